Source: an optimization exercise on an open RTL-to-GDS flow (aim: small area and a short achievable clock period). Production flows keep margins and buffers that such runs may drop. At most, simulation tests tie the RTL to the original design; equivalence was not proved. Order is by start time. A run may have started before the one above it ended, and the first run may already hold edits. Not every run is shown, and edits may drop behaviour that the tests do not exercise. No functional check of the RTL was part of runs 2, 3, 5, 7, 8, 17, 20, 21, 23, 30 and 31. Power figures rest on the tool's default switching activity, not on a simulated workload.

$ cat design/flow/run.sh
#!/bin/bash
# synth_recipe.tcl (not shown) runs the flow's synth.tcl, then flattens the netlist and writes it again
# the make line also repeats each setting of config.mk as NAME=value (left out here)
make -C /OpenROAD-flow-scripts/flow DESIGN_CONFIG=/design/flow/config.mk WORK_HOME=/design/flow/orfs CLKGATE_MAP_FILE= SYNTH_SCRIPT=/design/flow/synth_recipe.tcl finish
$ cat design/flow/design.v
module apb_slave(
  input wire sys_clk,
  input wire sys_rst_n,
  input wire tim_pwrite,
  input wire tim_psel,
  input wire tim_penable,
  output wire tim_pready,
  output wire wr_en,
  output wire rd_en
);
reg wait_state;
assign wr_en = tim_psel & tim_penable & tim_pwrite;
assign rd_en = tim_psel & tim_penable & ~tim_pwrite;
always @(posedge sys_clk or negedge sys_rst_n) begin
  if (!sys_rst_n) begin
    wait_state <= 0;
  end
  else begin
    if (tim_psel & tim_penable) begin
      wait_state <= 1;
    end
    else begin
      wait_state <= 0;
    end
  end
end
assign tim_pready = (tim_psel & tim_penable) ? (wait_state ? 1'b1 : 1'b0) : 1'b0;
endmodule
module register
(
  input wire sys_clk,
  input wire sys_rst_n,
  input wire [63:0] cnt,
  input wire wr_en,
  input wire rd_en,
  input wire [11:0] addr,
  input wire [31:0] wdata,
  input wire [3:0] pstrb,
  input wire tim_pready,
  input wire halt_ack,
  input wire int_st,
  output reg int_en,
  output wire tisr_wr_sel,
  output wire cnt_clr,
  output reg [31:0] rdata,
  output reg timer_en,
  output reg [3:0] div_val,
  output reg div_en,
  output reg halt_req,
  output reg [63:0] tcmp,
  output wire tdr_0_wr_sel,
  output wire tdr_1_wr_sel,
  output wire error
);
parameter ADDR_TCR    = 12'h00;
parameter ADDR_TDR0   = 12'h04;
parameter ADDR_TDR1   = 12'h08;
parameter ADDR_TCMP0  = 12'h0C;
parameter ADDR_TCMP1  = 12'h10;
parameter ADDR_TIER   = 12'h14;
parameter ADDR_TISR   = 12'h18;
parameter ADDR_THCSR  = 12'h1C;
wire tcr_wr_sel;
wire tier_wr_sel;
reg timer_en_pre;
wire err_div_en_change;
wire err_div_val_change;
assign tcr_wr_sel    = wr_en & (addr == ADDR_TCR);  
assign tdr_0_wr_sel  = wr_en & (addr == ADDR_TDR0); 
assign tdr_1_wr_sel  = wr_en & (addr == ADDR_TDR1); 
assign tier_wr_sel   = wr_en & (addr == ADDR_TIER); 
assign tisr_wr_sel   = wr_en & (addr == ADDR_TISR); 
assign err_div_en_change    = timer_en & tcr_wr_sel & pstrb[0] & (wdata[1] != div_en);
assign err_div_val_change   = (timer_en & tcr_wr_sel & pstrb[1] & (wdata[11:8] != div_val)) | (tcr_wr_sel && pstrb[1] && (wdata[11:8] > 4'b1000));
assign error = err_div_en_change || err_div_val_change ;
always @(posedge sys_clk or negedge sys_rst_n) begin
  if (!sys_rst_n) begin
    div_en   <= 1'b0;
    timer_en <= 1'b0;
    div_val  <= 4'b0001;
    tcmp     <= 64'hFFFF_FFFF_FFFF_FFFF;
    halt_req <= 1'b0;
    int_en   <= 1'b0;
  end
  else if (wr_en) begin
    case (addr)
      ADDR_TCR: begin
	timer_en <= (~error && pstrb[0]) ? wdata[0] : timer_en; 	
	div_en   <= (~error && pstrb[0]) ? wdata[1] : div_en; 	
	div_val  <= (~error && pstrb[1]) ? wdata[11:8] : div_val; 	
      end
      ADDR_TCMP0: begin
        tcmp[31:24] <= (pstrb[3]) ? wdata[31:24]  : tcmp[31:24];
        tcmp[23:16] <= (pstrb[2]) ? wdata[23:16]  : tcmp[23:16];
        tcmp[15:8]  <= (pstrb[1]) ? wdata[15:8]   : tcmp[15:8];
        tcmp[7:0]   <= (pstrb[0]) ? wdata[7:0]    : tcmp[7:0];
      end     
      ADDR_TCMP1: begin
        tcmp[63:56] <= (pstrb[3]) ? wdata[31:24]  : tcmp[63:56];
        tcmp[55:48] <= (pstrb[2]) ? wdata[23:16]  : tcmp[55:48];
        tcmp[47:40] <= (pstrb[1]) ? wdata[15:8]   : tcmp[47:40];
        tcmp[39:32] <= (pstrb[0]) ? wdata[7:0]    : tcmp[39:32];
      end     
      ADDR_TIER: begin
        int_en <= (pstrb[0]) ? wdata[0] : int_en;
      end
      ADDR_THCSR: begin
        halt_req <= (pstrb[0]) ? wdata[0] : halt_req;
      end
      default: begin
        div_val  <= div_val;
	div_en   <= div_en;
	timer_en <= timer_en;
	tcmp     <= tcmp;
	int_en   <= int_en;
	halt_req <= halt_req;
      end
    endcase
  end
  else begin
    div_val  <= div_val;
    div_en   <= div_en;
    timer_en <= timer_en;
    tcmp     <= tcmp;
    int_en   <= int_en;
    halt_req <= halt_req;
  end
end
always @(*) begin
  if (rd_en && tim_pready) begin
    case (addr)
      ADDR_TCR    : rdata = {20'b0, div_val, 6'b0, div_en, timer_en};
      ADDR_TDR0   : rdata = cnt[31:0];
      ADDR_TDR1   : rdata = cnt[63:32];
      ADDR_TCMP0  : rdata = tcmp[31:0];
      ADDR_TCMP1  : rdata = tcmp[63:32];
      ADDR_TIER   : rdata = {31'b0, int_en};
      ADDR_TISR   : rdata = {31'b0, int_st};
      ADDR_THCSR  : rdata = {30'b0, halt_ack, halt_req};
      default     : rdata = 32'h0000_0000;  
    endcase
  end
  else begin
    rdata = 32'h0000_0000;
  end
end
always @(posedge sys_clk or negedge sys_rst_n) begin
  if(!sys_rst_n)
    timer_en_pre <= 1'b0;
  else
    timer_en_pre <= timer_en;
end
assign cnt_clr = timer_en_pre & ~timer_en;
endmodule
module counter_control
(
  input wire sys_clk,
  input wire sys_rst_n,
  input wire dbg_mode,
  input wire timer_en,
  input wire div_en,
  input wire halt_req,
  input wire [3:0] div_val,
  output wire cnt_en,
  output wire halt_ack
);
reg [7:0] int_cnt;
reg [7:0] limit;
wire normal_mode;
wire control_mode;
wire mode0;
wire cnt_rst;
wire [7:0] int_cnt_nxt;
always @* begin
  case (div_val)
    4'b0001: limit = 8'd1;
    4'b0010: limit = 8'd3;
    4'b0011: limit = 8'd7;
    4'b0100: limit = 8'd15;
    4'b0101: limit = 8'd31;
    4'b0110: limit = 8'd63;
    4'b0111: limit = 8'd127;
    4'b1000: limit = 8'd255;
    default: limit = 8'd0;
  endcase
end
assign cnt_rst = ~timer_en | ~div_en | (int_cnt == limit);
assign halt_ack = halt_req & dbg_mode;
assign normal_mode = timer_en & ~div_en;
assign mode0 = timer_en & div_en & (div_val == 4'b0000);
assign control_mode = timer_en & div_en & (div_val != 4'b0000);
assign int_cnt_nxt = halt_ack ? int_cnt : (cnt_rst ? 8'h0 : (timer_en ? int_cnt + 1 : int_cnt));
always @(posedge sys_clk or negedge sys_rst_n)
  if (!sys_rst_n)
    int_cnt  <= 1'b0;
  else
    int_cnt <= int_cnt_nxt;
assign cnt_en = (normal_mode || mode0 || (control_mode && (int_cnt == limit))) & ~halt_ack;
endmodule
module counter_block
(
  input wire sys_clk,
  input wire sys_rst_n,
  input wire cnt_en,
  input wire [3:0] pstrb,
  input wire [31:0] wdata,
  input wire tdr_0_wr_sel,
  input wire tdr_1_wr_sel,
  input wire cnt_clr,
  output reg [63:0] cnt
);
always @(posedge sys_clk or negedge sys_rst_n) begin
  if (!sys_rst_n) begin
    cnt[63:0] <= 64'b0;
  end
  else if (cnt_clr) begin
    cnt[63:0] <= 64'b0;
  end
  else if (tdr_0_wr_sel) begin
    cnt[31:24] <= (pstrb[3]) ? wdata[31:24]  : cnt[31:24];
    cnt[23:16] <= (pstrb[2]) ? wdata[23:16]  : cnt[23:16];
    cnt[15:8]  <= (pstrb[1]) ? wdata[15:8]   : cnt[15:8];
    cnt[7:0]   <= (pstrb[0]) ? wdata[7:0]    : cnt[7:0];
  end
  else if (tdr_1_wr_sel) begin
    cnt[63:56] <= (pstrb[3]) ? wdata[31:24]  : cnt[63:56];
    cnt[55:48] <= (pstrb[2]) ? wdata[23:16]  : cnt[55:48];
    cnt[47:40] <= (pstrb[1]) ? wdata[15:8]   : cnt[47:40];
    cnt[39:32] <= (pstrb[0]) ? wdata[7:0]    : cnt[39:32];
  end
  else if (cnt_en)
    cnt <= cnt + 1;
  else 
    cnt <= cnt;
end
endmodule
module interrupt
(
  input wire sys_clk,
  input wire sys_rst_n,
  input wire tisr_wr_sel,
  input wire [31:0] wdata,
  input wire [3:0] pstrb,
  input wire [63:0] cnt,
  input wire [63:0] tcmp,
  input wire int_en,
  output reg int_st,
  output wire tim_int
);
wire int_set;
wire int_clr;
assign int_set = (cnt == tcmp);
assign int_clr = (int_st == 1) && tisr_wr_sel && (wdata[0] == 1'b1) && pstrb[0]; 
always @(posedge sys_clk or negedge sys_rst_n) begin
  if (!sys_rst_n) begin
    int_st <= 0;
  end
  else begin
    if (int_clr)
      int_st <= 1'b0;
    else begin
      if (int_set)
        int_st <= 1'b1;
      else
        int_st <= int_st;
    end
  end
end
assign tim_int = int_en && int_st;
endmodule
module timer_top
( input wire sys_clk,
  input wire sys_rst_n,
  input wire tim_pwrite,
  input wire tim_psel,
  input wire tim_penable,
  input wire [11:0] tim_paddr,
  input wire [31:0] tim_pwdata,
  input wire [3:0] tim_pstrb,
  input wire dbg_mode,
  output wire [31:0] tim_prdata,
  output wire tim_int,
  output wire tim_pready,
  output wire tim_pslverr
);
wire wr_en;
wire rd_en;
wire timer_en;
wire [3:0] div_val;
wire div_en;
wire halt_req;
wire halt_ack;
wire [63:0] cnt;
wire cnt_clr;
wire cnt_en;
wire tdr_0_wr_sel;
wire tdr_1_wr_sel;
wire int_st;
wire int_en;
wire tisr_wr_sel;
wire [63:0] tcmp;
apb_slave u_apb_slave
(
  .sys_clk                  (sys_clk),
  .sys_rst_n                (sys_rst_n),
  .tim_pwrite               (tim_pwrite),
  .tim_psel                 (tim_psel),
  .tim_penable              (tim_penable),
  .tim_pready               (tim_pready),
  .wr_en                    (wr_en),
  .rd_en                    (rd_en)
);
register u_register
(
  .sys_clk                  (sys_clk),
  .sys_rst_n                (sys_rst_n),
  .cnt                      (cnt),
  .wr_en                    (wr_en),
  .rd_en                    (rd_en),
  .addr                     (tim_paddr),
  .wdata                    (tim_pwdata),
  .pstrb                    (tim_pstrb),
  .tim_pready               (tim_pready),
  .halt_ack                 (halt_ack),
  .int_st                   (int_st),    
  .int_en                   (int_en),
  .tisr_wr_sel              (tisr_wr_sel),
  .cnt_clr                  (cnt_clr),
  .rdata                    (tim_prdata),
  .timer_en                 (timer_en),
  .div_val                  (div_val),
  .div_en                   (div_en),
  .halt_req                 (halt_req),
  .tcmp                     (tcmp), 
  .tdr_0_wr_sel             (tdr_0_wr_sel),
  .tdr_1_wr_sel             (tdr_1_wr_sel),
  .error                    (tim_pslverr)
);
counter_control u_counter_control
(
  .sys_clk                  (sys_clk),
  .sys_rst_n                (sys_rst_n),
  .dbg_mode                 (dbg_mode),
  .timer_en                 (timer_en),
  .div_en                   (div_en),
  .halt_req                 (halt_req),
  .div_val                  (div_val),
  .cnt_en                   (cnt_en),
  .halt_ack                 (halt_ack)
);
counter_block u_counter_block
(
  .sys_clk		    (sys_clk),	      
  .sys_rst_n                (sys_rst_n),
  .cnt_en                   (cnt_en),
  .pstrb                    (tim_pstrb),
  .wdata                    (tim_pwdata),
  .tdr_0_wr_sel             (tdr_0_wr_sel),
  .tdr_1_wr_sel             (tdr_1_wr_sel),
  .cnt_clr                  (cnt_clr),                            
  .cnt                      (cnt)
);
interrupt u_interrupt
(
  .sys_clk		    (sys_clk),	      
  .sys_rst_n                (sys_rst_n),
  .tisr_wr_sel              (tisr_wr_sel),
  .wdata                    (tim_pwdata),
  .pstrb                    (tim_pstrb),
  .cnt                      (cnt),
  .tcmp                     (tcmp), 
  .int_en                   (int_en),
  .int_st                   (int_st),    
  .tim_int                  (tim_int)
);
endmodule
$ cat design/flow/constraint.sdc
create_clock -name core_clock -period 5.0 [get_ports {sys_clk}]
set_input_delay 1.0000 -clock core_clock [delete_from_list [all_inputs] [get_ports {sys_clk}]]
set_output_delay 1.0000 -clock core_clock [all_outputs]
set_load 0.01 [all_outputs]
$ cat design/flow/config.mk
export PLATFORM = sky130hd
export DESIGN_NAME = timer_top
export DESIGN_NICKNAME = timer_top
export VERILOG_FILES = /design/flow/design.v
export SDC_FILE = /design/flow/constraint.sdc
export NUM_CORES = 4
export LEC_CHECK = 0
export CAP_MARGIN = 20
export CORE_MARGIN = 2
export CORE_UTILIZATION = 40
export SLEW_MARGIN = 20
==> results of run 1 <==
placed cells by master, fill, tap and decap left out, types with 29 or more instances in the layout:
| cell | instances |
|---|---|
| nor2_1 | 46 |
| mux2_2 | 74 |
| dfstp_2 | 65 |
| dfrtp_1 | 82 |
| clkdlybuf4s50_1 | 87 |
| o21ai_0 | 37 |
| xnor2_1 | 67 |
| nand4_1 | 29 |
| nor4_1 | 44 |
| nand2_1 | 118 |
| a222oi_1 | 30 |
| a21oi_1 | 83 |
| nand3_1 | 39 |
cells in the mapped netlist (4+ instances only):
master       n  area [um^2]
a21o_1       6         45.0
xnor2_1     67          587
dfrtp_1     82         2050
nand3_1     39          195
nor4_1      44          275
nand2b_1     6         37.5
a2bb2oi_1   17          149
a31oi_1     12         75.1
o31a_1       5         43.8
clkbuf_1    56          210
inv_1       14         52.6
or2_2        4         25.0
o311ai_0     5         43.8
mux2_2      74          833
nor2_2       4         25.0
o41a_1       5         56.3
o22ai_1     11         68.8
xor2_1       8         70.1
buf_2       11         55.1
a21oi_1     83          415
o31ai_1     10         75.1
nand2_1    118          443
or4_1        6         45.0
dfstp_2     65         1710
o211ai_1    19          143
nor2b_1      8         50.1
nor2_1      46          173
and3_1      12         75.1
nor3_1      20          100
o311ai_1     8         70.1
o21ai_1     23          115
o21ai_0     37          185
and4_1       5         43.8
nand4_1     29          181
a222oi_1    30          300
a22oi_1      6         45.0
nor3b_1      5         37.5
and2_1      16          100
per-stage QoR:
stage	cell area, um^2	total power, W	util [%]	hold slack, ps
after floorplan	9880	0.00124	-	465
after global placement	11200	0.00134	45.9	511
after detailed placement	11200	0.00134	45.9	504
after CTS	11800	0.00264	48.3	515
after global routing	11800	0.00271	48.3	574
final	11800	0.00263	48.3	508
worst max-delay path, stage by stage:
cell and delay (ps):
clkdlybuf4s50_1 400, nor4_1 350, nand3_1 380, or3b_2 560, buf_4 270, a21oi_1 180
clkdlybuf4s50_1 550
logic make-up after synthesis:
logic type | Yosys count
AO/OA/AOI/OAI | 313
XOR/XNOR | 75
adder cells (fa/ha/maj) | 2
buffers and inverters | 87
flip-flops | 147
multiplexers | 75
AND/OR/NAND/NOR | 383
report_power, final:
part	internal, W	switching [W]
clock network	0.000779	0.000534
logic	0.0000487	0.0000695
registers	0.00119	0.00000212
layout make-up:
cell class,count,area (um^2),share of cell area (%)
Multi-Input combinational cell,848,5800,49.3
Sequential cell,147,3760,32.0
Timing Repair Buffer,117,1150,9.78
Clock buffer,17,425,3.62
Tap cell,324,405,3.45
Clock inverter,14,165,1.41
Inverter,14,52.6,0.447
per-layer routing:
layer | part of all wire [%] | global-route usage (%) | routed length, um
met2 | 46 | 44.0 | 16600
met1 | 44 | 39.7 | 15900
met4 | 2.7 | 8.32 | 952
met5 | 0 | 0 | 0
met3 | 6.7 | 4.65 | 2390
flip-flops by register name, summed over array words and instances (netlist names):
name / cells
u_register.tcmp: 64
u_register.int_en: 1
u_register.timer_en: 1
u_register.timer_en_pre: 1
u_register.halt_req: 1
u_register.div_en: 1
u_interrupt.int_st: 1
u_counter_control.int_cnt: 8
u_apb_slave.wait_state: 1
u_counter_block.cnt: 64
u_register.div_val: 4
worst paths after layout:
check,start,endpoint,slack (ps),depth (start not counted)
worst max-delay path,tim_paddr[9],tim_prdata[22],270,7
worst min-delay path,u_interrupt.int_st$_DFFE_PN0P_,u_interrupt.int_st$_DFFE_PN0P_,510,1
worst max register to register,u_register.div_val[3]$_DFFE_PN0P_,u_counter_block.cnt[50]$_DFFE_PN0P_,1350,9
worst min register to register,u_interrupt.int_st$_DFFE_PN0P_,u_interrupt.int_st$_DFFE_PN0P_,510,1
max in group asynchronous,sys_rst_n,u_register.tcmp[26]$_DFFE_PN1P_,3300,2
min in group asynchronous,sys_rst_n,u_counter_control.int_cnt[6]$_DFFE_PN0P_,590,1
==> notes.md, run 1 <==
* Synth warn at 5
* DRC at 0
* Fillers at 2,310
* Setup TNS at 0 ps
* Grt ovf at 0
* Core outline area at 24,300 um^2
* H-tree levels at 4
* IO Count at 89
* Hold Crit Class: flip-flop to flip-flop
* Count of buffers from port buffering at 88
* Worst vdd ir at 0.172 mV
* Clock Skew at 8.88 ps
* Antenna diodes at 0
* Initial antenna violation count at 0
* Final Hold Fails at 0
* Vias/cell at 6.43
* Setup ws final at 274 ps
* Worst-margin pin slew at 1060 ps
* Commonest register cell after synthesis: dfrtp_1
* CTS buffer count at 17
* Row count at 57
* Cells after DPL at 1,450
* Post-CTS sizing at 0
* Post-Syn Nets at 1,138
* Fin crit share at 94.5%
* CTS hold repair buffers at 0
* GRT Util Overall at 28.0%
* Die area at 26,000 um^2
* CTS tree: built
* Netlist cell types at 83
* Final HPWL DP at 25,800 um
* Setup CP Type: input pin to output port
* Post-synthesis compound-gate area fraction at 22.2%
* CP Capture Type: output port
* Register area share after synthesis at 38.0%
* CTS sink cnt at 147
* Clock latency (worst-skew pair) at 430 ps
* Die H at 161 um
* Max FO, Critical Path at 32
* XOR/XNOR share of the synthesized area at 6.65%
* Crit start category: input pin
* Largest net degree at the start of global routing at 83
* Synth async-reset ratio at 100%
* Post-route ant nets at 0
* Synth Area in Simple Gates at 20.6%
* # setup viols final at 0
* Max Root-Sink Buffers at 2
* Mean post-synth cell area at 9.13 um^2
* Drt pass-1 iters at 6
* Nets at 1,201
* Post-Place Worst Slack at 251 ps
* Starting Density at 40.6%
* Vias in the first global route at 9,013
* Fmax at 0.212 GHz
* WL final at 35,900 um
* Adder-cell share of the synthesized area at 0.253%
* Largest family of logic cells by synthesized area: compound AO/OA/AOI/OAI gates
* # Max-Cap Violations at 0
* Post-Syn Instances at 1,082
* Finished Layout Cells at 1,481
* Routed length per placed instance at 24.2 um
* Unrepaired setup endpoints after global routing: false
* Post-CTS setup buffers at 0
* Area Growth Syn to Fin at 19.0%
* Initial DRC Count at 1,085
* Final min period at 4730 ps
* Final Slew Violations at 0
* RePlAce Congestion at 0.972
* Vias at 9,516
* Post-synthesis mux area share at 8.66%
* Die W at 161 um
* CP required at 4000 ps
* Clk slew on worst S/H paths at 60 ps
* Fraction of layout cells with a size suffix above 1 at 20.0%
* Root buffer cell: clkbuf_16
* EDFF count, synth at 0
* Register bit count reported by yosys at 147
* Post-synthesis cell area at 9880 um^2
* Pwr/cell area at 223 nW/um^2
* Leak at 4.00 nW
* First-pass GRT wire length at 55,900 um
* Relative slew slack at 29.1%
* Run status: no timing/DRC/antenna violations
* WP data arrival at 3730 ps
==> inputs of run 2 (changes only) <==
==> design/flow/design.v (replaced) <==
module timer_top
( input wire sys_clk,
  input wire sys_rst_n,
  input wire tim_pwrite,
  input wire tim_psel,
  input wire tim_penable,
  input wire [11:0] tim_paddr,
  input wire [31:0] tim_pwdata,
  input wire [3:0] tim_pstrb,
  input wire dbg_mode,
  output wire [31:0] tim_prdata,
  output wire tim_int,
  output wire tim_pready,
  output wire tim_pslverr
);
reg wait_state;
wire acc = tim_psel & tim_penable;
always @(posedge sys_clk or negedge sys_rst_n)
  if (!sys_rst_n) wait_state <= 1'b0;
  else            wait_state <= acc;
assign tim_pready = acc & wait_state;
reg [2:0] a_idx;
reg       a_ok;
always @(posedge sys_clk) begin
  a_idx <= tim_paddr[4:2];
  a_ok  <= (tim_paddr[11:5] == 7'd0) & (tim_paddr[1:0] == 2'd0);
end
wire s_tcr   = a_ok & (a_idx == 3'd0);
wire s_tdr0  = a_ok & (a_idx == 3'd1);
wire s_tdr1  = a_ok & (a_idx == 3'd2);
wire s_tcmp0 = a_ok & (a_idx == 3'd3);
wire s_tcmp1 = a_ok & (a_idx == 3'd4);
wire s_tier  = a_ok & (a_idx == 3'd5);
wire s_tisr  = a_ok & (a_idx == 3'd6);
wire s_thcsr = a_ok & (a_idx == 3'd7);
wire wr = acc & tim_pwrite;
wire [3:0] st = tim_pstrb;
wire [31:0] wd = tim_pwdata;
reg        timer_en, div_en, halt_req, int_en, int_st, timer_en_pre;
reg  [3:0] div_val;
reg [63:0] tcmp;
reg [63:0] cnt;
reg  [7:0] p;
wire halt_ack = halt_req & dbg_mode;
wire err_cond = (timer_en & st[0] & (wd[1] != div_en)) |
                (timer_en & st[1] & (wd[11:8] != div_val)) |
                (st[1] & (wd[11:8] > 4'd8));
wire wr_tcr = wr & s_tcr;
always @(posedge sys_clk or negedge sys_rst_n) begin
  if (!sys_rst_n) begin
    timer_en <= 1'b0;
    div_en   <= 1'b0;
    div_val  <= 4'd1;
    halt_req <= 1'b0;
    int_en   <= 1'b0;
  end else begin
    if (wr_tcr & ~err_cond & st[0]) begin
      timer_en <= wd[0];
      div_en   <= wd[1];
    end
    if (wr_tcr & ~err_cond & st[1]) div_val <= wd[11:8];
    if (wr & s_tier & st[0])  int_en   <= wd[0];
    if (wr & s_thcsr & st[0]) halt_req <= wd[0];
  end
end
reg err_q;
always @(posedge sys_clk or negedge sys_rst_n)
  if (!sys_rst_n) err_q <= 1'b0;
  else            err_q <= wr_tcr & err_cond;
assign tim_pslverr = err_q;
genvar b;
generate for (b = 0; b < 4; b = b + 1) begin : g_tcmp
  always @(posedge sys_clk or negedge sys_rst_n)
    if (!sys_rst_n) begin
      tcmp[8*b+7:8*b]    <= 8'hFF;
      tcmp[8*b+39:8*b+32] <= 8'hFF;
    end else begin
      if (wr & s_tcmp0 & st[b]) tcmp[8*b+7:8*b]     <= wd[8*b+7:8*b];
      if (wr & s_tcmp1 & st[b]) tcmp[8*b+39:8*b+32] <= wd[8*b+7:8*b];
    end
end endgenerate
reg [7:0] limit;
always @* begin
  case (div_val)
    4'd1: limit = 8'd1;
    4'd2: limit = 8'd3;
    4'd3: limit = 8'd7;
    4'd4: limit = 8'd15;
    4'd5: limit = 8'd31;
    4'd6: limit = 8'd63;
    4'd7: limit = 8'd127;
    4'd8: limit = 8'd255;
    default: limit = 8'd0;
  endcase
end
wire p_hit = (p == limit);
always @(posedge sys_clk or negedge sys_rst_n)
  if (!sys_rst_n) p <= 8'd0;
  else if (!halt_ack) p <= (~timer_en | ~div_en | p_hit) ? 8'd0 : p + 8'd1;
wire cnt_en = timer_en & ~halt_ack & (~div_en | (div_val == 4'd0) | p_hit);
always @(posedge sys_clk or negedge sys_rst_n)
  if (!sys_rst_n) timer_en_pre <= 1'b0;
  else            timer_en_pre <= timer_en;
wire cnt_clr = timer_en_pre & ~timer_en;
wire wr_tdr0 = wr & s_tdr0;
wire wr_tdr1 = wr & s_tdr1;
wire [63:0] cnt_inc = cnt + 64'd1;
generate for (b = 0; b < 4; b = b + 1) begin : g_cnt
  always @(posedge sys_clk or negedge sys_rst_n)
    if (!sys_rst_n) begin
      cnt[8*b+7:8*b]     <= 8'd0;
      cnt[8*b+39:8*b+32] <= 8'd0;
    end else if (cnt_clr) begin
      cnt[8*b+7:8*b]     <= 8'd0;
      cnt[8*b+39:8*b+32] <= 8'd0;
    end else if (wr_tdr0 | wr_tdr1) begin
      if (wr_tdr0 & st[b]) cnt[8*b+7:8*b]     <= wd[8*b+7:8*b];
      if (wr_tdr1 & st[b]) cnt[8*b+39:8*b+32] <= wd[8*b+7:8*b];
    end else if (cnt_en) begin
      cnt[8*b+7:8*b]     <= cnt_inc[8*b+7:8*b];
      cnt[8*b+39:8*b+32] <= cnt_inc[8*b+39:8*b+32];
    end
end endgenerate
wire int_set = (cnt == tcmp);
wire int_clr_req = wr & s_tisr & st[0] & wd[0];
always @(posedge sys_clk or negedge sys_rst_n)
  if (!sys_rst_n) int_st <= 1'b0;
  else            int_st <= int_st ? ~int_clr_req : int_set;
assign tim_int = int_en & int_st;
assign tim_prdata =
    ({32{s_tcr}}   & {20'b0, div_val, 6'b0, div_en, timer_en}) |
    ({32{s_tdr0}}  & cnt[31:0]) |
    ({32{s_tdr1}}  & cnt[63:32]) |
    ({32{s_tcmp0}} & tcmp[31:0]) |
    ({32{s_tcmp1}} & tcmp[63:32]) |
    ({32{s_tier}}  & {31'b0, int_en}) |
    ({32{s_tisr}}  & {31'b0, int_st}) |
    ({32{s_thcsr}} & {30'b0, halt_ack, halt_req});
endmodule
==> notes.md, run 2 <==
* Post-Place Worst Slack at 1090 ps (+839 ps)
* CP required at 4000 ps (about the same)
* Area contributors post-synth: dfrtp_1, dfstp_2, mux2_2
* Routed length per placed instance at 26.2 um (+8.3%)
* Core outline area at 25,000 um^2 (+2.6%)
* Setup CP Type: flip-flop to output port
* CP Cell Sequence: nand3_1, o21ai_0, a221o_1, clkdlybuf4s50_1
* Setup ws final at 922 ps (+648 ps)
* Final HPWL DP at 28,800 um (+11%)
* Grt ovf at 0 (unchanged)
* Clock latency (worst-skew pair) at 440 ps (about the same)
* First-pass GRT wire length at 61,100 um (+9.3%)
* # setup viols final at 0 (unchanged)
* Worst-margin pin slew at 1080 ps (+20.6 ps)
* Area Growth Syn to Fin at 16.9%
* Worst vdd ir at 0.170 mV (-1.6%)
* Drt pass-1 iters at 6 (unchanged)
* Worst r2r src: cnt[0]$_DFFE_PN0P_
* Worst R2R Path Depth at 9 (unchanged)
* CP startpoint: a_idx[1]$_DFF_P_
* CTS hold repair buffers at 0 (unchanged)
* Fin crit share at 81.6% (-13 points)
* Most frequent cells in the layout: nand2_1, clkdlybuf4s50_1, dfrtp_1, mux2_2
* CTS sink cnt at 152 (+3.4%)
* Post-synth top cells: nand2_1, dfrtp_1, mux2_2, dfstp_2, o21ai_0
* Antenna diodes at 0 (unchanged)
* Final Slew Violations at 0 (unchanged)
* Worst Hold Launch: int_en$_DFFE_PN0P_
* WL final at 40,000 um (+11%)
* Row count at 58 (+1.8%)
* CTS buffer count at 17 (unchanged)
* EDFF count, synth at 0 (unchanged)
* Register bit count reported by yosys at 152 (+3.4%)
* # Max-Cap Violations at 0 (unchanged)
* Post-Syn Instances at 1,132 (+4.6%)
* Fillers at 2,444 (+5.8%)
* CP Capture Type: output port
* Initial antenna violation count at 2 (+2)
* H-tree levels at 4 (unchanged)
* Area after DPL at 11,200 um^2 (+0.38%)
* Leak at 4.35 nW (+8.6%)
* Max FO, Critical Path at 15 (-53%)
* Largest net degree at the start of global routing at 74 (-11%)
* GRT Util Overall at 30.7% (+2.7 points)
* Final Cell Area at 11,800 um^2 (+0.55%)
* Die H at 163 um (+1.1%)
* Hold WS at 524 ps (+16.1 ps)
* Clock Skew at 10.4 ps (+1.57 ps)
* Worst reg2reg endpoint: cnt[52]$_DFFE_PN0P_
* Synth async-reset ratio at 97.4% (-2.6 points)
* Critical Path Slowest Stage Cell: nand3_1
* Clk slew on worst S/H paths at 60 ps (about the same)
* Vias/cell at 6.66 (+3.7%)
* Count of buffers from port buffering at 88 (unchanged)
* Initial DRC Count at 1,380 (+27%)
* Post-synthesis cell area at 10,100 um^2 (+2.3%)
* Pwr/cell area at 233 nW/um^2 (+4.4%)
* Unrepaired setup endpoints after global routing: false
* Commonest register cell after synthesis: dfrtp_1
* Hold Crit Class: flip-flop to flip-flop
* Post-synth top area cell: dfrtp_1
* Fmax at 0.245 GHz (+16%)
* Top cell type's share of synthesized area at 20.5% (-0.22 points)
* Most common cell after layout, fill and taps aside: nand2_1
* WP data arrival at 3080 ps (-650 ps)
* Biggest regs: cnt (64), tcmp (64), p (8)
* DRC at 0 (unchanged)
* Root buffer cell: clkbuf_16
* Run status: no timing/DRC/antenna violations
* IO Count at 89 (unchanged)
* Post-Syn Nets at 1,188 (+4.4%)
* Register area share after synthesis at 38.2% (+0.19 points)
* Setup TNS at 0 ps (unchanged)
* Nets at 1,235 (+2.8%)
* Netlist cell types at 77 (-7.2%)
* Hold EP: int_en$_DFFE_PN0P_
* Die W at 163 um (+1.1%)
* Max Root-Sink Buffers at 2 (unchanged)
* Crit start category: flip-flop
* Final min period at 4080 ps (-648 ps)
* RePlAce Congestion at 0.992 (+2.1%)
* Post-CTS sizing at 0 (unchanged)
* Hold path depth at 1 (unchanged)
* Synth warn at 1 (-4)
* Fraction of layout cells with a size suffix above 1 at 17.6% (-2.3 points)
* Vias in the first global route at 9,634 (+6.9%)
* Relative slew slack at 28.1% (-0.93 points)
* Vias at 10,100 (+6.6%)
* CP peak stage delay at 840 ps (+280 ps)
* Final Hold Fails at 0 (unchanged)
* Mean post-synth cell area at 8.93 um^2 (-2.2%)
* Post-route ant nets at 0 (unchanged)
* Post-layout util at 47.3% (-0.99 points)
* Die area at 26,600 um^2 (+2.2%)
* Starting Density at 40.5% (-0.15 points)
* Post-CTS setup buffers at 0 (unchanged)
* Count leader, synth: nand2_1
* Worst R2R Setup Slack at 1350 ps (about the same)
* CTS tree: built
==> run 2: changes by cell type after synthesis, moves of 20 or more <==
cell | before | now
o31ai_1 | 10 | 31
nor3_1 | 20 | 52
nor4_1 | 44 | 13
o21ai_1 | 23 | 3
inv_1 | 14 | 42
a21oi_1 | 83 | 46
a222oi_1 | 30 | 1
o21ai_0 | 37 | 65
xnor2_1 | 67 | 38
a22oi_1 | 6 | 52
nand2_1 | 118 | 95
==> run 2: final cells by class <==
type / count / area (um^2) / area share (%)
well taps: 330 / 413 / 3.49
multi-input cells: 861 / 5760 / 48.7
flip-flops and latches: 152 / 3860 / 32.7
inverters: 42 / 158 / 1.33
clock buffers: 20 / 437 / 3.69
repair buffers: 105 / 1010 / 8.54
clock inverters: 12 / 176 / 1.49
==> run 2: how the worst max path moves through the flow <==
| stage | endpoint |
|---|---|
| 2_1_floorplan | tim_prdata[12] |
| 3_3_place_gp | tim_prdata[1] |
| 3_5_place_dp | tim_prdata[1] |
| 4_1_cts | tim_prdata[6] |
| 5_1_grt | tim_prdata[16] |
| 6_report | tim_prdata[6] |
==> run 2: cells by family after synthesis <==
group,after synthesis,share of synthesized area [%]
buf+inv,119,4.88
xor+xnor,49,4.25
simple gates,388,20.2
compound gates,346,23.7
flops,152,38.2
fa+ha+maj,2,0.248
mux,76,8.55
==> run 2: per-layer routing <==
metal | up-vias | GRT usage [%] | share of wire, %
li1 | 4420 | - | -
met1 | 5019 | 43.6 | 43
met2 | 608 | 46.3 | 44
met3 | 93 | 6.57 | 10
met4 | 0 | 10.6 | 3.1
met5 | - | 0 | 0
==> run 2: where the power goes <==
part	switching, W	internal [W]
logic	0.0000683	0.0000497
clock network	0.000552	0.000836
registers	0.0000119	0.00124
total	0.000633	0.00212
==> run 2: per-stage QoR <==
step / power (W) / std cells
global placement: 0.00139 / 1490
CTS: 0.00277 / 1522
detailed placement: 0.00139 / 1490
global route: 0.00283 / 1522
finish: 0.00276 / 1522
floorplan: 0.00129 / 1132
==> run 2: critical path, delay by kind of cell (launching register included) <==
family                 cells  cell delay (ps)
AND/OR/NAND/NOR            1              840
flip-flops                 1              600
AO/OA/AOI/OAI              2              650
buffers and inverters      1              550
==> inputs of run 3 (changes only) <==
--- a/design/flow/design.v
+++ b/design/flow/design.v
@@ -38,8 +38,6 @@
 wire [31:0] wd = tim_pwdata;
 reg        timer_en, div_en, halt_req, int_en, int_st, timer_en_pre;
 reg  [3:0] div_val;
-reg [63:0] tcmp;
-reg [63:0] cnt;
 reg  [7:0] p;
 wire halt_ack = halt_req & dbg_mode;
 wire err_cond = (timer_en & st[0] & (wd[1] != div_en)) |
@@ -68,16 +66,26 @@
   if (!sys_rst_n) err_q <= 1'b0;
   else            err_q <= wr_tcr & err_cond;
 assign tim_pslverr = err_q;
+reg [63:0] tcmp_q;
+reg  [7:0] tcmp_v;
 genvar b;
 generate for (b = 0; b < 4; b = b + 1) begin : g_tcmp
+  always @(posedge sys_clk) begin
+    if (wr & s_tcmp0 & st[b]) tcmp_q[8*b+7:8*b]     <= wd[8*b+7:8*b];
+    if (wr & s_tcmp1 & st[b]) tcmp_q[8*b+39:8*b+32] <= wd[8*b+7:8*b];
+  end
   always @(posedge sys_clk or negedge sys_rst_n)
     if (!sys_rst_n) begin
-      tcmp[8*b+7:8*b]    <= 8'hFF;
-      tcmp[8*b+39:8*b+32] <= 8'hFF;
+      tcmp_v[b]   <= 1'b0;
+      tcmp_v[b+4] <= 1'b0;
     end else begin
-      if (wr & s_tcmp0 & st[b]) tcmp[8*b+7:8*b]     <= wd[8*b+7:8*b];
-      if (wr & s_tcmp1 & st[b]) tcmp[8*b+39:8*b+32] <= wd[8*b+7:8*b];
+      if (wr & s_tcmp0 & st[b]) tcmp_v[b]   <= 1'b1;
+      if (wr & s_tcmp1 & st[b]) tcmp_v[b+4] <= 1'b1;
     end
+end endgenerate
+wire [63:0] tcmp;
+generate for (b = 0; b < 8; b = b + 1) begin : g_tcmp_eff
+  assign tcmp[8*b+7:8*b] = tcmp_q[8*b+7:8*b] | {8{~tcmp_v[b]}};
 end endgenerate
 reg [7:0] limit;
 always @* begin
@@ -102,24 +110,21 @@
   if (!sys_rst_n) timer_en_pre <= 1'b0;
   else            timer_en_pre <= timer_en;
 wire cnt_clr = timer_en_pre & ~timer_en;
+reg cnt_v;
+always @(posedge sys_clk or negedge sys_rst_n)
+  if (!sys_rst_n) cnt_v <= 1'b0;
+  else            cnt_v <= ~cnt_clr;
+reg [63:0] cnt_q;
+wire [63:0] cnt = cnt_q & {64{cnt_v}};
 wire wr_tdr0 = wr & s_tdr0;
 wire wr_tdr1 = wr & s_tdr1;
-wire [63:0] cnt_inc = cnt + 64'd1;
+wire inc = cnt_en & ~wr_tdr0 & ~wr_tdr1;
+wire [63:0] cnt_inc = cnt + {63'd0, inc};
 generate for (b = 0; b < 4; b = b + 1) begin : g_cnt
-  always @(posedge sys_clk or negedge sys_rst_n)
-    if (!sys_rst_n) begin
-      cnt[8*b+7:8*b]     <= 8'd0;
-      cnt[8*b+39:8*b+32] <= 8'd0;
-    end else if (cnt_clr) begin
-      cnt[8*b+7:8*b]     <= 8'd0;
-      cnt[8*b+39:8*b+32] <= 8'd0;
-    end else if (wr_tdr0 | wr_tdr1) begin
-      if (wr_tdr0 & st[b]) cnt[8*b+7:8*b]     <= wd[8*b+7:8*b];
-      if (wr_tdr1 & st[b]) cnt[8*b+39:8*b+32] <= wd[8*b+7:8*b];
-    end else if (cnt_en) begin
-      cnt[8*b+7:8*b]     <= cnt_inc[8*b+7:8*b];
-      cnt[8*b+39:8*b+32] <= cnt_inc[8*b+39:8*b+32];
-    end
+  always @(posedge sys_clk) begin
+    cnt_q[8*b+7:8*b]     <= (wr_tdr0 & st[b]) ? wd[8*b+7:8*b] : cnt_inc[8*b+7:8*b];
+    cnt_q[8*b+39:8*b+32] <= (wr_tdr1 & st[b]) ? wd[8*b+7:8*b] : cnt_inc[8*b+39:8*b+32];
+  end
 end endgenerate
 wire int_set = (cnt == tcmp);
 wire int_clr_req = wr & s_tisr & st[0] & wd[0];
--- a/design/flow/config.mk
+++ b/design/flow/config.mk
@@ -8,4 +8,5 @@
 export CAP_MARGIN = 20
 export CORE_MARGIN = 2
 export CORE_UTILIZATION = 40
+export SETUP_SLACK_MARGIN = 2.4
 export SLEW_MARGIN = 20
==> notes.md, run 3 <==
* Run status: no timing/DRC/antenna violations
* Relative slew slack at 25.5% (-2.7 points)
* Die W at 160 um (-1.7%)
* Post-Syn Instances at 1,139 (+0.62%)
* Area Growth Syn to Fin at 42.4%
* Unrepaired setup endpoints after global routing: true
* Most common cell after layout, fill and taps aside: nand2_1
* Mean post-synth cell area at 8.58 um^2 (-3.9%)
* # setup viols final at 0 (unchanged)
* Routed length per placed instance at 28.1 um (+7.0%)
* Hold WS at 424 ps (-99.8 ps)
* WL final at 47,200 um (+18%)
* Netlist cell types at 85 (+10%)
* Initial antenna violation count at 0 (-2)
* Vias/cell at 6.48 (-2.7%)
* Final HPWL DP at 29,200 um (+1.5%)
* CTS sink cnt at 161 (+5.9%)
* Setup ws final at 858 ps (-63.3 ps)
* Fin crit share at 82.8% (+1.3 points)
* Clock latency (worst-skew pair) at 460 ps (+20 ps)
* Drt pass-1 iters at 6 (unchanged)
* Final min period at 4140 ps (+63.3 ps)
* Vias at 10,900 (+7.4%)
* Nets at 1,401 (+13%)
* Multi-input gate area in the final layout at 6220 um^2 (+7.9%)
* CP required at 5340 ps (+1340 ps)
* Die H at 160 um (-1.7%)
* Area contributors post-synth: edfxtp_1, dfxtp_1, dfrtp_1
* EDFF count, synth at 64 (+64)
* Post-synth top cells: nand2_1, nor2_1, o21ai_0, dfxtp_1, edfxtp_1
* Post-Place Worst Slack at 552 ps (-539 ps)
* Commonest register cell after synthesis: dfxtp_1
* Worst vdd ir at 0.133 mV (-21%)
* Clk slew on worst S/H paths at 70 ps (about the same)
* WP data arrival at 4480 ps (+1400 ps)
* Antenna diodes at 0 (unchanged)
* Post-route ant nets at 0 (unchanged)
* First-pass GRT wire length at 66,400 um (+8.7%)
* GRT Util Overall at 35.2% (+4.4 points)
* DRC at 0 (unchanged)
* H-tree levels at 4 (unchanged)
* Initial DRC Count at 1,513 (+9.6%)
* Starting Density at 40.4% (-0.085 points)
* RePlAce Congestion at 1.01 (+2.0%)
* Crit start category: flip-flop
* Fillers at 2,124 (-13%)
* Fmax at 0.241 GHz (-1.5%)
* Most frequent cells in the layout: nand2_1, buf_4, nor2_1, dfxtp_1, edfxtp_1
* Row count at 57 (-1.7%)
* CTS hold repair buffers at 0 (unchanged)
* Clock Skew at 13.0 ps (+2.52 ps)
* # Max-Cap Violations at 0 (unchanged)
* Grt ovf at 0 (unchanged)
* Fraction of layout cells with a size suffix above 1 at 31.2% (+14 points)
* Hold Crit Class: flip-flop to flip-flop
* CTS buffer count at 17 (unchanged)
* Register area share after synthesis at 41.1% (+2.8 points)
* Vias in the first global route at 10,000 (+4.1%)
* Power Total at 0.00282 W (+2.3%)
* Setup CP Type: flip-flop to flip-flop
* IO Count at 89 (unchanged)
* Count leader, synth: nand2_1
* Post-synthesis cell area at 9770 um^2 (-3.4%)
* Count of buffers from port buffering at 88 (unchanged)
* Max Root-Sink Buffers at 2 (unchanged)
* Root buffer cell: clkbuf_16
* Post-Syn Nets at 1,196 (+0.67%)
* Top cell type's share of synthesized area at 19.7% (-0.87 points)
* Core outline area at 24,200 um^2 (-3.2%)
* Pwr/cell area at 203 nW/um^2 (-13%)
* Final Hold Fails at 0 (unchanged)
* Synth async-reset ratio at 18.0% (-79 points)
* CTS tree: built
* Max FO, Critical Path at 5 (-10)
* Largest net degree at the start of global routing at 35 (-53%)
* Post-synth top area cell: edfxtp_1
* Biggest regs: cnt_q (64), tcmp_q (64)
* CP Capture Type: flip-flop
* Worst-margin pin slew at 1110 ps (+38.1 ps)
* Final Slew Violations at 0 (unchanged)
* Leak at 5.22 nW (+20%)
* Die area at 25,700 um^2 (-3.3%)
* Sequential Area at 4040 um^2 (+4.5%)
* Synth warn at 1 (unchanged)
* Register bit count reported by yosys at 161 (+5.9%)
* Setup TNS at 0 ps (unchanged)
==> run 3: cell count changes in the layout (fill, tap and decap cells not counted), sizes merged, moves of 20 or more <==
cell           change
dfrtp             -55
nand2             +50
dfstp             -64
mux2              -64
nor2b             +26
nor2              +38
edfxtp            +64
a22oi             -20
clkdlybuf4s50     -41
xor2              +34
dfxtp             +64
nor3              -35
buf              +172
==> run 3: path summary, 6_finish.rpt <==
check | start | end | slack (ps) | depth (start not counted)
max in group asynchronous | sys_rst_n | cnt_v$_DFF_PN0_ | 3690 | 1
min reg2reg | timer_en_pre$_DFF_PN0_ | cnt_v$_DFF_PN0_ | 420 | 1
min | timer_en_pre$_DFF_PN0_ | cnt_v$_DFF_PN0_ | 420 | 1
min in group asynchronous | sys_rst_n | p[2]$_DFFE_PN0N_ | 660 | 1
max reg2reg | p[4]$_DFFE_PN0N_ | cnt_q[54]$_DFF_P_ | 860 | 15
max | p[4]$_DFFE_PN0N_ | cnt_q[54]$_DFF_P_ | 860 | 15
==> run 3: area by class of cell <==
type | instances | share of cell area (%)
Inverter | 40 | 1.23
Clock inverter | 15 | 1.01
Clock buffer | 17 | 3.06
Timing Repair Buffer | 248 | 17.9
Tap cell | 324 | 2.91
Sequential cell | 161 | 29.0
Timing Repair inverter | 2 | 0.126
Multi-Input combinational cell | 874 | 44.7
==> run 3: power by group <==
part           total [W]  internal [W]  leakage (nW)  switching (W)
combinational   0.000125     0.0000573          3.46      0.0000674
sequential       0.00138       0.00137          1.49     0.00000829
clock            0.00132      0.000661         0.275       0.000658
total            0.00282       0.00209          5.22       0.000733
==> run 3: what timing repair did <==
item / CTS / global route
pin swaps: 62 / 78
setup buffers: 100 / 40
gates cloned: 10 / 2
setup endpoints to repair: 136 / 151
resized for setup: 337 / 95
==> run 3: worst max-delay path, cell delays in order, from the launching register on <==
cell,delay (ps)
dfrtp_2,420
or3b_4,400
a211oi_2,210
o21ai_1,80
a31o_2,270
or3_4,390
a31oi_4,280
ha_4,170
and4_4,250
nand3_4,90
nor4_4,150
buf_4,180
or4b_4,590
nor4b_4,310
xor2_1,170
a21oi_1,70
==> run 3: cells by family after synthesis <==
family / share of synthesized area [%]
compound gates: 19.1
xor+xnor: 7.08
fa+ha+maj: 0.384
buf+inv: 4.52
flops: 41.1
mux: 1.04
simple gates: 26.8
==> run 3: per-layer routing <==
layer	part of all wire, %	vias to the layer above	track usage [%]
met5	0	-	0
met2	42	862	51.9
met3	12	271	9.74
met1	37	5157	45.5
li1	-	4602	-
met4	8.1	0	22.1
==> run 3: stage by stage <==
step                      cell area [um^2]  utilization [%]  instances
after detailed placement             11000             45.5       1497
after global placement               11000             45.5       1497
after floorplan                       9940                -       1139
after CTS                            13100             54.4       1639
final                                13900             57.5       1681
after global routing                 13900             57.5       1681
==> inputs of run 4 (changes only) <==
--- a/design/flow/design.v
+++ b/design/flow/design.v
@@ -19,20 +19,18 @@
   if (!sys_rst_n) wait_state <= 1'b0;
   else            wait_state <= acc;
 assign tim_pready = acc & wait_state;
-reg [2:0] a_idx;
-reg       a_ok;
-always @(posedge sys_clk) begin
-  a_idx <= tim_paddr[4:2];
-  a_ok  <= (tim_paddr[11:5] == 7'd0) & (tim_paddr[1:0] == 2'd0);
-end
-wire s_tcr   = a_ok & (a_idx == 3'd0);
-wire s_tdr0  = a_ok & (a_idx == 3'd1);
-wire s_tdr1  = a_ok & (a_idx == 3'd2);
-wire s_tcmp0 = a_ok & (a_idx == 3'd3);
-wire s_tcmp1 = a_ok & (a_idx == 3'd4);
-wire s_tier  = a_ok & (a_idx == 3'd5);
-wire s_tisr  = a_ok & (a_idx == 3'd6);
-wire s_thcsr = a_ok & (a_idx == 3'd7);
+reg [7:0] sel;
+wire a_ok = (tim_paddr[11:5] == 7'd0) & (tim_paddr[1:0] == 2'd0);
+always @(posedge sys_clk)
+  sel <= {8{a_ok}} & (8'd1 << tim_paddr[4:2]);
+wire s_tcr   = sel[0];
+wire s_tdr0  = sel[1];
+wire s_tdr1  = sel[2];
+wire s_tcmp0 = sel[3];
+wire s_tcmp1 = sel[4];
+wire s_tier  = sel[5];
+wire s_tisr  = sel[6];
+wire s_thcsr = sel[7];
 wire wr = acc & tim_pwrite;
 wire [3:0] st = tim_pstrb;
 wire [31:0] wd = tim_pwdata;
@@ -66,26 +64,18 @@
   if (!sys_rst_n) err_q <= 1'b0;
   else            err_q <= wr_tcr & err_cond;
 assign tim_pslverr = err_q;
-reg [63:0] tcmp_q;
-reg  [7:0] tcmp_v;
+reg init;
+always @(posedge sys_clk or negedge sys_rst_n)
+  if (!sys_rst_n) init <= 1'b0;
+  else            init <= 1'b1;
+wire [31:0] wd_c = wd | {32{~init}};
+reg [63:0] tcmp;
 genvar b;
 generate for (b = 0; b < 4; b = b + 1) begin : g_tcmp
   always @(posedge sys_clk) begin
-    if (wr & s_tcmp0 & st[b]) tcmp_q[8*b+7:8*b]     <= wd[8*b+7:8*b];
-    if (wr & s_tcmp1 & st[b]) tcmp_q[8*b+39:8*b+32] <= wd[8*b+7:8*b];
+    if (~init | (wr & s_tcmp0 & st[b])) tcmp[8*b+7:8*b]     <= wd_c[8*b+7:8*b];
+    if (~init | (wr & s_tcmp1 & st[b])) tcmp[8*b+39:8*b+32] <= wd_c[8*b+7:8*b];
   end
-  always @(posedge sys_clk or negedge sys_rst_n)
-    if (!sys_rst_n) begin
-      tcmp_v[b]   <= 1'b0;
-      tcmp_v[b+4] <= 1'b0;
-    end else begin
-      if (wr & s_tcmp0 & st[b]) tcmp_v[b]   <= 1'b1;
-      if (wr & s_tcmp1 & st[b]) tcmp_v[b+4] <= 1'b1;
-    end
-end endgenerate
-wire [63:0] tcmp;
-generate for (b = 0; b < 8; b = b + 1) begin : g_tcmp_eff
-  assign tcmp[8*b+7:8*b] = tcmp_q[8*b+7:8*b] | {8{~tcmp_v[b]}};
 end endgenerate
 reg [7:0] limit;
 always @* begin
@@ -102,31 +92,57 @@
   endcase
 end
 wire p_hit = (p == limit);
+wire [7:0] p_inc;
+assign p_inc[0] = ~p[0];
+genvar i;
+generate for (i = 1; i < 8; i = i + 1) begin : g_pinc
+  assign p_inc[i] = p[i] ^ (&p[i-1:0]);
+end endgenerate
 always @(posedge sys_clk or negedge sys_rst_n)
   if (!sys_rst_n) p <= 8'd0;
-  else if (!halt_ack) p <= (~timer_en | ~div_en | p_hit) ? 8'd0 : p + 8'd1;
+  else if (!halt_ack) p <= (~timer_en | ~div_en | p_hit) ? 8'd0 : p_inc;
 wire cnt_en = timer_en & ~halt_ack & (~div_en | (div_val == 4'd0) | p_hit);
 always @(posedge sys_clk or negedge sys_rst_n)
   if (!sys_rst_n) timer_en_pre <= 1'b0;
   else            timer_en_pre <= timer_en;
 wire cnt_clr = timer_en_pre & ~timer_en;
-reg cnt_v;
-always @(posedge sys_clk or negedge sys_rst_n)
-  if (!sys_rst_n) cnt_v <= 1'b0;
-  else            cnt_v <= ~cnt_clr;
-reg [63:0] cnt_q;
-wire [63:0] cnt = cnt_q & {64{cnt_v}};
 wire wr_tdr0 = wr & s_tdr0;
 wire wr_tdr1 = wr & s_tdr1;
 wire inc = cnt_en & ~wr_tdr0 & ~wr_tdr1;
-wire [63:0] cnt_inc = cnt + {63'd0, inc};
-generate for (b = 0; b < 4; b = b + 1) begin : g_cnt
-  always @(posedge sys_clk) begin
-    cnt_q[8*b+7:8*b]     <= (wr_tdr0 & st[b]) ? wd[8*b+7:8*b] : cnt_inc[8*b+7:8*b];
-    cnt_q[8*b+39:8*b+32] <= (wr_tdr1 & st[b]) ? wd[8*b+7:8*b] : cnt_inc[8*b+39:8*b+32];
+reg [63:0] cnt;
+wire [15:0] g4;
+wire [15:0] gp;    
+generate for (i = 0; i < 16; i = i + 1) begin : g_grp
+  assign g4[i] = &cnt[4*i+3:4*i];
+  if (i == 0) begin : g0
+    assign gp[i] = 1'b1;
+  end else begin : gn
+    assign gp[i] = &g4[i-1:0];
   end
 end endgenerate
-wire int_set = (cnt == tcmp);
+wire [63:0] tog;
+generate for (i = 0; i < 64; i = i + 1) begin : g_tog
+  if (i % 4 == 0) begin : j0
+    assign tog[i] = inc & gp[i/4];
+  end else begin : jn
+    assign tog[i] = inc & gp[i/4] & (&cnt[i-1:(i/4)*4]);
+  end
+end endgenerate
+wire [63:0] cnt_inc = cnt ^ tog;
+generate for (b = 0; b < 4; b = b + 1) begin : g_cnt
+  always @(posedge sys_clk or negedge sys_rst_n)
+    if (!sys_rst_n) begin
+      cnt[8*b+7:8*b]     <= 8'd0;
+      cnt[8*b+39:8*b+32] <= 8'd0;
+    end else if (cnt_clr) begin
+      cnt[8*b+7:8*b]     <= 8'd0;
+      cnt[8*b+39:8*b+32] <= 8'd0;
+    end else begin
+      cnt[8*b+7:8*b]     <= (wr_tdr0 & st[b]) ? wd[8*b+7:8*b] : cnt_inc[8*b+7:8*b];
+      cnt[8*b+39:8*b+32] <= (wr_tdr1 & st[b]) ? wd[8*b+7:8*b] : cnt_inc[8*b+39:8*b+32];
+    end
+end endgenerate
+wire int_set = init & (cnt == tcmp);
 wire int_clr_req = wr & s_tisr & st[0] & wd[0];
 always @(posedge sys_clk or negedge sys_rst_n)
   if (!sys_rst_n) int_st <= 1'b0;
--- a/design/flow/config.mk
+++ b/design/flow/config.mk
@@ -8,5 +8,5 @@
 export CAP_MARGIN = 20
 export CORE_MARGIN = 2
 export CORE_UTILIZATION = 40
-export SETUP_SLACK_MARGIN = 2.4
+export SETUP_SLACK_MARGIN = 2.0
 export SLEW_MARGIN = 20
==> notes.md, run 4 <==
* Run status: no timing/DRC/antenna violations
* Max FO, Critical Path at 7 (+2)
* Post-synth top cells: nand2_1, dfrtp_1, edfxtp_1, a22oi_1, o21ai_0
* Worst R2R Path Depth at 9 (-6)
* Relative slew slack at 36.0% (+10 points)
* CP peak stage delay at 500 ps (-90 ps)
* Clk slew on worst S/H paths at 70 ps (about the same)
* Die area at 24,600 um^2 (-4.1%)
* Post-synthesis cell area at 9360 um^2 (-4.2%)
* WL final at 31,000 um (-34%)
* Internal power at 0.00215 W (+3.0%)
* Root buffer cell: clkbuf_16
* Register bit count reported by yosys at 157 (-2.5%)
* Vias at 8,331 (-24%)
* Count leader, synth: nand2_1
* Post-Syn Nets at 1,055 (-12%)
* Worst-margin pin slew at 952 ps (-162 ps)
* Drt pass-1 iters at 6 (unchanged)
* Core outline area at 22,800 um^2 (-5.8%)
* WP data arrival at 1950 ps (-2530 ps)
* Setup crit end: tim_prdata[10]
* Setup ws final at 2050 ps (+1190 ps)
* CTS tree: built
* Final Slew Violations at 0 (unchanged)
* Row count at 55 (-3.5%)
* Final HPWL DP at 22,100 um (-24%)
* CTS sink cnt at 157 (-2.5%)
* DRC at 0 (unchanged)
* Initial DRC Count at 957 (-37%)
* RePlAce Congestion at 0.954 (-5.7%)
* Top cell type's share of synthesized area at 22.5% (+2.8 points)
* Die W at 157 um (-2.1%)
* Clock network power share at 46.9% (about the same)
* IO Count at 89 (unchanged)
* Switching pwr at 0.000695 W (-5.2%)
* Netlist cell types at 74 (-13%)
* Count of buffers from port buffering at 88 (unchanged)
* Synth warn at 1 (unchanged)
* Setup TNS at 0 ps (unchanged)
* Area Growth Syn to Fin at 22.7%
* Critical Path Slowest Stage Cell: clkdlybuf4s50_1
* Worst r2r src: div_val[0]$_DFFE_PN1P_
* Die H at 157 um (-2.1%)
* Register area share after synthesis at 45.0% (+3.9 points)
* Routed length per placed instance at 22.2 um (-21%)
* Worst R2R Setup Slack at 2080 ps (+1220 ps)
* Hold WS at 532 ps (+108 ps)
* Mean post-synth cell area at 9.47 um^2 (+10%)
* Fillers at 2,147 (+1.1%)
* Grt ovf at 0 (unchanged)
* Leak at 4.44 nW (-15%)
* First-pass GRT wire length at 47,600 um (-28%)
* Post-Place Worst Slack at 1270 ps (+714 ps)
* WP depth at 4 (-11)
* Fin crit share at 59.1% (-24 points)
* Worst vdd ir at 0.178 mV (+34%)
* Post-Syn Instances at 989 (-13%)
* Nets at 1,141 (-19%)
* Commonest register cell after synthesis: dfrtp_1
* Worst Hold Launch: int_en$_DFFE_PN0P_
* Fraction of layout cells with a size suffix above 1 at 12.1% (-19 points)
* Area contributors post-synth: dfrtp_1, edfxtp_1, xor2_1
* Combinational cell fraction of total power at 4.7% (+0.3 points)
* CTS buffer count at 17 (unchanged)
* GRT Util Overall at 25.8% (-9.4 points)
* Fmax at 0.339 GHz (+40%)
* Final min period at 2950 ps (-1190 ps)
* CP Cell Sequence: buf_4, a222oi_1, nand2_1, clkdlybuf4s50_1
* Largest net degree at the start of global routing at 44 (+26%)
* Clock latency (worst-skew pair) at 440 ps (-20 ps)
* Unrepaired setup endpoints after global routing: false
* CP bufs+invs at 2 (+1)
* Biggest regs: cnt (64), tcmp (64)
* Starting Density at 41.1% (+0.70 points)
* Crit-path leading delay family: buffers and inverters
* EDFF count, synth at 64 (unchanged)
* H-tree levels at 4 (unchanged)
* Clock Skew at 8.29 ps (-4.68 ps)
* Most frequent cells in the layout: nand2_1, clkdlybuf4s50_1, dfrtp_1, edfxtp_1, a22oi_1
* Hold Crit Class: flip-flop to flip-flop
* Max Root-Sink Buffers at 2 (unchanged)
* Most common cell after layout, fill and taps aside: nand2_1
* Vias in the first global route at 7,793 (-22%)
* CP startpoint: div_val[2]$_DFFE_PN0P_
* CP Capture Type: output port
* # setup viols final at 0 (unchanged)
* Pwr/cell area at 247 nW/um^2 (+22%)
* Vias/cell at 5.95 (-8.2%)
* Setup CP Type: flip-flop to output port
* Switching share of power at 24.4% (-1.6 points)
* Post-route ant nets at 0 (unchanged)
* CP required at 4000 ps (-1340 ps)
* Initial antenna violation count at 0 (unchanged)
* Synth async-reset ratio at 54.1% (+36 points)
* Power Total at 0.00284 W (+0.86%)
* Final Hold Fails at 0 (unchanged)
* Worst reg2reg endpoint: cnt[13]$_DFF_PN0_
* Antenna diodes at 0 (unchanged)
* # Max-Cap Violations at 0 (unchanged)
* Crit start category: flip-flop
* Sequential Power Share at 48.5% (-0.3 points)
* Post-synth top area cell: dfrtp_1
-- run 4: cell count changes in the layout (fill, tap and decap cells not counted), sizes merged, moves of 22 or more --
| cell | delta |
|---|---|
| o21ai | -22 |
| nor2 | -62 |
| buf | -142 |
| a22oi | +29 |
| nand2 | -26 |
| clkdlybuf4s50 | +37 |
| dfxtp | -60 |
| nor2b | -28 |
| dfrtp | +56 |
-- run 4: layout make-up --
class,count,area [um^2],share of cell area [%]
repair buffers,134,1280,11.2
multi-input cells,740,4890,42.6
clock inverters,12,111,0.969
well taps,313,392,3.41
clock buffers,20,489,4.26
flip-flops and latches,157,4230,36.8
inverters,25,93.8,0.817
-- run 4: worst min path at each step --
stage,to,slack [ps],depth (start not counted)
after floorplan,timer_en_pre$_DFF_PN0_,440,0
after global placement,int_en$_DFFE_PN0P_,510,1
after detailed placement,int_en$_DFFE_PN0P_,520,1
after CTS,int_en$_DFFE_PN0P_,540,1
after global routing,int_en$_DFFE_PN0P_,570,2
final,int_en$_DFFE_PN0P_,530,1
-- run 4: power groups by stage --
stage	logic, W	registers (W)	clock network [W]
after CTS	0.000133	0.00138	0.00135
after detailed placement	0.000132	0.00141	0
final	0.000133	0.00138	0.00133
after global routing	0.000143	0.00138	0.00140
after global placement	0.000132	0.00141	0
after floorplan	0.0000409	0.00140	0
-- run 4: logic make-up (layout without fill, tap and decap cells) --
kind of cell / after synthesis / count (layout) / share of synthesized area (%)
AO/OA/AOI/OAI: 239 / 239 / 16.9
XOR/XNOR: 97 / 97 / 9.08
adder cells (fa/ha/maj): 12 / 12 / 1.60
buffers and inverters: 92 / 191 / 4.00
flip-flops: 157 / 157 / 45.0
multiplexers: 17 / 17 / 1.92
other: 1 / 1 / 0.0401
AND/OR/NAND/NOR: 374 / 374 / 21.5
-- run 4: layer usage --
layer / up-vias / part of all wire (%) / GRT usage, %
met5: - / 0 / 0
met4: 0 / 2.1 / 7.08
met3: 40 / 7.9 / 4.74
met2: 371 / 45 / 39.7
met1: 4108 / 45 / 37.3
li1: 3812 / - / -
-- run 4: what timing repair did --
action | CTS | global route
gates resized for setup | 32 | 15
pin swaps | 5 | 3
buffers inserted | 23 | 13
endpoints found under the setup margin | 73 | 25
hold buffers | 0 | 0
-- run 4: through the flow --
stage	util (%)	instance area (um^2)	std cells
finish	50.4	11500	1401
global route	50.4	11500	1401
CTS	49.6	11300	1388
floorplan	-	9360	989
global placement	45.8	10400	1333
detailed placement	45.8	10400	1333
==> inputs of run 5 (changes only) <==
--- a/design/flow/design.v
+++ b/design/flow/design.v
@@ -109,11 +109,16 @@
 wire wr_tdr0 = wr & s_tdr0;
 wire wr_tdr1 = wr & s_tdr1;
 wire inc = cnt_en & ~wr_tdr0 & ~wr_tdr1;
-reg [63:0] cnt;
+reg cnt_v;
+always @(posedge sys_clk or negedge sys_rst_n)
+  if (!sys_rst_n) cnt_v <= 1'b0;
+  else            cnt_v <= ~cnt_clr;
+reg [63:0] cnt_q;
+wire [63:0] cnt = cnt_q & {64{cnt_v}};
 wire [15:0] g4;
 wire [15:0] gp;    
 generate for (i = 0; i < 16; i = i + 1) begin : g_grp
-  assign g4[i] = &cnt[4*i+3:4*i];
+  assign g4[i] = &cnt_q[4*i+3:4*i];
   if (i == 0) begin : g0
     assign gp[i] = 1'b1;
   end else begin : gn
@@ -125,24 +130,17 @@
   if (i % 4 == 0) begin : j0
     assign tog[i] = inc & gp[i/4];
   end else begin : jn
-    assign tog[i] = inc & gp[i/4] & (&cnt[i-1:(i/4)*4]);
+    assign tog[i] = inc & gp[i/4] & (&cnt_q[i-1:(i/4)*4]);
   end
 end endgenerate
-wire [63:0] cnt_inc = cnt ^ tog;
+wire [63:0] cnt_inc = cnt_v ? (cnt_q ^ tog) : {63'd0, inc};
 generate for (b = 0; b < 4; b = b + 1) begin : g_cnt
-  always @(posedge sys_clk or negedge sys_rst_n)
-    if (!sys_rst_n) begin
-      cnt[8*b+7:8*b]     <= 8'd0;
-      cnt[8*b+39:8*b+32] <= 8'd0;
-    end else if (cnt_clr) begin
-      cnt[8*b+7:8*b]     <= 8'd0;
-      cnt[8*b+39:8*b+32] <= 8'd0;
-    end else begin
-      cnt[8*b+7:8*b]     <= (wr_tdr0 & st[b]) ? wd[8*b+7:8*b] : cnt_inc[8*b+7:8*b];
-      cnt[8*b+39:8*b+32] <= (wr_tdr1 & st[b]) ? wd[8*b+7:8*b] : cnt_inc[8*b+39:8*b+32];
-    end
+  always @(posedge sys_clk) begin
+    cnt_q[8*b+7:8*b]     <= (wr_tdr0 & st[b]) ? wd[8*b+7:8*b] : cnt_inc[8*b+7:8*b];
+    cnt_q[8*b+39:8*b+32] <= (wr_tdr1 & st[b]) ? wd[8*b+7:8*b] : cnt_inc[8*b+39:8*b+32];
+  end
 end endgenerate
-wire int_set = init & (cnt == tcmp);
+wire int_set = init & (cnt_v ? (cnt_q == tcmp) : (tcmp == 64'd0));
 wire int_clr_req = wr & s_tisr & st[0] & wd[0];
 always @(posedge sys_clk or negedge sys_rst_n)
   if (!sys_rst_n) int_st <= 1'b0;
--- a/design/flow/config.mk
+++ b/design/flow/config.mk
@@ -8,5 +8,5 @@
 export CAP_MARGIN = 20
 export CORE_MARGIN = 2
 export CORE_UTILIZATION = 40
-export SETUP_SLACK_MARGIN = 2.0
+export SETUP_SLACK_MARGIN = 2.5
 export SLEW_MARGIN = 20
==> notes.md, run 5 <==
* Initial antenna violation count at 0 (unchanged)
* Worst R2R Setup Slack at 1990 ps (-90 ps)
* Pwr/cell area at 236 nW/um^2 (-4.8%)
* RePlAce Congestion at 0.915 (-4.2%)
* Final Slew Violations at 0 (unchanged)
* Post-Syn Nets at 1,022 (-3.1%)
* Leak at 4.74 nW (+6.8%)
* Clock network power share at 46.8% (about the same)
* Root buffer cell: clkbuf_16
* # setup viols final at 0 (unchanged)
* Area after DPL at 10,100 um^2 (-3.5%)
* Fmax at 0.332 GHz (-1.9%)
* Max FO, Critical Path at 7 (unchanged)
* Fin crit share at 60.2% (+1.1 points)
* IO Count at 89 (unchanged)
* Core outline area at 21,900 um^2 (-3.9%)
* Routed length per placed instance at 23.0 um (+3.8%)
* Max Root-Sink Buffers at 2 (unchanged)
* Die W at 154 um (-2.2%)
* Switching share of power at 22.3% (-2.2 points)
* Vias at 8,540 (+2.5%)
* Starting Density at 40.9% (-0.21 points)
* Synth async-reset ratio at 13.9% (-40 points)
* Final Hold Fails at 0 (unchanged)
* Worst Hold Launch: timer_en_pre$_DFF_PN0_
* CTS sink cnt at 158 (+0.64%)
* Clock latency (worst-skew pair) at 430 ps (about the same)
* Worst R2R Path Depth at 10 (+1)
* DRC at 0 (unchanged)
* Grt ovf at 0 (unchanged)
* Relative slew slack at 54.8% (+19 points)
* Combinational cell fraction of total power at 4.5% (-0.2 points)
* Post-synthesis cell area at 8950 um^2 (-4.4%)
* Post-synth top area cell: edfxtp_1
* WL final at 32,300 um (+4.0%)
* Setup CP Type: flip-flop to flip-flop
* Unrepaired setup endpoints after global routing: true
* Area contributors post-synth: edfxtp_1, dfxtp_1, xnor2_1
* Fraction of layout cells with a size suffix above 1 at 25.4% (+13 points)
* CP required at 5350 ps (+1350 ps)
* Largest net degree at the start of global routing at 29 (-34%)
* Hold WS at 410 ps (-122 ps)
* Vias in the first global route at 8,161 (+4.7%)
* Final min period at 3010 ps (+55.8 ps)
* WP data arrival at 3360 ps (+1410 ps)
* Post-synth top cells: nand2_1, dfxtp_1, xnor2_1, o21ai_0, edfxtp_1
* Register area share after synthesis at 43.7% (-1.2 points)
* Sequential Power Share at 48.8% (+0.3 points)
* Internal power at 0.00221 W (+2.8%)
* Die area at 23,600 um^2 (-4.3%)
* Clk slew on worst S/H paths at 60 ps (about the same)
* Nets at 1,177 (+3.2%)
* Top cell type's share of synthesized area at 21.5% (-0.98 points)
* # Max-Cap Violations at 0 (unchanged)
* First-pass GRT wire length at 48,600 um (+2.0%)
* EDFF count, synth at 64 (unchanged)
* Synth warn at 1 (unchanged)
* Worst vdd ir at 0.206 mV (+16%)
* CTS buffer count at 17 (unchanged)
* CTS tree: built
* Mean post-synth cell area at 9.36 um^2 (-1.1%)
* Switching pwr at 0.000633 W (-9.0%)
* Final Cell Area at 12,100 um^2 (+5.0%)
* Final HPWL DP at 21,000 um (-4.9%)
* Crit start category: flip-flop
* Post-Syn Instances at 956 (-3.3%)
* Run status: no timing/DRC/antenna violations
* GRT Util Overall at 26.9% (+1.1 points)
* Netlist cell types at 63 (-15%)
* Register bit count reported by yosys at 158 (+0.64%)
* Count leader, synth: nand2_1
* H-tree levels at 4 (unchanged)
* Setup TNS at 0 ps (unchanged)
* Worst r2r src: cnt_q[24]$_DFF_P_
* Biggest regs: cnt_q (64), tcmp (64)
* Post-route ant nets at 0 (unchanged)
* CP Capture Type: flip-flop
* Hold Crit Class: flip-flop to flip-flop
* Initial DRC Count at 1,264 (+32%)
* Count of buffers from port buffering at 88 (unchanged)
* Hold EP: cnt_v$_DFF_PN0_
* Most common cell after layout, fill and taps aside: nand2_1
* CTS hold repair buffers at 0 (unchanged)
* Die H at 154 um (-2.2%)
* Row count at 54 (-1.8%)
* Area Growth Syn to Fin at 34.7%
* Worst reg2reg endpoint: cnt_q[61]$_DFF_P_
* Hold path depth at 1 (unchanged)
* Most frequent cells in the layout: nand2_1, xnor2_1, dfxtp_1, edfxtp_1, buf_4
* Drt pass-1 iters at 6 (unchanged)
* Commonest register cell after synthesis: dfxtp_1
* Antenna diodes at 0 (unchanged)
* Clock Skew at 10.2 ps (+1.87 ps)
* Vias/cell at 6.08 (+2.3%)
* Worst-margin pin slew at 671 ps (-281 ps)
## run 5: cell count changes after synthesis, sizes merged, moves of 25 or more
| cell | before | now |
|---|---|---|
| a222oi | 6 | 31 |
| xnor2 | 42 | 70 |
| a21oi | 49 | 6 |
| dfrtp | 84 | 21 |
| dfxtp | 8 | 72 |
| a22oi | 61 | 9 |
| o21ai | 56 | 82 |
## run 5: what timing repair did
action,in CTS,in global routing
gates resized for setup,265,104
pin swaps,72,70
endpoints found under the hold margin,0,0
gates cloned,5,2
endpoints found under the setup margin,128,112
buffers inserted,62,29
## run 5: final cells by class
class / count / area, um^2
clock buffers: 22 / 444
clock inverters: 10 / 141
fillers: 1932 / 9830
inverters: 37 / 149
multi-input cells: 703 / 5140
flip-flops and latches: 158 / 3940
well taps: 280 / 350
repair buffers: 192 / 1870
repair inverters: 2 / 27.5
## run 5: how the worst max path moves through the flow
stage / end / from / slack, ps / cells after the start
after CTS: cnt_q[61]$_DFF_P_ / div_val[0]$_DFFE_PN1P_ / 2040 / 11
after global placement: cnt_q[0]$_DFF_P_ / tim_psel / 1400 / 10
after detailed placement: cnt_q[0]$_DFF_P_ / tim_psel / 1320 / 10
final: cnt_q[61]$_DFF_P_ / cnt_q[24]$_DFF_P_ / 1990 / 10
after floorplan: cnt_q[37]$_DFF_P_ / div_val[2]$_DFFE_PN0P_ / 2280 / 12
after global routing: cnt_q[61]$_DFF_P_ / cnt_q[24]$_DFF_P_ / 1910 / 10
## run 5: routing by layer
metal	wire length (um)	GRT usage, %	part of all wire (%)	vias up
met5	0	0	0	-
met4	1310	10.6	4.1	0
li1	-	-	-	3821
met1	13400	36.9	41	4147
met2	14700	41.9	46	467
met3	2890	5.24	8.9	105
## run 5: kinds of logic (layout without fill, tap and decap cells)
kind of cell             count (synthesis)  after routing  synth area share (%)
multiplexers                             6              6                 0.755
other                                    1              1                0.0419
buffers and inverters                   95            263                  4.28
AO/OA/AOI/OAI                          185            185                  14.5
adder cells (fa/ha/maj)                 12             12                  1.68
XOR/XNOR                               124            124                  12.1
flip-flops                             158            158                  43.7
AND/OR/NAND/NOR                        375            375                  22.8
## run 5: metrics by stage
stage                     setup slack, ps  util, %  power, W  instances
after global placement               1400     46.0   0.00153       1274
after floorplan                      2280        -   0.00144        956
after CTS                            2040     53.0   0.00285       1373
after global routing                 1910     55.1   0.00291       1404
after detailed placement             1320     46.0   0.00153       1274
final                                1990     55.1   0.00284       1404
## run 5: critical path, stage by stage (launching register included)
cell,delay (ps)
dfxtp_1,540
and4_1,310
and3_1,270
nand3_2,300
nor3_4,340
nand4_1,240
and2b_1,320
and3_4,220
ha_4,130
xnor2_1,70
o31ai_1,180
## run 5: power by group through the flow
stage / Clock [W] / Sequential (W) / Combinational, W
CTS: 0.00134 / 0.00138 / 0.000125
detailed placement: 0 / 0.00142 / 0.000119
floorplan: 0 / 0.00140 / 0.0000422
global route: 0.00139 / 0.00139 / 0.000136
finish: 0.00133 / 0.00139 / 0.000127
global placement: 0 / 0.00142 / 0.000118
==> inputs of run 6 (changes only) <==
--- a/design/flow/design.v
+++ b/design/flow/design.v
@@ -109,16 +109,11 @@
 wire wr_tdr0 = wr & s_tdr0;
 wire wr_tdr1 = wr & s_tdr1;
 wire inc = cnt_en & ~wr_tdr0 & ~wr_tdr1;
-reg cnt_v;
-always @(posedge sys_clk or negedge sys_rst_n)
-  if (!sys_rst_n) cnt_v <= 1'b0;
-  else            cnt_v <= ~cnt_clr;
-reg [63:0] cnt_q;
-wire [63:0] cnt = cnt_q & {64{cnt_v}};
+reg [63:0] cnt;
 wire [15:0] g4;
 wire [15:0] gp;    
 generate for (i = 0; i < 16; i = i + 1) begin : g_grp
-  assign g4[i] = &cnt_q[4*i+3:4*i];
+  assign g4[i] = &cnt[4*i+3:4*i];
   if (i == 0) begin : g0
     assign gp[i] = 1'b1;
   end else begin : gn
@@ -130,17 +125,24 @@
   if (i % 4 == 0) begin : j0
     assign tog[i] = inc & gp[i/4];
   end else begin : jn
-    assign tog[i] = inc & gp[i/4] & (&cnt_q[i-1:(i/4)*4]);
+    assign tog[i] = inc & gp[i/4] & (&cnt[i-1:(i/4)*4]);
   end
 end endgenerate
-wire [63:0] cnt_inc = cnt_v ? (cnt_q ^ tog) : {63'd0, inc};
+wire [63:0] cnt_inc = cnt ^ tog;
 generate for (b = 0; b < 4; b = b + 1) begin : g_cnt
-  always @(posedge sys_clk) begin
-    cnt_q[8*b+7:8*b]     <= (wr_tdr0 & st[b]) ? wd[8*b+7:8*b] : cnt_inc[8*b+7:8*b];
-    cnt_q[8*b+39:8*b+32] <= (wr_tdr1 & st[b]) ? wd[8*b+7:8*b] : cnt_inc[8*b+39:8*b+32];
-  end
+  always @(posedge sys_clk or negedge sys_rst_n)
+    if (!sys_rst_n) begin
+      cnt[8*b+7:8*b]     <= 8'd0;
+      cnt[8*b+39:8*b+32] <= 8'd0;
+    end else if (cnt_clr) begin
+      cnt[8*b+7:8*b]     <= 8'd0;
+      cnt[8*b+39:8*b+32] <= 8'd0;
+    end else begin
+      cnt[8*b+7:8*b]     <= (wr_tdr0 & st[b]) ? wd[8*b+7:8*b] : cnt_inc[8*b+7:8*b];
+      cnt[8*b+39:8*b+32] <= (wr_tdr1 & st[b]) ? wd[8*b+7:8*b] : cnt_inc[8*b+39:8*b+32];
+    end
 end endgenerate
-wire int_set = init & (cnt_v ? (cnt_q == tcmp) : (tcmp == 64'd0));
+wire int_set = init & (cnt == tcmp);
 wire int_clr_req = wr & s_tisr & st[0] & wd[0];
 always @(posedge sys_clk or negedge sys_rst_n)
   if (!sys_rst_n) int_st <= 1'b0;
==> design/flow/flow/run.sh (new file) <==
#!/bin/bash
# Layout: the standard flow's synthesis script with an area-oriented ABC mapping script,
# then the standard flow for the remaining steps, with plain buffers on
# the ports.
set -euo pipefail
HERE=$(pwd)
export AREA_ABC_SCRIPT=$HERE/flow/abc_area.script
make -C $FLOW_HOME DESIGN_CONFIG=$FLOW_CONFIG WORK_HOME=$HERE/orfs CLKGATE_MAP_FILE= \
  SYNTH_SCRIPT=$HERE/flow/synth_area.tcl synth > $HERE/synth.log 2>&1
bash standard.sh "BUFFER_PORTS_ARGS=-buffer_cell sky130_fd_sc_hd__buf_2" finish > $HERE/standard.log 2>&1
==> design/flow/flow/abc_area.script (new file) <==
&get -n
&st
&syn2
&dch -f
&nf -a -R 1000
&put
topo
==> design/flow/flow/synth_area.tcl (new file) <==
# synth_recipe.tcl with ABC's cell mapping run by an area-oriented script
proc synth {args} { yosys synth -nofsm -noshare {*}$args }
proc abc {args} {
  set i [lsearch -exact $args -script]
  if {$i >= 0} { lset args [expr {$i + 1}] $::env(AREA_ABC_SCRIPT) }
  yosys abc {*}$args
}
source $::env(SCRIPTS_DIR)/synth.tcl
# left out here: clear keep_hierarchy, flatten, clean up, hide names made inside functions, write 1_2_yosys.v
==> design/flow/standard.sh (new file) <==
#!/bin/bash
# synth_recipe.tcl (not shown) runs the flow's synth.tcl, then flattens the netlist and writes it again
# the make line also repeats each setting of config.mk as NAME=value (left out here)
make -C /OpenROAD-flow-scripts/flow DESIGN_CONFIG=/design/flow/config.mk WORK_HOME=/design/flow/orfs CLKGATE_MAP_FILE= SYNTH_SCRIPT=/design/flow/synth_recipe.tcl "${@:-finish}"
--- a/design/flow/config.mk
+++ b/design/flow/config.mk
@@ -8,5 +8,5 @@
 export CAP_MARGIN = 20
 export CORE_MARGIN = 2
 export CORE_UTILIZATION = 40
-export SETUP_SLACK_MARGIN = 2.5
+export SETUP_SLACK_MARGIN = 2.0
 export SLEW_MARGIN = 20
removed: design/flow/run.sh
==> notes.md, run 6 <==
* Run status: no timing/DRC/antenna violations
* # setup viols final at 0 (unchanged)
* Fmax at 0.326 GHz (-1.9%)
* Nets at 1,025 (-13%)
* GRT met1 Usage at 31.1% (-5.8 points)
* Hold Crit Class: flip-flop to flip-flop
* Met3 usage at 5.31% (+0.064 points)
* Die area at 22,000 um^2 (-6.9%)
* Post-synth top area cell: dfrtp_1
* Cells after DPL at 1,184 (-7.1%)
* Post-layout util at 49.8% (-5.3 points)
* WP data arrival at 3360 ps (about the same)
* Count of buffers from port buffering at 88 (unchanged)
* Root buffer cell: clkbuf_16
* Adder-cell share of the synthesized area at 1.81% (+0.13 points)
* Switching share of power at 22.3% (about the same)
* H-tree levels at 4 (unchanged)
* Area after DPL at 9200 um^2 (-8.7%)
* Worst vdd ir at 0.228 mV (+10%)
* Post-Syn Nets at 884 (-14%)
* RePlAce Congestion at 0.833 (-9.0%)
* Switching pwr at 0.000598 W (-5.4%)
* Max FO, Critical Path at 6 (-1)
* Internal power at 0.00209 W (-5.4%)
* WL final at 25,500 um (-21%)
* Met2 usage at 37.9% (-3.9 points)
* Sequential Area at 4220 um^2 (+7.0%)
* XOR/XNOR share of the synthesized area at 12.0% (-0.13 points)
* Fraction of layout cells with a size suffix above 1 at 20.0% (-5.4 points)
* Multi-input gate area in the final layout at 4290 um^2 (-17%)
* Register bit count reported by yosys at 157 (-0.63%)
* Clock Skew at 9.97 ps (-0.193 ps)
* Sequential Power Share at 51.3% (+2.5 points)
* Final HPWL DP at 17,300 um (-18%)
* Die H at 148 um (-3.5%)
* Post-synthesis cell area at 8320 um^2 (-7.1%)
* Crit start category: flip-flop
* Most common cell after layout, fill and taps aside: nand2_1
* CTS hold repair buffers at 0 (unchanged)
* Post-synthesis mux area share at 1.08% (+0.33 points)
* Post-synthesis compound-gate area fraction at 15.0% (+0.49 points)
* Final Slew Violations at 0 (unchanged)
* Row count at 52 (-3.7%)
* Final Cell Area at 10,100 um^2 (-16%)
* Fillers at 1,901 (-1.6%)
* Setup ws final at 1930 ps (-57.4 ps)
* # Max-Cap Violations at 0 (unchanged)
* Unrepaired setup endpoints after global routing: true
* Core outline area at 20,300 um^2 (-7.3%)
* Finished Layout Cells at 1,242 (-12%)
* Clock latency (worst-skew pair) at 430 ps (about the same)
* Pwr/cell area at 266 nW/um^2 (+13%)
* Most frequent cells in the layout: nand2_1, buf_2, dfrtp_1, xor2_1, edfxtp_1
* First-pass GRT wire length at 39,100 um (-20%)
* Combinational cell fraction of total power at 4.0% (-0.5 points)
* Final Hold Fails at 0 (unchanged)
* Routed length per placed instance at 20.5 um (-11%)
* Grt ovf at 0 (unchanged)
* Largest net degree at the start of global routing at 63 (+120%)
* Post-Syn Instances at 818 (-14%)
* Area contributors post-synth: dfrtp_1, edfxtp_1, xor2_1
* Worst-margin pin slew at 980 ps (+309 ps)
* Synth Area in Simple Gates at 19.0% (-3.9 points)
* Post-route ant nets at 0 (unchanged)
* Setup CP Type: flip-flop to flip-flop
* CP required at 5290 ps (-60 ps)
* DRC at 0 (unchanged)
* Vias at 7,197 (-16%)
* Top cell type's share of synthesized area at 25.3% (+3.8 points)
* Final min period at 3070 ps (+57.4 ps)
* Vias in the first global route at 6,975 (-15%)
* Biggest regs: cnt (64), tcmp (64)
* Register area share after synthesis at 50.6% (+6.9 points)
* Max Root-Sink Buffers at 2 (unchanged)
* Synth warn at 1 (unchanged)
* Initial antenna violation count at 1 (+1)
* Synth async-reset ratio at 54.1% (+40 points)
* Clk slew on worst S/H paths at 60 ps (about the same)
* GRT Util Overall at 23.3% (-3.5 points)
* Netlist cell types at 43 (-32%)
* Drt pass-1 iters at 8 (+2)
* Relative slew slack at 34.6% (-20 points)
* CP Capture Type: flip-flop
* Post-synth top cells: nand2_1, dfrtp_1, o21ai_0, xor2_1, edfxtp_1
* Clock network power share at 44.7% (-2.1 points)
* Largest family of logic cells by synthesized area: simple AND/OR/NAND/NOR gates
* IO Count at 89 (unchanged)
* Vias/cell at 5.79 (-4.7%)
* Commonest register cell after synthesis: dfrtp_1
* Setup TNS at 0 ps (unchanged)
* CTS sink cnt at 157 (-0.63%)
* CTS tree: built
* Leak at 4.32 nW (-8.8%)
* Starting Density at 41.0% (+0.081 points)
* Initial DRC Count at 650 (-49%)
* Post-Place Worst Slack at 1470 ps (+151 ps)
* Mean post-synth cell area at 10.2 um^2 (+8.6%)
* Global route hottest layer: met2
* EDFF count, synth at 64 (unchanged)
* Count leader, synth: nand2_1
* CTS buffer count at 17 (unchanged)
* Fin crit share at 61.3% (+1.1 points)
* Die W at 148 um (-3.5%)
* Area Growth Syn to Fin at 21.6%
==> run 6: layout make-up <==
type,count,area share (%)
Multi-Input combinational cell,651,42.4
Sequential cell,157,41.7
Timing Repair Buffer,122,6.98
Clock buffer,23,4.53
Tap cell,270,3.34
Clock inverter,8,0.693
Inverter,10,0.383
Antenna cell,1,0.0247
==> run 6: logic make-up after synthesis <==
kind of cell / count (synthesis)
flops: 157
other cells: 1
buf+inv: 10
xor+xnor: 114
mux: 8
compound gates: 194
fa+ha+maj: 12
simple gates: 322
==> run 6: worst paths after layout <==
path | from | end | slack, ps | cells after the start
max | div_val[0]$_DFFE_PN1P_ | cnt[63]$_DFF_PN0_ | 1930 | 16
min | int_st$_DFF_PN0_ | int_st$_DFF_PN0_ | 520 | 1
max reg2reg | div_val[0]$_DFFE_PN1P_ | cnt[63]$_DFF_PN0_ | 1930 | 16
min reg2reg | int_st$_DFF_PN0_ | int_st$_DFF_PN0_ | 520 | 1
max in group asynchronous | sys_rst_n | cnt[30]$_DFF_PN0_ | 3450 | 2
min in group asynchronous | sys_rst_n | cnt[53]$_DFF_PN0_ | 660 | 1
==> run 6: power groups by stage <==
stage | registers, W | clock network, W | logic (W)
floorplan | 0.00140 | 0 | 0.0000357
global placement | 0.00140 | 0 | 0.000107
detailed placement | 0.00140 | 0 | 0.000107
CTS | 0.00138 | 0.00122 | 0.000108
global route | 0.00138 | 0.00126 | 0.000118
finish | 0.00138 | 0.00120 | 0.000107
==> run 6: per-layer routing <==
| layer | up-vias | wire length, um |
|---|---|---|
| met5 | - | 0 |
| met4 | 0 | 525 |
| met3 | 35 | 1720 |
| met2 | 278 | 12100 |
| met1 | 3530 | 11200 |
| li1 | 3354 | - |
==> run 6: what timing repair did <==
item | in CTS | in global routing
gates resized for setup | 16 | 51
endpoints found under the setup margin | 26 | 39
pin swaps | 10 | 22
setup buffers | 18 | 8
==> run 6: stage by stage <==
step	hold WS, ps	total power (W)
after floorplan	473	0.00144
after CTS	520	0.00270
after global placement	501	0.00151
after global routing	552	0.00276
after detailed placement	506	0.00151
final	518	0.00269
==> run 6: critical path: stages, from the launching register on <==
cell,delay (ps)
dfstp_2,560
nor2_2,60
nand3b_1,180
o21ai_1,120
xnor2_1,140
nand4_1,110
o21a_1,230
a21oi_4,260
clkinv_2,110
or3_4,430
buf_6,140
nor2_4,80
nand2_2,80
nor2_4,130
nand2_2,70
xor2_1,140
a21oi_1,80
==> inputs of run 7 (changes only) <==
--- a/design/flow/design.v
+++ b/design/flow/design.v
@@ -77,31 +77,41 @@
     if (~init | (wr & s_tcmp1 & st[b])) tcmp[8*b+39:8*b+32] <= wd_c[8*b+7:8*b];
   end
 end endgenerate
-reg [7:0] limit;
-always @* begin
-  case (div_val)
-    4'd1: limit = 8'd1;
-    4'd2: limit = 8'd3;
-    4'd3: limit = 8'd7;
-    4'd4: limit = 8'd15;
-    4'd5: limit = 8'd31;
-    4'd6: limit = 8'd63;
-    4'd7: limit = 8'd127;
-    4'd8: limit = 8'd255;
-    default: limit = 8'd0;
+function [7:0] lim;
+  input [3:0] d;
+  case (d)
+    4'd1: lim = 8'd1;
+    4'd2: lim = 8'd3;
+    4'd3: lim = 8'd7;
+    4'd4: lim = 8'd15;
+    4'd5: lim = 8'd31;
+    4'd6: lim = 8'd63;
+    4'd7: lim = 8'd127;
+    4'd8: lim = 8'd255;
+    default: lim = 8'd0;
   endcase
-end
-wire p_hit = (p == limit);
+endfunction
+reg ph;
+wire p_rst = ~timer_en | ~div_en | ph;
 wire [7:0] p_inc;
 assign p_inc[0] = ~p[0];
 genvar i;
 generate for (i = 1; i < 8; i = i + 1) begin : g_pinc
   assign p_inc[i] = p[i] ^ (&p[i-1:0]);
 end endgenerate
+wire wen_dv = wr_tcr & ~err_cond & st[1];
+wire ph_nxt = halt_ack ? (wen_dv ? (p == lim(wd[11:8])) : ph)
+            : p_rst    ? (lim(wen_dv ? wd[11:8] : div_val) == 8'd0)
+            :            (p_inc == lim(div_val));
 always @(posedge sys_clk or negedge sys_rst_n)
-  if (!sys_rst_n) p <= 8'd0;
-  else if (!halt_ack) p <= (~timer_en | ~div_en | p_hit) ? 8'd0 : p_inc;
-wire cnt_en = timer_en & ~halt_ack & (~div_en | (div_val == 4'd0) | p_hit);
+  if (!sys_rst_n) begin
+    p  <= 8'd0;
+    ph <= 1'b0;
+  end else begin
+    if (!halt_ack) p <= p_rst ? 8'd0 : p_inc;
+    ph <= ph_nxt;
+  end
+wire cnt_en = timer_en & ~halt_ack & (~div_en | (div_val == 4'd0) | ph);
 always @(posedge sys_clk or negedge sys_rst_n)
   if (!sys_rst_n) timer_en_pre <= 1'b0;
   else            timer_en_pre <= timer_en;
@@ -109,11 +119,16 @@
 wire wr_tdr0 = wr & s_tdr0;
 wire wr_tdr1 = wr & s_tdr1;
 wire inc = cnt_en & ~wr_tdr0 & ~wr_tdr1;
-reg [63:0] cnt;
+reg cnt_v;
+always @(posedge sys_clk or negedge sys_rst_n)
+  if (!sys_rst_n) cnt_v <= 1'b0;
+  else            cnt_v <= ~cnt_clr;
+reg [63:0] cnt_q;
+wire [63:0] cnt = cnt_q & {64{cnt_v}};
 wire [15:0] g4;
 wire [15:0] gp;    
 generate for (i = 0; i < 16; i = i + 1) begin : g_grp
-  assign g4[i] = &cnt[4*i+3:4*i];
+  assign g4[i] = &cnt_q[4*i+3:4*i];
   if (i == 0) begin : g0
     assign gp[i] = 1'b1;
   end else begin : gn
@@ -125,24 +140,17 @@
   if (i % 4 == 0) begin : j0
     assign tog[i] = inc & gp[i/4];
   end else begin : jn
-    assign tog[i] = inc & gp[i/4] & (&cnt[i-1:(i/4)*4]);
+    assign tog[i] = inc & gp[i/4] & (&cnt_q[i-1:(i/4)*4]);
   end
 end endgenerate
-wire [63:0] cnt_inc = cnt ^ tog;
+wire [63:0] cnt_inc = cnt_v ? (cnt_q ^ tog) : {63'd0, inc};
 generate for (b = 0; b < 4; b = b + 1) begin : g_cnt
-  always @(posedge sys_clk or negedge sys_rst_n)
-    if (!sys_rst_n) begin
-      cnt[8*b+7:8*b]     <= 8'd0;
-      cnt[8*b+39:8*b+32] <= 8'd0;
-    end else if (cnt_clr) begin
-      cnt[8*b+7:8*b]     <= 8'd0;
-      cnt[8*b+39:8*b+32] <= 8'd0;
-    end else begin
-      cnt[8*b+7:8*b]     <= (wr_tdr0 & st[b]) ? wd[8*b+7:8*b] : cnt_inc[8*b+7:8*b];
-      cnt[8*b+39:8*b+32] <= (wr_tdr1 & st[b]) ? wd[8*b+7:8*b] : cnt_inc[8*b+39:8*b+32];
-    end
+  always @(posedge sys_clk) begin
+    cnt_q[8*b+7:8*b]     <= (wr_tdr0 & st[b]) ? wd[8*b+7:8*b] : cnt_inc[8*b+7:8*b];
+    cnt_q[8*b+39:8*b+32] <= (wr_tdr1 & st[b]) ? wd[8*b+7:8*b] : cnt_inc[8*b+39:8*b+32];
+  end
 end endgenerate
-wire int_set = init & (cnt == tcmp);
+wire int_set = init & (cnt_v ? (cnt_q == tcmp) : (tcmp == 64'd0));
 wire int_clr_req = wr & s_tisr & st[0] & wd[0];
 always @(posedge sys_clk or negedge sys_rst_n)
   if (!sys_rst_n) int_st <= 1'b0;
==> design/flow/flow/run.sh (replaced) <==
#!/bin/bash
# Layout: the standard flow's synthesis script with its own ABC mapping script, then
# the standard flow for the remaining steps, with plain buffers on the
# ports. Each tool's output goes to a log file here.
set -euo pipefail
HERE=$(pwd)
export OWN_ABC_SCRIPT=$HERE/flow/abc_map.script
make -C $FLOW_HOME DESIGN_CONFIG=$FLOW_CONFIG WORK_HOME=$HERE/orfs CLKGATE_MAP_FILE= \
  SYNTH_SCRIPT=$HERE/flow/synth_own.tcl synth > $HERE/synth.log 2>&1
bash standard.sh "BUFFER_PORTS_ARGS=-buffer_cell sky130_fd_sc_hd__buf_2" finish > $HERE/standard.log 2>&1
==> design/flow/flow/abc_map.script (new file) <==
&get -n
&st
&dch
&nf
&st
&syn2
&if -g -K 6
&synch2
&nf
&st
&syn2
&if -g -K 6
&synch2
&nf
&st
&syn2
&if -g -K 6
&synch2
&nf
&st
&syn2
&if -g -K 6
&synch2
&nf
&st
&syn2
&if -g -K 6
&synch2
&nf
&put
topo
stime -c
upsize -c
dnsize -c
==> design/flow/flow/synth_own.tcl (new file) <==
# synth_recipe.tcl, with ABC's cell mapping run by abc_map.script (ORFS's
# speed script without ABC's own buffering; the layout flow buffers)
proc synth {args} { yosys synth -nofsm -noshare {*}$args }
proc abc {args} {
  set i [lsearch -exact $args -script]
  if {$i >= 0} { lset args [expr {$i + 1}] $::env(OWN_ABC_SCRIPT) }
  yosys abc {*}$args
}
source $::env(SCRIPTS_DIR)/synth.tcl
# left out here: clear keep_hierarchy, flatten, clean up, hide names made inside functions, write 1_2_yosys.v
--- a/design/flow/config.mk
+++ b/design/flow/config.mk
@@ -8,5 +8,5 @@
 export CAP_MARGIN = 20
 export CORE_MARGIN = 2
 export CORE_UTILIZATION = 40
-export SETUP_SLACK_MARGIN = 2.0
+export SETUP_SLACK_MARGIN = 2.4
 export SLEW_MARGIN = 20
removed: design/flow/flow/abc_area.script
removed: design/flow/flow/synth_area.tcl
==> notes.md, run 7 <==
* Run status: no timing/DRC/antenna violations
* First-pass GRT wire length at 46,100 um (+18%)
* Starting Density at 41.0% (+0.067 points)
* DRC at 0 (unchanged)
* Max FO, Critical Path at 4 (-2)
* Post-synthesis cell area at 9010 um^2 (+8.3%)
* Clk slew on worst S/H paths at 60 ps (about the same)
* Final min period at 2900 ps (-163 ps)
* Row count at 54 (+3.8%)
* Count leader, synth: nand2_1
* IO Count at 89 (unchanged)
* Hold Crit Class: flip-flop to flip-flop
* Final Hold Fails at 0 (unchanged)
* # Max-Cap Violations at 0 (unchanged)
* Root buffer cell: clkbuf_16
* Worst-margin pin slew at 753 ps (-228 ps)
* Crit-path leading delay family: compound AO/OA/AOI/OAI gates
* Setup TNS at 0 ps (unchanged)
* Drt pass-1 iters at 6 (-2)
* Multi-input gate area in the final layout at 5010 um^2 (+17%)
* Fin crit share at 58.1% (-3.3 points)
* CTS buffer count at 17 (unchanged)
* Synth async-reset ratio at 14.5% (-40 points)
* H-tree levels at 4 (unchanged)
* Antenna diodes at 0 (-1)
* Commonest register cell after synthesis: dfxtp_1
* CP Cell Sequence: buf_12, a222oi_1, clkinv_1, buf_2
* WP data arrival at 1900 ps (-1460 ps)
* CTS tree: built
* Vias in the first global route at 7,851 (+13%)
* Post-route ant nets at 0 (unchanged)
* EDFF count, synth at 64 (unchanged)
* Mean post-synth cell area at 9.54 um^2 (-6.2%)
* GRT Util Overall at 25.2% (+1.9 points)
* Biggest regs: cnt_q (64), tcmp (64)
* Crit start category: flip-flop
* Initial antenna violation count at 0 (-1)
* Power Total at 0.00276 W (+2.7%)
* Netlist cell types at 68 (+58%)
* Post-Syn Instances at 945 (+16%)
* Fraction of layout cells with a size suffix above 1 at 18.1% (-1.9 points)
* Relative slew slack at 49.1% (+14 points)
* Initial DRC Count at 873 (+34%)
* Critical Path Slowest Stage Cell: a222oi_1
* Largest net degree at the start of global routing at 42 (-33%)
* CP peak stage delay at 520 ps (-40 ps)
* Fillers at 2,079 (+9.4%)
* Routed length per placed instance at 21.4 um (+4.4%)
* Final HPWL DP at 21,000 um (+22%)
* Top cell type's share of synthesized area at 21.3% (-3.9 points)
* Synth warn at 1 (unchanged)
* Sequential Area at 3970 um^2 (-5.8%)
* CP required at 4000 ps (-1290 ps)
* Clock latency (worst-skew pair) at 430 ps (about the same)
* Core outline area at 22,000 um^2 (+8.2%)
* CP bufs+invs at 3 (+1)
* Post-synth top cells: nand2_1, xnor2_1, dfxtp_1, o21ai_0, edfxtp_1
* Area contributors post-synth: edfxtp_1, dfxtp_1, xnor2_1
* Register area share after synthesis at 43.7% (-6.9 points)
* Die H at 154 um (+4.0%)
* Vias/cell at 5.93 (+2.3%)
* Die area at 23,700 um^2 (+8.1%)
* RePlAce Congestion at 0.959 (+15%)
* Nets at 1,171 (+14%)
* Post-Syn Nets at 1,018 (+15%)
* Die W at 154 um (+4.0%)
* Vias at 8,246 (+15%)
* Setup CP Type: flip-flop to output port
* CTS hold repair buffers at 0 (unchanged)
* Leak at 3.99 nW (-7.6%)
* CTS sink cnt at 159 (+1.3%)
* Max Root-Sink Buffers at 2 (unchanged)
* Fmax at 0.344 GHz (+5.6%)
* Pwr/cell area at 251 nW/um^2 (-5.3%)
* Count of buffers from port buffering at 88 (unchanged)
* WL final at 29,800 um (+17%)
* # setup viols final at 0 (unchanged)
* Final Slew Violations at 0 (unchanged)
* CP Capture Type: output port
* Most frequent cells in the layout: nand2_1, xnor2_1, buf_2, dfxtp_1, edfxtp_1
* Grt ovf at 0 (unchanged)
* Worst vdd ir at 0.172 mV (-24%)
* Area Growth Syn to Fin at 21.8%
* Clock Skew at 11.9 ps (+1.93 ps)
* Unrepaired setup endpoints after global routing: true
* Register bit count reported by yosys at 159 (+1.3%)
* Post-synth top area cell: edfxtp_1
* Most common cell after layout, fill and taps aside: nand2_1
[run 7: cell types whose count changed after synthesis, sizes merged, moves of 23 or more]
cell / previous run / this run
nand2: 104 / 155
nor2: 58 / 31
xor2: 65 / 30
nor3: 9 / 32
a21oi: 52 / 4
xnor2: 49 / 95
dfrtp: 84 / 22
dfxtp: 8 / 72
clkinv: 10 / 39
a22o: 3 / 27
[run 7: cell type report]
cell class	count	share of cell area, %
clock inverters	12	1.01
well taps	280	3.19
flip-flops and latches	159	36.2
clock buffers	20	4.07
repair buffers	134	8.43
multi-input cells	746	45.6
inverters	40	1.48
[run 7: path summary, 6_finish.rpt]
| kind | depth (start not counted) | from | endpoint | slack, ps |
|---|---|---|---|---|
| worst max-delay path | 4 | cnt_v$_DFF_PN0_ | tim_prdata[7] | 2100 |
| worst min-delay path | 1 | timer_en_pre$_DFF_PN0_ | cnt_v$_DFF_PN0_ | 420 |
| worst max register to register | 8 | cnt_q[11]$_DFF_P_ | cnt_q[57]$_DFF_P_ | 2510 |
| worst min register to register | 1 | timer_en_pre$_DFF_PN0_ | cnt_v$_DFF_PN0_ | 420 |
| max in group asynchronous | 1 | sys_rst_n | div_val[3]$_DFF_PN0_ | 4050 |
| min in group asynchronous | 1 | sys_rst_n | p[4]$_DFFE_PN0N_ | 540 |
[run 7: kinds of logic after synthesis]
family / after synthesis / synth area share, %
other cells: 1 / 0.0416
flops: 159 / 43.7
buf+inv: 40 / 1.82
xor+xnor: 125 / 12.1
fa+ha+maj: 19 / 2.64
mux: 10 / 1.21
simple gates: 396 / 22.7
compound gates: 195 / 15.7
[run 7: layer usage]
layer	track usage [%]	vias to the layer above	wire length (um)
li1	-	3841	-
met1	34.4	3961	12700
met2	40.6	386	13800
met3	4.85	58	2490
met4	8.01	0	811
met5	0	-	0
[run 7: where the power goes]
group          leakage [nW]  total (W)  internal [W]  switching [W]
clock network         0.257    0.00126      0.000700       0.000557
registers              1.41    0.00139       0.00137      0.0000190
logic                  2.32   0.000115     0.0000408      0.0000743
[run 7: stage by stage]
step	cells	setup WS [ps]	hold WS, ps	util, %	instance area (um^2)
after floorplan	945	2420	386	-	9010
after global placement	1321	2030	395	44.9	9860
after detailed placement	1321	1990	401	44.9	9860
after CTS	1376	2110	420	49.0	10800
after global routing	1391	2020	441	50.0	11000
final	1391	2100	418	50.0	11000
[run 7: what timing repair did]
action                                  CTS  global route
gates cloned                              2             0
pin swaps                                20            20
endpoints found under the setup margin   39            43
gates resized for setup                  40            22
setup buffers                            21            15
==> inputs of run 8 (changes only) <==
--- a/design/flow/design.v
+++ b/design/flow/design.v
@@ -41,7 +41,12 @@
 wire err_cond = (timer_en & st[0] & (wd[1] != div_en)) |
                 (timer_en & st[1] & (wd[11:8] != div_val)) |
                 (st[1] & (wd[11:8] > 4'd8));
-wire wr_tcr = wr & s_tcr;
+reg err_q;
+always @(posedge sys_clk or negedge sys_rst_n)
+  if (!sys_rst_n) err_q <= 1'b0;
+  else            err_q <= err_cond;
+wire wr_tcr = wr & s_tcr & ~err_q;
+assign tim_pslverr = err_q & s_tcr & tim_pwrite;
 always @(posedge sys_clk or negedge sys_rst_n) begin
   if (!sys_rst_n) begin
     timer_en <= 1'b0;
@@ -50,20 +55,15 @@
     halt_req <= 1'b0;
     int_en   <= 1'b0;
   end else begin
-    if (wr_tcr & ~err_cond & st[0]) begin
+    if (wr_tcr & st[0]) begin
       timer_en <= wd[0];
       div_en   <= wd[1];
     end
-    if (wr_tcr & ~err_cond & st[1]) div_val <= wd[11:8];
+    if (wr_tcr & st[1]) div_val <= wd[11:8];
     if (wr & s_tier & st[0])  int_en   <= wd[0];
     if (wr & s_thcsr & st[0]) halt_req <= wd[0];
   end
 end
-reg err_q;
-always @(posedge sys_clk or negedge sys_rst_n)
-  if (!sys_rst_n) err_q <= 1'b0;
-  else            err_q <= wr_tcr & err_cond;
-assign tim_pslverr = err_q;
 reg init;
 always @(posedge sys_clk or negedge sys_rst_n)
   if (!sys_rst_n) init <= 1'b0;
@@ -99,7 +99,7 @@
 generate for (i = 1; i < 8; i = i + 1) begin : g_pinc
   assign p_inc[i] = p[i] ^ (&p[i-1:0]);
 end endgenerate
-wire wen_dv = wr_tcr & ~err_cond & st[1];
+wire wen_dv = wr_tcr & st[1];
 wire ph_nxt = halt_ack ? (wen_dv ? (p == lim(wd[11:8])) : ph)
             : p_rst    ? (lim(wen_dv ? wd[11:8] : div_val) == 8'd0)
             :            (p_inc == lim(div_val));
--- a/design/flow/config.mk
+++ b/design/flow/config.mk
@@ -8,5 +8,6 @@
 export CAP_MARGIN = 20
 export CORE_MARGIN = 2
 export CORE_UTILIZATION = 40
-export SETUP_SLACK_MARGIN = 2.4
+export CTS_BUF_LIST = sky130_fd_sc_hd__clkbuf_8
+export SETUP_SLACK_MARGIN = 2.5
 export SLEW_MARGIN = 20
==> notes.md, run 8 <==
* Die H at 155 um (+0.28%)
* WL final at 31,100 um (+4.2%)
* Die area at 23,900 um^2 (+0.56%)
* Post-Syn Instances at 957 (+1.3%)
* Starting Density at 40.4% (-0.64 points)
* Count of buffers from port buffering at 88 (unchanged)
* Vias in the first global route at 8,122 (+3.5%)
* Count leader, synth: nand2_1
* Area contributors post-synth: edfxtp_1, dfxtp_1, xnor2_1
* CTS buffer count at 17 (unchanged)
* Register bit count reported by yosys at 159 (unchanged)
* CP startpoint: sel[1]$_DFF_P_
* Antenna diodes at 0 (unchanged)
* Max Root-Sink Buffers at 2 (unchanged)
* First-pass GRT wire length at 47,600 um (+3.4%)
* Most common cell after layout, fill and taps aside: nand2_1
* Drt pass-1 iters at 8 (+2)
* Final min period at 3070 ps (+162 ps)
* Worst vdd ir at 0.145 mV (-15%)
* Run status: no timing/DRC/antenna violations
* Grt ovf at 0 (unchanged)
* Root buffer cell: clkbuf_8
* RePlAce Congestion at 0.952 (-0.65%)
* Post-synth top cells: nand2_1, xnor2_1, dfxtp_1, edfxtp_1, o21ai_0
* Final HPWL DP at 21,700 um (+3.4%)
* Worst r2r src: cnt_q[4]$_DFF_P_
* Fillers at 2,141 (+3.0%)
* Area Growth Syn to Fin at 20.8%
* IO Count at 89 (unchanged)
* Hold WS at 408 ps (-10.3 ps)
* Leak at 3.95 nW (-1.0%)
* Cells after DPL at 1,337 (+1.2%)
* Fraction of layout cells with a size suffix above 1 at 18.8% (+0.75 points)
* # Max-Cap Violations at 0 (unchanged)
* Routed length per placed instance at 22.1 um (+3.2%)
* Commonest register cell after synthesis: dfxtp_1
* Die W at 155 um (+0.28%)
* Core outline area at 22,400 um^2 (+2.2%)
* Worst R2R Setup Slack at 2480 ps (-30 ps)
* Relative slew slack at 53.2% (+4.1 points)
* DRC at 0 (unchanged)
* Setup crit end: tim_prdata[17]
* # setup viols final at 0 (unchanged)
* WP data arrival at 2070 ps (+170 ps)
* Setup CP Type: flip-flop to output port
* Clock Skew at 23.9 ps (+12.0 ps)
* Max FO, Critical Path at 6 (+2)
* Post-synth top area cell: edfxtp_1
* CTS tree: built
* Largest net degree at the start of global routing at 52 (+24%)
* Fmax at 0.326 GHz (-5.3%)
* Nets at 1,180 (+0.77%)
* Most frequent cells in the layout: nand2_1, buf_2, xnor2_1, edfxtp_1, dfxtp_1
* GRT Util Overall at 26.1% (+0.86 points)
* CP Capture Type: output port
* Final Hold Fails at 0 (unchanged)
* Worst reg2reg endpoint: cnt_q[61]$_DFF_P_
* Clk slew on worst S/H paths at 90 ps (+30 ps)
* Setup TNS at 0 ps (unchanged)
* Synth async-reset ratio at 14.5% (unchanged)
* Worst R2R Path Depth at 9 (+1)
* Top cell type's share of synthesized area at 21.2% (-0.12 points)
* Post-Syn Nets at 1,030 (+1.2%)
* Finished Layout Cells at 1,405 (+1.0%)
* Post-route ant nets at 0 (unchanged)
* Worst-margin pin slew at 701 ps (-51.8 ps)
* Power Total at 0.00254 W (-7.9%)
* Mean post-synth cell area at 9.47 um^2 (-0.69%)
* CTS sink cnt at 159 (unchanged)
* Row count at 55 (+1.9%)
* Vias at 8,506 (+3.2%)
* Initial antenna violation count at 0 (unchanged)
* Clock latency (worst-skew pair) at 490 ps (+60 ps)
* Pwr/cell area at 232 nW/um^2 (-7.6%)
* Initial DRC Count at 1,040 (+19%)
* Vias/cell at 6.05 (+2.1%)
* EDFF count, synth at 64 (unchanged)
* Unrepaired setup endpoints after global routing: true
* CP required at 4000 ps (about the same)
* Hold Crit Class: flip-flop to flip-flop
* Register area share after synthesis at 43.5% (-0.25 points)
* CTS hold repair buffers at 0 (unchanged)
* Final Slew Violations at 0 (unchanged)
* Biggest regs: cnt_q (64), tcmp (64)
* Netlist cell types at 62 (-8.8%)
* Synth warn at 1 (unchanged)
* Fin crit share at 61.3% (+3.2 points)
* H-tree levels at 4 (unchanged)
* Crit start category: flip-flop
* Post-synthesis cell area at 9060 um^2 (+0.57%)
[run 8: power breakdown]
group	total, W	internal (W)	switching, W
Combinational	0.000118	0.0000404	0.0000780
Sequential	0.00139	0.00137	0.0000194
Clock	0.00104	0.000533	0.000505
Total	0.00254	0.00194	0.000602
[run 8: stage by stage]
stage / util [%] / area (um^2) / setup slack (ps)
floorplan: - / 9070 / 2400
global placement: 44.2 / 9920 / 2030
detailed placement: 44.2 / 9920 / 1970
CTS: 48.0 / 10800 / 2020
global route: 48.8 / 10900 / 1900
finish: 48.8 / 10900 / 1930
[run 8: routing by layer]
metal / vias to the layer above / wire length, um / global-route usage [%]
met4: 0 / 821 / 8.25
met3: 58 / 2490 / 4.85
met5: - / 0 / 0
met1: 4131 / 13500 / 35.7
met2: 407 / 14200 / 42.0
li1: 3910 / - / -
[run 8: worst min-delay path by stage]
| stage | from | to | slack [ps] | cells past startpoint |
|---|---|---|---|---|
| floorplan | timer_en_pre$_DFF_PN0_ | cnt_v$_DFF_PN0_ | 390 | 1 |
| global placement | timer_en_pre$_DFF_PN0_ | cnt_v$_DFF_PN0_ | 390 | 1 |
| detailed placement | timer_en_pre$_DFF_PN0_ | cnt_v$_DFF_PN0_ | 390 | 1 |
| CTS | timer_en_pre$_DFF_PN0_ | cnt_v$_DFF_PN0_ | 410 | 1 |
| global route | timer_en_pre$_DFF_PN0_ | cnt_v$_DFF_PN0_ | 420 | 1 |
| finish | timer_en_pre$_DFF_PN0_ | cnt_v$_DFF_PN0_ | 410 | 1 |
[run 8: cells by family after synthesis]
| group | count (synthesis) | synth area share, % |
|---|---|---|
| simple gates | 409 | 23.2 |
| mux | 11 | 1.33 |
| other cells | 1 | 0.0414 |
| fa+ha+maj | 19 | 2.62 |
| xor+xnor | 124 | 12.0 |
| flops | 159 | 43.5 |
| buf+inv | 42 | 1.77 |
| compound gates | 192 | 15.6 |
[run 8: worst max-delay path, cell delays in order, from the launching register on]
cell	delay, ps
dfxtp_4	390
buf_12	150
a22o_1	220
a222oi_1	500
clkinv_1	150
buf_2	170
[run 8: area by class of cell]
cell class              count  area [um^2]  area share, %
well taps                 285          357           3.26
inverters                  42          160           1.46
clock inverters            15          181           1.66
repair buffers            130          877           8.02
multi-input cells         757         5150           47.1
flip-flops and latches    159         3980           36.4
clock buffers              17          234           2.14
[run 8: what timing repair did]
action,CTS,global route
pin swaps,23,18
gates resized for setup,48,30
setup endpoints to repair,62,57
gates cloned,2,1
setup buffers,29,4
==> inputs of run 9 (changes only) <==
--- a/design/flow/design.v
+++ b/design/flow/design.v
@@ -156,10 +156,15 @@
   if (!sys_rst_n) int_st <= 1'b0;
   else            int_st <= int_st ? ~int_clr_req : int_set;
 assign tim_int = int_en & int_st;
+reg rs_tdr0, rs_tdr1;
+always @(posedge sys_clk) begin
+  rs_tdr0 <= a_ok & (tim_paddr[4:2] == 3'd1) & ~cnt_clr;
+  rs_tdr1 <= a_ok & (tim_paddr[4:2] == 3'd2) & ~cnt_clr;
+end
 assign tim_prdata =
     ({32{s_tcr}}   & {20'b0, div_val, 6'b0, div_en, timer_en}) |
-    ({32{s_tdr0}}  & cnt[31:0]) |
-    ({32{s_tdr1}}  & cnt[63:32]) |
+    ({32{rs_tdr0}} & cnt_q[31:0]) |
+    ({32{rs_tdr1}} & cnt_q[63:32]) |
     ({32{s_tcmp0}} & tcmp[31:0]) |
     ({32{s_tcmp1}} & tcmp[63:32]) |
     ({32{s_tier}}  & {31'b0, int_en}) |
==> design/flow/flow/abc_map.script (replaced) <==
&get -n
&st
&syn2
&dch -f
&nf -a -R 1000
&put
topo
--- a/design/flow/flow/synth_own.tcl
+++ b/design/flow/flow/synth_own.tcl
@@ -1,5 +1,5 @@
 # synth_recipe.tcl, with ABC's cell mapping run by abc_map.script (ORFS's
-# speed script without ABC's own buffering; the layout flow buffers)
+# area-oriented mapping; the layout flow buffers and sizes)
 proc synth {args} { yosys synth -nofsm -noshare {*}$args }
 proc abc {args} {
   set i [lsearch -exact $args -script]
--- a/design/flow/config.mk
+++ b/design/flow/config.mk
@@ -9,5 +9,5 @@
 export CORE_MARGIN = 2
 export CORE_UTILIZATION = 40
 export CTS_BUF_LIST = sky130_fd_sc_hd__clkbuf_8
-export SETUP_SLACK_MARGIN = 2.5
+export SETUP_SLACK_MARGIN = 2.0
 export SLEW_MARGIN = 20
==> notes.md, run 9 <==
* Finished Layout Cells at 1,282 (-8.8%)
* WL final at 26,600 um (-14%)
* GRT met1 Usage at 32.9% (-2.8 points)
* Post-synth top area cell: edfxtp_1
* Run status: no timing/DRC/antenna violations
* Count leader, synth: nand2_1
* Synth warn at 1 (unchanged)
* Root buffer cell: clkbuf_8
* Routed length per placed instance at 20.8 um (-6.1%)
* CTS tree: built
* Area Growth Syn to Fin at 16.6%
* Biggest regs: cnt_q (64), tcmp (64)
* Fraction of layout cells with a size suffix above 1 at 14.7% (-4.1 points)
* Met3 usage at 4.45% (-0.40 points)
* Netlist cell types at 50 (-19%)
* Setup CP Type: input pin to flip-flop
* Commonest register cell after synthesis: dfxtp_1
* Row count at 53 (-3.6%)
* Max Root-Sink Buffers at 2 (unchanged)
* Leak at 3.97 nW (+0.40%)
* Initial DRC Count at 867 (-17%)
* Register bit count reported by yosys at 161 (+1.3%)
* Final Slew Violations at 0 (unchanged)
* # setup viols final at 0 (unchanged)
* Drt pass-1 iters at 7 (-1)
* Vias/cell at 5.88 (-2.9%)
* Die H at 150 um (-3.2%)
* CTS sink cnt at 161 (+1.3%)
* CP required at 5360 ps (+1360 ps)
* Initial antenna violation count at 0 (unchanged)
* Most common cell after layout, fill and taps aside: nand2_1
* Post-Syn Nets at 948 (-8.0%)
* RePlAce Congestion at 0.870 (-8.6%)
* Die area at 22,400 um^2 (-6.2%)
* IO Count at 89 (unchanged)
* Nets at 1,067 (-9.6%)
* Hold Crit Class: flip-flop to flip-flop
* Fin crit share at 58.5% (-2.9 points)
* Cells after DPL at 1,243 (-7.0%)
* Synth async-reset ratio at 14.3% (-0.18 points)
* EDFF count, synth at 64 (unchanged)
* Met2 usage at 40.3% (-1.7 points)
* Final Hold Fails at 0 (unchanged)
* Antenna diodes at 0 (unchanged)
* CTS buffer count at 17 (unchanged)
* DRC at 0 (unchanged)
* Post-Syn Instances at 875 (-8.6%)
* Top cell type's share of synthesized area at 22.7% (+1.4 points)
* WP data arrival at 3280 ps (+1210 ps)
* Worst vdd ir at 0.167 mV (+15%)
* Setup TNS at 0 ps (unchanged)
* Mean post-synth cell area at 9.70 um^2 (+2.4%)
* Area contributors post-synth: edfxtp_1, dfxtp_1, xor2_1
* Crit start category: input pin
* Final HPWL DP at 19,500 um (-10%)
* Post-route ant nets at 0 (unchanged)
* Clk slew on worst S/H paths at 80 ps (about the same)
* Post-synth top cells: nand2_1, xor2_1, dfxtp_1, edfxtp_1, o21ai_0
* Core outline area at 20,900 um^2 (-6.9%)
* Post-synthesis cell area at 8480 um^2 (-6.4%)
* Register area share after synthesis at 46.9% (+3.4 points)
* Grt ovf at 0 (unchanged)
* Worst-margin pin slew at 775 ps (+73.8 ps)
* Largest net degree at the start of global routing at 37 (-29%)
* Global route hottest layer: met2
* Unrepaired setup endpoints after global routing: true
* Die W at 150 um (-3.2%)
* Pwr/cell area at 257 nW/um^2 (+11%)
* Final min period at 2920 ps (-144 ps)
* Starting Density at 40.6% (+0.21 points)
* CP Capture Type: flip-flop
* Most frequent cells in the layout: nand2_1, buf_2, xor2_1, dfxtp_1, edfxtp_1
* First-pass GRT wire length at 41,100 um (-14%)
* Vias at 7,538 (-11%)
* Count of buffers from port buffering at 88 (unchanged)
* # Max-Cap Violations at 0 (unchanged)
* Vias in the first global route at 7,081 (-13%)
* GRT Util Overall at 24.3% (-1.8 points)
* H-tree levels at 4 (unchanged)
* Relative slew slack at 47.9% (-5.4 points)
* Clock latency (worst-skew pair) at 460 ps (-30 ps)
* Clock Skew at 15.3 ps (-8.62 ps)
* Fmax at 0.342 GHz (+4.9%)
* Max FO, Critical Path at 3 (-3)
==> run 9: cell families (layout without fill, tap and decap cells) <==
family                     count (synthesis)  count (layout)  share of synthesized area (%)
AOI/OAI and AO/OA                        170             170                           14.2
xor gates and xnor gates                 105             105                           10.8
adders and majority gates                 19              19                           2.80
buffers and inverters                     15             147                          0.664
DFF                                      161             161                           46.9
muxes                                      8               8                           1.02
other                                      1               1                         0.0442
and+or+nand+nor                          396             396                           23.5
==> run 9: area by class of cell <==
type                    count  area (um^2)
clock buffers              18          248
repair buffers            100          538
multi-input cells         699         4530
inverters                  15         57.6
flip-flops and latches    161         4000
clock inverters            14          174
well taps                 275          344
fillers                  2034        11000
==> run 9: worst paths after layout <==
check / start / endpoint / slack, ps / depth (start not counted)
hold reg to reg: sel[6]$_DFF_P_ / int_st$_DFF_PN0_ / 500 / 1
min in group asynchronous: sys_rst_n / p[5]$_DFFE_PN0N_ / 510 / 1
setup reg to reg: cnt_q[9]$_DFF_P_ / cnt_q[60]$_DFF_P_ / 2110 / 11
hold / removal: sel[6]$_DFF_P_ / int_st$_DFF_PN0_ / 500 / 1
setup / recovery: tim_pwrite / cnt_q[60]$_DFF_P_ / 2080 / 14
max in group asynchronous: sys_rst_n / cnt_v$_DFF_PN0_ / 4100 / 1
==> run 9: repair_timing <==
action	CTS	global route
hold buffers	0	0
setup buffers	5	2
gates resized for setup	10	13
pin swaps	5	3
setup endpoints to repair	36	10
==> run 9: layer usage <==
layer / routed length, um / vias up
li1: - / 3534
met2: 12500 / 331
met5: 0 / -
met4: 592 / 0
met1: 11600 / 3631
met3: 1860 / 42
==> run 9: report_power, final <==
group | switching (W) | internal [W]
Sequential | 0.0000209 | 0.00139
Clock | 0.000478 | 0.000548
Combinational | 0.0000702 | 0.0000380
Total | 0.000569 | 0.00197
==> run 9: worst max-delay path, stage by stage <==
cell,delay [ps]
buf_2,100
and3_4,180
o21ai_1,70
and3_1,210
nand2_4,90
nor4_4,190
and3_4,240
clkinv_2,60
nor3_4,120
nand4_1,190
nor3_4,220
and3_4,220
ha_1,220
a22o_1,170
==> run 9: per-stage QoR <==
stage / cell area [um^2] / utilization [%] / hold slack [ps] / worst slack [ps] / total power, W
finish: 9890 / 47.3 / 503 / 2080 / 0.00254
global route: 9890 / 47.3 / 536 / 1960 / 0.00262
global placement: 9340 / 44.7 / 477 / 1310 / 0.00154
detailed placement: 9340 / 44.7 / 485 / 1210 / 0.00155
floorplan: 8520 / - / 445 / 1810 / 0.00147
CTS: 9850 / 47.2 / 506 / 1930 / 0.00256
==> inputs of run 10 (changes only) <==
==> design/flow/flow/abc_map.script (replaced) <==
&get -n
&st
&dch
&nf
&st
&syn2
&if -g -K 6
&synch2
&nf
&put
topo
stime -c
upsize -c
dnsize -c
--- a/design/flow/config.mk
+++ b/design/flow/config.mk
@@ -9,5 +9,5 @@
 export CORE_MARGIN = 2
 export CORE_UTILIZATION = 40
 export CTS_BUF_LIST = sky130_fd_sc_hd__clkbuf_8
-export SETUP_SLACK_MARGIN = 2.0
+export SETUP_SLACK_MARGIN = 2.5
 export SLEW_MARGIN = 20
==> notes.md, run 10 <==
* Setup CP Type: input pin to output port
* Netlist cell types at 65 (+30%)
* CTS buffer count at 17 (unchanged)
* CP Cell Sequence: buf_6, and2_4, a222oi_1, nand2_1, buf_2
* Worst reg2reg endpoint: cnt_q[61]$_DFF_P_
* Area after DPL at 9850 um^2 (+5.4%)
* Biggest regs: cnt_q (64), tcmp (64)
* Starting Density at 41.0% (+0.43 points)
* Leak at 4.20 nW (+5.8%)
* IO Count at 89 (unchanged)
* Unrepaired setup endpoints after global routing: true
* Power Total at 0.00276 W (+8.8%)
* Grt ovf at 0 (unchanged)
* Post-synth top area cell: edfxtp_1
* Vias/cell at 6.11 (+3.9%)
* Count leader, synth: nand2_1
* Post-Place Worst Slack at 1600 ps (+392 ps)
* Post-Syn Nets at 1,020 (+7.6%)
* Relative slew slack at 54.7% (+6.8 points)
* CP Capture Type: output port
* Hold Crit Class: input pin to asynchronous set/reset pin
* Vias at 8,617 (+14%)
* Crit start category: input pin
* Row count at 54 (+1.9%)
* Setup crit end: tim_prdata[1]
* Top cell type's share of synthesized area at 21.3% (-1.3 points)
* First-pass GRT wire length at 48,100 um (+17%)
* WP depth at 5 (-9)
* Vias in the first global route at 7,922 (+12%)
* Root buffer cell: clkbuf_8
* Commonest register cell after synthesis: dfxtp_1
* Count of buffers from port buffering at 88 (unchanged)
* Die H at 154 um (+3.0%)
* Worst R2R Path Depth at 8 (-3)
* CP startpoint: dbg_mode
* Final min period at 2760 ps (-164 ps)
* Post-route ant nets at 0 (unchanged)
* Die area at 23,700 um^2 (+6.1%)
* Drt pass-1 iters at 6 (-1)
* Area contributors post-synth: edfxtp_1, dfxtp_1, nand2_1
* Fin crit share at 55.2% (-3.3 points)
* EDFF count, synth at 64 (unchanged)
* Crit-path leading delay family: simple AND/OR/NAND/NOR gates
* Final HPWL DP at 22,500 um (+16%)
* Clock Skew at 19.3 ps (+3.99 ps)
* Worst-margin pin slew at 670 ps (-104 ps)
* Post-synth top cells: nand2_1, dfxtp_1, edfxtp_1, o21ai_0, xnor2_1
* Most frequent cells in the layout: nand2_1, buf_2, dfxtp_1, edfxtp_1, xnor2_1
* Initial DRC Count at 912 (+5.2%)
* Clk slew on worst S/H paths at 90 ps (about the same)
* CP bufs+invs at 2 (unchanged)
* H-tree levels at 4 (unchanged)
* Fmax at 0.362 GHz (+5.9%)
* Post-synthesis cell area at 9010 um^2 (+6.2%)
* Mean post-synth cell area at 9.52 um^2 (-1.8%)
* Die W at 154 um (+3.0%)
* Pwr/cell area at 242 nW/um^2 (-5.8%)
* GRT Util Overall at 27.0% (+2.7 points)
* Worst vdd ir at 0.126 mV (-25%)
* Setup ws final at 2240 ps (+164 ps)
* Run status: no timing/DRC/antenna violations
* Initial antenna violation count at 1 (+1)
* Nets at 1,190 (+12%)
* Worst r2r src: cnt_q[6]$_DFF_P_
* WL final at 33,200 um (+25%)
* CTS tree: built
* Synth async-reset ratio at 14.3% (unchanged)
* Area Growth Syn to Fin at 26.7%
* Worst R2R Setup Slack at 2300 ps (+190 ps)
* Clock latency (worst-skew pair) at 480 ps (+20 ps)
* WP data arrival at 1760 ps (-1520 ps)
* # Max-Cap Violations at 0 (unchanged)
* # setup viols final at 0 (unchanged)
* Max Root-Sink Buffers at 2 (unchanged)
* Max FO, Critical Path at 3 (unchanged)
* Register area share after synthesis at 44.2% (-2.8 points)
* Critical Path Slowest Stage Cell: a222oi_1
* Setup TNS at 0 ps (unchanged)
* Register bit count reported by yosys at 161 (unchanged)
* Core outline area at 22,000 um^2 (+5.1%)
* Final Cell Area at 11,400 um^2 (+15%)
* CP peak stage delay at 230 ps (about the same)
* Fraction of layout cells with a size suffix above 1 at 24.3% (+9.6 points)
* Routed length per placed instance at 23.5 um (+13%)
* Most common cell after layout, fill and taps aside: nand2_1
* Synth warn at 1 (unchanged)
* DRC at 0 (unchanged)
* CTS sink cnt at 161 (unchanged)
* Post-Syn Instances at 947 (+8.2%)
* Final Slew Violations at 0 (unchanged)
* Largest net degree at the start of global routing at 42 (+14%)
* CP required at 4000 ps (-1360 ps)
* RePlAce Congestion at 0.987 (+13%)
* Final Hold Fails at 0 (unchanged)
==> run 10: cell count changes after synthesis, moves of 11 or more <==
| cell | change |
|---|---|
| a222oi_1 | -25 |
| a22o_1 | -21 |
| a22oi_1 | +55 |
| and3_1 | -11 |
| nand4_1 | +11 |
| xnor2_1 | +33 |
| xor2_1 | -17 |
==> run 10: where the power goes <==
group | internal, W | leakage [nW] | switching (W)
sequential | 0.00141 | 1.41 | 0.0000819
clock | 0.000505 | 0.202 | 0.000530
combinational | 0.0000899 | 2.58 | 0.000143
total | 0.00201 | 4.20 | 0.000754
==> run 10: how the worst min path moves through the flow <==
| stage | startpoint | endpoint | cells past startpoint |
|---|---|---|---|
| final | sys_rst_n | p[4]$_DFFE_PN0N_ | 1 |
| after global routing | sys_rst_n | p[7]$_DFFE_PN0N_ | 1 |
| after CTS | sys_rst_n | p[4]$_DFFE_PN0N_ | 1 |
| after detailed placement | int_en$_DFFE_PN0P_ | int_en$_DFFE_PN0P_ | 1 |
| after global placement | int_en$_DFFE_PN0P_ | int_en$_DFFE_PN0P_ | 1 |
| after floorplan | int_st$_DFF_PN0_ | int_st$_DFF_PN0_ | 1 |
==> run 10: timing repair <==
item / CTS / global route
pin swaps: 7 / 59
endpoints found under the setup margin: 65 / 61
hold buffers: 0 / 0
gates resized for setup: 37 / 85
setup buffers: 25 / 27
cloned: 0 / 7
==> run 10: per-stage QoR <==
stage / std cells / hold WS (ps) / util [%]
detailed placement: 1319 / 517 / 44.8
global placement: 1319 / 505 / 44.8
finish: 1411 / 509 / 52.0
global route: 1410 / 536 / 52.0
CTS: 1376 / 512 / 48.4
floorplan: 947 / 477 / -
==> run 10: cell type report <==
| class | count | area (um^2) |
|---|---|---|
| Clock buffer | 18 | 248 |
| Tap cell | 280 | 350 |
| Fill cell | 2008 | 10500 |
| Antenna cell | 1 | 2.50 |
| Sequential cell | 161 | 4000 |
| Inverter | 23 | 91.3 |
| Multi-Input combinational cell | 763 | 5380 |
| Clock inverter | 14 | 164 |
| Timing Repair Buffer | 151 | 1180 |
==> run 10: routing by layer <==
metal | vias up | GRT usage, % | wire length, um
met5 | - | 0 | 10
met2 | 458 | 39.1 | 14300
met3 | 62 | 5.19 | 3410
met4 | 2 | 9.39 | 852
met1 | 4167 | 40.1 | 14700
li1 | 3928 | - | -
==> run 10: worst register-to-register path, delay by kind of cell (launching register included) <==
family | cells | cell delay (ps)
compound gates | 1 | 180
xor+xnor | 1 | 70
fa+ha+maj | 1 | 200
flops | 1 | 530
simple gates | 5 | 1630
==> run 10: cells by family (layout without fill, tap and decap cells) <==
group	after synthesis	after routing	synth area share, %
flip-flops	161	161	44.2
AO/OA/AOI/OAI	190	190	14.3
AND/OR/NAND/NOR	424	424	25.1
adder cells (fa/ha/maj)	20	20	2.75
buffers and inverters	23	206	1.01
other	1	2	0.0416
XOR/XNOR	121	121	11.8
multiplexers	7	7	0.847
==> inputs of run 11 (changes only) <==
==> design/flow/flow/abc_map.script (replaced) <==
&get -n
&st
&dch
&nf
&st
&syn2
&if -g -K 6
&synch2
&nf
&st
&syn2
&if -g -K 6
&synch2
&nf
&st
&syn2
&if -g -K 6
&synch2
&nf
&st
&syn2
&if -g -K 6
&synch2
&nf
&st
&syn2
&if -g -K 6
&synch2
&nf
&put
topo
stime -c
upsize -c
dnsize -c
==> notes.md, run 11 <==
* Run status: no timing/DRC/antenna violations
* Die W at 153 um (-0.43%)
* Largest net degree at the start of global routing at 24 (-43%)
* Post-Syn Instances at 936 (-1.2%)
* CTS sink cnt at 161 (unchanged)
* Clock latency (worst-skew pair) at 470 ps (about the same)
* Synth warn at 1 (unchanged)
* Final min period at 2720 ps (-42.9 ps)
* Register area share after synthesis at 44.6% (+0.39 points)
* Post-synthesis cell area at 8930 um^2 (-0.87%)
* Count of buffers from port buffering at 88 (unchanged)
* Leak at 4.22 nW (+0.66%)
* WL final at 31,000 um (-6.6%)
* DRC at 0 (unchanged)
* Fmax at 0.368 GHz (+1.6%)
* Area Growth Syn to Fin at 27.8%
* Netlist cell types at 62 (-4.6%)
* Hold WS at 524 ps (+14.7 ps)
* Die area at 23,500 um^2 (-0.85%)
* Top cell type's share of synthesized area at 21.5% (+0.19 points)
* Register bit count reported by yosys at 161 (unchanged)
* Clock network power share at 34.4% (-3.0 points)
* CTS hold repair buffers at 0 (unchanged)
* Post-layout util at 52.1% (+0.13 points)
* Routed length per placed instance at 22.1 um (-6.2%)
* CTS buffer count at 17 (unchanged)
* Worst vdd ir at 0.139 mV (+11%)
* IO Count at 89 (unchanged)
* Initial antenna violation count at 0 (-1)
* WP data arrival at 1720 ps (-40 ps)
* Mean post-synth cell area at 9.54 um^2 (+0.29%)
* Clk slew on worst S/H paths at 80 ps (about the same)
* Starting Density at 40.8% (-0.23 points)
* Die H at 153 um (-0.43%)
* Area contributors post-synth: edfxtp_1, dfxtp_1, xnor2_1
* CP Capture Type: output port
* Vias at 8,385 (-2.7%)
* Internal power at 0.00188 W (-6.5%)
* Switching pwr at 0.000731 W (-3.1%)
* Clock Skew at 16.4 ps (-2.89 ps)
* GRT Util Overall at 26.0% (-1.0 points)
* Fin crit share at 54.3% (-0.86 points)
* Final Slew Violations at 0 (unchanged)
* Vias/cell at 5.97 (-2.3%)
* Hold Crit Class: flip-flop to flip-flop
* Post-synth top cells: nand2_1, xnor2_1, dfxtp_1, edfxtp_1, a22oi_1
* Relative slew slack at 34.7% (-20 points)
* # setup viols final at 0 (unchanged)
* RePlAce Congestion at 0.893 (-9.6%)
* EDFF count, synth at 64 (unchanged)
* Sequential Power Share at 57.1% (+3.0 points)
* Pwr/cell area at 229 nW/um^2 (-5.5%)
* First-pass GRT wire length at 47,100 um (-2.2%)
* Switching share of power at 28.0% (+0.72 points)
* Row count at 54 (unchanged)
* Fraction of layout cells with a size suffix above 1 at 26.2% (+1.9 points)
* Synth async-reset ratio at 14.3% (unchanged)
* Antenna diodes at 0 (-1)
* Combinational cell fraction of total power at 8.4% (about the same)
* Drt pass-1 iters at 5 (-1)
* Setup CP Type: input pin to output port
* Worst-margin pin slew at 973 ps (+303 ps)
* Commonest register cell after synthesis: dfxtp_1
* Root buffer cell: clkbuf_8
* H-tree levels at 4 (unchanged)
* Setup TNS at 0 ps (unchanged)
* Cells after DPL at 1,308 (-0.83%)
* CTS tree: built
* Nets at 1,185 (-0.42%)
* Unrepaired setup endpoints after global routing: true
* Biggest regs: cnt_q (64), tcmp (64)
* Max Root-Sink Buffers at 2 (unchanged)
* # Max-Cap Violations at 0 (unchanged)
* Post-Syn Nets at 1,009 (-1.1%)
* Vias in the first global route at 8,073 (+1.9%)
* Finished Layout Cells at 1,405 (-0.43%)
* Most frequent cells in the layout: nand2_1, buf_2, xnor2_1, dfxtp_1, edfxtp_1
* Final HPWL DP at 21,300 um (-5.3%)
* CP required at 4000 ps (about the same)
* Grt ovf at 0 (unchanged)
* Max FO, Critical Path at 2 (-1)
* Most common cell after layout, fill and taps aside: nand2_1
* Count leader, synth: nand2_1
* Post-route ant nets at 0 (unchanged)
* Core outline area at 21,900 um^2 (-0.31%)
* Final Hold Fails at 0 (unchanged)
* Initial DRC Count at 766 (-16%)
* Crit start category: input pin
* Post-synth top area cell: edfxtp_1
[run 11: layout make-up]
| type | count | area, um^2 |
|---|---|---|
| tap | 280 | 350 |
| inverter | 12 | 48.8 |
| sequential | 161 | 4000 |
| fill | 2059 | 10500 |
| multi-input combinational | 763 | 5450 |
| clock inverter | 14 | 103 |
| clock buffer | 18 | 248 |
| timing repair buffer | 157 | 1210 |
[run 11: path summary, 6_finish.rpt]
path / start / endpoint / slack, ps / cells past startpoint
max in group asynchronous: sys_rst_n / div_val[3]$_DFF_PN0_ / 4020 / 1
min in group asynchronous: sys_rst_n / int_st$_DFF_PN0_ / 540 / 1
setup / recovery: dbg_mode / tim_prdata[1] / 2280 / 5
hold / removal: int_en$_DFFE_PN0P_ / int_en$_DFFE_PN0P_ / 520 / 1
hold reg to reg: int_en$_DFFE_PN0P_ / int_en$_DFFE_PN0P_ / 520 / 1
setup reg to reg: cnt_q[12]$_DFF_P_ / cnt_q[57]$_DFF_P_ / 2360 / 8
[run 11: metal layers]
metal | wire length, um | vias up | GRT usage, %
li1 | - | 3861 | -
met1 | 13100 | 4074 | 34.0
met2 | 14600 | 387 | 42.6
met3 | 2460 | 63 | 5.78
met4 | 915 | 0 | 9.00
met5 | 0 | - | 0
[run 11: critical path, stage by stage]
cell and delay [ps]:
buf_6 90, and2_4 150, a222oi_1 200, nand2_1 120, buf_2 160
[run 11: cells by family (layout without fill, tap and decap cells)]
| family | Yosys count | after routing | synth area share [%] |
|---|---|---|---|
| buf+inv | 12 | 201 | 0.504 |
| mux | 10 | 10 | 1.22 |
| flops | 161 | 161 | 44.6 |
| other cells | 1 | 1 | 0.0420 |
| xor+xnor | 125 | 125 | 12.3 |
| compound gates | 187 | 187 | 14.3 |
| simple gates | 421 | 421 | 24.5 |
| fa+ha+maj | 19 | 19 | 2.66 |
[run 11: metrics by stage]
| stage | cell area (um^2) | setup slack (ps) | total power, W |
|---|---|---|---|
| global placement | 9790 | 1970 | 0.00170 |
| floorplan | 8960 | 2360 | 0.00160 |
| finish | 11400 | 2280 | 0.00261 |
| detailed placement | 9790 | 1940 | 0.00170 |
| global route | 11400 | 2190 | 0.00270 |
| CTS | 10600 | 2300 | 0.00257 |
[run 11: power by group through the flow]
| stage | registers (W) | clock network, W | logic, W |
|---|---|---|---|
| floorplan | 0.00149 | 0 | 0.000109 |
| global placement | 0.00151 | 0 | 0.000188 |
| detailed placement | 0.00151 | 0 | 0.000190 |
| CTS | 0.00148 | 0.000901 | 0.000192 |
| global route | 0.00150 | 0.000964 | 0.000241 |
| finish | 0.00149 | 0.000899 | 0.000220 |
[run 11: what timing repair did]
action	CTS	global route
buffers inserted	38	25
pin swaps	17	54
resized for setup	40	116
gates cloned	1	1
endpoints found under the hold margin	0	0
setup endpoints to repair	80	71
==> inputs of run 12 (changes only) <==
==> design/flow/flow/abc_map.script (replaced) <==
&get -n
&st
&syn2
&dch -f
&nf -a -R 1000
&put
topo
--- a/design/flow/flow/synth_own.tcl
+++ b/design/flow/flow/synth_own.tcl
@@ -1,5 +1,5 @@
-# synth_recipe.tcl, with ABC's cell mapping run by abc_map.script (ORFS's
-# area-oriented mapping; the layout flow buffers and sizes)
+# synth_recipe.tcl, with ABC's cell mapping run by flow/abc_map.script, an
+# area-oriented mapping; the layout flow buffers and sizes afterwards.
 proc synth {args} { yosys synth -nofsm -noshare {*}$args }
 proc abc {args} {
   set i [lsearch -exact $args -script]
--- a/design/flow/config.mk
+++ b/design/flow/config.mk
@@ -9,5 +9,5 @@
 export CORE_MARGIN = 2
 export CORE_UTILIZATION = 40
 export CTS_BUF_LIST = sky130_fd_sc_hd__clkbuf_8
-export SETUP_SLACK_MARGIN = 2.5
+export SETUP_SLACK_MARGIN = 2.0
 export SLEW_MARGIN = 20
==> notes.md, run 12 <==
* Run status: no timing/DRC/antenna violations
* Post-Syn Nets at 948 (-6.0%)
* Count leader, synth: nand2_1
* Die area at 22,400 um^2 (-4.9%)
* Grt ovf at 0 (unchanged)
* Worst-margin pin slew at 775 ps (-198 ps)
* Routed length per placed instance at 20.8 um (-6.0%)
* Die W at 150 um (-2.5%)
* CP Capture Type: flip-flop
* Finished Layout Cells at 1,282 (-8.8%)
* Final Hold Fails at 0 (unchanged)
* Nets at 1,067 (-10%)
* Fin crit share at 58.5% (+4.1 points)
* CTS buffer count at 17 (unchanged)
* GRT Util Overall at 24.3% (-1.6 points)
* Fmax at 0.342 GHz (-7.1%)
* Most common cell after layout, fill and taps aside: nand2_1
* DRC at 0 (unchanged)
* Vias at 7,538 (-10%)
* Post-layout util at 47.3% (-4.8 points)
* Area contributors post-synth: edfxtp_1, dfxtp_1, xor2_1
* WP data arrival at 3280 ps (+1560 ps)
* Final HPWL DP at 19,500 um (-8.6%)
* Worst vdd ir at 0.167 mV (+20%)
* Top cell type's share of synthesized area at 22.7% (+1.1 points)
* Count of buffers from port buffering at 88 (unchanged)
* Vias in the first global route at 7,081 (-12%)
* Unrepaired setup endpoints after global routing: true
* # Max-Cap Violations at 0 (unchanged)
* Register bit count reported by yosys at 161 (unchanged)
* Post-synthesis cell area at 8480 um^2 (-5.0%)
* IO Count at 89 (unchanged)
* Final min period at 2920 ps (+207 ps)
* Post-synth top cells: nand2_1, xor2_1, dfxtp_1, edfxtp_1, o21ai_0
* Setup TNS at 0 ps (unchanged)
* Core outline area at 20,900 um^2 (-4.6%)
* Commonest register cell after synthesis: dfxtp_1
* Relative slew slack at 47.9% (+13 points)
* Initial antenna violation count at 0 (unchanged)
* # setup viols final at 0 (unchanged)
* CP required at 5360 ps (+1360 ps)
* Pwr/cell area at 257 nW/um^2 (+12%)
* Area after DPL at 9340 um^2 (-4.5%)
* Mean post-synth cell area at 9.70 um^2 (+1.6%)
* Largest net degree at the start of global routing at 37 (+54%)
* Max Root-Sink Buffers at 2 (unchanged)
* Leak at 3.97 nW (-6.1%)
* Final Cell Area at 9890 um^2 (-13%)
* Clock Skew at 15.3 ps (-1.10 ps)
* Fraction of layout cells with a size suffix above 1 at 14.7% (-12 points)
* Setup CP Type: input pin to flip-flop
* Netlist cell types at 50 (-19%)
* Clk slew on worst S/H paths at 80 ps (about the same)
* Die H at 150 um (-2.5%)
* Starting Density at 40.6% (-0.20 points)
* CTS tree: built
* Antenna diodes at 0 (unchanged)
* Post-route ant nets at 0 (unchanged)
* Crit start category: input pin
* EDFF count, synth at 64 (unchanged)
* Vias/cell at 5.88 (-1.5%)
* Post-synth top area cell: edfxtp_1
* Initial DRC Count at 867 (+13%)
* WL final at 26,600 um (-14%)
* Max FO, Critical Path at 3 (+1)
* Final Slew Violations at 0 (unchanged)
* Most frequent cells in the layout: nand2_1, buf_2, xor2_1, dfxtp_1, edfxtp_1
* H-tree levels at 4 (unchanged)
* Biggest regs: cnt_q (64), tcmp (64)
* Hold Crit Class: flip-flop to flip-flop
* Clock latency (worst-skew pair) at 460 ps (about the same)
* Synth async-reset ratio at 14.3% (unchanged)
* Synth warn at 1 (unchanged)
* CTS hold repair buffers at 0 (unchanged)
* Row count at 53 (-1.9%)
* Cells after DPL at 1,243 (-5.0%)
* First-pass GRT wire length at 41,100 um (-13%)
* Post-Syn Instances at 875 (-6.5%)
* Root buffer cell: clkbuf_8
* CTS sink cnt at 161 (unchanged)
* RePlAce Congestion at 0.870 (-2.5%)
* Area Growth Syn to Fin at 16.6%
* Register area share after synthesis at 46.9% (+2.4 points)
* Drt pass-1 iters at 7 (+2)
run 12: metrics by stage:
stage	total power [W]	hold slack, ps	setup slack, ps
final	0.00254	503	2080
after global routing	0.00262	536	1960
after CTS	0.00256	506	1930
after detailed placement	0.00155	485	1210
after global placement	0.00154	477	1310
after floorplan	0.00147	445	1810
run 12: critical path, stage by stage:
cell	delay [ps]
buf_2	100
and3_4	180
o21ai_1	70
and3_1	210
nand2_4	90
nor4_4	190
and3_4	240
clkinv_2	60
nor3_4	120
nand4_1	190
nor3_4	220
and3_4	220
ha_1	220
a22o_1	170
run 12: kinds of logic (layout without fill, tap and decap cells):
group / after synthesis / in the layout / synth area share, %
AO/OA/AOI/OAI: 170 / 170 / 14.2
XOR/XNOR: 105 / 105 / 10.8
adder cells (fa/ha/maj): 19 / 19 / 2.80
buffers and inverters: 15 / 147 / 0.664
flip-flops: 161 / 161 / 46.9
multiplexers: 8 / 8 / 1.02
other: 1 / 1 / 0.0442
AND/OR/NAND/NOR: 396 / 396 / 23.5
run 12: repair_timing:
action                     4_1_cts  5_1_grt
pin swaps                        5        3
setup endpoints to repair       36       10
setup buffers                    5        2
gates resized for setup         10       13
run 12: layout make-up:
type	instances	area, um^2
Timing Repair Buffer	100	538
Fill cell	2034	11000
Inverter	15	57.6
Sequential cell	161	4000
Clock inverter	14	174
Clock buffer	18	248
Tap cell	275	344
Multi-Input combinational cell	699	4530
run 12: routing by layer:
layer  routed length (um)  GRT usage (%)  up-vias
li1                     -              -     3534
met1                11600           32.9     3631
met2                12500           40.3      331
met3                 1860           4.45       42
met4                  592           6.19        0
met5                    0              0        -
run 12: report_power, final:
group / internal, W / switching [W]
sequential: 0.00139 / 0.0000209
combinational: 0.0000380 / 0.0000702
clock: 0.000548 / 0.000478
run 12: path summary, 6_finish.rpt:
kind / from / endpoint / slack, ps / cells after the start
setup / recovery: tim_pwrite / cnt_q[60]$_DFF_P_ / 2080 / 14
hold / removal: sel[6]$_DFF_P_ / int_st$_DFF_PN0_ / 500 / 1
setup reg to reg: cnt_q[9]$_DFF_P_ / cnt_q[60]$_DFF_P_ / 2110 / 11
hold reg to reg: sel[6]$_DFF_P_ / int_st$_DFF_PN0_ / 500 / 1
max in group asynchronous: sys_rst_n / cnt_v$_DFF_PN0_ / 4100 / 1
min in group asynchronous: sys_rst_n / p[5]$_DFFE_PN0N_ / 510 / 1
==> inputs of run 13 (changes only) <==
--- a/design/flow/design.v
+++ b/design/flow/design.v
@@ -15,9 +15,8 @@
 );
 reg wait_state;
 wire acc = tim_psel & tim_penable;
-always @(posedge sys_clk or negedge sys_rst_n)
-  if (!sys_rst_n) wait_state <= 1'b0;
-  else            wait_state <= acc;
+always @(posedge sys_clk)
+  wait_state <= acc;
 assign tim_pready = acc & wait_state;
 reg [7:0] sel;
 wire a_ok = (tim_paddr[11:5] == 7'd0) & (tim_paddr[1:0] == 2'd0);
@@ -42,9 +41,8 @@
                 (timer_en & st[1] & (wd[11:8] != div_val)) |
                 (st[1] & (wd[11:8] > 4'd8));
 reg err_q;
-always @(posedge sys_clk or negedge sys_rst_n)
-  if (!sys_rst_n) err_q <= 1'b0;
-  else            err_q <= err_cond;
+always @(posedge sys_clk)
+  err_q <= err_cond;
 wire wr_tcr = wr & s_tcr & ~err_q;
 assign tim_pslverr = err_q & s_tcr & tim_pwrite;
 always @(posedge sys_clk or negedge sys_rst_n) begin
@@ -103,18 +101,20 @@
 wire ph_nxt = halt_ack ? (wen_dv ? (p == lim(wd[11:8])) : ph)
             : p_rst    ? (lim(wen_dv ? wd[11:8] : div_val) == 8'd0)
             :            (p_inc == lim(div_val));
+always @(posedge sys_clk) begin
+  if (!halt_ack) p <= p_rst ? 8'd0 : p_inc;
+  ph <= ph_nxt;
+end
+wire       te_nxt = (wr_tcr & st[0]) ? wd[0]    : timer_en;
+wire       de_nxt = (wr_tcr & st[0]) ? wd[1]    : div_en;
+wire [3:0] dv_nxt = (wr_tcr & st[1]) ? wd[11:8] : div_val;
+reg tick0;
 always @(posedge sys_clk or negedge sys_rst_n)
-  if (!sys_rst_n) begin
-    p  <= 8'd0;
-    ph <= 1'b0;
-  end else begin
-    if (!halt_ack) p <= p_rst ? 8'd0 : p_inc;
-    ph <= ph_nxt;
-  end
-wire cnt_en = timer_en & ~halt_ack & (~div_en | (div_val == 4'd0) | ph);
-always @(posedge sys_clk or negedge sys_rst_n)
-  if (!sys_rst_n) timer_en_pre <= 1'b0;
-  else            timer_en_pre <= timer_en;
+  if (!sys_rst_n) tick0 <= 1'b0;
+  else            tick0 <= te_nxt & (~de_nxt | (dv_nxt == 4'd0));
+wire cnt_en = ~halt_ack & (tick0 | (timer_en & ph));
+always @(posedge sys_clk)
+  timer_en_pre <= timer_en;
 wire cnt_clr = timer_en_pre & ~timer_en;
 wire wr_tdr0 = wr & s_tdr0;
 wire wr_tdr1 = wr & s_tdr1;
==> notes.md, run 13 <==
* Root buffer cell: clkbuf_8
* Clock network power share at 37.0% (-3.4 points)
* Multi-input gate area in the final layout at 4510 um^2 (-0.58%)
* Final min period at 3290 ps (+370 ps)
* Die area at 22,300 um^2 (-0.36%)
* Setup CP Type: input pin to flip-flop
* Max Root-Sink Buffers at 2 (unchanged)
* Fillers at 2,006 (-1.4%)
* Post-synth top area cell: edfxtp_1
* Critical Path Slowest Stage Cell: or3_4
* Biggest regs: cnt_q (64), tcmp (64)
* Clock latency (worst-skew pair) at 480 ps (+20 ps)
* Crit-path leading delay family: simple AND/OR/NAND/NOR gates
* # Max-Cap Violations at 0 (unchanged)
* Antenna diodes at 0 (unchanged)
* RePlAce Congestion at 0.897 (+3.1%)
* Switching share of power at 26.0% (+3.6 points)
* Unrepaired setup endpoints after global routing: true
* Post-route ant nets at 0 (unchanged)
* Post-synthesis cell area at 8450 um^2 (-0.37%)
* Adder-cell share of the synthesized area at 2.81% (+0.010 points)
* First-pass GRT wire length at 41,000 um (about the same)
* Clk slew on worst S/H paths at 90 ps (about the same)
* Final Hold Fails at 0 (unchanged)
* WL final at 27,300 um (+2.6%)
* Row count at 53 (unchanged)
* Vias/cell at 5.90 (+0.37%)
* Setup TNS at 0 ps (unchanged)
* Synth async-reset ratio at 7.41% (-6.9 points)
* Synth warn at 1 (unchanged)
* XOR/XNOR share of the synthesized area at 10.8% (-0.064 points)
* Area Growth Syn to Fin at 19.6%
* Sequential Power Share at 55.8% (+0.4 points)
* Post-synthesis compound-gate area fraction at 13.8% (-0.45 points)
* Register area share after synthesis at 47.7% (+0.83 points)
* Sequential Area at 4050 um^2 (+1.3%)
* EDFF count, synth at 73 (+14%)
* CP Capture Type: flip-flop
* Post-Syn Instances at 867 (-0.91%)
* Routed length per placed instance at 21.1 um (+1.9%)
* Post-Place Worst Slack at 807 ps (-403 ps)
* CP bufs+invs at 1 (-1)
* Grt ovf at 0 (unchanged)
* Most frequent cells in the layout: nand2_1, buf_2, xor2_1, dfxtp_1, edfxtp_1
* H-tree levels at 4 (unchanged)
* Mean post-synth cell area at 9.75 um^2 (+0.55%)
* CTS sink cnt at 162 (+0.62%)
* Post-Syn Nets at 940 (-0.84%)
* Post-synthesis mux area share at 0.873% (-0.14 points)
* CTS tree: built
* Hold WS at 399 ps (-104 ps)
* Worst vdd ir at 0.186 mV (+11%)
* CP peak stage delay at 350 ps (+110 ps)
* Pwr/cell area at 267 nW/um^2 (+4.0%)
* Vias in the first global route at 7,182 (+1.4%)
* Post-layout util at 48.4% (+1.0 points)
* Drt pass-1 iters at 9 (+2)
* Starting Density at 40.5% (-0.15 points)
* Final Cell Area at 10,100 um^2 (+2.2%)
* Run status: no timing/DRC/antenna violations
* Count of buffers from port buffering at 88 (unchanged)
* Nets at 1,076 (+0.84%)
* Post-synth top cells: nand2_1, dfxtp_1, xor2_1, edfxtp_1, o21ai_0
* DRC at 0 (unchanged)
* Final Slew Violations at 0 (unchanged)
* Area after DPL at 9330 um^2 (-0.13%)
* Fin crit share at 65.8% (+7.4 points)
* Hold Crit Class: input pin to asynchronous set/reset pin
* # setup viols final at 0 (unchanged)
* Max FO, Critical Path at 2 (-1)
* Netlist cell types at 51 (+2.0%)
* Relative slew slack at 43.7% (-4.2 points)
* Register bit count reported by yosys at 162 (+0.62%)
* Internal power at 0.00200 W (+1.4%)
* Initial DRC Count at 728 (-16%)
* Core outline area at 20,900 um^2 (unchanged)
* Switching pwr at 0.000702 W (+23%)
* CP Cell Sequence: buf_8, and3_4, a221o_1, a21oi_4, nand3_4, or3_4, or2_4, nor4_4, nand3_2, nor3_4, nand4_1, or2_0, a32o_1
* WP data arrival at 3670 ps (+390 ps)
* Area contributors post-synth: edfxtp_1, dfxtp_1, xor2_1
* Most common cell after layout, fill and taps aside: nand2_1
* Largest family of logic cells by synthesized area: simple AND/OR/NAND/NOR gates
* Crit start category: input pin
* GRT Util Overall at 24.5% (+0.19 points)
* Top cell type's share of synthesized area at 25.9% (+3.3 points)
* Fraction of layout cells with a size suffix above 1 at 17.2% (+2.5 points)
* Worst-margin pin slew at 845 ps (+70.0 ps)
* Vias at 7,619 (+1.1%)
* Largest net degree at the start of global routing at 37 (unchanged)
* Synth Area in Simple Gates at 23.2% (-0.27 points)
* Leak at 3.88 nW (-2.1%)
* Commonest register cell after synthesis: dfxtp_1
* Final HPWL DP at 19,100 um (-1.9%)
* Die W at 149 um (-0.18%)
* IO Count at 89 (unchanged)
* Fmax at 0.304 GHz (-11%)
* Initial antenna violation count at 0 (unchanged)
* Setup ws final at 1710 ps (-370 ps)
* CTS buffer count at 17 (unchanged)
* CP required at 5380 ps (+20 ps)
* Count leader, synth: nand2_1
* Combinational cell fraction of total power at 7.2% (+2.9 points)
* Die H at 149 um (-0.18%)
* Clock Skew at 14.3 ps (-1.03 ps)
-- run 13: final timing paths --
check | from | to | slack, ps | cells past startpoint
worst max-delay path | tim_pwrite | cnt_q[63]$_DFF_P_ | 1710 | 13
worst max register to register | timer_en$_DFF_PN0_ | cnt_q[63]$_DFF_P_ | 1970 | 12
worst min-delay path | sys_rst_n | div_val[1]$_DFF_PN0_ | 400 | 1
max in group asynchronous | sys_rst_n | div_val[0]$_DFF_PN1_ | 4320 | 1
min in group core_clock | sel[6]$_DFF_P_ | int_st$_DFF_PN0_ | 500 | 1
worst min register to register | sel[6]$_DFF_P_ | int_st$_DFF_PN0_ | 500 | 1
-- run 13: final cells by class --
class	count	area share, %
clock buffers	20	2.72
clock inverters	12	1.29
inverters	17	0.681
multi-input cells	689	44.6
flip-flops and latches	162	40.0
well taps	275	3.40
repair buffers	116	7.27
-- run 13: what timing repair did --
action                                  CTS  global route
buffers inserted                         15             7
hold buffers                              0             0
hold endpoints to repair                  0             0
cloned                                    1             1
resized for setup                        28            27
endpoints found under the setup margin   45            27
pin swaps                                12             6
-- run 13: cell families (layout without fill, tap and decap cells) --
family                     after synthesis  count (layout)
other                                    1               1
muxes                                    7               7
DFF                                    162             162
xor gates and xnor gates               104             104
buffers and inverters                   17             165
and+or+nand+nor                        394             395
AOI/OAI and AO/OA                      163             163
adders and majority gates               19              19
-- run 13: through the flow --
| stage | cells | power (W) |
|---|---|---|
| 6_report | 1291 | 0.00270 |
| 4_1_cts | 1283 | 0.00270 |
| 2_1_floorplan | 867 | 0.00161 |
| 5_1_grt | 1291 | 0.00278 |
| 3_5_place_dp | 1235 | 0.00171 |
| 3_3_place_gp | 1235 | 0.00171 |
-- run 13: power groups by stage --
stage | clock (W) | combinational (W) | sequential [W]
6_report | 0.000999 | 0.000196 | 0.00151
3_3_place_gp | 0 | 0.000177 | 0.00153
3_5_place_dp | 0 | 0.000180 | 0.00153
4_1_cts | 0.00101 | 0.000187 | 0.00150
5_1_grt | 0.00106 | 0.000210 | 0.00151
2_1_floorplan | 0 | 0.000101 | 0.00151
-- run 13: per-layer routing --
layer	global-route usage [%]	vias to the layer above	wire [um]
li1	-	3538	-
met1	33.4	3682	11800
met2	40.0	359	12800
met3	4.25	40	2160
met4	7.57	0	554
met5	0	-	0
==> inputs of run 14 (changes only) <==
--- a/design/flow/design.v
+++ b/design/flow/design.v
@@ -30,7 +30,10 @@
 wire s_tier  = sel[5];
 wire s_tisr  = sel[6];
 wire s_thcsr = sel[7];
-wire wr = acc & tim_pwrite;
+reg wr;
+always @(posedge sys_clk or negedge sys_rst_n)
+  if (!sys_rst_n) wr <= 1'b0;
+  else            wr <= tim_psel & ~tim_pready & tim_pwrite;
 wire [3:0] st = tim_pstrb;
 wire [31:0] wd = tim_pwdata;
 reg        timer_en, div_en, halt_req, int_en, int_st, timer_en_pre;
@@ -44,7 +47,7 @@
 always @(posedge sys_clk)
   err_q <= err_cond;
 wire wr_tcr = wr & s_tcr & ~err_q;
-assign tim_pslverr = err_q & s_tcr & tim_pwrite;
+assign tim_pslverr = err_q & s_tcr & wr;
 always @(posedge sys_clk or negedge sys_rst_n) begin
   if (!sys_rst_n) begin
     timer_en <= 1'b0;
--- a/design/flow/flow/run.sh
+++ b/design/flow/flow/run.sh
@@ -7,4 +7,4 @@
 export OWN_ABC_SCRIPT=$HERE/flow/abc_map.script
 make -C $FLOW_HOME DESIGN_CONFIG=$FLOW_CONFIG WORK_HOME=$HERE/orfs CLKGATE_MAP_FILE= \
   SYNTH_SCRIPT=$HERE/flow/synth_own.tcl synth > $HERE/synth.log 2>&1
-bash standard.sh "BUFFER_PORTS_ARGS=-buffer_cell sky130_fd_sc_hd__buf_2" finish > $HERE/standard.log 2>&1
+bash standard.sh "BUFFER_PORTS_ARGS=-buffer_cell sky130_fd_sc_hd__buf_1" finish > $HERE/standard.log 2>&1
==> design/flow/flow/abc_map.script (replaced) <==
&get -n
&st
&dch
&nf
&st
&syn2
&if -g -K 6
&synch2
&nf
&st
&syn2
&if -g -K 6
&synch2
&nf
&st
&syn2
&if -g -K 6
&synch2
&nf
&st
&syn2
&if -g -K 6
&synch2
&nf
&st
&syn2
&if -g -K 6
&synch2
&nf
&put
topo
stime -c
upsize -c
dnsize -c
==> design/flow/flow/synth_own.tcl (replaced) <==
# synth_recipe.tcl, with ABC's cell mapping run by flow/abc_map.script (ORFS's
# speed script without ABC's own buffering) and without the slow a222oi
# cell; the layout flow buffers and sizes.
proc synth {args} { yosys synth -nofsm -noshare {*}$args }
proc abc {args} {
  set i [lsearch -exact $args -script]
  if {$i >= 0} { lset args [expr {$i + 1}] $::env(OWN_ABC_SCRIPT) }
  lappend args -dont_use sky130_fd_sc_hd__a222oi_1
  yosys abc {*}$args
}
source $::env(SCRIPTS_DIR)/synth.tcl
# left out here: clear keep_hierarchy, flatten, clean up, hide names made inside functions, write 1_2_yosys.v
--- a/design/flow/config.mk
+++ b/design/flow/config.mk
@@ -9,5 +9,6 @@
 export CORE_MARGIN = 2
 export CORE_UTILIZATION = 40
 export CTS_BUF_LIST = sky130_fd_sc_hd__clkbuf_8
-export SETUP_SLACK_MARGIN = 2.0
+export CTS_CLUSTER_SIZE = 40
+export SETUP_SLACK_MARGIN = 2.4
 export SLEW_MARGIN = 20
==> notes.md, run 14 <==
* Routed length per placed instance at 21.7 um (+2.6%)
* Clock latency (worst-skew pair) at 460 ps (-20 ps)
* Final HPWL DP at 21,200 um (+11%)
* Worst reg2reg endpoint: ph$_DFFE_PP_
* CTS buffer count at 17 (unchanged)
* Fin crit share at 51.9% (-14 points)
* Power Total at 0.00258 W (-4.5%)
* Hold WS at 513 ps (+114 ps)
* Area contributors post-synth: edfxtp_1, dfxtp_1, xnor2_1
* Commonest register cell after synthesis: dfxtp_1
* Final min period at 2590 ps (-698 ps)
* Synth async-reset ratio at 7.98% (+0.57 points)
* Fillers at 2,162 (+7.8%)
* Area Growth Syn to Fin at 15.9%
* Multi-input gate area in the final layout at 4890 um^2 (+8.4%)
* Unrepaired setup endpoints after global routing: true
* Post-route ant nets at 0 (unchanged)
* Hold EP: cnt_v$_DFF_PN0_
* Die H at 154 um (+2.9%)
* Synth warn at 1 (unchanged)
* Fraction of layout cells with a size suffix above 1 at 8.56% (-8.7 points)
* Worst-margin pin slew at 832 ps (-12.3 ps)
* Core outline area at 21,900 um^2 (+4.8%)
* Register area share after synthesis at 45.3% (-2.5 points)
* Starting Density at 41.0% (+0.51 points)
* Antenna diodes at 0 (unchanged)
* Register bit count reported by yosys at 163 (+0.62%)
* WL final at 29,700 um (+8.6%)
* Worst vdd ir at 0.190 mV (+1.9%)
* CP Capture Type: flip-flop
* DRC at 0 (unchanged)
* CTS tree: built
* Leak at 3.52 nW (-9.4%)
* Most frequent cells in the layout: nand2_1, buf_1, xnor2_1, edfxtp_1, dfxtp_1
* Most common cell after layout, fill and taps aside: nand2_1
* Count leader, synth: nand2_1
* Initial DRC Count at 743 (+2.1%)
* Root buffer cell: clkbuf_8
* Post-Syn Nets at 1,015 (+8.0%)
* Post-Syn Instances at 944 (+8.9%)
* Count of buffers from port buffering at 88 (unchanged)
* # Max-Cap Violations at 0 (unchanged)
* Max Root-Sink Buffers at 2 (unchanged)
* Largest net degree at the start of global routing at 37 (unchanged)
* Setup TNS at 0 ps (unchanged)
* Max FO, Critical Path at 10 (+8)
* CP Cell Sequence: buf_1, clkinv_1, nor3_1, and3_1, o21ai_0, a221oi_1, a311o_1
* Post-layout util at 47.5% (-0.90 points)
* Critical Path Slowest Stage Cell: a221oi_1
* Final Hold Fails at 0 (unchanged)
* First-pass GRT wire length at 45,200 um (+10%)
* GRT Util Overall at 24.9% (+0.34 points)
* Worst r2r src: p[1]$_SDFFCE_PN0P_
* Die W at 154 um (+2.9%)
* Crit start category: input pin
* Grt ovf at 0 (unchanged)
* Top cell type's share of synthesized area at 24.4% (-1.5 points)
* Row count at 54 (+1.9%)
* Post-synth top area cell: edfxtp_1
* Vias at 7,987 (+4.8%)
* Netlist cell types at 61 (+20%)
* RePlAce Congestion at 0.917 (+2.2%)
* Initial antenna violation count at 0 (unchanged)
* Hold Crit Class: flip-flop to flip-flop
* CP startpoint: tim_pwdata[9]
* Sequential Area at 4090 um^2 (+1.0%)
* Setup CP Type: input pin to flip-flop
* Fmax at 0.385 GHz (+27%)
* CTS sink cnt at 163 (+0.62%)
* EDFF count, synth at 73 (unchanged)
* Nets at 1,145 (+6.4%)
* Post-synth top cells: nand2_1, xnor2_1, dfxtp_1, edfxtp_1, a22oi_1
* H-tree levels at 4 (unchanged)
* CTS hold repair buffers at 0 (unchanged)
* Vias in the first global route at 7,720 (+7.5%)
* Drt pass-1 iters at 5 (-4)
* CP required at 5330 ps (-50 ps)
* Hold path depth at 2
* # setup viols final at 0 (unchanged)
* WP data arrival at 2920 ps (-750 ps)
* CP peak stage delay at 380 ps (+30 ps)
* Mean post-synth cell area at 9.50 um^2 (-2.5%)
* Final Slew Violations at 0 (unchanged)
* Pwr/cell area at 248 nW/um^2 (-7.2%)
* Vias/cell at 5.84 (-1.0%)
* Worst R2R Path Depth at 10 (-2)
* IO Count at 89 (unchanged)
* Relative slew slack at 44.2% (+0.48 points)
* Clk slew on worst S/H paths at 90 ps (about the same)
* Worst R2R Setup Slack at 2550 ps (+580 ps)
* Run status: no timing/DRC/antenna violations
* Biggest regs: cnt_q (64), tcmp (64)
* Clock Skew at 15.6 ps (+1.36 ps)
* Worst Hold Launch: timer_en_pre$_DFF_P_
* Die area at 23,600 um^2 (+6.0%)
* Post-synthesis cell area at 8970 um^2 (+6.1%)
==> run 14: cell count changes in the layout (fill, tap and decap cells not counted), sizes merged, moves of 10 or more <==
cell    delta
o31ai     +10
a22oi     +59
a222oi    -31
xnor2     +53
a22o      -15
xor2      -31
o21ai     +14
nand3     +15
nor3      +15
==> run 14: power by group <==
| part | total (W) | switching (W) | internal [W] |
|---|---|---|---|
| combinational | 0.000108 | 0.0000731 | 0.0000345 |
| clock | 0.00104 | 0.000536 | 0.000502 |
| sequential | 0.00143 | 0.0000227 | 0.00141 |
| total | 0.00258 | 0.000632 | 0.00195 |
==> run 14: worst max-delay path by stage <==
stage	to
final	ph$_DFFE_PP_
after global routing	ph$_DFFE_PP_
after CTS	tim_prdata[0]
after detailed placement	ph$_DFFE_PP_
after global placement	ph$_DFFE_PP_
after floorplan	cnt_q[18]$_DFF_P_
==> run 14: through the flow <==
| stage | setup WS, ps | instance area (um^2) | cells |
|---|---|---|---|
| floorplan | 2400 | 8990 | 944 |
| global placement | 2000 | 9710 | 1317 |
| detailed placement | 1970 | 9710 | 1317 |
| CTS | 2390 | 10300 | 1360 |
| global route | 2330 | 10400 | 1367 |
| finish | 2410 | 10400 | 1367 |
==> run 14: cell type report <==
| class | count | share of cell area [%] |
|---|---|---|
| clock buffers | 17 | 2.25 |
| inverters | 23 | 0.843 |
| multi-input cells | 758 | 47.0 |
| flip-flops and latches | 163 | 39.3 |
| clock inverters | 15 | 1.73 |
| repair buffers | 111 | 5.45 |
| well taps | 280 | 3.37 |
==> run 14: repair_timing <==
item / CTS / global route
pin swaps: 0 / 3
setup endpoints to repair: 34 / 18
gates resized for setup: 16 / 17
setup buffers: 11 / 6
gates cloned: 0 / 1
==> run 14: worst max-delay path: cells and delay by family <==
kind,cells,cell delay [ps]
compound gates,3,710
buf+inv,2,650
simple gates,2,560
==> run 14: logic make-up (layout without fill, tap and decap cells) <==
family,count (synthesis),after routing,share of synthesized area (%)
xor gates and xnor gates,126,126,12.3
buffers and inverters,23,166,0.963
AOI/OAI and AO/OA,189,189,13.8
and+or+nand+nor,419,419,24.5
adders and majority gates,17,17,2.37
DFF,163,163,45.3
muxes,6,6,0.739
other,1,1,0.0418
==> run 14: metal layers <==
layer / up-vias / wire, um / track usage (%)
li1: 3768 / - / -
met1: 3877 / 13500 / 35.2
met2: 302 / 13400 / 38.7
met3: 40 / 2010 / 4.62
met4: 0 / 685 / 7.60
met5: - / 0 / 0
==> inputs of run 15 (changes only) <==
--- a/design/flow/design.v
+++ b/design/flow/design.v
@@ -30,10 +30,7 @@
 wire s_tier  = sel[5];
 wire s_tisr  = sel[6];
 wire s_thcsr = sel[7];
-reg wr;
-always @(posedge sys_clk or negedge sys_rst_n)
-  if (!sys_rst_n) wr <= 1'b0;
-  else            wr <= tim_psel & ~tim_pready & tim_pwrite;
+wire wr = acc & tim_pwrite;
 wire [3:0] st = tim_pstrb;
 wire [31:0] wd = tim_pwdata;
 reg        timer_en, div_en, halt_req, int_en, int_st, timer_en_pre;
@@ -47,7 +44,7 @@
 always @(posedge sys_clk)
   err_q <= err_cond;
 wire wr_tcr = wr & s_tcr & ~err_q;
-assign tim_pslverr = err_q & s_tcr & wr;
+assign tim_pslverr = err_q & s_tcr & tim_pwrite;
 always @(posedge sys_clk or negedge sys_rst_n) begin
   if (!sys_rst_n) begin
     timer_en <= 1'b0;
--- a/design/flow/flow/run.sh
+++ b/design/flow/flow/run.sh
@@ -7,4 +7,4 @@
 export OWN_ABC_SCRIPT=$HERE/flow/abc_map.script
 make -C $FLOW_HOME DESIGN_CONFIG=$FLOW_CONFIG WORK_HOME=$HERE/orfs CLKGATE_MAP_FILE= \
   SYNTH_SCRIPT=$HERE/flow/synth_own.tcl synth > $HERE/synth.log 2>&1
-bash standard.sh "BUFFER_PORTS_ARGS=-buffer_cell sky130_fd_sc_hd__buf_1" finish > $HERE/standard.log 2>&1
+bash standard.sh "BUFFER_PORTS_ARGS=-buffer_cell sky130_fd_sc_hd__buf_2" finish > $HERE/standard.log 2>&1
==> design/flow/flow/synth_own.tcl (replaced) <==
# synth_recipe.tcl, with ABC's cell mapping run by flow/abc_map.script (ORFS's
# speed script without ABC's own buffering); the layout flow buffers and sizes.
proc synth {args} { yosys synth -nofsm -noshare {*}$args }
proc abc {args} {
  set i [lsearch -exact $args -script]
  if {$i >= 0} { lset args [expr {$i + 1}] $::env(OWN_ABC_SCRIPT) }
  yosys abc {*}$args
}
source $::env(SCRIPTS_DIR)/synth.tcl
# left out here: clear keep_hierarchy, flatten, clean up, hide names made inside functions, write 1_2_yosys.v
--- a/design/flow/config.mk
+++ b/design/flow/config.mk
@@ -9,6 +9,5 @@
 export CORE_MARGIN = 2
 export CORE_UTILIZATION = 40
 export CTS_BUF_LIST = sky130_fd_sc_hd__clkbuf_8
-export CTS_CLUSTER_SIZE = 40
-export SETUP_SLACK_MARGIN = 2.4
+export SETUP_SLACK_MARGIN = 2.3
 export SLEW_MARGIN = 20
==> notes.md, run 15 <==
* Die H at 153 um (-0.45%)
* Core outline area at 21,800 um^2 (-0.31%)
* Antenna diodes at 0 (unchanged)
* Unrepaired setup endpoints after global routing: true
* Max FO, Critical Path at 4 (-6)
* CTS hold repair buffers at 0 (unchanged)
* Post-synth top area cell: edfxtp_1
* Final min period at 2710 ps (+117 ps)
* Multi-input gate area in the final layout at 4910 um^2 (+0.54%)
* Hold Crit Class: input pin to asynchronous set/reset pin
* Fillers at 2,115 (-2.2%)
* Grt ovf at 0 (unchanged)
* CTS sink cnt at 162 (-0.61%)
* Fmax at 0.369 GHz (-4.3%)
* Pwr/cell area at 249 nW/um^2 (+0.30%)
* Nets at 1,115 (-2.6%)
* CP bufs+invs at 2 (unchanged)
* Fin crit share at 54.2% (+2.3 points)
* Clk slew on worst S/H paths at 90 ps (about the same)
* Die area at 23,400 um^2 (-0.90%)
* EDFF count, synth at 73 (unchanged)
* Vias in the first global route at 7,691 (-0.38%)
* WP data arrival at 1710 ps (-1210 ps)
* Max Root-Sink Buffers at 2 (unchanged)
* Final Hold Fails at 0 (unchanged)
* Synth warn at 1 (unchanged)
* Post-Syn Nets at 986 (-2.9%)
* Synth async-reset ratio at 7.41% (-0.57 points)
* # setup viols final at 0 (unchanged)
* Sequential Area at 4050 um^2 (-0.92%)
* CP peak stage delay at 220 ps (-160 ps)
* Vias at 7,855 (-1.7%)
* Finished Layout Cells at 1,335 (-2.3%)
* Top cell type's share of synthesized area at 24.7% (+0.23 points)
* Mean post-synth cell area at 9.73 um^2 (+2.4%)
* Count of buffers from port buffering at 88 (unchanged)
* Post-synth top cells: nand2_1, dfxtp_1, edfxtp_1, xor2_1, xnor2_1
* IO Count at 89 (unchanged)
* Die W at 153 um (-0.45%)
* Row count at 54 (unchanged)
* Most frequent cells in the layout: nand2_1, buf_2, dfxtp_1, edfxtp_1, xor2_1
* Post-synthesis cell area at 8890 um^2 (-0.92%)
* Setup CP Type: input pin to output port
* Post-route ant nets at 0 (unchanged)
* Clock Skew at 13.5 ps (-2.08 ps)
* # Max-Cap Violations at 0 (unchanged)
* Final Slew Violations at 0 (unchanged)
* Commonest register cell after synthesis: dfxtp_1
* Register area share after synthesis at 45.4% (+0.14 points)
* WL final at 29,300 um (-1.0%)
* Worst vdd ir at 0.168 mV (-11%)
* CP required at 4000 ps (-1330 ps)
* Count leader, synth: nand2_1
* Clock latency (worst-skew pair) at 480 ps (+20 ps)
* Critical Path Slowest Stage Cell: a222oi_1
* Fraction of layout cells with a size suffix above 1 at 16.4% (+7.8 points)
* Area Growth Syn to Fin at 17.4%
* Routed length per placed instance at 22.0 um (+1.3%)
* Root buffer cell: clkbuf_8
* Cells after DPL at 1,285 (-2.4%)
* CP Cell Sequence: buf_6, and2_4, a222oi_1, nand2_1, buf_2
* Run status: no timing/DRC/antenna violations
* CTS tree: built
* Post-Syn Instances at 913 (-3.3%)
* Most common cell after layout, fill and taps aside: nand2_1
* Crit start category: input pin
* Setup ws final at 2290 ps (-117 ps)
* Power Total at 0.00260 W (+0.71%)
* Netlist cell types at 56 (-8.2%)
* Starting Density at 40.7% (-0.25 points)
* Initial antenna violation count at 0 (unchanged)
* Initial DRC Count at 706 (-5.0%)
* Largest net degree at the start of global routing at 34 (-8.1%)
* Area contributors post-synth: edfxtp_1, dfxtp_1, nand2_1
* Relative slew slack at 38.2% (-6.0 points)
* Drt pass-1 iters at 5 (unchanged)
* DRC at 0 (unchanged)
* Worst-margin pin slew at 927 ps (+94.0 ps)
* Register bit count reported by yosys at 162 (-0.61%)
* CTS buffer count at 17 (unchanged)
* Leak at 3.87 nW (+10%)
* Vias/cell at 5.88 (+0.70%)
* RePlAce Congestion at 0.939 (+2.4%)
* H-tree levels at 4 (unchanged)
* First-pass GRT wire length at 44,600 um (-1.3%)
* Crit-path leading delay family: buffers and inverters
* Biggest regs: cnt_q (64), tcmp (64)
* Hold WS at 399 ps (-114 ps)
* Post-Place Worst Slack at 1590 ps (-381 ps)
* Setup TNS at 0 ps (unchanged)
* Final HPWL DP at 21,300 um (+0.65%)
* GRT Util Overall at 24.7% (-0.13 points)
* CP Capture Type: output port
run 15: changes by cell type in the layout (fill, tap and decap cells not counted), moves of 6 or more:
cell      previous run  this run
buf_1               86         0
buf_2                2        85
xor2_1              45        65
nor3_1              33        15
xnor2_1             80        63
and2_0               9        20
o21ai_0             58        48
nand4_1             26        35
and3_1              20        12
clkinv_1            19        11
nand3_1             30        23
a222oi_1             0         6
nand2b_1            39        45
run 15: layout make-up:
| cell class | instances | area share [%] |
|---|---|---|
| Multi-Input combinational cell | 739 | 47.1 |
| Sequential cell | 162 | 38.8 |
| Timing Repair Buffer | 110 | 6.26 |
| Tap cell | 280 | 3.36 |
| Clock buffer | 17 | 2.24 |
| Clock inverter | 15 | 1.81 |
| Inverter | 12 | 0.444 |
run 15: through the flow:
stage | cell area, um^2 | utilization, %
final | 10400 | 47.8
after global routing | 10400 | 47.8
after CTS | 10200 | 46.9
after detailed placement | 9730 | 44.6
after global placement | 9730 | 44.6
after floorplan | 8910 | -
run 15: timing repair:
item | CTS | global route
hold endpoints to repair | 0 | 0
setup endpoints to repair | 49 | 66
resized for setup | 15 | 19
pin swaps | 7 | 9
cloned | 0 | 0
buffers inserted | 5 | 13
run 15: logic make-up after synthesis:
group / Yosys count / share of synthesized area (%)
other: 1 / 0.0422
buffers and inverters: 12 / 0.521
DFF: 162 / 45.4
xor gates and xnor gates: 129 / 12.7
AOI/OAI and AO/OA: 167 / 12.7
muxes: 9 / 1.13
and+or+nand+nor: 413 / 24.7
adders and majority gates: 20 / 2.79
run 15: layer usage:
| metal | global-route usage [%] | wire length [um] | up-vias |
|---|---|---|---|
| met4 | 9.92 | 893 | 0 |
| met5 | 0 | 0 | - |
| li1 | - | - | 3669 |
| met2 | 39.1 | 13400 | 334 |
| met3 | 5.19 | 2320 | 57 |
| met1 | 33.2 | 12800 | 3795 |
run 15: worst paths after layout:
path / startpoint / to / slack [ps] / cells after the start
max: dbg_mode / tim_prdata[1] / 2290 / 5
min: sys_rst_n / halt_req$_DFFE_PN0P_ / 400 / 1
max reg2reg: cnt_q[33]$_DFF_P_ / cnt_q[56]$_DFF_P_ / 2410 / 8
min reg2reg: timer_en_pre$_DFF_P_ / cnt_v$_DFF_PN0_ / 520 / 2
max in group asynchronous: sys_rst_n / div_val[0]$_DFF_PN1_ / 4320 / 1
min in group core_clock: timer_en_pre$_DFF_P_ / cnt_v$_DFF_PN0_ / 520 / 2
run 15: where the power goes:
part	internal [W]	switching, W
sequential	0.00140	0.0000217
combinational	0.0000415	0.0000708
clock	0.000540	0.000521
==> inputs of run 16 (changes only) <==
--- a/design/flow/design.v
+++ b/design/flow/design.v
@@ -30,7 +30,10 @@
 wire s_tier  = sel[5];
 wire s_tisr  = sel[6];
 wire s_thcsr = sel[7];
-wire wr = acc & tim_pwrite;
+reg wr;
+always @(posedge sys_clk or negedge sys_rst_n)
+  if (!sys_rst_n) wr <= 1'b0;
+  else            wr <= tim_psel & ~tim_pready & tim_pwrite;
 wire [3:0] st = tim_pstrb;
 wire [31:0] wd = tim_pwdata;
 reg        timer_en, div_en, halt_req, int_en, int_st, timer_en_pre;
@@ -44,7 +47,7 @@
 always @(posedge sys_clk)
   err_q <= err_cond;
 wire wr_tcr = wr & s_tcr & ~err_q;
-assign tim_pslverr = err_q & s_tcr & tim_pwrite;
+assign tim_pslverr = err_q & s_tcr & wr;
 always @(posedge sys_clk or negedge sys_rst_n) begin
   if (!sys_rst_n) begin
     timer_en <= 1'b0;
==> design/flow/flow/synth_own.tcl (replaced) <==
# synth_recipe.tcl, with ABC's cell mapping run by flow/abc_map.script (ORFS's
# speed script without ABC's own buffering) and without the slow a222oi
# cell; the layout flow buffers and sizes.
proc synth {args} { yosys synth -nofsm -noshare {*}$args }
proc abc {args} {
  set i [lsearch -exact $args -script]
  if {$i >= 0} { lset args [expr {$i + 1}] $::env(OWN_ABC_SCRIPT) }
  lappend args -dont_use sky130_fd_sc_hd__a222oi_1
  yosys abc {*}$args
}
source $::env(SCRIPTS_DIR)/synth.tcl
# left out here: clear keep_hierarchy, flatten, clean up, hide names made inside functions, write 1_2_yosys.v
--- a/design/flow/config.mk
+++ b/design/flow/config.mk
@@ -9,5 +9,5 @@
 export CORE_MARGIN = 2
 export CORE_UTILIZATION = 40
 export CTS_BUF_LIST = sky130_fd_sc_hd__clkbuf_8
-export SETUP_SLACK_MARGIN = 2.3
+export SETUP_SLACK_MARGIN = 2.6
 export SLEW_MARGIN = 20
==> notes.md, run 16 <==
* Global route hottest layer: met2
* DRC at 0 (unchanged)
* GRT Util Overall at 25.0% (+0.21 points)
* Row count at 54 (unchanged)
* Area after DPL at 9860 um^2 (+1.3%)
* Synth warn at 1 (unchanged)
* WL final at 31,900 um (+8.7%)
* CTS buffer count at 17 (unchanged)
* Clock Skew at 21.0 ps (+7.52 ps)
* Synth async-reset ratio at 7.98% (+0.57 points)
* Area Growth Syn to Fin at 26.7%
* Hold Crit Class: input pin to asynchronous set/reset pin
* Starting Density at 41.0% (+0.25 points)
* Drt pass-1 iters at 5 (unchanged)
* Max Root-Sink Buffers at 2 (unchanged)
* Most frequent cells in the layout: nand2_1, buf_2, xnor2_1, edfxtp_1, dfxtp_1
* Met3 usage at 4.79% (-0.40 points)
* Mean post-synth cell area at 9.50 um^2 (-2.4%)
* Biggest regs: cnt_q (64), tcmp (64)
* Post-Syn Instances at 944 (+3.4%)
* Worst vdd ir at 0.152 mV (-9.7%)
* Relative slew slack at 50.7% (+13 points)
* Core outline area at 21,900 um^2 (+0.31%)
* Register bit count reported by yosys at 163 (+0.62%)
* # setup viols final at 0 (unchanged)
* Initial antenna violation count at 0 (unchanged)
* Pwr/cell area at 219 nW/um^2 (-12%)
* Max FO, Critical Path at 7 (+3)
* Final HPWL DP at 21,200 um (-0.61%)
* Final min period at 2570 ps (-144 ps)
* # Max-Cap Violations at 0 (unchanged)
* CTS sink cnt at 163 (+0.62%)
* Post-layout util at 51.9% (+4.1 points)
* Initial DRC Count at 736 (+4.2%)
* Fillers at 2,063 (-2.5%)
* Routed length per placed instance at 22.6 um (+3.0%)
* WP data arrival at 1570 ps (-140 ps)
* Final Cell Area at 11,400 um^2 (+8.8%)
* Register area share after synthesis at 45.3% (-0.14 points)
* Post-synthesis cell area at 8970 um^2 (+0.93%)
* Root buffer cell: clkbuf_8
* Fin crit share at 51.4% (-2.9 points)
* Worst-margin pin slew at 739 ps (-187 ps)
* Count of buffers from port buffering at 88 (unchanged)
* Die area at 23,600 um^2 (+0.91%)
* First-pass GRT wire length at 45,500 um (+2.1%)
* Top cell type's share of synthesized area at 24.4% (-0.23 points)
* Clock latency (worst-skew pair) at 480 ps (about the same)
* Nets at 1,186 (+6.4%)
* Vias at 8,437 (+7.4%)
* Die W at 154 um (+0.45%)
* Crit start category: flip-flop
* Leak at 4.08 nW (+5.5%)
* Die H at 154 um (+0.45%)
* Cells after DPL at 1,318 (+2.6%)
* Post-route ant nets at 0 (unchanged)
* Grt ovf at 0 (unchanged)
* CP Capture Type: output port
* Worst R2R Setup Slack at 2690 ps (+280 ps)
* Largest net degree at the start of global routing at 37 (+8.8%)
* Fraction of layout cells with a size suffix above 1 at 26.4% (+10 points)
* Finished Layout Cells at 1,408 (+5.5%)
* H-tree levels at 4 (unchanged)
* Netlist cell types at 61 (+8.9%)
* Met2 usage at 39.0% (-0.15 points)
* CP required at 4000 ps (about the same)
* IO Count at 89 (unchanged)
* Most common cell after layout, fill and taps aside: nand2_1
* CTS tree: built
* Count leader, synth: nand2_1
* GRT met1 Usage at 34.7% (+1.5 points)
* Final Hold Fails at 0 (unchanged)
* Commonest register cell after synthesis: dfxtp_1
* Area contributors post-synth: edfxtp_1, dfxtp_1, xnor2_1
* Post-synth top area cell: edfxtp_1
* Setup CP Type: flip-flop to output port
* Clk slew on worst S/H paths at 90 ps (about the same)
* EDFF count, synth at 73 (unchanged)
* Unrepaired setup endpoints after global routing: true
* Post-Syn Nets at 1,015 (+2.9%)
* Antenna diodes at 0 (unchanged)
* Fmax at 0.389 GHz (+5.6%)
* Vias/cell at 5.99 (+1.8%)
* Run status: no timing/DRC/antenna violations
* Final Slew Violations at 0 (unchanged)
* RePlAce Congestion at 0.917 (-2.3%)
* Setup TNS at 0 ps (unchanged)
* Vias in the first global route at 7,856 (+2.1%)
* Post-synth top cells: nand2_1, xnor2_1, dfxtp_1, edfxtp_1, a22oi_1
[run 16: cells by family after synthesis]
family                   count (synthesis)  synth area share [%]
AO/OA/AOI/OAI                          189                  13.8
flip-flops                             163                  45.3
adder cells (fa/ha/maj)                 17                  2.37
other                                    1                0.0418
buffers and inverters                   23                 0.963
XOR/XNOR                               126                  12.3
multiplexers                             6                 0.739
AND/OR/NAND/NOR                        419                  24.5
[run 16: path summary, 6_finish.rpt]
check,startpoint,to,cells past startpoint
max in group asynchronous,sys_rst_n,div_val[0]$_DFF_PN1_,1
max,sel[3]$_DFF_P_,tim_prdata[7],4
max reg2reg,cnt_q[3]$_DFF_P_,cnt_q[33]$_DFF_P_,8
min,sys_rst_n,div_en$_DFF_PN0_,1
min in group core_clock,timer_en_pre$_DFF_P_,cnt_v$_DFF_PN0_,2
min reg2reg,timer_en_pre$_DFF_P_,cnt_v$_DFF_PN0_,2
[run 16: report_power, final]
group	internal [W]	leakage (nW)	switching, W	total (W)
combinational	0.0000428	2.47	0.0000748	0.000118
sequential	0.00141	1.43	0.0000269	0.00144
clock	0.000396	0.177	0.000538	0.000933
[run 16: repair_timing]
| item | CTS | global route |
|---|---|---|
| setup endpoints to repair | 37 | 55 |
| hold buffers | 0 | 0 |
| resized for setup | 41 | 99 |
| cloned | 0 | 9 |
| buffers inserted | 19 | 30 |
| pin swaps | 7 | 52 |
[run 16: layout make-up]
class	instances	area (um^2)	area share, %
clock inverter	15	131	1.16
clock buffer	17	234	2.06
multi-input combinational	758	5290	46.5
inverter	23	105	0.925
tap	280	350	3.08
sequential	163	4100	36.1
timing repair buffer	152	1160	10.2
[run 16: through the flow]
step	setup WS [ps]	total power [W]	hold WS (ps)
floorplan	2480	0.00151	480
global placement	2190	0.00158	488
detailed placement	2140	0.00158	497
CTS	2440	0.00248	413
global route	2370	0.00256	421
finish	2430	0.00249	417
[run 16: routing by layer]
layer	share of wire [%]	wire (um)
met5	0	0
met4	3.7	1200
met3	9.5	3040
met2	45	14400
met1	42	13300
[run 16: critical path, stage by stage, from the launching register on]
cell and delay, ps:
dfxtp_4 520, clkbuf_16 240, a22oi_2 80, nand2_1 110
buf_2 140
==> inputs of run 17 (changes only) <==
--- a/design/flow/design.v
+++ b/design/flow/design.v
@@ -92,6 +92,20 @@
     default: lim = 8'd0;
   endcase
 endfunction
+function [7:0] lim_m1;
+  input [3:0] d;
+  case (d)
+    4'd1: lim_m1 = 8'd0;
+    4'd2: lim_m1 = 8'd2;
+    4'd3: lim_m1 = 8'd6;
+    4'd4: lim_m1 = 8'd14;
+    4'd5: lim_m1 = 8'd30;
+    4'd6: lim_m1 = 8'd62;
+    4'd7: lim_m1 = 8'd126;
+    4'd8: lim_m1 = 8'd254;
+    default: lim_m1 = 8'd255;
+  endcase
+endfunction
 reg ph;
 wire p_rst = ~timer_en | ~div_en | ph;
 wire [7:0] p_inc;
@@ -103,7 +117,7 @@
 wire wen_dv = wr_tcr & st[1];
 wire ph_nxt = halt_ack ? (wen_dv ? (p == lim(wd[11:8])) : ph)
             : p_rst    ? (lim(wen_dv ? wd[11:8] : div_val) == 8'd0)
-            :            (p_inc == lim(div_val));
+            :            (p == lim_m1(div_val));
 always @(posedge sys_clk) begin
   if (!halt_ack) p <= p_rst ? 8'd0 : p_inc;
   ph <= ph_nxt;
@@ -159,18 +173,22 @@
   if (!sys_rst_n) int_st <= 1'b0;
   else            int_st <= int_st ? ~int_clr_req : int_set;
 assign tim_int = int_en & int_st;
-reg rs_tdr0, rs_tdr1;
+reg rs_tdr0, rs_tdr1, rs_tcmp0, rs_tcmp1, halt_q;
 always @(posedge sys_clk) begin
-  rs_tdr0 <= a_ok & (tim_paddr[4:2] == 3'd1) & ~cnt_clr;
-  rs_tdr1 <= a_ok & (tim_paddr[4:2] == 3'd2) & ~cnt_clr;
+  rs_tdr0  <= a_ok & (tim_paddr[4:2] == 3'd1) & ~tim_pwrite & ~cnt_clr;
+  rs_tdr1  <= a_ok & (tim_paddr[4:2] == 3'd2) & ~tim_pwrite & ~cnt_clr;
+  rs_tcmp0 <= a_ok & (tim_paddr[4:2] == 3'd3) & ~tim_pwrite;
+  rs_tcmp1 <= a_ok & (tim_paddr[4:2] == 3'd4) & ~tim_pwrite;
+  halt_q   <= a_ok & (tim_paddr[4:2] == 3'd7) & halt_req;
 end
 assign tim_prdata =
     ({32{s_tcr}}   & {20'b0, div_val, 6'b0, div_en, timer_en}) |
     ({32{rs_tdr0}} & cnt_q[31:0]) |
     ({32{rs_tdr1}} & cnt_q[63:32]) |
-    ({32{s_tcmp0}} & tcmp[31:0]) |
-    ({32{s_tcmp1}} & tcmp[63:32]) |
+    ({32{rs_tcmp0}} & tcmp[31:0]) |
+    ({32{rs_tcmp1}} & tcmp[63:32]) |
     ({32{s_tier}}  & {31'b0, int_en}) |
     ({32{s_tisr}}  & {31'b0, int_st}) |
-    ({32{s_thcsr}} & {30'b0, halt_ack, halt_req});
+    ({32{s_thcsr}} & {31'b0, halt_req}) |
+    {30'b0, halt_q & dbg_mode, 1'b0};
 endmodule
--- a/design/flow/config.mk
+++ b/design/flow/config.mk
@@ -9,5 +9,5 @@
 export CORE_MARGIN = 2
 export CORE_UTILIZATION = 40
 export CTS_BUF_LIST = sky130_fd_sc_hd__clkbuf_8
-export SETUP_SLACK_MARGIN = 2.6
+export SETUP_SLACK_MARGIN = 2.4
 export SLEW_MARGIN = 20
==> notes.md, run 17 <==
* Antenna diodes at 0 (unchanged)
* Row count at 55 (+1.9%)
* Clk slew on worst S/H paths at 90 ps (about the same)
* Internal power at 0.00207 W (+12%)
* Fillers at 2,215 (+7.4%)
* CP required at 4000 ps (about the same)
* Core outline area at 22,400 um^2 (+2.5%)
* RePlAce Congestion at 0.961 (+4.7%)
* Final min period at 2530 ps (-37.7 ps)
* Run status: no timing/DRC/antenna violations
* CTS tree: built
* Area Growth Syn to Fin at 17.4%
* # setup viols final at 0 (unchanged)
* CP Capture Type: output port
* Post-synth top area cell: edfxtp_1
* Setup CP Type: flip-flop to output port
* Fmax at 0.395 GHz (+1.5%)
* Setup TNS at 0 ps (unchanged)
* Biggest regs: cnt_q (64), tcmp (64)
* Switching share of power at 23.6% (-2.0 points)
* Die W at 154 um (+0.47%)
* Crit start category: flip-flop
* WP data arrival at 1530 ps (-40 ps)
* Vias at 8,091 (-4.1%)
* Hold Crit Class: input pin to asynchronous set/reset pin
* EDFF count, synth at 73 (unchanged)
* CTS sink cnt at 166 (+1.8%)
* Root buffer cell: clkbuf_8
* H-tree levels at 4 (unchanged)
* Mean post-synth cell area at 9.63 um^2 (+1.3%)
* Max Root-Sink Buffers at 2 (unchanged)
* Leak at 3.81 nW (-6.8%)
* Count of buffers from port buffering at 88 (unchanged)
* Clock network power share at 42.2% (+4.7 points)
* Clock Skew at 12.3 ps (-8.78 ps)
* Vias/cell at 5.92 (-1.2%)
* DRC at 0 (unchanged)
* Vias in the first global route at 7,910 (+0.69%)
* WL final at 30,200 um (-5.1%)
* Die H at 154 um (+0.47%)
* Final Slew Violations at 0 (unchanged)
* Drt pass-1 iters at 7 (+2)
* Relative slew slack at 45.6% (-5.2 points)
* Post-synthesis cell area at 9060 um^2 (+0.98%)
* Starting Density at 40.4% (-0.60 points)
* Synth warn at 1 (unchanged)
* First-pass GRT wire length at 47,000 um (+3.3%)
* Post-Syn Instances at 941 (-0.32%)
* # Max-Cap Violations at 0 (unchanged)
* Post-synth top cells: nand2_1, xnor2_1, dfxtp_1, edfxtp_1, a22oi_1
* Fraction of layout cells with a size suffix above 1 at 16.0% (-10 points)
* Commonest register cell after synthesis: dfxtp_1
* Unrepaired setup endpoints after global routing: true
* Post-route ant nets at 0 (unchanged)
* Count leader, synth: nand2_1
* Area contributors post-synth: edfxtp_1, dfxtp_1, xnor2_1
* CTS buffer count at 17 (unchanged)
* Synth async-reset ratio at 7.83% (-0.14 points)
* Pwr/cell area at 255 nW/um^2 (+17%)
* Sequential Power Share at 53.8% (-4.0 points)
* Nets at 1,143 (-3.6%)
* Final Hold Fails at 0 (unchanged)
* Netlist cell types at 57 (-6.6%)
* Initial DRC Count at 737 (+0.14%)
* Combinational cell fraction of total power at 4.0% (-0.7 points)
* Register bit count reported by yosys at 166 (+1.8%)
* Clock latency (worst-skew pair) at 480 ps (about the same)
* Largest net degree at the start of global routing at 33 (-11%)
* Final HPWL DP at 21,800 um (+2.9%)
* IO Count at 89 (unchanged)
* GRT Util Overall at 25.8% (+0.90 points)
* Worst R2R Setup Slack at 2480 ps (-210 ps)
* Routed length per placed instance at 22.1 um (-2.2%)
* Die area at 23,900 um^2 (+0.95%)
* Post-layout util at 47.4% (-4.5 points)
* Max FO, Critical Path at 8 (+1)
* Post-Syn Nets at 1,016 (+0.099%)
* Grt ovf at 0 (unchanged)
* Switching pwr at 0.000642 W (+0.44%)
* CTS hold repair buffers at 0 (unchanged)
* Fin crit share at 50.6% (-0.75 points)
* Worst vdd ir at 0.157 mV (+3.2%)
* Register area share after synthesis at 45.5% (+0.23 points)
* Initial antenna violation count at 0 (unchanged)
* Most frequent cells in the layout: nand2_1, xnor2_1, buf_2, dfxtp_1, edfxtp_1
* Worst-margin pin slew at 816 ps (+77.3 ps)
* Top cell type's share of synthesized area at 24.2% (-0.24 points)
* Most common cell after layout, fill and taps aside: nand2_1
[run 17: power groups by stage]
stage | combinational (W) | sequential [W] | clock, W
4_1_cts | 0.000108 | 0.00146 | 0.00116
5_1_grt | 0.000118 | 0.00146 | 0.00122
6_report | 0.000108 | 0.00146 | 0.00115
3_5_place_dp | 0.000107 | 0.00149 | 0
3_3_place_gp | 0.000107 | 0.00149 | 0
2_1_floorplan | 0.0000445 | 0.00148 | 0
[run 17: worst paths after layout]
check	startpoint	end	depth (start not counted)
max	rs_tdr0$_DFF_P_	tim_prdata[7]	4
min	sys_rst_n	wr$_DFF_PN0_	1
max reg2reg	cnt_q[30]$_DFF_P_	cnt_q[53]$_DFF_P_	7
min reg2reg	timer_en_pre$_DFF_P_	cnt_v$_DFF_PN0_	1
max in group asynchronous	sys_rst_n	div_val[0]$_DFF_PN1_	1
min in group core_clock	timer_en_pre$_DFF_P_	cnt_v$_DFF_PN0_	1
[run 17: final cells by class]
| class | count | area, um^2 | area share, % |
|---|---|---|---|
| Timing Repair Buffer | 108 | 659 | 6.20 |
| Tap cell | 285 | 357 | 3.35 |
| Clock inverter | 15 | 225 | 2.12 |
| Multi-Input combinational cell | 756 | 4950 | 46.6 |
| Inverter | 19 | 71.3 | 0.670 |
| Sequential cell | 166 | 4140 | 38.9 |
| Clock buffer | 17 | 234 | 2.20 |
[run 17: timing repair]
item                       CTS  global route
gates cloned                 0             0
setup buffers               10             7
resized for setup           11            14
pin swaps                    1             1
setup endpoints to repair   48            41
[run 17: stage by stage]
stage / cells / total power, W / instance area, um^2 / worst slack, ps / hold slack (ps)
after floorplan: 941 / 0.00153 / 9070 / 2430 / 383
after global placement: 1317 / 0.00160 / 9900 / 2000 / 418
after detailed placement: 1317 / 0.00160 / 9900 / 1950 / 422
after CTS: 1359 / 0.00273 / 10500 / 2400 / 375
after global routing: 1366 / 0.00280 / 10600 / 2350 / 391
final: 1366 / 0.00272 / 10600 / 2470 / 395
[run 17: logic make-up after synthesis]
family                   count (synthesis)  share of synthesized area [%]
AO/OA/AOI/OAI                          162                           11.9
XOR/XNOR                               132                           12.8
adder cells (fa/ha/maj)                 21                           2.90
buffers and inverters                   19                          0.787
flip-flops                             166                           45.5
multiplexers                            11                           1.30
other                                    1                         0.0414
AND/OR/NAND/NOR                        429                           24.8
[run 17: routing by layer]
metal  vias up  part of all wire, %  track usage [%]
met5         -                    0                0
met4         0                  3.0             8.86
met3        55                  7.4             5.02
met2       339                   46             41.0
met1      3941                   44             35.5
li1       3756                    -                -
[run 17: critical path, cell delays in order, from the launching register on]
cell     delay, ps
dfxtp_4        410
buf_12         160
a22oi_1        240
nand2_1         90
buf_2          150
==> inputs of run 18 (changes only) <==
--- a/design/flow/design.v
+++ b/design/flow/design.v
@@ -92,20 +92,6 @@
     default: lim = 8'd0;
   endcase
 endfunction
-function [7:0] lim_m1;
-  input [3:0] d;
-  case (d)
-    4'd1: lim_m1 = 8'd0;
-    4'd2: lim_m1 = 8'd2;
-    4'd3: lim_m1 = 8'd6;
-    4'd4: lim_m1 = 8'd14;
-    4'd5: lim_m1 = 8'd30;
-    4'd6: lim_m1 = 8'd62;
-    4'd7: lim_m1 = 8'd126;
-    4'd8: lim_m1 = 8'd254;
-    default: lim_m1 = 8'd255;
-  endcase
-endfunction
 reg ph;
 wire p_rst = ~timer_en | ~div_en | ph;
 wire [7:0] p_inc;
@@ -117,7 +103,7 @@
 wire wen_dv = wr_tcr & st[1];
 wire ph_nxt = halt_ack ? (wen_dv ? (p == lim(wd[11:8])) : ph)
             : p_rst    ? (lim(wen_dv ? wd[11:8] : div_val) == 8'd0)
-            :            (p == lim_m1(div_val));
+            :            (p_inc == lim(div_val));
 always @(posedge sys_clk) begin
   if (!halt_ack) p <= p_rst ? 8'd0 : p_inc;
   ph <= ph_nxt;
@@ -173,22 +159,18 @@
   if (!sys_rst_n) int_st <= 1'b0;
   else            int_st <= int_st ? ~int_clr_req : int_set;
 assign tim_int = int_en & int_st;
-reg rs_tdr0, rs_tdr1, rs_tcmp0, rs_tcmp1, halt_q;
+reg rs_tdr0, rs_tdr1;
 always @(posedge sys_clk) begin
-  rs_tdr0  <= a_ok & (tim_paddr[4:2] == 3'd1) & ~tim_pwrite & ~cnt_clr;
-  rs_tdr1  <= a_ok & (tim_paddr[4:2] == 3'd2) & ~tim_pwrite & ~cnt_clr;
-  rs_tcmp0 <= a_ok & (tim_paddr[4:2] == 3'd3) & ~tim_pwrite;
-  rs_tcmp1 <= a_ok & (tim_paddr[4:2] == 3'd4) & ~tim_pwrite;
-  halt_q   <= a_ok & (tim_paddr[4:2] == 3'd7) & halt_req;
+  rs_tdr0 <= a_ok & (tim_paddr[4:2] == 3'd1) & ~cnt_clr;
+  rs_tdr1 <= a_ok & (tim_paddr[4:2] == 3'd2) & ~cnt_clr;
 end
 assign tim_prdata =
     ({32{s_tcr}}   & {20'b0, div_val, 6'b0, div_en, timer_en}) |
     ({32{rs_tdr0}} & cnt_q[31:0]) |
     ({32{rs_tdr1}} & cnt_q[63:32]) |
-    ({32{rs_tcmp0}} & tcmp[31:0]) |
-    ({32{rs_tcmp1}} & tcmp[63:32]) |
+    ({32{s_tcmp0}} & tcmp[31:0]) |
+    ({32{s_tcmp1}} & tcmp[63:32]) |
     ({32{s_tier}}  & {31'b0, int_en}) |
     ({32{s_tisr}}  & {31'b0, int_st}) |
-    ({32{s_thcsr}} & {31'b0, halt_req}) |
-    {30'b0, halt_q & dbg_mode, 1'b0};
+    ({32{s_thcsr}} & {30'b0, halt_ack, halt_req});
 endmodule
==> notes.md, run 18 <==
* WL final at 29,200 um (-3.5%)
* Die area at 23,600 um^2 (-0.94%)
* Clock network power share at 40.2% (-2.0 points)
* CP startpoint: dbg_mode
* Antenna diodes at 0 (unchanged)
* Final Slew Violations at 0 (unchanged)
* Fmax at 0.386 GHz (-2.2%)
* Grt ovf at 0 (unchanged)
* CP peak stage delay at 160 ps (-250 ps)
* Post-Syn Instances at 944 (+0.32%)
* Fraction of layout cells with a size suffix above 1 at 15.8% (-0.19 points)
* H-tree levels at 4 (unchanged)
* Vias at 8,062 (-0.36%)
* Initial antenna violation count at 2 (+2)
* Nets at 1,146 (+0.26%)
* Pwr/cell area at 248 nW/um^2 (-3.0%)
* Die W at 154 um (-0.47%)
* Register bit count reported by yosys at 163 (-1.8%)
* Setup crit end: tim_prdata[1]
* Max FO, Critical Path at 4 (-4)
* Most frequent CP cell: buf_2
* Switching share of power at 24.1% (+0.44 points)
* CTS buffer count at 17 (unchanged)
* Top cell type's share of synthesized area at 24.4% (+0.24 points)
* Biggest regs: cnt_q (64), tcmp (64)
* Internal power at 0.00196 W (-5.3%)
* Post-synth top cells: nand2_1, xnor2_1, dfxtp_1, edfxtp_1, a22oi_1
* Worst reg2reg endpoint: ph$_DFFE_PP_
* Post-synth top area cell: edfxtp_1
* Most frequent cells in the layout: nand2_1, buf_2, xnor2_1, dfxtp_1, edfxtp_1
* RePlAce Congestion at 0.939 (-2.3%)
* CTS hold repair buffers at 0 (unchanged)
* GRT Util Overall at 24.4% (-1.5 points)
* Count leader, synth: nand2_1
* Final HPWL DP at 21,100 um (-3.6%)
* Vias/cell at 5.89 (-0.50%)
* Power Total at 0.00259 W (-4.7%)
* Run status: no timing/DRC/antenna violations
* Relative slew slack at 30.0% (-16 points)
* Unrepaired setup endpoints after global routing: true
* Final min period at 2590 ps (+57.1 ps)
* Mean post-synth cell area at 9.50 um^2 (-1.3%)
* Synth async-reset ratio at 7.98% (+0.14 points)
* Sequential Power Share at 55.5% (+1.7 points)
* Core outline area at 21,900 um^2 (-2.4%)
* Largest net degree at the start of global routing at 37 (+12%)
* Area after DPL at 9810 um^2 (-0.82%)
* CP Cell Sequence: buf_2, and2_4, nand2_1, nand4_1, buf_2
* Vias in the first global route at 7,658 (-3.2%)
* Area Growth Syn to Fin at 16.5%
* CP required at 4000 ps (about the same)
* Switching pwr at 0.000623 W (-2.9%)
* Area contributors post-synth: edfxtp_1, dfxtp_1, xnor2_1
* Count of buffers from port buffering at 88 (unchanged)
* Routed length per placed instance at 21.3 um (-3.7%)
* IO Count at 89 (unchanged)
* Hold Crit Class: input pin to asynchronous set/reset pin
* # Max-Cap Violations at 0 (unchanged)
* Post-synthesis cell area at 8970 um^2 (-0.97%)
* Worst R2R Path Depth at 10 (+3)
* Worst r2r src: p[0]$_SDFFCE_PN0P_
* Synth warn at 1 (unchanged)
* Commonest register cell after synthesis: dfxtp_1
* Final Cell Area at 10,500 um^2 (-1.7%)
* Die H at 154 um (-0.47%)
* CP Capture Type: output port
* Clk slew on worst S/H paths at 90 ps (about the same)
* Worst R2R Setup Slack at 2500 ps (+20 ps)
* Setup TNS at 0 ps (unchanged)
* First-pass GRT wire length at 44,600 um (-5.2%)
* CP bufs+invs at 2 (unchanged)
* Max Root-Sink Buffers at 2 (unchanged)
* Root buffer cell: clkbuf_8
* EDFF count, synth at 73 (unchanged)
* Crit start category: input pin
* Register area share after synthesis at 45.3% (-0.23 points)
* Crit-path leading delay family: simple AND/OR/NAND/NOR gates
* WP depth at 5 (+1)
* Netlist cell types at 61 (+7.0%)
* # setup viols final at 0 (unchanged)
* Drt pass-1 iters at 5 (-2)
* Starting Density at 41.0% (+0.60 points)
* Most common cell after layout, fill and taps aside: nand2_1
* Post-route ant nets at 0 (unchanged)
* Initial DRC Count at 654 (-11%)
* Clock latency (worst-skew pair) at 470 ps (about the same)
* DRC at 0 (unchanged)
* CTS tree: built
* Critical Path Slowest Stage Cell: and2_4
* Worst-margin pin slew at 1050 ps (+233 ps)
* Post-Syn Nets at 1,015 (-0.098%)
* WP data arrival at 1590 ps (+60 ps)
* Final Hold Fails at 0 (unchanged)
* Fin crit share at 51.7% (+1.1 points)
* Leak at 3.80 nW (-0.24%)
* Clock Skew at 13.6 ps (+1.31 ps)
* CTS sink cnt at 163 (-1.8%)
* Worst vdd ir at 0.178 mV (+14%)
* Combinational cell fraction of total power at 4.2% (+0.2 points)
* Row count at 54 (-1.8%)
* Setup CP Type: input pin to output port
[run 18: cell count changes in the layout (fill, tap and decap cells not counted), sizes merged, moves of 8 or more]
cell and delta:
a21oi +11, nand4 -8, nor3 +14, o21ai +8, xnor2 -12
[run 18: worst min path at each step]
stage	start	to	slack [ps]	cells past startpoint
4_1_cts	sys_rst_n	wr$_DFF_PN0_	410	1
6_report	sys_rst_n	timer_en$_DFF_PN0_	420	1
5_1_grt	sys_rst_n	cnt_v$_DFF_PN0_	410	1
3_3_place_gp	timer_en_pre$_DFF_P_	cnt_v$_DFF_PN0_	490	2
3_5_place_dp	timer_en_pre$_DFF_P_	cnt_v$_DFF_PN0_	490	2
2_1_floorplan	timer_en_pre$_DFF_P_	cnt_v$_DFF_PN0_	480	2
[run 18: what timing repair did]
action / 4_1_cts / 5_1_grt
buffers inserted: 8 / 12
pin swaps: 0 / 1
endpoints found under the setup margin: 33 / 29
gates resized for setup: 13 / 7
[run 18: layout make-up]
type / count / area, um^2
sequential: 163 / 4080
fill: 2141 / 11400
inverter: 23 / 87.6
clock buffer: 18 / 248
clock inverter: 14 / 176
tap: 280 / 350
timing repair buffer: 112 / 656
multi-input combinational: 758 / 4850
[run 18: layer usage]
layer	wire (um)	global-route usage, %
met5	0	0
met2	13200	38.4
met3	2420	4.51
met4	836	8.91
met1	12700	33.6
[run 18: metrics by stage]
step | worst slack (ps) | hold WS [ps] | utilization, % | cells
6_report | 2410 | 416 | 47.8 | 1368
5_1_grt | 2390 | 413 | 47.8 | 1368
4_1_cts | 2400 | 408 | 47.3 | 1356
3_5_place_dp | 1990 | 488 | 44.8 | 1316
3_3_place_gp | 2050 | 487 | 44.8 | 1316
2_1_floorplan | 2400 | 480 | - | 944
[run 18: power by group through the flow]
stage	registers, W	logic, W	clock network [W]
after floorplan	0.00146	0.0000466	0
after global placement	0.00147	0.000107	0
after detailed placement	0.00147	0.000108	0
after CTS	0.00144	0.000109	0.00105
after global routing	0.00144	0.000119	0.00110
final	0.00144	0.000110	0.00104
[run 18: cells by family (layout without fill, tap and decap cells)]
kind of cell | after synthesis | count (layout) | synth area share [%]
other cells | 1 | 1 | 0.0418
xor+xnor | 126 | 126 | 12.3
flops | 163 | 163 | 45.3
buf+inv | 23 | 167 | 0.963
mux | 6 | 6 | 0.739
simple gates | 419 | 419 | 24.5
fa+ha+maj | 17 | 17 | 2.37
compound gates | 189 | 189 | 13.8
==> inputs of run 19 (changes only) <==
==> design/flow/flow/synth_own.tcl (replaced) <==
# synth_recipe.tcl, with ABC's cell mapping run by flow/abc_map.script (ORFS's
# speed script without ABC's own buffering) and without the slow a222oi,
# or3 and or4 cells; the layout flow buffers and sizes.
proc synth {args} { yosys synth -nofsm -noshare {*}$args }
proc abc {args} {
  set i [lsearch -exact $args -script]
  if {$i >= 0} { lset args [expr {$i + 1}] $::env(OWN_ABC_SCRIPT) }
  foreach c {sky130_fd_sc_hd__a222oi_1 sky130_fd_sc_hd__or4_1 sky130_fd_sc_hd__or4_2 sky130_fd_sc_hd__or4_4 sky130_fd_sc_hd__or4b_1 sky130_fd_sc_hd__or4b_2 sky130_fd_sc_hd__or4b_4 sky130_fd_sc_hd__or4bb_1 sky130_fd_sc_hd__or4bb_2 sky130_fd_sc_hd__or4bb_4 sky130_fd_sc_hd__or3_1 sky130_fd_sc_hd__or3_2 sky130_fd_sc_hd__or3_4 sky130_fd_sc_hd__or3b_1 sky130_fd_sc_hd__or3b_2 sky130_fd_sc_hd__or3b_4} {
    lappend args -dont_use $c
  }
  yosys abc {*}$args
}
source $::env(SCRIPTS_DIR)/synth.tcl
# left out here: clear keep_hierarchy, flatten, clean up, hide names made inside functions, write 1_2_yosys.v
==> notes.md, run 19 <==
* Run status: no timing/DRC/antenna violations
* Starting Density at 41.1% (+0.11 points)
* CTS sink cnt at 163 (unchanged)
* Max Root-Sink Buffers at 2 (unchanged)
* Pwr/cell area at 245 nW/um^2 (-1.1%)
* Vias/cell at 5.80 (-1.6%)
* Final Hold Fails at 0 (unchanged)
* Register area share after synthesis at 45.0% (-0.26 points)
* CP peak stage delay at 170 ps (about the same)
* Finished Layout Cells at 1,364 (-0.29%)
* Vias in the first global route at 7,483 (-2.3%)
* Post-layout util at 47.7% (about the same)
* CP Capture Type: output port
* Post-synth top area cell: edfxtp_1
* Initial DRC Count at 774 (+18%)
* Worst-margin pin slew at 801 ps (-249 ps)
* CP required at 4000 ps (about the same)
* Root buffer cell: clkbuf_8
* EDFF count, synth at 73 (unchanged)
* Die W at 154 um (+0.28%)
* Post-route ant nets at 0 (unchanged)
* Register bit count reported by yosys at 163 (unchanged)
* CTS buffer count at 17 (unchanged)
* Max FO, Critical Path at 2 (-2)
* Fraction of layout cells with a size suffix above 1 at 15.8% (-0.034 points)
* Leak at 3.83 nW (+0.88%)
* Drt pass-1 iters at 6 (+1)
* # Max-Cap Violations at 0 (unchanged)
* WL final at 28,800 um (-1.2%)
* Hold WS at 417 ps (+0.843 ps)
* Die H at 154 um (+0.28%)
* Setup ws final at 2410 ps (-3.38 ps)
* Synth async-reset ratio at 7.98% (unchanged)
* CTS tree: built
* Biggest regs: cnt_q (64), tcmp (64)
* Row count at 54 (unchanged)
* Clock Skew at 14.1 ps (+0.492 ps)
* Synth warn at 1 (unchanged)
* Core outline area at 22,000 um^2 (+0.31%)
* Worst vdd ir at 0.145 mV (-19%)
* Fillers at 2,087 (-2.5%)
* Post-synthesis cell area at 9020 um^2 (+0.57%)
* Nets at 1,142 (-0.35%)
* Clk slew on worst S/H paths at 90 ps (about the same)
* Critical Path Slowest Stage Cell: buf_2
* Mean post-synth cell area at 9.55 um^2 (+0.47%)
* Setup TNS at 0 ps (unchanged)
* Clock latency (worst-skew pair) at 480 ps (about the same)
* CTS hold repair buffers at 0 (unchanged)
* Count leader, synth: nand2_1
* Antenna diodes at 0 (unchanged)
* Largest net degree at the start of global routing at 42 (+14%)
* Crit start category: input pin
* IO Count at 89 (unchanged)
* Routed length per placed instance at 21.1 um (-0.92%)
* Most common cell after layout, fill and taps aside: nand2_1
* Area contributors post-synth: edfxtp_1, dfxtp_1, xnor2_1
* Relative slew slack at 46.3% (+16 points)
* Unrepaired setup endpoints after global routing: true
* Final min period at 2590 ps (+3.38 ps)
* Top cell type's share of synthesized area at 24.3% (-0.14 points)
* Most frequent cells in the layout: nand2_1, buf_2, xnor2_1, dfxtp_1, edfxtp_1
* RePlAce Congestion at 0.905 (-3.6%)
* Post-Syn Nets at 1,016 (+0.099%)
* Setup CP Type: input pin to output port
* CP Cell Sequence: buf_6, and2_4, nand2_2, nand4_1, buf_2
* Grt ovf at 0 (unchanged)
* Die area at 23,800 um^2 (+0.55%)
* Fin crit share at 51.8% (+0.068 points)
* GRT Util Overall at 24.6% (+0.17 points)
* Fmax at 0.386 GHz (-0.13%)
* Hold Crit Class: input pin to asynchronous set/reset pin
* Vias at 7,909 (-1.9%)
* Cells after DPL at 1,319 (+0.23%)
* # setup viols final at 0 (unchanged)
* H-tree levels at 4 (unchanged)
* Area Growth Syn to Fin at 16.2%
* Commonest register cell after synthesis: dfxtp_1
* First-pass GRT wire length at 44,700 um (+0.34%)
* Netlist cell types at 59 (-3.3%)
* Post-Place Worst Slack at 2090 ps (+96.0 ps)
* Post-synth top cells: nand2_1, xnor2_1, dfxtp_1, edfxtp_1, a22oi_1
* WP data arrival at 1590 ps (about the same)
* Initial antenna violation count at 0 (-2)
* Final HPWL DP at 21,100 um (+0.38%)
* Post-Syn Instances at 945 (+0.11%)
* Final Slew Violations at 0 (unchanged)
* Count of buffers from port buffering at 88 (unchanged)
* DRC at 0 (unchanged)
[run 19: cell types whose count changed after synthesis, moves of 4 or more]
cell / previous run / this run
a21oi_1: 15 / 9
o21ai_0: 58 / 51
nand4_1: 26 / 20
nand2_1: 153 / 157
nand3_1: 30 / 35
[run 19: path summary, 6_finish.rpt]
| path | startpoint | end | slack [ps] | depth (start not counted) |
|---|---|---|---|---|
| min in group core_clock | timer_en_pre$_DFF_P_ | cnt_v$_DFF_PN0_ | 520 | 2 |
| max in group asynchronous | sys_rst_n | div_val[0]$_DFF_PN1_ | 4280 | 1 |
| hold reg to reg | timer_en_pre$_DFF_P_ | cnt_v$_DFF_PN0_ | 520 | 2 |
| setup / recovery | dbg_mode | tim_prdata[1] | 2410 | 5 |
| hold / removal | sys_rst_n | div_val[2]$_DFF_PN0_ | 420 | 1 |
| setup reg to reg | p[0]$_SDFFCE_PN0P_ | ph$_DFFE_PP_ | 2570 | 10 |
[run 19: metrics by stage]
stage / area (um^2) / total power (W)
finish: 10500 / 0.00257
global route: 10500 / 0.00264
CTS: 10400 / 0.00257
floorplan: 9050 / 0.00151
detailed placement: 9890 / 0.00158
global placement: 9890 / 0.00158
[run 19: area by class of cell]
type | count | area (um^2) | share of cell area, %
clock inverters | 14 | 161 | 1.54
repair buffers | 107 | 617 | 5.88
multi-input cells | 762 | 4950 | 47.3
inverters | 20 | 80.1 | 0.764
well taps | 280 | 350 | 3.34
clock buffers | 18 | 248 | 2.36
flip-flops and latches | 163 | 4070 | 38.8
[run 19: worst max-delay path: cells and delay by family]
family                 cells  cell delay (ps)
buffers and inverters      2              260
AND/OR/NAND/NOR            3              330
[run 19: power by group]
part,internal (W),switching (W)
logic,0.0000414,0.0000750
registers,0.00141,0.0000223
clock network,0.000504,0.000511
total,0.00196,0.000608
[run 19: layer usage]
metal | global-route usage [%] | wire [um]
met1 | 33.0 | 12200
met2 | 40.9 | 13800
met3 | 4.12 | 2270
met4 | 7.34 | 616
met5 | 0 | 0
[run 19: what timing repair did]
item                                    in CTS  in global routing
endpoints found under the setup margin      34                 17
setup buffers                                5                  8
resized for setup                           14                 15
pin swaps                                    1                  1
[run 19: cells by family after synthesis]
family,count (synthesis),share of synthesized area (%)
xor gates and xnor gates,126,12.2
AOI/OAI and AO/OA,183,13.5
DFF,163,45.0
other,1,0.0416
buffers and inverters,20,0.832
and+or+nand+nor,428,25.1
adders and majority gates,17,2.36
muxes,7,0.860
==> inputs of run 20 (changes only) <==
--- a/design/flow/design.v
+++ b/design/flow/design.v
@@ -92,6 +92,20 @@
     default: lim = 8'd0;
   endcase
 endfunction
+function [7:0] lim_m1;
+  input [3:0] d;
+  case (d)
+    4'd1: lim_m1 = 8'd0;
+    4'd2: lim_m1 = 8'd2;
+    4'd3: lim_m1 = 8'd6;
+    4'd4: lim_m1 = 8'd14;
+    4'd5: lim_m1 = 8'd30;
+    4'd6: lim_m1 = 8'd62;
+    4'd7: lim_m1 = 8'd126;
+    4'd8: lim_m1 = 8'd254;
+    default: lim_m1 = 8'd255;
+  endcase
+endfunction
 reg ph;
 wire p_rst = ~timer_en | ~div_en | ph;
 wire [7:0] p_inc;
@@ -103,7 +117,7 @@
 wire wen_dv = wr_tcr & st[1];
 wire ph_nxt = halt_ack ? (wen_dv ? (p == lim(wd[11:8])) : ph)
             : p_rst    ? (lim(wen_dv ? wd[11:8] : div_val) == 8'd0)
-            :            (p_inc == lim(div_val));
+            :            (p == lim_m1(div_val));
 always @(posedge sys_clk) begin
   if (!halt_ack) p <= p_rst ? 8'd0 : p_inc;
   ph <= ph_nxt;
@@ -159,18 +173,22 @@
   if (!sys_rst_n) int_st <= 1'b0;
   else            int_st <= int_st ? ~int_clr_req : int_set;
 assign tim_int = int_en & int_st;
-reg rs_tdr0, rs_tdr1;
+reg rs_tdr0, rs_tdr1, rs_tcmp0, rs_tcmp1, halt_q;
 always @(posedge sys_clk) begin
-  rs_tdr0 <= a_ok & (tim_paddr[4:2] == 3'd1) & ~cnt_clr;
-  rs_tdr1 <= a_ok & (tim_paddr[4:2] == 3'd2) & ~cnt_clr;
+  rs_tdr0  <= a_ok & (tim_paddr[4:2] == 3'd1) & ~tim_pwrite & ~cnt_clr;
+  rs_tdr1  <= a_ok & (tim_paddr[4:2] == 3'd2) & ~tim_pwrite & ~cnt_clr;
+  rs_tcmp0 <= a_ok & (tim_paddr[4:2] == 3'd3) & ~tim_pwrite;
+  rs_tcmp1 <= a_ok & (tim_paddr[4:2] == 3'd4) & ~tim_pwrite;
+  halt_q   <= a_ok & (tim_paddr[4:2] == 3'd7) & halt_req;
 end
 assign tim_prdata =
     ({32{s_tcr}}   & {20'b0, div_val, 6'b0, div_en, timer_en}) |
     ({32{rs_tdr0}} & cnt_q[31:0]) |
     ({32{rs_tdr1}} & cnt_q[63:32]) |
-    ({32{s_tcmp0}} & tcmp[31:0]) |
-    ({32{s_tcmp1}} & tcmp[63:32]) |
+    ({32{rs_tcmp0}} & tcmp[31:0]) |
+    ({32{rs_tcmp1}} & tcmp[63:32]) |
     ({32{s_tier}}  & {31'b0, int_en}) |
     ({32{s_tisr}}  & {31'b0, int_st}) |
-    ({32{s_thcsr}} & {30'b0, halt_ack, halt_req});
+    ({32{s_thcsr}} & {31'b0, halt_req}) |
+    {30'b0, halt_q & dbg_mode, 1'b0};
 endmodule
==> notes.md, run 20 <==
* Run status: no timing/DRC/antenna violations
* Synth warn at 1 (unchanged)
* Final Slew Violations at 0 (unchanged)
* CTS sink cnt at 166 (+1.8%)
* Hold Crit Class: input pin to asynchronous set/reset pin
* CTS buffer count at 17 (unchanged)
* Max FO, Critical Path at 7 (+5)
* Fmax at 0.389 GHz (+0.72%)
* Biggest regs: cnt_q (64), tcmp (64)
* Row count at 55 (+1.9%)
* Commonest register cell after synthesis: dfxtp_1
* Combinational cell fraction of total power at 4.1% (-0.4 points)
* # setup viols final at 0 (unchanged)
* Setup CP Type: input pin to flip-flop
* Clock network power share at 41.7% (+2.1 points)
* Netlist cell types at 59 (unchanged)
* Pwr/cell area at 255 nW/um^2 (+4.0%)
* Setup TNS at 0 ps (unchanged)
* Relative slew slack at 52.5% (+6.2 points)
* RePlAce Congestion at 0.942 (+4.1%)
* EDFF count, synth at 73 (unchanged)
* Count leader, synth: nand2_1
* CTS tree: built
* Starting Density at 40.6% (-0.49 points)
* Fillers at 2,168 (+3.9%)
* CP required at 5380 ps (+1380 ps)
* Largest net degree at the start of global routing at 42 (unchanged)
* Final HPWL DP at 22,400 um (+5.9%)
* Vias in the first global route at 7,717 (+3.1%)
* Unrepaired setup endpoints after global routing: true
* CP Capture Type: flip-flop
* Internal power at 0.00208 W (+6.4%)
* Area contributors post-synth: edfxtp_1, dfxtp_1, xnor2_1
* Worst-margin pin slew at 707 ps (-94.4 ps)
* Post-route ant nets at 0 (unchanged)
* Post-Syn Nets at 1,021 (+0.49%)
* Post-Syn Instances at 946 (+0.11%)
* Post-synth top area cell: edfxtp_1
* Die area at 24,100 um^2 (+1.2%)
* Die H at 155 um (+0.61%)
* Sequential Area at 4130 um^2 (+1.3%)
* DRC at 0 (unchanged)
* Leak at 3.80 nW (-0.96%)
* Worst vdd ir at 0.143 mV (-1.7%)
* Register area share after synthesis at 45.1% (+0.10 points)
* WP data arrival at 2950 ps (+1360 ps)
* Vias at 8,057 (+1.9%)
* First-pass GRT wire length at 46,700 um (+4.4%)
* Grt ovf at 0 (unchanged)
* Die W at 155 um (+0.61%)
* Post-synth top cells: nand2_1, xnor2_1, dfxtp_1, edfxtp_1, a22oi_1
* Hold WS at 420 ps (+3.10 ps)
* Synth async-reset ratio at 7.83% (-0.14 points)
* Final min period at 2570 ps (-18.5 ps)
* Initial antenna violation count at 0 (unchanged)
* Core outline area at 22,500 um^2 (+2.5%)
* Switching share of power at 22.8% (-0.87 points)
* Routed length per placed instance at 22.0 um (+3.9%)
* # Max-Cap Violations at 0 (unchanged)
* Fin crit share at 51.4% (-0.37 points)
* Register bit count reported by yosys at 166 (+1.8%)
* Count of buffers from port buffering at 88 (unchanged)
* IO Count at 89 (unchanged)
* Initial DRC Count at 835 (+7.9%)
* Drt pass-1 iters at 5 (-1)
* Final Hold Fails at 0 (unchanged)
* Top cell type's share of synthesized area at 24.0% (-0.30 points)
* GRT Util Overall at 25.5% (+0.98 points)
* Vias/cell at 5.90 (+1.7%)
* Fraction of layout cells with a size suffix above 1 at 15.6% (-0.22 points)
* Most frequent cells in the layout: nand2_1, xnor2_1, buf_2, dfxtp_1, edfxtp_1
* WL final at 30,000 um (+4.0%)
* Clk slew on worst S/H paths at 90 ps (about the same)
* Clock Skew at 8.50 ps (-5.56 ps)
* Switching pwr at 0.000616 W (+1.4%)
* Max Root-Sink Buffers at 2 (unchanged)
* Post-synthesis cell area at 9130 um^2 (+1.2%)
* Multi-input gate area in the final layout at 5020 um^2 (+1.2%)
* Area Growth Syn to Fin at 16.1% (about the same)
* Crit start category: input pin
* Post-layout util at 47.1% (-0.62 points)
* Most common cell after layout, fill and taps aside: nand2_1
* Mean post-synth cell area at 9.66 um^2 (+1.1%)
* Root buffer cell: clkbuf_8
* Clock latency (worst-skew pair) at 470 ps (about the same)
* Sequential Power Share at 54.1% (-1.8 points)
* Nets at 1,142 (unchanged)
* H-tree levels at 4 (unchanged)
run 20: cell count changes after synthesis, moves of 5 or more:
cell,before,now
o21ai_0,51,31
nand4_1,20,34
xnor2_1,84,95
xor2_1,42,36
nor4_2,3,11
nor3_1,32,22
o21ai_1,9,23
o31ai_1,20,15
run 20: logic make-up after synthesis:
logic type / count (synthesis) / synth area share, %
simple gates: 438 / 25.7
flops: 166 / 45.1
compound gates: 162 / 11.9
xor+xnor: 131 / 12.6
fa+ha+maj: 21 / 2.88
buf+inv: 18 / 0.740
mux: 9 / 1.05
other cells: 1 / 0.0411
run 20: layout make-up:
type / count / share of cell area, %
Multi-Input combinational cell: 762 / 47.3
Sequential cell: 166 / 38.9
Timing Repair Buffer: 102 / 5.49
Tap cell: 285 / 3.36
Clock buffer: 18 / 2.34
Clock inverter: 14 / 1.96
Inverter: 18 / 0.637
Antenna cell: 1 / 0.0236
run 20: timing repair:
| item | in CTS | in global routing |
|---|---|---|
| hold buffers | 0 | 0 |
| cloned | 0 | 0 |
| pin swaps | 2 | 4 |
| buffers inserted | 1 | 7 |
| gates resized for setup | 13 | 14 |
| endpoints found under the setup margin | 41 | 36 |
run 20: worst paths after layout:
kind	start	endpoint	slack [ps]	depth (start not counted)
max	dbg_mode	cnt_q[25]$_DFF_P_	2430	10
max in group asynchronous	sys_rst_n	div_val[0]$_DFF_PN1_	4280	1
max reg2reg	cnt_q[10]$_DFF_P_	cnt_q[52]$_DFF_P_	2540	8
min	sys_rst_n	div_val[3]$_DFF_PN0_	420	1
min reg2reg	timer_en_pre$_DFF_P_	cnt_v$_DFF_PN0_	440	1
min in group core_clock	timer_en_pre$_DFF_P_	cnt_v$_DFF_PN0_	440	1
run 20: worst max-delay path, stage by stage:
cell     delay, ps
buf_2          110
and2_2         250
nor3_4         290
buf_4          160
nand4_1        220
nor3_1         330
and2_0         190
ha_1           160
xnor2_1         70
o31ai_1        180
run 20: metal layers:
layer	wire (um)	share of wire, %	track usage (%)
met1	13400	45	35.8
met2	13800	46	39.9
met3	1850	6.2	4.37
met4	880	2.9	9.08
met5	0	0	0
run 20: metrics by stage:
stage	setup WS [ps]	instances	area (um^2)	total power (W)
CTS	2420	1358	10500	0.00271
floorplan	2400	946	9140	0.00153
global route	2320	1365	10600	0.00278
finish	2430	1366	10600	0.00270
detailed placement	1860	1325	9980	0.00160
global placement	1970	1325	9980	0.00160
run 20: power groups by stage:
stage	registers [W]	clock network (W)	logic, W
2_1_floorplan	0.00148	0	0.0000459
3_3_place_gp	0.00149	0	0.000109
3_5_place_dp	0.00149	0	0.000110
4_1_cts	0.00146	0.00114	0.000111
5_1_grt	0.00146	0.00119	0.000122
6_report	0.00146	0.00113	0.000111
==> inputs of run 21 (changes only) <==
--- a/design/flow/design.v
+++ b/design/flow/design.v
@@ -92,21 +92,7 @@
     default: lim = 8'd0;
   endcase
 endfunction
-function [7:0] lim_m1;
-  input [3:0] d;
-  case (d)
-    4'd1: lim_m1 = 8'd0;
-    4'd2: lim_m1 = 8'd2;
-    4'd3: lim_m1 = 8'd6;
-    4'd4: lim_m1 = 8'd14;
-    4'd5: lim_m1 = 8'd30;
-    4'd6: lim_m1 = 8'd62;
-    4'd7: lim_m1 = 8'd126;
-    4'd8: lim_m1 = 8'd254;
-    default: lim_m1 = 8'd255;
-  endcase
-endfunction
-reg ph;
+wire ph = (p == lim(div_val));
 wire p_rst = ~timer_en | ~div_en | ph;
 wire [7:0] p_inc;
 assign p_inc[0] = ~p[0];
@@ -114,13 +100,8 @@
 generate for (i = 1; i < 8; i = i + 1) begin : g_pinc
   assign p_inc[i] = p[i] ^ (&p[i-1:0]);
 end endgenerate
-wire wen_dv = wr_tcr & st[1];
-wire ph_nxt = halt_ack ? (wen_dv ? (p == lim(wd[11:8])) : ph)
-            : p_rst    ? (lim(wen_dv ? wd[11:8] : div_val) == 8'd0)
-            :            (p == lim_m1(div_val));
 always @(posedge sys_clk) begin
   if (!halt_ack) p <= p_rst ? 8'd0 : p_inc;
-  ph <= ph_nxt;
 end
 wire       te_nxt = (wr_tcr & st[0]) ? wd[0]    : timer_en;
 wire       de_nxt = (wr_tcr & st[0]) ? wd[1]    : div_en;
@@ -173,22 +154,18 @@
   if (!sys_rst_n) int_st <= 1'b0;
   else            int_st <= int_st ? ~int_clr_req : int_set;
 assign tim_int = int_en & int_st;
-reg rs_tdr0, rs_tdr1, rs_tcmp0, rs_tcmp1, halt_q;
+reg rs_tdr0, rs_tdr1;
 always @(posedge sys_clk) begin
-  rs_tdr0  <= a_ok & (tim_paddr[4:2] == 3'd1) & ~tim_pwrite & ~cnt_clr;
-  rs_tdr1  <= a_ok & (tim_paddr[4:2] == 3'd2) & ~tim_pwrite & ~cnt_clr;
-  rs_tcmp0 <= a_ok & (tim_paddr[4:2] == 3'd3) & ~tim_pwrite;
-  rs_tcmp1 <= a_ok & (tim_paddr[4:2] == 3'd4) & ~tim_pwrite;
-  halt_q   <= a_ok & (tim_paddr[4:2] == 3'd7) & halt_req;
+  rs_tdr0 <= a_ok & (tim_paddr[4:2] == 3'd1) & ~cnt_clr;
+  rs_tdr1 <= a_ok & (tim_paddr[4:2] == 3'd2) & ~cnt_clr;
 end
 assign tim_prdata =
     ({32{s_tcr}}   & {20'b0, div_val, 6'b0, div_en, timer_en}) |
     ({32{rs_tdr0}} & cnt_q[31:0]) |
     ({32{rs_tdr1}} & cnt_q[63:32]) |
-    ({32{rs_tcmp0}} & tcmp[31:0]) |
-    ({32{rs_tcmp1}} & tcmp[63:32]) |
+    ({32{s_tcmp0}} & tcmp[31:0]) |
+    ({32{s_tcmp1}} & tcmp[63:32]) |
     ({32{s_tier}}  & {31'b0, int_en}) |
     ({32{s_tisr}}  & {31'b0, int_st}) |
-    ({32{s_thcsr}} & {31'b0, halt_req}) |
-    {30'b0, halt_q & dbg_mode, 1'b0};
+    ({32{s_thcsr}} & {30'b0, halt_ack, halt_req});
 endmodule
==> design/flow/flow/synth_own.tcl (replaced) <==
# synth_recipe.tcl, with ABC's cell mapping run by flow/abc_map.script (ORFS's
# speed script without ABC's own buffering) and without the slow a222oi
# cell; the layout flow buffers and sizes.
proc synth {args} { yosys synth -nofsm -noshare {*}$args }
proc abc {args} {
  set i [lsearch -exact $args -script]
  if {$i >= 0} { lset args [expr {$i + 1}] $::env(OWN_ABC_SCRIPT) }
  lappend args -dont_use sky130_fd_sc_hd__a222oi_1
  yosys abc {*}$args
}
source $::env(SCRIPTS_DIR)/synth.tcl
# left out here: clear keep_hierarchy, flatten, clean up, hide names made inside functions, write 1_2_yosys.v
==> notes.md, run 21 <==
* Vias at 7,831 (-2.8%)
* Final Slew Violations at 0 (unchanged)
* WL final at 29,800 um (-0.77%)
* Netlist cell types at 51 (-14%)
* Synth warn at 1 (unchanged)
* Run status: no timing/DRC/antenna violations
* CTS tree: built
* Clk slew on worst S/H paths at 90 ps (about the same)
* Pwr/cell area at 224 nW/um^2 (-12%)
* Fin crit share at 56.7% (+5.3 points)
* Setup ws final at 2160 ps (-265 ps)
* Setup TNS at 0 ps (unchanged)
* Register area share after synthesis at 46.8% (+1.6 points)
* Register bit count reported by yosys at 162 (-2.4%)
* Vias/cell at 5.85 (-0.77%)
* Worst R2R Path Depth at 12 (+4)
* Final Cell Area at 10,900 um^2 (+3.0%)
* Biggest regs: cnt_q (64), tcmp (64)
* Starting Density at 40.9% (+0.29 points)
* Post-synth top cells: nand2_1, xnor2_1, dfxtp_1, edfxtp_1, a22oi_1
* Root buffer cell: clkbuf_8
* Row count at 53 (-3.6%)
* First-pass GRT wire length at 45,300 um (-3.0%)
* Post-Syn Nets at 945 (-7.4%)
* Fmax at 0.352 GHz (-9.3%)
* Vias in the first global route at 7,599 (-1.5%)
* Post-synth top area cell: edfxtp_1
* Worst-margin pin slew at 1090 ps (+380 ps)
* CTS sink cnt at 162 (-2.4%)
* Initial DRC Count at 960 (+15%)
* Initial antenna violation count at 0 (unchanged)
* Post-Place Worst Slack at 1390 ps (-471 ps)
* EDFF count, synth at 72 (-1.4%)
* Largest net degree at the start of global routing at 37 (-12%)
* Setup CP Type: flip-flop to flip-flop
* Max Root-Sink Buffers at 2 (unchanged)
* Synth async-reset ratio at 8.02% (+0.19 points)
* Post-synthesis cell area at 8620 um^2 (-5.6%)
* Area Growth Syn to Fin at 26.8%
* Grt ovf at 0 (unchanged)
* Fraction of layout cells with a size suffix above 1 at 25.0% (+9.5 points)
* Die area at 22,700 um^2 (-5.5%)
* RePlAce Congestion at 0.965 (+2.4%)
* Worst vdd ir at 0.164 mV (+15%)
* Mean post-synth cell area at 9.81 um^2 (+1.6%)
* Final min period at 2840 ps (+265 ps)
* H-tree levels at 4 (unchanged)
* Fillers at 1,982 (-8.6%)
* Sequential Area at 4050 um^2 (-1.8%)
* Die W at 151 um (-2.8%)
* Count leader, synth: nand2_1
* Clock latency (worst-skew pair) at 470 ps (about the same)
* CP required at 5380 ps (about the same)
* Final Hold Fails at 0 (unchanged)
* Core outline area at 21,100 um^2 (-6.3%)
* Hold Crit Class: input pin to asynchronous set/reset pin
* Leak at 4.03 nW (+6.1%)
* Area after DPL at 9520 um^2 (-4.7%)
* Post-route ant nets at 0 (unchanged)
* # Max-Cap Violations at 0 (unchanged)
* Count of buffers from port buffering at 88 (unchanged)
* GRT Util Overall at 26.9% (+1.4 points)
* # setup viols final at 0 (unchanged)
* Worst reg2reg endpoint: cnt_q[61]$_DFF_P_
* Clock Skew at 15.9 ps (+7.36 ps)
* IO Count at 89 (unchanged)
* CTS buffer count at 17 (unchanged)
* Nets at 1,115 (-2.4%)
* Most common cell after layout, fill and taps aside: nand2_1
* Relative slew slack at 27.6% (-25 points)
* Multi-input gate area in the final layout at 4980 um^2 (-0.62%)
* DRC at 0 (unchanged)
* Top cell type's share of synthesized area at 25.1% (+1.1 points)
* Post-Syn Instances at 879 (-7.1%)
* Worst r2r src: div_val[2]$_DFF_PN0_
* Final HPWL DP at 20,200 um (-9.7%)
* Die H at 151 um (-2.8%)
* Crit start category: flip-flop
* WP data arrival at 3220 ps (+270 ps)
* Max FO, Critical Path at 6 (-1)
* CTS hold repair buffers at 0 (unchanged)
* Area contributors post-synth: edfxtp_1, dfxtp_1, xnor2_1
* Commonest register cell after synthesis: dfxtp_1
* Drt pass-1 iters at 5 (unchanged)
* Routed length per placed instance at 22.2 um (+1.3%)
* Worst R2R Setup Slack at 2160 ps (-380 ps)
* Most frequent cells in the layout: nand2_1, xnor2_1, buf_2, dfxtp_1, edfxtp_1
* Unrepaired setup endpoints after global routing: true
* CP Capture Type: flip-flop
[run 21: cell types whose count changed in the layout (fill, tap and decap cells not counted), moves of 10 or more]
cell	previous run	this run
nand2_1	160	145
buf_4	10	44
o21ai_1	23	46
o21ai_0	31	12
ha_1	21	7
a22oi_1	62	52
[run 21: final cells by class]
class                      count  share of cell area [%]
multi-input combinational    704                    45.6
sequential                   162                    37.1
timing repair buffer         151                    10.3
tap                          275                    3.15
clock buffer                  18                    2.27
clock inverter                14                    1.08
inverter                      13                   0.447
antenna                        1                  0.0229
[run 21: worst max-delay path: stages, from the launching register on]
cell and delay, ps:
dfrtp_2 460, or4b_4 560, a21oi_1 160, a221o_1 180
nor4_4 70, buf_4 150, a41oi_4 360, buf_6 190
nor2_4 40, and3_4 150, ha_4 150, xnor2_1 120
o31ai_1 170
[run 21: layer usage]
layer	part of all wire (%)	wire, um	track usage [%]	up-vias
met4	3.1	915	11.1	0
li1	-	-	-	3614
met2	45	13500	40.8	368
met3	8.2	2430	5.33	63
met1	44	13000	37.8	3786
met5	0	0	0	-
[run 21: kinds of logic after synthesis]
kind of cell	count (synthesis)	share of synthesized area, %
fa+ha+maj	12	1.74
other cells	1	0.0435
flops	162	46.8
buf+inv	13	0.566
xor+xnor	131	13.3
mux	8	1.05
compound gates	161	12.5
simple gates	391	24.0
[run 21: how the worst max path moves through the flow]
stage	startpoint	endpoint	slack [ps]	cells past startpoint
finish	div_val[2]$_DFF_PN0_	cnt_q[61]$_DFF_P_	2160	12
global route	div_val[2]$_DFF_PN0_	cnt_q[61]$_DFF_P_	2050	12
CTS	div_val[1]$_DFF_PN0_	cnt_q[0]$_DFF_P_	2160	11
detailed placement	dbg_mode	cnt_q[60]$_DFF_P_	1390	11
global placement	dbg_mode	cnt_q[60]$_DFF_P_	1460	11
floorplan	dbg_mode	cnt_q[60]$_DFF_P_	1820	10
[run 21: what timing repair did]
item / CTS / global route
setup buffers: 42 / 11
pin swaps: 29 / 22
setup endpoints to repair: 96 / 88
cloned: 3 / 0
resized for setup: 78 / 46
[run 21: power breakdown]
part | switching (W) | total [W] | internal (W)
combinational | 0.0000626 | 0.000100 | 0.0000375
clock | 0.000511 | 0.000913 | 0.000402
sequential | 0.0000270 | 0.00143 | 0.00140
total | 0.000600 | 0.00244 | 0.00184
[run 21: metrics by stage]
step | hold slack [ps] | power [W] | cells | utilization (%)
after floorplan | 473 | 0.00149 | 879 | -
after global placement | 492 | 0.00156 | 1249 | 45.1
after detailed placement | 501 | 0.00156 | 1249 | 45.1
after CTS | 411 | 0.00245 | 1326 | 50.4
after global routing | 422 | 0.00251 | 1337 | 51.8
final | 413 | 0.00244 | 1338 | 51.8
==> inputs of run 22 (changes only) <==
--- a/design/flow/design.v
+++ b/design/flow/design.v
@@ -92,7 +92,7 @@
     default: lim = 8'd0;
   endcase
 endfunction
-wire ph = (p == lim(div_val));
+reg ph;
 wire p_rst = ~timer_en | ~div_en | ph;
 wire [7:0] p_inc;
 assign p_inc[0] = ~p[0];
@@ -100,8 +100,13 @@
 generate for (i = 1; i < 8; i = i + 1) begin : g_pinc
   assign p_inc[i] = p[i] ^ (&p[i-1:0]);
 end endgenerate
+wire wen_dv = wr_tcr & st[1];
+wire ph_nxt = halt_ack ? (wen_dv ? (p == lim(wd[11:8])) : ph)
+            : p_rst    ? (lim(wen_dv ? wd[11:8] : div_val) == 8'd0)
+            :            (p_inc == lim(div_val));
 always @(posedge sys_clk) begin
   if (!halt_ack) p <= p_rst ? 8'd0 : p_inc;
+  ph <= ph_nxt;
 end
 wire       te_nxt = (wr_tcr & st[0]) ? wd[0]    : timer_en;
 wire       de_nxt = (wr_tcr & st[0]) ? wd[1]    : div_en;
--- a/design/flow/config.mk
+++ b/design/flow/config.mk
@@ -9,5 +9,5 @@
 export CORE_MARGIN = 2
 export CORE_UTILIZATION = 40
 export CTS_BUF_LIST = sky130_fd_sc_hd__clkbuf_8
-export SETUP_SLACK_MARGIN = 2.4
+export SETUP_SLACK_MARGIN = 2.3
 export SLEW_MARGIN = 20
==> notes.md, run 22 <==
* Post-synth top area cell: edfxtp_1
* Fillers at 2,167 (+9.3%)
* Nets at 1,137 (+2.0%)
* Relative slew slack at 43.1% (+15 points)
* First-pass GRT wire length at 44,100 um (-2.6%)
* Register area share after synthesis at 45.3% (-1.5 points)
* Most frequent CP cell: buf_2
* RePlAce Congestion at 0.874 (-9.4%)
* Most frequent cells in the layout: nand2_1, buf_2, xnor2_1, dfxtp_1, edfxtp_1
* Die H at 154 um (+2.0%)
* CP peak stage delay at 200 ps (-360 ps)
* CP bufs+invs at 2 (unchanged)
* GRT Util Overall at 24.4% (-2.5 points)
* # Max-Cap Violations at 0 (unchanged)
* Antenna diodes at 0 (-1)
* Post-Syn Nets at 1,015 (+7.4%)
* Fraction of layout cells with a size suffix above 1 at 15.0% (-10 points)
* Starting Density at 41.0% (+0.10 points)
* Met3 usage at 4.34% (-0.99 points)
* Vias at 7,887 (+0.72%)
* Mean post-synth cell area at 9.50 um^2 (-3.1%)
* Synth async-reset ratio at 7.98% (-0.049 points)
* WL final at 28,700 um (-3.7%)
* Hold Crit Class: input pin to asynchronous set/reset pin
* CTS hold repair buffers at 0 (unchanged)
* # setup viols final at 0 (unchanged)
* Final Hold Fails at 0 (unchanged)
* Post-Syn Instances at 944 (+7.4%)
* Initial DRC Count at 597 (-38%)
* CTS sink cnt at 163 (+0.62%)
* H-tree levels at 4 (unchanged)
* CTS tree: built
* Crit start category: input pin
* Cells after DPL at 1,318 (+5.5%)
* Most common cell after layout, fill and taps aside: nand2_1
* Largest net degree at the start of global routing at 42 (+14%)
* Unrepaired setup endpoints after global routing: false
* Post-synth top cells: nand2_1, xnor2_1, dfxtp_1, edfxtp_1, a22oi_1
* Area contributors post-synth: edfxtp_1, dfxtp_1, xnor2_1
* IO Count at 89 (unchanged)
* Post-route ant nets at 0 (unchanged)
* Register bit count reported by yosys at 163 (+0.62%)
* Pwr/cell area at 248 nW/um^2 (+11%)
* Max Root-Sink Buffers at 2 (unchanged)
* Final Slew Violations at 0 (unchanged)
* Drt pass-1 iters at 5 (unchanged)
* Combinational cell fraction of total power at 4.4% (+0.3 points)
* CP Cell Sequence: buf_2, and2_1, nand2_1, nand4_1, buf_2
* Max FO, Critical Path at 4 (-2)
* Netlist cell types at 61 (+20%)
* Clock network power share at 39.8% (+2.4 points)
* Finished Layout Cells at 1,359 (+1.6%)
* Clock latency (worst-skew pair) at 480 ps (about the same)
* Final HPWL DP at 21,100 um (+4.7%)
* Fmax at 0.379 GHz (+7.4%)
* Post-layout util at 47.3% (-4.5 points)
* Routed length per placed instance at 21.1 um (-5.2%)
* Final min period at 2640 ps (-196 ps)
* Die area at 23,600 um^2 (+4.0%)
* Vias/cell at 5.80 (-0.84%)
* Clock Skew at 13.2 ps (-2.70 ps)
* Worst-margin pin slew at 849 ps (-238 ps)
* Crit-path leading delay family: simple AND/OR/NAND/NOR gates
* Core outline area at 21,900 um^2 (+3.8%)
* Grt ovf at 0 (unchanged)
* GRT met1 Usage at 33.2% (-4.6 points)
* Count leader, synth: nand2_1
* Met2 usage at 39.0% (-1.8 points)
* CP required at 4000 ps (-1380 ps)
* Top cell type's share of synthesized area at 24.4% (-0.64 points)
* Fin crit share at 52.8% (-3.9 points)
* EDFF count, synth at 73 (+1.4%)
* Hold WS at 427 ps (+14.1 ps)
* Vias in the first global route at 7,560 (-0.51%)
* Switching share of power at 25.6% (+1.0 points)
* Sequential Power Share at 55.8% (-2.7 points)
* Synth warn at 1 (unchanged)
* WP data arrival at 1640 ps (-1580 ps)
* Count of buffers from port buffering at 88 (unchanged)
* Critical Path Slowest Stage Cell: and2_1
* Area Growth Syn to Fin at 15.4%
* Clk slew on worst S/H paths at 100 ps (about the same)
* Worst vdd ir at 0.152 mV (-7.4%)
* CTS buffer count at 17 (unchanged)
* Global route hottest layer: met2
* Setup TNS at 0 ps (unchanged)
* Run status: no timing/DRC/antenna violations
* Initial antenna violation count at 0 (unchanged)
* Leak at 3.74 nW (-7.1%)
* CP Capture Type: output port
* Row count at 54 (+1.9%)
* Setup CP Type: input pin to output port
* Biggest regs: cnt_q (64), tcmp (64)
* Internal power at 0.00191 W (+3.8%)
* DRC at 0 (unchanged)
* Die W at 154 um (+2.0%)
* Commonest register cell after synthesis: dfxtp_1
* Switching pwr at 0.000659 W (+9.7%)
* Root buffer cell: clkbuf_8
* Post-synthesis cell area at 8970 um^2 (+4.1%)
==> run 22: worst paths after layout <==
path	startpoint	depth (start not counted)	slack [ps]	endpoint
setup / recovery	dbg_mode	5	2360	tim_prdata[1]
hold / removal	sys_rst_n	1	430	wr$_DFF_PN0_
setup reg to reg	p[0]$_SDFFCE_PN0P_	10	2480	ph$_DFFE_PP_
hold reg to reg	int_en$_DFFE_PN0P_	1	520	int_en$_DFFE_PN0P_
max in group asynchronous	sys_rst_n	1	4250	div_val[0]$_DFF_PN1_
min in group core_clock	int_en$_DFFE_PN0P_	1	520	int_en$_DFFE_PN0P_
==> run 22: power groups by stage <==
stage | clock [W] | sequential [W] | combinational [W]
2_1_floorplan | 0 | 0.00146 | 0.0000466
3_3_place_gp | 0 | 0.00146 | 0.000112
3_5_place_dp | 0 | 0.00146 | 0.000113
4_1_cts | 0.00103 | 0.00143 | 0.000114
5_1_grt | 0.00108 | 0.00144 | 0.000124
6_report | 0.00102 | 0.00143 | 0.000114
==> run 22: layer usage <==
metal  part of all wire [%]  vias to the layer above  routed length [um]
met1                     44                     3795               12600
li1                       -                     3753                   -
met4                    2.4                        0                 700
met5                      0                        -                   0
met2                     47                      301               13400
met3                    6.8                       38                1950
==> run 22: logic make-up after synthesis <==
family                   synth area share, %
AND/OR/NAND/NOR                         24.5
AO/OA/AOI/OAI                           13.8
flip-flops                              45.3
XOR/XNOR                                12.3
buffers and inverters                  0.963
adder cells (fa/ha/maj)                 2.37
multiplexers                           0.739
other                                 0.0418
==> run 22: timing repair <==
| item | CTS | global route |
|---|---|---|
| cloned | 0 | 0 |
| pin swaps | 1 | 1 |
| resized for setup | 11 | 8 |
| buffers inserted | 2 | 7 |
| endpoints found under the hold margin | 0 | 0 |
| setup endpoints to repair | 33 | 24 |
==> run 22: cell type report <==
cell class | count | area (um^2) | share of cell area [%]
Clock buffer | 17 | 234 | 2.26
Clock inverter | 15 | 169 | 1.63
Inverter | 23 | 88.8 | 0.858
Multi-Input combinational cell | 758 | 4860 | 47.0
Sequential cell | 163 | 4080 | 39.4
Tap cell | 280 | 350 | 3.38
Timing Repair Buffer | 103 | 572 | 5.52
==> run 22: metrics by stage <==
stage          total power (W)  area [um^2]  worst slack (ps)
4_1_cts                0.00258        10300              2280
6_report               0.00257        10300              2360
3_3_place_gp           0.00158         9810              1900
5_1_grt                0.00264        10300              2310
2_1_floorplan          0.00151         8980              2290
3_5_place_dp           0.00158         9810              1850
==> inputs of run 23 (changes only) <==
--- a/design/flow/design.v
+++ b/design/flow/design.v
@@ -92,7 +92,7 @@
     default: lim = 8'd0;
   endcase
 endfunction
-reg ph;
+wire ph = (p == lim(div_val));
 wire p_rst = ~timer_en | ~div_en | ph;
 wire [7:0] p_inc;
 assign p_inc[0] = ~p[0];
@@ -100,13 +100,8 @@
 generate for (i = 1; i < 8; i = i + 1) begin : g_pinc
   assign p_inc[i] = p[i] ^ (&p[i-1:0]);
 end endgenerate
-wire wen_dv = wr_tcr & st[1];
-wire ph_nxt = halt_ack ? (wen_dv ? (p == lim(wd[11:8])) : ph)
-            : p_rst    ? (lim(wen_dv ? wd[11:8] : div_val) == 8'd0)
-            :            (p_inc == lim(div_val));
 always @(posedge sys_clk) begin
   if (!halt_ack) p <= p_rst ? 8'd0 : p_inc;
-  ph <= ph_nxt;
 end
 wire       te_nxt = (wr_tcr & st[0]) ? wd[0]    : timer_en;
 wire       de_nxt = (wr_tcr & st[0]) ? wd[1]    : div_en;
--- a/design/flow/config.mk
+++ b/design/flow/config.mk
@@ -9,5 +9,5 @@
 export CORE_MARGIN = 2
 export CORE_UTILIZATION = 40
 export CTS_BUF_LIST = sky130_fd_sc_hd__clkbuf_8
-export SETUP_SLACK_MARGIN = 2.3
+export SETUP_SLACK_MARGIN = 2.2
 export SLEW_MARGIN = 20
==> notes.md, run 23 <==
* Vias at 7,771 (-1.5%)
* Fraction of layout cells with a size suffix above 1 at 23.9% (+8.8 points)
* IO Count at 89 (unchanged)
* Finished Layout Cells at 1,331 (-2.1%)
* Mean post-synth cell area at 9.81 um^2 (+3.2%)
* Root buffer cell: clkbuf_8
* Most common cell after layout, fill and taps aside: nand2_1
* Biggest regs: cnt_q (64), tcmp (64)
* Die W at 151 um (-1.9%)
* Nets at 1,109 (-2.5%)
* Vias in the first global route at 7,436 (-1.6%)
* Setup CP Type: flip-flop to flip-flop
* Setup ws final at 2070 ps (-285 ps)
* Final Slew Violations at 0 (unchanged)
* Unrepaired setup endpoints after global routing: true
* CP Capture Type: flip-flop
* Max FO, Critical Path at 6 (+2)
* Crit start category: flip-flop
* Die area at 22,700 um^2 (-3.8%)
* Clk slew on worst S/H paths at 100 ps (about the same)
* Count leader, synth: nand2_1
* Most frequent cells in the layout: nand2_1, xnor2_1, buf_2, dfxtp_1, edfxtp_1
* Initial antenna violation count at 0 (unchanged)
* Hold Crit Class: input pin to asynchronous set/reset pin
* Final HPWL DP at 20,200 um (-4.2%)
* Routed length per placed instance at 21.8 um (+3.2%)
* WP data arrival at 3320 ps (+1680 ps)
* Synth async-reset ratio at 8.02% (+0.049 points)
* # setup viols final at 0 (unchanged)
* Grt ovf at 0 (unchanged)
* Power Total at 0.00254 W (-1.3%)
* H-tree levels at 4 (unchanged)
* Netlist cell types at 51 (-16%)
* CTS hold repair buffers at 0 (unchanged)
* CTS buffer count at 17 (unchanged)
* Initial DRC Count at 809 (+36%)
* Worst vdd ir at 0.166 mV (+9.6%)
* Cells after DPL at 1,251 (-5.1%)
* Row count at 53 (-1.9%)
* EDFF count, synth at 72 (-1.4%)
* Post-Syn Instances at 879 (-6.9%)
* Max Root-Sink Buffers at 2 (unchanged)
* Die H at 151 um (-1.9%)
* CP required at 5390 ps (+1390 ps)
* Area Growth Syn to Fin at 24.9%
* Post-Syn Nets at 945 (-6.9%)
* Clock latency (worst-skew pair) at 490 ps (about the same)
* Top cell type's share of synthesized area at 25.1% (+0.64 points)
* Commonest register cell after synthesis: dfxtp_1
* Post-route ant nets at 0 (unchanged)
* GRT Util Overall at 25.8% (+1.3 points)
* Antenna diodes at 0 (unchanged)
* RePlAce Congestion at 0.947 (+8.4%)
* Core outline area at 21,100 um^2 (-3.7%)
* CTS tree: built
* DRC at 0 (unchanged)
* Post-synth top cells: nand2_1, xnor2_1, dfxtp_1, edfxtp_1, a22oi_1
* Leak at 4.06 nW (+8.6%)
* Fin crit share at 58.5% (+5.7 points)
* Vias/cell at 5.84 (+0.60%)
* Pwr/cell area at 236 nW/um^2 (-5.1%)
* WL final at 29,000 um (+1.1%)
* Final min period at 2930 ps (+285 ps)
* First-pass GRT wire length at 43,500 um (-1.3%)
* Fmax at 0.342 GHz (-9.7%)
* Relative slew slack at 37.3% (-5.8 points)
* Post-synth top area cell: edfxtp_1
* Sequential Area at 4050 um^2 (-0.68%)
* Count of buffers from port buffering at 88 (unchanged)
* Run status: no timing/DRC/antenna violations
* Starting Density at 40.9% (-0.10 points)
* Multi-input gate area in the final layout at 4920 um^2 (+1.2%)
* Worst-margin pin slew at 941 ps (+92.5 ps)
* Final Hold Fails at 0 (unchanged)
* Drt pass-1 iters at 7 (+2)
* Post-layout util at 51.1% (+3.8 points)
* # Max-Cap Violations at 0 (unchanged)
* Area contributors post-synth: edfxtp_1, dfxtp_1, xnor2_1
* Synth warn at 1 (unchanged)
* Post-synthesis cell area at 8620 um^2 (-3.9%)
* Post-Place Worst Slack at 1440 ps (-407 ps)
* CTS sink cnt at 162 (-0.61%)
* Register area share after synthesis at 46.8% (+1.5 points)
* Fillers at 1,995 (-7.9%)
* Setup TNS at 0 ps (unchanged)
* Clock Skew at 11.9 ps (-1.28 ps)
* Worst R2R Setup Slack at 2070 ps (-410 ps)
* Register bit count reported by yosys at 162 (-0.61%)
* Largest net degree at the start of global routing at 37 (-12%)
-- run 23: cell types whose count changed in the layout (fill, tap and decap cells not counted), sizes merged, moves of 5 or more --
cell and change:
buf +40, nand2b +5, xnor2 +9, a21oi -9, ha -5, o31ai -5
nand2 -8, and2 -5, nor3 -14, clkinv -8
-- run 23: per-layer routing --
layer	track usage (%)	part of all wire [%]
met1	36.9	44
met4	9.72	3.1
met5	0	0
met3	4.55	7.7
met2	38.9	45
-- run 23: cell type report --
cell class / count / share of cell area (%)
clock buffers: 18 / 2.30
clock inverters: 14 / 1.37
well taps: 275 / 3.20
repair buffers: 145 / 9.38
flip-flops and latches: 162 / 37.6
inverters: 13 / 0.453
multi-input cells: 704 / 45.7
-- run 23: path summary, 6_finish.rpt --
path / startpoint / to / depth (start not counted)
max: div_val[2]$_DFF_PN0_ / cnt_q[21]$_DFF_P_ / 14
min: sys_rst_n / wr$_DFF_PN0_ / 1
max reg2reg: div_val[2]$_DFF_PN0_ / cnt_q[21]$_DFF_P_ / 14
min reg2reg: timer_en_pre$_DFF_P_ / cnt_v$_DFF_PN0_ / 2
max in group asynchronous: sys_rst_n / div_val[0]$_DFF_PN1_ / 1
min in group core_clock: timer_en_pre$_DFF_P_ / cnt_v$_DFF_PN0_ / 2
-- run 23: where the power goes --
| part | switching, W | internal (W) |
|---|---|---|
| sequential | 0.0000248 | 0.00140 |
| combinational | 0.0000635 | 0.0000383 |
| clock | 0.000543 | 0.000464 |
| total | 0.000631 | 0.00190 |
-- run 23: what timing repair did --
item,CTS,global route
setup buffers,26,19
endpoints found under the setup margin,82,60
gates cloned,1,2
resized for setup,40,60
pin swaps,18,31
-- run 23: worst max-delay path: stages (launching register included) --
cell	delay [ps]
dfrtp_2	440
buf_4	150
buf_6	120
nand2b_1	130
a221o_1	360
nor4_4	320
buf_4	150
a41o_1	220
buf_12	140
nand3_4	110
buf_4	170
nor2_2	90
ha_2	180
xnor2_1	60
o31ai_1	190
-- run 23: through the flow --
stage / area, um^2 / hold slack, ps
final: 10800 / 401
after global routing: 10800 / 398
after CTS: 10300 / 401
after detailed placement: 9520 / 503
after global placement: 9520 / 493
after floorplan: 8670 / 473
-- run 23: logic make-up after synthesis --
kind of cell               count (synthesis)  synth area share, %
DFF                                      162                 46.8
xor gates and xnor gates                 131                 13.3
adders and majority gates                 12                 1.74
and+or+nand+nor                          391                 24.0
AOI/OAI and AO/OA                        161                 12.5
buffers and inverters                     13                0.566
other                                      1               0.0435
muxes                                      8                 1.05
==> inputs of run 24 (changes only) <==
--- a/design/flow/design.v
+++ b/design/flow/design.v
@@ -92,7 +92,7 @@
     default: lim = 8'd0;
   endcase
 endfunction
-wire ph = (p == lim(div_val));
+reg ph;
 wire p_rst = ~timer_en | ~div_en | ph;
 wire [7:0] p_inc;
 assign p_inc[0] = ~p[0];
@@ -100,8 +100,13 @@
 generate for (i = 1; i < 8; i = i + 1) begin : g_pinc
   assign p_inc[i] = p[i] ^ (&p[i-1:0]);
 end endgenerate
+wire wen_dv = wr_tcr & st[1];
+wire ph_nxt = halt_ack ? (wen_dv ? (p == lim(wd[11:8])) : ph)
+            : p_rst    ? (lim(wen_dv ? wd[11:8] : div_val) == 8'd0)
+            :            (p_inc == lim(div_val));
 always @(posedge sys_clk) begin
   if (!halt_ack) p <= p_rst ? 8'd0 : p_inc;
+  ph <= ph_nxt;
 end
 wire       te_nxt = (wr_tcr & st[0]) ? wd[0]    : timer_en;
 wire       de_nxt = (wr_tcr & st[0]) ? wd[1]    : div_en;
--- a/design/flow/config.mk
+++ b/design/flow/config.mk
@@ -7,7 +7,7 @@
 export LEC_CHECK = 0
 export CAP_MARGIN = 20
 export CORE_MARGIN = 2
-export CORE_UTILIZATION = 40
+export CORE_UTILIZATION = 60
 export CTS_BUF_LIST = sky130_fd_sc_hd__clkbuf_8
-export SETUP_SLACK_MARGIN = 2.2
+export SETUP_SLACK_MARGIN = 2.4
 export SLEW_MARGIN = 20
==> notes.md, run 24 <==
* Run status: no timing/DRC/antenna violations
* CTS sink cnt at 163 (+0.62%)
* WL final at 27,100 um (-6.3%)
* Setup TNS at 0 ps (unchanged)
* Drt pass-1 iters at 5 (-2)
* EDFF count, synth at 73 (+1.4%)
* Grt ovf at 0 (unchanged)
* Root buffer cell: clkbuf_8
* Max Root-Sink Buffers at 2 (unchanged)
* Unrepaired setup endpoints after global routing: false
* Post-Place Worst Slack at 2030 ps (+589 ps)
* Largest net degree at the start of global routing at 37 (unchanged)
* RePlAce Congestion at 0.935 (-1.3%)
* Clk slew on worst S/H paths at 100 ps (about the same)
* Core outline area at 14,600 um^2 (-31%)
* Relative slew slack at 45.0% (+7.7 points)
* CTS tree: built
* IO Count at 89 (unchanged)
* Vias in the first global route at 7,707 (+3.6%)
* Starting Density at 61.5% (+21 points)
* Final Hold Fails at 0 (unchanged)
* Initial DRC Count at 826 (+2.1%)
* Clock latency (worst-skew pair) at 470 ps (-20 ps)
* Area contributors post-synth: edfxtp_1, dfxtp_1, xnor2_1
* Post-synthesis cell area at 8970 um^2 (+4.1%)
* Leak at 3.79 nW (-6.7%)
* Biggest regs: cnt_q (64), tcmp (64)
* Die H at 126 um (-16%)
* DRC at 0 (unchanged)
* CTS buffer count at 17 (unchanged)
* H-tree levels at 4 (unchanged)
* Setup CP Type: flip-flop to output port
* Setup ws final at 2420 ps (+351 ps)
* Initial antenna violation count at 0 (unchanged)
* CP Capture Type: output port
* CTS hold repair buffers at 0 (unchanged)
* # Max-Cap Violations at 0 (unchanged)
* Pwr/cell area at 247 nW/um^2 (+4.8%)
* Count leader, synth: nand2_1
* Netlist cell types at 61 (+20%)
* Antenna diodes at 0 (unchanged)
* Clock Skew at 9.51 ps (-2.36 ps)
* Fmax at 0.388 GHz (+14%)
* Register bit count reported by yosys at 163 (+0.62%)
* Hold Crit Class: input pin to asynchronous set/reset pin
* Synth async-reset ratio at 7.98% (-0.049 points)
* WP data arrival at 1580 ps (-1740 ps)
* Register area share after synthesis at 45.3% (-1.5 points)
* Die W at 126 um (-16%)
* Routed length per placed instance at 21.4 um (-1.8%)
* Post-synth top cells: nand2_1, xnor2_1, dfxtp_1, edfxtp_1, a22oi_1
* CP required at 4000 ps (-1390 ps)
* Count of buffers from port buffering at 88 (unchanged)
* Max FO, Critical Path at 32 (+26)
* Final Slew Violations at 0 (unchanged)
* Fraction of layout cells with a size suffix above 1 at 15.9% (-7.9 points)
* Post-synth top area cell: edfxtp_1
* Final HPWL DP at 19,400 um (-4.0%)
* # setup viols final at 0 (unchanged)
* Crit start category: flip-flop
* Worst vdd ir at 0.199 mV (+20%)
* Final min period at 2580 ps (-351 ps)
* Row count at 44 (-17%)
* Most common cell after layout, fill and taps aside: nand2_1
* Synth warn at 1 (unchanged)
* GRT Util Overall at 34.4% (+8.7 points)
* Fin crit share at 51.5% (-7.0 points)
* Post-Syn Instances at 944 (+7.4%)
* Commonest register cell after synthesis: dfxtp_1
* Die area at 15,900 um^2 (-30%)
* Vias/cell at 6.43 (+10%)
* First-pass GRT wire length at 42,700 um (-2.0%)
* Worst-margin pin slew at 821 ps (-121 ps)
* Top cell type's share of synthesized area at 24.4% (-0.64 points)
* Nets at 1,144 (+3.2%)
* Most frequent cells in the layout: nand2_1, buf_2, xnor2_1, dfxtp_1, edfxtp_1
* Mean post-synth cell area at 9.50 um^2 (-3.1%)
* Post-route ant nets at 0 (unchanged)
* Vias at 8,163 (+5.0%)
* Area Growth Syn to Fin at 15.0%
* Post-Syn Nets at 1,015 (+7.4%)
==> run 24: cell count changes after synthesis, moves of 6 or more <==
cell / change
a21oi_1: +10
o21ai_0: +22
xnor2_1: -9
clkinv_1: +8
o21ai_1: -19
nand2_1: +7
nor4_2: -6
nor3_1: +14
nor4_1: +7
==> run 24: power by group <==
group / internal, W / switching (W) / leakage (nW) / total (W)
clock: 0.000427 / 0.000574 / 0.210 / 0.00100
sequential: 0.00141 / 0.0000252 / 1.43 / 0.00144
combinational: 0.0000399 / 0.0000689 / 2.15 / 0.000109
total: 0.00188 / 0.000668 / 3.79 / 0.00255
==> run 24: what timing repair did <==
item,CTS,global route
pin swaps,0,1
resized for setup,15,10
endpoints found under the setup margin,34,10
cloned,0,0
buffers inserted,3,13
==> run 24: metrics by stage <==
step	util [%]	instance area [um^2]	cells	hold WS [ps]	power, W
floorplan	-	8990	944	480	0.00151
global placement	66.5	9710	1222	490	0.00157
detailed placement	66.5	9710	1222	490	0.00157
CTS	69.8	10200	1257	391	0.00255
global route	70.7	10300	1270	408	0.00263
finish	70.7	10300	1270	406	0.00255
==> run 24: final cells by class <==
| class | count | area (um^2) |
|---|---|---|
| Multi-Input combinational cell | 758 | 4880 |
| Fill cell | 1197 | 4270 |
| Sequential cell | 163 | 4070 |
| Timing Repair Buffer | 110 | 633 |
| Clock buffer | 17 | 234 |
| Tap cell | 184 | 230 |
| Clock inverter | 15 | 178 |
| Inverter | 23 | 87.6 |
==> run 24: final timing paths <==
check	startpoint	endpoint	slack, ps	depth (start not counted)
max in group asynchronous	sys_rst_n	div_val[0]$_DFF_PN1_	4300	1
worst min-delay path	sys_rst_n	div_val[2]$_DFF_PN0_	410	1
worst max-delay path	rs_tdr0$_DFF_P_	tim_prdata[8]	2420	4
worst max register to register	p[0]$_SDFFCE_PN0P_	ph$_DFFE_PP_	2480	10
worst min register to register	timer_en_pre$_DFF_P_	cnt_v$_DFF_PN0_	510	2
min in group core_clock	timer_en_pre$_DFF_P_	cnt_v$_DFF_PN0_	510	2
==> run 24: logic make-up after synthesis <==
group	Yosys count	synth area share (%)
xor+xnor	126	12.3
fa+ha+maj	17	2.37
other cells	1	0.0418
flops	163	45.3
buf+inv	23	0.963
compound gates	189	13.8
mux	6	0.739
simple gates	419	24.5
==> run 24: worst max-delay path: stages (launching register included) <==
cell and delay (ps):
dfxtp_1 330, buf_8 190, a22oi_1 270, nand3_1 140, buf_2 160
==> run 24: layer usage <==
| layer | GRT usage (%) | vias to the layer above | part of all wire, % | wire (um) |
|---|---|---|---|---|
| li1 | - | 3767 | - | - |
| met1 | 46.4 | 3883 | 42 | 11400 |
| met2 | 56.3 | 442 | 47 | 12800 |
| met3 | 5.44 | 71 | 7.9 | 2130 |
| met4 | 13.3 | 0 | 3.2 | 857 |
| met5 | 0 | - | 0 | 0 |
==> inputs of run 25 (changes only) <==
==> design/flow/flow/abc_map.script (replaced) <==
&get -n
&st
&dch
&nf
&put
topo
==> notes.md, run 25 <==
* Die H at 123 um (-2.4%)
* Post-Syn Nets at 903 (-11%)
* Leak at 3.76 nW (-0.73%)
* Pwr/cell area at 248 nW/um^2 (+0.43%)
* Crit-path leading delay family: simple AND/OR/NAND/NOR gates
* Area contributors post-synth: edfxtp_1, dfxtp_1, xnor2_1
* Netlist cell types at 53 (-13%)
* Routed length per placed instance at 22.1 um (+3.2%)
* Worst R2R Setup Slack at 2400 ps (-80 ps)
* Post-Syn Instances at 832 (-12%)
* WP data arrival at 2940 ps (+1360 ps)
* Setup TNS at 0 ps (unchanged)
* Antenna diodes at 0 (unchanged)
* Power Total at 0.00247 W (-3.2%)
* Relative slew slack at 33.3% (-12 points)
* RePlAce Congestion at 0.919 (-1.7%)
* Initial DRC Count at 794 (-3.9%)
* Most common cell after layout, fill and taps aside: buf_2
* Run status: no timing/DRC/antenna violations
* # Max-Cap Violations at 0 (unchanged)
* Fraction of layout cells with a size suffix above 1 at 16.7% (+0.77 points)
* CP required at 5330 ps (+1330 ps)
* Switching share of power at 23.0% (-3.2 points)
* DRC at 0 (unchanged)
* CP bufs+invs at 0 (-2)
* Drt pass-1 iters at 6 (+1)
* Starting Density at 61.5% (about the same)
* Clock network power share at 37.5% (-1.8 points)
* GRT Util Overall at 34.3% (-0.19 points)
* Final Hold Fails at 0 (unchanged)
* Clock Skew at 11.9 ps (+2.34 ps)
* CP peak stage delay at 520 ps (+190 ps)
* Count leader, synth: nand2_1
* CTS hold repair buffers at 0 (unchanged)
* H-tree levels at 4 (unchanged)
* Vias at 7,682 (-5.9%)
* Final min period at 2600 ps (+26.5 ps)
* Post-synth top cells: nand2_1, dfxtp_1, xnor2_1, edfxtp_1, a22oi_1
* Worst reg2reg endpoint: cnt_q[57]$_DFF_P_
* Most frequent cells in the layout: buf_2, nand2_1, xnor2_1, edfxtp_1, dfxtp_1
* Final HPWL DP at 18,100 um (-6.8%)
* Synth warn at 1 (unchanged)
* Max Root-Sink Buffers at 2 (unchanged)
* Final Slew Violations at 0 (unchanged)
* Hold Crit Class: input pin to asynchronous set/reset pin
* CP Capture Type: flip-flop
* Worst-margin pin slew at 1000 ps (+180 ps)
* Top cell type's share of synthesized area at 25.7% (+1.3 points)
* Register bit count reported by yosys at 163 (unchanged)
* Root buffer cell: clkbuf_8
* Synth async-reset ratio at 7.98% (unchanged)
* Biggest regs: cnt_q (64), tcmp (64)
* Area Growth Syn to Fin at 16.5%
* Post-synthesis cell area at 8530 um^2 (-4.9%)
* Largest net degree at the start of global routing at 37 (unchanged)
* Clk slew on worst S/H paths at 80 ps (-20 ps)
* Critical Path Slowest Stage Cell: or3_1
* Count of buffers from port buffering at 88 (unchanged)
* Vias in the first global route at 7,351 (-4.6%)
* Fin crit share at 52.1% (+0.53 points)
* Nets at 1,028 (-10%)
* Most frequent CP cell: or3_1
* Row count at 43 (-2.3%)
* Vias/cell at 6.68 (+3.9%)
* Post-synth top area cell: edfxtp_1
* WL final at 25,400 um (-6.6%)
* Worst R2R Path Depth at 8 (-2)
* Commonest register cell after synthesis: dfxtp_1
* First-pass GRT wire length at 38,900 um (-8.9%)
* Sequential Power Share at 58.3% (+1.8 points)
* IO Count at 89 (unchanged)
* Worst vdd ir at 0.231 mV (+17%)
* Fmax at 0.384 GHz (-1.0%)
* Max FO, Critical Path at 9 (-72%)
* EDFF count, synth at 73 (unchanged)
* CTS tree: built
* Clock latency (worst-skew pair) at 460 ps (about the same)
* Die W at 123 um (-2.4%)
* # setup viols final at 0 (unchanged)
* Core outline area at 13,900 um^2 (-4.9%)
* Unrepaired setup endpoints after global routing: true
* Internal power at 0.00190 W (+1.1%)
* Register area share after synthesis at 47.6% (+2.3 points)
* CTS buffer count at 17 (unchanged)
* Die area at 15,200 um^2 (-4.7%)
* Combinational cell fraction of total power at 4.2% (about the same)
* Post-route ant nets at 0 (unchanged)
* Crit start category: flip-flop
* Setup CP Type: flip-flop to flip-flop
* Switching pwr at 0.000566 W (-15%)
* CP Cell Sequence: nand4_1, or3_1, or3_1, nor2_4, and2_4, ha_4, xnor2_1, o21ai_0
* CTS sink cnt at 163 (unchanged)
* Initial antenna violation count at 0 (unchanged)
* Grt ovf at 0 (unchanged)
* Mean post-synth cell area at 10.3 um^2 (+7.9%)
* Worst r2r src: cnt_q[35]$_DFF_P_
[run 25: how the worst max path moves through the flow]
stage,start,end,slack [ps],cells after the start
after global placement,dbg_mode,cnt_q[50]$_DFF_P_,1870,7
final,cnt_q[35]$_DFF_P_,cnt_q[57]$_DFF_P_,2400,8
after detailed placement,dbg_mode,cnt_q[50]$_DFF_P_,1770,7
after CTS,rs_tdr1$_DFF_P_,tim_prdata[15],2370,5
after global routing,rs_tdr1$_DFF_P_,tim_prdata[0],2290,5
after floorplan,dbg_mode,cnt_q[50]$_DFF_P_,2380,6
[run 25: layer usage]
metal | part of all wire (%) | up-vias | global-route usage (%)
li1 | - | 3483 | -
met1 | 39 | 3709 | 41.6
met2 | 49 | 401 | 56.4
met3 | 7.8 | 89 | 7.75
met4 | 4.5 | 0 | 18.0
met5 | 0 | - | 3.47
[run 25: area by class of cell]
class                   count  area, um^2
inverters                   8        30.0
flip-flops and latches    163        4080
fillers                  1052        3940
multi-input cells         661        4570
repair buffers            106         671
clock inverters            14         125
well taps                 180         225
clock buffers              18         248
[run 25: per-stage QoR]
| step | setup WS, ps | instance area, um^2 | hold WS [ps] | std cells | utilization (%) |
|---|---|---|---|---|---|
| after floorplan | 2380 | 8590 | 473 | 832 | - |
| after global placement | 1870 | 9300 | 492 | 1105 | 67.0 |
| after detailed placement | 1770 | 9300 | 506 | 1105 | 67.0 |
| after CTS | 2370 | 9860 | 416 | 1149 | 71.0 |
| after global routing | 2290 | 9940 | 426 | 1150 | 71.6 |
| final | 2400 | 9940 | 429 | 1150 | 71.6 |
[run 25: worst reg2reg max path, stage by stage, from the launching register on]
cell     delay (ps)
dfxtp_1         440
nand4_1         210
or3_1           480
or3_1           520
nor2_4          240
and2_4          200
ha_4            120
xnor2_1         140
o21ai_0         140
[run 25: power groups by stage]
stage | combinational (W) | clock (W) | sequential, W
floorplan | 0.0000457 | 0 | 0.00146
global placement | 0.0000983 | 0 | 0.00147
detailed placement | 0.000103 | 0 | 0.00147
global route | 0.000114 | 0.000981 | 0.00144
finish | 0.000105 | 0.000924 | 0.00144
CTS | 0.000103 | 0.000925 | 0.00144
[run 25: kinds of logic (layout without fill, tap and decap cells)]
kind of cell             Yosys count  after routing  share of synthesized area, %
AND/OR/NAND/NOR                  339            339                          21.3
buffers and inverters              8            146                         0.352
multiplexers                       9              9                          1.13
XOR/XNOR                         101            101                          10.5
flip-flops                       163            163                          47.6
adder cells (fa/ha/maj)           17             17                          2.49
AO/OA/AOI/OAI                    194            194                          16.5
other                              1              1                        0.0440
[run 25: timing repair]
item                                   in CTS  in global routing
pin swaps                                   6                  5
setup buffers                              10                  1
gates cloned                                2                  0
setup endpoints to repair                  38                 44
resized for setup                          15                 21
endpoints found under the hold margin       0                  0
==> inputs of run 26 (changes only) <==
==> design/flow/flow/abc_map.script (replaced) <==
&get -n
&st
&dch
&nf
&st
&syn2
&if -g -K 6
&synch2
&nf
&put
topo
stime -c
upsize -c
dnsize -c
==> notes.md, run 26 <==
* Unrepaired setup endpoints after global routing: true
* First-pass GRT wire length at 42,700 um (+9.7%)
* Synth async-reset ratio at 7.98% (unchanged)
* Row count at 44 (+2.3%)
* Post-synth top area cell: edfxtp_1
* Largest family of logic cells by synthesized area: simple AND/OR/NAND/NOR gates
* Vias at 8,253 (+7.4%)
* Initial antenna violation count at 0 (unchanged)
* Largest net degree at the start of global routing at 42 (+14%)
* Die area at 15,900 um^2 (+4.4%)
* Pwr/cell area at 239 nW/um^2 (-3.6%)
* Routed length per placed instance at 21.8 um (-1.3%)
* Most common cell after layout, fill and taps aside: nand2_1
* Post-synthesis compound-gate area fraction at 14.5% (-2.1 points)
* Final HPWL DP at 20,000 um (+11%)
* CP required at 5380 ps (+50 ps)
* Top cell type's share of synthesized area at 24.6% (-1.1 points)
* Initial DRC Count at 890 (+12%)
* Final Hold Fails at 0 (unchanged)
* Root buffer cell: clkbuf_8
* Most frequent cells in the layout: nand2_1, buf_2, dfxtp_1, edfxtp_1, a22oi_1
* Synth warn at 1 (unchanged)
* Post-synth top cells: nand2_1, dfxtp_1, edfxtp_1, a22oi_1, xnor2_1
* Clock latency (worst-skew pair) at 480 ps (+20 ps)
* Post-route ant nets at 0 (unchanged)
* CTS sink cnt at 163 (unchanged)
* Worst R2R Path Depth at 8 (unchanged)
* CTS tree: built
* Post-synthesis cell area at 8920 um^2 (+4.5%)
* Commonest register cell after synthesis: dfxtp_1
* Run status: no timing/DRC/antenna violations
* Adder-cell share of the synthesized area at 2.50% (+0.0038 points)
* Post-Syn Instances at 945 (+14%)
* RePlAce Congestion at 0.969 (+5.4%)
* Nets at 1,150 (+12%)
* Netlist cell types at 58 (+9.4%)
* Fmax at 0.377 GHz (-1.8%)
* Register area share after synthesis at 45.5% (-2.1 points)
* Antenna diodes at 0 (unchanged)
* Final min period at 2650 ps (+49.0 ps)
* WP data arrival at 3030 ps (+90 ps)
* Vias in the first global route at 7,837 (+6.6%)
* Synth Area in Simple Gates at 24.1% (+2.7 points)
* Area after DPL at 9720 um^2 (+4.6%)
* Vias/cell at 6.47 (-3.2%)
* Leak at 3.94 nW (+4.8%)
* Crit start category: input pin
* Post-synthesis mux area share at 0.954% (-0.18 points)
* Post-Syn Nets at 1,016 (+13%)
* Fraction of layout cells with a size suffix above 1 at 17.2% (+0.52 points)
* Worst-margin pin slew at 844 ps (-157 ps)
* XOR/XNOR share of the synthesized area at 10.9% (+0.36 points)
* Hold Crit Class: input pin to asynchronous set/reset pin
* Max FO, Critical Path at 6 (-3)
* Clk slew on worst S/H paths at 100 ps (+20 ps)
* EDFF count, synth at 73 (unchanged)
* Die W at 126 um (+2.2%)
* # setup viols final at 0 (unchanged)
* Drt pass-1 iters at 6 (unchanged)
* IO Count at 89 (unchanged)
* Count leader, synth: nand2_1
* Clock Skew at 11.6 ps (-0.270 ps)
* Final Cell Area at 10,400 um^2 (+4.9%)
* CTS buffer count at 17 (unchanged)
* Final Slew Violations at 0 (unchanged)
* Starting Density at 61.4% (-0.093 points)
* H-tree levels at 4 (unchanged)
* Biggest regs: cnt_q (64), tcmp (64)
* Area Growth Syn to Fin at 17.0%
* # Max-Cap Violations at 0 (unchanged)
* Fin crit share at 53.0% (+0.98 points)
* CP Capture Type: flip-flop
* Core outline area at 14,500 um^2 (+4.7%)
* Die H at 126 um (+2.2%)
* Worst vdd ir at 0.213 mV (-7.9%)
* DRC at 0 (unchanged)
* Setup TNS at 0 ps (unchanged)
* Max Root-Sink Buffers at 2 (unchanged)
* Relative slew slack at 43.0% (+9.6 points)
* Count of buffers from port buffering at 88 (unchanged)
* Mean post-synth cell area at 9.44 um^2 (-8.0%)
* Area contributors post-synth: edfxtp_1, dfxtp_1, nand2_1
* Setup CP Type: input pin to flip-flop
* GRT Util Overall at 34.9% (+0.64 points)
* Grt ovf at 0 (unchanged)
* Register bit count reported by yosys at 163 (unchanged)
* WL final at 27,800 um (+9.5%)
-- run 26: repair_timing --
action	4_1_cts	5_1_grt
hold buffers	0	0
setup buffers	14	7
pin swaps	5	5
endpoints found under the setup margin	63	48
resized for setup	22	16
-- run 26: layer usage --
metal	track usage, %	share of wire (%)	routed length, um
met1	44.8	39	10800
met2	57.1	47	13000
met3	6.67	8.7	2410
met4	16.9	5.4	1490
met5	0	0	0
-- run 26: power breakdown --
| part | internal [W] | switching (W) |
|---|---|---|
| combinational | 0.0000398 | 0.0000717 |
| sequential | 0.00141 | 0.0000214 |
| clock | 0.000407 | 0.000541 |
-- run 26: final timing paths --
path                               startpoint                   end  slack, ps
min reg2reg                int_en$_DFFE_PN0P_    int_en$_DFFE_PN0P_        520
max                                  dbg_mode     cnt_q[45]$_DFF_P_       2350
min in group core_clock    int_en$_DFFE_PN0P_    int_en$_DFFE_PN0P_        520
max in group asynchronous           sys_rst_n  div_val[0]$_DFF_PN1_       4310
max reg2reg                    sel[2]$_DFF_P_     cnt_q[45]$_DFF_P_       2410
min                                 sys_rst_n          wr$_DFF_PN0_        400
-- run 26: critical path, cell delays in order --
cell	delay [ps]
buf_6	90
and2_4	150
or4_4	530
or4_4	540
buf_6	170
nor2_4	70
ha_2	170
xnor2_1	80
o31ai_1	240
-- run 26: cell type report --
type / count / area, um^2
multi-input combinational: 745 / 4900
tap: 184 / 230
timing repair buffer: 115 / 717
clock inverter: 15 / 145
clock buffer: 17 / 234
inverter: 37 / 139
fill: 1169 / 4100
sequential: 163 / 4070
-- run 26: stage by stage --
stage | hold slack, ps | instances | total power, W | utilization [%] | setup WS (ps)
after global routing | 409 | 1276 | 0.00256 | 71.8 | 2320
after CTS | 402 | 1269 | 0.00249 | 71.0 | 2370
after floorplan | 460 | 945 | 0.00150 | - | 2050
after global placement | 492 | 1223 | 0.00157 | 66.9 | 1840
final | 400 | 1276 | 0.00249 | 71.8 | 2350
after detailed placement | 503 | 1223 | 0.00157 | 66.9 | 1790
-- run 26: kinds of logic after synthesis --
| logic type | count (synthesis) |
|---|---|
| adders and majority gates | 18 |
| and+or+nand+nor | 414 |
| DFF | 163 |
| xor gates and xnor gates | 111 |
| muxes | 8 |
| buffers and inverters | 37 |
| other | 1 |
| AOI/OAI and AO/OA | 193 |
==> inputs of run 27 (changes only) <==
==> design/flow/flow/abc_map.script (replaced) <==
&get -n
&st
&dch
&nf
&put
topo
==> design/flow/flow/synth_own.tcl (replaced) <==
# synth_recipe.tcl, with ABC's cell mapping run by flow/abc_map.script (a
# delay-oriented mapping without ABC's restructuring and buffering) and
# without the slow a222oi cell; the layout flow buffers and sizes.
proc synth {args} { yosys synth -nofsm -noshare {*}$args }
proc abc {args} {
  set i [lsearch -exact $args -script]
  if {$i >= 0} { lset args [expr {$i + 1}] $::env(OWN_ABC_SCRIPT) }
  lappend args -dont_use sky130_fd_sc_hd__a222oi_1
  yosys abc {*}$args
}
source $::env(SCRIPTS_DIR)/synth.tcl
# left out here: clear keep_hierarchy, flatten, clean up, hide names made inside functions, write 1_2_yosys.v
==> notes.md, run 27 <==
* Pwr/cell area at 248 nW/um^2 (+3.7%)
* CTS buffer count at 17 (unchanged)
* Vias at 7,682 (-6.9%)
* Root buffer cell: clkbuf_8
* Most frequent cells in the layout: buf_2, nand2_1, xnor2_1, edfxtp_1, dfxtp_1
* First-pass GRT wire length at 38,900 um (-8.9%)
* Fin crit share at 52.1% (-0.98 points)
* Final Hold Fails at 0 (unchanged)
* GRT Util Overall at 34.3% (-0.64 points)
* CP required at 5330 ps (-50 ps)
* Nets at 1,028 (-11%)
* Die area at 15,200 um^2 (-4.2%)
* CTS sink cnt at 163 (unchanged)
* Clock Skew at 11.9 ps (+0.270 ps)
* Grt ovf at 0 (unchanged)
* Synth async-reset ratio at 7.98% (unchanged)
* Count of buffers from port buffering at 88 (unchanged)
* Post-layout util at 71.6% (-0.15 points)
* Most frequent CP cell: or3_1
* Vias/cell at 6.68 (+3.3%)
* Fmax at 0.384 GHz (+1.9%)
* Setup ws final at 2400 ps (+49.0 ps)
* Fraction of layout cells with a size suffix above 1 at 16.7% (-0.52 points)
* Die W at 123 um (-2.1%)
* # setup viols final at 0 (unchanged)
* Register area share after synthesis at 47.6% (+2.1 points)
* Die H at 123 um (-2.1%)
* Row count at 43 (-2.3%)
* Drt pass-1 iters at 6 (unchanged)
* Largest net degree at the start of global routing at 37 (-12%)
* RePlAce Congestion at 0.919 (-5.1%)
* WP data arrival at 2940 ps (-90 ps)
* H-tree levels at 4 (unchanged)
* Post-synth top cells: nand2_1, dfxtp_1, xnor2_1, edfxtp_1, a22oi_1
* Run status: no timing/DRC/antenna violations
* Area contributors post-synth: edfxtp_1, dfxtp_1, xnor2_1
* DRC at 0 (unchanged)
* EDFF count, synth at 73 (unchanged)
* Netlist cell types at 53 (-8.6%)
* WL final at 25,400 um (-8.7%)
* CTS hold repair buffers at 0 (unchanged)
* Mean post-synth cell area at 10.3 um^2 (+8.6%)
* Initial antenna violation count at 0 (unchanged)
* Max Root-Sink Buffers at 2 (unchanged)
* IO Count at 89 (unchanged)
* Clk slew on worst S/H paths at 80 ps (-20 ps)
* Relative slew slack at 33.3% (-9.6 points)
* Core outline area at 13,900 um^2 (-4.5%)
* Register bit count reported by yosys at 163 (unchanged)
* # Max-Cap Violations at 0 (unchanged)
* Worst-margin pin slew at 1000 ps (+157 ps)
* CP Cell Sequence: nand4_1, or3_1, or3_1, nor2_4, and2_4, ha_4, xnor2_1, o21ai_0
* Fillers at 1,052 (-10%)
* CP bufs+invs at 0 (-2)
* Final min period at 2600 ps (-49.0 ps)
* Hold WS at 429 ps (+28.5 ps)
* Setup TNS at 0 ps (unchanged)
* Hold Crit Class: input pin to asynchronous set/reset pin
* Biggest regs: cnt_q (64), tcmp (64)
* Post-synthesis cell area at 8530 um^2 (-4.3%)
* Post-synth top area cell: edfxtp_1
* Setup CP Type: flip-flop to flip-flop
* Critical Path Slowest Stage Cell: or3_1
* Vias in the first global route at 7,351 (-6.2%)
* Crit-path leading delay family: simple AND/OR/NAND/NOR gates
* Antenna diodes at 0 (unchanged)
* Commonest register cell after synthesis: dfxtp_1
* Count leader, synth: nand2_1
* Max FO, Critical Path at 9 (+3)
* Final Slew Violations at 0 (unchanged)
* Initial DRC Count at 794 (-11%)
* Crit start category: flip-flop
* Clock latency (worst-skew pair) at 460 ps (-20 ps)
* Most common cell after layout, fill and taps aside: buf_2
* Power Total at 0.00247 W (-1.1%)
* Worst vdd ir at 0.231 mV (+8.6%)
* Post-Place Worst Slack at 1770 ps (-25.1 ps)
* CTS tree: built
* Leak at 3.76 nW (-4.6%)
* Final HPWL DP at 18,100 um (-9.6%)
* Post-Syn Instances at 832 (-12%)
* Post-route ant nets at 0 (unchanged)
* Unrepaired setup endpoints after global routing: true
* Post-Syn Nets at 903 (-11%)
* Area Growth Syn to Fin at 16.5%
* Synth warn at 1 (unchanged)
* CP peak stage delay at 520 ps (-20 ps)
* Top cell type's share of synthesized area at 25.7% (+1.1 points)
* CP Capture Type: flip-flop
* Starting Density at 61.5% (+0.093 points)
* Routed length per placed instance at 22.1 um (+1.3%)
run 27: through the flow:
stage	cell area, um^2	cells
final	9940	1150
after global routing	9940	1150
after CTS	9860	1149
after detailed placement	9300	1105
after global placement	9300	1105
after floorplan	8590	832
run 27: kinds of logic after synthesis:
kind of cell	after synthesis	share of synthesized area, %
multiplexers	9	1.13
XOR/XNOR	101	10.5
adder cells (fa/ha/maj)	17	2.49
other	1	0.0440
AO/OA/AOI/OAI	194	16.5
AND/OR/NAND/NOR	339	21.3
buffers and inverters	8	0.352
flip-flops	163	47.6
run 27: path summary, 6_finish.rpt:
check,endpoint,cells after the start,slack [ps],startpoint
setup / recovery,cnt_q[57]$_DFF_P_,8,2400,cnt_q[35]$_DFF_P_
hold / removal,int_en$_DFFE_PN0P_,1,430,sys_rst_n
setup reg to reg,cnt_q[57]$_DFF_P_,8,2400,cnt_q[35]$_DFF_P_
hold reg to reg,cnt_v$_DFF_PN0_,2,530,timer_en_pre$_DFF_P_
max in group asynchronous,div_val[0]$_DFF_PN1_,1,4280,sys_rst_n
min in group core_clock,cnt_v$_DFF_PN0_,2,530,timer_en_pre$_DFF_P_
run 27: worst reg2reg max path: stages (launching register included):
cell	delay (ps)
dfxtp_1	440
nand4_1	210
or3_1	480
or3_1	520
nor2_4	240
and2_4	200
ha_4	120
xnor2_1	140
o21ai_0	140
run 27: repair_timing:
action	CTS	global route
gates cloned	2	0
pin swaps	6	5
setup buffers	10	1
resized for setup	15	21
endpoints found under the setup margin	38	44
endpoints found under the hold margin	0	0
run 27: layer usage:
metal	global-route usage (%)	wire [um]	vias up
met1	41.6	9910	3709
met2	56.4	12300	401
li1	-	-	3483
met4	18.0	1150	0
met3	7.75	1970	89
met5	3.47	0	-
run 27: layout make-up:
class,count,area [um^2],area share (%)
Multi-Input combinational cell,661,4570,45.9
Sequential cell,163,4080,41.0
Inverter,8,30.0,0.302
Clock inverter,14,125,1.26
Tap cell,180,225,2.27
Clock buffer,18,248,2.49
Timing Repair Buffer,106,671,6.74
run 27: where the power goes:
group	internal, W	switching, W	total, W
sequential	0.00141	0.0000252	0.00144
clock	0.000446	0.000478	0.000924
combinational	0.0000409	0.0000636	0.000105
total	0.00190	0.000566	0.00247
==> inputs of run 28 (changes only) <==
--- a/design/flow/config.mk
+++ b/design/flow/config.mk
@@ -9,5 +9,5 @@
 export CORE_MARGIN = 2
 export CORE_UTILIZATION = 60
 export CTS_BUF_LIST = sky130_fd_sc_hd__clkbuf_8
-export SETUP_SLACK_MARGIN = 2.4
+export SETUP_SLACK_MARGIN = 2.5
 export SLEW_MARGIN = 20
==> notes.md, run 28 <==
* Fraction of layout cells with a size suffix above 1 at 20.4% (+3.7 points)
* Die H at 123 um (unchanged)
* Root buffer cell: clkbuf_8
* CP peak stage delay at 360 ps (-160 ps)
* Initial DRC Count at 810 (+2.0%)
* Row count at 43 (unchanged)
* Setup TNS at 0 ps (unchanged)
* Post-synth top cells: nand2_1, dfxtp_1, xnor2_1, edfxtp_1, a22oi_1
* Multi-input gate area in the final layout at 4720 um^2 (+3.4%)
* Commonest register cell after synthesis: dfxtp_1
* Count of buffers from port buffering at 88 (unchanged)
* Final min period at 2630 ps (+25.9 ps)
* Die W at 123 um (unchanged)
* Grt ovf at 0 (unchanged)
* CP Capture Type: output port
* Sequential Area at 4090 um^2 (+0.21%)
* DRC at 0 (unchanged)
* Unrepaired setup endpoints after global routing: true
* Setup ws final at 2370 ps (-25.9 ps)
* Final Hold Fails at 0 (unchanged)
* Crit start category: flip-flop
* Clock network power share at 37.4% (about the same)
* Post-layout util at 73.1% (+1.5 points)
* Fin crit share at 52.6% (+0.52 points)
* Vias at 7,747 (+0.85%)
* CP required at 4000 ps (-1330 ps)
* Routed length per placed instance at 22.8 um (+3.5%)
* GRT Util Overall at 34.7% (+0.45 points)
* Final HPWL DP at 18,100 um (about the same)
* Netlist cell types at 53 (unchanged)
* Pwr/cell area at 243 nW/um^2 (-2.0%)
* Largest net degree at the start of global routing at 42 (+14%)
* Initial antenna violation count at 0 (unchanged)
* CP startpoint: rs_tdr0$_DFF_P_
* Fillers at 1,011 (-3.9%)
* Internal power at 0.00190 W (-0.18%)
* Register bit count reported by yosys at 163 (unchanged)
* Critical Path Slowest Stage Cell: dfxtp_4
* Sequential Power Share at 58.2% (about the same)
* Synth warn at 1 (unchanged)
* First-pass GRT wire length at 39,900 um (+2.6%)
* Post-synthesis cell area at 8530 um^2 (unchanged)
* Final Slew Violations at 0 (unchanged)
* Post-Syn Instances at 832 (unchanged)
* # Max-Cap Violations at 0 (unchanged)
* Count leader, synth: nand2_1
* Starting Density at 61.5% (unchanged)
* Top cell type's share of synthesized area at 25.7% (unchanged)
* Area contributors post-synth: edfxtp_1, dfxtp_1, xnor2_1
* IO Count at 89 (unchanged)
* Switching pwr at 0.000569 W (+0.51%)
* Vias/cell at 6.72 (+0.67%)
* Post-Place Worst Slack at 1750 ps (-13.3 ps)
* Switching share of power at 23.1% (+0.12 points)
* Max FO, Critical Path at 4 (-5)
* Area Growth Syn to Fin at 18.9%
* EDFF count, synth at 73 (unchanged)
* Register area share after synthesis at 47.6% (unchanged)
* RePlAce Congestion at 0.926 (+0.76%)
* Setup CP Type: flip-flop to output port
* Antenna diodes at 0 (unchanged)
* Run status: no timing/DRC/antenna violations
* Die area at 15,200 um^2 (unchanged)
* CP Cell Sequence: buf_12, a22o_1, a221oi_2, nand3_1, buf_2
* Most frequent cells in the layout: buf_2, nand2_1, xnor2_1, edfxtp_1, dfxtp_1
* Relative slew slack at 51.6% (+18 points)
* CTS hold repair buffers at 0 (unchanged)
* Worst r2r src: sel[2]$_DFF_P_
* # setup viols final at 0 (unchanged)
* CTS sink cnt at 163 (unchanged)
* Mean post-synth cell area at 10.3 um^2 (unchanged)
* Vias in the first global route at 7,442 (+1.2%)
* Clock Skew at 9.03 ps (-2.82 ps)
* Leak at 3.79 nW (+0.65%)
* Synth async-reset ratio at 7.98% (unchanged)
* Clock latency (worst-skew pair) at 450 ps (about the same)
* Clk slew on worst S/H paths at 80 ps (about the same)
* CTS buffer count at 17 (unchanged)
* Max Root-Sink Buffers at 2 (unchanged)
* Core outline area at 13,900 um^2 (unchanged)
* Post-Syn Nets at 903 (unchanged)
* Worst vdd ir at 0.209 mV (-9.7%)
* Nets at 1,031 (+0.29%)
* WP data arrival at 1630 ps (-1310 ps)
* Biggest regs: cnt_q (64), tcmp (64)
* Most common cell after layout, fill and taps aside: buf_2
* Post-route ant nets at 0 (unchanged)
* H-tree levels at 4 (unchanged)
* WL final at 26,300 um (+3.7%)
* Fmax at 0.380 GHz (-0.99%)
* Worst-margin pin slew at 727 ps (-274 ps)
* Hold WS at 437 ps (+7.77 ps)
* Post-synth top area cell: edfxtp_1
* Drt pass-1 iters at 5 (-1)
* CTS tree: built
* Combinational cell fraction of total power at 4.4% (+0.2 points)
* Hold Crit Class: input pin to asynchronous set/reset pin
-- run 28: cell counts after synthesis --
Identical to the previous run, type by type.
-- run 28: kinds of logic after synthesis --
kind of cell | Yosys count | synth area share [%]
and+or+nand+nor | 339 | 21.3
AOI/OAI and AO/OA | 194 | 16.5
DFF | 163 | 47.6
xor gates and xnor gates | 101 | 10.5
adders and majority gates | 17 | 2.49
muxes | 9 | 1.13
buffers and inverters | 8 | 0.352
other | 1 | 0.0440
-- run 28: worst paths after layout --
path                                        end  slack (ps)  cells after the start
setup / recovery                  tim_prdata[1]        2370                      5
hold / removal                  tick0$_DFF_PN0_         440                      1
setup reg to reg              cnt_q[20]$_DFF_P_        2570                      8
hold reg to reg                 cnt_v$_DFF_PN0_         530                      2
max in group asynchronous  div_val[0]$_DFF_PN1_        4270                      1
min in group core_clock         cnt_v$_DFF_PN0_         530                      2
-- run 28: area by class of cell --
| cell class | count | share of cell area, % |
|---|---|---|
| clock inverter | 13 | 1.17 |
| multi-input combinational | 661 | 46.5 |
| timing repair buffer | 109 | 7.06 |
| inverter | 8 | 0.296 |
| sequential | 163 | 40.3 |
| clock buffer | 18 | 2.44 |
| tap | 180 | 2.22 |
-- run 28: per-stage QoR --
step / instances / cell area [um^2] / power (W)
after floorplan: 832 / 8590 / 0.00151
after global placement: 1105 / 9300 / 0.00156
after detailed placement: 1105 / 9300 / 0.00157
after CTS: 1151 / 10000 / 0.00246
after global routing: 1152 / 10100 / 0.00253
final: 1152 / 10100 / 0.00247
-- run 28: timing repair --
item,in CTS,in global routing
pin swaps,8,18
endpoints found under the hold margin,0,0
endpoints found under the setup margin,67,48
gates resized for setup,51,29
cloned,2,1
setup buffers,13,0
-- run 28: critical path: cells and delay by family, from the launching register on --
| kind | cells | cell delay, ps |
|---|---|---|
| AO/OA/AOI/OAI | 2 | 450 |
| buffers and inverters | 2 | 280 |
| flip-flops | 1 | 360 |
| AND/OR/NAND/NOR | 1 | 90 |
-- run 28: routing by layer --
layer / GRT usage (%) / vias to the layer above / share of wire [%]
met5: 0 / - / 0
met4: 15.9 / 0 / 4.1
met3: 6.73 / 85 / 7.2
met2: 59.5 / 429 / 50
met1: 42.1 / 3740 / 39
li1: - / 3493 / -
-- run 28: power by group through the flow --
stage | Combinational [W] | Sequential (W) | Clock, W
after floorplan | 0.0000457 | 0.00146 | 0
after global placement | 0.000101 | 0.00146 | 0
after detailed placement | 0.000106 | 0.00146 | 0
after CTS | 0.000107 | 0.00143 | 0.000924
after global routing | 0.000118 | 0.00144 | 0.000976
final | 0.000109 | 0.00143 | 0.000922
==> inputs of run 29 (changes only) <==
==> design/flow/flow/abc_map.script (replaced) <==
&get -n
&st
&dch -f
&nf
&put
topo
--- a/design/flow/config.mk
+++ b/design/flow/config.mk
@@ -9,5 +9,5 @@
 export CORE_MARGIN = 2
 export CORE_UTILIZATION = 60
 export CTS_BUF_LIST = sky130_fd_sc_hd__clkbuf_8
-export SETUP_SLACK_MARGIN = 2.5
+export SETUP_SLACK_MARGIN = 2.4
 export SLEW_MARGIN = 20
==> notes.md, run 29 <==
* # setup viols final at 0 (unchanged)
* Setup CP Type: flip-flop to output port
* Vias in the first global route at 7,250 (-2.6%)
* Clock latency (worst-skew pair) at 480 ps (+30 ps)
* Drt pass-1 iters at 6 (+1)
* Initial DRC Count at 1,011 (+25%)
* CTS tree: built
* CTS sink cnt at 163 (unchanged)
* CP Capture Type: output port
* Count of buffers from port buffering at 88 (unchanged)
* Root buffer cell: clkbuf_8
* DRC at 0 (unchanged)
* Die area at 15,100 um^2 (-0.74%)
* Core outline area at 13,800 um^2 (-0.39%)
* Post-synth top area cell: edfxtp_1
* Row count at 43 (unchanged)
* Post-synthesis cell area at 8470 um^2 (-0.76%)
* Final min period at 2620 ps (-5.48 ps)
* Area contributors post-synth: edfxtp_1, dfxtp_1, xnor2_1
* Area Growth Syn to Fin at 17.1%
* Critical Path Slowest Stage Cell: dfxtp_4
* WL final at 25,800 um (-1.8%)
* Unrepaired setup endpoints after global routing: true
* Vias at 7,686 (-0.79%)
* H-tree levels at 4 (unchanged)
* Worst-margin pin slew at 728 ps (+1.60 ps)
* Met2 Wirelength at 12,700 um (-2.3%)
* Fmax at 0.381 GHz (+0.21%)
* Max FO, Critical Path at 3 (-1)
* Clock Skew at 13.2 ps (+4.19 ps)
* Run status: no timing/DRC/antenna violations
* Die W at 123 um (-0.37%)
* Final Slew Violations at 0 (unchanged)
* Routed length per placed instance at 22.5 um (-1.3%)
* Crit start category: flip-flop
* CTS hold repair buffers at 0 (unchanged)
* CTS buffer count at 17 (unchanged)
* Synth warn at 1 (unchanged)
* Final Hold Fails at 0 (unchanged)
* Nets at 1,024 (-0.68%)
* WP data arrival at 1620 ps (about the same)
* Biggest regs: cnt_q (64), tcmp (64)
* Register area share after synthesis at 48.0% (+0.37 points)
* Power Total at 0.00256 W (+4.0%)
* Initial antenna violation count at 0 (unchanged)
* Setup ws final at 2380 ps (+5.48 ps)
* Fraction of layout cells with a size suffix above 1 at 18.0% (-2.4 points)
* Leak at 3.81 nW (+0.64%)
* Post-Place Worst Slack at 1800 ps (+47.5 ps)
* CP Cell Sequence: buf_12, a22o_1, a221oi_2, nand3_1, buf_2
* # Max-Cap Violations at 0 (unchanged)
* Commonest register cell after synthesis: dfxtp_1
* Relative slew slack at 51.4% (-0.11 points)
* Synth async-reset ratio at 7.98% (unchanged)
* CP required at 4000 ps (about the same)
* WL met3 at 2120 um (+12%)
* Final HPWL DP at 18,000 um (-0.33%)
* WL met1 at 10,000 um (-2.5%)
* Die H at 123 um (-0.37%)
* Count leader, synth: nand2_1
* Most common cell after layout, fill and taps aside: nand2_1
* Largest net degree at the start of global routing at 42 (unchanged)
* Grt ovf at 0 (unchanged)
* Post-Syn Instances at 828 (-0.48%)
* Pwr/cell area at 258 nW/um^2 (+6.4%)
* CP peak stage delay at 370 ps (about the same)
* Mean post-synth cell area at 10.2 um^2 (-0.28%)
* Setup TNS at 0 ps (unchanged)
* Starting Density at 61.2% (-0.23 points)
* Vias/cell at 6.71 (-0.27%)
* Worst vdd ir at 0.217 mV (+3.9%)
* DR top layer: met4
* Register bit count reported by yosys at 163 (unchanged)
* Antenna diodes at 0 (unchanged)
* Post-synth top cells: nand2_1, dfxtp_1, edfxtp_1, xnor2_1, a22oi_1
* Hold Crit Class: input pin to asynchronous set/reset pin
* Top cell type's share of synthesized area at 25.9% (+0.20 points)
* Clk slew on worst S/H paths at 90 ps (about the same)
* Netlist cell types at 50 (-5.7%)
* Finished Layout Cells at 1,146 (-0.52%)
* IO Count at 89 (unchanged)
* Cells after DPL at 1,100 (-0.45%)
* EDFF count, synth at 73 (unchanged)
* GRT Util Overall at 33.8% (-0.92 points)
* RePlAce Congestion at 0.973 (+5.1%)
* Post-Syn Nets at 899 (-0.44%)
* Post-route ant nets at 0 (unchanged)
* Max Root-Sink Buffers at 2 (unchanged)
* Fin crit share at 52.5% (-0.11 points)
* First-pass GRT wire length at 38,400 um (-3.7%)
* Crit-path leading delay family: compound AO/OA/AOI/OAI gates
* Most frequent cells in the layout: nand2_1, buf_2, edfxtp_1, xnor2_1, dfxtp_1
* CP bufs+invs at 2 (unchanged)
==> run 29: cell types whose count changed after synthesis, moves of 4 or more <==
cell      before  now
nor3_1        22   17
clkinv_1       8   12
nand2b_1      45   41
o31ai_1       10   18
xnor2_1       77   72
nand4_1       48   37
a31o_1        11    5
xor2_1        23   30
nand2_1       84   93
nand3_1       21   26
==> run 29: logic make-up after synthesis <==
group | after synthesis | synth area share, %
other | 1 | 0.0443
buffers and inverters | 12 | 0.532
flip-flops | 163 | 48.0
XOR/XNOR | 103 | 10.8
multiplexers | 9 | 1.18
AND/OR/NAND/NOR | 332 | 20.7
adder cells (fa/ha/maj) | 17 | 2.51
AO/OA/AOI/OAI | 191 | 16.2
==> run 29: report_power, final <==
group          switching [W]  internal, W
clock network       0.000513     0.000506
registers          0.0000206      0.00141
logic              0.0000718    0.0000418
total               0.000605      0.00196
==> run 29: cell type report <==
class | count | area [um^2]
clock inverter | 14 | 161
fill | 1039 | 3910
clock buffer | 18 | 248
tap | 180 | 225
multi-input combinational | 653 | 4510
sequential | 163 | 4100
inverter | 12 | 45.0
timing repair buffer | 106 | 632
==> run 29: routing by layer <==
| layer | GRT usage [%] | vias to the layer above |
|---|---|---|
| met1 | 42.1 | 3696 |
| met3 | 6.88 | 86 |
| met4 | 13.4 | 0 |
| li1 | - | 3436 |
| met2 | 57.4 | 468 |
| met5 | 0 | - |
==> run 29: worst register-to-register path, delay by kind of cell (launching register included) <==
| kind | cells | cell delay (ps) |
|---|---|---|
| flops | 1 | 480 |
| simple gates | 3 | 550 |
| xor+xnor | 1 | 280 |
| fa+ha+maj | 2 | 460 |
| compound gates | 3 | 640 |
==> run 29: worst paths after layout <==
| path | startpoint | endpoint | slack [ps] | cells past startpoint |
|---|---|---|---|---|
| min in group core_clock | timer_en_pre$_DFF_P_ | cnt_v$_DFF_PN0_ | 520 | 2 |
| max in group asynchronous | sys_rst_n | div_val[0]$_DFF_PN1_ | 4290 | 1 |
| hold reg to reg | timer_en_pre$_DFF_P_ | cnt_v$_DFF_PN0_ | 520 | 2 |
| setup / recovery | rs_tdr0$_DFF_P_ | tim_prdata[1] | 2380 | 5 |
| setup reg to reg | p[0]$_SDFFCE_PN0P_ | ph$_DFFE_PP_ | 2450 | 9 |
| hold / removal | sys_rst_n | wr$_DFF_PN0_ | 410 | 1 |
==> run 29: per-stage QoR <==
stage	util, %	area, um^2	hold slack, ps
after floorplan	-	8510	461
final	71.7	9920	407
after detailed placement	66.6	9210	507
after global placement	66.6	9210	499
after CTS	70.6	9760	403
after global routing	71.7	9920	413
==> run 29: what timing repair did <==
item / CTS / global route
setup buffers: 7 / 7
cloned: 0 / 0
pin swaps: 3 / 12
resized for setup: 22 / 23
setup endpoints to repair: 68 / 35
==> inputs of run 30 (changes only) <==
--- a/design/flow/design.v
+++ b/design/flow/design.v
@@ -92,6 +92,20 @@
     default: lim = 8'd0;
   endcase
 endfunction
+function [7:0] lim_m1;
+  input [3:0] d;
+  case (d)
+    4'd1: lim_m1 = 8'd0;
+    4'd2: lim_m1 = 8'd2;
+    4'd3: lim_m1 = 8'd6;
+    4'd4: lim_m1 = 8'd14;
+    4'd5: lim_m1 = 8'd30;
+    4'd6: lim_m1 = 8'd62;
+    4'd7: lim_m1 = 8'd126;
+    4'd8: lim_m1 = 8'd254;
+    default: lim_m1 = 8'd255;
+  endcase
+endfunction
 reg ph;
 wire p_rst = ~timer_en | ~div_en | ph;
 wire [7:0] p_inc;
@@ -103,7 +117,7 @@
 wire wen_dv = wr_tcr & st[1];
 wire ph_nxt = halt_ack ? (wen_dv ? (p == lim(wd[11:8])) : ph)
             : p_rst    ? (lim(wen_dv ? wd[11:8] : div_val) == 8'd0)
-            :            (p_inc == lim(div_val));
+            :            (p == lim_m1(div_val));
 always @(posedge sys_clk) begin
   if (!halt_ack) p <= p_rst ? 8'd0 : p_inc;
   ph <= ph_nxt;
@@ -159,18 +173,22 @@
   if (!sys_rst_n) int_st <= 1'b0;
   else            int_st <= int_st ? ~int_clr_req : int_set;
 assign tim_int = int_en & int_st;
-reg rs_tdr0, rs_tdr1;
+reg rs_tdr0, rs_tdr1, rs_tcmp0, rs_tcmp1, halt_q;
 always @(posedge sys_clk) begin
-  rs_tdr0 <= a_ok & (tim_paddr[4:2] == 3'd1) & ~cnt_clr;
-  rs_tdr1 <= a_ok & (tim_paddr[4:2] == 3'd2) & ~cnt_clr;
+  rs_tdr0  <= a_ok & (tim_paddr[4:2] == 3'd1) & ~tim_pwrite & ~cnt_clr;
+  rs_tdr1  <= a_ok & (tim_paddr[4:2] == 3'd2) & ~tim_pwrite & ~cnt_clr;
+  rs_tcmp0 <= a_ok & (tim_paddr[4:2] == 3'd3) & ~tim_pwrite;
+  rs_tcmp1 <= a_ok & (tim_paddr[4:2] == 3'd4) & ~tim_pwrite;
+  halt_q   <= a_ok & (tim_paddr[4:2] == 3'd7) & halt_req;
 end
 assign tim_prdata =
     ({32{s_tcr}}   & {20'b0, div_val, 6'b0, div_en, timer_en}) |
     ({32{rs_tdr0}} & cnt_q[31:0]) |
     ({32{rs_tdr1}} & cnt_q[63:32]) |
-    ({32{s_tcmp0}} & tcmp[31:0]) |
-    ({32{s_tcmp1}} & tcmp[63:32]) |
+    ({32{rs_tcmp0}} & tcmp[31:0]) |
+    ({32{rs_tcmp1}} & tcmp[63:32]) |
     ({32{s_tier}}  & {31'b0, int_en}) |
     ({32{s_tisr}}  & {31'b0, int_st}) |
-    ({32{s_thcsr}} & {30'b0, halt_ack, halt_req});
+    ({32{s_thcsr}} & {31'b0, halt_req}) |
+    {30'b0, halt_q & dbg_mode, 1'b0};
 endmodule
==> notes.md, run 30 <==
* Count leader, synth: nand2_1
* Pwr/cell area at 243 nW/um^2 (-6.1%)
* Fraction of layout cells with a size suffix above 1 at 19.4% (+1.4 points)
* Netlist cell types at 46 (-8.0%)
* Vias/cell at 6.82 (+1.6%)
* GRT met1 Usage at 45.1% (+3.0 points)
* Final Hold Fails at 0 (unchanged)
* Multi-input gate area in the final layout at 4810 um^2 (+6.6%)
* Hold Crit Class: input pin to asynchronous set/reset pin
* Die H at 124 um (+1.3%)
* Post-synth top cells: nand2_1, dfxtp_1, edfxtp_1, xnor2_1, a22oi_1
* Final HPWL DP at 19,200 um (+6.7%)
* RePlAce Congestion at 0.950 (-2.3%)
* CTS hold repair buffers at 0 (unchanged)
* Antenna diodes at 0 (unchanged)
* CP required at 4000 ps (about the same)
* Most frequent cells in the layout: nand2_1, buf_2, dfxtp_1, xnor2_1, edfxtp_1
* Commonest register cell after synthesis: dfxtp_1
* Core outline area at 14,400 um^2 (+3.9%)
* Count of buffers from port buffering at 88 (unchanged)
* Area contributors post-synth: edfxtp_1, dfxtp_1, xnor2_1
* DRC at 0 (unchanged)
* Routed length per placed instance at 23.6 um (+4.7%)
* Post-Syn Nets at 934 (+3.9%)
* Post-synth top area cell: edfxtp_1
* Run status: no timing/DRC/antenna violations
* Fin crit share at 52.7% (+0.26 points)
* Worst R2R Setup Slack at 2430 ps (-20 ps)
* WP data arrival at 1640 ps (+20 ps)
* Global route hottest layer: met2
* CP Capture Type: output port
* Mean post-synth cell area at 10.1 um^2 (-0.95%)
* CTS buffer count at 17 (unchanged)
* Worst-margin pin slew at 755 ps (+26.6 ps)
* Post-Syn Instances at 859 (+3.7%)
* Register area share after synthesis at 47.4% (-0.60 points)
* Worst reg2reg endpoint: cnt_q[20]$_DFF_P_
* Setup CP Type: flip-flop to output port
* Nets at 1,069 (+4.4%)
* EDFF count, synth at 73 (unchanged)
* Starting Density at 60.6% (-0.68 points)
* GRT Util Overall at 35.5% (+1.7 points)
* Post-synthesis cell area at 8700 um^2 (+2.8%)
* Sequential Area at 4130 um^2 (+0.95%)
* Initial antenna violation count at 0 (unchanged)
* Leak at 3.91 nW (+2.7%)
* CTS sink cnt at 166 (+1.8%)
* Row count at 44 (+2.3%)
* Max FO, Critical Path at 6 (+3)
* CTS tree: built
* Unrepaired setup endpoints after global routing: true
* Post-route ant nets at 0 (unchanged)
* Grt ovf at 0 (unchanged)
* Biggest regs: cnt_q (64), tcmp (64)
* Synth async-reset ratio at 7.83% (-0.14 points)
* Synth warn at 1 (unchanged)
* Final Slew Violations at 0 (unchanged)
* Clock Skew at 13.7 ps (+0.430 ps)
* # Max-Cap Violations at 0 (unchanged)
* Area after DPL at 9480 um^2 (+2.9%)
* Met2 usage at 57.7% (+0.34 points)
* Final Cell Area at 10,400 um^2 (+4.9%)
* Max Root-Sink Buffers at 2 (unchanged)
* IO Count at 89 (unchanged)
* Area Growth Syn to Fin at 19.6%
* Fmax at 0.379 GHz (-0.50%)
* Clk slew on worst S/H paths at 90 ps (about the same)
* Register bit count reported by yosys at 166 (+1.8%)
* Largest net degree at the start of global routing at 42 (unchanged)
* Drt pass-1 iters at 7 (+1)
* Setup TNS at 0 ps (unchanged)
* Met3 usage at 8.16% (+1.3 points)
* Initial DRC Count at 1,021 (+0.99%)
* WL final at 28,100 um (+8.8%)
* Vias at 8,118 (+5.6%)
* H-tree levels at 4 (unchanged)
* Top cell type's share of synthesized area at 25.2% (-0.70 points)
* Worst vdd ir at 0.202 mV (-7.0%)
* Vias in the first global route at 7,794 (+7.5%)
* Crit start category: flip-flop
* First-pass GRT wire length at 43,000 um (+12%)
* Clock latency (worst-skew pair) at 470 ps (about the same)
* Worst r2r src: wr$_DFF_PN0_
* Fillers at 1,050 (+1.1%)
* Die W at 124 um (+1.3%)
* Die area at 15,500 um^2 (+2.7%)
* Root buffer cell: clkbuf_8
* CP startpoint: rs_tdr1$_DFF_P_
* Most common cell after layout, fill and taps aside: nand2_1
* Relative slew slack at 49.2% (-2.2 points)
* Final min period at 2640 ps (+13.2 ps)
* Worst R2R Path Depth at 7 (-2)
* # setup viols final at 0 (unchanged)
[run 30: cell count changes after synthesis, moves of 4 or more]
cell     delta
a22o_1      -4
a32o_1      +7
and2_0      +5
ha_1        +4
nand4_1     +9
nor2_1      +6
nor4_1     +11
[run 30: report_power, final]
part / internal, W / total (W) / switching, W
combinational: 0.0000431 / 0.000117 / 0.0000740
sequential: 0.00144 / 0.00146 / 0.0000197
clock: 0.000425 / 0.000952 / 0.000527
[run 30: timing repair]
item	4_1_cts	5_1_grt
cloned	3	1
endpoints found under the setup margin	53	64
gates resized for setup	29	30
setup buffers	12	7
pin swaps	10	15
[run 30: cells by family after synthesis]
group / after synthesis / synth area share (%)
AO/OA/AOI/OAI: 189 / 15.9
XOR/XNOR: 101 / 10.2
other: 1 / 0.0431
adder cells (fa/ha/maj): 21 / 3.02
buffers and inverters: 13 / 0.561
flip-flops: 166 / 47.4
multiplexers: 7 / 0.906
AND/OR/NAND/NOR: 361 / 22.1
[run 30: routing by layer]
layer | part of all wire, % | vias to the layer above
met3 | 8.4 | 103
met5 | 0 | -
met1 | 39 | 3919
met4 | 4.9 | 0
met2 | 48 | 498
li1 | - | 3598
[run 30: worst max-delay path by stage]
stage / end / cells after the start / slack, ps
3_5_place_dp: cnt_q[38]$_DFF_P_ / 8 / 1850
6_report: tim_prdata[3] / 5 / 2360
2_1_floorplan: cnt_q[20]$_DFF_P_ / 7 / 2180
5_1_grt: tim_prdata[0] / 5 / 2270
3_3_place_gp: cnt_q[38]$_DFF_P_ / 8 / 1920
4_1_cts: tim_prdata[0] / 5 / 2360
[run 30: through the flow]
step | hold WS (ps) | power (W) | setup WS, ps | util (%) | std cells
floorplan | 460 | 0.00153 | 2180 | - | 859
global placement | 497 | 0.00159 | 1920 | 66.0 | 1136
global route | 397 | 0.00259 | 2270 | 72.4 | 1191
detailed placement | 499 | 0.00160 | 1850 | 66.0 | 1136
finish | 407 | 0.00252 | 2360 | 72.4 | 1191
CTS | 393 | 0.00252 | 2360 | 70.9 | 1183
[run 30: critical path, cell delays in order (launching register included)]
cell and delay (ps):
dfxtp_4 390, buf_12 140, buf_4 170, a22oi_1 230
nand2_1 100, buf_2 150
[run 30: layout make-up]
class                      count  share of cell area (%)
inverter                      13                   0.517
clock buffer                  19                    2.51
multi-input combinational    681                    46.2
timing repair buffer         115                    7.64
tap                          184                    2.21
sequential                   166                    39.7
clock inverter                13                    1.17
==> inputs of run 31 (changes only) <==
--- a/design/flow/design.v
+++ b/design/flow/design.v
@@ -92,21 +92,7 @@
     default: lim = 8'd0;
   endcase
 endfunction
-function [7:0] lim_m1;
-  input [3:0] d;
-  case (d)
-    4'd1: lim_m1 = 8'd0;
-    4'd2: lim_m1 = 8'd2;
-    4'd3: lim_m1 = 8'd6;
-    4'd4: lim_m1 = 8'd14;
-    4'd5: lim_m1 = 8'd30;
-    4'd6: lim_m1 = 8'd62;
-    4'd7: lim_m1 = 8'd126;
-    4'd8: lim_m1 = 8'd254;
-    default: lim_m1 = 8'd255;
-  endcase
-endfunction
-reg ph;
+wire ph = (p == lim(div_val));
 wire p_rst = ~timer_en | ~div_en | ph;
 wire [7:0] p_inc;
 assign p_inc[0] = ~p[0];
@@ -114,13 +100,8 @@
 generate for (i = 1; i < 8; i = i + 1) begin : g_pinc
   assign p_inc[i] = p[i] ^ (&p[i-1:0]);
 end endgenerate
-wire wen_dv = wr_tcr & st[1];
-wire ph_nxt = halt_ack ? (wen_dv ? (p == lim(wd[11:8])) : ph)
-            : p_rst    ? (lim(wen_dv ? wd[11:8] : div_val) == 8'd0)
-            :            (p == lim_m1(div_val));
 always @(posedge sys_clk) begin
   if (!halt_ack) p <= p_rst ? 8'd0 : p_inc;
-  ph <= ph_nxt;
 end
 wire       te_nxt = (wr_tcr & st[0]) ? wd[0]    : timer_en;
 wire       de_nxt = (wr_tcr & st[0]) ? wd[1]    : div_en;
@@ -173,22 +154,18 @@
   if (!sys_rst_n) int_st <= 1'b0;
   else            int_st <= int_st ? ~int_clr_req : int_set;
 assign tim_int = int_en & int_st;
-reg rs_tdr0, rs_tdr1, rs_tcmp0, rs_tcmp1, halt_q;
+reg rs_tdr0, rs_tdr1;
 always @(posedge sys_clk) begin
-  rs_tdr0  <= a_ok & (tim_paddr[4:2] == 3'd1) & ~tim_pwrite & ~cnt_clr;
-  rs_tdr1  <= a_ok & (tim_paddr[4:2] == 3'd2) & ~tim_pwrite & ~cnt_clr;
-  rs_tcmp0 <= a_ok & (tim_paddr[4:2] == 3'd3) & ~tim_pwrite;
-  rs_tcmp1 <= a_ok & (tim_paddr[4:2] == 3'd4) & ~tim_pwrite;
-  halt_q   <= a_ok & (tim_paddr[4:2] == 3'd7) & halt_req;
+  rs_tdr0 <= a_ok & (tim_paddr[4:2] == 3'd1) & ~cnt_clr;
+  rs_tdr1 <= a_ok & (tim_paddr[4:2] == 3'd2) & ~cnt_clr;
 end
 assign tim_prdata =
     ({32{s_tcr}}   & {20'b0, div_val, 6'b0, div_en, timer_en}) |
     ({32{rs_tdr0}} & cnt_q[31:0]) |
     ({32{rs_tdr1}} & cnt_q[63:32]) |
-    ({32{rs_tcmp0}} & tcmp[31:0]) |
-    ({32{rs_tcmp1}} & tcmp[63:32]) |
+    ({32{s_tcmp0}} & tcmp[31:0]) |
+    ({32{s_tcmp1}} & tcmp[63:32]) |
     ({32{s_tier}}  & {31'b0, int_en}) |
     ({32{s_tisr}}  & {31'b0, int_st}) |
-    ({32{s_thcsr}} & {31'b0, halt_req}) |
-    {30'b0, halt_q & dbg_mode, 1'b0};
+    ({32{s_thcsr}} & {30'b0, halt_ack, halt_req});
 endmodule
==> notes.md, run 31 <==
* Routed length per placed instance at 23.8 um (+0.88%)
* Fraction of layout cells with a size suffix above 1 at 31.0% (+12 points)
* Nets at 1,097 (+2.6%)
* Area Growth Syn to Fin at 32.4%
* Largest net degree at the start of global routing at 42 (unchanged)
* Setup TNS at 0 ps (unchanged)
* Count of buffers from port buffering at 88 (unchanged)
* CTS hold repair buffers at 0 (unchanged)
* Die W at 122 um (-2.0%)
* H-tree levels at 4 (unchanged)
* DRC at 0 (unchanged)
* Post-Syn Instances at 842 (-2.0%)
* RePlAce Congestion at 0.943 (-0.72%)
* Initial DRC Count at 963 (-5.7%)
* Die H at 122 um (-2.0%)
* Register bit count reported by yosys at 162 (-2.4%)
* Max Root-Sink Buffers at 2 (unchanged)
* # setup viols final at 0 (unchanged)
* Vias in the first global route at 7,897 (+1.3%)
* Cells after DPL at 1,114 (-1.9%)
* Netlist cell types at 44 (-4.3%)
* Drt pass-1 iters at 5 (-2)
* Fmax at 0.335 GHz (-12%)
* GRT Util Overall at 37.3% (+1.8 points)
* Finished Layout Cells at 1,224 (+2.8%)
* Core outline area at 13,700 um^2 (-4.5%)
* Max FO, Critical Path at 7 (+1)
* First-pass GRT wire length at 41,900 um (-2.5%)
* Area after DPL at 9170 um^2 (-3.3%)
* Commonest register cell after synthesis: dfxtp_1
* CTS buffer count at 17 (unchanged)
* Area contributors post-synth: edfxtp_1, dfxtp_1, xnor2_1
* Vias/cell at 6.88 (+1.0%)
* Post-synth top cells: nand2_1, xnor2_1, dfxtp_1, edfxtp_1, a22oi_1
* Setup ws final at 2010 ps (-350 ps)
* Setup CP Type: flip-flop to flip-flop
* IO Count at 89 (unchanged)
* Relative slew slack at 45.8% (-3.4 points)
* Initial antenna violation count at 0 (unchanged)
* Root buffer cell: clkbuf_8
* WP data arrival at 3380 ps (+1740 ps)
* Post-route ant nets at 0 (unchanged)
* Run status: no timing/DRC/antenna violations
* Pwr/cell area at 225 nW/um^2 (-7.2%)
* Post-Place Worst Slack at 1550 ps (-298 ps)
* Top cell type's share of synthesized area at 25.9% (+0.70 points)
* Worst-margin pin slew at 801 ps (+46.5 ps)
* Post-synthesis cell area at 8350 um^2 (-4.0%)
* Die area at 14,900 um^2 (-3.9%)
* Worst vdd ir at 0.208 mV (+3.1%)
* EDFF count, synth at 72 (-1.4%)
* Grt ovf at 0 (unchanged)
* Most frequent cells in the layout: nand2_1, buf_2, xnor2_1, edfxtp_1, dfxtp_1
* Final min period at 2990 ps (+350 ps)
* Final Cell Area at 11,100 um^2 (+6.2%)
* Most common cell after layout, fill and taps aside: nand2_1
* Biggest regs: cnt_q (64), tcmp (64)
* Unrepaired setup endpoints after global routing: true
* Synth warn at 1 (unchanged)
* Leak at 4.18 nW (+6.8%)
* Hold Crit Class: input pin to asynchronous set/reset pin
* # Max-Cap Violations at 0 (unchanged)
* Vias at 8,427 (+3.8%)
* Antenna diodes at 0 (unchanged)
* Mean post-synth cell area at 9.92 um^2 (-2.1%)
* Count leader, synth: nand2_1
* Clk slew on worst S/H paths at 100 ps (about the same)
* Final HPWL DP at 17,900 um (-6.9%)
* Crit start category: flip-flop
* Clock latency (worst-skew pair) at 500 ps (+30 ps)
* Final Slew Violations at 0 (unchanged)
* Starting Density at 60.9% (+0.30 points)
* Post-Syn Nets at 908 (-2.8%)
* Clock Skew at 16.8 ps (+3.11 ps)
* Final Hold Fails at 0 (unchanged)
* CP required at 5390 ps (+1390 ps)
* Fin crit share at 59.7% (+7.0 points)
* Post-synth top area cell: edfxtp_1
* Row count at 43 (-2.3%)
* WL final at 29,100 um (+3.7%)
* Post-layout util at 80.5% (+8.1 points)
* Synth async-reset ratio at 8.02% (+0.19 points)
* Register area share after synthesis at 48.3% (+0.92 points)
* CTS tree: built
* CP Capture Type: flip-flop
* CTS sink cnt at 162 (-2.4%)
==> run 31: per-layer routing <==
metal | wire length, um | track usage, % | vias to the layer above | part of all wire, %
met5 | 0 | 0 | - | 0
met4 | 1750 | 18.2 | 0 | 6.0
met3 | 2860 | 9.60 | 155 | 9.8
met2 | 13900 | 61.7 | 604 | 48
met1 | 10600 | 45.3 | 4028 | 36
li1 | - | - | 3640 | -
==> run 31: critical path, cell delays in order, from the launching register on <==
cell	delay, ps
dfrtp_2	480
o31a_1	360
o21ai_1	250
nor4bb_4	430
buf_4	190
buf_6	120
a41oi_4	200
buf_6	200
nor3_2	220
a41oi_1	170
o31ai_1	270
==> run 31: where the power goes <==
group	leakage (nW)	internal [W]	switching (W)
Sequential	1.42	0.00140	0.0000219
Combinational	2.56	0.0000373	0.0000605
Clock	0.197	0.000448	0.000523
Total	4.18	0.00188	0.000606
==> run 31: kinds of logic after synthesis <==
kind of cell	share of synthesized area, %
AO/OA/AOI/OAI	17.1
XOR/XNOR	9.55
adder cells (fa/ha/maj)	1.80
buffers and inverters	0.629
flip-flops	48.3
multiplexers	0.944
other	0.0449
AND/OR/NAND/NOR	21.7
==> run 31: path summary, 6_finish.rpt <==
kind,startpoint,endpoint,slack [ps],depth (start not counted)
min in group core_clock,timer_en_pre$_DFF_P_,cnt_v$_DFF_PN0_,530,2
hold / removal,sys_rst_n,div_val[2]$_DFF_PN0_,380,1
setup reg to reg,div_val[2]$_DFF_PN0_,cnt_q[51]$_DFF_P_,2010,10
max in group asynchronous,sys_rst_n,div_val[0]$_DFF_PN1_,4330,1
hold reg to reg,timer_en_pre$_DFF_P_,cnt_v$_DFF_PN0_,530,2
setup / recovery,div_val[2]$_DFF_PN0_,cnt_q[51]$_DFF_P_,2010,10
==> run 31: final cells by class <==
cell class	count	area, um^2
clock buffer	17	234
clock inverter	15	158
fill	819	2670
inverter	14	60.1
multi-input combinational	669	5050
sequential	162	4090
tap	180	225
timing repair buffer	167	1230
==> run 31: what timing repair did <==
action,4_1_cts,5_1_grt
cloned,6,1
endpoints found under the hold margin,0,0
pin swaps,46,52
gates resized for setup,126,74
setup endpoints to repair,97,93
setup buffers,45,26
==> run 31: metrics by stage <==
stage / hold slack, ps / power [W]
finish: 383 / 0.00249
floorplan: 473 / 0.00149
detailed placement: 511 / 0.00155
global placement: 504 / 0.00154
CTS: 396 / 0.00248
global route: 409 / 0.00254
==> inputs of run 32 (changes only) <==
--- a/design/flow/design.v
+++ b/design/flow/design.v
@@ -92,7 +92,7 @@
     default: lim = 8'd0;
   endcase
 endfunction
-wire ph = (p == lim(div_val));
+reg ph;
 wire p_rst = ~timer_en | ~div_en | ph;
 wire [7:0] p_inc;
 assign p_inc[0] = ~p[0];
@@ -100,8 +100,13 @@
 generate for (i = 1; i < 8; i = i + 1) begin : g_pinc
   assign p_inc[i] = p[i] ^ (&p[i-1:0]);
 end endgenerate
+wire wen_dv = wr_tcr & st[1];
+wire ph_nxt = halt_ack ? (wen_dv ? (p == lim(wd[11:8])) : ph)
+            : p_rst    ? (lim(wen_dv ? wd[11:8] : div_val) == 8'd0)
+            :            (p_inc == lim(div_val));
 always @(posedge sys_clk) begin
   if (!halt_ack) p <= p_rst ? 8'd0 : p_inc;
+  ph <= ph_nxt;
 end
 wire       te_nxt = (wr_tcr & st[0]) ? wd[0]    : timer_en;
 wire       de_nxt = (wr_tcr & st[0]) ? wd[1]    : div_en;
--- a/design/flow/flow/synth_own.tcl
+++ b/design/flow/flow/synth_own.tcl
@@ -1,6 +1,7 @@
 # synth_recipe.tcl, with ABC's cell mapping run by flow/abc_map.script (a
-# delay-oriented mapping without ABC's restructuring and buffering) and
-# without the slow a222oi cell; the layout flow buffers and sizes.
+# delay-oriented mapping on choices from a full dch, without ABC's
+# restructuring and buffering) and without the slow a222oi cell; the layout
+# flow buffers and sizes.
 proc synth {args} { yosys synth -nofsm -noshare {*}$args }
 proc abc {args} {
   set i [lsearch -exact $args -script]
==> notes.md, run 32 <==
* Internal power at 0.00196 W (+4.0%)
* Initial antenna violation count at 0 (unchanged)
* Relative slew slack at 51.4% (+5.6 points)
* Fin crit share at 52.5% (-7.3 points)
* Sequential Power Share at 55.8% (-1.3 points)
* Worst-margin pin slew at 728 ps (-73.1 ps)
* Critical Path Slowest Stage Cell: dfxtp_4
* GRT Util Overall at 33.8% (-3.5 points)
* Final min period at 2620 ps (-363 ps)
* Hold Crit Class: input pin to asynchronous set/reset pin
* EDFF count, synth at 73 (+1.4%)
* Fraction of layout cells with a size suffix above 1 at 18.0% (-13 points)
* Root buffer cell: clkbuf_8
* Drt pass-1 iters at 6 (+1)
* Synth async-reset ratio at 7.98% (-0.049 points)
* Final HPWL DP at 18,000 um (+0.70%)
* Most frequent cells in the layout: nand2_1, buf_2, edfxtp_1, xnor2_1, dfxtp_1
* Unrepaired setup endpoints after global routing: true
* Register area share after synthesis at 48.0% (-0.32 points)
* Max FO, Critical Path at 3 (-4)
* Clock Skew at 13.2 ps (-3.54 ps)
* Run status: no timing/DRC/antenna violations
* Setup CP Type: flip-flop to output port
* Netlist cell types at 50 (+14%)
* Synth warn at 1 (unchanged)
* Fmax at 0.381 GHz (+14%)
* Starting Density at 61.2% (+0.38 points)
* Pwr/cell area at 258 nW/um^2 (+15%)
* Final Hold Fails at 0 (unchanged)
* Switching pwr at 0.000605 W (about the same)
* Vias in the first global route at 7,250 (-8.2%)
* WL final at 25,800 um (-11%)
* Die area at 15,100 um^2 (+1.4%)
* Leak at 3.81 nW (-8.8%)
* CP required at 4000 ps (-1390 ps)
* Vias at 7,686 (-8.8%)
* Mean post-synth cell area at 10.2 um^2 (+3.1%)
* Worst R2R Path Depth at 9 (-1)
* Setup TNS at 0 ps (unchanged)
* CTS buffer count at 17 (unchanged)
* # Max-Cap Violations at 0 (unchanged)
* First-pass GRT wire length at 38,400 um (-8.4%)
* WP data arrival at 1620 ps (-1760 ps)
* Nets at 1,024 (-6.7%)
* Vias/cell at 6.71 (-2.6%)
* Post-synthesis cell area at 8470 um^2 (+1.4%)
* DRC at 0 (unchanged)
* Commonest register cell after synthesis: dfxtp_1
* Post-synth top cells: nand2_1, dfxtp_1, edfxtp_1, xnor2_1, a22oi_1
* Area after DPL at 9210 um^2 (+0.48%)
* CP bufs+invs at 2 (-1)
* Sequential Area at 4100 um^2 (about the same)
* Core outline area at 13,800 um^2 (+0.78%)
* Biggest regs: cnt_q (64), tcmp (64)
* Hold WS at 407 ps (+24.3 ps)
* Worst vdd ir at 0.217 mV (+4.2%)
* Post-Syn Nets at 899 (-0.99%)
* CTS tree: built
* Most common cell after layout, fill and taps aside: nand2_1
* Worst R2R Setup Slack at 2450 ps (+440 ps)
* Post-route ant nets at 0 (unchanged)
* Antenna diodes at 0 (unchanged)
* Count leader, synth: nand2_1
* Initial DRC Count at 1,011 (+5.0%)
* Largest net degree at the start of global routing at 42 (unchanged)
* Clock latency (worst-skew pair) at 480 ps (-20 ps)
* Row count at 43 (unchanged)
* Clk slew on worst S/H paths at 90 ps (about the same)
* Combinational cell fraction of total power at 4.4% (+0.5 points)
* Clock network power share at 39.8% (+0.8 points)
* Area Growth Syn to Fin at 17.1%
* Routed length per placed instance at 22.5 um (-5.3%)
* Final Slew Violations at 0 (unchanged)
* CP Capture Type: output port
* Fillers at 1,039 (+27%)
* Multi-input gate area in the final layout at 4510 um^2 (-11%)
* Area contributors post-synth: edfxtp_1, dfxtp_1, xnor2_1
* IO Count at 89 (unchanged)
* Final Cell Area at 9920 um^2 (-10%)
* Crit start category: flip-flop
* Top cell type's share of synthesized area at 25.9% (about the same)
* Grt ovf at 0 (unchanged)
* # setup viols final at 0 (unchanged)
* Worst r2r src: p[0]$_SDFFCE_PN0P_
* Worst reg2reg endpoint: ph$_DFFE_PP_
* Power Total at 0.00256 W (+3.0%)
* CP Cell Sequence: buf_12, a22o_1, a221oi_2, nand3_1, buf_2
* H-tree levels at 4 (unchanged)
* CTS sink cnt at 163 (+0.62%)
* Die H at 123 um (+0.68%)
* Post-synth top area cell: edfxtp_1
* Crit-path leading delay family: compound AO/OA/AOI/OAI gates
* Post-Syn Instances at 828 (-1.7%)
* CP peak stage delay at 370 ps (-110 ps)
* Switching share of power at 23.6% (-0.73 points)
* Register bit count reported by yosys at 163 (+0.62%)
* Count of buffers from port buffering at 88 (unchanged)
* Max Root-Sink Buffers at 2 (unchanged)
* Die W at 123 um (+0.68%)
* RePlAce Congestion at 0.973 (+3.1%)
-- run 32: cell types whose count changed after synthesis, moves of 8 or more --
cell / previous run / this run
xor2_1: 5 / 30
nand2_1: 117 / 93
a22o_1: 9 / 23
xnor2_1: 86 / 72
a41o_1: 10 / 0
nor2b_1: 1 / 9
-- run 32: through the flow --
step / worst slack, ps / cells / utilization, %
after floorplan: 2360 / 828 / -
after global placement: 1860 / 1100 / 66.6
after detailed placement: 1800 / 1100 / 66.6
after CTS: 2350 / 1139 / 70.6
after global routing: 2210 / 1146 / 71.7
final: 2380 / 1146 / 71.7
-- run 32: how the worst max path moves through the flow --
stage,from,endpoint,cells past startpoint
global route,p[0]$_SDFFCE_PN0P_,ph$_DFFE_PP_,9
floorplan,dbg_mode,cnt_q[60]$_DFF_P_,6
detailed placement,dbg_mode,cnt_q[41]$_DFF_P_,7
global placement,dbg_mode,cnt_q[36]$_DFF_P_,8
finish,rs_tdr0$_DFF_P_,tim_prdata[1],5
CTS,rs_tdr0$_DFF_P_,tim_prdata[1],5
-- run 32: power groups by stage --
stage	Clock [W]	Combinational, W	Sequential [W]
2_1_floorplan	0	0.0000460	0.00146
3_3_place_gp	0	0.000103	0.00146
3_5_place_dp	0	0.000108	0.00146
4_1_cts	0.00101	0.000109	0.00143
5_1_grt	0.00107	0.000122	0.00143
6_report	0.00102	0.000114	0.00143
-- run 32: worst register-to-register path: cells and delay by family, from the launching register on --
kind,cells,cell delay (ps)
AOI/OAI and AO/OA,3,640
adders and majority gates,2,460
DFF,1,480
and+or+nand+nor,3,550
xor gates and xnor gates,1,280
-- run 32: metal layers --
metal / vias up / global-route usage [%] / part of all wire [%]
li1: 3436 / - / -
met1: 3696 / 42.1 / 39
met2: 468 / 57.4 / 49
met3: 86 / 6.88 / 8.2
met4: 0 / 13.4 / 3.6
met5: - / 0 / 0
-- run 32: repair_timing --
item | 4_1_cts | 5_1_grt
gates resized for setup | 22 | 23
setup endpoints to repair | 68 | 35
hold buffers | 0 | 0
pin swaps | 3 | 12
setup buffers | 7 | 7
-- run 32: cells by family (layout without fill, tap and decap cells) --
logic type,Yosys count,after routing,synth area share (%)
other cells,1,1,0.0443
simple gates,332,332,20.7
flops,163,163,48.0
mux,9,9,1.18
xor+xnor,103,103,10.8
buf+inv,12,150,0.532
compound gates,191,191,16.2
fa+ha+maj,17,17,2.51
-- run 32: final cells by class --
type	count	area share [%]
clock inverters	14	1.63
clock buffers	18	2.50
well taps	180	2.27
inverters	12	0.454
flip-flops and latches	163	41.3
repair buffers	106	6.37
multi-input cells	653	45.5
==> inputs of run 33 (changes only) <==
--- a/design/flow/config.mk
+++ b/design/flow/config.mk
@@ -9,5 +9,5 @@
 export CORE_MARGIN = 2
 export CORE_UTILIZATION = 60
 export CTS_BUF_LIST = sky130_fd_sc_hd__clkbuf_8
-export SETUP_SLACK_MARGIN = 2.4
+export SETUP_SLACK_MARGIN = 2.45
 export SLEW_MARGIN = 20
==> notes.md, run 33 <==
* WL final at 25,400 um (-1.7%)
* GRT Util Overall at 34.2% (+0.39 points)
* EDFF count, synth at 73 (unchanged)
* Run status: no timing/DRC/antenna violations
* WP data arrival at 1670 ps (+50 ps)
* Initial antenna violation count at 0 (unchanged)
* Final Hold Fails at 0 (unchanged)
* Mean post-synth cell area at 10.2 um^2 (unchanged)
* CP Capture Type: output port
* Count of buffers from port buffering at 88 (unchanged)
* Count leader, synth: nand2_1
* Post-synth top area cell: edfxtp_1
* Final Slew Violations at 0 (unchanged)
* Clock latency (worst-skew pair) at 470 ps (about the same)
* Die area at 15,100 um^2 (unchanged)
* H-tree levels at 4 (unchanged)
* Final HPWL DP at 18,000 um (about the same)
* Hold WS at 412 ps (+4.87 ps)
* Core outline area at 13,800 um^2 (unchanged)
* CTS buffer count at 17 (unchanged)
* CP required at 4000 ps (about the same)
* Worst-margin pin slew at 735 ps (+6.33 ps)
* Crit start category: flip-flop
* Grt ovf at 0 (unchanged)
* Global route hottest layer: met2
* CP peak stage delay at 370 ps (about the same)
* Worst R2R Path Depth at 6 (-3)
* Starting Density at 61.2% (unchanged)
* RePlAce Congestion at 1.00 (+2.8%)
* Vias at 7,684 (-0.026%)
* Area Growth Syn to Fin at 17.7%
* Top cell type's share of synthesized area at 25.9% (unchanged)
* First-pass GRT wire length at 38,800 um (+1.1%)
* Synth async-reset ratio at 7.98% (unchanged)
* CP startpoint: rs_tdr0$_DFF_P_
* Met3 usage at 5.81% (-1.1 points)
* Vias in the first global route at 7,316 (+0.91%)
* Commonest register cell after synthesis: dfxtp_1
* CTS sink cnt at 163 (unchanged)
* Most frequent cells in the layout: nand2_1, buf_2, edfxtp_1, xnor2_1, dfxtp_1
* Row count at 43 (unchanged)
* Most common cell after layout, fill and taps aside: nand2_1
* Setup ws final at 2330 ps (-45.8 ps)
* Worst vdd ir at 0.248 mV (+14%)
* Initial DRC Count at 746 (-26%)
* Register bit count reported by yosys at 163 (unchanged)
* Worst R2R Setup Slack at 2510 ps (+60 ps)
* Root buffer cell: clkbuf_8
* Largest net degree at the start of global routing at 42 (unchanged)
* Clk slew on worst S/H paths at 90 ps (about the same)
* # Max-Cap Violations at 0 (unchanged)
* Netlist cell types at 50 (unchanged)
* Worst r2r src: wr$_DFF_PN0_
* Leak at 3.82 nW (+0.16%)
* Post-synthesis cell area at 8470 um^2 (unchanged)
* Post-synth top cells: nand2_1, dfxtp_1, edfxtp_1, xnor2_1, a22oi_1
* Die W at 123 um (unchanged)
* Setup TNS at 0 ps (unchanged)
* Setup CP Type: flip-flop to output port
* CP Cell Sequence: buf_12, a22o_1, a221oi_2, nand3_1, buf_2
* Vias/cell at 6.69 (-0.29%)
* Antenna diodes at 0 (unchanged)
* Biggest regs: cnt_q (64), tcmp (64)
* Relative slew slack at 51.0% (-0.42 points)
* Hold Crit Class: input pin to asynchronous set/reset pin
* Drt pass-1 iters at 5 (-1)
* Post-Syn Nets at 899 (unchanged)
* Max FO, Critical Path at 3 (unchanged)
* Worst reg2reg endpoint: cnt_q[10]$_DFF_P_
* Post-route ant nets at 0 (unchanged)
* Power Total at 0.00253 W (-1.1%)
* Max Root-Sink Buffers at 2 (unchanged)
* Critical Path Slowest Stage Cell: dfxtp_4
* Fin crit share at 53.4% (+0.92 points)
* IO Count at 89 (unchanged)
* Met2 usage at 58.6% (+1.2 points)
* # setup viols final at 0 (unchanged)
* Routed length per placed instance at 22.1 um (-1.9%)
* CTS tree: built
* Post-layout util at 72.1% (+0.34 points)
* Clock Skew at 9.71 ps (-3.52 ps)
* Pwr/cell area at 254 nW/um^2 (-1.6%)
* Post-Place Worst Slack at 1770 ps (-37.1 ps)
* GRT met1 Usage at 41.8% (-0.24 points)
* Post-Syn Instances at 828 (unchanged)
* Synth warn at 1 (unchanged)
* Register area share after synthesis at 48.0% (unchanged)
* Fraction of layout cells with a size suffix above 1 at 19.6% (+1.6 points)
* Nets at 1,027 (+0.29%)
* Area contributors post-synth: edfxtp_1, dfxtp_1, xnor2_1
* Die H at 123 um (unchanged)
* Unrepaired setup endpoints after global routing: true
* Fmax at 0.375 GHz (-1.7%)
* DRC at 0 (unchanged)
* Final min period at 2670 ps (+45.8 ps)
run 33: cell types whose count changed in the layout (fill, tap and decap cells not counted), moves of 3 or more:
cell,previous run,this run
a22oi_1,56,48
a22oi_2,7,15
buf_4,12,16
clkinv_4,2,5
dfxtp_4,6,3
inv_1,3,0
run 33: metal layers:
metal  vias to the layer above  wire (um)
met5                         -          0
met4                         0       1190
met3                        96       1890
met2                       433      12500
met1                      3711       9870
li1                       3444          -
run 33: kinds of logic after synthesis:
family	share of synthesized area (%)
DFF	48.0
and+or+nand+nor	20.7
AOI/OAI and AO/OA	16.2
other	0.0443
xor gates and xnor gates	10.8
buffers and inverters	0.532
muxes	1.18
adders and majority gates	2.51
run 33: final cells by class:
cell class	instances	area (um^2)
Multi-Input combinational cell	653	4570
Timing Repair Buffer	109	633
Clock inverter	13	149
Fill cell	1016	3860
Sequential cell	163	4090
Tap cell	180	225
Inverter	12	45.0
Clock buffer	19	262
run 33: critical path, delay by kind of cell (launching register included):
| kind | cells | cell delay [ps] |
|---|---|---|
| AOI/OAI and AO/OA | 2 | 430 |
| DFF | 1 | 370 |
| buffers and inverters | 2 | 280 |
| and+or+nand+nor | 1 | 120 |
run 33: how the worst max path moves through the flow:
stage / end / slack [ps] / depth (start not counted)
floorplan: cnt_q[60]$_DFF_P_ / 2360 / 6
global placement: cnt_q[60]$_DFF_P_ / 1870 / 7
detailed placement: cnt_q[41]$_DFF_P_ / 1770 / 7
CTS: tim_prdata[1] / 2350 / 5
global route: tim_prdata[1] / 2270 / 4
finish: tim_prdata[1] / 2330 / 5
run 33: where the power goes:
| group | total [W] | internal [W] | switching [W] |
|---|---|---|---|
| clock | 0.000987 | 0.000477 | 0.000511 |
| combinational | 0.000114 | 0.0000418 | 0.0000718 |
| sequential | 0.00143 | 0.00141 | 0.0000217 |
run 33: stage by stage:
stage,std cells,area (um^2)
after detailed placement,1101,9230
final,1149,9970
after floorplan,828,8530
after global placement,1101,9230
after global routing,1149,9970
after CTS,1146,9860
run 33: what timing repair did:
item                       in CTS  in global routing
resized for setup              34                 24
hold buffers                    0                  0
pin swaps                       9                  2
gates cloned                    0                  0
setup endpoints to repair      74                 47
buffers inserted               13                  3
==> inputs of run 34 (changes only) <==
--- a/design/flow/config.mk
+++ b/design/flow/config.mk
@@ -7,7 +7,7 @@
 export LEC_CHECK = 0
 export CAP_MARGIN = 20
 export CORE_MARGIN = 2
-export CORE_UTILIZATION = 60
+export CORE_UTILIZATION = 70
 export CTS_BUF_LIST = sky130_fd_sc_hd__clkbuf_8
-export SETUP_SLACK_MARGIN = 2.45
+export SETUP_SLACK_MARGIN = 2.4
 export SLEW_MARGIN = 20
==> notes.md, run 34 <==
* Run status: no timing/DRC/antenna violations
* Commonest register cell after synthesis: dfxtp_1
* Pwr/cell area at 254 nW/um^2 (about the same)
* Clock Skew at 13.2 ps (+3.50 ps)
* Fmax at 0.371 GHz (-1.0%)
* Synth async-reset ratio at 7.98% (unchanged)
* Biggest regs: cnt_q (64), tcmp (64)
* CP Capture Type: output port
* Vias in the first global route at 7,532 (+3.0%)
* Post-Syn Nets at 899 (unchanged)
* Row count at 40 (-7.0%)
* Grt ovf at 0 (unchanged)
* Vias/cell at 7.10 (+6.1%)
* Post-Place Worst Slack at 1770 ps (+8.21 ps)
* Post-synth top cells: nand2_1, dfxtp_1, edfxtp_1, xnor2_1, a22oi_1
* Vias at 7,928 (+3.2%)
* DRC at 0 (unchanged)
* WL final at 26,400 um (+3.8%)
* GRT Util Overall at 40.2% (+6.0 points)
* Final Slew Violations at 0 (unchanged)
* Final HPWL DP at 17,900 um (-0.90%)
* Setup TNS at 0 ps (unchanged)
* Post-route ant nets at 0 (unchanged)
* Final Hold Fails at 0 (unchanged)
* Post-synth top area cell: edfxtp_1
* Root buffer cell: clkbuf_8
* Register bit count reported by yosys at 163 (unchanged)
* Starting Density at 71.1% (+9.8 points)
* Crit start category: flip-flop
* Setup CP Type: flip-flop to output port
* Post-Syn Instances at 828 (unchanged)
* CTS sink cnt at 163 (unchanged)
* CTS buffer count at 17 (unchanged)
* Leak at 3.82 nW (+0.14%)
* Final Cell Area at 9930 um^2 (-0.34%)
* CTS hold repair buffers at 0 (unchanged)
* Count leader, synth: nand2_1
* Most frequent cells in the layout: nand2_1, buf_2, edfxtp_1, xnor2_1, dfxtp_1
* Post-synthesis cell area at 8470 um^2 (unchanged)
* Max Root-Sink Buffers at 2 (unchanged)
* CP peak stage delay at 360 ps (about the same)
* Cells after DPL at 1,068 (-3.0%)
* Routed length per placed instance at 23.6 um (+6.8%)
* Drt pass-1 iters at 5 (unchanged)
* # Max-Cap Violations at 0 (unchanged)
* Die W at 114 um (-7.2%)
* Worst-margin pin slew at 781 ps (+45.9 ps)
* Fin crit share at 53.9% (+0.54 points)
* Largest net degree at the start of global routing at 37 (-12%)
* Register area share after synthesis at 48.0% (unchanged)
* Die area at 13,000 um^2 (-14%)
* Relative slew slack at 48.0% (-3.1 points)
* Max FO, Critical Path at 4 (+1)
* # setup viols final at 0 (unchanged)
* Top cell type's share of synthesized area at 25.9% (unchanged)
* Hold Crit Class: input pin to asynchronous set/reset pin
* Antenna diodes at 0 (unchanged)
* Count of buffers from port buffering at 88 (unchanged)
* Unrepaired setup endpoints after global routing: true
* First-pass GRT wire length at 39,800 um (+2.6%)
* WP data arrival at 1700 ps (+30 ps)
* Fraction of layout cells with a size suffix above 1 at 19.3% (-0.33 points)
* Final min period at 2700 ps (+27.2 ps)
* Finished Layout Cells at 1,117 (-2.8%)
* Area after DPL at 9180 um^2 (-0.61%)
* CP Cell Sequence: buf_12, a22o_1, a221oi_2, nand3_1, buf_2
* Netlist cell types at 50 (unchanged)
* EDFF count, synth at 73 (unchanged)
* Area contributors post-synth: edfxtp_1, dfxtp_1, xnor2_1
* Crit-path leading delay family: compound AO/OA/AOI/OAI gates
* IO Count at 89 (unchanged)
* Core outline area at 11,900 um^2 (-14%)
* Initial DRC Count at 1,203 (+61%)
* Worst vdd ir at 0.240 mV (-3.4%)
* RePlAce Congestion at 0.948 (-5.2%)
* Critical Path Slowest Stage Cell: dfxtp_4
* Clk slew on worst S/H paths at 90 ps (about the same)
* Initial antenna violation count at 0 (unchanged)
* Synth warn at 1 (unchanged)
* Clock latency (worst-skew pair) at 490 ps (+20 ps)
* Die H at 114 um (-7.2%)
* CP bufs+invs at 2 (unchanged)
* CP required at 4000 ps (about the same)
* Nets at 1,028 (+0.097%)
* CTS tree: built
* Mean post-synth cell area at 10.2 um^2 (unchanged)
* Setup ws final at 2300 ps (-27.2 ps)
* Most common cell after layout, fill and taps aside: nand2_1
* H-tree levels at 4 (unchanged)
* Area Growth Syn to Fin at 17.3%
run 34: changes by cell type in the layout (fill, tap and decap cells not counted), sizes merged:
cell	before	now
buf	109	110
inv	4	5
clkinv	17	16
run 34: final timing paths:
kind / startpoint / to / slack, ps / depth (start not counted)
worst max register to register: p[0]$_SDFFCE_PN0P_ / ph$_DFFE_PP_ / 2310 / 9
worst max-delay path: rs_tdr0$_DFF_P_ / tim_prdata[1] / 2300 / 5
max in group asynchronous: sys_rst_n / div_val[0]$_DFF_PN1_ / 4310 / 1
worst min register to register: int_en$_DFFE_PN0P_ / int_en$_DFFE_PN0P_ / 530 / 1
min in group core_clock: int_en$_DFFE_PN0P_ / int_en$_DFFE_PN0P_ / 530 / 1
worst min-delay path: sys_rst_n / wr$_DFF_PN0_ / 390 / 1
run 34: worst reg2reg max path: stages, from the launching register on:
cell	delay, ps
edfxtp_1	440
ha_1	240
and3_1	220
ha_1	220
xnor2_2	170
nor3b_1	160
nor4_1	290
nand4_1	190
o31ai_1	400
a22o_1	230
run 34: metrics by stage:
step / total power, W / hold WS (ps) / utilization (%)
after floorplan: 0.00151 / 461 / -
after global placement: 0.00156 / 492 / 77.0
after detailed placement: 0.00157 / 503 / 77.0
after CTS: 0.00251 / 393 / 82.1
after global routing: 0.00258 / 413 / 83.4
final: 0.00253 / 391 / 83.4
run 34: kinds of logic (layout without fill, tap and decap cells):
logic type / count (synthesis) / after routing / share of synthesized area, %
adder cells (fa/ha/maj): 17 / 17 / 2.51
flip-flops: 163 / 163 / 48.0
multiplexers: 9 / 9 / 1.18
XOR/XNOR: 103 / 103 / 10.8
other: 1 / 1 / 0.0443
buffers and inverters: 12 / 154 / 0.532
AND/OR/NAND/NOR: 332 / 332 / 20.7
AO/OA/AOI/OAI: 191 / 191 / 16.2
run 34: layout make-up:
| type | instances | area [um^2] |
|---|---|---|
| Tap cell | 147 | 184 |
| Clock buffer | 19 | 262 |
| Fill cell | 698 | 1980 |
| Timing Repair Buffer | 110 | 662 |
| Multi-Input combinational cell | 653 | 4550 |
| Clock inverter | 13 | 134 |
| Inverter | 12 | 45.0 |
| Sequential cell | 163 | 4100 |
run 34: power by group:
part / total [W] / switching (W) / leakage [nW] / internal, W
registers: 0.00143 / 0.0000244 / 1.44 / 0.00141
logic: 0.000113 / 0.0000711 / 2.18 / 0.0000419
clock network: 0.000980 / 0.000511 / 0.205 / 0.000469
run 34: timing repair:
action | CTS | global route
setup endpoints to repair | 70 | 39
setup buffers | 10 | 6
pin swaps | 4 | 6
resized for setup | 34 | 24
cloned | 1 | 0
run 34: routing by layer:
metal,vias up,track usage [%],part of all wire [%]
met5,-,0,0
met4,0,17.8,5.1
met3,129,8.66,9.4
met2,573,69.6,49
met1,3778,48.3,36
li1,3448,-,-
==> inputs of run 35 (changes only) <==
==> design/flow/flow/synth_own.tcl (replaced) <==
# synth_recipe.tcl, with ABC's cell mapping run by flow/abc_map.script (a
# delay-oriented mapping on choices from a full dch, without ABC's
# restructuring and buffering) and without the slow a222oi, or3 and or4 cells; the layout
# flow buffers and sizes.
proc synth {args} { yosys synth -nofsm -noshare {*}$args }
proc abc {args} {
  set i [lsearch -exact $args -script]
  if {$i >= 0} { lset args [expr {$i + 1}] $::env(OWN_ABC_SCRIPT) }
  foreach c {sky130_fd_sc_hd__a222oi_1 sky130_fd_sc_hd__or4_1 sky130_fd_sc_hd__or4_2 sky130_fd_sc_hd__or4_4 sky130_fd_sc_hd__or4b_1 sky130_fd_sc_hd__or4b_2 sky130_fd_sc_hd__or4b_4 sky130_fd_sc_hd__or4bb_1 sky130_fd_sc_hd__or4bb_2 sky130_fd_sc_hd__or4bb_4 sky130_fd_sc_hd__or3_1 sky130_fd_sc_hd__or3_2 sky130_fd_sc_hd__or3_4 sky130_fd_sc_hd__or3b_1 sky130_fd_sc_hd__or3b_2 sky130_fd_sc_hd__or3b_4} {
    lappend args -dont_use $c
  }
  yosys abc {*}$args
}
source $::env(SCRIPTS_DIR)/synth.tcl
# left out here: clear keep_hierarchy, flatten, clean up, hide names made inside functions, write 1_2_yosys.v
--- a/design/flow/config.mk
+++ b/design/flow/config.mk
@@ -7,7 +7,7 @@
 export LEC_CHECK = 0
 export CAP_MARGIN = 20
 export CORE_MARGIN = 2
-export CORE_UTILIZATION = 70
+export CORE_UTILIZATION = 60
 export CTS_BUF_LIST = sky130_fd_sc_hd__clkbuf_8
 export SETUP_SLACK_MARGIN = 2.4
 export SLEW_MARGIN = 20
==> notes.md, run 35 <==
* Run status: no timing/DRC/antenna violations
* Netlist cell types at 45 (-10%)
* Clock Skew at 14.5 ps (+1.30 ps)
* Worst reg2reg endpoint: cnt_q[57]$_DFF_P_
* Nets at 1,026 (-0.19%)
* Starting Density at 61.3% (-9.8 points)
* Register bit count reported by yosys at 163 (unchanged)
* Sequential Area at 4070 um^2 (-0.52%)
* Die H at 123 um (+8.0%)
* Hold WS at 405 ps (+14.6 ps)
* Worst-margin pin slew at 996 ps (+215 ps)
* Row count at 43 (+7.5%)
* DR top layer: met4
* Die area at 15,100 um^2 (+17%)
* Post-synth top area cell: edfxtp_1
* Max Root-Sink Buffers at 2 (unchanged)
* Setup CP Type: flip-flop to output port
* CTS hold repair buffers at 0 (unchanged)
* Die W at 123 um (+8.0%)
* Final Slew Violations at 0 (unchanged)
* CTS sink cnt at 163 (unchanged)
* # setup viols final at 0 (unchanged)
* Count leader, synth: nand2_1
* WL met1 at 10,100 um (+4.7%)
* Synth async-reset ratio at 7.98% (unchanged)
* Worst R2R Path Depth at 8 (-1)
* Initial antenna violation count at 0 (unchanged)
* Vias in the first global route at 7,338 (-2.6%)
* Area contributors post-synth: edfxtp_1, dfxtp_1, xnor2_1
* CTS tree: built
* Biggest regs: cnt_q (64), tcmp (64)
* # Max-Cap Violations at 0 (unchanged)
* Worst vdd ir at 0.200 mV (-17%)
* Most common cell after layout, fill and taps aside: nand2_1
* Post-layout util at 71.8% (-12 points)
* Post-synthesis cell area at 8510 um^2 (+0.46%)
* RePlAce Congestion at 0.948 (about the same)
* Met2 Wirelength at 12,400 um (-4.2%)
* First-pass GRT wire length at 38,800 um (-2.7%)
* CP required at 4000 ps (about the same)
* H-tree levels at 4 (unchanged)
* CTS buffer count at 17 (unchanged)
* Leak at 3.83 nW (+0.12%)
* Area Growth Syn to Fin at 17.2%
* DRC at 0 (unchanged)
* Cells after DPL at 1,106 (+3.6%)
* Fin crit share at 57.5% (+3.6 points)
* Vias/cell at 6.66 (-6.1%)
* Largest net degree at the start of global routing at 37 (unchanged)
* Worst r2r src: wr$_DFF_PN0_
* Core outline area at 13,900 um^2 (+17%)
* Synth warn at 1 (unchanged)
* Final HPWL DP at 17,900 um (-0.12%)
* Count of buffers from port buffering at 88 (unchanged)
* Grt ovf at 0 (unchanged)
* Worst R2R Setup Slack at 2520 ps (+210 ps)
* Commonest register cell after synthesis: dfxtp_1
* Multi-input gate area in the final layout at 4510 um^2 (-0.88%)
* IO Count at 89 (unchanged)
* Fillers at 1,022 (+46%)
* CP Capture Type: output port
* Fmax at 0.348 GHz (-6.2%)
* Post-Syn Instances at 833 (+0.60%)
* Post-Syn Nets at 904 (+0.56%)
* Antenna diodes at 0 (unchanged)
* Unrepaired setup endpoints after global routing: true
* WP data arrival at 1880 ps (+180 ps)
* Max FO, Critical Path at 2 (-2)
* Finished Layout Cells at 1,148 (+2.8%)
* Register area share after synthesis at 47.7% (-0.22 points)
* Clk slew on worst S/H paths at 90 ps (about the same)
* EDFF count, synth at 73 (unchanged)
* WL final at 25,200 um (-4.3%)
* Root buffer cell: clkbuf_8
* Mean post-synth cell area at 10.2 um^2 (-0.14%)
* Pwr/cell area at 267 nW/um^2 (+5.0%)
* Hold Crit Class: input pin to asynchronous set/reset pin
* Clock latency (worst-skew pair) at 480 ps (about the same)
* Initial DRC Count at 961 (-20%)
* WL met3 at 1930 um (-22%)
* GRT Util Overall at 33.8% (-6.4 points)
* Post-route ant nets at 0 (unchanged)
* Top cell type's share of synthesized area at 25.8% (-0.12 points)
* Vias at 7,651 (-3.5%)
* Setup TNS at 0 ps (unchanged)
* Final min period at 2880 ps (+180 ps)
* Fraction of layout cells with a size suffix above 1 at 16.4% (-2.9 points)
* Routed length per placed instance at 22.0 um (-6.9%)
* Crit start category: flip-flop
* Relative slew slack at 33.6% (-14 points)
* Post-synth top cells: nand2_1, dfxtp_1, xnor2_1, edfxtp_1, a22oi_1
* Drt pass-1 iters at 6 (+1)
* Final Hold Fails at 0 (unchanged)
* Most frequent cells in the layout: nand2_1, buf_2, xnor2_1, dfxtp_1, edfxtp_1
==> run 35: worst max path at each step <==
stage                    start                end  slack, ps
2_1_floorplan         dbg_mode  cnt_q[56]$_DFF_P_       2370
3_3_place_gp          dbg_mode  cnt_q[56]$_DFF_P_       1930
3_5_place_dp          dbg_mode  cnt_q[36]$_DFF_P_       1910
4_1_cts        rs_tdr0$_DFF_P_      tim_prdata[1]       2140
5_1_grt        rs_tdr0$_DFF_P_      tim_prdata[1]       2100
6_report       rs_tdr0$_DFF_P_      tim_prdata[1]       2120
==> run 35: per-stage QoR <==
| step | area [um^2] | total power, W | worst slack (ps) |
|---|---|---|---|
| 2_1_floorplan | 8550 | 0.00151 | 2370 |
| 3_3_place_gp | 9260 | 0.00157 | 1930 |
| 3_5_place_dp | 9260 | 0.00157 | 1910 |
| 4_1_cts | 9870 | 0.00266 | 2140 |
| 5_1_grt | 9970 | 0.00273 | 2100 |
| 6_report | 9970 | 0.00266 | 2120 |
==> run 35: repair_timing <==
| action | 4_1_cts | 5_1_grt |
|---|---|---|
| cloned | 1 | 0 |
| gates resized for setup | 17 | 14 |
| setup endpoints to repair | 62 | 48 |
| buffers inserted | 6 | 3 |
| pin swaps | 3 | 3 |
==> run 35: layout make-up <==
class,instances,share of cell area (%)
tap,180,2.26
sequential,163,40.9
clock buffer,19,2.62
clock inverter,13,2.08
multi-input combinational,656,45.3
inverter,14,0.527
timing repair buffer,103,6.37
==> run 35: worst max-delay path, cell delays in order, from the launching register on <==
cell	delay (ps)
dfxtp_4	370
buf_12	120
a22o_1	200
a221o_1	290
a221o_1	280
buf_2	140
==> run 35: layer usage <==
layer / GRT usage (%) / vias up
li1: - / 3461
met1: 42.5 / 3696
met2: 57.6 / 420
met3: 6.23 / 74
met4: 13.6 / 0
met5: 0 / -
==> run 35: kinds of logic after synthesis <==
group                    after synthesis  synth area share (%)
AND/OR/NAND/NOR                      330                  20.7
AO/OA/AOI/OAI                        195                  16.4
flip-flops                           163                  47.7
XOR/XNOR                             104                  10.9
adder cells (fa/ha/maj)               17                  2.50
buffers and inverters                 14                 0.618
multiplexers                           9                  1.15
other                                  1                0.0441
==> run 35: power breakdown <==
| part | internal [W] | total (W) | leakage, nW | switching, W |
|---|---|---|---|---|
| combinational | 0.0000431 | 0.000111 | 2.15 | 0.0000683 |
| clock | 0.000621 | 0.00111 | 0.241 | 0.000493 |
| sequential | 0.00141 | 0.00144 | 1.43 | 0.0000250 |
| total | 0.00208 | 0.00266 | 3.83 | 0.000587 |
==> inputs of run 36 (changes only) <==
==> design/flow/flow/synth_own.tcl (replaced) <==
# synth_recipe.tcl, with ABC's cell mapping run by flow/abc_map.script (a
# delay-oriented mapping on choices from a full dch, without ABC's
# restructuring and buffering) and without the slow a222oi cell; the layout
# flow buffers and sizes.
proc synth {args} { yosys synth -nofsm -noshare {*}$args }
proc abc {args} {
  set i [lsearch -exact $args -script]
  if {$i >= 0} { lset args [expr {$i + 1}] $::env(OWN_ABC_SCRIPT) }
  lappend args -dont_use sky130_fd_sc_hd__a222oi_1
  yosys abc {*}$args
}
source $::env(SCRIPTS_DIR)/synth.tcl
# left out here: clear keep_hierarchy, flatten, clean up, hide names made inside functions, write 1_2_yosys.v
--- a/design/flow/config.mk
+++ b/design/flow/config.mk
@@ -9,5 +9,5 @@
 export CORE_MARGIN = 2
 export CORE_UTILIZATION = 60
 export CTS_BUF_LIST = sky130_fd_sc_hd__clkbuf_8
-export SETUP_SLACK_MARGIN = 2.4
+export SETUP_SLACK_MARGIN = 2.35
 export SLEW_MARGIN = 20
==> notes.md, run 36 <==
* Mean post-synth cell area at 10.2 um^2 (+0.15%)
* Post-Place Worst Slack at 1760 ps (-147 ps)
* Fmax at 0.382 GHz (+10%)
* Biggest regs: cnt_q (64), tcmp (64)
* Switching share of power at 23.6% (+1.6 points)
* Synth async-reset ratio at 7.98% (unchanged)
* Commonest register cell after synthesis: dfxtp_1
* Vias/cell at 6.66 (about the same)
* Final Hold Fails at 0 (unchanged)
* Crit start category: flip-flop
* Largest net degree at the start of global routing at 42 (+14%)
* RePlAce Congestion at 0.979 (+3.3%)
* Final HPWL DP at 18,200 um (+2.0%)
* Vias at 7,628 (-0.30%)
* Antenna diodes at 0 (unchanged)
* Leak at 3.77 nW (-1.5%)
* Worst R2R Path Depth at 6 (-2)
* Initial DRC Count at 800 (-17%)
* Clock Skew at 13.5 ps (-0.978 ps)
* Starting Density at 61.2% (about the same)
* Pwr/cell area at 257 nW/um^2 (-3.7%)
* First-pass GRT wire length at 40,200 um (+3.6%)
* Drt pass-1 iters at 6 (unchanged)
* Clock network power share at 39.1% (-2.7 points)
* Vias in the first global route at 7,488 (+2.0%)
* CTS buffer count at 17 (unchanged)
* H-tree levels at 4 (unchanged)
* CP required at 4000 ps (about the same)
* Setup CP Type: flip-flop to output port
* XOR/XNOR share of the synthesized area at 10.8% (-0.054 points)
* Multi-input gate area in the final layout at 4480 um^2 (-0.72%)
* Worst-margin pin slew at 715 ps (-281 ps)
* Setup TNS at 0 ps (unchanged)
* Area after DPL at 9220 um^2 (-0.43%)
* Nets at 1,023 (-0.29%)
* WL final at 26,200 um (+3.7%)
* WP data arrival at 1620 ps (-260 ps)
* CP Capture Type: output port
* # Max-Cap Violations at 0 (unchanged)
* Register bit count reported by yosys at 163 (unchanged)
* Hold Crit Class: input pin to asynchronous set/reset pin
* Post-synthesis mux area share at 1.18% (+0.035 points)
* Critical Path Slowest Stage Cell: dfxtp_4
* Post-Syn Nets at 899 (-0.55%)
* Switching pwr at 0.000599 W (+2.2%)
* EDFF count, synth at 73 (unchanged)
* Combinational cell fraction of total power at 4.5% (+0.3 points)
* Run status: no timing/DRC/antenna violations
* Final Slew Violations at 0 (unchanged)
* Internal power at 0.00194 W (-6.6%)
* Area contributors post-synth: edfxtp_1, dfxtp_1, xnor2_1
* CP peak stage delay at 370 ps (about the same)
* Power Total at 0.00254 W (-4.6%)
* Clk slew on worst S/H paths at 80 ps (about the same)
* Synth Area in Simple Gates at 20.7% (+0.021 points)
* Post-synthesis compound-gate area fraction at 16.2% (-0.15 points)
* Count leader, synth: nand2_1
* Top cell type's share of synthesized area at 25.9% (+0.12 points)
* Most frequent cells in the layout: nand2_1, buf_2, edfxtp_1, xnor2_1, dfxtp_1
* Largest family of logic cells by synthesized area: simple AND/OR/NAND/NOR gates
* Grt ovf at 0 (unchanged)
* Count of buffers from port buffering at 88 (unchanged)
* CP Cell Sequence: buf_12, a22o_1, a221oi_2, nand3_1, buf_2
* Synth warn at 1 (unchanged)
* Post-synth top cells: nand2_1, dfxtp_1, edfxtp_1, xnor2_1, a22oi_1
* Initial antenna violation count at 0 (unchanged)
* Die W at 123 um (-0.22%)
* Fraction of layout cells with a size suffix above 1 at 17.3% (+0.88 points)
* Row count at 43 (unchanged)
* Setup ws final at 2380 ps (+261 ps)
* Max Root-Sink Buffers at 2 (unchanged)
* Post-synth top area cell: edfxtp_1
* # setup viols final at 0 (unchanged)
* IO Count at 89 (unchanged)
* Fin crit share at 52.3% (-5.2 points)
* CTS sink cnt at 163 (unchanged)
* Area Growth Syn to Fin at 16.5%
* Netlist cell types at 50 (+11%)
* Sequential Power Share at 56.4% (+2.4 points)
* Relative slew slack at 51.9% (+18 points)
* Root buffer cell: clkbuf_8
* Post-synthesis cell area at 8470 um^2 (-0.46%)
* Post-route ant nets at 0 (unchanged)
* Final Cell Area at 9860 um^2 (-1.0%)
* DRC at 0 (unchanged)
* Die area at 15,100 um^2 (-0.45%)
* GRT Util Overall at 35.1% (+1.3 points)
* Fillers at 1,052 (+2.9%)
* Sequential Area at 4090 um^2 (+0.46%)
* Unrepaired setup endpoints after global routing: true
* Adder-cell share of the synthesized area at 2.51% (+0.011 points)
* Post-Syn Instances at 828 (-0.60%)
* Core outline area at 13,800 um^2 (-0.39%)
* Clock latency (worst-skew pair) at 480 ps (about the same)
* Post-layout util at 71.3% (-0.45 points)
* Worst vdd ir at 0.249 mV (+25%)
* Most common cell after layout, fill and taps aside: nand2_1
* Routed length per placed instance at 22.9 um (+4.0%)
* Die H at 123 um (-0.22%)
* CTS tree: built
* Final min period at 2620 ps (-261 ps)
* Register area share after synthesis at 48.0% (+0.22 points)
* CTS hold repair buffers at 0 (unchanged)
* Max FO, Critical Path at 4 (+2)
## run 36: cell types whose count changed in the layout (fill, tap and decap cells not counted), moves of 4 or more
| cell | delta |
|---|---|
| xor2_1 | +4 |
| a22oi_2 | -7 |
| and2_0 | -4 |
| clkinv_4 | -4 |
| buf_4 | +4 |
| dfxtp_2 | +7 |
| dfxtp_1 | -10 |
| a22oi_1 | +7 |
| xnor2_1 | -5 |
## run 36: area by class of cell
class	count	share of cell area, %
clock buffer	17	2.37
clock inverter	15	1.67
inverter	12	0.457
multi-input combinational	653	45.4
sequential	163	41.5
tap	180	2.28
timing repair buffer	105	6.33
## run 36: critical path: cells and delay by family, from the launching register on
family	cells	cell delay [ps]
flip-flops	1	370
AND/OR/NAND/NOR	1	110
buffers and inverters	2	280
AO/OA/AOI/OAI	2	400
## run 36: final timing paths
kind                            slack, ps               start                    to
worst max-delay path                 2380     rs_tdr0$_DFF_P_         tim_prdata[1]
worst min-delay path                  410           sys_rst_n      int_st$_DFF_PN0_
worst max register to register       2410   cnt_q[34]$_DFF_P_     cnt_q[56]$_DFF_P_
worst min register to register        530  int_en$_DFFE_PN0P_    int_en$_DFFE_PN0P_
max in group asynchronous            4300           sys_rst_n  div_val[0]$_DFF_PN1_
min in group core_clock               530  int_en$_DFFE_PN0P_    int_en$_DFFE_PN0P_
## run 36: metrics by stage
| stage | instances | hold slack, ps |
|---|---|---|
| floorplan | 828 | 461 |
| global placement | 1101 | 502 |
| detailed placement | 1101 | 512 |
| CTS | 1140 | 404 |
| global route | 1145 | 421 |
| finish | 1145 | 405 |
## run 36: layer usage
layer | GRT usage, % | routed length, um | vias to the layer above
li1 | - | - | 3442
met1 | 42.8 | 10200 | 3692
met2 | 59.8 | 12900 | 410
met3 | 6.97 | 2060 | 84
met4 | 16.2 | 1000 | 0
met5 | 0 | 0 | -
## run 36: cells by family after synthesis
group | after synthesis
xor gates and xnor gates | 103
adders and majority gates | 17
muxes | 9
other | 1
buffers and inverters | 12
DFF | 163
and+or+nand+nor | 332
AOI/OAI and AO/OA | 191
## run 36: power groups by stage
stage | clock network, W | logic (W) | registers (W)
after floorplan | 0 | 0.0000460 | 0.00146
after global placement | 0 | 0.000103 | 0.00146
after detailed placement | 0 | 0.000108 | 0.00146
after CTS | 0.000995 | 0.000109 | 0.00143
after global routing | 0.00104 | 0.000123 | 0.00143
final | 0.000993 | 0.000114 | 0.00143
## run 36: repair_timing
item / in CTS / in global routing
gates cloned: 1 / 0
endpoints found under the setup margin: 66 / 51
pin swaps: 2 / 9
resized for setup: 18 / 22
buffers inserted: 6 / 5
==> inputs of run 37 (changes only) <==
--- a/design/flow/config.mk
+++ b/design/flow/config.mk
@@ -9,5 +9,5 @@
 export CORE_MARGIN = 2
 export CORE_UTILIZATION = 60
 export CTS_BUF_LIST = sky130_fd_sc_hd__clkbuf_8
-export SETUP_SLACK_MARGIN = 2.35
+export SETUP_SLACK_MARGIN = 2.3
 export SLEW_MARGIN = 20
==> notes.md, run 37 <==
* Run status: no timing/DRC/antenna violations
* Critical Path Slowest Stage Cell: dfxtp_4
* Antenna diodes at 0 (unchanged)
* Row count at 43 (unchanged)
* Final Hold Fails at 0 (unchanged)
* Hold Crit Class: input pin to asynchronous set/reset pin
* Sequential Power Share at 56.4% (about the same)
* Worst R2R Setup Slack at 2380 ps (-30 ps)
* GRT Util Overall at 33.3% (-1.8 points)
* WP data arrival at 1630 ps (about the same)
* Mean post-synth cell area at 10.2 um^2 (unchanged)
* Register bit count reported by yosys at 163 (unchanged)
* Root buffer cell: clkbuf_8
* Commonest register cell after synthesis: dfxtp_1
* # setup viols final at 0 (unchanged)
* Setup crit end: tim_prdata[0]
* Biggest regs: cnt_q (64), tcmp (64)
* Combinational cell fraction of total power at 4.3% (-0.2 points)
* Final Slew Violations at 0 (unchanged)
* Internal power at 0.00194 W (+0.12%)
* Area Growth Syn to Fin at 16.5% (about the same)
* Top cell type's share of synthesized area at 25.9% (unchanged)
* RePlAce Congestion at 0.966 (-1.3%)
* Initial DRC Count at 864 (+8.0%)
* Max Root-Sink Buffers at 2 (unchanged)
* IO Count at 89 (unchanged)
* Clock latency (worst-skew pair) at 460 ps (-20 ps)
* CP Capture Type: output port
* DRC at 0 (unchanged)
* Count leader, synth: nand2_1
* Fmax at 0.380 GHz (-0.70%)
* Most frequent cells in the layout: nand2_1, buf_2, edfxtp_1, xnor2_1, dfxtp_1
* Clk slew on worst S/H paths at 90 ps (about the same)
* Die area at 15,100 um^2 (unchanged)
* CTS buffer count at 17 (unchanged)
* Fraction of layout cells with a size suffix above 1 at 17.3% (unchanged)
* EDFF count, synth at 73 (unchanged)
* Starting Density at 61.2% (unchanged)
* Clock network power share at 39.2% (about the same)
* Post-layout util at 71.3% (about the same)
* Nets at 1,023 (unchanged)
* Initial antenna violation count at 0 (unchanged)
* Synth async-reset ratio at 7.98% (unchanged)
* Register area share after synthesis at 48.0% (unchanged)
* Synth warn at 1 (unchanged)
* Leak at 3.78 nW (+0.40%)
* Die W at 123 um (unchanged)
* WL final at 25,200 um (-3.6%)
* Hold WS at 412 ps (+6.70 ps)
* Area contributors post-synth: edfxtp_1, dfxtp_1, xnor2_1
* Worst reg2reg endpoint: cnt_q[20]$_DFF_P_
* CTS hold repair buffers at 0 (unchanged)
* Post-synth top area cell: edfxtp_1
* Worst R2R Path Depth at 7 (+1)
* Setup ws final at 2370 ps (-18.5 ps)
* Clock Skew at 10.3 ps (-3.19 ps)
* Fin crit share at 52.7% (+0.37 points)
* Worst vdd ir at 0.303 mV (+22%)
* H-tree levels at 4 (unchanged)
* CTS sink cnt at 163 (unchanged)
* Pwr/cell area at 258 nW/um^2 (about the same)
* Vias in the first global route at 7,230 (-3.4%)
* Core outline area at 13,800 um^2 (unchanged)
* Count of buffers from port buffering at 88 (unchanged)
* Netlist cell types at 50 (unchanged)
* Drt pass-1 iters at 7 (+1)
* Post-Syn Nets at 899 (unchanged)
* Crit start category: flip-flop
* Vias/cell at 6.67 (+0.18%)
* Post-synthesis cell area at 8470 um^2 (unchanged)
* Largest net degree at the start of global routing at 42 (unchanged)
* CP peak stage delay at 360 ps (about the same)
* CP required at 4000 ps (about the same)
* CTS tree: built
* Switching share of power at 23.5% (-0.077 points)
* Post-synth top cells: nand2_1, dfxtp_1, edfxtp_1, xnor2_1, a22oi_1
* First-pass GRT wire length at 38,100 um (-5.3%)
* # Max-Cap Violations at 0 (unchanged)
* Die H at 123 um (unchanged)
* Post-Syn Instances at 828 (unchanged)
* Post-Place Worst Slack at 1600 ps (-158 ps)
* CP Cell Sequence: buf_12, a22o_1, a221oi_1, nand3_1, buf_2
* Switching pwr at 0.000598 W (-0.30%)
* Setup CP Type: flip-flop to output port
* Power Total at 0.00254 W (about the same)
* Final min period at 2630 ps (+18.5 ps)
* Vias at 7,642 (+0.18%)
* Grt ovf at 0 (unchanged)
* Relative slew slack at 43.5% (-8.4 points)
* Post-route ant nets at 0 (unchanged)
* Routed length per placed instance at 22.0 um (-3.6%)
* Most common cell after layout, fill and taps aside: nand2_1
* Final HPWL DP at 17,500 um (-3.7%)
* Unrepaired setup endpoints after global routing: false
* Worst r2r src: wr$_DFF_PN0_
* Max FO, Critical Path at 18 (+14)
* Worst-margin pin slew at 848 ps (+133 ps)
* CP startpoint: sel[4]$_DFF_P_
* Setup TNS at 0 ps (unchanged)
run 37: worst max-delay path: cells and delay by family (launching register included):
family | cells | cell delay (ps)
flip-flops | 1 | 360
buffers and inverters | 2 | 300
AO/OA/AOI/OAI | 2 | 410
AND/OR/NAND/NOR | 1 | 100
run 37: logic make-up after synthesis:
logic type | synth area share (%)
muxes | 1.18
and+or+nand+nor | 20.7
DFF | 48.0
xor gates and xnor gates | 10.8
buffers and inverters | 0.532
adders and majority gates | 2.51
other | 0.0443
AOI/OAI and AO/OA | 16.2
run 37: worst min-delay path by stage:
stage                         startpoint              endpoint  slack (ps)  depth (start not counted)
CTS                            sys_rst_n          wr$_DFF_PN0_         410                          1
detailed placement  timer_en_pre$_DFF_P_       cnt_v$_DFF_PN0_         510                          2
global route                   sys_rst_n          wr$_DFF_PN0_         420                          1
floorplan             timer_en$_DFF_PN0_  timer_en_pre$_DFF_P_         460                          0
global placement      int_en$_DFFE_PN0P_    int_en$_DFFE_PN0P_         500                          1
finish                         sys_rst_n    int_en$_DFFE_PN0P_         410                          1
run 37: area by class of cell:
class	count	area, um^2
clock inverters	15	164
well taps	180	225
flip-flops and latches	163	4090
clock buffers	17	234
multi-input cells	653	4480
inverters	12	45.0
fillers	1037	3970
repair buffers	105	631
run 37: power by group through the flow:
stage	Sequential [W]	Clock, W	Combinational, W
2_1_floorplan	0.00146	0	0.0000459
4_1_cts	0.00143	0.000996	0.000108
6_report	0.00143	0.000996	0.000110
5_1_grt	0.00143	0.00105	0.000118
3_5_place_dp	0.00146	0	0.000107
3_3_place_gp	0.00146	0	0.000103
run 37: timing repair:
action | CTS | global route
gates resized for setup | 18 | 24
pin swaps | 2 | 8
buffers inserted | 3 | 7
setup endpoints to repair | 38 | 34
cloned | 1 | 1
run 37: layer usage:
metal / wire length (um) / GRT usage (%) / vias up / part of all wire [%]
li1: - / - / 3441 / -
met1: 9740 / 40.6 / 3716 / 39
met2: 12600 / 58.3 / 403 / 50
met3: 1990 / 6.37 / 82 / 7.9
met4: 918 / 12.8 / 0 / 3.6
met5: 0 / 0 / - / 0
run 37: metrics by stage:
step	area [um^2]	cells
after floorplan	8490	828
after CTS	9720	1137
final	9860	1145
after global placement	9200	1101
after detailed placement	9200	1101
after global routing	9860	1145

==> port drivers added, routing unchanged <==
The flow's constraints put no driver on any port. The routed layouts listed below were extracted and timed again, unchanged, in two steps.
Step 1 assumes that a clkbuf_16 drives the clock port and a buf_2 every other input.
Step 2 also shifts input and output timing later by t, the mid clock arrival at the registers, as if the neighbouring blocks saw the same clock.
Three values: ideal ports, drivers, drivers and shift; two values: the first two.
run	t (ns)	slack for setup (ns)	worst slew at a driven data input, ns
run 1	0.472	0.274 / 0.250 / 0.250	0.04
run 2	0.488	0.922 / 0.870 / 1.082	0.04
run 3	0.503	0.858 / 0.858 / 0.811	0.04
run 4	0.481	2.047 / 2.000 / 1.646	0.04
run 5	0.478	1.991 / 1.991 / 1.703	0.04
run 6	0.463	1.934 / 1.934 / 1.668	0.07
run 7	0.473	2.096 / 2.052 / 2.115	0.04
run 8	0.516	1.934 / 1.891 / 2.091	0.04
run 9	0.495	2.077 / 2.097 / 1.602	0.04
run 10	0.514	2.241 / 2.207 / 1.745	0.04
run 11	0.500	2.284 / 2.253 / 1.964	0.04
run 12	0.495	2.077 / 2.097 / 1.602	0.04
run 13	0.511	1.708 / 1.708 / 1.197	0.05
run 14	0.499	2.405 / 2.411 / 1.924	0.04
run 15	0.519	2.288 / 2.251 / 1.780	0.05
run 16	0.509	2.432 / 2.391 / 2.129	0.04
run 17	0.514	2.470 / 2.429 / 2.017	0.03
run 18	0.504	2.413 / 2.392 / 2.037	0.04
run 19	0.516	2.409 / 2.377 / 2.058	0.04
run 20	0.510	2.428 / 2.418 / 1.944	0.03
run 21	0.503	2.163 / 2.163 / 1.797	0.04
run 22	0.518	2.358 / 2.325 / 1.972	0.03
run 23	0.521	2.073 / 2.073 / 1.716	0.04
run 24	0.508	2.424 / 2.384 / 2.048	0.03
run 25	0.493	2.397 / 2.364 / 2.116	0.03
run 26	0.512	2.348 / 2.357 / 1.845	0.04
run 27	0.493	2.397 / 2.364 / 2.116	0.03
run 28	0.486	2.371 / 2.333 / 2.115	0.03
run 29	0.510	2.377 / 2.341 / 1.985	0.03
run 30	0.502	2.364 / 2.325 / 1.929	0.04
run 31	0.524	2.014 / 2.014 / 1.923	0.04
run 32	0.510	2.377 / 2.341 / 1.985	0.03
run 33	0.499	2.331 / 2.293 / 2.047	0.04
run 34	0.516	2.304 / 2.267 / 1.869	0.04
run 35	0.505	2.124 / 2.090 / 2.056	0.04
run 36	0.506	2.385 / 2.349 / 2.023	0.03
run 37	0.497	2.366 / 2.326 / 1.945	0.03
After both steps every run listed still meets setup and hold. The setup slack of run 13, which loses most, moves by 0.000 ns with the drivers and by -0.511 ns with both steps.
